Background: an optimization exercise with open tools, aiming at small area and a short achievable clock period. Do not read the settings as production practice.
Where RTL was checked, it was by simulation tests only, not by an equivalence proof against the original.
Order is by start time. A run may have started before the one above it ended, and the first run may already hold edits.
Some runs may be left out. An edit can pass the tests and still lose a function that they never use.
Function not checked in runs 1 to 6, 19, 26, 29, 30, 32, 34, 36 and 39: the RTL went through the layout flow alone.

[flow/config.mk]
export PLATFORM = sky130hd
export DESIGN_NAME = ahb_bus_matrix
export DESIGN_NICKNAME = ahb_bus_matrix
export VERILOG_FILES = /design/flow/design.v
export SDC_FILE = /design/flow/constraint.sdc
export NUM_CORES = 4
export LEC_CHECK = 0
export CAP_MARGIN = 20
export CORE_AREA = 6 6 274 274
export DIE_AREA = 0 0 280 280
export SETUP_SLACK_MARGIN = 1.0
export SLEW_MARGIN = 20
[flow/constraint.sdc]
create_clock -name core_clock -period 4.0 [get_ports {HCLK}]
set_input_delay 0.8000 -clock core_clock [delete_from_list [all_inputs] [get_ports {HCLK}]]
set_output_delay 0.8000 -clock core_clock [all_outputs]
set_load 0.01 [all_outputs]
[flow/design.v]
module ahb_bus_matrix
(
  input HBUSREQx0,
  input HBUSREQx1,
  input HBUSREQx2,
  input HBUSREQx3,
  input HLOCKx0,
  input HLOCKx1,
  input HLOCKx2,
  input HLOCKx3,
  input [1:0] HTRANSx0,
  input [1:0] HTRANSx1,
  input [1:0] HTRANSx2,
  input [1:0] HTRANSx3,
  input [31:0] HADDRx0,
  input [31:0] HADDRx1,
  input [31:0] HADDRx2,
  input [31:0] HADDRx3,
  input HWRITEx0,
  input HWRITEx1,
  input HWRITEx2,
  input HWRITEx3,
  input [2:0] HSIZEx0,
  input [2:0] HSIZEx1,
  input [2:0] HSIZEx2,
  input [2:0] HSIZEx3,
  input [2:0] HBURSTx0,
  input [2:0] HBURSTx1,
  input [2:0] HBURSTx2,
  input [2:0] HBURSTx3,
  input [31:0] HWDATAx0,
  input [31:0] HWDATAx1,
  input [31:0] HWDATAx2,
  input [31:0] HWDATAx3,
  input HREADYx0,
  input HREADYx1,
  input HREADYx2,
  input HREADYx3,
  input HREADYx4,
  input HREADYx5,
  input HREADYx6,
  input [1:0] HRESPx0,
  input [1:0] HRESPx1,
  input [1:0] HRESPx2,
  input [1:0] HRESPx3,
  input [1:0] HRESPx4,
  input [1:0] HRESPx5,
  input [1:0] HRESPx6,
  input [31:0] HRDATAx0,
  input [31:0] HRDATAx1,
  input [31:0] HRDATAx2,
  input [31:0] HRDATAx3,
  input [31:0] HRDATAx4,
  input [31:0] HRDATAx5,
  input [31:0] HRDATAx6, 
  input [3:0] HSPLITx0,
  input [3:0] HSPLITx1,
  input [3:0] HSPLITx2,
  input [3:0] HSPLITx3,
  input [3:0] HSPLITx4,
  input [3:0] HSPLITx5,
  input [3:0] HSPLITx6,
  output HGRANTx0,
  output HGRANTx1,
  output HGRANTx2,
  output HGRANTx3,
  output HSELx0,
  output HSELx1,
  output HSELx2,
  output HSELx3,
  output HSELx4,
  output HSELx5,
  output HSELx6,
  input HRESETn,
  input HCLK,
  output [1:0] HTRANS,
  output [31:0] HADDR,
  output HWRITE,
  output [2:0] HSIZE,
  output [2:0] HBURST,
  output [31:0] HWDATA,
  output HREADY,
  output [1:0] HRESP,
  output [31:0] HRDATA,
  output [3:0] HMASTER,
  output HMASTLOCK
);
reg [1:0] grant;       
reg [1:0] hm;          
reg [1:0] hmd;         
reg       fixlen;      
reg       split_q;     
reg       retry_q;     
reg [5:0] count;       
reg [3:0] req_mask;    
reg [2:0] ss;          
wire a0 = (hm == 2'd0);
wire a1 = (hm == 2'd1);
wire a2 = (hm == 2'd2);
wire a3 = (hm == 2'd3);
assign HADDR  = ({32{a0}} & HADDRx0)  | ({32{a1}} & HADDRx1)  |
                ({32{a2}} & HADDRx2)  | ({32{a3}} & HADDRx3);
assign HWRITE = (a0 & HWRITEx0) | (a1 & HWRITEx1) |
                (a2 & HWRITEx2) | (a3 & HWRITEx3);
assign HTRANS = ({2{a0}} & HTRANSx0) | ({2{a1}} & HTRANSx1) |
                ({2{a2}} & HTRANSx2) | ({2{a3}} & HTRANSx3);
assign HSIZE  = ({3{a0}} & HSIZEx0)  | ({3{a1}} & HSIZEx1)  |
                ({3{a2}} & HSIZEx2)  | ({3{a3}} & HSIZEx3);
assign HBURST = ({3{a0}} & HBURSTx0) | ({3{a1}} & HBURSTx1) |
                ({3{a2}} & HBURSTx2) | ({3{a3}} & HBURSTx3);
wire d0 = (hmd == 2'd0);
wire d1 = (hmd == 2'd1);
wire d2 = (hmd == 2'd2);
wire d3 = (hmd == 2'd3);
assign HWDATA = ({32{d0}} & HWDATAx0) | ({32{d1}} & HWDATAx1) |
                ({32{d2}} & HWDATAx2) | ({32{d3}} & HWDATAx3);
wire [3:0] ah = HADDR[31:28];
assign HSELx1 = (ah == 4'h1);
assign HSELx2 = (ah == 4'h2);
assign HSELx3 = (ah == 4'h3);
assign HSELx4 = (ah == 4'h4);
assign HSELx5 = (ah == 4'h5);
assign HSELx6 = (ah == 4'h6);
assign HSELx0 = ah[3] | (ah[2:0] == 3'd0) | (ah[2:0] == 3'd7);
wire [2:0] ss_dec = HSELx0 ? 3'd0 : ah[2:0];
always @(posedge HCLK or negedge HRESETn) begin
  if (!HRESETn)     ss <= 3'd0;
  else if (HREADY)  ss <= ss_dec;
end
wire s0 = (ss == 3'd0);
wire s1 = (ss == 3'd1);
wire s2 = (ss == 3'd2);
wire s3 = (ss == 3'd3);
wire s4 = (ss == 3'd4);
wire s5 = (ss == 3'd5);
wire s6 = (ss == 3'd6);
assign HRDATA = ({32{s0}} & HRDATAx0) | ({32{s1}} & HRDATAx1) |
                ({32{s2}} & HRDATAx2) | ({32{s3}} & HRDATAx3) |
                ({32{s4}} & HRDATAx4) | ({32{s5}} & HRDATAx5) |
                ({32{s6}} & HRDATAx6);
assign HRESP  = ({2{s0}} & HRESPx0) | ({2{s1}} & HRESPx1) |
                ({2{s2}} & HRESPx2) | ({2{s3}} & HRESPx3) |
                ({2{s4}} & HRESPx4) | ({2{s5}} & HRESPx5) |
                ({2{s6}} & HRESPx6);
assign HREADY = (s0 & HREADYx0) | (s1 & HREADYx1) |
                (s2 & HREADYx2) | (s3 & HREADYx3) |
                (s4 & HREADYx4) | (s5 & HREADYx5) |
                (s6 & HREADYx6);
wire g0 = (grant == 2'd0);
wire g1 = (grant == 2'd1);
wire g2 = (grant == 2'd2);
wire g3 = (grant == 2'd3);
assign HGRANTx0 = g0;
assign HGRANTx1 = g1;
assign HGRANTx2 = g2;
assign HGRANTx3 = g3;
wire locked = (g0 & HLOCKx0) | (g1 & HLOCKx1) | (g2 & HLOCKx2) | (g3 & HLOCKx3);
assign HMASTLOCK = locked;
assign HMASTER   = {2'b00, hm};
wire busreq = (g0 & HBUSREQx0) | (g1 & HBUSREQx1) | (g2 & HBUSREQx2) | (g3 & HBUSREQx3);
wire t_idle   = (HTRANS == 2'b00);
wire t_busy   = (HTRANS == 2'b01);
wire t_nonseq = (HTRANS == 2'b10);
wire t_seq    = (HTRANS == 2'b11);
reg [5:0] next_count;
always @(*) begin
  case (HTRANS)
    2'b10: begin
      case (HBURST)
        3'b000: next_count = HREADY ? 6'h0 : 6'h1;
        3'b001:   next_count = 6'h20;
        3'b010,
        3'b011:  next_count = HREADY ? 6'h3 : 6'h4;
        3'b100,
        3'b101:  next_count = HREADY ? 6'h7 : 6'h8;
        default:        next_count = HREADY ? 6'hf : 6'h10;
      endcase
    end
    2'b01: next_count = count;
    2'b00: next_count = 6'h0;
    default:      next_count = (HREADY && !count[5]) ? count - 6'd1 : count;
  endcase
end
always @(posedge HCLK or negedge HRESETn) begin
  if (!HRESETn) count <= 6'h0;
  else          count <= next_count;
end
wire cnt_le1 = t_nonseq ? (HBURST == 3'b000) :
               (t_seq && HREADY && !count[5]) ? (count[5:2] == 4'd0 && count[1:0] != 2'd0 && count[1:0] != 2'd3) :
               (count[5:1] == 5'd0);
wire degrant = !busreq | t_idle | (fixlen & !locked & cnt_le1) | split_q | retry_q;
wire resp_split = (HRESP == 2'b11);
wire to_dummy = (locked & resp_split) |
                (g1 & resp_split & !HBUSREQx2 & !HBUSREQx3) |
                (req_mask == 4'b0);
wire [1:0] next_grant = (HBUSREQx3 & req_mask[3]) ? 2'd3 :
                        (HBUSREQx2 & req_mask[2]) ? 2'd2 : 2'd1;
always @(posedge HCLK or negedge HRESETn) begin
  if (!HRESETn)      grant <= 2'd1;
  else if (to_dummy) grant <= 2'd0;
  else if (degrant)  grant <= next_grant;
end
always @(posedge HCLK or negedge HRESETn) begin
  if (!HRESETn) begin
    hm  <= 2'd1;
    hmd <= 2'd0;
  end else if (HREADY) begin
    hm  <= grant;
    hmd <= hm;
  end
end
always @(posedge HCLK or negedge HRESETn) begin
  if (!HRESETn) begin
    fixlen  <= 1'b0;
    split_q <= 1'b0;
    retry_q <= 1'b0;
  end else begin
    fixlen  <= (HBURST != 3'b001);
    split_q <= resp_split;
    retry_q <= (HRESP == 2'b10);
  end
end
wire [3:0] hsplit = HSPLITx0 | HSPLITx1 | HSPLITx2 | HSPLITx3 |
                    HSPLITx4 | HSPLITx5 | HSPLITx6;
wire [3:0] hm_oh  = {a3, a2, a1, a0};
always @(posedge HCLK or negedge HRESETn) begin
  if (!HRESETn) req_mask <= 4'b1111;
  else          req_mask <= (req_mask | hsplit) & ~({4{split_q}} & hm_oh);
end
endmodule
[flow/run.sh]
#!/bin/bash
# synth_recipe.tcl (not shown) runs the flow's synth.tcl, then flattens the netlist and writes it again
# the make line also repeats each setting of config.mk as NAME=value (left out here)
make -C /OpenROAD-flow-scripts/flow DESIGN_CONFIG=/design/flow/config.mk WORK_HOME=/design/flow/orfs CLKGATE_MAP_FILE= SYNTH_SCRIPT=/design/flow/synth_recipe.tcl finish
==> results.cfg, run 1 <==
[floorplanning]
die_w_microns = 280
io_pins = 699
dieArea_sq_um = 78400
core_region_area_sq_um = 70500
fp.dieH_microns = 280
num_rows = 97
start_util_pct = 7.00

[finish]
fillers = 7648
fin_nets = 1844
syn_to_final_growth_pct = 192
final_common_cell = clkdlybuf4s50_1
drive_gt1_share_pct = 25.4
final_cell_mix = clkdlybuf4s50_1 (579), buf_4 (87), mux4_2 (86)

[clock_tree]
clk_pin_slew_worst_paths_ps = 70
cts.sinks = 22
numCtsBuffers = 3
insertion_delay_ps = 280
ctsHoldBuffers = 0
clock_path_buffers = 2
clockRootBuffer = clkbuf_16
tritoncts = done
cts_max_level = 1

[worst_setup_path]
cp-startpoint = HADDRx2[28]
cp.required_ps = 3200
cp.buffers_inverters = 3
start_kind = input port
max_stage_delay_ps = 510
endpoint_kind = output pin
worstPathCellList = dlygate4sd2_1, mux4_2, buf_6, and3_4, or3_4, buf_12
arrival_ps = 2450
crit_fanout = 3
cp_top_family = buffers and inverters
slowest_stage = mux4_2
r2r_start = hm[0]$_DFFE_PN1N_
path_class = input port to output pin

[timing]
period_share_pct = 81.1
holdWs_ps = 570
fin_crit_ps = 3250
fin_skew_ps = 13.0
setup_violations = 0
maxSlewViolCount = 0
setup-tns-final_ps = 0
hold_viol_final = 0
worst_pin_slew_ps = 844
slew_headroom_pct = 43.2
fmax_mhz = 308
rsz0062_at_grt = yes

[routing]
wl_per_cell_microns = 25.0
drcViolationCount = 0
vias_per_cell = 3.70
ant_nets = 0
vias = 8195
first_pass_iters = 4
wl_met3_microns = 4910
wirelength_met1_microns = 21100
wl_microns = 55400
drt_iter0_drc = 404
wl_met2_microns = 28300
top_layer = met5

[yosys]
synth_area_per_cell_sq_um = 9.89
synth-edff-count = 0
yosys_warnings = 1
synth_ff_type = dfrtp_1
synth.distinct_cells = 56
synth_seq_cells = 22
async_flop_share_pct = 100
syn_inst = 499
seq_area_frac_synth_pct = 11.3
syn_area_sq_um = 4930

[global_route]
track_usage_pct = 12.7
gr-total-overflow = 0
grt_pass1_wl_microns = 70800
grt_max_degree = 34
antenna_found_initial = 23
first_global_vias = 9027

[placed_design]
gp_congestion = 1.05
dp_hpwl_microns = 46900
port-buffer-count = 696

[min_path]
hold_class = flip-flop to flip-flop
min-delay-start = count[3]$_DFFE_PN0P_

[run_status]
status = finished clean

[flow_run]
cap_violations = 0
through the flow:
stage,utilization [%],setup WS [ps],std cells,area (sq um)
after detailed placement,18.7,240,2117,13200
after global placement,18.7,226,2117,13200
after CTS,19.8,704,2176,14000
final,20.4,754,2214,14400
after floorplan,-,1110,500,4940
after global routing,20.4,681,2213,14400
Yosys cell counts (all sizes together), types with 11 or more instances:
cell type	instances	area, sq um
mux4	86	1940
nor2	56	210
a21oi	38	190
mux2i	33	330
clkbuf	30	113
nand2	25	93.8
o21ai	25	125
mux2	22	251
a22oi	21	158
buf	20	110
dfrtp	16	400
a221oi	11	96.3
final cells by class:
cell class	count	area (sq um)	area share [%]
Timing Repair Buffer	812	8080	56.1
Multi-Input combinational cell	420	4420	30.6
Tap cell	940	1180	8.16
Sequential cell	22	577	4.00
Clock buffer	4	100	0.694
Inverter	8	43.8	0.304
Antenna cell	8	20.0	0.139
per-layer routing:
layer	GRT usage (%)	vias to the layer above
li1	-	3604
met1	14.6	3910
met2	23.4	604
met3	3.15	67
met4	2.99	10
met5	0	-
flip-flops by register name, summed over array words and instances, names as in the netlist:
signal / count
ss: 3
hm: 2
split_q: 1
fixlen: 1
retry_q: 1
req_mask: 4
grant: 2
count: 6
hmd: 2
path summary, 6_finish.rpt:
check                                        end  slack [ps]  depth (start not counted)
min reg2reg                 count[3]$_DFFE_PN0P_         570                          1
min in group asynchronous       fixlen$_DFF_PN0_         890                          2
max reg2reg                 grant[1]$_DFFE_PN0P_         960                          9
max in group asynchronous  req_mask[2]$_DFF_PN1_        2800                          2
min                         count[3]$_DFFE_PN0P_         570                          1
max                                       HSELx0         750                          6
timing repair:
action,4_1_cts,5_1_grt
gates resized for setup,212,94
setup endpoints to repair,106,76
pin swaps,10,9
gates cloned,4,3
buffers inserted,51,27
kinds of logic after synthesis:
logic type | share of synthesized area [%]
other | 0.0760
and+or+nand+nor | 13.0
buffers and inverters | 5.12
muxes | 51.0
AOI/OAI and AO/OA | 18.9
DFF | 11.3
adders and majority gates | 0.507
Power of run 1 is not shown: the default activity estimate is doubtful for this run.
==> run 2, diff against run 1 <==
==> flow/flow/run.sh (new file) <==
#!/bin/bash
# Standard ORFS layout, with the port buffers made from the smallest buffer cell.
set -euo pipefail
export BUFFER_PORTS_ARGS="-buffer_cell sky130_fd_sc_hd__buf_1"
bash standard.sh > flow_make.log 2>&1
==> flow/standard.sh (new file) <==
#!/bin/bash
# synth_recipe.tcl (not shown) runs the flow's synth.tcl, then flattens the netlist and writes it again
# the make line also repeats each setting of config.mk as NAME=value (left out here)
make -C /OpenROAD-flow-scripts/flow DESIGN_CONFIG=/design/flow/config.mk WORK_HOME=/design/flow/orfs CLKGATE_MAP_FILE= SYNTH_SCRIPT=/design/flow/synth_recipe.tcl "${@:-finish}"
removed: flow/run.sh
==> run 2 against run 1 <==
- still clean
- synthesized cell count unchanged
- sequential share of layout area increased by 1.8 points
- die area unchanged
- utilization down 6.2 points
- non-clock buffer count down 29
- cell count is 1.0% lower
- worst hold slack lost 62 ps
- count of clock-buffer cells in the layout decreased by 1
- clock skew decreased by 8.9 ps
- register-to-register slack improved by 60 ps
- fmax increased by 3.5%
- global-route usage is 0.49 points lower
- critical path type is now flip-flop to output pin
- critical endpoint unchanged
- highest routed layer unchanged
==> results.cfg, run 2 <==
[run_status]
status = finished clean

[yosys]
synth_area_per_cell_sq_um = 9.89
synth.area.top_cells = mux4_2 (39%), dfrtp_1 (8.1%), mux2i_1 (6.7%)
synth_commonest_cells = mux4_2 (86), nor2_1 (56), a21oi_1 (38)
async_flop_share_pct = 100
seq_area_frac_synth_pct = 11.3
yosysMostFrequentCell = mux4_2
synth_area_leader_cell = mux4_2
yosys_warnings = 1
syn_area_sq_um = 4930
synth_ff_type = dfrtp_1
synth_seq_cells = 22
post-synth-top-area-fraction_pct = 39.2
syn_inst = 499
synth-edff-count = 0
synth.distinct_cells = 56

[global_route]
grt_max_degree = 37
grt_pass1_wl_microns = 67900
track_usage_pct = 12.2
antenna_found_initial = 31
gr-total-overflow = 0
first_global_vias = 8785

[worst_setup_path]
arrival_ps = 2340
start_kind = flip-flop
endpoint_kind = output pin
path_class = flip-flop to output pin
crit_fanout = 5
reg2reg_depth = 8
cp.required_ps = 3200

[floorplanning]
fp.dieH_microns = 280
num_rows = 97
core_region_area_sq_um = 70500
dieArea_sq_um = 78400
start_util_pct = 7.00
die_w_microns = 280
io_pins = 699

[timing]
period_share_pct = 78.4
fin_skew_ps = 4.10
worst_pin_slew_ps = 789
slew_headroom_pct = 46.9
setup-tns-final_ps = 0
fmax_mhz = 319
setup_violations = 0
fin_crit_ps = 3140
rsz0062_at_grt = yes
hold_viol_final = 0
maxSlewViolCount = 0

[routing]
vias_per_cell = 3.75
drt_iter0_drc = 538
wl_microns = 53100
drcViolationCount = 0
vias = 8222
ant_nets = 0
first_pass_iters = 5
wl_per_cell_microns = 24.3

[clock_tree]
clockRootBuffer = clkbuf_16
ctsHoldBuffers = 0
cts_max_level = 1
tritoncts = done
clk_pin_slew_worst_paths_ps = 70
clock_path_buffers = 2
insertion_delay_ps = 270
numCtsBuffers = 3
cts.sinks = 22

[finish]
syn_to_final_growth_pct = 103
largestRegisters = count (6), req_mask (4), ss (3)
drive_gt1_share_pct = 24.0
regMostFlops = count
multi_input_area_sq_um = 4360
largest_reg_flops = 6
final_cell_mix = buf_1 (650), mux4_2 (86), buf_4 (62)
fin_nets = 1815
final_common_cell = buf_1
seq_area_sq_um = 577
fillers = 8108

[flow_run]
cap_violations = 0

[placed_design]
gp_congestion = 0.934
port-buffer-count = 696
dp_hpwl_microns = 45800

[min_path]
hold_class = input port to async pin
## run 2: cell types whose count changed in the layout (fill, tap and decap cells not counted), moves of 5 or more
| cell | delta |
|---|---|
| buf_1 | +650 |
| clkdlybuf4s50_1 | -579 |
| dlygate4sd2_1 | -65 |
| buf_4 | -25 |
| dlymetal6s2s_1 | -11 |
| clkbuf_2 | +8 |
| clkdlybuf4s15_1 | -6 |
| diode_2 | +6 |
| buf_2 | +5 |
| clkdlybuf4s15_2 | -5 |
## run 2: layer usage
layer  global-route usage, %  up-vias  share of wire [%]
met5                       0        -               0.20
met4                    4.50       18                4.2
met3                    3.62      118                 10
met2                    21.2      664                 48
met1                    14.1     3868                 37
li1                        -     3554                  -
## run 2: cells by family (layout without fill, tap and decap cells)
logic type / Yosys count / after routing / synth area share, %
AND/OR/NAND/NOR: 135 / 135 / 13.0
adder cells (fa/ha/maj): 2 / 2 / 0.507
multiplexers: 141 / 141 / 51.0
other: 1 / 16 / 0.0760
AO/OA/AOI/OAI: 140 / 140 / 18.9
buffers and inverters: 58 / 795 / 5.12
flip-flops: 22 / 22 / 11.3
## run 2: repair_timing
item,4_1_cts,5_1_grt
endpoints found under the setup margin,80,65
setup buffers,43,13
resized for setup,81,67
endpoints found under the hold margin,0,0
pin swaps,10,5
cloned,3,1
## run 2: critical path, cell delays in order, from the launching register on
cell     delay (ps)
dfstp_4         700
mux4_2          630
and3_4          190
or3_4           370
buf_6           150
## run 2: final cells by class
type / count / area share [%]
Inverter: 8 / 0.437
Antenna cell: 14 / 0.350
Multi-Input combinational cell: 420 / 43.6
Sequential cell: 22 / 5.76
Clock buffer: 3 / 0.750
Tap cell: 940 / 11.7
Clock inverter: 1 / 0.300
Timing Repair Buffer: 783 / 37.1
## run 2: metrics by stage
step	setup slack, ps	hold slack (ps)	util (%)	cells	cell area, sq um
floorplan	1110	481	-	500	4940
global placement	619	543	12.4	2113	8760
detailed placement	615	548	12.4	2113	8760
CTS	834	527	13.7	2163	9640
global route	799	543	14.2	2185	10000
finish	865	508	14.2	2191	10000
## run 2: final timing paths
kind	from	endpoint	slack [ps]
max	hm[0]$_DFFE_PN1N_	HSELx0	860
min	HRESETn	retry_q$_DFF_PN0_	510
max reg2reg	hm[0]$_DFFE_PN1N_	grant[1]$_DFFE_PN0P_	1020
min reg2reg	count[3]$_DFFE_PN0P_	count[3]$_DFFE_PN0P_	570
max in group asynchronous	HRESETn	hm[0]$_DFFE_PN1N_	3190
min in group core_clock	count[3]$_DFFE_PN0P_	count[3]$_DFFE_PN0P_	570
Power of run 2 is not shown: the default activity estimate is doubtful for this run.
==> run 3, diff against run 2 <==
--- a/flow/design.v
+++ b/flow/design.v
@@ -85,19 +85,22 @@
   output [3:0] HMASTER,
   output HMASTLOCK
 );
-reg [1:0] grant;       
-reg [1:0] hm;          
+reg [1:0] grant_x;     
+reg [3:0] hm_x;        
 reg [1:0] hmd;         
 reg       fixlen;      
 reg       split_q;     
 reg       retry_q;     
 reg [5:0] count;       
-reg [3:0] req_mask;    
+reg [3:0] mask_n;      
 reg [2:0] ss;          
-wire a0 = (hm == 2'd0);
-wire a1 = (hm == 2'd1);
-wire a2 = (hm == 2'd2);
-wire a3 = (hm == 2'd3);
+wire [1:0] grant    = grant_x ^ 2'b01;
+wire [3:0] hm_oh    = hm_x ^ 4'b0010;
+wire [3:0] req_mask = ~mask_n;
+wire a0 = hm_oh[0];
+wire a1 = hm_oh[1];
+wire a2 = hm_oh[2];
+wire a3 = hm_oh[3];
 assign HADDR  = ({32{a0}} & HADDRx0)  | ({32{a1}} & HADDRx1)  |
                 ({32{a2}} & HADDRx2)  | ({32{a3}} & HADDRx3);
 assign HWRITE = (a0 & HWRITEx0) | (a1 & HWRITEx1) |
@@ -108,6 +111,7 @@
                 ({3{a2}} & HSIZEx2)  | ({3{a3}} & HSIZEx3);
 assign HBURST = ({3{a0}} & HBURSTx0) | ({3{a1}} & HBURSTx1) |
                 ({3{a2}} & HBURSTx2) | ({3{a3}} & HBURSTx3);
+wire [1:0] hm = {a2 | a3, a1 | a3};
 wire d0 = (hmd == 2'd0);
 wire d1 = (hmd == 2'd1);
 wire d2 = (hmd == 2'd2);
@@ -196,17 +200,18 @@
 wire [1:0] next_grant = (HBUSREQx3 & req_mask[3]) ? 2'd3 :
                         (HBUSREQx2 & req_mask[2]) ? 2'd2 : 2'd1;
 always @(posedge HCLK or negedge HRESETn) begin
-  if (!HRESETn)      grant <= 2'd1;
-  else if (to_dummy) grant <= 2'd0;
-  else if (degrant)  grant <= next_grant;
-end
+  if (!HRESETn)      grant_x <= 2'd0;
+  else if (to_dummy) grant_x <= 2'd0 ^ 2'b01;
+  else if (degrant)  grant_x <= next_grant ^ 2'b01;
+end
+wire [3:0] grant_oh = {g3, g2, g1, g0};
 always @(posedge HCLK or negedge HRESETn) begin
   if (!HRESETn) begin
-    hm  <= 2'd1;
-    hmd <= 2'd0;
+    hm_x <= 4'd0;
+    hmd  <= 2'd0;
   end else if (HREADY) begin
-    hm  <= grant;
-    hmd <= hm;
+    hm_x <= grant_oh ^ 4'b0010;
+    hmd  <= hm;
   end
 end
 always @(posedge HCLK or negedge HRESETn) begin
@@ -222,9 +227,8 @@
 end
 wire [3:0] hsplit = HSPLITx0 | HSPLITx1 | HSPLITx2 | HSPLITx3 |
                     HSPLITx4 | HSPLITx5 | HSPLITx6;
-wire [3:0] hm_oh  = {a3, a2, a1, a0};
-always @(posedge HCLK or negedge HRESETn) begin
-  if (!HRESETn) req_mask <= 4'b1111;
-  else          req_mask <= (req_mask | hsplit) & ~({4{split_q}} & hm_oh);
+always @(posedge HCLK or negedge HRESETn) begin
+  if (!HRESETn) mask_n <= 4'b0000;
+  else          mask_n <= ~((req_mask | hsplit) & ~({4{split_q}} & hm_oh));
 end
 endmodule
--- a/flow/config.mk
+++ b/flow/config.mk
@@ -6,7 +6,7 @@
 export NUM_CORES = 4
 export LEC_CHECK = 0
 export CAP_MARGIN = 20
-export CORE_AREA = 6 6 274 274
-export DIE_AREA = 0 0 280 280
+export CORE_AREA = 6 6 194 194
+export DIE_AREA = 0 0 200 200
 export SETUP_SLACK_MARGIN = 1.0
 export SLEW_MARGIN = 20
==> run 3 against run 2 <==
- non-clock buffer count shrank 51
- sequential cell count up 2
- fmax is 5.8% higher
- largest cell class unchanged
- via count is 2.4% higher
- first-iteration DRC count grew 9.7%
- cell count decreased by 21%
- routed wire length down 21%
- clock skew shrank 0.97 ps
==> results.cfg, run 3 <==
[run_status]
status = finished clean

[yosys]
synth_area_per_cell_sq_um = 8.80
synth_seq_cells = 24
synth-edff-count = 0
synth_ff_type = dfrtp_1
synth_commonest_cells = nor2_1 (70), mux4_2 (54), a21oi_1 (41), a22o_1 (41), nand2_1 (40)
seq_area_frac_synth_pct = 11.8
yosys_warnings = 1
yosysMostFrequentCell = nor2_1
syn_area_sq_um = 5080
syn_inst = 577
synth_area_leader_cell = mux4_2
post-synth-top-area-fraction_pct = 23.9
synth.distinct_cells = 61
synth.area.top_cells = mux4_2 (24%), dfrtp_1 (12%), mux2i_1 (7.1%)
async_flop_share_pct = 100

[global_route]
grt_max_degree = 49
antenna_found_initial = 26
track_usage_pct = 18.6
grt_pass1_wl_microns = 55000
gr-total-overflow = 0
first_global_vias = 8273

[clock_tree]
insertion_delay_ps = 270
cts_max_level = 1
ctsHoldBuffers = 0
clock_path_buffers = 2
clockRootBuffer = clkbuf_16
clk_pin_slew_worst_paths_ps = 70
tritoncts = done
numCtsBuffers = 3
cts.sinks = 24

[floorplanning]
io_pins = 699
fp.dieH_microns = 200
dieArea_sq_um = 40000
num_rows = 68
core_region_area_sq_um = 34600
die_w_microns = 200
start_util_pct = 14.7

[worst_setup_path]
endpoint_kind = output pin
reg2reg_depth = 9
max_stage_delay_ps = 470
crit_fanout = 15
cp-startpoint = hm_x[2]$_DFFE_PN0N_
slowest_stage = dfrtp_2
r2r_start = hm_x[2]$_DFFE_PN0N_
arrival_ps = 2160
reg2reg_to = grant_x[1]$_DFFE_PN0P_
worstPathCellList = buf_6, a22oi_1, and3_2, inv_1, nor3_1, a211o_1, buf_1
cp.required_ps = 3200
r2r_slack_ps = 1100
critPathCapture = HSELx0
start_kind = flip-flop
path_class = flip-flop to output pin

[finish]
largest_reg_flops = 6
final_cell_mix = buf_1 (693), nor2_1 (70), mux4_2 (54)
final_cells = 1723
fin_nets = 1830
fillers = 3879
regMostFlops = count
syn_to_final_growth_pct = 68.6
final_common_cell = buf_1
drive_gt1_share_pct = 11.3
fin_area_sq_um = 8570
largestRegisters = count (6), hm_x (4), mask_n (4)

[timing]
setup_violations = 0
fin_crit_ps = 2960
slew_headroom_pct = 58.2
setup-tns-final_ps = 0
fin_ws_ps = 1040
fin_skew_ps = 3.13
worst_pin_slew_ps = 626
rsz0062_at_grt = yes
hold_viol_final = 0
fmax_mhz = 337
period_share_pct = 74.1
maxSlewViolCount = 0

[placed_design]
port-buffer-count = 696
place_ws_ps = 816
dpl.cell_count = 1688
gp_congestion = 0.942
dpl_cell_area_sq_um = 8150
dp_hpwl_microns = 36800

[routing]
drcViolationCount = 0
vias_per_cell = 4.89
first_pass_iters = 5
vias = 8417
ant_nets = 0
wl_per_cell_microns = 24.5
wl_microns = 42200
drt_iter0_drc = 590

[flow_run]
cap_violations = 0

[min_path]
hold_class = input port to async pin
-- run 3: cell count changes after synthesis, sizes merged, moves of 14 or more --
cell,delta
nor2,+14
nand2,+15
mux4,-32
a221o,+32
buf,+18
a22o,+35
-- run 3: final cells by class --
type | instances | area (sq um) | share of cell area [%]
multi-input combinational | 476 | 4180 | 48.8
timing repair buffer | 732 | 2990 | 34.9
sequential | 24 | 617 | 7.20
tap | 455 | 569 | 6.65
clock buffer | 3 | 75.1 | 0.876
inverter | 16 | 66.3 | 0.774
antenna | 16 | 40.0 | 0.467
clock inverter | 1 | 30.0 | 0.351
-- run 3: timing repair --
action,in CTS,in global routing
buffers inserted,7,6
setup endpoints to repair,42,38
endpoints found under the hold margin,0,0
resized for setup,19,17
gates cloned,1,1
pin swaps,2,2
-- run 3: worst min path at each step --
| stage | from | to | slack, ps |
|---|---|---|---|
| after floorplan | HRESETn | count[0]$_DFFE_PN0P_ | 500 |
| after global placement | count[4]$_DFFE_PN0P_ | count[4]$_DFFE_PN0P_ | 620 |
| after detailed placement | count[4]$_DFFE_PN0P_ | count[4]$_DFFE_PN0P_ | 620 |
| after CTS | HRESETn | count[0]$_DFFE_PN0P_ | 550 |
| after global routing | HRESETn | fixlen$_DFF_PN0_ | 580 |
| final | HRESETn | count[0]$_DFFE_PN0P_ | 560 |
-- run 3: logic make-up after synthesis --
family | after synthesis | synth area share [%]
simple gates | 160 | 15.0
fa+ha+maj | 2 | 0.493
other cells | 1 | 0.0738
compound gates | 202 | 30.0
buf+inv | 78 | 7.07
flops | 24 | 11.8
xor+xnor | 4 | 0.690
mux | 106 | 34.9
-- run 3: critical path: cells and delay by family (launching register included) --
family | cells | cell delay, ps
AND/OR/NAND/NOR | 2 | 560
buffers and inverters | 3 | 510
flip-flops | 1 | 470
AO/OA/AOI/OAI | 2 | 350
-- run 3: per-layer routing --
| metal | up-vias | part of all wire, % | global-route usage (%) |
|---|---|---|---|
| met4 | 22 | 2.1 | 3.41 |
| li1 | 3672 | - | - |
| met2 | 618 | 43 | 27.3 |
| met3 | 67 | 14 | 9.27 |
| met1 | 4038 | 40 | 24.6 |
| met5 | - | 0.39 | 2.35 |
-- run 3: per-stage QoR --
stage               hold slack (ps)  util [%]
floorplan                       504         -
global placement                618      23.5
detailed placement              616      23.5
CTS                             550      24.3
global route                    580      24.7
finish                          565      24.7
Power of run 3 is not shown: the default activity estimate is doubtful for this run.
==> run 4, diff against run 3 <==
--- a/flow/config.mk
+++ b/flow/config.mk
@@ -6,7 +6,7 @@
 export NUM_CORES = 4
 export LEC_CHECK = 0
 export CAP_MARGIN = 20
-export CORE_AREA = 6 6 194 194
-export DIE_AREA = 0 0 200 200
+export CORE_AREA = 6 6 274 274
+export DIE_AREA = 0 0 280 280
 export SETUP_SLACK_MARGIN = 1.0
 export SLEW_MARGIN = 20
==> run 4 against run 3 <==
- via count is 0.18% higher
- critical path depth is 1 higher
- non-clock buffer count is 29 higher
- clock skew is 1.7 ps higher
==> results.cfg, run 4 <==
[timing]
setup_violations = 0
worst_pin_slew_ps = 863
hold_viol_final = 0
slew_headroom_pct = 42.5
maxSlewViolCount = 0
period_share_pct = 74.4
fmax_mhz = 336
fin_skew_ps = 4.86
rsz0062_at_grt = yes
setup-tns-final_ps = 0
fin_crit_ps = 2980

[yosys]
synth_ff_type = dfrtp_1
yosys_warnings = 1
synth_commonest_cells = nor2_1 (70), mux4_2 (54), a21oi_1 (41), a22o_1 (41), nand2_1 (40)
synth.area.top_cells = mux4_2 (24%), dfrtp_1 (12%), mux2i_1 (7.1%)
synth_area_leader_cell = mux4_2
synth_area_per_cell_sq_um = 8.80
seq_area_frac_synth_pct = 11.8
syn_area_sq_um = 5080
synth_seq_cells = 24
async_flop_share_pct = 100
syn_inst = 577
post-synth-top-area-fraction_pct = 23.9
yosysMostFrequentCell = nor2_1
synth.distinct_cells = 61
synth-edff-count = 0

[routing]
drcViolationCount = 0
drt_iter0_drc = 605
vias_per_cell = 3.78
ant_nets = 0
vias = 8432
first_pass_iters = 5
wl_per_cell_microns = 21.6
wl_microns = 48200

[floorplanning]
dieArea_sq_um = 78400
io_pins = 699
num_rows = 97
core_region_area_sq_um = 70500
start_util_pct = 7.20
fp.dieH_microns = 280
die_w_microns = 280

[placed_design]
dp_hpwl_microns = 39900
gp_congestion = 0.996
dpl_cell_area_sq_um = 8870
port-buffer-count = 696

[finish]
final_common_cell = buf_1
syn_to_final_growth_pct = 85.8
largest_reg_flops = 6
fin_nets = 1859
fillers = 8165
postLayoutCoreUtil_pct = 13.4
drive_gt1_share_pct = 13.8
final_cell_mix = buf_1 (693), nor2_1 (68), mux4_2 (54)
largestRegisters = count (6), hm_x (4), mask_n (4)
regMostFlops = count
fin_area_sq_um = 9440

[worst_setup_path]
crit_fanout = 7
endpoint_kind = output pin
crit_top_cell = buf_4
slowest_stage = dfrtp_4
arrival_ps = 2180
worstPathCellList = buf_4, and2_1, buf_4, a21oi_1, nor2_1, a31oi_1, o21ai_0, buf_1
r2r_slack_ps = 1320
cp.required_ps = 3200
cp.buffers_inverters = 3
reg2reg_depth = 9
max_stage_delay_ps = 560
path_class = flip-flop to output pin
cp.depth = 8
start_kind = flip-flop
cp_top_family = buffers and inverters

[clock_tree]
numCtsBuffers = 3
clock_path_buffers = 2
cts.sinks = 24
clockRootBuffer = clkbuf_16
insertion_delay_ps = 280
clk_pin_slew_worst_paths_ps = 80
cts_max_level = 1
tritoncts = done

[flow_run]
cap_violations = 0

[global_route]
grt_pass1_wl_microns = 62000
track_usage_pct = 10.9
grt_max_degree = 44
antenna_found_initial = 10
first_global_vias = 8880
gr-total-overflow = 0

[min_path]
holdPathStages = 2
hold_class = flip-flop to flip-flop

[run_status]
status = finished clean
## run 4: cell count changes in the layout (fill, tap and decap cells not counted), sizes merged
cell      before  now
clkinv         0    2
inv           15   14
clkinvlp       1    0
buf          729  757
clkbuf         5    7
diode         16    7
bufinv         1    0
## run 4: logic make-up (layout without fill, tap and decap cells)
family | Yosys count | after routing | synth area share (%)
AO/OA/AOI/OAI | 202 | 202 | 30.0
XOR/XNOR | 4 | 4 | 0.690
adder cells (fa/ha/maj) | 2 | 2 | 0.493
buffers and inverters | 78 | 781 | 7.07
flip-flops | 24 | 24 | 11.8
multiplexers | 106 | 106 | 34.9
other | 1 | 9 | 0.0738
AND/OR/NAND/NOR | 160 | 160 | 15.0
## run 4: worst paths after layout
kind / start / to
min in group asynchronous: HRESETn / mask_n[0]$_DFF_PN0_
max: ss[2]$_DFFE_PN0N_ / HRDATA[12]
max reg2reg: hm_x[2]$_DFFE_PN0N_ / grant_x[0]$_DFFE_PN0P_
min: count[5]$_DFFE_PN0P_ / count[5]$_DFFE_PN0P_
max in group asynchronous: HRESETn / ss[0]$_DFFE_PN0N_
min reg2reg: count[5]$_DFFE_PN0P_ / count[5]$_DFFE_PN0P_
## run 4: area by class of cell
| class | count | area [sq um] | area share (%) |
|---|---|---|---|
| tap | 940 | 1180 | 12.5 |
| clock buffer | 4 | 88.8 | 0.941 |
| timing repair buffer | 761 | 3280 | 34.8 |
| inverter | 16 | 66.3 | 0.703 |
| sequential | 24 | 628 | 6.66 |
| antenna | 7 | 17.5 | 0.186 |
| multi-input combinational | 476 | 4180 | 44.3 |
## run 4: repair_timing
action	CTS	global route
pin swaps	0	3
endpoints found under the setup margin	53	13
cloned	1	2
gates resized for setup	26	7
hold buffers	0	0
buffers inserted	19	9
## run 4: metal layers
layer / vias up / share of wire [%] / GRT usage (%)
met5: - / 0.098 / 0
met1: 4058 / 41 / 13.6
met3: 71 / 11 / 4.07
met2: 574 / 45 / 17.4
li1: 3723 / - / -
met4: 6 / 2.7 / 3.00
## run 4: per-stage QoR
step	hold WS, ps	setup WS [ps]	instances
after floorplan	504	1210	578
after global placement	599	777	2186
after detailed placement	593	810	2186
after CTS	611	923	2210
after global routing	636	944	2223
final	614	1020	2228
## run 4: worst min-delay path, cell delays in order (launching register included)
cell,delay (ps)
dfrtp_1,390
a41oi_1,60
o22ai_1,120
Power of run 4 is not shown: the default activity estimate is doubtful for this run.
==> run 5, diff against run 4 <==
--- a/flow/config.mk
+++ b/flow/config.mk
@@ -6,7 +6,7 @@
 export NUM_CORES = 4
 export LEC_CHECK = 0
 export CAP_MARGIN = 20
-export CORE_AREA = 6 6 274 274
-export DIE_AREA = 0 0 280 280
-export SETUP_SLACK_MARGIN = 1.0
+export CORE_AREA = 6 6 194 194
+export DIE_AREA = 0 0 200 200
+export SETUP_SLACK_MARGIN = 1.5
 export SLEW_MARGIN = 20
==> run 5 against run 4 <==
- sequential share of layout area decreased by 0.60 points
- critical path type unchanged
- global-route usage up 10 points
- highest routed layer unchanged
- still clean
- register-to-register slack improved by 90 ps
- clock skew grew 2.6 ps
- sequential cell count stayed put
- worst setup slack better by 91 ps
==> results.cfg, run 5 <==
[run_status]
status = finished clean

[floorplanning]
io_pins = 699
num_rows = 68
dieArea_sq_um = 40000
fp.dieH_microns = 200
die_w_microns = 200
start_util_pct = 14.7
core_region_area_sq_um = 34600

[clock_tree]
clockRootBuffer = clkbuf_16
cts.sinks = 24
insertion_delay_ps = 270
ctsHoldBuffers = 0
cts_max_level = 1
clk_pin_slew_worst_paths_ps = 70
numCtsBuffers = 3
tritoncts = done
clock_path_buffers = 2

[finish]
drive_gt1_share_pct = 27.2
final_cell_mix = buf_1 (615), buf_4 (60), nor2_1 (59)
syn_to_final_growth_pct = 103
regMostFlops = count
largestRegisters = count (6), hm_x (4), mask_n (4)
fin_nets = 1911
final_common_cell = buf_1
fillers = 3763
largest_reg_flops = 6

[routing]
drt_iter0_drc = 743
vias_per_cell = 4.96
drcViolationCount = 0
first_pass_iters = 5
wl_per_cell_microns = 27.0
vias = 8944
ant_nets = 0
wl_microns = 48700

[timing]
fin_crit_ps = 2880
setup-tns-final_ps = 0
hold_viol_final = 0
maxSlewViolCount = 0
fmax_mhz = 347
period_share_pct = 72.1
fin_skew_ps = 7.45
setup_violations = 0
rsz0062_at_grt = yes

[yosys]
synth.area.top_cells = mux4_2 (24%), dfrtp_1 (12%), mux2i_1 (7.1%)
syn_area_sq_um = 5080
async_flop_share_pct = 100
synth_commonest_cells = nor2_1 (70), mux4_2 (54), a21oi_1 (41), a22o_1 (41), nand2_1 (40)
synth_seq_cells = 24
synth-edff-count = 0
synth_area_per_cell_sq_um = 8.80
syn_inst = 577
seq_area_frac_synth_pct = 11.8
synth.distinct_cells = 61
muxShareOfSynthArea_pct = 34.9
post-synth-top-area-fraction_pct = 23.9
synth-simple-area-share_pct = 15.0
yosysMostFrequentCell = nor2_1
synth_compound_area_share_pct = 30.0
synth_ff_type = dfrtp_1
synth_xor_area_share_pct = 0.690
synth_top_family_by_area = multiplexers
synth-adder-area-share_pct = 0.493
synth_area_leader_cell = mux4_2
yosys_warnings = 1

[global_route]
grt_max_degree = 35
gr-total-overflow = 0
antenna_found_initial = 27
track_usage_pct = 20.9
grt_pass1_wl_microns = 60800
first_global_vias = 8740

[worst_setup_path]
arrival_ps = 2080
crit_fanout = 7
path_class = flip-flop to output pin
start_kind = flip-flop
reg2reg_depth = 11
endpoint_kind = output pin
cp.required_ps = 3200

[placed_design]
port-buffer-count = 696
dp_hpwl_microns = 38500
gp_congestion = 0.986

[min_path]
hold_class = input port to async pin

[flow_run]
cap_violations = 0
## run 5: changes by cell type in the layout (fill, tap and decap cells not counted), moves of 8 or more
| cell | delta |
|---|---|
| buf_6 | +22 |
| o21ai_1 | +21 |
| buf_4 | +9 |
| buf_2 | +46 |
| nor2_1 | -9 |
| buf_1 | -78 |
| diode_2 | +9 |
| clkbuf_2 | +20 |
| nor2_2 | +8 |
| buf_16 | +9 |
| buf_12 | +11 |
| o21ai_0 | -25 |
## run 5: metrics by stage
stage	instance area, sq um	hold WS, ps	cells	util, %	setup slack (ps)
2_1_floorplan	5110	504	578	-	1420
3_3_place_gp	8140	600	1683	23.5	736
3_5_place_dp	8140	605	1683	23.5	750
4_1_cts	9370	542	1746	27.1	1140
5_1_grt	10300	568	1792	29.7	1070
6_report	10300	539	1804	29.8	1120
## run 5: metal layers
metal / wire length (microns) / GRT usage, % / part of all wire (%) / vias up
li1: - / - / - / 3861
met1: 19200 / 27.2 / 39 / 4291
met2: 20800 / 30.4 / 43 / 699
met3: 7620 / 11.6 / 16 / 71
met4: 893 / 3.87 / 1.8 / 22
met5: 128 / 1.48 / 0.26 / -
## run 5: timing repair
| action | CTS | global route |
|---|---|---|
| gates resized for setup | 152 | 155 |
| pin swaps | 22 | 33 |
| setup buffers | 50 | 34 |
| cloned | 9 | 8 |
| setup endpoints to repair | 111 | 98 |
## run 5: logic make-up (layout without fill, tap and decap cells)
logic type               after synthesis  in the layout
other                                  1             18
multiplexers                         106            106
AND/OR/NAND/NOR                      160            160
flip-flops                            24             24
XOR/XNOR                               4              4
buffers and inverters                 78            833
adder cells (fa/ha/maj)                2              2
AO/OA/AOI/OAI                        202            202
## run 5: path summary, 6_finish.rpt
check	from	to	slack (ps)
setup / recovery	ss[0]$_DFFE_PN0N_	HRDATA[27]	1120
max in group asynchronous	HRESETn	hm_x[2]$_DFFE_PN0N_	3150
hold reg to reg	count[4]$_DFFE_PN0P_	count[4]$_DFFE_PN0P_	630
hold / removal	HRESETn	fixlen$_DFF_PN0_	540
setup reg to reg	hm_x[2]$_DFFE_PN0N_	grant_x[0]$_DFFE_PN0P_	1410
min in group core_clock	count[4]$_DFFE_PN0P_	count[4]$_DFFE_PN0P_	630
## run 5: critical path: stages, from the launching register on
cell and delay [ps]:
dfrtp_4 520, buf_12 170, buf_16 150, mux2i_1 150, nor2_1 60, a21oi_1 150
nor2_1 60, a31oi_1 230, o21ai_1 150, buf_2 170
## run 5: area by class of cell
type                            instances  area, sq um  share of cell area [%]
Antenna cell                           16         40.0                   0.388
Clock buffer                            3         75.1                   0.728
Clock inverter                          1         30.0                   0.291
Inverter                               16         80.1                   0.777
Multi-Input combinational cell        476         4530                    44.0
Sequential cell                        24          624                    6.06
Tap cell                              455          569                    5.52
Timing Repair Buffer                  813         4360                    42.3
Power of run 5 is not shown: the default activity estimate is doubtful for this run.
==> run 6, diff against run 5 <==
--- a/flow/config.mk
+++ b/flow/config.mk
@@ -8,5 +8,5 @@
 export CAP_MARGIN = 20
 export CORE_AREA = 6 6 194 194
 export DIE_AREA = 0 0 200 200
-export SETUP_SLACK_MARGIN = 1.5
+export SETUP_SLACK_MARGIN = 2.0
 export SLEW_MARGIN = 20
==> run 6 against run 5 <==
- die area stayed put
- count of clock-buffer cells in the layout stayed put
- critical path type is now input port to output pin
- clock skew is 5.1 ps lower
==> results.cfg, run 6 <==
[yosys]
synth.distinct_cells = 61
syn_inst = 577
synth_area_per_cell_sq_um = 8.80
synth_compound_area_share_pct = 30.0
seq_area_frac_synth_pct = 11.8
synth_xor_area_share_pct = 0.690
synth_area_leader_cell = mux4_2
post-synth-top-area-fraction_pct = 23.9
synth_seq_cells = 24
synth-simple-area-share_pct = 15.0
synth-adder-area-share_pct = 0.493
yosysMostFrequentCell = nor2_1
synth_top_family_by_area = multiplexers
synth_commonest_cells = nor2_1 (70), mux4_2 (54), a21oi_1 (41), a22o_1 (41), nand2_1 (40)
synth_ff_type = dfrtp_1
syn_area_sq_um = 5080
muxShareOfSynthArea_pct = 34.9
async_flop_share_pct = 100
yosys_warnings = 1
synth-edff-count = 0
synth.area.top_cells = mux4_2 (24%), dfrtp_1 (12%), mux2i_1 (7.1%)

[timing]
worst_pin_slew_ps = 735
setup-tns-final_ps = 0
setup_violations = 0
maxSlewViolCount = 0
fin_skew_ps = 2.33
fin_crit_ps = 2890
fin_ws_ps = 1110
hold_viol_final = 0
period_share_pct = 72.3
rsz0062_at_grt = yes
fmax_mhz = 346
slew_headroom_pct = 51.0

[clock_tree]
insertion_delay_ps = 270
clk_pin_slew_worst_paths_ps = 70
tritoncts = done
cts_max_level = 1
clockRootBuffer = clkbuf_16
cts.sinks = 24
numCtsBuffers = 3
clock_path_buffers = 2

[finish]
postLayoutCoreUtil_pct = 32.1
regMostFlops = count
largest_reg_flops = 6
drive_gt1_share_pct = 36.0
final_cell_mix = buf_1 (573), buf_6 (65), buf_4 (55)
largestRegisters = count (6), hm_x (4), mask_n (4)
final_common_cell = buf_1
fin_nets = 1927
syn_to_final_growth_pct = 119

[global_route]
grt_max_degree = 34
antenna_found_initial = 38
gr-total-overflow = 0
first_global_vias = 9021
grt_pass1_wl_microns = 65900
track_usage_pct = 23.0

[floorplanning]
fp.dieH_microns = 200
start_util_pct = 14.7
num_rows = 68
core_region_area_sq_um = 34600
io_pins = 699
die_w_microns = 200
dieArea_sq_um = 40000

[worst_setup_path]
cp_top_family = compound AO/OA/AOI/OAI gates
crit_fanout = 3
reg2reg_depth = 12
cp.buffers_inverters = 3
start_kind = input port
r2r_slack_ps = 1470
reg2reg_to = grant_x[1]$_DFFE_PN0P_
slowest_stage = or2_4
endpoint_kind = output pin
arrival_ps = 2090
r2r_start = hm_x[2]$_DFFE_PN0N_
max_stage_delay_ps = 280
worstPathCellList = buf_1, a22o_1, a221oi_2, inv_1, or2_4, nor3_4, buf_2
cp.required_ps = 3200
path_class = input port to output pin

[run_status]
status = finished clean

[min_path]
hold_class = input port to async pin

[routing]
wl_per_cell_microns = 28.6
vias_per_cell = 5.08
vias = 9278
ant_nets = 0
drt_iter0_drc = 775
drcViolationCount = 0
wl_microns = 52300
first_pass_iters = 5

[placed_design]
gp_congestion = 0.999
port-buffer-count = 696
dp_hpwl_microns = 39100
place_ws_ps = 957

[flow_run]
cap_violations = 0
[run 6: changes by cell type in the layout (fill, tap and decap cells not counted), moves of 7 or more]
cell / previous run / this run
a21oi_1: 38 / 23
a21oi_2: 2 / 18
buf_1: 615 / 573
buf_12: 14 / 22
buf_6: 27 / 65
clkbuf_2: 21 / 40
diode_2: 16 / 23
o21ai_1: 21 / 7
o21ai_2: 4 / 21
[run 6: final cells by class]
| class | instances | area [sq um] |
|---|---|---|
| Antenna cell | 23 | 57.6 |
| Clock buffer | 3 | 75.1 |
| Clock inverter | 1 | 30.0 |
| Fill cell | 3616 | 23500 |
| Inverter | 16 | 90.1 |
| Multi-Input combinational cell | 477 | 4810 |
| Sequential cell | 24 | 632 |
| Tap cell | 455 | 569 |
| Timing Repair Buffer | 828 | 4840 |
[run 6: worst max path at each step]
stage | start | to | slack [ps] | cells after the start
floorplan | HADDRx2[30] | HSELx1 | 1420 | 4
global placement | HREADYx2 | HREADY | 1010 | 6
detailed placement | ss[2]$_DFFE_PN0N_ | HREADY | 960 | 5
CTS | ss[2]$_DFFE_PN0N_ | HREADY | 1190 | 5
global route | HADDRx2[31] | HSELx3 | 1090 | 7
finish | HADDRx2[31] | HSELx3 | 1110 | 7
[run 6: metrics by stage]
stage | hold slack, ps | std cells | area [sq um]
global route | 633 | 1817 | 11100
floorplan | 504 | 578 | 5580
CTS | 591 | 1775 | 10400
detailed placement | 608 | 1677 | 8390
global placement | 594 | 1677 | 8390
finish | 582 | 1827 | 11100
[run 6: logic make-up after synthesis]
kind of cell | Yosys count
AND/OR/NAND/NOR | 160
multiplexers | 106
AO/OA/AOI/OAI | 202
other | 1
buffers and inverters | 78
XOR/XNOR | 4
flip-flops | 24
adder cells (fa/ha/maj) | 2
[run 6: worst register-to-register path: stages (launching register included)]
cell and delay [ps]:
dfrtp_4 540, buf_12 180, buf_12 130, buf_16 140
a22oi_2 160, and3_4 260, inv_6 50, buf_6 110
buf_6 110, o21ai_2 110, a211oi_2 60, nor3_2 220
mux2_1 350
[run 6: timing repair]
item	CTS	global route
cloned	13	7
setup buffers	81	22
hold buffers	0	0
resized for setup	230	130
endpoints found under the setup margin	142	137
pin swaps	57	36
[run 6: layer usage]
metal | global-route usage [%] | up-vias | part of all wire, %
met5 | 5.31 | - | 0.55
met4 | 6.04 | 24 | 2.8
met3 | 12.0 | 116 | 15
met2 | 33.4 | 782 | 42
met1 | 29.5 | 4450 | 39
li1 | - | 3906 | -
Power of run 6 is not shown: the default activity estimate is doubtful for this run.
==> run 7, diff against run 6 <==
--- a/flow/design.v
+++ b/flow/design.v
@@ -93,7 +93,6 @@
 reg       retry_q;     
 reg [5:0] count;       
 reg [3:0] mask_n;      
-reg [2:0] ss;          
 wire [1:0] grant    = grant_x ^ 2'b01;
 wire [3:0] hm_oh    = hm_x ^ 4'b0010;
 wire [3:0] req_mask = ~mask_n;
@@ -118,26 +117,38 @@
 wire d3 = (hmd == 2'd3);
 assign HWDATA = ({32{d0}} & HWDATAx0) | ({32{d1}} & HWDATAx1) |
                 ({32{d2}} & HWDATAx2) | ({32{d3}} & HWDATAx3);
-wire [3:0] ah = HADDR[31:28];
-assign HSELx1 = (ah == 4'h1);
-assign HSELx2 = (ah == 4'h2);
-assign HSELx3 = (ah == 4'h3);
-assign HSELx4 = (ah == 4'h4);
-assign HSELx5 = (ah == 4'h5);
-assign HSELx6 = (ah == 4'h6);
-assign HSELx0 = ah[3] | (ah[2:0] == 3'd0) | (ah[2:0] == 3'd7);
-wire [2:0] ss_dec = HSELx0 ? 3'd0 : ah[2:0];
-always @(posedge HCLK or negedge HRESETn) begin
-  if (!HRESETn)     ss <= 3'd0;
-  else if (HREADY)  ss <= ss_dec;
-end
-wire s0 = (ss == 3'd0);
-wire s1 = (ss == 3'd1);
-wire s2 = (ss == 3'd2);
-wire s3 = (ss == 3'd3);
-wire s4 = (ss == 3'd4);
-wire s5 = (ss == 3'd5);
-wire s6 = (ss == 3'd6);
+function [6:0] dec;
+  input [3:0] a;
+  begin
+    dec[0] = a[3] | (a[2:0] == 3'd0) | (a[2:0] == 3'd7);
+    dec[1] = (a == 4'h1);
+    dec[2] = (a == 4'h2);
+    dec[3] = (a == 4'h3);
+    dec[4] = (a == 4'h4);
+    dec[5] = (a == 4'h5);
+    dec[6] = (a == 4'h6);
+  end
+endfunction
+wire [6:0] dm0 = dec(HADDRx0[31:28]);
+wire [6:0] dm1 = dec(HADDRx1[31:28]);
+wire [6:0] dm2 = dec(HADDRx2[31:28]);
+wire [6:0] dm3 = dec(HADDRx3[31:28]);
+wire [6:0] hsel = ({7{a0}} & dm0) | ({7{a1}} & dm1) |
+                  ({7{a2}} & dm2) | ({7{a3}} & dm3);
+assign {HSELx6, HSELx5, HSELx4, HSELx3, HSELx2, HSELx1, HSELx0} = hsel;
+reg [6:0] ss_x;
+wire [6:0] ss_oh = ss_x ^ 7'b0000001;
+always @(posedge HCLK or negedge HRESETn) begin
+  if (!HRESETn)     ss_x <= 7'd0;
+  else if (HREADY)  ss_x <= hsel ^ 7'b0000001;
+end
+wire s0 = ss_oh[0];
+wire s1 = ss_oh[1];
+wire s2 = ss_oh[2];
+wire s3 = ss_oh[3];
+wire s4 = ss_oh[4];
+wire s5 = ss_oh[5];
+wire s6 = ss_oh[6];
 assign HRDATA = ({32{s0}} & HRDATAx0) | ({32{s1}} & HRDATAx1) |
                 ({32{s2}} & HRDATAx2) | ({32{s3}} & HRDATAx3) |
                 ({32{s4}} & HRDATAx4) | ({32{s5}} & HRDATAx5) |
--- a/flow/config.mk
+++ b/flow/config.mk
@@ -8,5 +8,5 @@
 export CAP_MARGIN = 20
 export CORE_AREA = 6 6 194 194
 export DIE_AREA = 0 0 200 200
-export SETUP_SLACK_MARGIN = 2.0
+export SETUP_SLACK_MARGIN = 0.3
 export SLEW_MARGIN = 20
==> run 7 against run 6 <==
- global-route usage fell by 4.1 points
- still clean on timing, DRC and antenna
- count of clock-buffer cells in the layout is the same
- cell area fell by 28%
- critical path depth is 3 lower
- critical path type is now flip-flop to output pin
- via count is 10% lower
- first-iteration DRC count rose by 43%
- cell count down 9.8%
==> results.cfg, run 7 <==
[worst_setup_path]
cp.buffers_inverters = 2
cp_top_family = flip-flops
slowest_stage = dfrtp_1
path_class = flip-flop to output pin
cp.required_ps = 3200
max_stage_delay_ps = 680
worstPathCellList = buf_4, a222oi_1, nand3_1, buf_1
endpoint_kind = output pin
arrival_ps = 2340
crit_fanout = 15
start_kind = flip-flop

[finish]
drive_gt1_share_pct = 7.52
largest_reg_flops = 7
syn_to_final_growth_pct = 70.8
largestRegisters = ss_x (7), count (6)
fin_area_sq_um = 7950
fin_nets = 1761
final_cells = 1648
final_common_cell = buf_1
regMostFlops = ss_x
final_cell_mix = buf_1 (695), a22oi_1 (72), a22o_1 (44)

[flow_run]
cap_violations = 0

[global_route]
first_global_vias = 7978
gr-total-overflow = 0
grt_max_degree = 34
track_usage_pct = 18.9
grt_pass1_wl_microns = 55200
antenna_found_initial = 34

[timing]
hold_viol_final = 0
setup-tns-final_ps = 0
rsz0062_at_grt = no
setup_violations = 0
fmax_mhz = 319
maxSlewViolCount = 0
worst_pin_slew_ps = 973
fin_skew_ps = 10.9
slew_headroom_pct = 35.1
fin_crit_ps = 3140
period_share_pct = 78.5

[floorplanning]
core_region_area_sq_um = 34600
die_w_microns = 200
num_rows = 68
io_pins = 699
dieArea_sq_um = 40000
fp.dieH_microns = 200
start_util_pct = 13.4

[yosys]
yosys_warnings = 1
post-synth-top-area-fraction_pct = 16.0
synth_area_leader_cell = mux4_2
yosysMostFrequentCell = a22oi_1
seq_area_frac_synth_pct = 15.1
synth_seq_cells = 28
synth-edff-count = 0
synth_area_per_cell_sq_um = 9.00
synth.distinct_cells = 61
synth_commonest_cells = a22oi_1 (72), a22o_1 (44), clkbuf_1 (42)
syn_inst = 517
synth_ff_type = dfrtp_1
async_flop_share_pct = 100
synth.area.top_cells = mux4_2 (16%), dfrtp_1 (15%), a22oi_1 (12%)
syn_area_sq_um = 4650

[clock_tree]
clk_pin_slew_worst_paths_ps = 90
clockRootBuffer = clkbuf_16
cts_resized = 0
insertion_delay_ps = 280
cts.sinks = 28
cts_max_level = 1
numCtsBuffers = 3
ctsHoldBuffers = 0
postCtsSetupBuffers = 0
tritoncts = done
clock_path_buffers = 2

[placed_design]
port-buffer-count = 696
dp_hpwl_microns = 37600
dpl.cell_count = 1634
gp_congestion = 1.00
dpl_cell_area_sq_um = 7820

[routing]
wl_microns = 42600
wl_per_cell_microns = 25.9
first_pass_iters = 7
drcViolationCount = 0
vias_per_cell = 5.04
vias = 8307
drt_iter0_drc = 1106
ant_nets = 0

[run_status]
status = finished clean

[min_path]
hold_class = flip-flop to flip-flop
==> run 7: through the flow <==
stage	utilization (%)	hold WS (ps)	worst slack, ps
2_1_floorplan	-	479	1420
3_3_place_gp	22.6	492	1180
3_5_place_dp	22.6	498	1250
4_1_cts	22.9	521	926
5_1_grt	22.9	535	877
6_report	23.0	518	862
==> run 7: logic make-up (layout without fill, tap and decap cells) <==
family	after synthesis	after routing	synth area share, %
AOI/OAI and AO/OA	224	224	41.5
and+or+nand+nor	145	145	17.2
buffers and inverters	69	734	5.86
muxes	43	43	18.7
DFF	28	28	15.1
xor gates and xnor gates	5	5	0.941
adders and majority gates	2	2	0.538
other	1	12	0.0806
==> run 7: worst reg2reg max path, stage by stage, from the launching register on <==
cell	delay, ps
dfrtp_1	750
a222oi_1	540
nand4_1	350
a31oi_4	280
o2111a_1	210
o211ai_2	110
mux2_4	310
==> run 7: worst paths after layout <==
check | from | to | slack [ps] | cells past startpoint
max in group asynchronous | HRESETn | hmd[0]$_DFFE_PN0N_ | 2770 | 1
worst min register to register | hmd[1]$_DFFE_PN0N_ | hmd[1]$_DFFE_PN0N_ | 520 | 1
worst min-delay path | hmd[1]$_DFFE_PN0N_ | hmd[1]$_DFFE_PN0N_ | 520 | 1
min in group asynchronous | HRESETn | mask_n[1]$_DFF_PN0_ | 630 | 1
worst max-delay path | ss_x[2]$_DFFE_PN0N_ | HRDATA[18] | 860 | 4
worst max register to register | ss_x[3]$_DFFE_PN0N_ | grant_x[0]$_DFFE_PN0P_ | 1320 | 6
==> run 7: cell type report <==
type	instances	area (sq um)
multi-input combinational	421	3680
clock buffer	3	75.1
tap	455	569
fill	3925	26700
sequential	28	706
inverter	9	33.8
clock inverter	1	30.0
timing repair buffer	721	2830
antenna	10	25.0
==> run 7: layer usage <==
metal / vias to the layer above / track usage, % / wire, microns
met1: 3928 / 24.9 / 16800
met5: - / 0 / 225
met4: 36 / 2.43 / 704
li1: 3596 / - / -
met2: 658 / 27.2 / 17700
met3: 89 / 11.4 / 7210
Power of run 7 is not shown: the default activity estimate is doubtful for this run.
==> run 8, diff against run 7 <==
--- a/flow/config.mk
+++ b/flow/config.mk
@@ -8,5 +8,5 @@
 export CAP_MARGIN = 20
 export CORE_AREA = 6 6 194 194
 export DIE_AREA = 0 0 200 200
-export SETUP_SLACK_MARGIN = 0.3
+export SETUP_SLACK_MARGIN = 1.0
 export SLEW_MARGIN = 20
==> run 8 against run 7 <==
- worst setup slack better by 180 ps
- sequential cell count stayed put
- register-to-register slack better by 140 ps
- clock skew is 1.0 ps lower
- non-clock buffer count stayed put
- still clean on timing, DRC and antenna
- area after synthesis stayed put
==> results.cfg, run 8 <==
[worst_setup_path]
cp.required_ps = 3200
endpoint_kind = output pin
start_kind = flip-flop
arrival_ps = 2150
crit_fanout = 33
path_class = flip-flop to output pin

[yosys]
async_flop_share_pct = 100
syn_inst = 517
yosys_warnings = 1
synth_commonest_cells = a22oi_1 (72), a22o_1 (44), clkbuf_1 (42)
seq_area_frac_synth_pct = 15.1
synth-edff-count = 0
synth_area_leader_cell = mux4_2
syn_area_sq_um = 4650
synth_area_per_cell_sq_um = 9.00
yosysMostFrequentCell = a22oi_1
post-synth-top-area-fraction_pct = 16.0
synth_seq_cells = 28
synth.area.top_cells = mux4_2 (16%), dfrtp_1 (15%), a22oi_1 (12%)
synth.distinct_cells = 61
synth_ff_type = dfrtp_1

[timing]
hold_viol_final = 0
setup-tns-final_ps = 0
maxSlewViolCount = 0
fin_crit_ps = 2950
slew_headroom_pct = 39.1
fin_ws_ps = 1050
fmax_mhz = 338
worst_pin_slew_ps = 914
rsz0062_at_grt = no
setup_violations = 0
period_share_pct = 73.9
fin_skew_ps = 9.88

[floorplanning]
start_util_pct = 13.4
fp.dieH_microns = 200
core_region_area_sq_um = 34600
die_w_microns = 200
num_rows = 68
io_pins = 699
dieArea_sq_um = 40000

[clock_tree]
postCtsSetupBuffers = 0
clk_pin_slew_worst_paths_ps = 90
cts_max_level = 1
clock_path_buffers = 2
numCtsBuffers = 3
tritoncts = done
insertion_delay_ps = 280
clockRootBuffer = clkbuf_16
cts.sinks = 28

[finish]
fillers = 3925
drive_gt1_share_pct = 7.69
final_common_cell = buf_1
regMostFlops = ss_x
syn_to_final_growth_pct = 71.1
largestRegisters = ss_x (7), count (6)
final_cell_mix = buf_1 (695), a22oi_1 (72), a22o_1 (44)
largest_reg_flops = 7
fin_nets = 1761

[routing]
ant_nets = 0
wl_per_cell_microns = 25.8
drt_iter0_drc = 1092
drcViolationCount = 0
wl_microns = 42600
first_pass_iters = 7
vias = 8281
vias_per_cell = 5.02

[placed_design]
place_ws_ps = 1250
dp_hpwl_microns = 37600
gp_congestion = 1.00
port-buffer-count = 696

[global_route]
gr-total-overflow = 0
grt_max_degree = 34
grtUsageMet2_pct = 27.2
global_route.usage.met3_pct = 11.4
grt_pass1_wl_microns = 55200
antenna_found_initial = 34
first_global_vias = 7978
use_met1_pct = 24.9
busiest_layer = met2
track_usage_pct = 18.9

[min_path]
hold_class = flip-flop to flip-flop

[flow_run]
cap_violations = 0

[run_status]
status = finished clean
## run 8: cell counts after synthesis
Identical to the previous run, type by type.
## run 8: path summary, 6_finish.rpt
kind | start | to | slack [ps] | depth (start not counted)
setup / recovery | ss_x[0]$_DFFE_PN0N_ | HRDATA[18] | 1050 | 5
hold reg to reg | hmd[1]$_DFFE_PN0N_ | hmd[1]$_DFFE_PN0N_ | 520 | 1
hold / removal | hmd[1]$_DFFE_PN0N_ | hmd[1]$_DFFE_PN0N_ | 520 | 1
max in group asynchronous | HRESETn | hmd[0]$_DFFE_PN0N_ | 2730 | 1
min in group asynchronous | HRESETn | mask_n[1]$_DFF_PN0_ | 630 | 1
setup reg to reg | hm_x[3]$_DFFE_PN0N_ | grant_x[0]$_DFFE_PN0P_ | 1460 | 7
## run 8: worst max-delay path, cell delays in order (launching register included)
cell and delay [ps]:
dfrtp_1 470, inv_1 60, buf_4 240, a222oi_1 700, nand3_1 160, buf_1 220
## run 8: area by class of cell
type	count	area (sq um)	area share, %
timing repair buffer	721	2830	35.5
tap	455	569	7.15
antenna	12	30.0	0.377
clock inverter	1	30.0	0.377
multi-input combinational	421	3680	46.3
inverter	9	33.8	0.424
sequential	28	716	8.99
clock buffer	3	75.1	0.943
## run 8: layer usage
| metal | routed length (microns) | part of all wire [%] | vias to the layer above |
|---|---|---|---|
| li1 | - | - | 3598 |
| met1 | 16600 | 39 | 3906 |
| met2 | 17800 | 42 | 668 |
| met3 | 7410 | 17 | 73 |
| met4 | 602 | 1.4 | 36 |
| met5 | 224 | 0.53 | - |
## run 8: what timing repair did
item                                    4_1_cts  5_1_grt
pin swaps                                     1        0
gates resized for setup                       1        4
hold buffers                                  0        0
endpoints found under the setup margin        2       18
endpoints found under the hold margin         0        0
## run 8: kinds of logic (layout without fill, tap and decap cells)
group | after synthesis | count (layout) | share of synthesized area (%)
AND/OR/NAND/NOR | 145 | 145 | 17.2
flip-flops | 28 | 28 | 15.1
adder cells (fa/ha/maj) | 2 | 2 | 0.538
XOR/XNOR | 5 | 5 | 0.941
buffers and inverters | 69 | 734 | 5.86
multiplexers | 43 | 43 | 18.7
other | 1 | 14 | 0.0806
AO/OA/AOI/OAI | 224 | 224 | 41.5
## run 8: stage by stage
| stage | utilization [%] | instance area [sq um] | std cells | hold slack, ps |
|---|---|---|---|---|
| after floorplan | - | 4660 | 518 | 479 |
| after detailed placement | 22.6 | 7820 | 1634 | 498 |
| after CTS | 22.9 | 7930 | 1638 | 521 |
| final | 23.0 | 7960 | 1650 | 519 |
| after global placement | 22.6 | 7820 | 1634 | 492 |
| after global routing | 22.9 | 7930 | 1638 | 535 |
Power of run 8 is not shown: the default activity estimate is doubtful for this run.
==> run 9, diff against run 8 <==
==> flow/flow/run.sh (replaced) <==
#!/bin/bash
# Standard ORFS layout, with the port buffers made from the smallest buffer
# cell and I/O pins on met3 (left/right) and met2 or met4 (top/bottom).
set -euo pipefail
export BUFFER_PORTS_ARGS="-buffer_cell sky130_fd_sc_hd__buf_1"
export IO_PLACER_H="met3"
export IO_PLACER_V="met2 met4"
bash standard.sh > flow_make.log 2>&1
--- a/flow/config.mk
+++ b/flow/config.mk
@@ -6,7 +6,7 @@
 export NUM_CORES = 4
 export LEC_CHECK = 0
 export CAP_MARGIN = 20
-export CORE_AREA = 6 6 194 194
-export DIE_AREA = 0 0 200 200
+export CORE_AREA = 4 4 156 156
+export DIE_AREA = 0 0 160 160
 export SETUP_SLACK_MARGIN = 1.0
 export SLEW_MARGIN = 20
==> run 9 against run 8 <==
- still clean
- fmax rose by 0.97%
- area after synthesis did not move
- first-iteration DRC count is 15% lower
- cell count down 10%
- global-route usage grew 13 points
- sequential share of layout area up 0.32 points
==> results.cfg, run 9 <==
[routing]
drt_iter0_drc = 925
wl_microns = 43800
drcViolationCount = 0
wl_per_cell_microns = 29.5
vias = 8318
first_pass_iters = 9
ant_nets = 0
vias_per_cell = 5.61

[global_route]
first_global_vias = 8453
track_usage_pct = 31.6
antenna_found_initial = 23
grt_pass1_wl_microns = 60300
gr-total-overflow = 0
grt_max_degree = 47

[worst_setup_path]
reg2reg_depth = 6
crit_fanout = 13
max_stage_delay_ps = 770
worstPathCellList = buf_4, a222oi_1, nand3_1, buf_1
start_kind = flip-flop
cp.buffers_inverters = 2
arrival_ps = 2130
cp.required_ps = 3200
cp.depth = 4
slowest_stage = a222oi_1
cp_top_family = compound AO/OA/AOI/OAI gates
path_class = flip-flop to output pin
endpoint_kind = output pin

[floorplanning]
die_w_microns = 160
start_util_pct = 20.5
core_region_area_sq_um = 22700
io_pins = 699
num_rows = 55
fp.dieH_microns = 160
dieArea_sq_um = 25600

[finish]
fillers = 2641
final_cells = 1484
regMostFlops = ss_x
fin_nets = 1756
largest_reg_flops = 7
largestRegisters = ss_x (7), count (6)
final_cell_mix = buf_1 (695), a22oi_1 (72), a22o_1 (44)
drive_gt1_share_pct = 7.47
final_common_cell = buf_1
postLayoutCoreUtil_pct = 33.9
syn_to_final_growth_pct = 65.5

[yosys]
synth.distinct_cells = 61
muxShareOfSynthArea_pct = 18.7
synth_seq_cells = 28
synth_area_per_cell_sq_um = 9.00
synth_xor_area_share_pct = 0.941
syn_area_sq_um = 4650
post-synth-top-area-fraction_pct = 16.0
synth_ff_type = dfrtp_1
async_flop_share_pct = 100
seq_area_frac_synth_pct = 15.1
synth-simple-area-share_pct = 17.2
synth-adder-area-share_pct = 0.538
synth-edff-count = 0
synth_area_leader_cell = mux4_2
yosysMostFrequentCell = a22oi_1
synth_commonest_cells = a22oi_1 (72), a22o_1 (44), clkbuf_1 (42)
synth.area.top_cells = mux4_2 (16%), dfrtp_1 (15%), a22oi_1 (12%)
synth_compound_area_share_pct = 41.5
yosys_warnings = 1
synth_top_family_by_area = compound AO/OA/AOI/OAI gates
syn_inst = 517

[clock_tree]
insertion_delay_ps = 270
numCtsBuffers = 3
cts_max_level = 1
clock_path_buffers = 2
ctsHoldBuffers = 0
tritoncts = done
cts.sinks = 28
clockRootBuffer = clkbuf_16
clk_pin_slew_worst_paths_ps = 70

[timing]
rsz0062_at_grt = no
worst_pin_slew_ps = 855
setup-tns-final_ps = 0
period_share_pct = 73.1
hold_viol_final = 0
slew_headroom_pct = 43.0
maxSlewViolCount = 0
fin_skew_ps = 12.0
setup_violations = 0
fin_crit_ps = 2930
fmax_mhz = 342

[min_path]
hold_class = flip-flop to flip-flop
holdPathStages = 2

[placed_design]
dpl.cell_count = 1457
port-buffer-count = 696
dp_hpwl_microns = 37900
gp_congestion = 1.04

[flow_run]
cap_violations = 0

[run_status]
status = finished clean
run 9: timing repair:
action | in CTS | in global routing
cloned | 0 | 0
buffers inserted | 0 | 2
endpoints found under the setup margin | 4 | 9
gates resized for setup | 1 | 6
pin swaps | 2 | 2
run 9: kinds of logic after synthesis:
kind of cell    count (synthesis)
compound gates                224
simple gates                  145
buf+inv                        69
mux                            43
flops                          28
xor+xnor                        5
fa+ha+maj                       2
other cells                     1
run 9: final timing paths:
kind	to	from	slack (ps)
setup / recovery	HRDATA[26]	ss_x[3]$_DFFE_PN0N_	1070
hold / removal	ss_x[0]$_DFFE_PN0N_	ss_x[0]$_DFFE_PN0N_	540
setup reg to reg	grant_x[0]$_DFFE_PN0P_	ss_x[2]$_DFFE_PN0N_	1400
hold reg to reg	ss_x[0]$_DFFE_PN0N_	ss_x[0]$_DFFE_PN0N_	540
max in group asynchronous	ss_x[5]$_DFFE_PN0N_	HRESETn	2840
min in group asynchronous	grant_x[0]$_DFFE_PN0P_	HRESETn	600
run 9: layer usage:
layer / up-vias / track usage (%) / share of wire, %
li1: 3603 / - / -
met1: 3865 / 38.1 / 38
met2: 616 / 50.5 / 47
met3: 234 / 7.07 / 8.1
met4: 0 / 20.1 / 7.5
met5: - / 3.22 / 0
run 9: through the flow:
| step | worst slack, ps | hold WS (ps) | instance area (sq um) |
|---|---|---|---|
| after detailed placement | 1060 | 537 | 7540 |
| after global routing | 1040 | 606 | 7700 |
| after CTS | 947 | 552 | 7620 |
| final | 1070 | 541 | 7700 |
| after floorplan | 1420 | 479 | 4660 |
| after global placement | 1090 | 509 | 7540 |
run 9: tightest hold or removal path: cells and delay by family (launching register included):
kind,cells,cell delay (ps)
compound gates,1,80
simple gates,1,50
flops,1,370
run 9: final cells by class:
cell class | instances | area (sq um) | area share, %
Sequential cell | 28 | 717 | 9.31
Antenna cell | 21 | 52.6 | 0.682
Tap cell | 285 | 357 | 4.63
Multi-Input combinational cell | 421 | 3680 | 47.8
Clock buffer | 4 | 78.8 | 1.02
Timing Repair Buffer | 716 | 2780 | 36.1
Inverter | 9 | 33.8 | 0.439
Power of run 9 is not shown: the default activity estimate is doubtful for this run.
==> run 10, diff against run 9 <==
==> flow/flow/run.sh (replaced) <==
#!/bin/bash
# Standard ORFS layout, with:
# - the port buffers made from the smallest buffer cell,
# - I/O pins on met3 (left/right) and met2 or met4 (top/bottom),
# - the pins of each multiplexed output bit kept together.
set -euo pipefail
export BUFFER_PORTS_ARGS="-buffer_cell sky130_fd_sc_hd__buf_1"
export IO_PLACER_H="met3"
export IO_PLACER_V="met2 met4"
export PLACE_PINS_ARGS="$(cat flow/pin_groups.txt)"
bash standard.sh > flow_make.log 2>&1
==> flow/flow/pin_groups.txt (new file) <==
-group_pins {HRDATAx0[0] HRDATAx1[0] HRDATAx2[0] HRDATAx3[0] HRDATAx4[0] HRDATAx5[0] HRDATAx6[0] HRDATA[0]} -group_pins {HADDRx0[0] HADDRx1[0] HADDRx2[0] HADDRx3[0] HADDR[0]} -group_pins {HWDATAx0[0] HWDATAx1[0] HWDATAx2[0] HWDATAx3[0] HWDATA[0]} -group_pins {HRDATAx0[1] HRDATAx1[1] HRDATAx2[1] HRDATAx3[1] HRDATAx4[1] HRDATAx5[1] HRDATAx6[1] HRDATA[1]} -group_pins {HADDRx0[1] HADDRx1[1] HADDRx2[1] HADDRx3[1] HADDR[1]} -group_pins {HWDATAx0[1] HWDATAx1[1] HWDATAx2[1] HWDATAx3[1] HWDATA[1]} -group_pins {HRDATAx0[2] HRDATAx1[2] HRDATAx2[2] HRDATAx3[2] HRDATAx4[2] HRDATAx5[2] HRDATAx6[2] HRDATA[2]} -group_pins {HADDRx0[2] HADDRx1[2] HADDRx2[2] HADDRx3[2] HADDR[2]} -group_pins {HWDATAx0[2] HWDATAx1[2] HWDATAx2[2] HWDATAx3[2] HWDATA[2]} -group_pins {HRDATAx0[3] HRDATAx1[3] HRDATAx2[3] HRDATAx3[3] HRDATAx4[3] HRDATAx5[3] HRDATAx6[3] HRDATA[3]} -group_pins {HADDRx0[3] HADDRx1[3] HADDRx2[3] HADDRx3[3] HADDR[3]} -group_pins {HWDATAx0[3] HWDATAx1[3] HWDATAx2[3] HWDATAx3[3] HWDATA[3]} -group_pins {HRDATAx0[4] HRDATAx1[4] HRDATAx2[4] HRDATAx3[4] HRDATAx4[4] HRDATAx5[4] HRDATAx6[4] HRDATA[4]} -group_pins {HADDRx0[4] HADDRx1[4] HADDRx2[4] HADDRx3[4] HADDR[4]} -group_pins {HWDATAx0[4] HWDATAx1[4] HWDATAx2[4] HWDATAx3[4] HWDATA[4]} -group_pins {HRDATAx0[5] HRDATAx1[5] HRDATAx2[5] HRDATAx3[5] HRDATAx4[5] HRDATAx5[5] HRDATAx6[5] HRDATA[5]} -group_pins {HADDRx0[5] HADDRx1[5] HADDRx2[5] HADDRx3[5] HADDR[5]} -group_pins {HWDATAx0[5] HWDATAx1[5] HWDATAx2[5] HWDATAx3[5] HWDATA[5]} -group_pins {HRDATAx0[6] HRDATAx1[6] HRDATAx2[6] HRDATAx3[6] HRDATAx4[6] HRDATAx5[6] HRDATAx6[6] HRDATA[6]} -group_pins {HADDRx0[6] HADDRx1[6] HADDRx2[6] HADDRx3[6] HADDR[6]} -group_pins {HWDATAx0[6] HWDATAx1[6] HWDATAx2[6] HWDATAx3[6] HWDATA[6]} -group_pins {HRDATAx0[7] HRDATAx1[7] HRDATAx2[7] HRDATAx3[7] HRDATAx4[7] HRDATAx5[7] HRDATAx6[7] HRDATA[7]} -group_pins {HADDRx0[7] HADDRx1[7] HADDRx2[7] HADDRx3[7] HADDR[7]} -group_pins {HWDATAx0[7] HWDATAx1[7] HWDATAx2[7] HWDATAx3[7] HWDATA[7]} -group_pins {HRDATAx0[8] HRDATAx1[8] HRDATAx2[8] HRDATAx3[8] HRDATAx4[8] HRDATAx5[8] HRDATAx6[8] HRDATA[8]} -group_pins {HADDRx0[8] HADDRx1[8] HADDRx2[8] HADDRx3[8] HADDR[8]} -group_pins {HWDATAx0[8] HWDATAx1[8] HWDATAx2[8] HWDATAx3[8] HWDATA[8]} -group_pins {HRDATAx0[9] HRDATAx1[9] HRDATAx2[9] HRDATAx3[9] HRDATAx4[9] HRDATAx5[9] HRDATAx6[9] HRDATA[9]} -group_pins {HADDRx0[9] HADDRx1[9] HADDRx2[9] HADDRx3[9] HADDR[9]} -group_pins {HWDATAx0[9] HWDATAx1[9] HWDATAx2[9] HWDATAx3[9] HWDATA[9]} -group_pins {HRDATAx0[10] HRDATAx1[10] HRDATAx2[10] HRDATAx3[10] HRDATAx4[10] HRDATAx5[10] HRDATAx6[10] HRDATA[10]} -group_pins {HADDRx0[10] HADDRx1[10] HADDRx2[10] HADDRx3[10] HADDR[10]} -group_pins {HWDATAx0[10] HWDATAx1[10] HWDATAx2[10] HWDATAx3[10] HWDATA[10]} -group_pins {HRDATAx0[11] HRDATAx1[11] HRDATAx2[11] HRDATAx3[11] HRDATAx4[11] HRDATAx5[11] HRDATAx6[11] HRDATA[11]} -group_pins {HADDRx0[11] HADDRx1[11] HADDRx2[11] HADDRx3[11] HADDR[11]} -group_pins {HWDATAx0[11] HWDATAx1[11] HWDATAx2[11] HWDATAx3[11] HWDATA[11]} -group_pins {HRDATAx0[12] HRDATAx1[12] HRDATAx2[12] HRDATAx3[12] HRDATAx4[12] HRDATAx5[12] HRDATAx6[12] HRDATA[12]} -group_pins {HADDRx0[12] HADDRx1[12] HADDRx2[12] HADDRx3[12] HADDR[12]} -group_pins {HWDATAx0[12] HWDATAx1[12] HWDATAx2[12] HWDATAx3[12] HWDATA[12]} -group_pins {HRDATAx0[13] HRDATAx1[13] HRDATAx2[13] HRDATAx3[13] HRDATAx4[13] HRDATAx5[13] HRDATAx6[13] HRDATA[13]} -group_pins {HADDRx0[13] HADDRx1[13] HADDRx2[13] HADDRx3[13] HADDR[13]} -group_pins {HWDATAx0[13] HWDATAx1[13] HWDATAx2[13] HWDATAx3[13] HWDATA[13]} -group_pins {HRDATAx0[14] HRDATAx1[14] HRDATAx2[14] HRDATAx3[14] HRDATAx4[14] HRDATAx5[14] HRDATAx6[14] HRDATA[14]} -group_pins {HADDRx0[14] HADDRx1[14] HADDRx2[14] HADDRx3[14] HADDR[14]} -group_pins {HWDATAx0[14] HWDATAx1[14] HWDATAx2[14] HWDATAx3[14] HWDATA[14]} -group_pins {HRDATAx0[15] HRDATAx1[15] HRDATAx2[15] HRDATAx3[15] HRDATAx4[15] HRDATAx5[15] HRDATAx6[15] HRDATA[15]} -group_pins {HADDRx0[15] HADDRx1[15] HADDRx2[15] HADDRx3[15] HADDR[15]} -group_pins {HWDATAx0[15] HWDATAx1[15] HWDATAx2[15] HWDATAx3[15] HWDATA[15]} -group_pins {HRDATAx0[16] HRDATAx1[16] HRDATAx2[16] HRDATAx3[16] HRDATAx4[16] HRDATAx5[16] HRDATAx6[16] HRDATA[16]} -group_pins {HADDRx0[16] HADDRx1[16] HADDRx2[16] HADDRx3[16] HADDR[16]} -group_pins {HWDATAx0[16] HWDATAx1[16] HWDATAx2[16] HWDATAx3[16] HWDATA[16]} -group_pins {HRDATAx0[17] HRDATAx1[17] HRDATAx2[17] HRDATAx3[17] HRDATAx4[17] HRDATAx5[17] HRDATAx6[17] HRDATA[17]} -group_pins {HADDRx0[17] HADDRx1[17] HADDRx2[17] HADDRx3[17] HADDR[17]} -group_pins {HWDATAx0[17] HWDATAx1[17] HWDATAx2[17] HWDATAx3[17] HWDATA[17]} -group_pins {HRDATAx0[18] HRDATAx1[18] HRDATAx2[18] HRDATAx3[18] HRDATAx4[18] HRDATAx5[18] HRDATAx6[18] HRDATA[18]} -group_pins {HADDRx0[18] HADDRx1[18] HADDRx2[18] HADDRx3[18] HADDR[18]} -group_pins {HWDATAx0[18] HWDATAx1[18] HWDATAx2[18] HWDATAx3[18] HWDATA[18]} -group_pins {HRDATAx0[19] HRDATAx1[19] HRDATAx2[19] HRDATAx3[19] HRDATAx4[19] HRDATAx5[19] HRDATAx6[19] HRDATA[19]} -group_pins {HADDRx0[19] HADDRx1[19] HADDRx2[19] HADDRx3[19] HADDR[19]} -group_pins {HWDATAx0[19] HWDATAx1[19] HWDATAx2[19] HWDATAx3[19] HWDATA[19]} -group_pins {HRDATAx0[20] HRDATAx1[20] HRDATAx2[20] HRDATAx3[20] HRDATAx4[20] HRDATAx5[20] HRDATAx6[20] HRDATA[20]} -group_pins {HADDRx0[20] HADDRx1[20] HADDRx2[20] HADDRx3[20] HADDR[20]} -group_pins {HWDATAx0[20] HWDATAx1[20] HWDATAx2[20] HWDATAx3[20] HWDATA[20]} -group_pins {HRDATAx0[21] HRDATAx1[21] HRDATAx2[21] HRDATAx3[21] HRDATAx4[21] HRDATAx5[21] HRDATAx6[21] HRDATA[21]} -group_pins {HADDRx0[21] HADDRx1[21] HADDRx2[21] HADDRx3[21] HADDR[21]} -group_pins {HWDATAx0[21] HWDATAx1[21] HWDATAx2[21] HWDATAx3[21] HWDATA[21]} -group_pins {HRDATAx0[22] HRDATAx1[22] HRDATAx2[22] HRDATAx3[22] HRDATAx4[22] HRDATAx5[22] HRDATAx6[22] HRDATA[22]} -group_pins {HADDRx0[22] HADDRx1[22] HADDRx2[22] HADDRx3[22] HADDR[22]} -group_pins {HWDATAx0[22] HWDATAx1[22] HWDATAx2[22] HWDATAx3[22] HWDATA[22]} -group_pins {HRDATAx0[23] HRDATAx1[23] HRDATAx2[23] HRDATAx3[23] HRDATAx4[23] HRDATAx5[23] HRDATAx6[23] HRDATA[23]} -group_pins {HADDRx0[23] HADDRx1[23] HADDRx2[23] HADDRx3[23] HADDR[23]} -group_pins {HWDATAx0[23] HWDATAx1[23] HWDATAx2[23] HWDATAx3[23] HWDATA[23]} -group_pins {HRDATAx0[24] HRDATAx1[24] HRDATAx2[24] HRDATAx3[24] HRDATAx4[24] HRDATAx5[24] HRDATAx6[24] HRDATA[24]} -group_pins {HADDRx0[24] HADDRx1[24] HADDRx2[24] HADDRx3[24] HADDR[24]} -group_pins {HWDATAx0[24] HWDATAx1[24] HWDATAx2[24] HWDATAx3[24] HWDATA[24]} -group_pins {HRDATAx0[25] HRDATAx1[25] HRDATAx2[25] HRDATAx3[25] HRDATAx4[25] HRDATAx5[25] HRDATAx6[25] HRDATA[25]} -group_pins {HADDRx0[25] HADDRx1[25] HADDRx2[25] HADDRx3[25] HADDR[25]} -group_pins {HWDATAx0[25] HWDATAx1[25] HWDATAx2[25] HWDATAx3[25] HWDATA[25]} -group_pins {HRDATAx0[26] HRDATAx1[26] HRDATAx2[26] HRDATAx3[26] HRDATAx4[26] HRDATAx5[26] HRDATAx6[26] HRDATA[26]} -group_pins {HADDRx0[26] HADDRx1[26] HADDRx2[26] HADDRx3[26] HADDR[26]} -group_pins {HWDATAx0[26] HWDATAx1[26] HWDATAx2[26] HWDATAx3[26] HWDATA[26]} -group_pins {HRDATAx0[27] HRDATAx1[27] HRDATAx2[27] HRDATAx3[27] HRDATAx4[27] HRDATAx5[27] HRDATAx6[27] HRDATA[27]} -group_pins {HADDRx0[27] HADDRx1[27] HADDRx2[27] HADDRx3[27] HADDR[27]} -group_pins {HWDATAx0[27] HWDATAx1[27] HWDATAx2[27] HWDATAx3[27] HWDATA[27]} -group_pins {HRDATAx0[28] HRDATAx1[28] HRDATAx2[28] HRDATAx3[28] HRDATAx4[28] HRDATAx5[28] HRDATAx6[28] HRDATA[28]} -group_pins {HADDRx0[28] HADDRx1[28] HADDRx2[28] HADDRx3[28] HADDR[28]} -group_pins {HWDATAx0[28] HWDATAx1[28] HWDATAx2[28] HWDATAx3[28] HWDATA[28]} -group_pins {HRDATAx0[29] HRDATAx1[29] HRDATAx2[29] HRDATAx3[29] HRDATAx4[29] HRDATAx5[29] HRDATAx6[29] HRDATA[29]} -group_pins {HADDRx0[29] HADDRx1[29] HADDRx2[29] HADDRx3[29] HADDR[29]} -group_pins {HWDATAx0[29] HWDATAx1[29] HWDATAx2[29] HWDATAx3[29] HWDATA[29]} -group_pins {HRDATAx0[30] HRDATAx1[30] HRDATAx2[30] HRDATAx3[30] HRDATAx4[30] HRDATAx5[30] HRDATAx6[30] HRDATA[30]} -group_pins {HADDRx0[30] HADDRx1[30] HADDRx2[30] HADDRx3[30] HADDR[30]} -group_pins {HWDATAx0[30] HWDATAx1[30] HWDATAx2[30] HWDATAx3[30] HWDATA[30]} -group_pins {HRDATAx0[31] HRDATAx1[31] HRDATAx2[31] HRDATAx3[31] HRDATAx4[31] HRDATAx5[31] HRDATAx6[31] HRDATA[31]} -group_pins {HADDRx0[31] HADDRx1[31] HADDRx2[31] HADDRx3[31] HADDR[31]} -group_pins {HWDATAx0[31] HWDATAx1[31] HWDATAx2[31] HWDATAx3[31] HWDATA[31]} -group_pins {HRESPx0[0] HRESPx1[0] HRESPx2[0] HRESPx3[0] HRESPx4[0] HRESPx5[0] HRESPx6[0] HRESP[0]} -group_pins {HTRANSx0[0] HTRANSx1[0] HTRANSx2[0] HTRANSx3[0] HTRANS[0]} -group_pins {HRESPx0[1] HRESPx1[1] HRESPx2[1] HRESPx3[1] HRESPx4[1] HRESPx5[1] HRESPx6[1] HRESP[1]} -group_pins {HTRANSx0[1] HTRANSx1[1] HTRANSx2[1] HTRANSx3[1] HTRANS[1]} -group_pins {HREADYx0 HREADYx1 HREADYx2 HREADYx3 HREADYx4 HREADYx5 HREADYx6 HREADY} -group_pins {HWRITEx0 HWRITEx1 HWRITEx2 HWRITEx3 HWRITE} -group_pins {HSIZEx0[0] HSIZEx1[0] HSIZEx2[0] HSIZEx3[0] HSIZE[0]} -group_pins {HBURSTx0[0] HBURSTx1[0] HBURSTx2[0] HBURSTx3[0] HBURST[0]} -group_pins {HSIZEx0[1] HSIZEx1[1] HSIZEx2[1] HSIZEx3[1] HSIZE[1]} -group_pins {HBURSTx0[1] HBURSTx1[1] HBURSTx2[1] HBURSTx3[1] HBURST[1]} -group_pins {HSIZEx0[2] HSIZEx1[2] HSIZEx2[2] HSIZEx3[2] HSIZE[2]} -group_pins {HBURSTx0[2] HBURSTx1[2] HBURSTx2[2] HBURSTx3[2] HBURST[2]}
==> run 10 against run 9 <==
- sequential share of layout area down 0.087 points
- worst hold slack better by 76 ps
- first-iteration DRC count down 39%
- via count down 4.8%
- cell count down 1.1%
- routed wire length down 34%
- synthesized cell count unchanged
- global-route usage down 11 points
- critical path depth up 2
- count of clock-buffer cells in the layout down 1
- utilization down 0.099 points
- clock skew down 7.8 ps
- critical endpoint is now HSELx5
==> results.cfg, run 10 <==
[finish]
fillers = 2530
final_common_cell = buf_1
final_cell_mix = buf_1 (694), a22oi_1 (72), a22o_1 (44)
fin_nets = 1757
drive_gt1_share_pct = 7.55
syn_to_final_growth_pct = 65.0
multi_input_area_sq_um = 3690
largest_reg_flops = 7
regMostFlops = ss_x
seq_area_sq_um = 708
postLayoutCoreUtil_pct = 33.8
largestRegisters = ss_x (7), count (6)

[timing]
fin_skew_ps = 4.19
period_share_pct = 71.4
setup_violations = 0
fin_crit_ps = 2860
setup-tns-final_ps = 0
slew_headroom_pct = 41.7
maxSlewViolCount = 0
worst_pin_slew_ps = 875
fmax_mhz = 350
rsz0062_at_grt = no
hold_viol_final = 0

[yosys]
synth.distinct_cells = 61
post-synth-top-area-fraction_pct = 16.0
synth_area_leader_cell = mux4_2
synth_area_per_cell_sq_um = 9.00
seq_area_frac_synth_pct = 15.1
synth_seq_cells = 28
syn_inst = 517
synth_commonest_cells = a22oi_1 (72), a22o_1 (44), clkbuf_1 (42)
muxShareOfSynthArea_pct = 18.7
synth_top_family_by_area = compound AO/OA/AOI/OAI gates
synth.area.top_cells = mux4_2 (16%), dfrtp_1 (15%), a22oi_1 (12%)
async_flop_share_pct = 100
synth-adder-area-share_pct = 0.538
synth-edff-count = 0
yosys_warnings = 1
synth-simple-area-share_pct = 17.2
yosysMostFrequentCell = a22oi_1
synth_xor_area_share_pct = 0.941
synth_ff_type = dfrtp_1
syn_area_sq_um = 4650
synth_compound_area_share_pct = 41.5

[floorplanning]
io_pins = 699
core_region_area_sq_um = 22700
fp.dieH_microns = 160
start_util_pct = 20.5
die_w_microns = 160
dieArea_sq_um = 25600
num_rows = 55

[placed_design]
port-buffer-count = 696
dp_hpwl_microns = 24600
gp_congestion = 0.963

[clock_tree]
clk_pin_slew_worst_paths_ps = 80
cts_max_level = 1
ctsHoldBuffers = 0
clock_path_buffers = 2
insertion_delay_ps = 270
numCtsBuffers = 3
clockRootBuffer = clkbuf_16
tritoncts = done
cts.sinks = 28

[run_status]
status = finished clean

[routing]
vias_per_cell = 5.39
first_pass_iters = 8
wl_per_cell_microns = 19.8
ant_nets = 0
drt_iter0_drc = 563
drcViolationCount = 0
vias = 7919
wl_microns = 29100

[worst_setup_path]
endpoint_kind = output pin
r2r_start = ss_x[4]$_DFFE_PN0N_
reg2reg_depth = 7
cp-startpoint = hm_x[1]$_DFFE_PN0N_
path_class = flip-flop to output pin
arrival_ps = 2060
start_kind = flip-flop
crit_fanout = 29
cp.required_ps = 3200

[global_route]
gr-total-overflow = 0
antenna_found_initial = 4
grt_pass1_wl_microns = 42800
track_usage_pct = 20.5
first_global_vias = 8409
grt_max_degree = 36

[flow_run]
cap_violations = 0

[min_path]
hold_class = input port to async pin
## run 10: changes by cell type in the layout (fill, tap and decap cells not counted), moves of 2 or more
cell	previous run	this run
diode_2	21	4
dfrtp_1	19	24
inv_1	7	5
dfrtp_2	7	3
buf_4	18	20
clkinvlp_4	0	2
## run 10: worst paths after layout
kind                                                to  slack (ps)
worst max-delay path                            HSELx5        1140
worst min-delay path              count[2]$_DFFE_PN0P_         620
worst max register to register  grant_x[0]$_DFFE_PN0P_        1490
worst min register to register    count[4]$_DFFE_PN0P_         620
max in group asynchronous           hmd[0]$_DFFE_PN0N_        2750
min in group core_clock           count[4]$_DFFE_PN0P_         620
## run 10: cells by family after synthesis
group,Yosys count
other cells,1
simple gates,145
buf+inv,69
fa+ha+maj,2
mux,43
compound gates,224
flops,28
xor+xnor,5
## run 10: per-layer routing
layer | part of all wire [%] | up-vias | track usage [%] | wire, microns
met5 | 0.36 | - | 2.84 | 106
met1 | 35 | 3578 | 21.9 | 10300
li1 | - | 3589 | - | -
met2 | 50 | 523 | 36.7 | 14500
met4 | 6.5 | 2 | 10.2 | 1890
met3 | 7.9 | 227 | 5.70 | 2290
## run 10: metrics by stage
| step | std cells | hold slack (ps) | instance area [sq um] | worst slack, ps |
|---|---|---|---|---|
| after floorplan | 518 | 479 | 4660 | 1420 |
| after global placement | 1458 | 505 | 7540 | 1060 |
| after detailed placement | 1458 | 517 | 7540 | 1060 |
| after CTS | 1464 | 619 | 7660 | 1020 |
| after global routing | 1467 | 650 | 7680 | 1040 |
| final | 1468 | 617 | 7680 | 1140 |
## run 10: repair_timing
action	CTS	global route
buffers inserted	1	0
gates resized for setup	1	3
cloned	1	0
endpoints found under the setup margin	1	17
## run 10: layout make-up
type	count	area share (%)
repair inverters	1	0.0978
repair buffers	716	36.0
flip-flops and latches	28	9.22
well taps	285	4.64
clock inverters	1	0.391
multi-input cells	421	48.0
clock buffers	3	0.978
diodes	4	0.130
inverters	9	0.489
## run 10: worst max-delay path: stages, from the launching register on
cell and delay, ps:
dfrtp_1 390, inv_2 500, nand2_1 180, nor2_1 240, a22oi_1 150, nand2_1 110
buf_1 200
Power of run 10 is not shown: the default activity estimate is doubtful for this run.
==> run 11, diff against run 10 <==
--- a/flow/config.mk
+++ b/flow/config.mk
@@ -8,5 +8,5 @@
 export CAP_MARGIN = 20
 export CORE_AREA = 4 4 156 156
 export DIE_AREA = 0 0 160 160
-export SETUP_SLACK_MARGIN = 1.0
+export SETUP_SLACK_MARGIN = 1.6
 export SLEW_MARGIN = 20
==> run 11 against run 10 <==
- routed wire length grew 15%
- cell count grew 5.7%
- cell area increased by 23%
- count of clock-buffer cells in the layout did not move
- fmax is 13% higher
- worst hold slack worse by 82 ps
- first-iteration DRC count rose by 30%
- via count up 7.7%
- clock skew grew 2.1 ps
- critical path type is now input port to output pin
- critical endpoint is now HSELx0
==> results.cfg, run 11 <==
[timing]
hold_viol_final = 0
period_share_pct = 63.2
fin_skew_ps = 6.29
fin_crit_ps = 2530
fmax_mhz = 396
worst_pin_slew_ps = 995
slew_headroom_pct = 33.1
maxSlewViolCount = 0
setup-tns-final_ps = 0
setup_violations = 0
rsz0062_at_grt = yes

[yosys]
syn_area_sq_um = 4650
async_flop_share_pct = 100
seq_area_frac_synth_pct = 15.1
synth.distinct_cells = 61
yosysMostFrequentCell = a22oi_1
synth.area.top_cells = mux4_2 (16%), dfrtp_1 (15%), a22oi_1 (12%)
yosys_warnings = 1
synth-edff-count = 0
post-synth-top-area-fraction_pct = 16.0
synth_seq_cells = 28
syn_inst = 517
synth_area_per_cell_sq_um = 9.00
synth_ff_type = dfrtp_1
synth_commonest_cells = a22oi_1 (72), a22o_1 (44), clkbuf_1 (42)
synth_area_leader_cell = mux4_2

[routing]
wl_per_cell_microns = 21.6
drcViolationCount = 0
wl_met2_microns = 17100
drt_iter0_drc = 730
wl_microns = 33500
vias = 8525
first_pass_iters = 12
wl_met3_microns = 2390
top_layer = met5
vias_per_cell = 5.50
ant_nets = 0
wirelength_met1_microns = 11800

[finish]
fin_nets = 1844
drive_gt1_share_pct = 26.4
final_cell_mix = buf_1 (578), a22oi_1 (68), clkbuf_2 (56)
final_common_cell = buf_1
syn_to_final_growth_pct = 102
num_antenna_cells = 0
largest_reg_flops = 7
regMostFlops = ss_x
largestRegisters = ss_x (7), count (6)

[global_route]
track_usage_pct = 22.3
first_global_vias = 8506
grt_pass1_wl_microns = 45500
antenna_found_initial = 5
gr-total-overflow = 0
grt_max_degree = 37

[placed_design]
dp_hpwl_microns = 25000
port-buffer-count = 696
gp_congestion = 0.918

[worst_setup_path]
endpoint_kind = output pin
r2r_slack_ps = 1550
start_kind = input port
path_class = input port to output pin
reg2reg_to = grant_x[0]$_DFFE_PN0P_
reg2reg_depth = 9
cp.required_ps = 3200
crit_fanout = 7
arrival_ps = 1730
cp-startpoint = HADDRx1[29]
r2r_start = hm_x[2]$_DFFE_PN0N_

[floorplanning]
core_region_area_sq_um = 22700
dieArea_sq_um = 25600
num_rows = 55
die_w_microns = 160
fp.dieH_microns = 160
start_util_pct = 20.5
io_pins = 699

[clock_tree]
numCtsBuffers = 3
cts.sinks = 28
tritoncts = done
cts_max_level = 1
clk_pin_slew_worst_paths_ps = 80
clockRootBuffer = clkbuf_16
clock_path_buffers = 2
insertion_delay_ps = 280

[min_path]
hold_class = flip-flop to flip-flop
min_to = hmd[1]$_DFFE_PN0N_
holdPathStages = 1
min-delay-start = hmd[1]$_DFFE_PN0N_

[flow_run]
cap_violations = 0

[run_status]
status = finished clean
## run 11: timing repair
action                                  in CTS  in global routing
endpoints found under the setup margin     128                117
hold buffers                                 0                  0
endpoints found under the hold margin        0                  0
setup buffers                               54                 22
resized for setup                          159                144
gates cloned                                 4                  6
pin swaps                                   53                 52
## run 11: cells by family after synthesis
family                   after synthesis  synth area share, %
multiplexers                          43                 18.7
AND/OR/NAND/NOR                      145                 17.2
AO/OA/AOI/OAI                        224                 41.5
flip-flops                            28                 15.1
buffers and inverters                 69                 5.86
XOR/XNOR                               5                0.941
adder cells (fa/ha/maj)                2                0.538
other                                  1               0.0806
## run 11: area by class of cell
cell class	instances	area (sq um)
Fill cell	2325	13300
Timing Repair Buffer	804	4240
Multi-Input combinational cell	421	3950
Sequential cell	28	729
Tap cell	285	357
Clock buffer	3	75.1
Inverter	9	38.8
Clock inverter	1	30.0
## run 11: through the flow
stage | std cells | cell area [sq um] | hold slack [ps] | setup WS (ps) | util [%]
6_report | 1551 | 9420 | 535 | 1470 | 41.5
5_1_grt | 1551 | 9420 | 551 | 1420 | 41.5
4_1_cts | 1523 | 8720 | 516 | 1470 | 38.4
3_5_place_dp | 1461 | 7560 | 498 | 1190 | 33.3
3_3_place_gp | 1461 | 7560 | 495 | 1200 | 33.3
2_1_floorplan | 518 | 4670 | 479 | 1500 | -
## run 11: how the worst max path moves through the flow
stage / endpoint / slack, ps / cells past startpoint
floorplan: HREADY / 1500 / 5
global placement: grant_x[0]$_DFFE_PN0P_ / 1200 / 7
detailed placement: HSELx6 / 1190 / 5
CTS: HSELx0 / 1470 / 5
global route: HSELx6 / 1420 / 5
finish: HSELx0 / 1470 / 5
## run 11: layer usage
| layer | vias up | global-route usage (%) |
|---|---|---|
| met1 | 3932 | 24.4 |
| met5 | - | 0 |
| met4 | 4 | 11.0 |
| met2 | 589 | 40.8 |
| met3 | 245 | 4.67 |
| li1 | 3755 | - |
## run 11: critical path: stages
cell and delay [ps]:
buf_2 150, nor3_2 260, nor3_2 80, o2111ai_2 230, buf_2 200
Power of run 11 is not shown: the default activity estimate is doubtful for this run.
==> run 12, diff against run 11 <==
--- a/flow/config.mk
+++ b/flow/config.mk
@@ -8,5 +8,5 @@
 export CAP_MARGIN = 20
 export CORE_AREA = 4 4 156 156
 export DIE_AREA = 0 0 160 160
-export SETUP_SLACK_MARGIN = 1.6
+export SETUP_SLACK_MARGIN = 1.3
 export SLEW_MARGIN = 20
==> run 12 against run 11 <==
- register-to-register slack better by 100 ps
- global-route usage fell by 1.7 points
- die area unchanged
- critical path type unchanged
- highest routed layer unchanged
- synthesized cell count did not move
- cell count shrank 5.0%
- still clean on timing, DRC and antenna
==> results.cfg, run 12 <==
[run_status]
status = finished clean

[finish]
seq_area_sq_um = 718
fillers = 2511
syn_to_final_growth_pct = 68.1
fin_nets = 1763
final_cell_mix = buf_1 (685), a22oi_1 (72), a22o_1 (44)
largestRegisters = ss_x (7), count (6)
largest_reg_flops = 7
multi_input_area_sq_um = 3730
final_common_cell = buf_1
drive_gt1_share_pct = 9.62
regMostFlops = ss_x

[yosys]
synth.area.top_cells = mux4_2 (16%), dfrtp_1 (15%), a22oi_1 (12%)
synth_area_per_cell_sq_um = 9.00
synth_ff_type = dfrtp_1
synth_commonest_cells = a22oi_1 (72), a22o_1 (44), clkbuf_1 (42)
synth-edff-count = 0
syn_area_sq_um = 4650
post-synth-top-area-fraction_pct = 16.0
syn_inst = 517
seq_area_frac_synth_pct = 15.1
synth.distinct_cells = 61
async_flop_share_pct = 100
yosys_warnings = 1
yosysMostFrequentCell = a22oi_1
synth_seq_cells = 28
synth_area_leader_cell = mux4_2

[timing]
fin_crit_ps = 2660
period_share_pct = 66.4
hold_viol_final = 0
maxSlewViolCount = 0
fin_skew_ps = 4.21
worst_pin_slew_ps = 863
rsz0062_at_grt = yes
fmax_mhz = 376
slew_headroom_pct = 42.5
setup_violations = 0
fin_ws_ps = 1340
setup-tns-final_ps = 0

[floorplanning]
io_pins = 699
fp.dieH_microns = 160
dieArea_sq_um = 25600
start_util_pct = 20.5
die_w_microns = 160
num_rows = 55
core_region_area_sq_um = 22700

[clock_tree]
clock_path_buffers = 2
numCtsBuffers = 3
cts_max_level = 1
clk_pin_slew_worst_paths_ps = 80
insertion_delay_ps = 270
cts.sinks = 28
tritoncts = done
clockRootBuffer = clkbuf_16

[placed_design]
dp_hpwl_microns = 24600
gp_congestion = 0.963
port-buffer-count = 696
place_ws_ps = 1060

[min_path]
min-delay-start = count[4]$_DFFE_PN0P_
holdPathStages = 2
min_to = count[4]$_DFFE_PN0P_
hold_class = flip-flop to flip-flop

[global_route]
grt_pass1_wl_microns = 42900
first_global_vias = 8449
grt_max_degree = 36
track_usage_pct = 20.6
gr-total-overflow = 0
antenna_found_initial = 4

[worst_setup_path]
start_kind = input port
r2r_start = hm_x[0]$_DFFE_PN0N_
reg2reg_depth = 6
reg2reg_to = count[4]$_DFFE_PN0P_
path_class = input port to output pin
arrival_ps = 1860
crit_fanout = 8
endpoint_kind = output pin
cp.required_ps = 3200
r2r_slack_ps = 1650

[routing]
top_layer = met5
vias_per_cell = 5.39
wl_met3_microns = 2290
ant_nets = 0
wirelength_met1_microns = 10300
wl_met2_microns = 14600
first_pass_iters = 10
drcViolationCount = 0
drt_iter0_drc = 532
wl_per_cell_microns = 19.8
vias = 7940
wl_microns = 29200

[flow_run]
cap_violations = 0
[run 12: worst max-delay path, stage by stage]
cell and delay (ps):
buf_1 290, nor3_1 90, o31ai_1 280, o2111ai_2 180, buf_2 210
[run 12: cell families after synthesis]
logic type,share of synthesized area (%)
muxes,18.7
other,0.0806
and+or+nand+nor,17.2
DFF,15.1
AOI/OAI and AO/OA,41.5
xor gates and xnor gates,0.941
buffers and inverters,5.86
adders and majority gates,0.538
[run 12: area by class of cell]
class                      count  area share, %
sequential                    28           9.18
clock buffer                   3          0.960
tap                          285           4.56
timing repair inverter         1         0.0960
inverter                       9          0.544
antenna                        4          0.128
clock inverter                 1          0.384
timing repair buffer         722           36.5
multi-input combinational    421           47.7
[run 12: what timing repair did]
item | in CTS | in global routing
endpoints found under the setup margin | 75 | 41
hold buffers | 0 | 0
hold endpoints to repair | 0 | 0
buffers inserted | 6 | 1
pin swaps | 3 | 1
gates resized for setup | 16 | 13
gates cloned | 1 | 0
[run 12: worst max path at each step]
stage                      from     end  slack (ps)  depth (start not counted)
floorplan              HREADYx2  HREADY        1420                          5
global placement    HADDRx1[28]  HSELx0        1060                          5
detailed placement  HADDRx1[28]  HSELx0        1060                          5
CTS                    HREADYx2  HREADY        1230                          6
global route           HREADYx2  HREADY        1280                          6
finish              HADDRx3[28]  HSELx0        1340                          5
[run 12: metal layers]
| metal | vias to the layer above | GRT usage [%] |
|---|---|---|
| met2 | 528 | 37.0 |
| met3 | 225 | 5.45 |
| met5 | - | 2.84 |
| met1 | 3590 | 22.0 |
| met4 | 2 | 10.4 |
| li1 | 3595 | - |
[run 12: per-stage QoR]
step           hold WS [ps]  util, %  instance area, sq um  std cells
6_report                618     34.4                  7820       1474
5_1_grt                 647     34.4                  7820       1473
4_1_cts                 619     34.2                  7760       1469
3_5_place_dp            517     33.2                  7540       1458
3_3_place_gp            505     33.2                  7540       1458
2_1_floorplan           479        -                  4660        518
Power of run 12 is not shown: the default activity estimate is doubtful for this run.
==> run 13, diff against run 12 <==
==> flow/flow/run.sh (replaced) <==
#!/bin/bash
# Standard ORFS layout, with:
# - the port buffers made from the smallest buffer cell,
# - I/O pins on met3 (left/right) and met2 or met4 (top/bottom),
# - the pins of each multiplexed output bit kept together,
# - a fanout limit for repair_design, so high-fanout selects get buffer trees.
set -euo pipefail
export BUFFER_PORTS_ARGS="-buffer_cell sky130_fd_sc_hd__buf_1"
export IO_PLACER_H="met3"
export IO_PLACER_V="met2 met4"
export PLACE_PINS_ARGS="$(cat flow/pin_groups.txt)"
export PRE_RESIZE_TCL="$PWD/flow/pre_resize.tcl"
bash standard.sh > flow_make.log 2>&1
==> flow/flow/pre_resize.tcl (new file) <==
# Layout directive for repair_design: buffer nets with many loads (the
# multiplexer selects) into trees instead of driving them from one cell.
set_max_fanout 10 [current_design]
==> run 13 against run 12 <==
- still clean
- fmax shrank 1.1%
- utilization grew 2.5 points
- worst setup slack lost 29 ps
==> results.cfg, run 13 <==
[yosys]
post-synth-top-area-fraction_pct = 16.0
synth.area.top_cells = mux4_2 (16%), dfrtp_1 (15%), a22oi_1 (12%)
synth_commonest_cells = a22oi_1 (72), a22o_1 (44), clkbuf_1 (42)
synth_ff_type = dfrtp_1
synth_seq_cells = 28
synth_area_per_cell_sq_um = 9.00
synth-edff-count = 0
syn_inst = 517
yosys_warnings = 1
async_flop_share_pct = 100
synth_area_leader_cell = mux4_2
yosysMostFrequentCell = a22oi_1
seq_area_frac_synth_pct = 15.1
syn_area_sq_um = 4650
synth.distinct_cells = 61

[worst_setup_path]
cp.buffers_inverters = 6
arrival_ps = 1890
r2r_slack_ps = 1390
crit_top_cell = buf_8
crit_fanout = 7
worstPathCellList = buf_6, buf_8, buf_6, buf_8, buf_8, a22o_1, a221o_1, buf_2
cp_top_family = buffers and inverters
max_stage_delay_ps = 400
slowest_stage = dfrtp_2
path_class = flip-flop to output pin
endpoint_kind = output pin
cp.required_ps = 3200
start_kind = flip-flop

[finish]
final_common_cell = buf_1
largestRegisters = ss_x (7), count (6)
regMostFlops = ss_x
fillers = 2469
largest_reg_flops = 7
drive_gt1_share_pct = 15.0
fin_nets = 1831
syn_to_final_growth_pct = 80.2
final_cell_mix = buf_1 (664), a22oi_1 (72), buf_4 (47)

[clock_tree]
clk_pin_slew_worst_paths_ps = 80
numCtsBuffers = 3
cts_max_level = 1
insertion_delay_ps = 270
tritoncts = done
cts.sinks = 28
clockRootBuffer = clkbuf_16
clock_path_buffers = 2

[timing]
fmax_mhz = 372
fin_ws_ps = 1310
setup_violations = 0
maxSlewViolCount = 0
hold_viol_final = 0
worst_pin_slew_ps = 616
period_share_pct = 67.1
slew_headroom_pct = 58.9
fin_crit_ps = 2690
rsz0062_at_grt = yes
fin_skew_ps = 6.00

[routing]
vias = 8338
ant_nets = 0
vias_per_cell = 5.41
drt_iter0_drc = 708
first_pass_iters = 9
drcViolationCount = 0
wl_microns = 31400
wl_per_cell_microns = 20.3

[floorplanning]
core_region_area_sq_um = 22700
start_util_pct = 20.5
num_rows = 55
io_pins = 699
dieArea_sq_um = 25600
die_w_microns = 160
fp.dieH_microns = 160

[global_route]
antenna_found_initial = 5
gr-total-overflow = 0
track_usage_pct = 21.9
grt_max_degree = 17
first_global_vias = 8712
grt_pass1_wl_microns = 45200

[placed_design]
dp_hpwl_microns = 27200
port-buffer-count = 696
place_ws_ps = -1740
gp_congestion = 0.963

[flow_run]
cap_violations = 0

[min_path]
hold_class = flip-flop to flip-flop

[run_status]
status = finished clean
run 13: final timing paths:
check | cells after the start | endpoint | start
setup / recovery | 8 | HADDR[28] | hm_x[2]$_DFFE_PN0N_
hold / removal | 1 | hm_x[0]$_DFFE_PN0N_ | hm_x[0]$_DFFE_PN0N_
setup reg to reg | 13 | count[3]$_DFFE_PN0P_ | ss_x[0]$_DFFE_PN0N_
hold reg to reg | 1 | hm_x[0]$_DFFE_PN0N_ | hm_x[0]$_DFFE_PN0N_
max in group asynchronous | 4 | hm_x[0]$_DFFE_PN0N_ | HRESETn
min in group asynchronous | 2 | ss_x[2]$_DFFE_PN0N_ | HRESETn
run 13: worst register-to-register path, cell delays in order (launching register included):
cell and delay, ps:
dfrtp_1 370, inv_1 110, buf_4 200, buf_4 180, a221o_1 390, nor2_4 140
inv_2 40, buf_4 130, buf_4 180, buf_2 180, buf_4 190, xnor2_1 140
a31oi_1 190, a21oi_1 60
run 13: layer usage:
metal  track usage, %  vias up  wire length (microns)
li1                 -     3744                      -
met1             23.7     3770                  11000
met2             39.7      595                  15700
met3             5.45      227                   2650
met4             10.1        2                   1910
met5             3.41        -                    125
run 13: layout make-up:
cell class                      count  area, sq um  area share (%)
Multi-Input combinational cell    421         3730            44.5
Timing Repair Buffer              791         3440            41.1
Sequential cell                    28          707            8.43
Tap cell                          285          357            4.25
Clock buffer                        3         75.1           0.895
Inverter                            9         33.8           0.403
Clock inverter                      1         30.0           0.358
Antenna cell                        4         10.0           0.119
run 13: cell families (layout without fill, tap and decap cells):
family | Yosys count | count (layout) | share of synthesized area, %
flip-flops | 28 | 28 | 15.1
AO/OA/AOI/OAI | 224 | 224 | 41.5
adder cells (fa/ha/maj) | 2 | 2 | 0.538
AND/OR/NAND/NOR | 145 | 145 | 17.2
buffers and inverters | 69 | 804 | 5.86
multiplexers | 43 | 43 | 18.7
XOR/XNOR | 5 | 5 | 0.941
other | 1 | 6 | 0.0806
run 13: through the flow:
step                TNS [ps]  util, %  cell area (sq um)  instances  hold WS, ps
floorplan                  0        -               4660        518          479
global placement           0     33.2               7540       1458          505
detailed placement    -31520     35.7               8110       1515          516
CTS                        0     36.7               8330       1535          532
global route               0     36.9               8380       1542          616
finish                     0     36.9               8380       1542          588
run 13: what timing repair did:
item,in CTS,in global routing
gates resized for setup,253,65
endpoints found under the setup margin,149,91
buffers inserted,15,3
pin swaps,11,12
hold buffers,0,0
cloned,1,0
Power of run 13 is not shown: the default activity estimate is doubtful for this run.
==> run 14, diff against run 13 <==
==> flow/flow/run.sh (replaced) <==
#!/bin/bash
# Standard ORFS layout, with:
# - the port buffers made from the smallest buffer cell,
# - I/O pins on met3 (left/right) and met2 or met4 (top/bottom),
# - the pins of each multiplexed output bit kept together.
set -euo pipefail
export BUFFER_PORTS_ARGS="-buffer_cell sky130_fd_sc_hd__buf_1"
export IO_PLACER_H="met3"
export IO_PLACER_V="met2 met4"
export PLACE_PINS_ARGS="$(cat flow/pin_groups.txt)"
bash standard.sh > flow_make.log 2>&1
--- a/flow/config.mk
+++ b/flow/config.mk
@@ -8,5 +8,5 @@
 export CAP_MARGIN = 20
 export CORE_AREA = 4 4 156 156
 export DIE_AREA = 0 0 160 160
-export SETUP_SLACK_MARGIN = 1.3
+export SETUP_SLACK_MARGIN = 1.5
 export SLEW_MARGIN = 20
removed: flow/flow/pre_resize.tcl
==> run 14 against run 13 <==
- worst hold slack got worse by 74 ps
- register-to-register slack improved by 180 ps
- routed wire length rose by 3.9%
- largest cell class unchanged
- clock skew rose by 4.9 ps
- cell count fell by 0.26%
- area after synthesis did not move
- sequential share of layout area fell by 0.11 points
- sequential cell count did not move
- critical path depth fell by 2
- fmax rose by 5.0%
- still clean on timing, DRC and antenna
- highest routed layer unchanged
==> results.cfg, run 14 <==
[run_status]
status = finished clean

[placed_design]
port-buffer-count = 696
gp_congestion = 0.894
dpl.cell_count = 1455
dp_hpwl_microns = 24200

[routing]
vias_per_cell = 5.48
wl_per_cell_microns = 21.2
drt_iter0_drc = 681
top_layer = met5
first_pass_iters = 8
vias = 8434
wl_met3_microns = 2530
wl_met2_microns = 16000
drcViolationCount = 0
wirelength_met1_microns = 12000
wl_microns = 32600
ant_nets = 0

[timing]
setup_violations = 0
maxSlewViolCount = 0
slew_headroom_pct = 44.7
fin_crit_ps = 2560
period_share_pct = 63.9
setup-tns-final_ps = 0
worst_pin_slew_ps = 830
fin_skew_ps = 10.9
fmax_mhz = 391
rsz0062_at_grt = yes
hold_viol_final = 0

[worst_setup_path]
cp.required_ps = 3200
endpoint_kind = output pin
path_class = input port to output pin
start_kind = input port
crit_fanout = 4
arrival_ps = 1760

[finish]
syn_to_final_growth_pct = 89.0
fin_nets = 1828
largestRegisters = ss_x (7), count (6)
largest_reg_flops = 7
fillers = 2396
final_cells = 1538
final_common_cell = buf_1
drive_gt1_share_pct = 19.8
final_cell_mix = buf_1 (632), a22oi_1 (71), buf_4 (56)
regMostFlops = ss_x

[yosys]
async_flop_share_pct = 100
yosysMostFrequentCell = a22oi_1
syn_inst = 517
seq_area_frac_synth_pct = 15.1
synth.area.top_cells = mux4_2 (16%), dfrtp_1 (15%), a22oi_1 (12%)
post-synth-top-area-fraction_pct = 16.0
synth-edff-count = 0
synth_commonest_cells = a22oi_1 (72), a22o_1 (44), clkbuf_1 (42)
synth_ff_type = dfrtp_1
synth.distinct_cells = 61
synth_seq_cells = 28
synth_area_per_cell_sq_um = 9.00
synth_area_leader_cell = mux4_2
syn_area_sq_um = 4650
yosys_warnings = 1

[clock_tree]
numCtsBuffers = 3
insertion_delay_ps = 280
cts.sinks = 28
ctsHoldBuffers = 0
tritoncts = done
cts_max_level = 1
clk_pin_slew_worst_paths_ps = 70
clock_path_buffers = 2
clockRootBuffer = clkbuf_16

[global_route]
grt_max_degree = 34
track_usage_pct = 22.0
grt_pass1_wl_microns = 45000
first_global_vias = 8322
gr-total-overflow = 0
antenna_found_initial = 7

[flow_run]
cap_violations = 0

[floorplanning]
io_pins = 699
start_util_pct = 20.5
die_w_microns = 160
fp.dieH_microns = 160
core_region_area_sq_um = 22700
num_rows = 55
dieArea_sq_um = 25600

[min_path]
hold_class = flip-flop to flip-flop
-- run 14: changes by cell type in the layout (fill, tap and decap cells not counted), sizes merged --
cell           change
clkbuf            +13
dlygate4sd2       -10
clkdlybuf4s15      -4
buf                -3
diode              -1
inv                +1
-- run 14: cells by family after synthesis --
group / synth area share [%]
AOI/OAI and AO/OA: 41.5
buffers and inverters: 5.86
xor gates and xnor gates: 0.941
and+or+nand+nor: 17.2
adders and majority gates: 0.538
other: 0.0806
DFF: 15.1
muxes: 18.7
-- run 14: layout make-up --
cell class / instances / area [sq um] / area share (%)
clock inverters: 1 / 30.0 / 0.341
well taps: 285 / 357 / 4.05
repair buffers: 787 / 3740 / 42.5
multi-input cells: 421 / 3810 / 43.3
clock buffers: 3 / 75.1 / 0.853
flip-flops and latches: 28 / 732 / 8.32
repair inverters: 1 / 6.26 / 0.0711
inverters: 9 / 41.3 / 0.469
diodes: 3 / 7.51 / 0.0853
-- run 14: worst paths after layout --
check	slack, ps	start	depth (start not counted)	end
setup / recovery	1440	HADDRx2[31]	6	HSELx5
hold / removal	510	hmd[1]$_DFFE_PN0N_	1	hmd[1]$_DFFE_PN0N_
setup reg to reg	1570	ss_x[5]$_DFFE_PN0N_	9	grant_x[0]$_DFFE_PN0P_
hold reg to reg	510	hmd[1]$_DFFE_PN0N_	1	hmd[1]$_DFFE_PN0N_
max in group asynchronous	2780	HRESETn	1	hm_x[0]$_DFFE_PN0N_
min in group asynchronous	610	HRESETn	1	count[0]$_DFFE_PN0P_
-- run 14: per-layer routing --
metal | vias to the layer above | GRT usage (%)
li1 | 3735 | -
met1 | 3875 | 25.2
met2 | 586 | 38.4
met3 | 232 | 5.39
met4 | 6 | 10.8
met5 | - | 0
-- run 14: timing repair --
item / CTS / global route
cloned: 3 / 4
endpoints found under the setup margin: 123 / 78
setup buffers: 43 / 26
hold endpoints to repair: 0 / 0
pin swaps: 12 / 23
resized for setup: 74 / 94
-- run 14: critical path: stages --
cell	delay (ps)
buf_4	140
nand3b_1	260
nor3b_2	230
a21oi_1	80
nand2_1	80
buf_2	150
-- run 14: per-stage QoR --
stage	instance area (sq um)	worst slack [ps]	utilization (%)	hold slack [ps]
4_1_cts	8280	1400	36.4	513
6_report	8800	1440	38.7	515
2_1_floorplan	4670	1500	-	479
3_5_place_dp	7520	1160	33.1	497
5_1_grt	8800	1400	38.7	530
3_3_place_gp	7520	1140	33.1	492
Power of run 14 is not shown: the default activity estimate is doubtful for this run.
==> run 15, diff against run 14 <==
--- a/flow/config.mk
+++ b/flow/config.mk
@@ -6,7 +6,7 @@
 export NUM_CORES = 4
 export LEC_CHECK = 0
 export CAP_MARGIN = 20
-export CORE_AREA = 4 4 156 156
-export DIE_AREA = 0 0 160 160
-export SETUP_SLACK_MARGIN = 1.5
+export CORE_AREA = 4 4 146 146
+export DIE_AREA = 0 0 150 150
+export SETUP_SLACK_MARGIN = 1.4
 export SLEW_MARGIN = 20
==> run 15 against run 14 <==
- the run now fails in 3_2_place_iop
- synthesized cell count is the same
- area after synthesis stayed put
==> results.cfg, run 15 <==
[run_status]
lastStage = 3_2_place_iop
stop_error = [ERROR PPL-0024] Number of IO pins (699) exceeds maximum number of available positions (694). Increase the die perimeter from 600.00um to 1286.16um.
status = did not finish

[yosys]
syn_inst = 517
seq_area_frac_synth_pct = 15.1
synth-edff-count = 0
synth_commonest_cells = a22oi_1 (72), a22o_1 (44), clkbuf_1 (42)
yosys_warnings = 1
synth.distinct_cells = 61
async_flop_share_pct = 100
syn_area_sq_um = 4650
post-synth-top-area-fraction_pct = 16.0
synth.area.top_cells = mux4_2 (16%), dfrtp_1 (15%), a22oi_1 (12%)
synth_ff_type = dfrtp_1
yosysMostFrequentCell = a22oi_1
synth_seq_cells = 28
synth_area_per_cell_sq_um = 9.00
synth_area_leader_cell = mux4_2

[floorplanning]
num_rows = 51
die_w_microns = 150
fp.dieH_microns = 150
start_util_pct = 23.7
run 15: cell counts after synthesis:
Identical to the previous run, type by type.
run 15: logic make-up after synthesis:
kind of cell	count (synthesis)	share of synthesized area, %
and+or+nand+nor	145	17.2
other	1	0.0806
AOI/OAI and AO/OA	224	41.5
xor gates and xnor gates	5	0.941
adders and majority gates	2	0.538
muxes	43	18.7
DFF	28	15.1
buffers and inverters	69	5.86
==> run 16, diff against run 15 <==
--- a/flow/config.mk
+++ b/flow/config.mk
@@ -6,7 +6,7 @@
 export NUM_CORES = 4
 export LEC_CHECK = 0
 export CAP_MARGIN = 20
-export CORE_AREA = 4 4 146 146
-export DIE_AREA = 0 0 150 150
+export CORE_AREA = 4 4 171 171
+export DIE_AREA = 0 0 175 175
 export SETUP_SLACK_MARGIN = 1.4
 export SLEW_MARGIN = 20
==> run 16 against run 15 <==
- now clean on timing, DRC and antenna
- synthesized cell count did not move
- area after synthesis is the same
==> results.cfg, run 16 <==
[yosys]
seq_area_frac_synth_pct = 15.1
synth_area_leader_cell = mux4_2
synth.area.top_cells = mux4_2 (16%), dfrtp_1 (15%), a22oi_1 (12%)
synth_seq_cells = 28
async_flop_share_pct = 100
yosys_warnings = 1
synth_commonest_cells = a22oi_1 (72), a22o_1 (44), clkbuf_1 (42)
synth_area_per_cell_sq_um = 9.00
syn_area_sq_um = 4650
synth-edff-count = 0
syn_inst = 517
post-synth-top-area-fraction_pct = 16.0
yosysMostFrequentCell = a22oi_1
synth.distinct_cells = 61
synth_ff_type = dfrtp_1

[worst_setup_path]
cp.required_ps = 3200
arrival_ps = 1790
endpoint_kind = output pin
start_kind = input port
r2r_slack_ps = 1660
crit_fanout = 4
path_class = input port to output pin

[placed_design]
port-buffer-count = 696
dpl_cell_area_sq_um = 7650
gp_congestion = 0.828
dp_hpwl_microns = 24500

[finish]
final_common_cell = buf_1
final_cell_mix = buf_1 (677), a22oi_1 (72), a22o_1 (44)
drive_gt1_share_pct = 11.9
fin_area_sq_um = 8140
largest_reg_flops = 7
fin_nets = 1778
postLayoutCoreUtil_pct = 29.9
syn_to_final_growth_pct = 74.9
largestRegisters = ss_x (7), count (6)
regMostFlops = ss_x

[global_route]
first_global_vias = 8298
track_usage_pct = 17.3
grt_pass1_wl_microns = 42900
gr-total-overflow = 0
antenna_found_initial = 1
grt_max_degree = 36

[timing]
setup-tns-final_ps = 0
fmax_mhz = 386
fin_crit_ps = 2590
rsz0062_at_grt = yes
slew_headroom_pct = 35.9
fin_skew_ps = 11.5
worst_pin_slew_ps = 953
setup_violations = 0
holdWs_ps = 608
period_share_pct = 64.8
hold_viol_final = 0
maxSlewViolCount = 0

[routing]
drcViolationCount = 0
ant_nets = 0
first_pass_iters = 10
vias_per_cell = 5.03
drt_iter0_drc = 543
wl_per_cell_microns = 19.0
wl_microns = 29900
vias = 7915

[clock_tree]
cts_max_level = 1
clockRootBuffer = clkbuf_16
ctsHoldBuffers = 0
clk_pin_slew_worst_paths_ps = 90
numCtsBuffers = 3
cts.sinks = 28
tritoncts = done
clock_path_buffers = 2
insertion_delay_ps = 280

[floorplanning]
io_pins = 699
fp.dieH_microns = 175
die_w_microns = 175
start_util_pct = 17.1
dieArea_sq_um = 30600
num_rows = 60
core_region_area_sq_um = 27200

[flow_run]
cap_violations = 0

[min_path]
hold_class = input port to async pin

[run_status]
status = finished clean
[run 16: logic make-up (layout without fill, tap and decap cells)]
group	Yosys count	in the layout	synth area share [%]
compound gates	224	224	41.5
other cells	1	3	0.0806
flops	28	28	15.1
fa+ha+maj	2	2	0.538
buf+inv	69	751	5.86
simple gates	145	145	17.2
xor+xnor	5	5	0.941
mux	43	43	18.7
[run 16: metal layers]
layer	vias to the layer above	routed length, microns	track usage, %
li1	3625	-	-
met1	3586	10500	19.1
met2	520	15400	32.1
met3	184	2790	5.45
met4	0	1160	4.81
met5	-	0	0
[run 16: stage by stage]
step / worst slack [ps] / cells
2_1_floorplan: 1420 / 518
3_3_place_gp: 978 / 1544
3_5_place_dp: 975 / 1544
4_1_cts: 1150 / 1564
5_1_grt: 1350 / 1572
6_report: 1410 / 1573
[run 16: area by class of cell]
class,count,area [sq um]
timing repair buffer,737,3040
tap,372,465
antenna,1,2.50
clock buffer,3,75.1
timing repair inverter,1,7.51
clock inverter,1,30.0
fill,3023,19000
multi-input combinational,421,3750
inverter,9,45.0
sequential,28,728
[run 16: final timing paths]
path	from	to	cells past startpoint
worst max register to register	ss_x[2]$_DFFE_PN0N_	grant_x[0]$_DFFE_PN0P_	8
worst min-delay path	HRESETn	count[2]$_DFFE_PN0P_	1
worst max-delay path	HADDRx2[31]	HSELx3	5
worst min register to register	count[4]$_DFFE_PN0P_	count[4]$_DFFE_PN0P_	2
min in group core_clock	count[4]$_DFFE_PN0P_	count[4]$_DFFE_PN0P_	2
max in group asynchronous	HRESETn	hm_x[3]$_DFFE_PN0N_	1
[run 16: critical path, stage by stage]
cell and delay [ps]:
clkbuf_2 140, nor3b_2 290, nand3_1 110, nand4_1 220, clkbuf_2 220
[run 16: repair_timing]
item                                   4_1_cts  5_1_grt
gates resized for setup                     25       29
pin swaps                                    3        5
endpoints found under the hold margin        0        0
setup endpoints to repair                  113       42
setup buffers                               14        8
cloned                                       2        0
Power of run 16 is not shown: the default activity estimate is doubtful for this run.
==> run 17, diff against run 16 <==
--- a/flow/config.mk
+++ b/flow/config.mk
@@ -6,7 +6,8 @@
 export NUM_CORES = 4
 export LEC_CHECK = 0
 export CAP_MARGIN = 20
-export CORE_AREA = 4 4 171 171
-export DIE_AREA = 0 0 175 175
+export CORE_AREA = 4 4 156 156
+export DIE_AREA = 0 0 160 160
 export SETUP_SLACK_MARGIN = 1.4
 export SLEW_MARGIN = 20
+export TNS_END_PERCENT = 10
==> run 17 against run 16 <==
- cell area fell by 3.6%
- utilization is 4.6 points higher
- fmax decreased by 1.8%
- synthesized cell count is the same
- first-iteration DRC count is 4.4% lower
- area after synthesis did not move
- sequential cell count unchanged
- non-clock buffer count fell by 14
- global-route usage grew 3.2 points
- worst setup slack worse by 49 ps
- count of clock-buffer cells in the layout did not move
==> results.cfg, run 17 <==
[run_status]
status = finished clean

[timing]
maxSlewViolCount = 0
setup-tns-final_ps = 0
fin_crit_ps = 2640
period_share_pct = 66.0
slew_headroom_pct = 43.4
hold_viol_final = 0
fmax_mhz = 379
rsz0062_at_grt = yes
worst_pin_slew_ps = 850
fin_skew_ps = 4.54
setup_violations = 0

[routing]
ant_nets = 0
drcViolationCount = 0
vias_per_cell = 5.41
wl_per_cell_microns = 20.0
first_pass_iters = 6
drt_iter0_drc = 519
vias = 7981
wl_microns = 29400

[floorplanning]
start_util_pct = 20.5
fp.dieH_microns = 160
die_w_microns = 160
io_pins = 699
dieArea_sq_um = 25600
num_rows = 55
core_region_area_sq_um = 22700

[global_route]
grt_max_degree = 36
gr-total-overflow = 0
first_global_vias = 8429
antenna_found_initial = 4
track_usage_pct = 20.6
grt_pass1_wl_microns = 42900

[clock_tree]
clock_path_buffers = 2
clk_pin_slew_worst_paths_ps = 80
insertion_delay_ps = 270
numCtsBuffers = 3
cts.sinks = 28
clockRootBuffer = clkbuf_16
ctsHoldBuffers = 0
tritoncts = done
cts_max_level = 1

[yosys]
syn_inst = 517
synth_commonest_cells = a22oi_1 (72), a22o_1 (44), clkbuf_1 (42)
synth_area_leader_cell = mux4_2
post-synth-top-area-fraction_pct = 16.0
synth.area.top_cells = mux4_2 (16%), dfrtp_1 (15%), a22oi_1 (12%)
synth_area_per_cell_sq_um = 9.00
synth.distinct_cells = 61
synth_seq_cells = 28
syn_area_sq_um = 4650
yosysMostFrequentCell = a22oi_1
synth-edff-count = 0
yosys_warnings = 1
seq_area_frac_synth_pct = 15.1
async_flop_share_pct = 100
synth_ff_type = dfrtp_1

[placed_design]
port-buffer-count = 696
gp_congestion = 0.963
dp_hpwl_microns = 24600

[finish]
largestRegisters = ss_x (7), count (6)
fillers = 2515
seq_area_sq_um = 716
drive_gt1_share_pct = 10.2
final_common_cell = buf_1
largest_reg_flops = 7
final_cell_mix = buf_1 (679), a22oi_1 (72), a22o_1 (44)
multi_input_area_sq_um = 3740
syn_to_final_growth_pct = 68.7
fin_nets = 1764
regMostFlops = ss_x

[worst_setup_path]
start_kind = input port
reg2reg_depth = 7
reg2reg_to = count[4]$_DFFE_PN0P_
r2r_slack_ps = 1640
cp.required_ps = 3200
crit_fanout = 7
arrival_ps = 1840
path_class = input port to output pin
r2r_start = hm_x[1]$_DFFE_PN0N_
endpoint_kind = output pin

[min_path]
hold_class = input port to async pin

[flow_run]
cap_violations = 0
==> run 17: cell counts after synthesis <==
Identical to the previous run, type by type.
==> run 17: stage by stage <==
stage | area (sq um) | hold WS, ps | util (%) | std cells | worst slack [ps]
CTS | 7700 | 619 | 33.9 | 1465 | 1150
detailed placement | 7540 | 517 | 33.2 | 1458 | 1060
finish | 7850 | 616 | 34.6 | 1474 | 1360
global placement | 7540 | 505 | 33.2 | 1458 | 1060
floorplan | 4660 | 479 | - | 518 | 1420
global route | 7850 | 647 | 34.6 | 1474 | 1260
==> run 17: what timing repair did <==
item | in CTS | in global routing
buffers inserted | 2 | 6
endpoints found under the setup margin | 110 | 97
gates resized for setup | 5 | 33
pin swaps | 0 | 5
gates cloned | 1 | 0
endpoints found under the hold margin | 0 | 0
==> run 17: kinds of logic after synthesis <==
family | synth area share (%)
other cells | 0.0806
mux | 18.7
fa+ha+maj | 0.538
simple gates | 17.2
buf+inv | 5.86
compound gates | 41.5
flops | 15.1
xor+xnor | 0.941
==> run 17: metal layers <==
| layer | GRT usage (%) | vias to the layer above | share of wire (%) |
|---|---|---|---|
| met4 | 10.3 | 2 | 6.7 |
| met3 | 5.63 | 227 | 7.9 |
| met2 | 37.0 | 524 | 50 |
| met1 | 21.9 | 3630 | 35 |
| li1 | - | 3598 | - |
| met5 | 2.84 | - | 0.36 |
==> run 17: how the worst max path moves through the flow <==
stage | from | to | slack [ps] | cells after the start
after CTS | hm_x[1]$_DFFE_PN0N_ | HSELx5 | 1150 | 6
after global routing | ss_x[0]$_DFFE_PN0N_ | HRDATA[23] | 1260 | 5
after detailed placement | HADDRx1[28] | HSELx0 | 1060 | 5
after floorplan | HREADYx2 | HREADY | 1420 | 5
after global placement | HADDRx1[28] | HSELx0 | 1060 | 5
final | HADDRx0[29] | HSELx0 | 1360 | 5
==> run 17: critical path, cell delays in order <==
cell and delay [ps]:
buf_1 250, nor3_1 110, o31ai_1 290, o2111ai_2 170, clkbuf_2 210
==> run 17: area by class of cell <==
| cell class | count | share of cell area (%) |
|---|---|---|
| clock inverter | 1 | 0.383 |
| inverter | 9 | 0.542 |
| tap | 285 | 4.54 |
| timing repair buffer | 723 | 36.6 |
| antenna | 3 | 0.0956 |
| multi-input combinational | 421 | 47.7 |
| timing repair inverter | 1 | 0.0956 |
| sequential | 28 | 9.12 |
| clock buffer | 3 | 0.956 |
Power of run 17 is not shown: the default activity estimate is doubtful for this run.
==> run 18, diff against run 17 <==
--- a/flow/config.mk
+++ b/flow/config.mk
@@ -10,4 +10,3 @@
 export DIE_AREA = 0 0 160 160
 export SETUP_SLACK_MARGIN = 1.4
 export SLEW_MARGIN = 20
-export TNS_END_PERCENT = 10
==> run 18 against run 17 <==
- cell count rose by 1.0%
- via count rose by 0.35%
- utilization rose by 0.69 points
- first-iteration DRC count rose by 6.2%
- worst hold slack improved by 0.61 ps
- routed wire length rose by 0.70%
- clock skew barely moved
- die area did not move
- count of clock-buffer cells in the layout did not move
- register-to-register slack barely moved
- synthesized cell count did not move
- critical path depth did not move
- largest cell class unchanged
- highest routed layer unchanged
==> results.cfg, run 18 <==
[run_status]
status = finished clean

[yosys]
synth.distinct_cells = 61
yosys_warnings = 1
seq_area_frac_synth_pct = 15.1
synth-edff-count = 0
synth.area.top_cells = mux4_2 (16%), dfrtp_1 (15%), a22oi_1 (12%)
syn_area_sq_um = 4650
async_flop_share_pct = 100
yosysMostFrequentCell = a22oi_1
syn_inst = 517
synth_area_per_cell_sq_um = 9.00
synth_commonest_cells = a22oi_1 (72), a22o_1 (44), clkbuf_1 (42)
synth_area_leader_cell = mux4_2
synth_seq_cells = 28
synth_ff_type = dfrtp_1
post-synth-top-area-fraction_pct = 16.0

[placed_design]
place_ws_ps = 1060
gp_congestion = 0.963
dp_hpwl_microns = 24600
port-buffer-count = 696
dpl.cell_count = 1458

[clock_tree]
tritoncts = done
insertion_delay_ps = 270
numCtsBuffers = 3
clock_path_buffers = 2
clockRootBuffer = clkbuf_16
clk_pin_slew_worst_paths_ps = 80
cts.sinks = 28
cts_max_level = 1

[worst_setup_path]
arrival_ps = 1750
path_class = input port to output pin
crit_fanout = 8
cp.required_ps = 3200
endpoint_kind = output pin
start_kind = input port

[finish]
final_cell_mix = buf_1 (675), a22oi_1 (72), a22o_1 (44)
drive_gt1_share_pct = 12.0
fin_nets = 1779
final_cells = 1489
largestRegisters = ss_x (7), count (6)
regMostFlops = ss_x
final_common_cell = buf_1
largest_reg_flops = 7
syn_to_final_growth_pct = 72.1

[routing]
vias = 8009
first_pass_iters = 6
wl_per_cell_microns = 19.9
ant_nets = 0
drt_iter0_drc = 551
drcViolationCount = 0
wl_microns = 29600
vias_per_cell = 5.38

[timing]
maxSlewViolCount = 0
setup-tns-final_ps = 0
setup_violations = 0
fin_crit_ps = 2550
period_share_pct = 63.8
fin_skew_ps = 4.73
fin_ws_ps = 1450
fmax_mhz = 392
holdWs_ps = 617
worst_pin_slew_ps = 841
rsz0062_at_grt = yes
hold_viol_final = 0
slew_headroom_pct = 43.9

[global_route]
first_global_vias = 8451
track_usage_pct = 20.7
grt_pass1_wl_microns = 43100
antenna_found_initial = 3
gr-total-overflow = 0
grt_max_degree = 36

[floorplanning]
num_rows = 55
core_region_area_sq_um = 22700
start_util_pct = 20.5
die_w_microns = 160
fp.dieH_microns = 160
dieArea_sq_um = 25600
io_pins = 699

[flow_run]
cap_violations = 0

[min_path]
hold_class = input port to async pin
run 18: logic make-up (layout without fill, tap and decap cells):
kind of cell             after synthesis  count (layout)  synth area share [%]
AO/OA/AOI/OAI                        224             224                  41.5
AND/OR/NAND/NOR                      145             145                  17.2
buffers and inverters                 69             752                  5.86
multiplexers                          43              43                  18.7
flip-flops                            28              28                  15.1
XOR/XNOR                               5               5                 0.941
adder cells (fa/ha/maj)                2               2                 0.538
other                                  1               5                0.0806
run 18: area by class of cell:
type | instances | area [sq um]
fill | 2509 | 14700
sequential | 28 | 724
multi-input combinational | 421 | 3740
inverter | 9 | 42.5
tap | 285 | 357
antenna | 3 | 7.51
clock inverter | 1 | 30.0
clock buffer | 3 | 75.1
timing repair buffer | 738 | 3020
timing repair inverter | 1 | 7.51
run 18: routing by layer:
layer / up-vias / share of wire [%] / global-route usage [%]
met2: 534 / 51 / 37.5
met3: 227 / 7.7 / 5.34
met1: 3617 / 35 / 22.1
li1: 3629 / - / -
met4: 2 / 6.1 / 9.70
met5: - / 0.35 / 2.84
run 18: through the flow:
stage / cell area, sq um / utilization, %
after floorplan: 4660 / -
after global placement: 7540 / 33.2
after detailed placement: 7540 / 33.2
after CTS: 7810 / 34.4
after global routing: 8010 / 35.3
final: 8010 / 35.3
run 18: path summary, 6_finish.rpt:
| kind | startpoint | end | slack, ps | depth (start not counted) |
|---|---|---|---|---|
| min in group core_clock | count[4]$_DFFE_PN0P_ | count[4]$_DFFE_PN0P_ | 620 | 2 |
| setup reg to reg | hm_x[3]$_DFFE_PN0N_ | grant_x[0]$_DFFE_PN0P_ | 1640 | 7 |
| setup / recovery | HADDRx3[28] | HSELx0 | 1450 | 5 |
| hold / removal | HRESETn | count[2]$_DFFE_PN0P_ | 620 | 1 |
| hold reg to reg | count[4]$_DFFE_PN0P_ | count[4]$_DFFE_PN0P_ | 620 | 2 |
| max in group asynchronous | HRESETn | hm_x[0]$_DFFE_PN0N_ | 2770 | 1 |
run 18: repair_timing:
item / CTS / global route
pin swaps: 4 / 4
hold buffers: 0 / 0
gates cloned: 1 / 0
setup buffers: 8 / 15
gates resized for setup: 31 / 17
hold endpoints to repair: 0 / 0
endpoints found under the setup margin: 110 / 27
run 18: critical path, stage by stage:
cell	delay, ps
buf_2	150
and3_1	170
o31ai_1	230
o2111ai_2	180
buf_2	210
Power of run 18 is not shown: the default activity estimate is doubtful for this run.
==> run 19, diff against run 18 <==
--- a/flow/design.v
+++ b/flow/design.v
@@ -87,14 +87,14 @@
 );
 reg [1:0] grant_x;     
 reg [3:0] hm_x;        
-reg [1:0] hmd;         
+reg [3:0] hmd_oh;      
 reg       fixlen;      
 reg       split_q;     
 reg       retry_q;     
 reg [5:0] count;       
 reg [3:0] mask_n;      
 wire [1:0] grant    = grant_x ^ 2'b01;
-wire [3:0] hm_oh    = hm_x ^ 4'b0010;
+wire [3:0] hm_oh    = hm_x;
 wire [3:0] req_mask = ~mask_n;
 wire a0 = hm_oh[0];
 wire a1 = hm_oh[1];
@@ -111,10 +111,10 @@
 assign HBURST = ({3{a0}} & HBURSTx0) | ({3{a1}} & HBURSTx1) |
                 ({3{a2}} & HBURSTx2) | ({3{a3}} & HBURSTx3);
 wire [1:0] hm = {a2 | a3, a1 | a3};
-wire d0 = (hmd == 2'd0);
-wire d1 = (hmd == 2'd1);
-wire d2 = (hmd == 2'd2);
-wire d3 = (hmd == 2'd3);
+wire d0 = hmd_oh[0];
+wire d1 = hmd_oh[1];
+wire d2 = hmd_oh[2];
+wire d3 = hmd_oh[3];
 assign HWDATA = ({32{d0}} & HWDATAx0) | ({32{d1}} & HWDATAx1) |
                 ({32{d2}} & HWDATAx2) | ({32{d3}} & HWDATAx3);
 function [6:0] dec;
@@ -137,10 +137,10 @@
                   ({7{a2}} & dm2) | ({7{a3}} & dm3);
 assign {HSELx6, HSELx5, HSELx4, HSELx3, HSELx2, HSELx1, HSELx0} = hsel;
 reg [6:0] ss_x;
-wire [6:0] ss_oh = ss_x ^ 7'b0000001;
-always @(posedge HCLK or negedge HRESETn) begin
-  if (!HRESETn)     ss_x <= 7'd0;
-  else if (HREADY)  ss_x <= hsel ^ 7'b0000001;
+wire [6:0] ss_oh = ss_x;
+always @(posedge HCLK or negedge HRESETn) begin
+  if (!HRESETn)     ss_x <= 7'b0000001;
+  else if (HREADY)  ss_x <= hsel;
 end
 wire s0 = ss_oh[0];
 wire s1 = ss_oh[1];
@@ -218,11 +218,11 @@
 wire [3:0] grant_oh = {g3, g2, g1, g0};
 always @(posedge HCLK or negedge HRESETn) begin
   if (!HRESETn) begin
-    hm_x <= 4'd0;
-    hmd  <= 2'd0;
+    hm_x   <= 4'b0010;
+    hmd_oh <= 4'b0001;
   end else if (HREADY) begin
-    hm_x <= grant_oh ^ 4'b0010;
-    hmd  <= hm;
+    hm_x   <= grant_oh;
+    hmd_oh <= hm_oh;
   end
 end
 always @(posedge HCLK or negedge HRESETn) begin
==> run 19 against run 18 <==
- routed wire length fell by 2.1%
- sequential cell count grew 2
- synthesized cell count increased by 25%
- critical endpoint unchanged
==> results.cfg, run 19 <==
[yosys]
synth_ff_type = dfrtp_1
synth_seq_cells = 30
synth-edff-count = 0
synth_area_per_cell_sq_um = 7.14
synth_area_leader_cell = a22oi_1
synth.distinct_cells = 52
synth_commonest_cells = a22oi_1 (220), nand2_1 (109), clkbuf_1 (60)
yosysMostFrequentCell = a22oi_1
syn_inst = 645
yosys_warnings = 1
async_flop_share_pct = 100
synth.area.top_cells = a22oi_1 (36%), dfrtp_1 (15%), nand2_1 (8.9%)
post-synth-top-area-fraction_pct = 35.9
syn_area_sq_um = 4610
seq_area_frac_synth_pct = 16.4

[timing]
maxSlewViolCount = 0
hold_viol_final = 0
worst_pin_slew_ps = 1070
fmax_mhz = 383
rsz0062_at_grt = yes
slew_headroom_pct = 27.9
period_share_pct = 65.3
setup-tns-final_ps = 0
fin_ws_ps = 1390
setup_violations = 0
fin_skew_ps = 3.50
fin_crit_ps = 2610

[finish]
num_antenna_cells = 0
regMostFlops = ss_x
final_common_cell = buf_1
drive_gt1_share_pct = 7.04
syn_to_final_growth_pct = 70.4
fin_nets = 1883
largest_reg_flops = 7
largestRegisters = ss_x (7), count (6)
final_cell_mix = buf_1 (680), a22oi_1 (213), nand2_1 (109)
fillers = 2516

[clock_tree]
numCtsBuffers = 5
cts_max_level = 2
tritoncts = done
clock_path_buffers = 2
insertion_delay_ps = 270
clk_pin_slew_worst_paths_ps = 50
clockRootBuffer = clkbuf_16
cts.sinks = 30
ctsHoldBuffers = 0

[global_route]
grt_pass1_wl_microns = 42500
gr-total-overflow = 0
grt_max_degree = 42
track_usage_pct = 20.0
antenna_found_initial = 2
first_global_vias = 8665

[floorplanning]
core_region_area_sq_um = 22700
dieArea_sq_um = 25600
start_util_pct = 20.3
die_w_microns = 160
fp.dieH_microns = 160
io_pins = 699
num_rows = 55

[placed_design]
dp_hpwl_microns = 23000
port-buffer-count = 696
place_ws_ps = 1010
gp_congestion = 0.920

[routing]
wl_microns = 29000
first_pass_iters = 9
drcViolationCount = 0
vias = 8547
wl_per_cell_microns = 18.2
ant_nets = 0
drt_iter0_drc = 869
vias_per_cell = 5.37

[min_path]
hold_class = flip-flop to flip-flop

[worst_setup_path]
max_stage_delay_ps = 180
arrival_ps = 1810
cp.buffers_inverters = 3
cp_top_family = buffers and inverters
path_class = input port to output pin
worstPathCellList = buf_2, nor2_1, nor2_1, a21oi_1, o21ai_0, nand4_1, buf_4, buf_2
slowest_stage = nor2_1
endpoint_kind = output pin
crit_fanout = 6
start_kind = input port
cp.required_ps = 3200

[flow_run]
cap_violations = 0

[run_status]
status = finished clean
-- run 19: changes by cell type in the layout (fill, tap and decap cells not counted), moves of 7 or more --
cell / delta
mux4_2: -31
a22oi_1: +141
buf_4: -15
a21oi_1: +8
a22o_1: -39
clkbuf_2: -8
nor3_1: -10
a221o_1: -40
a22oi_2: +7
nand2_1: +94
-- run 19: timing repair --
| action | CTS | global route |
|---|---|---|
| hold endpoints to repair | 0 | 0 |
| setup buffers | 9 | 4 |
| setup endpoints to repair | 45 | 14 |
| resized for setup | 39 | 18 |
| pin swaps | 1 | 3 |
| cloned | 1 | 0 |
-- run 19: cell families after synthesis --
group / count (synthesis) / synth area share, %
AO/OA/AOI/OAI: 300 / 50.3
XOR/XNOR: 1 / 0.190
adder cells (fa/ha/maj): 2 / 0.543
buffers and inverters: 79 / 6.90
flip-flops: 30 / 16.4
multiplexers: 10 / 2.99
other: 1 / 0.0814
AND/OR/NAND/NOR: 222 / 22.6
-- run 19: per-layer routing --
metal,GRT usage (%),vias up,routed length (microns)
met3,2.84,227,2030
li1,-,3939,-
met4,11.0,0,1920
met2,36.6,594,14700
met5,0,-,0
met1,22.1,3787,10300
-- run 19: path summary, 6_finish.rpt --
kind / slack [ps] / cells after the start / end / start
setup reg to reg: 1540 / 7 / grant_x[0]$_DFFE_PN0P_ / hm_x[1]$_DFFE_PN1N_
hold reg to reg: 560 / 1 / count[4]$_DFFE_PN0P_ / count[4]$_DFFE_PN0P_
hold / removal: 560 / 1 / count[4]$_DFFE_PN0P_ / count[4]$_DFFE_PN0P_
setup / recovery: 1390 / 8 / HSELx0 / HADDRx1[29]
min in group asynchronous: 570 / 1 / fixlen$_DFF_PN0_ / HRESETn
max in group asynchronous: 2910 / 1 / hmd_oh[2]$_DFFE_PN0N_ / HRESETn
-- run 19: final cells by class --
class	count	area, sq um	area share [%]
multi-input cells	537	3620	46.2
repair buffers	723	2920	37.2
flip-flops and latches	30	769	9.80
well taps	285	357	4.54
clock buffers	7	143	1.82
inverters	9	33.8	0.430
clock inverters	1	5.00	0.0637
-- run 19: stage by stage --
stage	std cells	instance area [sq um]	hold slack [ps]	utilization [%]
final	1592	7850	561	34.6
after global routing	1592	7850	589	34.6
after CTS	1588	7750	556	34.1
after detailed placement	1570	7400	545	32.6
after global placement	1570	7400	539	32.6
after floorplan	646	4610	504	-
Power of run 19 is not shown: the default activity estimate is doubtful for this run.
==> run 20, diff against run 19 <==
--- a/flow/design.v
+++ b/flow/design.v
@@ -87,14 +87,14 @@
 );
 reg [1:0] grant_x;     
 reg [3:0] hm_x;        
-reg [3:0] hmd_oh;      
+reg [1:0] hmd;         
 reg       fixlen;      
 reg       split_q;     
 reg       retry_q;     
 reg [5:0] count;       
 reg [3:0] mask_n;      
 wire [1:0] grant    = grant_x ^ 2'b01;
-wire [3:0] hm_oh    = hm_x;
+wire [3:0] hm_oh    = hm_x ^ 4'b0010;
 wire [3:0] req_mask = ~mask_n;
 wire a0 = hm_oh[0];
 wire a1 = hm_oh[1];
@@ -111,10 +111,10 @@
 assign HBURST = ({3{a0}} & HBURSTx0) | ({3{a1}} & HBURSTx1) |
                 ({3{a2}} & HBURSTx2) | ({3{a3}} & HBURSTx3);
 wire [1:0] hm = {a2 | a3, a1 | a3};
-wire d0 = hmd_oh[0];
-wire d1 = hmd_oh[1];
-wire d2 = hmd_oh[2];
-wire d3 = hmd_oh[3];
+wire d0 = (hmd == 2'd0);
+wire d1 = (hmd == 2'd1);
+wire d2 = (hmd == 2'd2);
+wire d3 = (hmd == 2'd3);
 assign HWDATA = ({32{d0}} & HWDATAx0) | ({32{d1}} & HWDATAx1) |
                 ({32{d2}} & HWDATAx2) | ({32{d3}} & HWDATAx3);
 function [6:0] dec;
@@ -137,10 +137,10 @@
                   ({7{a2}} & dm2) | ({7{a3}} & dm3);
 assign {HSELx6, HSELx5, HSELx4, HSELx3, HSELx2, HSELx1, HSELx0} = hsel;
 reg [6:0] ss_x;
-wire [6:0] ss_oh = ss_x;
-always @(posedge HCLK or negedge HRESETn) begin
-  if (!HRESETn)     ss_x <= 7'b0000001;
-  else if (HREADY)  ss_x <= hsel;
+wire [6:0] ss_oh = ss_x ^ 7'b0000001;
+always @(posedge HCLK or negedge HRESETn) begin
+  if (!HRESETn)     ss_x <= 7'd0;
+  else if (HREADY)  ss_x <= hsel ^ 7'b0000001;
 end
 wire s0 = ss_oh[0];
 wire s1 = ss_oh[1];
@@ -218,11 +218,11 @@
 wire [3:0] grant_oh = {g3, g2, g1, g0};
 always @(posedge HCLK or negedge HRESETn) begin
   if (!HRESETn) begin
-    hm_x   <= 4'b0010;
-    hmd_oh <= 4'b0001;
+    hm_x <= 4'd0;
+    hmd  <= 2'd0;
   end else if (HREADY) begin
-    hm_x   <= grant_oh;
-    hmd_oh <= hm_oh;
+    hm_x <= grant_oh ^ 4'b0010;
+    hmd  <= hm;
   end
 end
 always @(posedge HCLK or negedge HRESETn) begin
--- a/flow/config.mk
+++ b/flow/config.mk
@@ -7,6 +7,8 @@
 export LEC_CHECK = 0
 export CAP_MARGIN = 20
 export CORE_AREA = 4 4 156 156
+export CTS_CLUSTER_DIAMETER = 150
+export CTS_CLUSTER_SIZE = 30
 export DIE_AREA = 0 0 160 160
 export SETUP_SLACK_MARGIN = 1.4
 export SLEW_MARGIN = 20
==> run 20 against run 19 <==
- die area is the same
- worst setup slack better by 62 ps
- fmax rose by 2.4%
- routed wire length rose by 2.2%
- cell area up 2.0%
- cell count decreased by 6.5%
- global-route usage increased by 0.70 points
- still clean
- sequential share of layout area shrank 0.75 points
- worst hold slack gained 55 ps
- register-to-register slack gained 100 ps
- first-iteration DRC count fell by 37%
- clock skew rose by 1.2 ps
==> results.cfg, run 20 <==
[worst_setup_path]
reg2reg_depth = 7
worstPathCellList = buf_2, and3_1, o31ai_1, o2111ai_2, buf_2
crit_fanout = 8
reg2reg_to = grant_x[0]$_DFFE_PN0P_
slowest_stage = o31ai_1
r2r_slack_ps = 1640
start_kind = input port
r2r_start = hm_x[3]$_DFFE_PN0N_
arrival_ps = 1750
cp.required_ps = 3200
path_class = input port to output pin
max_stage_delay_ps = 230
crit_top_cell = buf_2
endpoint_kind = output pin

[floorplanning]
die_w_microns = 160
dieArea_sq_um = 25600
start_util_pct = 20.5
io_pins = 699
num_rows = 55
core_region_area_sq_um = 22700
fp.dieH_microns = 160

[yosys]
synth_seq_cells = 28
synth_area_leader_cell = mux4_2
post-synth-top-area-fraction_pct = 16.0
synth.area.top_cells = mux4_2 (16%), dfrtp_1 (15%), a22oi_1 (12%)
seq_area_frac_synth_pct = 15.1
synth_commonest_cells = a22oi_1 (72), a22o_1 (44), clkbuf_1 (42)
synth_area_per_cell_sq_um = 9.00
synth.distinct_cells = 61
syn_area_sq_um = 4650
yosys_warnings = 1
async_flop_share_pct = 100
yosysMostFrequentCell = a22oi_1
synth-edff-count = 0
syn_inst = 517
synth_ff_type = dfrtp_1

[timing]
slew_headroom_pct = 43.9
setup_violations = 0
hold_viol_final = 0
maxSlewViolCount = 0
worst_pin_slew_ps = 841
setup-tns-final_ps = 0
fmax_mhz = 392
period_share_pct = 63.8
fin_crit_ps = 2550
fin_skew_ps = 4.73
rsz0062_at_grt = yes

[routing]
first_pass_iters = 6
vias_per_cell = 5.38
drt_iter0_drc = 551
wl_per_cell_microns = 19.9
wl_microns = 29600
vias = 8009
ant_nets = 0
drcViolationCount = 0

[finish]
syn_to_final_growth_pct = 72.1
fin_nets = 1779
drive_gt1_share_pct = 12.0
largest_reg_flops = 7
regMostFlops = ss_x
final_cell_mix = buf_1 (675), a22oi_1 (72), a22o_1 (44)
final_common_cell = buf_1
fillers = 2509
largestRegisters = ss_x (7), count (6)

[min_path]
hold_class = input port to async pin

[global_route]
first_global_vias = 8451
antenna_found_initial = 3
gr-total-overflow = 0
use_met1_pct = 22.1
grtUsageMet2_pct = 37.5
track_usage_pct = 20.7
grt_pass1_wl_microns = 43100
grt_max_degree = 36
busiest_layer = met2
global_route.usage.met3_pct = 5.34

[clock_tree]
clk_pin_slew_worst_paths_ps = 80
cts.sinks = 28
cts_max_level = 1
tritoncts = done
clock_path_buffers = 2
ctsHoldBuffers = 0
clockRootBuffer = clkbuf_16
insertion_delay_ps = 270
numCtsBuffers = 3

[flow_run]
cap_violations = 0

[placed_design]
port-buffer-count = 696
dp_hpwl_microns = 24600
gp_congestion = 0.963

[run_status]
status = finished clean
run 20: changes by cell type after synthesis, moves of 11 or more:
cell,before,now
a22oi_1,220,72
nand2_1,109,16
a221o_1,0,40
a22o_1,5,44
mux4_2,2,33
clkbuf_1,60,42
nor3_1,1,12
run 20: cells by family (layout without fill, tap and decap cells):
kind of cell,after synthesis,in the layout,synth area share [%]
AND/OR/NAND/NOR,145,145,17.2
XOR/XNOR,5,5,0.941
AO/OA/AOI/OAI,224,224,41.5
multiplexers,43,43,18.7
flip-flops,28,28,15.1
buffers and inverters,69,752,5.86
other,1,5,0.0806
adder cells (fa/ha/maj),2,2,0.538
run 20: worst max path at each step:
stage                startpoint  slack [ps]  cells after the start  endpoint
global placement    HADDRx1[28]        1060                      5    HSELx0
global route        HADDRx2[31]        1370                      6    HSELx5
finish              HADDRx3[28]        1450                      5    HSELx0
detailed placement  HADDRx1[28]        1060                      5    HSELx0
CTS                    HREADYx2        1230                      6    HREADY
floorplan              HREADYx2        1420                      5    HREADY
run 20: metrics by stage:
| step | setup slack [ps] | hold slack [ps] | std cells | cell area, sq um | utilization [%] |
|---|---|---|---|---|---|
| final | 1450 | 617 | 1489 | 8010 | 35.3 |
| after global routing | 1370 | 647 | 1489 | 8010 | 35.3 |
| after CTS | 1230 | 619 | 1471 | 7810 | 34.4 |
| after detailed placement | 1060 | 517 | 1458 | 7540 | 33.2 |
| after global placement | 1060 | 505 | 1458 | 7540 | 33.2 |
| after floorplan | 1420 | 479 | 518 | 4660 | - |
run 20: area by class of cell:
| type | count | area, sq um | area share (%) |
|---|---|---|---|
| antenna | 3 | 7.51 | 0.0938 |
| clock buffer | 3 | 75.1 | 0.938 |
| clock inverter | 1 | 30.0 | 0.375 |
| inverter | 9 | 42.5 | 0.531 |
| multi-input combinational | 421 | 3740 | 46.7 |
| sequential | 28 | 724 | 9.05 |
| tap | 285 | 357 | 4.45 |
| timing repair buffer | 738 | 3020 | 37.8 |
| timing repair inverter | 1 | 7.51 | 0.0938 |
run 20: per-layer routing:
layer / vias to the layer above / wire length, microns
met3: 227 / 2270
met1: 3617 / 10400
met4: 2 / 1820
met5: - / 104
met2: 534 / 15000
li1: 3629 / -
run 20: critical path, delay by kind of cell:
| kind | cells | cell delay [ps] |
|---|---|---|
| and+or+nand+nor | 1 | 170 |
| buffers and inverters | 2 | 360 |
| AOI/OAI and AO/OA | 2 | 410 |
run 20: repair_timing:
action | in CTS | in global routing
pin swaps | 4 | 4
endpoints found under the hold margin | 0 | 0
buffers inserted | 8 | 15
gates resized for setup | 31 | 17
setup endpoints to repair | 110 | 27
cloned | 1 | 0
Power of run 20 is not shown: the default activity estimate is doubtful for this run.
==> run 21, diff against run 20 <==
--- a/flow/flow/run.sh
+++ b/flow/flow/run.sh
@@ -8,4 +8,4 @@
 export IO_PLACER_H="met3"
 export IO_PLACER_V="met2 met4"
 export PLACE_PINS_ARGS="$(cat flow/pin_groups.txt)"
-bash standard.sh > flow_make.log 2>&1
+bash standard.sh SETUP_MOVE_SEQUENCE=unbuffer,swap,split,clone,buffer finish > flow_make.log 2>&1
--- a/flow/config.mk
+++ b/flow/config.mk
@@ -7,8 +7,6 @@
 export LEC_CHECK = 0
 export CAP_MARGIN = 20
 export CORE_AREA = 4 4 156 156
-export CTS_CLUSTER_DIAMETER = 150
-export CTS_CLUSTER_SIZE = 30
 export DIE_AREA = 0 0 160 160
-export SETUP_SLACK_MARGIN = 1.4
+export SETUP_SLACK_MARGIN = 1.6
 export SLEW_MARGIN = 20
==> run 21 against run 20 <==
- synthesized cell count is the same
- cell count grew 7.7%
- worst setup slack got worse by 200 ps
- area after synthesis stayed put
- cell area is 9.9% higher
- via count rose by 11%
- sequential cell count did not move
- routed wire length grew 24%
- critical path type unchanged
- first-iteration DRC count rose by 59%
- critical path depth rose by 2
- worst hold slack lost 100 ps
==> results.cfg, run 21 <==
[yosys]
yosys_warnings = 1
yosysMostFrequentCell = a22oi_1
synth_seq_cells = 28
syn_inst = 517
synth_area_leader_cell = mux4_2
synth_ff_type = dfrtp_1
synth_area_per_cell_sq_um = 9.00
async_flop_share_pct = 100
synth.area.top_cells = mux4_2 (16%), dfrtp_1 (15%), a22oi_1 (12%)
post-synth-top-area-fraction_pct = 16.0
syn_area_sq_um = 4650
synth_commonest_cells = a22oi_1 (72), a22o_1 (44), clkbuf_1 (42)
seq_area_frac_synth_pct = 15.1
synth-edff-count = 0
synth.distinct_cells = 61

[floorplanning]
start_util_pct = 20.5
num_rows = 55
dieArea_sq_um = 25600
core_region_area_sq_um = 22700
die_w_microns = 160
fp.dieH_microns = 160
io_pins = 699

[timing]
fmax_mhz = 363
fin_ws_ps = 1250
hold_viol_final = 0
period_share_pct = 68.8
setup_violations = 0
fin_skew_ps = 4.47
maxSlewViolCount = 0
setup-tns-final_ps = 0
holdWs_ps = 515
fin_crit_ps = 2750
worst_pin_slew_ps = 1220
rsz0062_at_grt = yes
slew_headroom_pct = 18.2

[global_route]
first_global_vias = 8732
track_usage_pct = 24.3
grt_pass1_wl_microns = 48300
grt_max_degree = 33
gr-total-overflow = 0
antenna_found_initial = 4

[flow_run]
cap_violations = 0

[finish]
final_common_cell = buf_1
largestRegisters = ss_x (7), count (6)
drive_gt1_share_pct = 16.8
syn_to_final_growth_pct = 89.1
num_antenna_cells = 0
regMostFlops = ss_x
largest_reg_flops = 7
final_cell_mix = buf_1 (699), buf_4 (127), a22oi_1 (72)
postLayoutCoreUtil_pct = 38.8
fin_nets = 1897

[worst_setup_path]
endpoint_kind = output pin
cp.required_ps = 3200
slowest_stage = nor3b_1
arrival_ps = 1950
worstPathCellList = buf_1, buf_4, nor3b_1, buf_4, a32oi_1, nand2_1, buf_1
max_stage_delay_ps = 260
crit_fanout = 3
start_kind = input port
cp_top_family = buffers and inverters
path_class = input port to output pin
cp.buffers_inverters = 4

[placed_design]
port-buffer-count = 696
place_ws_ps = 1190
dp_hpwl_microns = 25000
gp_congestion = 0.918

[clock_tree]
clk_pin_slew_worst_paths_ps = 80
clock_path_buffers = 2
cts_max_level = 1
numCtsBuffers = 3
insertion_delay_ps = 280
clockRootBuffer = clkbuf_16
tritoncts = done
cts.sinks = 28
cts_resized = 0

[routing]
drt_iter0_drc = 874
wl_microns = 36800
vias = 8896
first_pass_iters = 6
drcViolationCount = 0
ant_nets = 0
vias_per_cell = 5.55
wl_per_cell_microns = 23.0

[run_status]
status = finished clean

[min_path]
hold_class = flip-flop to flip-flop
## run 21: cell types whose count changed in the layout (fill, tap and decap cells not counted), moves of 3 or more
cell,change
clkbuf_4,+6
clkbuf_2,-8
diode_2,-3
buf_8,+4
buf_2,-7
nor3b_2,-4
dfrtp_4,-5
nor3b_1,+4
dfrtp_1,+5
buf_6,+4
buf_4,+94
buf_1,+24
## run 21: layer usage
metal	vias up	wire, microns	global-route usage, %
li1	3860	-	-
met1	4092	13300	27.7
met2	672	17700	42.8
met3	268	3160	5.63
met4	4	2590	11.3
met5	-	19	0
## run 21: worst reg2reg max path: stages, from the launching register on
cell      delay (ps)
dfrtp_2          460
buf_4            150
buf_4            170
a22o_1           210
a221o_1          280
buf_4            150
nor4b_2          310
nor3_1           110
o211ai_2         190
mux2_4           310
## run 21: area by class of cell
cell class | instances | area [sq um]
inverter | 9 | 33.8
sequential | 28 | 706
tap | 285 | 357
timing repair buffer | 857 | 3910
multi-input combinational | 421 | 3690
clock buffer | 3 | 75.1
clock inverter | 1 | 30.0
fill | 2414 | 13900
## run 21: per-stage QoR
step	cell area [sq um]	std cells
after floorplan	4670	518
after global placement	7560	1461
after detailed placement	7560	1461
after CTS	8400	1555
after global routing	8800	1604
final	8800	1604
## run 21: path summary, 6_finish.rpt
path | from | slack (ps) | to | depth (start not counted)
min in group asynchronous | HRESETn | 580 | count[4]$_DFFE_PN0P_ | 1
max in group asynchronous | HRESETn | 2870 | hm_x[3]$_DFFE_PN0N_ | 1
max | HADDRx2[31] | 1250 | HSELx1 | 7
min | hmd[1]$_DFFE_PN0N_ | 510 | hmd[1]$_DFFE_PN0N_ | 1
max reg2reg | hm_x[3]$_DFFE_PN0N_ | 1530 | grant_x[0]$_DFFE_PN0P_ | 9
min reg2reg | hmd[1]$_DFFE_PN0N_ | 510 | hmd[1]$_DFFE_PN0N_ | 1
## run 21: cells by family (layout without fill, tap and decap cells)
group           Yosys count  count (layout)  synth area share (%)
xor+xnor                  5               5                 0.941
flops                    28              28                  15.1
simple gates            145             145                  17.2
mux                      43              43                  18.7
other cells               1               2                0.0806
buf+inv                  69             870                  5.86
compound gates          224             224                  41.5
fa+ha+maj                 2               2                 0.538
## run 21: repair_timing
| action | 4_1_cts | 5_1_grt |
|---|---|---|
| hold buffers | 0 | 0 |
| buffers inserted | 90 | 49 |
| pin swaps | 60 | 56 |
| hold endpoints to repair | 0 | 0 |
| setup endpoints to repair | 128 | 114 |
Power of run 21 is not shown: the default activity estimate is doubtful for this run.
==> run 22, diff against run 21 <==
--- a/flow/flow/run.sh
+++ b/flow/flow/run.sh
@@ -8,4 +8,4 @@
 export IO_PLACER_H="met3"
 export IO_PLACER_V="met2 met4"
 export PLACE_PINS_ARGS="$(cat flow/pin_groups.txt)"
-bash standard.sh SETUP_MOVE_SEQUENCE=unbuffer,swap,split,clone,buffer finish > flow_make.log 2>&1
+bash standard.sh SETUP_MOVE_SEQUENCE=unbuffer,swap,split,buffer,sizeup finish > flow_make.log 2>&1
==> run 22 against run 21 <==
- count of clock-buffer cells in the layout unchanged
- register-to-register slack better by 80 ps
- worst setup slack gained 210 ps
- non-clock buffer count is 6 higher
- cell area rose by 8.7%
- global-route usage up 0.65 points
- still clean on timing, DRC and antenna
- die area unchanged
==> results.cfg, run 22 <==
[worst_setup_path]
max_stage_delay_ps = 490
r2r_start = hm_x[2]$_DFFE_PN0N_
slowest_stage = dfrtp_2
reg2reg_to = grant_x[0]$_DFFE_PN0P_
arrival_ps = 1740
crit_fanout = 6
endpoint_kind = output pin
critPathCapture = HRDATA[29]
cp-startpoint = ss_x[5]$_DFFE_PN0N_
start_kind = flip-flop
worstPathCellList = buf_4, clkbuf_2, a222oi_1, nand3_1, buf_2
reg2reg_depth = 8
cp.required_ps = 3200
path_class = flip-flop to output pin
r2r_slack_ps = 1610

[timing]
fin_crit_ps = 2540
setup_violations = 0
fin_ws_ps = 1460
fmax_mhz = 394
holdWs_ps = 523
setup-tns-final_ps = 0
fin_skew_ps = 7.56
rsz0062_at_grt = yes
hold_viol_final = 0
period_share_pct = 63.4
maxSlewViolCount = 0
worst_pin_slew_ps = 1120
slew_headroom_pct = 24.4

[finish]
largest_reg_flops = 7
final_cells = 1611
fin_nets = 1903
final_common_cell = buf_1
final_cell_mix = buf_1 (631), buf_4 (105), a22oi_1 (66)
drive_gt1_share_pct = 25.4
syn_to_final_growth_pct = 106
regMostFlops = ss_x
largestRegisters = ss_x (7), count (6)

[routing]
drcViolationCount = 0
drt_iter0_drc = 839
vias = 8920
wl_per_cell_microns = 22.9
first_pass_iters = 18
wl_microns = 36800
ant_nets = 0
vias_per_cell = 5.54

[placed_design]
place_ws_ps = 1190
dpl.cell_count = 1461
port-buffer-count = 696
gp_congestion = 0.918
dp_hpwl_microns = 25000

[yosys]
post-synth-top-area-fraction_pct = 16.0
synth_top_family_by_area = compound AO/OA/AOI/OAI gates
synth.area.top_cells = mux4_2 (16%), dfrtp_1 (15%), a22oi_1 (12%)
synth.distinct_cells = 61
async_flop_share_pct = 100
yosysMostFrequentCell = a22oi_1
synth_area_leader_cell = mux4_2
synth-adder-area-share_pct = 0.538
syn_area_sq_um = 4650
synth-edff-count = 0
synth_seq_cells = 28
synth-simple-area-share_pct = 17.2
muxShareOfSynthArea_pct = 18.7
synth_area_per_cell_sq_um = 9.00
synth_compound_area_share_pct = 41.5
synth_ff_type = dfrtp_1
synth_commonest_cells = a22oi_1 (72), a22o_1 (44), clkbuf_1 (42)
seq_area_frac_synth_pct = 15.1
synth_xor_area_share_pct = 0.941
syn_inst = 517
yosys_warnings = 1

[clock_tree]
clock_path_buffers = 2
insertion_delay_ps = 280
tritoncts = done
clk_pin_slew_worst_paths_ps = 80
cts_max_level = 1
cts.sinks = 28
numCtsBuffers = 3
clockRootBuffer = clkbuf_16
ctsHoldBuffers = 0

[flow_run]
cap_violations = 0

[global_route]
gr-total-overflow = 0
first_global_vias = 8891
grt_max_degree = 33
track_usage_pct = 24.9
grt_pass1_wl_microns = 49500
antenna_found_initial = 4

[run_status]
status = finished clean

[floorplanning]
die_w_microns = 160
fp.dieH_microns = 160
start_util_pct = 20.5
io_pins = 699
dieArea_sq_um = 25600
num_rows = 55
core_region_area_sq_um = 22700

[min_path]
hold_class = flip-flop to flip-flop
==> run 22: area by class of cell <==
| cell class | count | area, sq um |
|---|---|---|
| Clock buffer | 3 | 75.1 |
| Tap cell | 285 | 357 |
| Timing Repair Buffer | 863 | 4410 |
| Antenna cell | 1 | 2.50 |
| Sequential cell | 28 | 708 |
| Inverter | 9 | 33.8 |
| Multi-Input combinational cell | 421 | 3950 |
| Clock inverter | 1 | 30.0 |
| Fill cell | 2292 | 13100 |
==> run 22: logic make-up after synthesis <==
kind of cell / count (synthesis)
flops: 28
buf+inv: 69
compound gates: 224
fa+ha+maj: 2
xor+xnor: 5
other cells: 1
mux: 43
simple gates: 145
==> run 22: how the worst min path moves through the flow <==
stage / from / endpoint / slack, ps / depth (start not counted)
3_5_place_dp: hmd[1]$_DFFE_PN0N_ / hmd[1]$_DFFE_PN0N_ / 500 / 1
2_1_floorplan: ss_x[0]$_DFFE_PN0N_ / ss_x[0]$_DFFE_PN0N_ / 480 / 2
4_1_cts: hmd[1]$_DFFE_PN0N_ / hmd[1]$_DFFE_PN0N_ / 520 / 1
5_1_grt: hmd[1]$_DFFE_PN0N_ / hmd[1]$_DFFE_PN0N_ / 540 / 1
3_3_place_gp: hmd[1]$_DFFE_PN0N_ / hmd[1]$_DFFE_PN0N_ / 490 / 1
6_report: hmd[1]$_DFFE_PN0N_ / hmd[1]$_DFFE_PN0N_ / 520 / 1
==> run 22: routing by layer <==
| layer | global-route usage, % | wire length [microns] |
|---|---|---|
| met4 | 12.5 | 2290 |
| met5 | 0 | 19 |
| met1 | 28.5 | 13500 |
| met2 | 43.6 | 17800 |
| met3 | 5.50 | 3240 |
==> run 22: worst max-delay path, delay by kind of cell (launching register included) <==
family	cells	cell delay (ps)
AO/OA/AOI/OAI	1	330
AND/OR/NAND/NOR	1	120
flip-flops	1	490
buffers and inverters	3	510
==> run 22: timing repair <==
action                                 4_1_cts  5_1_grt
setup buffers                              105       40
endpoints found under the hold margin        0        0
setup endpoints to repair                  128      117
gates resized for setup                    102      127
pin swaps                                   36       66
==> run 22: through the flow <==
stage	util [%]	instance area, sq um
after floorplan	-	4670
after global placement	33.3	7560
after detailed placement	33.3	7560
after CTS	39.0	8850
after global routing	42.1	9560
final	42.1	9560
Power of run 22 is not shown: the default activity estimate is doubtful for this run.
==> run 23, diff against run 22 <==
--- a/flow/flow/run.sh
+++ b/flow/flow/run.sh
@@ -8,4 +8,4 @@
 export IO_PLACER_H="met3"
 export IO_PLACER_V="met2 met4"
 export PLACE_PINS_ARGS="$(cat flow/pin_groups.txt)"
-bash standard.sh SETUP_MOVE_SEQUENCE=unbuffer,swap,split,buffer,sizeup finish > flow_make.log 2>&1
+bash standard.sh > flow_make.log 2>&1
--- a/flow/config.mk
+++ b/flow/config.mk
@@ -8,5 +8,6 @@
 export CAP_MARGIN = 20
 export CORE_AREA = 4 4 156 156
 export DIE_AREA = 0 0 160 160
-export SETUP_SLACK_MARGIN = 1.6
+export PLACE_DENSITY = 0.8
+export SETUP_SLACK_MARGIN = 1.4
 export SLEW_MARGIN = 20
==> run 23 against run 22 <==
- still clean
- critical endpoint is now HREADY
- critical path depth grew 2
- fmax down 4.2%
- non-clock buffer count decreased by 135
- synthesized cell count did not move
- utilization down 7.0 points
- worst setup slack worse by 110 ps
- die area stayed put
- via count down 7.7%
- cell count down 7.9%
==> results.cfg, run 23 <==
[run_status]
status = finished clean

[finish]
largestRegisters = ss_x (7), count (6)
syn_to_final_growth_pct = 71.3
postLayoutCoreUtil_pct = 35.1
regMostFlops = ss_x
fin_nets = 1770
drive_gt1_share_pct = 11.6
largest_reg_flops = 7
final_common_cell = buf_1
final_cell_mix = buf_1 (673), a22oi_1 (72), a22o_1 (44)

[floorplanning]
num_rows = 55
io_pins = 699
dieArea_sq_um = 25600
start_util_pct = 20.5
core_region_area_sq_um = 22700
die_w_microns = 160
fp.dieH_microns = 160

[yosys]
yosys_warnings = 1
synth_compound_area_share_pct = 41.5
synth_commonest_cells = a22oi_1 (72), a22o_1 (44), clkbuf_1 (42)
synth_xor_area_share_pct = 0.941
synth.distinct_cells = 61
syn_area_sq_um = 4650
synth_top_family_by_area = compound AO/OA/AOI/OAI gates
synth-adder-area-share_pct = 0.538
synth_area_per_cell_sq_um = 9.00
synth_seq_cells = 28
synth-edff-count = 0
yosysMostFrequentCell = a22oi_1
synth_area_leader_cell = mux4_2
async_flop_share_pct = 100
synth_ff_type = dfrtp_1
post-synth-top-area-fraction_pct = 16.0
seq_area_frac_synth_pct = 15.1
synth.area.top_cells = mux4_2 (16%), dfrtp_1 (15%), a22oi_1 (12%)
synth-simple-area-share_pct = 17.2
muxShareOfSynthArea_pct = 18.7
syn_inst = 517

[placed_design]
port-buffer-count = 696
place_ws_ps = 1090
dp_hpwl_microns = 24900
gp_congestion = 0.879

[global_route]
grt_pass1_wl_microns = 43300
antenna_found_initial = 10
gr-total-overflow = 0
grt_max_degree = 37
track_usage_pct = 20.8
first_global_vias = 8530

[clock_tree]
clock_path_buffers = 2
clk_pin_slew_worst_paths_ps = 70
numCtsBuffers = 3
tritoncts = done
cts_max_level = 1
insertion_delay_ps = 270
cts.sinks = 28
clockRootBuffer = clkbuf_16
ctsHoldBuffers = 0

[worst_setup_path]
path_class = input port to output pin
cp.required_ps = 3200
endpoint_kind = output pin
start_kind = input port
crit_fanout = 5
arrival_ps = 1850

[timing]
fin_crit_ps = 2650
worst_pin_slew_ps = 1110
slew_headroom_pct = 25.0
fmax_mhz = 378
fin_skew_ps = 6.61
setup_violations = 0
setup-tns-final_ps = 0
maxSlewViolCount = 0
holdWs_ps = 595
fin_ws_ps = 1350
period_share_pct = 66.2
rsz0062_at_grt = yes
hold_viol_final = 0

[routing]
drcViolationCount = 0
drt_iter0_drc = 716
vias_per_cell = 5.55
vias = 8234
wl_microns = 30300
ant_nets = 0
first_pass_iters = 7
wl_per_cell_microns = 20.5

[min_path]
hold_class = input port to async pin

[flow_run]
cap_violations = 0
[run 23: changes by cell type in the layout (fill, tap and decap cells not counted), sizes merged]
cell	delta
diode	+5
inv	+2
clkdlybuf4s18	-1
clkbuf	-20
buf	-114
[run 23: worst paths after layout]
check | slack (ps) | endpoint | start | cells after the start
worst max-delay path | 1350 | HREADY | HREADYx2 | 7
worst min register to register | 600 | ss_x[0]$_DFFE_PN0N_ | ss_x[0]$_DFFE_PN0N_ | 2
worst max register to register | 1630 | grant_x[0]$_DFFE_PN0P_ | hm_x[3]$_DFFE_PN0N_ | 7
worst min-delay path | 600 | retry_q$_DFF_PN0_ | HRESETn | 1
min in group core_clock | 600 | ss_x[0]$_DFFE_PN0N_ | ss_x[0]$_DFFE_PN0N_ | 2
max in group asynchronous | 2840 | hm_x[2]$_DFFE_PN0N_ | HRESETn | 1
[run 23: repair_timing]
item / 4_1_cts / 5_1_grt
resized for setup: 28 / 37
pin swaps: 2 / 5
cloned: 0 / 2
buffers inserted: 9 / 9
endpoints found under the setup margin: 71 / 56
[run 23: cells by family (layout without fill, tap and decap cells)]
| kind of cell | Yosys count | count (layout) |
|---|---|---|
| AND/OR/NAND/NOR | 145 | 145 |
| XOR/XNOR | 5 | 5 |
| buffers and inverters | 69 | 743 |
| other | 1 | 8 |
| AO/OA/AOI/OAI | 224 | 224 |
| multiplexers | 43 | 43 |
| adder cells (fa/ha/maj) | 2 | 2 |
| flip-flops | 28 | 28 |
[run 23: layout make-up]
cell class / instances / area (sq um)
fillers: 2402 / 14700
multi-input cells: 421 / 3760
repair buffers: 728 / 2950
flip-flops and latches: 28 / 713
well taps: 285 / 357
clock buffers: 3 / 75.1
inverters: 9 / 48.8
clock inverters: 1 / 30.0
repair inverters: 2 / 17.5
diodes: 6 / 15.0
[run 23: critical path, stage by stage]
cell and delay [ps]:
buf_1 70, a22o_1 190, a221o_1 300, nor2_2 140, buf_6 150, clkinv_8 70, buf_6 120
[run 23: routing by layer]
metal	wire length (microns)	up-vias	track usage, %
met3	3000	232	6.19
met5	29	-	0
met1	10300	3732	21.7
met4	2140	4	11.5
li1	-	3617	-
met2	14800	649	37.2
[run 23: through the flow]
| step | cells | cell area, sq um |
|---|---|---|
| final | 1483 | 7970 |
| after detailed placement | 1453 | 7500 |
| after global routing | 1481 | 7970 |
| after global placement | 1453 | 7500 |
| after floorplan | 518 | 4660 |
| after CTS | 1466 | 7760 |
Power of run 23 is not shown: the default activity estimate is doubtful for this run.
==> run 24, diff against run 23 <==
--- a/flow/config.mk
+++ b/flow/config.mk
@@ -8,6 +8,6 @@
 export CAP_MARGIN = 20
 export CORE_AREA = 4 4 156 156
 export DIE_AREA = 0 0 160 160
-export PLACE_DENSITY = 0.8
+export PLACE_DENSITY = 0.45
 export SETUP_SLACK_MARGIN = 1.4
 export SLEW_MARGIN = 20
==> run 24 against run 23 <==
- die area stayed put
- sequential share of layout area hardly changed
- non-clock buffer count is 9 higher
- still clean on timing, DRC and antenna
==> results.cfg, run 24 <==
[clock_tree]
tritoncts = done
numCtsBuffers = 3
clock_path_buffers = 2
cts_max_level = 1
cts.sinks = 28
insertion_delay_ps = 270
clk_pin_slew_worst_paths_ps = 80
clockRootBuffer = clkbuf_16

[timing]
fmax_mhz = 380
setup-tns-final_ps = 0
fin_ws_ps = 1370
maxSlewViolCount = 0
hold_viol_final = 0
slew_headroom_pct = 47.1
period_share_pct = 65.7
rsz0062_at_grt = yes
setup_violations = 0
fin_crit_ps = 2630
worst_pin_slew_ps = 794
fin_skew_ps = 5.85

[yosys]
synth_seq_cells = 28
synth-simple-area-share_pct = 17.2
synth_area_leader_cell = mux4_2
synth_xor_area_share_pct = 0.941
seq_area_frac_synth_pct = 15.1
synth_ff_type = dfrtp_1
synth-adder-area-share_pct = 0.538
muxShareOfSynthArea_pct = 18.7
syn_inst = 517
synth-edff-count = 0
synth_area_per_cell_sq_um = 9.00
synth_top_family_by_area = compound AO/OA/AOI/OAI gates
synth.distinct_cells = 61
post-synth-top-area-fraction_pct = 16.0
yosysMostFrequentCell = a22oi_1
synth_compound_area_share_pct = 41.5
synth_commonest_cells = a22oi_1 (72), a22o_1 (44), clkbuf_1 (42)
yosys_warnings = 1
async_flop_share_pct = 100
syn_area_sq_um = 4650
synth.area.top_cells = mux4_2 (16%), dfrtp_1 (15%), a22oi_1 (12%)

[floorplanning]
dieArea_sq_um = 25600
start_util_pct = 20.5
core_region_area_sq_um = 22700
num_rows = 55
io_pins = 699
die_w_microns = 160
fp.dieH_microns = 160

[finish]
final_common_cell = buf_1
final_cell_mix = buf_1 (675), a22oi_1 (71), a22o_1 (44)
largest_reg_flops = 7
fin_area_sq_um = 8080
syn_to_final_growth_pct = 73.6
largestRegisters = ss_x (7), count (6)
drive_gt1_share_pct = 12.4
regMostFlops = ss_x
num_antenna_cells = 0
final_cells = 1484
fin_nets = 1777

[placed_design]
port-buffer-count = 696
dp_hpwl_microns = 25100
dpl.cell_count = 1457
gp_congestion = 0.951
place_ws_ps = 1190
dpl_cell_area_sq_um = 7540

[routing]
ant_nets = 0
drt_iter0_drc = 533
wl_microns = 31300
vias = 7948
first_pass_iters = 7
wl_per_cell_microns = 21.1
drcViolationCount = 0
vias_per_cell = 5.36

[global_route]
gr-total-overflow = 0
grt_pass1_wl_microns = 44400
antenna_found_initial = 2
track_usage_pct = 21.7
first_global_vias = 8200
grt_max_degree = 44

[worst_setup_path]
endpoint_kind = output pin
arrival_ps = 1830
reg2reg_to = grant_x[0]$_DFFE_PN0P_
critPathCapture = HSELx4
r2r_slack_ps = 1650
start_kind = input port
cp.required_ps = 3200
reg2reg_depth = 6
cp-startpoint = HADDRx3[31]
crit_fanout = 6
path_class = input port to output pin
r2r_start = ss_x[3]$_DFFE_PN0N_

[run_status]
status = finished clean

[flow_run]
cap_violations = 0

[min_path]
hold_class = flip-flop to flip-flop
[run 24: cell counts after synthesis]
No cell type changed its count.
[run 24: critical path, stage by stage]
cell	delay, ps
buf_1	200
nor4_1	430
a21oi_1	110
nand2_1	130
clkbuf_2	160
[run 24: final cells by class]
class	instances	area, sq um
well taps	285	357
fillers	2517	14600
multi-input cells	421	3820
clock buffers	3	75.1
repair buffers	737	3030
flip-flops and latches	28	724
inverters	9	38.8
clock inverters	1	30.0
[run 24: repair_timing]
item / 4_1_cts / 5_1_grt
pin swaps: 6 / 6
buffers inserted: 12 / 10
endpoints found under the setup margin: 104 / 30
cloned: 0 / 1
resized for setup: 47 / 22
hold buffers: 0 / 0
[run 24: stage by stage]
stage / hold slack, ps / util [%]
floorplan: 479 / -
global placement: 494 / 33.2
detailed placement: 500 / 33.2
CTS: 520 / 34.7
global route: 547 / 35.6
finish: 515 / 35.6
[run 24: kinds of logic (layout without fill, tap and decap cells)]
group / count (synthesis) / after routing
xor gates and xnor gates: 5 / 5
and+or+nand+nor: 145 / 145
adders and majority gates: 2 / 2
DFF: 28 / 28
muxes: 43 / 43
buffers and inverters: 69 / 750
other: 1 / 2
AOI/OAI and AO/OA: 224 / 224
[run 24: worst min-delay path by stage]
stage / startpoint / to / slack, ps / cells past startpoint
detailed placement: hmd[1]$_DFFE_PN0N_ / hmd[1]$_DFFE_PN0N_ / 500 / 1
finish: hmd[1]$_DFFE_PN0N_ / hmd[1]$_DFFE_PN0N_ / 520 / 1
global route: hmd[1]$_DFFE_PN0N_ / hmd[1]$_DFFE_PN0N_ / 550 / 1
global placement: hmd[1]$_DFFE_PN0N_ / hmd[1]$_DFFE_PN0N_ / 490 / 1
CTS: hmd[1]$_DFFE_PN0N_ / hmd[1]$_DFFE_PN0N_ / 520 / 1
floorplan: ss_x[0]$_DFFE_PN0N_ / ss_x[0]$_DFFE_PN0N_ / 480 / 2
[run 24: routing by layer]
metal,wire [microns],GRT usage [%],vias to the layer above,share of wire (%)
met3,2200,4.26,214,7.0
met2,16300,40.0,506,52
met5,0,0,-,0
li1,-,-,3620,-
met1,10700,23.5,3608,34
met4,2060,11.1,0,6.6
Power of run 24 is not shown: the default activity estimate is doubtful for this run.
==> run 25, diff against run 24 <==
==> flow/flow/run.sh (replaced) <==
#!/bin/bash
# Standard ORFS layout, with:
# - the combinational logic remapped for area after floorplanning,
# - the port buffers made from the smallest buffer cell,
# - I/O pins on met3 (left/right) and met2 or met4 (top/bottom),
# - the pins of each multiplexed output bit kept together.
set -euo pipefail
export BUFFER_PORTS_ARGS="-buffer_cell sky130_fd_sc_hd__buf_1"
export IO_PLACER_H="met3"
export IO_PLACER_V="met2 met4"
export PLACE_PINS_ARGS="$(cat flow/pin_groups.txt)"
export POST_FLOORPLAN_TCL="$PWD/flow/restructure.tcl"
bash standard.sh > flow_make.log 2>&1
==> flow/flow/restructure.tcl (new file) <==
# Remap the combinational logic between the registers for area with ABC
# (OpenROAD's restructure); registers and ports are left as synthesis made them.
set rmp_dir $::env(OBJECTS_DIR)/rmp
file mkdir $rmp_dir
set lib_file [lindex $::env(LIB_FILES) 0]
restructure -target area -liberty_file $lib_file \
  -tielo_port [join $::env(TIELO_CELL_AND_PORT) /] \
  -tiehi_port [join $::env(TIEHI_CELL_AND_PORT) /] \
  -work_dir $rmp_dir -abc_logfile $rmp_dir/abc.log
report_design_area
--- a/flow/config.mk
+++ b/flow/config.mk
@@ -8,6 +8,5 @@
 export CAP_MARGIN = 20
 export CORE_AREA = 4 4 156 156
 export DIE_AREA = 0 0 160 160
-export PLACE_DENSITY = 0.45
 export SETUP_SLACK_MARGIN = 1.4
 export SLEW_MARGIN = 20
==> run 25 against run 24 <==
- the flow now stops in 3_2_place_iop
- synthesized cell count is the same
- area after synthesis is the same
==> results.cfg, run 25 <==
[yosys]
synth.distinct_cells = 61
syn_area_sq_um = 4650
async_flop_share_pct = 100
synth_area_leader_cell = mux4_2
synth_area_per_cell_sq_um = 9.00
seq_area_frac_synth_pct = 15.1
yosys_warnings = 1
synth_ff_type = dfrtp_1
syn_inst = 517
post-synth-top-area-fraction_pct = 16.0
synth.area.top_cells = mux4_2 (16%), dfrtp_1 (15%), a22oi_1 (12%)
synth-edff-count = 0
synth_commonest_cells = a22oi_1 (72), a22o_1 (44), clkbuf_1 (42)
yosysMostFrequentCell = a22oi_1
synth_seq_cells = 28

[run_status]
lastStage = 3_2_place_iop
status = did not finish
stop_error = [ERROR PPL-0086] Pin group of size 8 was not assigned.

[floorplanning]
num_rows = 55
die_w_microns = 160
fp.dieH_microns = 160
start_util_pct = 20.5
==> run 25: cell counts after synthesis <==
No cell type changed its count.
==> run 25: kinds of logic after synthesis <==
group / after synthesis / share of synthesized area (%)
adders and majority gates: 2 / 0.538
DFF: 28 / 15.1
other: 1 / 0.0806
AOI/OAI and AO/OA: 224 / 41.5
muxes: 43 / 18.7
xor gates and xnor gates: 5 / 0.941
buffers and inverters: 69 / 5.86
and+or+nand+nor: 145 / 17.2
==> run 26, diff against run 25 <==
--- a/flow/design.v
+++ b/flow/design.v
@@ -87,7 +87,7 @@
 );
 reg [1:0] grant_x;     
 reg [3:0] hm_x;        
-reg [1:0] hmd;         
+reg [3:0] hmd_oh;      
 reg       fixlen;      
 reg       split_q;     
 reg       retry_q;     
@@ -111,10 +111,10 @@
 assign HBURST = ({3{a0}} & HBURSTx0) | ({3{a1}} & HBURSTx1) |
                 ({3{a2}} & HBURSTx2) | ({3{a3}} & HBURSTx3);
 wire [1:0] hm = {a2 | a3, a1 | a3};
-wire d0 = (hmd == 2'd0);
-wire d1 = (hmd == 2'd1);
-wire d2 = (hmd == 2'd2);
-wire d3 = (hmd == 2'd3);
+wire d0 = hmd_oh[0];
+wire d1 = hmd_oh[1];
+wire d2 = hmd_oh[2];
+wire d3 = hmd_oh[3];
 assign HWDATA = ({32{d0}} & HWDATAx0) | ({32{d1}} & HWDATAx1) |
                 ({32{d2}} & HWDATAx2) | ({32{d3}} & HWDATAx3);
 function [6:0] dec;
@@ -218,11 +218,11 @@
 wire [3:0] grant_oh = {g3, g2, g1, g0};
 always @(posedge HCLK or negedge HRESETn) begin
   if (!HRESETn) begin
-    hm_x <= 4'd0;
-    hmd  <= 2'd0;
+    hm_x   <= 4'd0;
+    hmd_oh <= 4'b0001;
   end else if (HREADY) begin
-    hm_x <= grant_oh ^ 4'b0010;
-    hmd  <= hm;
+    hm_x   <= grant_oh ^ 4'b0010;
+    hmd_oh <= hm_oh;
   end
 end
 always @(posedge HCLK or negedge HRESETn) begin
==> flow/flow/run.sh (replaced) <==
#!/bin/bash
# Standard ORFS layout, with:
# - the port buffers made from the smallest buffer cell,
# - I/O pins on met3 (left/right) and met2 or met4 (top/bottom),
# - the pins of each multiplexed output bit kept together.
set -euo pipefail
export BUFFER_PORTS_ARGS="-buffer_cell sky130_fd_sc_hd__buf_1"
export IO_PLACER_H="met3"
export IO_PLACER_V="met2 met4"
export PLACE_PINS_ARGS="$(cat flow/pin_groups.txt)"
bash standard.sh > flow_make.log 2>&1
removed: flow/flow/restructure.tcl
==> run 26 against run 25 <==
- the run again fails in 3_2_place_iop
- area after synthesis fell by 0.62%
- synthesized cell count rose by 15%
==> results.cfg, run 26 <==
[yosys]
seq_area_frac_synth_pct = 16.3
synth_area_per_cell_sq_um = 7.77
async_flop_share_pct = 100
synth_seq_cells = 30
syn_inst = 595
yosysMostFrequentCell = a22oi_1
syn_area_sq_um = 4620
post-synth-top-area-fraction_pct = 21.9
yosys_warnings = 1
synth.distinct_cells = 60
synth_area_leader_cell = a22oi_1
synth_ff_type = dfrtp_1
synth-edff-count = 0
synth_commonest_cells = a22oi_1 (135), nand2_1 (58), clkbuf_1 (53)
synth.area.top_cells = a22oi_1 (22%), dfrtp_1 (16%), a221o_1 (8.2%)

[floorplanning]
die_w_microns = 160
fp.dieH_microns = 160
num_rows = 55
start_util_pct = 20.4

[run_status]
status = did not finish
stop_error = [ERROR PPL-0086] Pin group of size 8 was not assigned.
lastStage = 3_2_place_iop
[run 26: cells by family after synthesis]
family	synth area share, %
other	0.0811
AO/OA/AOI/OAI	52.5
flip-flops	16.3
adder cells (fa/ha/maj)	0.541
XOR/XNOR	0.758
buffers and inverters	7.68
multiplexers	3.22
AND/OR/NAND/NOR	19.0
==> run 27, diff against run 26 <==
--- a/flow/design.v
+++ b/flow/design.v
@@ -87,7 +87,7 @@
 );
 reg [1:0] grant_x;     
 reg [3:0] hm_x;        
-reg [3:0] hmd_oh;      
+reg [1:0] hmd;         
 reg       fixlen;      
 reg       split_q;     
 reg       retry_q;     
@@ -111,10 +111,10 @@
 assign HBURST = ({3{a0}} & HBURSTx0) | ({3{a1}} & HBURSTx1) |
                 ({3{a2}} & HBURSTx2) | ({3{a3}} & HBURSTx3);
 wire [1:0] hm = {a2 | a3, a1 | a3};
-wire d0 = hmd_oh[0];
-wire d1 = hmd_oh[1];
-wire d2 = hmd_oh[2];
-wire d3 = hmd_oh[3];
+wire d0 = (hmd == 2'd0);
+wire d1 = (hmd == 2'd1);
+wire d2 = (hmd == 2'd2);
+wire d3 = (hmd == 2'd3);
 assign HWDATA = ({32{d0}} & HWDATAx0) | ({32{d1}} & HWDATAx1) |
                 ({32{d2}} & HWDATAx2) | ({32{d3}} & HWDATAx3);
 function [6:0] dec;
@@ -218,11 +218,11 @@
 wire [3:0] grant_oh = {g3, g2, g1, g0};
 always @(posedge HCLK or negedge HRESETn) begin
   if (!HRESETn) begin
-    hm_x   <= 4'd0;
-    hmd_oh <= 4'b0001;
+    hm_x <= 4'd0;
+    hmd  <= 2'd0;
   end else if (HREADY) begin
-    hm_x   <= grant_oh ^ 4'b0010;
-    hmd_oh <= hm_oh;
+    hm_x <= grant_oh ^ 4'b0010;
+    hmd  <= hm;
   end
 end
 always @(posedge HCLK or negedge HRESETn) begin
==> flow/flow/run.sh (replaced) <==
#!/bin/bash
# Standard ORFS layout, with:
# - the port buffers made from the smallest buffer cell,
# - I/O pins on met3 (left/right) and met2 or met4 (top/bottom),
# - the pins of each multiplexed output bit kept together,
# - the platform's don't-use list plus a222oi_1, a slow cell with no larger size.
set -euo pipefail
export BUFFER_PORTS_ARGS="-buffer_cell sky130_fd_sc_hd__buf_1"
export IO_PLACER_H="met3"
export IO_PLACER_V="met2 met4"
export PLACE_PINS_ARGS="$(cat flow/pin_groups.txt)"
DONT_USE="sky130_fd_sc_hd__probe_p_8 sky130_fd_sc_hd__probec_p_8 sky130_fd_sc_hd__lpflow_bleeder_1 sky130_fd_sc_hd__lpflow_clkbufkapwr_1 sky130_fd_sc_hd__lpflow_clkbufkapwr_16 sky130_fd_sc_hd__lpflow_clkbufkapwr_2 sky130_fd_sc_hd__lpflow_clkbufkapwr_4 sky130_fd_sc_hd__lpflow_clkbufkapwr_8 sky130_fd_sc_hd__lpflow_clkinvkapwr_1 sky130_fd_sc_hd__lpflow_clkinvkapwr_16 sky130_fd_sc_hd__lpflow_clkinvkapwr_2 sky130_fd_sc_hd__lpflow_clkinvkapwr_4 sky130_fd_sc_hd__lpflow_clkinvkapwr_8 sky130_fd_sc_hd__lpflow_decapkapwr_12 sky130_fd_sc_hd__lpflow_decapkapwr_3 sky130_fd_sc_hd__lpflow_decapkapwr_4 sky130_fd_sc_hd__lpflow_decapkapwr_6 sky130_fd_sc_hd__lpflow_decapkapwr_8 sky130_fd_sc_hd__lpflow_inputiso0n_1 sky130_fd_sc_hd__lpflow_inputiso0p_1 sky130_fd_sc_hd__lpflow_inputiso1n_1 sky130_fd_sc_hd__lpflow_inputiso1p_1 sky130_fd_sc_hd__lpflow_inputisolatch_1 sky130_fd_sc_hd__lpflow_isobufsrc_1 sky130_fd_sc_hd__lpflow_isobufsrc_16 sky130_fd_sc_hd__lpflow_isobufsrc_2 sky130_fd_sc_hd__lpflow_isobufsrc_4 sky130_fd_sc_hd__lpflow_isobufsrc_8 sky130_fd_sc_hd__lpflow_isobufsrckapwr_16 sky130_fd_sc_hd__lpflow_lsbuf_lh_hl_isowell_tap_1 sky130_fd_sc_hd__lpflow_lsbuf_lh_hl_isowell_tap_2 sky130_fd_sc_hd__lpflow_lsbuf_lh_hl_isowell_tap_4 sky130_fd_sc_hd__lpflow_lsbuf_lh_isowell_4 sky130_fd_sc_hd__lpflow_lsbuf_lh_isowell_tap_1 sky130_fd_sc_hd__lpflow_lsbuf_lh_isowell_tap_2 sky130_fd_sc_hd__lpflow_lsbuf_lh_isowell_tap_4 sky130_fd_sc_hd__a222oi_1"
bash standard.sh "DONT_USE_CELLS=$DONT_USE" finish > flow_make.log 2>&1
==> run 27 against run 26 <==
- now clean on timing, DRC and antenna
- area after synthesis is 4.5% higher
- synthesized cell count rose by 6.2%
==> results.cfg, run 27 <==
[run_status]
status = finished clean

[finish]
regMostFlops = ss_x
fin_nets = 1878
largest_reg_flops = 7
final_cells = 1585
final_common_cell = buf_1
num_antenna_cells = 0
drive_gt1_share_pct = 8.54
largestRegisters = ss_x (7), count (6)
final_cell_mix = buf_1 (684), a22oi_1 (106), nand2_1 (86)
syn_to_final_growth_pct = 66.4

[floorplanning]
num_rows = 55
core_region_area_sq_um = 22700
start_util_pct = 21.3
io_pins = 699
dieArea_sq_um = 25600
die_w_microns = 160
fp.dieH_microns = 160

[clock_tree]
numCtsBuffers = 3
clockRootBuffer = clkbuf_16
cts_max_level = 1
clock_path_buffers = 2
tritoncts = done
clk_pin_slew_worst_paths_ps = 80
cts.sinks = 28
insertion_delay_ps = 270

[timing]
fmax_mhz = 393
fin_skew_ps = 6.70
rsz0062_at_grt = yes
setup_violations = 0
slew_headroom_pct = 48.3
setup-tns-final_ps = 0
fin_crit_ps = 2540
hold_viol_final = 0
worst_pin_slew_ps = 776
maxSlewViolCount = 0
period_share_pct = 63.6

[global_route]
first_global_vias = 8526
antenna_found_initial = 0
grt_pass1_wl_microns = 41200
track_usage_pct = 19.2
gr-total-overflow = 0
grt_max_degree = 39

[yosys]
synth.area.top_cells = a22oi_1 (17%), mux4_2 (16%), dfrtp_1 (14%)
yosys_warnings = 1
synth_ff_type = dfrtp_1
synth_area_per_cell_sq_um = 7.65
async_flop_share_pct = 100
synth_area_leader_cell = a22oi_1
syn_inst = 632
yosysMostFrequentCell = a22oi_1
seq_area_frac_synth_pct = 14.5
syn_area_sq_um = 4830
synth.distinct_cells = 50
synth-edff-count = 0
post-synth-top-area-fraction_pct = 16.9
synth_seq_cells = 28
synth_commonest_cells = a22oi_1 (109), nand2_1 (86), inv_1 (43), o21ai_0 (43), clkbuf_1 (40)

[min_path]
hold_class = flip-flop to flip-flop
holdPathStages = 2
min_to = ss_x[0]$_DFFE_PN0N_
min-delay-start = ss_x[0]$_DFFE_PN0N_

[worst_setup_path]
r2r_start = grant_x[1]$_DFFE_PN0P_
reg2reg_depth = 6
reg2reg_to = grant_x[0]$_DFFE_PN0P_
endpoint_kind = output pin
cp.required_ps = 3200
arrival_ps = 1740
path_class = flip-flop to output pin
start_kind = flip-flop
crit_fanout = 38
r2r_slack_ps = 1650

[routing]
first_pass_iters = 5
wl_microns = 27600
vias = 8224
ant_nets = 0
drcViolationCount = 0
vias_per_cell = 5.19
wl_per_cell_microns = 17.4
drt_iter0_drc = 492

[placed_design]
gp_congestion = 0.895
dpl.cell_count = 1571
port-buffer-count = 696
dp_hpwl_microns = 22800

[flow_run]
cap_violations = 0
## run 27: cell count changes after synthesis, sizes merged, moves of 26 or more
cell / previous run / this run
a222oi: 35 / 0
o21ai: 8 / 43
a22o: 43 / 9
inv: 9 / 43
mux4: 2 / 34
nand2: 58 / 86
nand4: 2 / 30
a22oi: 135 / 109
## run 27: cells by family after synthesis
kind of cell	synth area share [%]
flops	14.5
compound gates	35.2
mux	17.8
simple gates	22.3
other cells	0.0776
fa+ha+maj	0.518
buf+inv	8.70
xor+xnor	0.906
## run 27: layout make-up
cell class / count / area (sq um)
inverters: 44 / 169
flip-flops and latches: 28 / 718
repair buffers: 724 / 2900
clock buffers: 3 / 75.1
multi-input cells: 500 / 3800
fillers: 2516 / 14700
well taps: 285 / 357
clock inverters: 1 / 30.0
## run 27: repair_timing
item,4_1_cts,5_1_grt
pin swaps,2,1
hold buffers,0,0
hold endpoints to repair,0,0
setup endpoints to repair,78,61
buffers inserted,9,1
gates resized for setup,27,18
## run 27: worst max path at each step
| stage | slack, ps | from | to |
|---|---|---|---|
| floorplan | 1470 | HREADYx2 | HREADY |
| global placement | 1120 | hm_x[0]$_DFFE_PN0N_ | HSELx2 |
| detailed placement | 1070 | hm_x[0]$_DFFE_PN0N_ | HSELx2 |
| CTS | 1400 | hm_x[2]$_DFFE_PN0N_ | HSELx2 |
| global route | 1350 | HADDRx0[28] | HSELx0 |
| finish | 1460 | hm_x[1]$_DFFE_PN0N_ | HSELx5 |
## run 27: metrics by stage
| stage | instance area [sq um] | hold slack [ps] | utilization [%] | setup slack, ps |
|---|---|---|---|---|
| after floorplan | 4840 | 458 | - | 1470 |
| after detailed placement | 7700 | 480 | 33.9 | 1070 |
| after global routing | 8040 | 591 | 35.4 | 1350 |
| after global placement | 7700 | 480 | 33.9 | 1120 |
| final | 8040 | 547 | 35.4 | 1460 |
| after CTS | 7990 | 500 | 35.2 | 1400 |
## run 27: per-layer routing
| layer | wire length (microns) | vias up | track usage (%) | share of wire [%] |
|---|---|---|---|---|
| met2 | 14800 | 523 | 37.5 | 54 |
| met3 | 1810 | 210 | 3.33 | 6.5 |
| li1 | - | 3807 | - | - |
| met1 | 9480 | 3684 | 20.0 | 34 |
| met4 | 1550 | 0 | 8.33 | 5.6 |
| met5 | 0 | - | 0 | 0 |
## run 27: worst max-delay path: stages, from the launching register on
cell and delay, ps:
dfrtp_2 420, buf_12 200, nand2b_1 170, nor2_2 70, a22oi_1 320, nand2_1 90, buf_2 160
Power of run 27 is not shown: the default activity estimate is doubtful for this run.
==> run 28, diff against run 27 <==
==> flow/flow/run.sh (replaced) <==
#!/bin/bash
# Standard ORFS layout, with:
# - the port buffers made from the smallest buffer cell,
# - I/O pins on met3 (left/right) and met2 or met4 (top/bottom),
# - the pins of each multiplexed output bit kept together.
set -euo pipefail
export BUFFER_PORTS_ARGS="-buffer_cell sky130_fd_sc_hd__buf_1"
export IO_PLACER_H="met3"
export IO_PLACER_V="met2 met4"
export PLACE_PINS_ARGS="$(cat flow/pin_groups.txt)"
bash standard.sh > flow_make.log 2>&1
--- a/flow/config.mk
+++ b/flow/config.mk
@@ -6,7 +6,7 @@
 export NUM_CORES = 4
 export LEC_CHECK = 0
 export CAP_MARGIN = 20
-export CORE_AREA = 4 4 156 156
-export DIE_AREA = 0 0 160 160
+export CORE_AREA = 4 4 161 161
+export DIE_AREA = 0 0 165 165
 export SETUP_SLACK_MARGIN = 1.4
 export SLEW_MARGIN = 20
==> run 28 against run 27 <==
- still clean on timing, DRC and antenna
- cell area is essentially flat
- critical path depth did not move
- routed wire length grew 8.7%
- highest routed layer unchanged
==> results.cfg, run 28 <==
[global_route]
track_usage_pct = 18.6
grt_pass1_wl_microns = 40100
first_global_vias = 7786
gr-total-overflow = 0
antenna_found_initial = 1
grt_max_degree = 40

[timing]
setup-tns-final_ps = 0
fmax_mhz = 388
setup_violations = 0
slew_headroom_pct = 28.5
fin_skew_ps = 5.86
fin_crit_ps = 2580
worst_pin_slew_ps = 1060
rsz0062_at_grt = yes
hold_viol_final = 0
maxSlewViolCount = 0
fin_ws_ps = 1420
period_share_pct = 64.4

[yosys]
synth_commonest_cells = a22oi_1 (72), a22o_1 (44), clkbuf_1 (42)
yosysMostFrequentCell = a22oi_1
synth_seq_cells = 28
seq_area_frac_synth_pct = 15.1
yosys_warnings = 1
synth_area_per_cell_sq_um = 9.00
synth.area.top_cells = mux4_2 (16%), dfrtp_1 (15%), a22oi_1 (12%)
synth_ff_type = dfrtp_1
syn_area_sq_um = 4650
synth-edff-count = 0
syn_inst = 517
synth.distinct_cells = 61
synth_area_leader_cell = mux4_2
post-synth-top-area-fraction_pct = 16.0
async_flop_share_pct = 100

[placed_design]
gp_congestion = 0.870
dp_hpwl_microns = 24200
place_ws_ps = 997
port-buffer-count = 696

[clock_tree]
tritoncts = done
insertion_delay_ps = 270
cts_max_level = 1
clockRootBuffer = clkbuf_16
cts.sinks = 28
ctsHoldBuffers = 0
numCtsBuffers = 3
clock_path_buffers = 2
clk_pin_slew_worst_paths_ps = 80

[routing]
drt_iter0_drc = 804
drcViolationCount = 0
vias_per_cell = 5.32
vias = 8097
ant_nets = 0
first_pass_iters = 8
wl_microns = 30000
wl_per_cell_microns = 19.7

[finish]
final_cell_mix = buf_1 (675), a22oi_1 (72), a22o_1 (44)
syn_to_final_growth_pct = 72.7
largestRegisters = ss_x (7), count (6)
drive_gt1_share_pct = 11.9
fin_nets = 1774
largest_reg_flops = 7
regMostFlops = ss_x
final_common_cell = buf_1

[worst_setup_path]
path_class = input port to output pin
slowest_stage = nand3b_1
cp-startpoint = HADDRx2[31]
cp.buffers_inverters = 2
cp.required_ps = 3200
r2r_start = hm_x[2]$_DFFE_PN0N_
worstPathCellList = clkbuf_4, nand3b_1, nor3b_2, a21oi_1, nand2_1, buf_2
crit_fanout = 4
cp_top_family = simple AND/OR/NAND/NOR gates
max_stage_delay_ps = 250
start_kind = input port
arrival_ps = 1780
endpoint_kind = output pin

[floorplanning]
dieArea_sq_um = 27200
core_region_area_sq_um = 24300
fp.dieH_microns = 165
die_w_microns = 165
io_pins = 699
num_rows = 57
start_util_pct = 19.1

[run_status]
status = finished clean

[min_path]
hold_class = input port to async pin

[flow_run]
cap_violations = 0
[run 28: cell types whose count changed after synthesis, sizes merged, moves of 25 or more]
cell,before,now
nand2,86,16
a22oi,109,72
o21ai,43,6
a22o,9,44
a222oi,0,34
inv,43,9
nand4,30,3
nand3,16,41
[run 28: worst register-to-register path: cells and delay by family (launching register included)]
family | cells | cell delay [ps]
compound gates | 3 | 810
buf+inv | 1 | 160
flops | 1 | 550
mux | 1 | 320
simple gates | 2 | 400
[run 28: stage by stage]
step	instance area [sq um]	hold WS [ps]	cells	utilization, %
3_3_place_gp	7550	545	1492	31.0
3_5_place_dp	7550	533	1492	31.0
5_1_grt	8040	624	1521	33.1
6_report	8040	599	1521	33.1
4_1_cts	7840	625	1506	32.2
2_1_floorplan	4660	479	518	-
[run 28: layout make-up]
type	instances	area, sq um
repair buffers	733	3000
multi-input cells	421	3740
diodes	1	2.50
well taps	324	405
clock inverters	1	30.0
repair inverters	1	7.51
clock buffers	3	75.1
fillers	2625	16300
inverters	9	42.5
flip-flops and latches	28	728
[run 28: final timing paths]
kind                            cells after the start  slack [ps]                endpoint
worst min register to register                      1         610     ss_x[6]$_DFFE_PN0N_
worst max-delay path                                6        1420                  HSELx5
worst max register to register                      7        1630  grant_x[0]$_DFFE_PN0P_
min in group core_clock                             1         610     ss_x[6]$_DFFE_PN0N_
max in group asynchronous                           1        2810     ss_x[6]$_DFFE_PN0N_
worst min-delay path                                1         600    count[3]$_DFFE_PN0P_
[run 28: what timing repair did]
action | CTS | global route
gates cloned | 1 | 0
endpoints found under the setup margin | 124 | 56
pin swaps | 4 | 5
gates resized for setup | 37 | 24
buffers inserted | 9 | 14
[run 28: metal layers]
layer  global-route usage [%]  vias to the layer above  share of wire [%]
li1                         -                     3615                  -
met1                     21.4                     3674                 36
met2                     33.6                      581                 51
met3                     3.54                      227                7.1
met4                     7.60                        0                5.3
met5                        0                        -                  0
[run 28: logic make-up (layout without fill, tap and decap cells)]
group | count (synthesis) | count (layout) | share of synthesized area [%]
XOR/XNOR | 5 | 5 | 0.941
multiplexers | 43 | 43 | 18.7
buffers and inverters | 69 | 747 | 5.86
AND/OR/NAND/NOR | 145 | 145 | 17.2
adder cells (fa/ha/maj) | 2 | 2 | 0.538
AO/OA/AOI/OAI | 224 | 224 | 41.5
other | 1 | 3 | 0.0806
flip-flops | 28 | 28 | 15.1
Power of run 28 is not shown: the default activity estimate is doubtful for this run.
==> run 29, diff against run 28 <==
--- a/flow/design.v
+++ b/flow/design.v
@@ -87,7 +87,7 @@
 );
 reg [1:0] grant_x;     
 reg [3:0] hm_x;        
-reg [1:0] hmd;         
+reg [3:0] hmd_oh;      
 reg       fixlen;      
 reg       split_q;     
 reg       retry_q;     
@@ -111,10 +111,10 @@
 assign HBURST = ({3{a0}} & HBURSTx0) | ({3{a1}} & HBURSTx1) |
                 ({3{a2}} & HBURSTx2) | ({3{a3}} & HBURSTx3);
 wire [1:0] hm = {a2 | a3, a1 | a3};
-wire d0 = (hmd == 2'd0);
-wire d1 = (hmd == 2'd1);
-wire d2 = (hmd == 2'd2);
-wire d3 = (hmd == 2'd3);
+wire d0 = hmd_oh[0];
+wire d1 = hmd_oh[1];
+wire d2 = hmd_oh[2];
+wire d3 = hmd_oh[3];
 assign HWDATA = ({32{d0}} & HWDATAx0) | ({32{d1}} & HWDATAx1) |
                 ({32{d2}} & HWDATAx2) | ({32{d3}} & HWDATAx3);
 function [6:0] dec;
@@ -218,11 +218,11 @@
 wire [3:0] grant_oh = {g3, g2, g1, g0};
 always @(posedge HCLK or negedge HRESETn) begin
   if (!HRESETn) begin
-    hm_x <= 4'd0;
-    hmd  <= 2'd0;
+    hm_x   <= 4'd0;
+    hmd_oh <= 4'b0001;
   end else if (HREADY) begin
-    hm_x <= grant_oh ^ 4'b0010;
-    hmd  <= hm;
+    hm_x   <= grant_oh ^ 4'b0010;
+    hmd_oh <= hm_oh;
   end
 end
 always @(posedge HCLK or negedge HRESETn) begin
==> run 29 against run 28 <==
- synthesized cell count is 15% higher
- the flow now stops in 3_2_place_iop
- area after synthesis is 0.62% lower
==> results.cfg, run 29 <==
[yosys]
synth_area_leader_cell = a22oi_1
seq_area_frac_synth_pct = 16.3
synth-edff-count = 0
async_flop_share_pct = 100
synth_seq_cells = 30
post-synth-top-area-fraction_pct = 21.9
syn_area_sq_um = 4620
synth.distinct_cells = 60
yosysMostFrequentCell = a22oi_1
syn_inst = 595
synth_commonest_cells = a22oi_1 (135), nand2_1 (58), clkbuf_1 (53)
synth.area.top_cells = a22oi_1 (22%), dfrtp_1 (16%), a221o_1 (8.2%)
synth_area_per_cell_sq_um = 7.77
synth_ff_type = dfrtp_1
yosys_warnings = 1

[floorplanning]
num_rows = 57
start_util_pct = 19.0
fp.dieH_microns = 165
die_w_microns = 165

[run_status]
status = did not finish
stop_error = [ERROR PPL-0086] Pin group of size 8 was not assigned.
lastStage = 3_2_place_iop
run 29: changes by cell type after synthesis, sizes merged, moves of 3 or more:
cell | before | now
mux4 | 34 | 2
nand3 | 41 | 34
nand2 | 16 | 58
nand2b | 7 | 11
a22oi | 72 | 135
o211ai | 1 | 4
nor3b | 5 | 2
o21a | 0 | 3
clkbuf | 42 | 53
a31oi | 5 | 2
run 29: kinds of logic after synthesis:
kind of cell               after synthesis  share of synthesized area (%)
DFF                                     30                           16.3
other                                    1                         0.0811
AOI/OAI and AO/OA                      293                           52.5
buffers and inverters                   79                           7.68
muxes                                   11                           3.22
and+or+nand+nor                        175                           19.0
xor gates and xnor gates                 4                          0.758
adders and majority gates                2                          0.541
==> run 30, diff against run 29 <==
--- a/flow/flow/run.sh
+++ b/flow/flow/run.sh
@@ -7,5 +7,5 @@
 export BUFFER_PORTS_ARGS="-buffer_cell sky130_fd_sc_hd__buf_1"
 export IO_PLACER_H="met3"
 export IO_PLACER_V="met2 met4"
-export PLACE_PINS_ARGS="$(cat flow/pin_groups.txt)"
+export PLACE_PINS_ARGS="-corner_avoidance 0 $(cat flow/pin_groups.txt)"
 bash standard.sh > flow_make.log 2>&1
--- a/flow/config.mk
+++ b/flow/config.mk
@@ -6,7 +6,7 @@
 export NUM_CORES = 4
 export LEC_CHECK = 0
 export CAP_MARGIN = 20
-export CORE_AREA = 4 4 161 161
-export DIE_AREA = 0 0 165 165
+export CORE_AREA = 4 4 156 156
+export DIE_AREA = 0 0 160 160
 export SETUP_SLACK_MARGIN = 1.4
 export SLEW_MARGIN = 20
==> run 30 against run 29 <==
- the run again fails in 3_2_place_iop
- synthesized cell count stayed put
- area after synthesis stayed put
==> results.cfg, run 30 <==
[yosys]
muxShareOfSynthArea_pct = 3.22
synth_ff_type = dfrtp_1
synth_top_family_by_area = compound AO/OA/AOI/OAI gates
synth-adder-area-share_pct = 0.541
synth.distinct_cells = 60
post-synth-top-area-fraction_pct = 21.9
async_flop_share_pct = 100
synth_compound_area_share_pct = 52.5
syn_area_sq_um = 4620
synth_seq_cells = 30
synth_area_per_cell_sq_um = 7.77
syn_inst = 595
seq_area_frac_synth_pct = 16.3
synth_area_leader_cell = a22oi_1
synth.area.top_cells = a22oi_1 (22%), dfrtp_1 (16%), a221o_1 (8.2%)
yosysMostFrequentCell = a22oi_1
synth_xor_area_share_pct = 0.758
yosys_warnings = 1
synth-edff-count = 0
synth-simple-area-share_pct = 19.0
synth_commonest_cells = a22oi_1 (135), nand2_1 (58), clkbuf_1 (53)

[run_status]
lastStage = 3_2_place_iop
status = did not finish
stop_error = [ERROR PPL-0086] Pin group of size 8 was not assigned.

[floorplanning]
die_w_microns = 160
fp.dieH_microns = 160
start_util_pct = 20.4
num_rows = 55
## run 30: cell counts after synthesis
Identical to the previous run, type by type.
## run 30: logic make-up after synthesis
logic type / after synthesis
adder cells (fa/ha/maj): 2
buffers and inverters: 79
AO/OA/AOI/OAI: 293
AND/OR/NAND/NOR: 175
other: 1
XOR/XNOR: 4
multiplexers: 11
flip-flops: 30
==> run 31, diff against run 30 <==
--- a/flow/design.v
+++ b/flow/design.v
@@ -87,7 +87,7 @@
 );
 reg [1:0] grant_x;     
 reg [3:0] hm_x;        
-reg [3:0] hmd_oh;      
+reg [1:0] hmd;         
 reg       fixlen;      
 reg       split_q;     
 reg       retry_q;     
@@ -111,10 +111,10 @@
 assign HBURST = ({3{a0}} & HBURSTx0) | ({3{a1}} & HBURSTx1) |
                 ({3{a2}} & HBURSTx2) | ({3{a3}} & HBURSTx3);
 wire [1:0] hm = {a2 | a3, a1 | a3};
-wire d0 = hmd_oh[0];
-wire d1 = hmd_oh[1];
-wire d2 = hmd_oh[2];
-wire d3 = hmd_oh[3];
+wire d0 = (hmd == 2'd0);
+wire d1 = (hmd == 2'd1);
+wire d2 = (hmd == 2'd2);
+wire d3 = (hmd == 2'd3);
 assign HWDATA = ({32{d0}} & HWDATAx0) | ({32{d1}} & HWDATAx1) |
                 ({32{d2}} & HWDATAx2) | ({32{d3}} & HWDATAx3);
 function [6:0] dec;
@@ -218,11 +218,11 @@
 wire [3:0] grant_oh = {g3, g2, g1, g0};
 always @(posedge HCLK or negedge HRESETn) begin
   if (!HRESETn) begin
-    hm_x   <= 4'd0;
-    hmd_oh <= 4'b0001;
+    hm_x <= 4'd0;
+    hmd  <= 2'd0;
   end else if (HREADY) begin
-    hm_x   <= grant_oh ^ 4'b0010;
-    hmd_oh <= hm_oh;
+    hm_x <= grant_oh ^ 4'b0010;
+    hmd  <= hm;
   end
 end
 always @(posedge HCLK or negedge HRESETn) begin
==> flow/flow/run.sh (replaced) <==
#!/bin/bash
# Standard ORFS layout, with:
# - the port buffers made from the smallest buffer cell,
# - I/O pins on met3 (left/right) and met2 or met4 (top/bottom),
# - the pins of each multiplexed output bit kept together,
# - synthesis as standard except for the ABC script (flow/synth.tcl).
set -euo pipefail
export BUFFER_PORTS_ARGS="-buffer_cell sky130_fd_sc_hd__buf_1"
export IO_PLACER_H="met3"
export IO_PLACER_V="met2 met4"
export PLACE_PINS_ARGS="$(cat flow/pin_groups.txt)"
bash standard.sh "SYNTH_SCRIPT=$PWD/flow/synth.tcl" finish > flow_make.log 2>&1
==> flow/flow/synth.tcl (new file) <==
# The standard synthesis (synth_recipe.tcl), except that ABC maps the logic with
# Yosys's own ABC script instead of ORFS's speed script. Registers are mapped
# before ABC runs, so they are the standard synthesis's.
proc synth {args} { yosys synth -nofsm -noshare {*}$args }
proc abc {args} {
  set out {}
  set skip 0
  foreach a $args {
    if {$skip} { set skip 0; continue }
    if {$a eq "-script"} { set skip 1; continue }
    lappend out $a
  }
  yosys abc {*}$out
}
source $::env(SCRIPTS_DIR)/synth.tcl
# left out here: clear keep_hierarchy, flatten, clean up, hide names made inside functions, write 1_2_yosys.v
==> run 31 against run 30 <==
- the flow again stops in 3_2_place_iop
- area after synthesis down 4.2%
- synthesized cell count rose by 8.9%
==> results.cfg, run 31 <==
[yosys]
synth_commonest_cells = nand2_1 (191), a222oi_1 (126), clkbuf_1 (51)
seq_area_frac_synth_pct = 15.8
syn_inst = 648
post-synth-top-area-fraction_pct = 28.5
yosysMostFrequentCell = nand2_1
synth_area_per_cell_sq_um = 6.84
synth_ff_type = dfrtp_1
syn_area_sq_um = 4430
synth.distinct_cells = 45
async_flop_share_pct = 100
synth-edff-count = 0
synth.area.top_cells = a222oi_1 (28%), nand2_1 (16%), dfrtp_1 (16%)
synth_area_leader_cell = a222oi_1
yosys_warnings = 1
synth_seq_cells = 28

[run_status]
status = did not finish
stop_error = [ERROR PPL-0086] Pin group of size 8 was not assigned.
lastStage = 3_2_place_iop

[floorplanning]
start_util_pct = 19.5
num_rows = 55
fp.dieH_microns = 160
die_w_microns = 160
## run 31: cell families after synthesis
| kind of cell | Yosys count | synth area share [%] |
|---|---|---|
| multiplexers | 3 | 1.02 |
| AO/OA/AOI/OAI | 208 | 42.0 |
| AND/OR/NAND/NOR | 328 | 32.9 |
| flip-flops | 28 | 15.8 |
| adder cells (fa/ha/maj) | 2 | 0.565 |
| buffers and inverters | 78 | 7.68 |
| other | 1 | 0.0846 |
==> run 32, diff against run 31 <==
--- a/flow/design.v
+++ b/flow/design.v
@@ -117,24 +117,15 @@
 wire d3 = (hmd == 2'd3);
 assign HWDATA = ({32{d0}} & HWDATAx0) | ({32{d1}} & HWDATAx1) |
                 ({32{d2}} & HWDATAx2) | ({32{d3}} & HWDATAx3);
-function [6:0] dec;
-  input [3:0] a;
-  begin
-    dec[0] = a[3] | (a[2:0] == 3'd0) | (a[2:0] == 3'd7);
-    dec[1] = (a == 4'h1);
-    dec[2] = (a == 4'h2);
-    dec[3] = (a == 4'h3);
-    dec[4] = (a == 4'h4);
-    dec[5] = (a == 4'h5);
-    dec[6] = (a == 4'h6);
-  end
-endfunction
-wire [6:0] dm0 = dec(HADDRx0[31:28]);
-wire [6:0] dm1 = dec(HADDRx1[31:28]);
-wire [6:0] dm2 = dec(HADDRx2[31:28]);
-wire [6:0] dm3 = dec(HADDRx3[31:28]);
-wire [6:0] hsel = ({7{a0}} & dm0) | ({7{a1}} & dm1) |
-                  ({7{a2}} & dm2) | ({7{a3}} & dm3);
+wire [3:0] ah = HADDR[31:28];
+wire [6:0] hsel;
+assign hsel[0] = ah[3] | (ah[2:0] == 3'd0) | (ah[2:0] == 3'd7);
+assign hsel[1] = (ah == 4'h1);
+assign hsel[2] = (ah == 4'h2);
+assign hsel[3] = (ah == 4'h3);
+assign hsel[4] = (ah == 4'h4);
+assign hsel[5] = (ah == 4'h5);
+assign hsel[6] = (ah == 4'h6);
 assign {HSELx6, HSELx5, HSELx4, HSELx3, HSELx2, HSELx1, HSELx0} = hsel;
 reg [6:0] ss_x;
 wire [6:0] ss_oh = ss_x ^ 7'b0000001;
==> run 32 against run 31 <==
- the flow again stops in 3_2_place_iop
- area after synthesis fell by 7.3%
- synthesized cell count down 8.2%
==> results.cfg, run 32 <==
[yosys]
synth-edff-count = 0
synth.area.top_cells = a222oi_1 (31%), dfrtp_1 (17%), nand2_1 (16%)
synth_ff_type = dfrtp_1
seq_area_frac_synth_pct = 17.1
synth_area_per_cell_sq_um = 6.90
synth_area_leader_cell = a222oi_1
async_flop_share_pct = 100
synth.distinct_cells = 42
syn_area_sq_um = 4110
synth_commonest_cells = nand2_1 (178), a222oi_1 (127), clkbuf_1 (52)
syn_inst = 595
post-synth-top-area-fraction_pct = 31.0
yosysMostFrequentCell = nand2_1
yosys_warnings = 1
synth_seq_cells = 28

[floorplanning]
die_w_microns = 160
num_rows = 55
start_util_pct = 18.1
fp.dieH_microns = 160

[run_status]
status = did not finish
stop_error = [ERROR PPL-0086] Pin group of size 8 was not assigned.
lastStage = 3_2_place_iop
## run 32: cell types whose count changed after synthesis, sizes merged, moves of 4 or more
cell	before	now
nand2	191	178
nand2b	11	5
a22oi	38	31
nor2	34	30
nand3	41	36
inv	10	14
nor2b	13	9
nand4	6	1
nand3b	4	0
a31oi	9	1
o311ai	4	0
buf	16	11
## run 32: logic make-up after synthesis
group | count (synthesis) | synth area share [%]
AND/OR/NAND/NOR | 282 | 29.3
AO/OA/AOI/OAI | 198 | 43.5
buffers and inverters | 78 | 7.71
flip-flops | 28 | 17.1
multiplexers | 6 | 1.71
adder cells (fa/ha/maj) | 2 | 0.609
other | 1 | 0.0913
==> run 33, diff against run 32 <==
--- a/flow/design.v
+++ b/flow/design.v
@@ -117,15 +117,24 @@
 wire d3 = (hmd == 2'd3);
 assign HWDATA = ({32{d0}} & HWDATAx0) | ({32{d1}} & HWDATAx1) |
                 ({32{d2}} & HWDATAx2) | ({32{d3}} & HWDATAx3);
-wire [3:0] ah = HADDR[31:28];
-wire [6:0] hsel;
-assign hsel[0] = ah[3] | (ah[2:0] == 3'd0) | (ah[2:0] == 3'd7);
-assign hsel[1] = (ah == 4'h1);
-assign hsel[2] = (ah == 4'h2);
-assign hsel[3] = (ah == 4'h3);
-assign hsel[4] = (ah == 4'h4);
-assign hsel[5] = (ah == 4'h5);
-assign hsel[6] = (ah == 4'h6);
+function [6:0] dec;
+  input [3:0] a;
+  begin
+    dec[0] = a[3] | (a[2:0] == 3'd0) | (a[2:0] == 3'd7);
+    dec[1] = (a == 4'h1);
+    dec[2] = (a == 4'h2);
+    dec[3] = (a == 4'h3);
+    dec[4] = (a == 4'h4);
+    dec[5] = (a == 4'h5);
+    dec[6] = (a == 4'h6);
+  end
+endfunction
+wire [6:0] dm0 = dec(HADDRx0[31:28]);
+wire [6:0] dm1 = dec(HADDRx1[31:28]);
+wire [6:0] dm2 = dec(HADDRx2[31:28]);
+wire [6:0] dm3 = dec(HADDRx3[31:28]);
+wire [6:0] hsel = ({7{a0}} & dm0) | ({7{a1}} & dm1) |
+                  ({7{a2}} & dm2) | ({7{a3}} & dm3);
 assign {HSELx6, HSELx5, HSELx4, HSELx3, HSELx2, HSELx1, HSELx0} = hsel;
 reg [6:0] ss_x;
 wire [6:0] ss_oh = ss_x ^ 7'b0000001;
--- a/flow/flow/run.sh
+++ b/flow/flow/run.sh
@@ -8,5 +8,5 @@
 export BUFFER_PORTS_ARGS="-buffer_cell sky130_fd_sc_hd__buf_1"
 export IO_PLACER_H="met3"
 export IO_PLACER_V="met2 met4"
-export PLACE_PINS_ARGS="$(cat flow/pin_groups.txt)"
+export PRE_IO_PLACEMENT_TCL="$PWD/flow/io_pins.tcl"
 bash standard.sh "SYNTH_SCRIPT=$PWD/flow/synth.tcl" finish > flow_make.log 2>&1
==> flow/flow/io_pins.tcl (new file) <==
# Pin placement before ORFS's own place_pins: keep the pins of each
# multiplexed output bit together (flow/pin_groups.txt). The grouped placement
# can fail when the groups do not fit the edge sections; then try again without
# corner avoidance, and if that fails too, ORFS's place_pins places the pins
# without groups. Pins placed here are fixed, so ORFS's call leaves them alone.
set pin_groups_file [file join [file dirname [info script]] pin_groups.txt]
set pin_groups [string trim [read [open $pin_groups_file]]]
foreach extra {{} {-corner_avoidance 0}} {
  if {![catch {place_pins -hor_layers $::env(IO_PLACER_H) -ver_layers $::env(IO_PLACER_V) \
                 {*}$extra {*}$pin_groups} err]} {
    puts "io_pins.tcl: grouped pins placed ($extra)"
    break
  }
  puts "io_pins.tcl: grouped place_pins failed ($extra): $err"
}
==> run 33 against run 32 <==
- the run again fails in 3_2_place_iop
- synthesized cell count up 8.9%
- area after synthesis rose by 7.9%
==> results.cfg, run 33 <==
[yosys]
syn_inst = 648
synth_commonest_cells = nand2_1 (191), a222oi_1 (126), clkbuf_1 (51)
synth.distinct_cells = 45
synth.area.top_cells = a222oi_1 (28%), nand2_1 (16%), dfrtp_1 (16%)
post-synth-top-area-fraction_pct = 28.5
yosys_warnings = 1
yosysMostFrequentCell = nand2_1
synth_area_per_cell_sq_um = 6.84
synth_ff_type = dfrtp_1
async_flop_share_pct = 100
seq_area_frac_synth_pct = 15.8
syn_area_sq_um = 4430
synth_seq_cells = 28
synth_area_leader_cell = a222oi_1
synth-edff-count = 0

[floorplanning]
start_util_pct = 19.5
num_rows = 55
fp.dieH_microns = 160
die_w_microns = 160

[run_status]
status = did not finish
lastStage = 3_2_place_iop
stop_error = [ERROR PPL-0104] Pins  HADDR[0] HADDR[10] HADDR[11] HADDR[12] HADDR[13] HADDR[14] HADDR[15] HADDR[16] HADDR[17] HADDR[18] HADDR[19] HADDR[1] HADDR[20] HADDR[21] HADDR[...
==> run 33: cell count changes after synthesis, moves of 5 or more <==
cell	before	now
a22oi_1	31	38
a31oi_1	1	9
inv_1	13	8
nand2_1	178	191
nand2b_1	5	11
nand3_1	36	41
nand4_1	1	6
==> run 33: cell families after synthesis <==
kind of cell	after synthesis	synth area share, %
simple gates	328	32.9
compound gates	208	42.0
buf+inv	78	7.68
flops	28	15.8
mux	3	1.02
fa+ha+maj	2	0.565
other cells	1	0.0846
==> run 34, diff against run 33 <==
--- a/flow/design.v
+++ b/flow/design.v
@@ -117,24 +117,15 @@
 wire d3 = (hmd == 2'd3);
 assign HWDATA = ({32{d0}} & HWDATAx0) | ({32{d1}} & HWDATAx1) |
                 ({32{d2}} & HWDATAx2) | ({32{d3}} & HWDATAx3);
-function [6:0] dec;
-  input [3:0] a;
-  begin
-    dec[0] = a[3] | (a[2:0] == 3'd0) | (a[2:0] == 3'd7);
-    dec[1] = (a == 4'h1);
-    dec[2] = (a == 4'h2);
-    dec[3] = (a == 4'h3);
-    dec[4] = (a == 4'h4);
-    dec[5] = (a == 4'h5);
-    dec[6] = (a == 4'h6);
-  end
-endfunction
-wire [6:0] dm0 = dec(HADDRx0[31:28]);
-wire [6:0] dm1 = dec(HADDRx1[31:28]);
-wire [6:0] dm2 = dec(HADDRx2[31:28]);
-wire [6:0] dm3 = dec(HADDRx3[31:28]);
-wire [6:0] hsel = ({7{a0}} & dm0) | ({7{a1}} & dm1) |
-                  ({7{a2}} & dm2) | ({7{a3}} & dm3);
+wire [3:0] ah = HADDR[31:28];
+wire [6:0] hsel;
+assign hsel[0] = ah[3] | (ah[2:0] == 3'd0) | (ah[2:0] == 3'd7);
+assign hsel[1] = (ah == 4'h1);
+assign hsel[2] = (ah == 4'h2);
+assign hsel[3] = (ah == 4'h3);
+assign hsel[4] = (ah == 4'h4);
+assign hsel[5] = (ah == 4'h5);
+assign hsel[6] = (ah == 4'h6);
 assign {HSELx6, HSELx5, HSELx4, HSELx3, HSELx2, HSELx1, HSELx0} = hsel;
 reg [6:0] ss_x;
 wire [6:0] ss_oh = ss_x ^ 7'b0000001;
==> run 34 against run 33 <==
- the run again fails in 3_2_place_iop
- area after synthesis decreased by 7.3%
- synthesized cell count is 8.2% lower
==> results.cfg, run 34 <==
[run_status]
status = did not finish
lastStage = 3_2_place_iop
stop_error = [ERROR PPL-0104] Pins  HADDR[0] HADDR[10] HADDR[11] HADDR[12] HADDR[13] HADDR[14] HADDR[15] HADDR[16] HADDR[17] HADDR[18] HADDR[19] HADDR[1] HADDR[20] HADDR[21] HADDR[...

[yosys]
synth-adder-area-share_pct = 0.610
synth_seq_cells = 28
synth_ff_type = dfrtp_1
syn_area_sq_um = 4110
async_flop_share_pct = 100
synth-edff-count = 0
synth_area_leader_cell = a222oi_1
syn_inst = 595
synth_top_family_by_area = compound AO/OA/AOI/OAI gates
synth_area_per_cell_sq_um = 6.90
seq_area_frac_synth_pct = 17.1
synth.distinct_cells = 42
muxShareOfSynthArea_pct = 1.71
synth_xor_area_share_pct = 0
synth_compound_area_share_pct = 43.5
post-synth-top-area-fraction_pct = 31.0
yosys_warnings = 1
synth.area.top_cells = a222oi_1 (31%), dfrtp_1 (17%), nand2_1 (16%)
yosysMostFrequentCell = nand2_1
synth-simple-area-share_pct = 29.3
synth_commonest_cells = nand2_1 (178), a222oi_1 (127), clkbuf_1 (52)

[floorplanning]
fp.dieH_microns = 160
num_rows = 55
die_w_microns = 160
start_util_pct = 18.1
[run 34: cell types whose count changed after synthesis, sizes merged, moves of 4 or more]
cell	before	now
a22oi	38	31
a31oi	9	1
buf	16	11
inv	10	14
nand2	191	178
nand2b	11	5
nand3	41	36
nand3b	4	0
nand4	6	1
nor2	34	30
nor2b	13	9
o311ai	4	0
[run 34: cells by family after synthesis]
group           count (synthesis)
mux                             6
flops                          28
simple gates                  282
other cells                     1
compound gates                198
fa+ha+maj                       2
buf+inv                        78
==> run 35, diff against run 34 <==
--- a/flow/design.v
+++ b/flow/design.v
@@ -117,15 +117,24 @@
 wire d3 = (hmd == 2'd3);
 assign HWDATA = ({32{d0}} & HWDATAx0) | ({32{d1}} & HWDATAx1) |
                 ({32{d2}} & HWDATAx2) | ({32{d3}} & HWDATAx3);
-wire [3:0] ah = HADDR[31:28];
-wire [6:0] hsel;
-assign hsel[0] = ah[3] | (ah[2:0] == 3'd0) | (ah[2:0] == 3'd7);
-assign hsel[1] = (ah == 4'h1);
-assign hsel[2] = (ah == 4'h2);
-assign hsel[3] = (ah == 4'h3);
-assign hsel[4] = (ah == 4'h4);
-assign hsel[5] = (ah == 4'h5);
-assign hsel[6] = (ah == 4'h6);
+function [6:0] dec;
+  input [3:0] a;
+  begin
+    dec[0] = a[3] | (a[2:0] == 3'd0) | (a[2:0] == 3'd7);
+    dec[1] = (a == 4'h1);
+    dec[2] = (a == 4'h2);
+    dec[3] = (a == 4'h3);
+    dec[4] = (a == 4'h4);
+    dec[5] = (a == 4'h5);
+    dec[6] = (a == 4'h6);
+  end
+endfunction
+wire [6:0] dm0 = dec(HADDRx0[31:28]);
+wire [6:0] dm1 = dec(HADDRx1[31:28]);
+wire [6:0] dm2 = dec(HADDRx2[31:28]);
+wire [6:0] dm3 = dec(HADDRx3[31:28]);
+wire [6:0] hsel = ({7{a0}} & dm0) | ({7{a1}} & dm1) |
+                  ({7{a2}} & dm2) | ({7{a3}} & dm3);
 assign {HSELx6, HSELx5, HSELx4, HSELx3, HSELx2, HSELx1, HSELx0} = hsel;
 reg [6:0] ss_x;
 wire [6:0] ss_oh = ss_x ^ 7'b0000001;
--- a/flow/flow/run.sh
+++ b/flow/flow/run.sh
@@ -8,5 +8,5 @@
 export BUFFER_PORTS_ARGS="-buffer_cell sky130_fd_sc_hd__buf_1"
 export IO_PLACER_H="met3"
 export IO_PLACER_V="met2 met4"
-export PRE_IO_PLACEMENT_TCL="$PWD/flow/io_pins.tcl"
+
 bash standard.sh "SYNTH_SCRIPT=$PWD/flow/synth.tcl" finish > flow_make.log 2>&1
removed: flow/flow/io_pins.tcl
==> run 35 against run 34 <==
- the run now finishes clean
- synthesized cell count rose by 8.9%
- area after synthesis rose by 7.9%
==> results.cfg, run 35 <==
[worst_setup_path]
cp.required_ps = 3200
path_class = input port to output pin
crit_fanout = 1
max_stage_delay_ps = 480
start_kind = input port
reg2reg_depth = 9
arrival_ps = 1850
endpoint_kind = output pin
worstPathCellList = clkbuf_2, a222oi_1, nand3_1, buf_6
slowest_stage = a222oi_1

[global_route]
busiest_layer = met2
use_met1_pct = 38.6
grt_pass1_wl_microns = 65500
grtUsageMet2_pct = 63.1
gr-total-overflow = 0
grt_max_degree = 34
antenna_found_initial = 22
track_usage_pct = 34.7
global_route.usage.met3_pct = 6.76
first_global_vias = 9189

[yosys]
yosys_warnings = 1
synth.area.top_cells = a222oi_1 (28%), nand2_1 (16%), dfrtp_1 (16%)
synth_area_per_cell_sq_um = 6.84
synth_area_leader_cell = a222oi_1
yosysMostFrequentCell = nand2_1
synth-edff-count = 0
syn_area_sq_um = 4430
async_flop_share_pct = 100
synth_commonest_cells = nand2_1 (191), a222oi_1 (126), clkbuf_1 (51)
synth.distinct_cells = 45
synth_seq_cells = 28
post-synth-top-area-fraction_pct = 28.5
seq_area_frac_synth_pct = 15.8
syn_inst = 648
synth_ff_type = dfrtp_1

[finish]
final_cells = 1657
fillers = 2621
final_common_cell = buf_1
syn_to_final_growth_pct = 85.9
fin_nets = 1934
largestRegisters = ss_x (7), count (6)
regMostFlops = ss_x
final_cell_mix = buf_1 (671), nand2_1 (191), a222oi_1 (126)
drive_gt1_share_pct = 9.88
largest_reg_flops = 7

[clock_tree]
insertion_delay_ps = 270
numCtsBuffers = 3
clock_path_buffers = 2
cts_max_level = 1
ctsHoldBuffers = 0
cts.sinks = 28
clk_pin_slew_worst_paths_ps = 80
tritoncts = done
clockRootBuffer = clkbuf_16

[routing]
drt_iter0_drc = 1520
first_pass_iters = 9
wl_per_cell_microns = 29.3
vias_per_cell = 5.72
ant_nets = 0
vias = 9482
drcViolationCount = 0
wl_microns = 48600

[floorplanning]
io_pins = 699
die_w_microns = 160
start_util_pct = 19.5
core_region_area_sq_um = 22700
fp.dieH_microns = 160
num_rows = 55
dieArea_sq_um = 25600

[timing]
fin_skew_ps = 3.23
slew_headroom_pct = 23.2
setup_violations = 0
worst_pin_slew_ps = 1140
setup-tns-final_ps = 0
hold_viol_final = 0
fmax_mhz = 377
period_share_pct = 66.2
rsz0062_at_grt = yes
maxSlewViolCount = 0
fin_crit_ps = 2650

[min_path]
hold_class = input port to async pin

[placed_design]
dpl.cell_count = 1582
gp_congestion = 1.03
dp_hpwl_microns = 40200
port-buffer-count = 696

[flow_run]
cap_violations = 0

[run_status]
status = finished clean
[run 35: cell count changes after synthesis, sizes merged, moves of 4 or more]
cell	delta
nand2	+13
a31oi	+8
a22oi	+7
nand2b	+6
buf	+5
nand3	+5
nand4	+5
inv	-4
nand3b	+4
nor2	+4
nor2b	+4
o311ai	+4
[run 35: area by class of cell]
cell class,count,area (sq um),area share [%]
tap,285,357,4.33
antenna,16,40.0,0.486
timing repair inverter,2,16.3,0.198
clock buffer,4,88.8,1.08
timing repair buffer,766,3480,42.2
multi-input combinational,545,3480,42.3
sequential,28,718,8.72
inverter,11,57.6,0.699
[run 35: logic make-up after synthesis]
| family | synth area share (%) |
|---|---|
| AOI/OAI and AO/OA | 42.0 |
| other | 0.0846 |
| adders and majority gates | 0.565 |
| DFF | 15.8 |
| buffers and inverters | 7.68 |
| muxes | 1.02 |
| and+or+nand+nor | 32.9 |
[run 35: timing repair]
action,CTS,global route
buffers inserted,30,17
resized for setup,64,47
cloned,7,1
hold endpoints to repair,0,0
pin swaps,15,25
endpoints found under the setup margin,103,60
[run 35: worst paths after layout]
path                                            from                      to  slack (ps)
max in group asynchronous                    HRESETn     hm_x[0]$_DFFE_PN0N_        3140
worst max-delay path                     HRDATAx2[2]               HRDATA[2]        1350
worst max register to register   ss_x[1]$_DFFE_PN0N_  grant_x[1]$_DFFE_PN0P_        1470
worst min register to register  count[5]$_DFFE_PN0P_    count[5]$_DFFE_PN0P_         580
min in group core_clock         count[5]$_DFFE_PN0P_    count[5]$_DFFE_PN0P_         580
worst min-delay path                         HRESETn     mask_n[3]$_DFF_PN0_         530
[run 35: stage by stage]
stage | area, sq um | hold WS (ps) | utilization [%] | worst slack, ps
floorplan | 4430 | 489 | - | 1450
global placement | 7260 | 555 | 32.0 | 1130
detailed placement | 7260 | 558 | 32.0 | 1160
CTS | 7890 | 547 | 34.7 | 1270
global route | 8230 | 565 | 36.3 | 1280
finish | 8240 | 525 | 36.3 | 1350
[run 35: routing by layer]
metal  vias to the layer above  routed length, microns
li1                       4060                       -
met1                      4359                   16700
met2                       821                   24500
met3                       238                    4440
met4                         4                    2970
met5                         -                      26
[run 35: worst max-delay path, delay by kind of cell]
| kind | cells | cell delay, ps |
|---|---|---|
| compound gates | 1 | 480 |
| buf+inv | 2 | 300 |
| simple gates | 1 | 270 |
Power of run 35 is not shown: the default activity estimate is doubtful for this run.
==> run 36, diff against run 35 <==
--- a/flow/design.v
+++ b/flow/design.v
@@ -117,24 +117,15 @@
 wire d3 = (hmd == 2'd3);
 assign HWDATA = ({32{d0}} & HWDATAx0) | ({32{d1}} & HWDATAx1) |
                 ({32{d2}} & HWDATAx2) | ({32{d3}} & HWDATAx3);
-function [6:0] dec;
-  input [3:0] a;
-  begin
-    dec[0] = a[3] | (a[2:0] == 3'd0) | (a[2:0] == 3'd7);
-    dec[1] = (a == 4'h1);
-    dec[2] = (a == 4'h2);
-    dec[3] = (a == 4'h3);
-    dec[4] = (a == 4'h4);
-    dec[5] = (a == 4'h5);
-    dec[6] = (a == 4'h6);
-  end
-endfunction
-wire [6:0] dm0 = dec(HADDRx0[31:28]);
-wire [6:0] dm1 = dec(HADDRx1[31:28]);
-wire [6:0] dm2 = dec(HADDRx2[31:28]);
-wire [6:0] dm3 = dec(HADDRx3[31:28]);
-wire [6:0] hsel = ({7{a0}} & dm0) | ({7{a1}} & dm1) |
-                  ({7{a2}} & dm2) | ({7{a3}} & dm3);
+wire [3:0] ah = HADDR[31:28];
+wire [6:0] hsel;
+assign hsel[0] = ah[3] | (ah[2:0] == 3'd0) | (ah[2:0] == 3'd7);
+assign hsel[1] = (ah == 4'h1);
+assign hsel[2] = (ah == 4'h2);
+assign hsel[3] = (ah == 4'h3);
+assign hsel[4] = (ah == 4'h4);
+assign hsel[5] = (ah == 4'h5);
+assign hsel[6] = (ah == 4'h6);
 assign {HSELx6, HSELx5, HSELx4, HSELx3, HSELx2, HSELx1, HSELx0} = hsel;
 reg [6:0] ss_x;
 wire [6:0] ss_oh = ss_x ^ 7'b0000001;
==> run 36 against run 35 <==
- still clean on timing, DRC and antenna
- via count fell by 7.7%
- sequential cell count did not move
- register-to-register slack got worse by 70 ps
- fmax fell by 18%
- die area did not move
- cell count fell by 3.6%
- area after synthesis fell by 7.3%
- largest cell class is now buffers
==> results.cfg, run 36 <==
[global_route]
track_usage_pct = 30.7
grt_max_degree = 42
grt_pass1_wl_microns = 58500
gr-total-overflow = 0
antenna_found_initial = 11
first_global_vias = 8574

[routing]
wl_microns = 43900
vias_per_cell = 5.48
drt_iter0_drc = 1402
vias = 8751
first_pass_iters = 10
wl_per_cell_microns = 27.5
drcViolationCount = 0
ant_nets = 0

[timing]
fmax_mhz = 309
rsz0062_at_grt = yes
fin_crit_ps = 3240
fin_skew_ps = 1.80
worst_pin_slew_ps = 817
setup_violations = 0
hold_viol_final = 0
slew_headroom_pct = 45.5
maxSlewViolCount = 0
period_share_pct = 81.0
setup-tns-final_ps = 0

[yosys]
synth_seq_cells = 28
syn_inst = 595
seq_area_frac_synth_pct = 17.1
async_flop_share_pct = 100
synth_area_leader_cell = a222oi_1
synth_commonest_cells = nand2_1 (178), a222oi_1 (127), clkbuf_1 (52)
syn_area_sq_um = 4110
yosysMostFrequentCell = nand2_1
post-synth-top-area-fraction_pct = 31.0
synth_area_per_cell_sq_um = 6.90
synth.area.top_cells = a222oi_1 (31%), dfrtp_1 (17%), nand2_1 (16%)
synth_ff_type = dfrtp_1
yosys_warnings = 1
synth-edff-count = 0
synth.distinct_cells = 42

[worst_setup_path]
endpoint_kind = output pin
cp.required_ps = 3200
arrival_ps = 2440
reg2reg_depth = 8
crit_fanout = 3
start_kind = input port
path_class = input port to output pin

[floorplanning]
dieArea_sq_um = 25600
start_util_pct = 18.1
core_region_area_sq_um = 22700
num_rows = 55
fp.dieH_microns = 160
io_pins = 699
die_w_microns = 160

[finish]
largestRegisters = ss_x (7), count (6)
final_cells = 1598
syn_to_final_growth_pct = 94.5
drive_gt1_share_pct = 11.3
final_common_cell = buf_1
regMostFlops = ss_x
final_cell_mix = buf_1 (669), nand2_1 (174), a222oi_1 (127)
largest_reg_flops = 7
fin_nets = 1880

[min_path]
holdPathStages = 2
hold_class = flip-flop to flip-flop

[clock_tree]
numCtsBuffers = 3
clockRootBuffer = clkbuf_16
clock_path_buffers = 2
cts.sinks = 28
tritoncts = done
clk_pin_slew_worst_paths_ps = 70
ctsHoldBuffers = 0
insertion_delay_ps = 270
cts_max_level = 1

[run_status]
status = finished clean

[placed_design]
port-buffer-count = 696
gp_congestion = 1.03
dp_hpwl_microns = 35800
dpl.cell_count = 1532

[flow_run]
cap_violations = 0
## run 36: changes by cell type in the layout (fill, tap and decap cells not counted), sizes merged, moves of 5 or more
cell / change
a22oi: -7
a31oi: -8
diode: -5
nand2: -13
nand2b: -6
nand3: -5
nand4: -5
nor2: -5
nor2b: -5
## run 36: final cells by class
class | count | area [sq um]
clock inverter | 1 | 30.0
clock buffer | 3 | 75.1
multi-input combinational | 490 | 3250
antenna | 11 | 27.5
fill | 2622 | 14700
sequential | 28 | 712
inverter | 15 | 80.1
tap | 285 | 357
timing repair inverter | 2 | 17.5
timing repair buffer | 763 | 3440
## run 36: final timing paths
path                                              from                endpoint  slack (ps)
worst max-delay path                       HADDRx2[31]                  HSELx3         760
worst min-delay path            grant_x[1]$_DFFE_PN0P_  grant_x[1]$_DFFE_PN0P_         590
worst max register to register     hm_x[2]$_DFFE_PN0N_  grant_x[0]$_DFFE_PN0P_        1400
worst min register to register  grant_x[1]$_DFFE_PN0P_  grant_x[1]$_DFFE_PN0P_         590
max in group asynchronous                      HRESETn     ss_x[1]$_DFFE_PN0N_        2810
min in group asynchronous                      HRESETn     ss_x[1]$_DFFE_PN0N_         600
## run 36: logic make-up after synthesis
family	synth area share (%)
AO/OA/AOI/OAI	43.5
adder cells (fa/ha/maj)	0.609
buffers and inverters	7.71
flip-flops	17.1
multiplexers	1.71
other	0.0913
AND/OR/NAND/NOR	29.3
## run 36: layer usage
layer  GRT usage (%)  share of wire [%]
met1            36.9                 37
met5               0              0.034
met2            50.1                 47
met3            8.18                9.8
met4            16.6                6.5
## run 36: timing repair
| action | CTS | global route |
|---|---|---|
| endpoints found under the setup margin | 86 | 57 |
| setup buffers | 29 | 18 |
| resized for setup | 84 | 51 |
| gates cloned | 1 | 3 |
| pin swaps | 23 | 31 |
| endpoints found under the hold margin | 0 | 0 |
## run 36: stage by stage
stage / hold slack (ps) / utilization (%) / cell area, sq um / setup slack, ps
global placement: 486 / 30.8 / 7000 / 621
finish: 590 / 35.2 / 7990 / 762
global route: 625 / 35.2 / 7980 / 786
detailed placement: 503 / 30.8 / 7000 / 634
CTS: 573 / 33.5 / 7620 / 799
floorplan: 470 / - / 4140 / 1380
## run 36: worst max-delay path, stage by stage
cell and delay (ps):
buf_1 70, a222oi_1 580, o21ai_1 270, or2_4 340, inv_4 70, and3_4 190, buf_6 110
Power of run 36 is not shown: the default activity estimate is doubtful for this run.
==> run 37, diff against run 36 <==
--- a/flow/design.v
+++ b/flow/design.v
@@ -117,15 +117,24 @@
 wire d3 = (hmd == 2'd3);
 assign HWDATA = ({32{d0}} & HWDATAx0) | ({32{d1}} & HWDATAx1) |
                 ({32{d2}} & HWDATAx2) | ({32{d3}} & HWDATAx3);
-wire [3:0] ah = HADDR[31:28];
-wire [6:0] hsel;
-assign hsel[0] = ah[3] | (ah[2:0] == 3'd0) | (ah[2:0] == 3'd7);
-assign hsel[1] = (ah == 4'h1);
-assign hsel[2] = (ah == 4'h2);
-assign hsel[3] = (ah == 4'h3);
-assign hsel[4] = (ah == 4'h4);
-assign hsel[5] = (ah == 4'h5);
-assign hsel[6] = (ah == 4'h6);
+function [6:0] dec;
+  input [3:0] a;
+  begin
+    dec[0] = a[3] | (a[2:0] == 3'd0) | (a[2:0] == 3'd7);
+    dec[1] = (a == 4'h1);
+    dec[2] = (a == 4'h2);
+    dec[3] = (a == 4'h3);
+    dec[4] = (a == 4'h4);
+    dec[5] = (a == 4'h5);
+    dec[6] = (a == 4'h6);
+  end
+endfunction
+wire [6:0] dm0 = dec(HADDRx0[31:28]);
+wire [6:0] dm1 = dec(HADDRx1[31:28]);
+wire [6:0] dm2 = dec(HADDRx2[31:28]);
+wire [6:0] dm3 = dec(HADDRx3[31:28]);
+wire [6:0] hsel = ({7{a0}} & dm0) | ({7{a1}} & dm1) |
+                  ({7{a2}} & dm2) | ({7{a3}} & dm3);
 assign {HSELx6, HSELx5, HSELx4, HSELx3, HSELx2, HSELx1, HSELx0} = hsel;
 reg [6:0] ss_x;
 wire [6:0] ss_oh = ss_x ^ 7'b0000001;
==> flow/flow/run.sh (replaced) <==
#!/bin/bash
# Standard ORFS layout, with:
# - the port buffers made from the smallest buffer cell,
# - I/O pins on met3 (left/right) and met2 or met4 (top/bottom), placed by
#   flow/io_pins.tcl with the pins of each multiplexed output bit together,
set -euo pipefail
export BUFFER_PORTS_ARGS="-buffer_cell sky130_fd_sc_hd__buf_1"
export IO_PLACER_H="met3"
export IO_PLACER_V="met2 met4"
export PRE_IO_PLACEMENT_TCL="$PWD/flow/io_pins.tcl"
bash standard.sh > flow_make.log 2>&1
==> flow/flow/io_pins.tcl (new file) <==
# I/O pin placement, sourced before ORFS's place_pins (PRE_IO_PLACEMENT_TCL).
# Each multiplexed output bit's pins (flow/pin_groups.txt) form a group that is
# placed on consecutive slots next to the cells it connects to; other pins are
# placed singly the same way. Slots are every other routing track: met3 on the
# left and right edges, met2 and met4 on the top and bottom edges. Pins placed
# here are fixed, so ORFS's place_pins call afterwards has nothing left to do.
set block [ord::get_db_block]
set tech [ord::get_db_tech]
set dbu [$tech getDbUnitsPerMicron]
set die [$block getDieArea]
set W [$die xMax]
set H [$die yMax]
set corner [expr {int(3.0 * $dbu)}]

proc io_tracks {block layer_name axis} {
  set layer [[ord::get_db_tech] findLayer $layer_name]
  set tg [$block findTrackGrid $layer]
  if {$axis eq "x"} { return [$tg getGridX] }
  return [$tg getGridY]
}

# Slots: {t layer x y}, t the position along the perimeter, counter-clockwise
# from the lower left corner.
set slots {}
foreach lname {met2 met4} {
  set i 0
  foreach x [io_tracks $block $lname x] {
    if {$i % 2 == 0 && $x > $corner && $x < $W - $corner} {
      lappend slots [list $x $lname $x 0]
      lappend slots [list [expr {$W + $H + ($W - $x)}] $lname $x $H]
    }
    incr i
  }
}
set i 0
foreach y [io_tracks $block met3 y] {
  if {$i % 2 == 0 && $y > $corner && $y < $H - $corner} {
    lappend slots [list [expr {$W + $y}] met3 $W $y]
    lappend slots [list [expr {2 * $W + $H + ($H - $y)}] met3 0 $y]
  }
  incr i
}
set slots [lsort -real -index 0 $slots]
set nslots [llength $slots]

# Where each pin would like to be: the mean location of the cells on its net.
proc io_target {bterm} {
  set net [$bterm getNet]
  set sx 0.0
  set sy 0.0
  set n 0
  if {$net ne "NULL"} {
    foreach it [$net getITerms] {
      set inst [$it getInst]
      set loc [$inst getLocation]
      set sx [expr {$sx + [lindex $loc 0]}]
      set sy [expr {$sy + [lindex $loc 1]}]
      incr n
    }
  }
  if {$n == 0} { return {} }
  return [list [expr {$sx / $n}] [expr {$sy / $n}]]
}

proc io_perimeter_t {x y W H} {
  set dl $x
  set dr [expr {$W - $x}]
  set db $y
  set dt [expr {$H - $y}]
  set m [tcl::mathfunc::min $dl $dr $db $dt]
  if {$m == $db} { return $x }
  if {$m == $dr} { return [expr {$W + $y}] }
  if {$m == $dt} { return [expr {$W + $H + ($W - $x)}] }
  return [expr {2 * $W + $H + ($H - $y)}]
}

# Items: lists of pin names placed together.
set grouped [dict create]
set items {}
set spec [string trim [read [open [file join [file dirname [info script]] pin_groups.txt]]]]
foreach {flag names} $spec {
  lappend items $names
  foreach n $names { dict set grouped $n 1 }
}
foreach bterm [$block getBTerms] {
  set n [$bterm getName]
  if {![dict exists $grouped $n]} { lappend items [list $n] }
}

set keyed {}
foreach item $items {
  set sx 0.0
  set sy 0.0
  set k 0
  foreach n $item {
    set tg [io_target [$block findBTerm $n]]
    if {$tg ne {}} {
      set sx [expr {$sx + [lindex $tg 0]}]
      set sy [expr {$sy + [lindex $tg 1]}]
      incr k
    }
  }
  if {$k == 0} {
    set t [expr {$W / 2.0}]
  } else {
    set t [io_perimeter_t [expr {$sx / $k}] [expr {$sy / $k}] $W $H]
  }
  lappend keyed [list $t $item]
}
set keyed [lsort -real -index 0 $keyed]

# Nearest slot index for a perimeter position.
proc io_nearest {slots t} {
  set lo 0
  set hi [expr {[llength $slots] - 1}]
  while {$lo < $hi} {
    set mid [expr {($lo + $hi) / 2}]
    if {[lindex $slots $mid 0] < $t} { set lo [expr {$mid + 1}] } else { set hi $mid }
  }
  return $lo
}

# Pack the items onto consecutive slots in perimeter order: forward, then
# backward so that nothing runs past the last slot.
set starts {}
set end 0
foreach e $keyed {
  set n [llength [lindex $e 1]]
  set s [tcl::mathfunc::max $end [expr {[io_nearest $slots [lindex $e 0]] - $n / 2}]]
  lappend starts $s
  set end [expr {$s + $n}]
}
set limit $nslots
for {set i [expr {[llength $keyed] - 1}]} {$i >= 0} {incr i -1} {
  set n [llength [lindex $keyed $i 1]]
  set s [tcl::mathfunc::min [lindex $starts $i] [expr {$limit - $n}]]
  lset starts $i $s
  set limit $s
}
if {[lindex $starts 0] < 0} { error "io_pins.tcl: not enough pin slots ($nslots)" }

set i 0
foreach e $keyed {
  set s [lindex $starts $i]
  foreach n [lindex $e 1] {
    lassign [lindex $slots $s] t lname x y
    place_pin -pin_name $n -layer $lname \
      -location [list [expr {double($x) / $dbu}] [expr {double($y) / $dbu}]] \
      -force_to_die_boundary
    incr s
  }
  incr i
}
puts "io_pins.tcl: placed [llength $keyed] pin groups and pins on $nslots slots"
removed: flow/flow/synth.tcl
==> run 37 against run 36 <==
- the flow now stops in 6_report
- global-route usage fell by 12 points
- via count fell by 8.8%
- area after synthesis rose by 13%
- synthesized cell count fell by 13%
- first-iteration DRC count fell by 56%
- routed wire length fell by 37%
==> results.cfg, run 37 <==
[global_route]
grt_pass1_wl_microns = 40800
track_usage_pct = 19.0
global_route.usage.met3_pct = 3.10
busiest_layer = met2
antenna_found_initial = 1
gr-total-overflow = 0
grt_max_degree = 40
grtUsageMet2_pct = 35.7
first_global_vias = 8326
use_met1_pct = 20.9

[yosys]
syn_inst = 517
synth_area_leader_cell = mux4_2
yosys_warnings = 1
synth_ff_type = dfrtp_1
synth-edff-count = 0
yosysMostFrequentCell = a22oi_1
syn_area_sq_um = 4650
seq_area_frac_synth_pct = 15.1
synth.distinct_cells = 61
synth_area_per_cell_sq_um = 9.00
async_flop_share_pct = 100
post-synth-top-area-fraction_pct = 16.0
synth_seq_cells = 28
synth.area.top_cells = mux4_2 (16%), dfrtp_1 (15%), a22oi_1 (12%)
synth_commonest_cells = a22oi_1 (72), a22o_1 (44), clkbuf_1 (42)

[routing]
wl_microns = 27400
drt_iter0_drc = 621
first_pass_iters = 8
ant_nets = 0
vias = 7982

[clock_tree]
cts.sinks = 28
clockRootBuffer = clkbuf_16
cts_max_level = 1
clock_path_buffers = 2
numCtsBuffers = 3

[run_status]
stop_error = [ERROR PSM-0069] Check connectivity failed on VDD.
lastStage = 6_report
status = did not finish

[floorplanning]
num_rows = 55
die_w_microns = 160
io_pins = 0
fp.dieH_microns = 160
start_util_pct = 20.5

[placed_design]
gp_congestion = 0.915
dp_hpwl_microns = 22100
dpl_cell_area_sq_um = 7530
port-buffer-count = 696

[timing]
endpoint_type = primary output
grt_worst_setup_endpoint = HADDR[12]
## run 37: worst max path at each step
stage | startpoint | end | slack (ps) | depth (start not counted)
4_1_cts | HADDRx0[29] | HSELx0 | 1360 | 5
5_1_grt | hm_x[2]$_DFFE_PN0N_ | HADDR[12] | 1350 | 5
3_5_place_dp | HADDRx1[28] | HSELx0 | 1050 | 5
3_3_place_gp | HADDRx1[29] | HSELx0 | 1050 | 5
2_1_floorplan | HREADYx2 | HREADY | 1420 | 5
## run 37: routing by layer
| metal | routed length (microns) | vias to the layer above |
|---|---|---|
| met2 | 14000 | 520 |
| met1 | 9960 | 3639 |
| met5 | 0 | - |
| met4 | 1480 | 0 |
| li1 | - | 3619 |
| met3 | 1930 | 204 |
## run 37: through the flow
| stage | instances | setup WS [ps] | hold slack, ps | util (%) |
|---|---|---|---|---|
| CTS | 1472 | 1360 | 529 | 34.5 |
| detailed placement | 1456 | 1050 | 512 | 33.2 |
| global placement | 1456 | 1050 | 499 | 33.2 |
| global route | 1481 | 1350 | 544 | 35.2 |
| floorplan | 518 | 1420 | 479 | - |
## run 37: timing repair
item	CTS	global route
pin swaps	4	3
hold endpoints to repair	0	0
resized for setup	23	24
cloned	1	0
endpoints found under the setup margin	115	36
buffers inserted	11	9
hold buffers	0	0
## run 37: cell families after synthesis
| logic type | share of synthesized area, % |
|---|---|
| AOI/OAI and AO/OA | 41.5 |
| and+or+nand+nor | 17.2 |
| buffers and inverters | 5.86 |
| muxes | 18.7 |
| DFF | 15.1 |
| xor gates and xnor gates | 0.941 |
| adders and majority gates | 0.538 |
| other | 0.0806 |
==> run 38, diff against run 37 <==
--- a/flow/flow/io_pins.tcl
+++ b/flow/flow/io_pins.tcl
@@ -84,6 +84,7 @@
 }
 foreach bterm [$block getBTerms] {
   set n [$bterm getName]
+  if {[$bterm getSigType] in {POWER GROUND}} { continue }
   if {![dict exists $grouped $n]} { lappend items [list $n] }
 }
 
==> run 38 against run 37 <==
- now clean on timing, DRC and antenna
- first-iteration DRC count fell by 12%
- global-route usage fell by 0.078 points
- area after synthesis did not move
- via count barely moved
- highest routed layer unchanged
- synthesized cell count did not move
- routed wire length fell by 0.55%
==> results.cfg, run 38 <==
[floorplanning]
io_pins = 0
core_region_area_sq_um = 22700
num_rows = 55
dieArea_sq_um = 25600
die_w_microns = 160
start_util_pct = 20.5
fp.dieH_microns = 160

[yosys]
synth_seq_cells = 28
seq_area_frac_synth_pct = 15.1
synth_ff_type = dfrtp_1
syn_area_sq_um = 4650
yosysMostFrequentCell = a22oi_1
synth_commonest_cells = a22oi_1 (72), a22o_1 (44), clkbuf_1 (42)
syn_inst = 517
yosys_warnings = 1
async_flop_share_pct = 100
synth-edff-count = 0
synth_area_per_cell_sq_um = 9.00
post-synth-top-area-fraction_pct = 16.0
synth_area_leader_cell = mux4_2
synth.distinct_cells = 61
synth.area.top_cells = mux4_2 (16%), dfrtp_1 (15%), a22oi_1 (12%)

[global_route]
track_usage_pct = 18.9
first_global_vias = 8271
grt_max_degree = 36
gr-total-overflow = 0
grt_pass1_wl_microns = 40500
antenna_found_initial = 0

[timing]
setup_violations = 0
worst_pin_slew_ps = 789
setup-tns-final_ps = 0
maxSlewViolCount = 0
fmax_mhz = 393
fin_skew_ps = 5.53
slew_headroom_pct = 47.4
rsz0062_at_grt = no
period_share_pct = 63.6
fin_crit_ps = 2550
hold_viol_final = 0

[min_path]
min_to = hmd[1]$_DFFE_PN0N_
min-delay-start = hmd[1]$_DFFE_PN0N_
holdPathStages = 1
hold_class = flip-flop to flip-flop

[worst_setup_path]
cp.buffers_inverters = 2
endpoint_kind = output pin
path_class = input port to output pin
reg2reg_to = grant_x[0]$_DFFE_PN0P_
start_kind = input port
slowest_stage = o31ai_1
max_stage_delay_ps = 260
cp.required_ps = 3200
arrival_ps = 1750
crit_fanout = 5
r2r_slack_ps = 1670
r2r_start = hm_x[2]$_DFFE_PN0N_
cp_top_family = compound AO/OA/AOI/OAI gates
reg2reg_depth = 7
worstPathCellList = buf_1, and3_1, o31ai_1, o2111ai_2, clkbuf_2

[finish]
fin_nets = 1780
syn_to_final_growth_pct = 72.6
postLayoutCoreUtil_pct = 35.4
seq_area_sq_um = 731
fin_area_sq_um = 8030
regMostFlops = ss_x
final_common_cell = buf_1
fillers = 2441
num_antenna_cells = 0
final_cell_mix = buf_1 (679), a22oi_1 (72), a22o_1 (44)
largest_reg_flops = 7
multi_input_area_sq_um = 3740
largestRegisters = ss_x (7), count (6)
drive_gt1_share_pct = 11.8

[clock_tree]
numCtsBuffers = 3
clk_pin_slew_worst_paths_ps = 80
cts.sinks = 28
tritoncts = done
insertion_delay_ps = 270
clock_path_buffers = 2
cts_max_level = 1
clockRootBuffer = clkbuf_16
ctsHoldBuffers = 0

[placed_design]
port-buffer-count = 696
dpl_cell_area_sq_um = 7500
dp_hpwl_microns = 21900
gp_congestion = 0.893

[routing]
first_pass_iters = 8
wl_microns = 27300
drt_iter0_drc = 545
ant_nets = 0
wl_per_cell_microns = 18.3
drcViolationCount = 0
vias = 7989
vias_per_cell = 5.37

[flow_run]
cap_violations = 0

[run_status]
status = finished clean
[run 38: cell counts after synthesis]
Identical to the previous run, type by type.
[run 38: metrics by stage]
step / instances / hold WS (ps) / worst slack, ps
after global routing: 1487 / 543 / 1390
after detailed placement: 1454 / 501 / 1100
final: 1487 / 515 / 1450
after global placement: 1454 / 493 / 1070
after floorplan: 518 / 479 / 1420
after CTS: 1469 / 519 / 1270
[run 38: logic make-up after synthesis]
family	count (synthesis)	synth area share [%]
AO/OA/AOI/OAI	224	41.5
XOR/XNOR	5	0.941
adder cells (fa/ha/maj)	2	0.538
buffers and inverters	69	5.86
flip-flops	28	15.1
multiplexers	43	18.7
other	1	0.0806
AND/OR/NAND/NOR	145	17.2
[run 38: final cells by class]
class / count / area share [%]
Clock inverter: 1 / 0.374
Inverter: 9 / 0.670
Tap cell: 285 / 4.44
Clock buffer: 3 / 0.935
Sequential cell: 28 / 9.10
Timing Repair inverter: 2 / 0.202
Multi-Input combinational cell: 421 / 46.5
Timing Repair Buffer: 738 / 37.8
[run 38: per-layer routing]
layer	global-route usage [%]	vias up	part of all wire (%)
met2	35.2	570	51
met5	0.189	-	0
met4	9.19	0	5.6
met3	3.74	204	7.7
met1	20.4	3590	36
li1	-	3625	-
[run 38: timing repair]
item	4_1_cts	5_1_grt
setup buffers	10	17
gates cloned	1	1
endpoints found under the setup margin	116	36
resized for setup	30	21
pin swaps	3	4
[run 38: how the worst max path moves through the flow]
stage | cells after the start | slack [ps] | from | to
CTS | 6 | 1270 | HREADYx2 | HREADY
finish | 5 | 1450 | HADDRx0[30] | HSELx0
global route | 5 | 1390 | HADDRx3[31] | HSELx3
floorplan | 5 | 1420 | HREADYx2 | HREADY
global placement | 5 | 1070 | HADDRx1[28] | HSELx0
detailed placement | 5 | 1100 | HADDRx1[29] | HSELx0
Power of run 38 is not shown: the default activity estimate is doubtful for this run.
==> run 39, diff against run 38 <==
--- a/flow/design.v
+++ b/flow/design.v
@@ -117,24 +117,15 @@
 wire d3 = (hmd == 2'd3);
 assign HWDATA = ({32{d0}} & HWDATAx0) | ({32{d1}} & HWDATAx1) |
                 ({32{d2}} & HWDATAx2) | ({32{d3}} & HWDATAx3);
-function [6:0] dec;
-  input [3:0] a;
-  begin
-    dec[0] = a[3] | (a[2:0] == 3'd0) | (a[2:0] == 3'd7);
-    dec[1] = (a == 4'h1);
-    dec[2] = (a == 4'h2);
-    dec[3] = (a == 4'h3);
-    dec[4] = (a == 4'h4);
-    dec[5] = (a == 4'h5);
-    dec[6] = (a == 4'h6);
-  end
-endfunction
-wire [6:0] dm0 = dec(HADDRx0[31:28]);
-wire [6:0] dm1 = dec(HADDRx1[31:28]);
-wire [6:0] dm2 = dec(HADDRx2[31:28]);
-wire [6:0] dm3 = dec(HADDRx3[31:28]);
-wire [6:0] hsel = ({7{a0}} & dm0) | ({7{a1}} & dm1) |
-                  ({7{a2}} & dm2) | ({7{a3}} & dm3);
+wire [3:0] ah = HADDR[31:28];
+wire [6:0] hsel;
+assign hsel[0] = ah[3] | (ah[2:0] == 3'd0) | (ah[2:0] == 3'd7);
+assign hsel[1] = (ah == 4'h1);
+assign hsel[2] = (ah == 4'h2);
+assign hsel[3] = (ah == 4'h3);
+assign hsel[4] = (ah == 4'h4);
+assign hsel[5] = (ah == 4'h5);
+assign hsel[6] = (ah == 4'h6);
 assign {HSELx6, HSELx5, HSELx4, HSELx3, HSELx2, HSELx1, HSELx0} = hsel;
 reg [6:0] ss_x;
 wire [6:0] ss_oh = ss_x ^ 7'b0000001;
==> run 39 against run 38 <==
- utilization is 0.072 points lower
- highest routed layer unchanged
- synthesized cell count is 6.0% lower
- die area stayed put
- fmax is 7.9% lower
- critical endpoint is now HSELx1
- critical path type unchanged
- non-clock buffer count is 19 higher
- critical path depth is 1 higher
- clock skew is 3.0 ps higher
==> results.cfg, run 39 <==
[timing]
slew_headroom_pct = 48.4
hold_viol_final = 0
fmax_mhz = 362
fin_crit_ps = 2760
rsz0062_at_grt = yes
fin_skew_ps = 8.51
setup_violations = 0
maxSlewViolCount = 0
setup-tns-final_ps = 0
worst_pin_slew_ps = 774
period_share_pct = 69.1

[yosys]
post-synth-top-area-fraction_pct = 17.6
yosysMostFrequentCell = a22oi_1
synth.area.top_cells = mux4_2 (18%), dfrtp_1 (16%), a22oi_1 (12%)
synth_seq_cells = 28
syn_area_sq_um = 4360
synth-edff-count = 0
synth_area_per_cell_sq_um = 8.98
async_flop_share_pct = 100
synth_commonest_cells = a22oi_1 (72), a22o_1 (42), clkbuf_1 (42)
synth.distinct_cells = 50
synth_ff_type = dfrtp_1
synth_area_leader_cell = mux4_2
seq_area_frac_synth_pct = 16.1
syn_inst = 486
yosys_warnings = 1

[routing]
drt_iter0_drc = 580
wl_microns = 27900
vias = 7769
first_pass_iters = 8
drcViolationCount = 0
wl_per_cell_microns = 18.9
vias_per_cell = 5.28
ant_nets = 0

[worst_setup_path]
cp-startpoint = HADDRx2[31]
crit_fanout = 5
start_kind = input port
endpoint_kind = output pin
worstPathCellList = buf_1, a22o_1, a221o_1, nand2b_4, nor3_4, buf_2
max_stage_delay_ps = 340
cp.required_ps = 3200
reg2reg_to = grant_x[0]$_DFFE_PN0P_
path_class = input port to output pin
r2r_start = hm_x[2]$_DFFE_PN0N_
arrival_ps = 1960
r2r_slack_ps = 1450
slowest_stage = a221o_1
reg2reg_depth = 7

[finish]
final_cell_mix = buf_1 (686), a22oi_1 (71), a22o_1 (42), buf_4 (42), a222oi_1 (35)
drive_gt1_share_pct = 12.7
largest_reg_flops = 7
final_common_cell = buf_1
fin_nets = 1765
fillers = 2404
largestRegisters = ss_x (7), count (6)
num_antenna_cells = 0
syn_to_final_growth_pct = 83.7
regMostFlops = ss_x

[clock_tree]
insertion_delay_ps = 280
cts.sinks = 28
cts_max_level = 1
tritoncts = done
clock_path_buffers = 2
numCtsBuffers = 3
clockRootBuffer = clkbuf_16
clk_pin_slew_worst_paths_ps = 80

[placed_design]
gp_congestion = 0.883
port-buffer-count = 696
dp_hpwl_microns = 21700

[floorplanning]
dieArea_sq_um = 25600
core_region_area_sq_um = 22700
die_w_microns = 160
fp.dieH_microns = 160
num_rows = 55
start_util_pct = 19.2
io_pins = 0

[min_path]
min-delay-start = hmd[1]$_DFFE_PN0N_
min_to = hmd[1]$_DFFE_PN0N_
hold_class = flip-flop to flip-flop
holdPathStages = 2

[global_route]
gr-total-overflow = 0
grt_pass1_wl_microns = 40000
grt_max_degree = 37
track_usage_pct = 19.0
antenna_found_initial = 0
first_global_vias = 8005

[flow_run]
cap_violations = 0

[run_status]
status = finished clean
## run 39: changes by cell type after synthesis, moves of 4 or more
cell and change:
nor3b_1 -4, nand3_1 -6, inv_1 +5, buf_1 -4, nor3_1 -5, nand2_1 +8
buf_2 +5
## run 39: per-stage QoR
step           cells  cell area, sq um  utilization, %  setup slack [ps]  hold slack (ps)
4_1_cts         1455              7760            34.2              1260              533
6_report        1472              8020            35.3              1240              521
2_1_floorplan    487              4370               -              1330              471
5_1_grt         1472              8020            35.3              1180              560
3_5_place_dp    1423              7220            31.8              1020              515
3_3_place_gp    1423              7220            31.8              1090              503
## run 39: cells by family after synthesis
logic type                 synth area share [%]
AOI/OAI and AO/OA                          42.4
xor gates and xnor gates                  0.402
adders and majority gates                 0.573
buffers and inverters                      7.03
DFF                                        16.1
muxes                                      19.7
other                                    0.0860
and+or+nand+nor                            13.7
## run 39: routing by layer
| metal | GRT usage [%] | part of all wire, % | vias to the layer above |
|---|---|---|---|
| met5 | 0 | 0 | - |
| met1 | 20.4 | 35 | 3504 |
| met4 | 8.92 | 5.0 | 0 |
| met2 | 36.4 | 53 | 563 |
| li1 | - | - | 3510 |
| met3 | 2.43 | 7.1 | 192 |
## run 39: layout make-up
| cell class | instances | area, sq um | area share, % |
|---|---|---|---|
| timing repair buffer | 757 | 3320 | 41.4 |
| multi-input combinational | 383 | 3440 | 42.9 |
| clock buffer | 3 | 75.1 | 0.936 |
| clock inverter | 1 | 30.0 | 0.375 |
| sequential | 28 | 723 | 9.02 |
| tap | 285 | 357 | 4.45 |
| inverter | 15 | 72.6 | 0.905 |
## run 39: what timing repair did
| item | CTS | global route |
|---|---|---|
| pin swaps | 4 | 7 |
| hold buffers | 0 | 0 |
| endpoints found under the setup margin | 92 | 45 |
| resized for setup | 51 | 23 |
| buffers inserted | 28 | 14 |
| gates cloned | 0 | 3 |
## run 39: worst max-delay path by stage
| stage | slack (ps) | endpoint |
|---|---|---|
| 2_1_floorplan | 1330 | HSELx4 |
| 3_3_place_gp | 1090 | HSELx4 |
| 3_5_place_dp | 1020 | HSELx1 |
| 4_1_cts | 1260 | HSELx0 |
| 5_1_grt | 1180 | HSELx1 |
| 6_report | 1240 | HSELx1 |
## run 39: critical path: cells and delay by family
kind,cells,cell delay [ps]
compound gates,2,550
simple gates,2,370
buf+inv,2,240
Power of run 39 is not shown: the default activity estimate is doubtful for this run.
==> run 40, diff against run 39 <==
--- a/flow/design.v
+++ b/flow/design.v
@@ -117,15 +117,24 @@
 wire d3 = (hmd == 2'd3);
 assign HWDATA = ({32{d0}} & HWDATAx0) | ({32{d1}} & HWDATAx1) |
                 ({32{d2}} & HWDATAx2) | ({32{d3}} & HWDATAx3);
-wire [3:0] ah = HADDR[31:28];
-wire [6:0] hsel;
-assign hsel[0] = ah[3] | (ah[2:0] == 3'd0) | (ah[2:0] == 3'd7);
-assign hsel[1] = (ah == 4'h1);
-assign hsel[2] = (ah == 4'h2);
-assign hsel[3] = (ah == 4'h3);
-assign hsel[4] = (ah == 4'h4);
-assign hsel[5] = (ah == 4'h5);
-assign hsel[6] = (ah == 4'h6);
+function [6:0] dec;
+  input [3:0] a;
+  begin
+    dec[0] = a[3] | (a[2:0] == 3'd0) | (a[2:0] == 3'd7);
+    dec[1] = (a == 4'h1);
+    dec[2] = (a == 4'h2);
+    dec[3] = (a == 4'h3);
+    dec[4] = (a == 4'h4);
+    dec[5] = (a == 4'h5);
+    dec[6] = (a == 4'h6);
+  end
+endfunction
+wire [6:0] dm0 = dec(HADDRx0[31:28]);
+wire [6:0] dm1 = dec(HADDRx1[31:28]);
+wire [6:0] dm2 = dec(HADDRx2[31:28]);
+wire [6:0] dm3 = dec(HADDRx3[31:28]);
+wire [6:0] hsel = ({7{a0}} & dm0) | ({7{a1}} & dm1) |
+                  ({7{a2}} & dm2) | ({7{a3}} & dm3);
 assign {HSELx6, HSELx5, HSELx4, HSELx3, HSELx2, HSELx1, HSELx0} = hsel;
 reg [6:0] ss_x;
 wire [6:0] ss_oh = ss_x ^ 7'b0000001;
--- a/flow/config.mk
+++ b/flow/config.mk
@@ -8,5 +8,5 @@
 export CAP_MARGIN = 20
 export CORE_AREA = 4 4 156 156
 export DIE_AREA = 0 0 160 160
-export SETUP_SLACK_MARGIN = 1.4
+export SETUP_SLACK_MARGIN = 1.35
 export SLEW_MARGIN = 20
==> run 40 against run 39 <==
- via count grew 1.7%
- non-clock buffer count down 34
- still clean on timing, DRC and antenna
- utilization is 0.71 points lower
- critical endpoint is now HREADY
- synthesized cell count is 6.4% higher
- sequential share of layout area grew 0.19 points
- area after synthesis increased by 6.7%
- critical path type unchanged
- worst setup slack gained 150 ps
- critical path depth did not move
- worst hold slack got worse by 0.57 ps
- die area unchanged
- first-iteration DRC count decreased by 5.7%
==> results.cfg, run 40 <==
[worst_setup_path]
path_class = input port to output pin
max_stage_delay_ps = 330
crit_fanout = 7
reg2reg_depth = 7
cp.required_ps = 3200
slowest_stage = a221o_1
worstPathCellList = buf_1, a22o_1, a221o_1, nor2_4, inv_2, buf_1
endpoint_kind = output pin
start_kind = input port
arrival_ps = 1810
crit_top_cell = buf_1

[placed_design]
dp_hpwl_microns = 21900
dpl_cell_area_sq_um = 7500
gp_congestion = 0.893
dpl.cell_count = 1454
port-buffer-count = 696

[clock_tree]
tritoncts = done
cts_max_level = 1
numCtsBuffers = 3
clock_path_buffers = 2
insertion_delay_ps = 270
clk_pin_slew_worst_paths_ps = 80
ctsHoldBuffers = 0
cts.sinks = 28
clockRootBuffer = clkbuf_16

[routing]
ant_nets = 0
drcViolationCount = 0
drt_iter0_drc = 547
vias = 7901
wl_per_cell_microns = 18.3
vias_per_cell = 5.37
first_pass_iters = 12
wl_microns = 26900

[yosys]
synth_commonest_cells = a22oi_1 (72), a22o_1 (44), clkbuf_1 (42)
async_flop_share_pct = 100
syn_inst = 517
post-synth-top-area-fraction_pct = 16.0
synth.area.top_cells = mux4_2 (16%), dfrtp_1 (15%), a22oi_1 (12%)
yosys_warnings = 1
synth.distinct_cells = 61
synth_seq_cells = 28
synth_area_per_cell_sq_um = 9.00
seq_area_frac_synth_pct = 15.1
synth_area_leader_cell = mux4_2
yosysMostFrequentCell = a22oi_1
synth_ff_type = dfrtp_1
synth-edff-count = 0
syn_area_sq_um = 4650

[finish]
drive_gt1_share_pct = 9.61
regMostFlops = ss_x
final_cells = 1471
largest_reg_flops = 7
fin_nets = 1764
fillers = 2459
final_cell_mix = buf_1 (687), a22oi_1 (72), a22o_1 (44)
largestRegisters = ss_x (7), count (6)
num_antenna_cells = 0
syn_to_final_growth_pct = 68.8
final_common_cell = buf_1
fin_area_sq_um = 7860

[global_route]
gr-total-overflow = 0
antenna_found_initial = 1
track_usage_pct = 18.7
grt_max_degree = 36
grt_pass1_wl_microns = 40200
first_global_vias = 8247

[timing]
maxSlewViolCount = 0
slew_headroom_pct = 48.2
rsz0062_at_grt = yes
setup-tns-final_ps = 0
period_share_pct = 65.3
fin_skew_ps = 8.78
setup_violations = 0
hold_viol_final = 0
worst_pin_slew_ps = 777
fmax_mhz = 383
fin_crit_ps = 2610

[floorplanning]
fp.dieH_microns = 160
dieArea_sq_um = 25600
io_pins = 0
die_w_microns = 160
start_util_pct = 20.5
core_region_area_sq_um = 22700
num_rows = 55

[min_path]
hold_class = flip-flop to flip-flop
holdPathStages = 1

[run_status]
status = finished clean

[flow_run]
cap_violations = 0
## run 40: final cells by class
type	count	area [sq um]	share of cell area [%]
clock buffer	3	75.1	0.956
clock inverter	1	30.0	0.382
inverter	9	63.8	0.812
multi-input combinational	421	3720	47.3
sequential	28	723	9.21
tap	285	357	4.54
timing repair buffer	723	2880	36.7
timing repair inverter	1	7.51	0.0956
## run 40: worst max-delay path, delay by kind of cell
family | cells | cell delay [ps]
and+or+nand+nor | 1 | 220
buffers and inverters | 3 | 270
AOI/OAI and AO/OA | 2 | 530
## run 40: per-layer routing
metal	share of wire [%]	up-vias	routed length, microns	GRT usage, %
met5	0	-	0	0.189
li1	-	3596	-	-
met4	5.4	0	1460	8.92
met2	52	543	13900	35.0
met1	36	3566	9600	20.1
met3	7.4	196	2000	3.77
## run 40: path summary, 6_finish.rpt
kind / startpoint / endpoint / slack, ps
max reg2reg: hm_x[2]$_DFFE_PN0N_ / grant_x[0]$_DFFE_PN0P_ / 1610
max: HREADYx2 / HREADY / 1390
min: hmd[1]$_DFFE_PN0N_ / hmd[1]$_DFFE_PN0N_ / 520
min reg2reg: hmd[1]$_DFFE_PN0N_ / hmd[1]$_DFFE_PN0N_ / 520
min in group asynchronous: HRESETn / mask_n[2]$_DFF_PN0_ / 590
max in group asynchronous: HRESETn / ss_x[3]$_DFFE_PN0N_ / 2830
## run 40: timing repair
item,in CTS,in global routing
cloned,1,0
pin swaps,3,0
setup endpoints to repair,105,47
resized for setup,19,14
setup buffers,10,2
endpoints found under the hold margin,0,0
## run 40: cell families (layout without fill, tap and decap cells)
kind of cell	Yosys count	in the layout	share of synthesized area, %
compound gates	224	224	41.5
xor+xnor	5	5	0.941
fa+ha+maj	2	2	0.538
buf+inv	69	737	5.86
flops	28	28	15.1
mux	43	43	18.7
other cells	1	2	0.0806
simple gates	145	145	17.2
## run 40: through the flow
stage	setup WS, ps	hold WS, ps	utilization, %
2_1_floorplan	1420	479	-
3_3_place_gp	1070	493	33.0
3_5_place_dp	1100	501	33.0
4_1_cts	1270	519	34.3
5_1_grt	1280	543	34.6
6_report	1390	520	34.6
Power of run 40 is not shown: the default activity estimate is doubtful for this run.
==> run 41, diff against run 40 <==
--- a/flow/config.mk
+++ b/flow/config.mk
@@ -8,5 +8,5 @@
 export CAP_MARGIN = 20
 export CORE_AREA = 4 4 156 156
 export DIE_AREA = 0 0 160 160
-export SETUP_SLACK_MARGIN = 1.35
+export SETUP_SLACK_MARGIN = 1.45
 export SLEW_MARGIN = 20
==> run 41 against run 40 <==
- sequential share of layout area is 0.39 points lower
- critical path depth decreased by 2
- count of clock-buffer cells in the layout unchanged
- non-clock buffer count rose by 26
- via count increased by 3.2%
- fmax grew 3.2%
- utilization increased by 1.6 points
- area after synthesis did not move
==> results.cfg, run 41 <==
[worst_setup_path]
cp.required_ps = 3200
reg2reg_to = grant_x[0]$_DFFE_PN0P_
reg2reg_depth = 9
arrival_ps = 1730
path_class = flip-flop to output pin
crit_fanout = 6
critPathCapture = HBURST[1]
r2r_slack_ps = 1540
r2r_start = ss_x[5]$_DFFE_PN0N_
start_kind = flip-flop
cp-startpoint = hm_x[2]$_DFFE_PN0N_
endpoint_kind = output pin

[clock_tree]
clockRootBuffer = clkbuf_16
insertion_delay_ps = 270
tritoncts = done
ctsHoldBuffers = 0
cts_max_level = 1
clock_path_buffers = 2
cts.sinks = 28
numCtsBuffers = 3
clk_pin_slew_worst_paths_ps = 80

[timing]
fmax_mhz = 395
setup_violations = 0
worst_pin_slew_ps = 747
fin_crit_ps = 2530
hold_viol_final = 0
period_share_pct = 63.2
maxSlewViolCount = 0
slew_headroom_pct = 50.2
fin_skew_ps = 7.72
setup-tns-final_ps = 0
fin_ws_ps = 1470
rsz0062_at_grt = yes

[yosys]
synth_area_leader_cell = mux4_2
synth.distinct_cells = 61
syn_inst = 517
yosysMostFrequentCell = a22oi_1
synth_area_per_cell_sq_um = 9.00
synth_seq_cells = 28
yosys_warnings = 1
post-synth-top-area-fraction_pct = 16.0
synth_ff_type = dfrtp_1
seq_area_frac_synth_pct = 15.1
synth.area.top_cells = mux4_2 (16%), dfrtp_1 (15%), a22oi_1 (12%)
async_flop_share_pct = 100
synth-edff-count = 0
syn_area_sq_um = 4650
synth_commonest_cells = a22oi_1 (72), a22o_1 (44), clkbuf_1 (42)

[finish]
largest_reg_flops = 7
syn_to_final_growth_pct = 76.8
largestRegisters = ss_x (7), count (6)
regMostFlops = ss_x
fin_nets = 1790
final_cell_mix = buf_1 (676), a22oi_1 (71), a22o_1 (44)
drive_gt1_share_pct = 13.4
num_antenna_cells = 0
seq_area_sq_um = 726
fillers = 2429
multi_input_area_sq_um = 3790
final_cells = 1497
final_common_cell = buf_1

[routing]
wl_microns = 28800
drcViolationCount = 0
wl_per_cell_microns = 19.2
vias = 8156
first_pass_iters = 8
drt_iter0_drc = 714
vias_per_cell = 5.45
ant_nets = 0

[global_route]
antenna_found_initial = 0
track_usage_pct = 19.1
grt_max_degree = 37
grt_pass1_wl_microns = 41100
gr-total-overflow = 0
first_global_vias = 8393

[placed_design]
gp_congestion = 0.987
dp_hpwl_microns = 22200
dpl.cell_count = 1453
place_ws_ps = 1100
port-buffer-count = 696

[floorplanning]
fp.dieH_microns = 160
die_w_microns = 160
num_rows = 55
dieArea_sq_um = 25600
start_util_pct = 20.5
io_pins = 0
core_region_area_sq_um = 22700

[flow_run]
cap_violations = 0

[run_status]
status = finished clean

[min_path]
hold_class = flip-flop to flip-flop
## run 41: cell counts after synthesis
No cell type changed its count.
## run 41: cells by family (layout without fill, tap and decap cells)
family	count (synthesis)	in the layout	synth area share [%]
buffers and inverters	69	763	5.86
other	1	2	0.0806
AOI/OAI and AO/OA	224	224	41.5
DFF	28	28	15.1
and+or+nand+nor	145	145	17.2
muxes	43	43	18.7
adders and majority gates	2	2	0.538
xor gates and xnor gates	5	5	0.941
## run 41: area by class of cell
class | instances | share of cell area, %
well taps | 285 | 4.33
multi-input cells | 421 | 46.1
clock inverters | 1 | 0.365
flip-flops and latches | 28 | 8.82
repair inverters | 1 | 0.0760
clock buffers | 3 | 0.913
inverters | 9 | 0.593
repair buffers | 749 | 38.8
## run 41: per-layer routing
| metal | routed length (microns) | GRT usage, % | vias to the layer above | part of all wire (%) |
|---|---|---|---|---|
| li1 | - | - | 3644 | - |
| met1 | 10400 | 20.7 | 3725 | 36 |
| met2 | 14600 | 36.2 | 581 | 51 |
| met3 | 2110 | 3.15 | 206 | 7.3 |
| met4 | 1670 | 8.88 | 0 | 5.8 |
| met5 | 0 | 0 | - | 0 |
## run 41: worst min-delay path by stage
stage / start / end / slack [ps] / cells after the start
floorplan: ss_x[0]$_DFFE_PN0N_ / ss_x[0]$_DFFE_PN0N_ / 480 / 2
global placement: hmd[1]$_DFFE_PN0N_ / hmd[1]$_DFFE_PN0N_ / 510 / 1
detailed placement: hmd[1]$_DFFE_PN0N_ / hmd[1]$_DFFE_PN0N_ / 500 / 1
CTS: hmd[1]$_DFFE_PN0N_ / hmd[1]$_DFFE_PN0N_ / 520 / 1
global route: hmd[1]$_DFFE_PN0N_ / hmd[1]$_DFFE_PN0N_ / 540 / 1
finish: hmd[1]$_DFFE_PN0N_ / hmd[1]$_DFFE_PN0N_ / 520 / 1
## run 41: timing repair
item	4_1_cts	5_1_grt
endpoints found under the setup margin	105	65
buffers inserted	18	19
gates resized for setup	32	40
gates cloned	1	2
pin swaps	5	8
## run 41: stage by stage
stage	hold WS (ps)	cell area [sq um]	util, %
after floorplan	479	4660	-
after global placement	509	7500	33.0
after detailed placement	502	7500	33.0
after CTS	519	7880	34.7
after global routing	541	8230	36.2
final	516	8230	36.2
## run 41: critical path, cell delays in order, from the launching register on
cell,delay (ps)
dfrtp_4,520
buf_4,200
a22o_1,210
a221o_1,360
buf_1,170
Power of run 41 is not shown: the default activity estimate is doubtful for this run.
==> run 42, diff against run 41 <==
--- a/flow/flow/io_pins.tcl
+++ b/flow/flow/io_pins.tcl
@@ -2,7 +2,8 @@
 # Each multiplexed output bit's pins (flow/pin_groups.txt) form a group that is
 # placed on consecutive slots next to the cells it connects to; other pins are
 # placed singly the same way. Slots are every other routing track: met3 on the
-# left and right edges, met2 and met4 on the top and bottom edges. Pins placed
+# left and right edges, met2 and every met4 track (as far apart as every
+# other met2 track) on the top and bottom edges. Pins placed
 # here are fixed, so ORFS's place_pins call afterwards has nothing left to do.
 set block [ord::get_db_block]
 set tech [ord::get_db_tech]
@@ -22,10 +23,10 @@
 # Slots: {t layer x y}, t the position along the perimeter, counter-clockwise
 # from the lower left corner.
 set slots {}
-foreach lname {met2 met4} {
+foreach {lname step} {met2 2 met4 1} {
   set i 0
   foreach x [io_tracks $block $lname x] {
-    if {$i % 2 == 0 && $x > $corner && $x < $W - $corner} {
+    if {$i % $step == 0 && $x > $corner && $x < $W - $corner} {
       lappend slots [list $x $lname $x 0]
       lappend slots [list [expr {$W + $H + ($W - $x)}] $lname $x $H]
     }
--- a/flow/config.mk
+++ b/flow/config.mk
@@ -6,7 +6,7 @@
 export NUM_CORES = 4
 export LEC_CHECK = 0
 export CAP_MARGIN = 20
-export CORE_AREA = 4 4 156 156
-export DIE_AREA = 0 0 160 160
-export SETUP_SLACK_MARGIN = 1.45
+export CORE_AREA = 4 4 136 136
+export DIE_AREA = 0 0 140 140
+export SETUP_SLACK_MARGIN = 1.4
 export SLEW_MARGIN = 20
==> run 42 against run 41 <==
- synthesized cell count unchanged
- first-iteration DRC count up 1.4%
- routed wire length up 4.0%
- still clean
- global-route usage up 8.1 points
- fmax down 2.9%
- critical path depth up 1
- clock skew down 3.7 ps
- cell area down 3.9%
- sequential cell count unchanged
- count of clock-buffer cells in the layout up 1
- worst setup slack worse by 76 ps
==> results.cfg, run 42 <==
[run_status]
status = finished clean

[finish]
largestRegisters = ss_x (7), count (6)
largest_reg_flops = 7
regMostFlops = ss_x
final_cells = 1417
drive_gt1_share_pct = 11.5
final_cell_mix = buf_1 (675), a22oi_1 (72), a22o_1 (44)
final_common_cell = buf_1
fin_nets = 1769
syn_to_final_growth_pct = 69.8

[timing]
holdWs_ps = 532
fmax_mhz = 384
fin_skew_ps = 4.06
hold_viol_final = 0
worst_pin_slew_ps = 709
fin_crit_ps = 2600
rsz0062_at_grt = yes
setup_violations = 0
maxSlewViolCount = 0
period_share_pct = 65.1
slew_headroom_pct = 52.7
setup-tns-final_ps = 0

[flow_run]
cap_violations = 0

[floorplanning]
io_pins = 0
die_w_microns = 140
fp.dieH_microns = 140
dieArea_sq_um = 19600
core_region_area_sq_um = 17200
start_util_pct = 27.1
num_rows = 48

[global_route]
first_global_vias = 8255
grt_pass1_wl_microns = 43500
grt_max_degree = 37
antenna_found_initial = 1
gr-total-overflow = 0
track_usage_pct = 27.2

[clock_tree]
cts_max_level = 1
cts.sinks = 28
clock_path_buffers = 2
tritoncts = done
numCtsBuffers = 3
clk_pin_slew_worst_paths_ps = 70
insertion_delay_ps = 270
clockRootBuffer = clkbuf_16

[yosys]
synth_commonest_cells = a22oi_1 (72), a22o_1 (44), clkbuf_1 (42)
yosysMostFrequentCell = a22oi_1
seq_area_frac_synth_pct = 15.1
syn_area_sq_um = 4650
synth_top_family_by_area = compound AO/OA/AOI/OAI gates
synth.distinct_cells = 61
synth_area_leader_cell = mux4_2
muxShareOfSynthArea_pct = 18.7
synth_xor_area_share_pct = 0.941
synth-adder-area-share_pct = 0.538
synth_area_per_cell_sq_um = 9.00
synth.area.top_cells = mux4_2 (16%), dfrtp_1 (15%), a22oi_1 (12%)
yosys_warnings = 1
syn_inst = 517
synth-simple-area-share_pct = 17.2
synth_compound_area_share_pct = 41.5
synth-edff-count = 0
async_flop_share_pct = 100
post-synth-top-area-fraction_pct = 16.0
synth_ff_type = dfrtp_1
synth_seq_cells = 28

[placed_design]
port-buffer-count = 696
dp_hpwl_microns = 23900
dpl.cell_count = 1392
gp_congestion = 0.975

[routing]
wl_per_cell_microns = 21.1
top_layer = met4
vias_per_cell = 5.87
wl_microns = 29900
drcViolationCount = 0
wirelength_met1_microns = 9730
first_pass_iters = 11
drt_iter0_drc = 724
vias = 8324
wl_met3_microns = 2480
wl_met2_microns = 14800
ant_nets = 0

[worst_setup_path]
start_kind = input port
endpoint_kind = output pin
arrival_ps = 1800
crit_fanout = 4
r2r_slack_ps = 1610
path_class = input port to output pin
cp.required_ps = 3200

[min_path]
hold_class = flip-flop to flip-flop
run 42: cell counts after synthesis:
Identical to the previous run, type by type.
run 42: cell type report:
class                   instances  area [sq um]
fillers                      1825          9270
multi-input cells             421          3810
repair buffers                728          2950
flip-flops and latches         28           719
well taps                     225           282
clock buffers                   4          88.8
inverters                       9          46.3
repair inverters                1          6.26
diodes                          1          2.50
run 42: repair_timing:
item                                    in CTS  in global routing
gates cloned                                 1                  0
hold buffers                                 0                  0
setup buffers                               11                  8
endpoints found under the setup margin      79                 29
resized for setup                           40                 25
hold endpoints to repair                     0                  0
pin swaps                                    6                  8
run 42: per-stage QoR:
| stage | area (sq um) | util [%] | worst slack (ps) |
|---|---|---|---|
| after floorplan | 4660 | - | 1420 |
| after global placement | 7420 | 43.2 | 986 |
| after detailed placement | 7420 | 43.2 | 985 |
| after CTS | 7720 | 45.0 | 1320 |
| after global routing | 7900 | 46.0 | 1360 |
| final | 7900 | 46.0 | 1400 |
run 42: path summary, 6_finish.rpt:
kind	to	start	cells past startpoint
min reg2reg	ss_x[0]$_DFFE_PN0N_	ss_x[0]$_DFFE_PN0N_	2
min in group asynchronous	retry_q$_DFF_PN0_	HRESETn	1
max in group asynchronous	hm_x[3]$_DFFE_PN0N_	HRESETn	1
max	HSELx6	HADDRx2[31]	5
max reg2reg	grant_x[0]$_DFFE_PN0P_	hm_x[3]$_DFFE_PN0N_	7
min	ss_x[0]$_DFFE_PN0N_	ss_x[0]$_DFFE_PN0N_	2
run 42: kinds of logic after synthesis:
kind of cell,after synthesis
compound gates,224
xor+xnor,5
fa+ha+maj,2
buf+inv,69
flops,28
mux,43
other cells,1
simple gates,145
run 42: critical path: stages:
cell and delay, ps:
clkbuf_2 190, nand3b_1 230, o32ai_2 110, a221o_1 300
buf_1 160
run 42: metal layers:
metal | vias up | track usage [%]
met4 | 0 | 19.0
met1 | 3720 | 28.3
met5 | - | 0.501
met2 | 663 | 48.4
li1 | 3603 | -
met3 | 338 | 6.08
Power of run 42 is not shown: the default activity estimate is doubtful for this run.
==> run 43, diff against run 42 <==
--- a/flow/config.mk
+++ b/flow/config.mk
@@ -6,7 +6,7 @@
 export NUM_CORES = 4
 export LEC_CHECK = 0
 export CAP_MARGIN = 20
-export CORE_AREA = 4 4 136 136
-export DIE_AREA = 0 0 140 140
+export CORE_AREA = 4 4 146 146
+export DIE_AREA = 0 0 150 150
 export SETUP_SLACK_MARGIN = 1.4
 export SLEW_MARGIN = 20
==> run 43 against run 42 <==
- still clean
- non-clock buffer count up 15
- sequential cell count unchanged
- global-route usage down 4.4 points
- first-iteration DRC count down 21%
- utilization down 4.8 points
- synthesized cell count unchanged
- via count down 0.83%
- cell area up 2.5%
- area after synthesis unchanged
- sequential share of layout area down 0.11 points
- critical path type unchanged
==> results.cfg, run 43 <==
[floorplanning]
io_pins = 0
dieArea_sq_um = 22500
fp.dieH_microns = 150
start_util_pct = 23.7
core_region_area_sq_um = 19700
die_w_microns = 150
num_rows = 51

[yosys]
async_flop_share_pct = 100
post-synth-top-area-fraction_pct = 16.0
seq_area_frac_synth_pct = 15.1
yosys_warnings = 1
synth_area_per_cell_sq_um = 9.00
synth_ff_type = dfrtp_1
synth_seq_cells = 28
synth_commonest_cells = a22oi_1 (72), a22o_1 (44), clkbuf_1 (42)
yosysMostFrequentCell = a22oi_1
syn_area_sq_um = 4650
synth.area.top_cells = mux4_2 (16%), dfrtp_1 (15%), a22oi_1 (12%)
synth.distinct_cells = 61
synth_area_leader_cell = mux4_2
synth-edff-count = 0
syn_inst = 517

[timing]
rsz0062_at_grt = yes
fmax_mhz = 387
worst_pin_slew_ps = 776
fin_crit_ps = 2580
maxSlewViolCount = 0
setup-tns-final_ps = 0
hold_viol_final = 0
slew_headroom_pct = 48.3
period_share_pct = 64.6
fin_skew_ps = 4.34
setup_violations = 0

[global_route]
grt_max_degree = 37
antenna_found_initial = 1
first_global_vias = 7899
gr-total-overflow = 0
track_usage_pct = 22.8
grt_pass1_wl_microns = 40900

[worst_setup_path]
endpoint_kind = output pin
path_class = input port to output pin
r2r_slack_ps = 1650
worstPathCellList = buf_12, and3_4, o31ai_4, o2111ai_4, buf_6
start_kind = input port
reg2reg_to = grant_x[0]$_DFFE_PN0P_
slowest_stage = o31ai_4
crit_fanout = 4
cp.required_ps = 3200
r2r_start = ss_x[2]$_DFFE_PN0N_
reg2reg_depth = 8
cp.buffers_inverters = 2
max_stage_delay_ps = 290
arrival_ps = 1780
cp_top_family = compound AO/OA/AOI/OAI gates

[finish]
final_common_cell = buf_1
postLayoutCoreUtil_pct = 41.2
fillers = 2117
drive_gt1_share_pct = 12.9
seq_area_sq_um = 728
regMostFlops = ss_x
final_cell_mix = buf_1 (675), a22oi_1 (72), a22o_1 (44), buf_4 (44)
fin_nets = 1784
syn_to_final_growth_pct = 74.0
largest_reg_flops = 7
multi_input_area_sq_um = 3810
largestRegisters = ss_x (7), count (6)

[flow_run]
cap_violations = 0

[clock_tree]
clock_path_buffers = 2
tritoncts = done
cts.sinks = 28
clockRootBuffer = clkbuf_16
numCtsBuffers = 3
cts_max_level = 1
insertion_delay_ps = 270
clk_pin_slew_worst_paths_ps = 70

[routing]
drcViolationCount = 0
vias = 8255
vias_per_cell = 5.61
wl_microns = 30000
first_pass_iters = 7
wl_per_cell_microns = 20.4
drt_iter0_drc = 572
ant_nets = 0

[placed_design]
dp_hpwl_microns = 23900
gp_congestion = 0.950
port-buffer-count = 696

[min_path]
hold_class = input port to async pin

[run_status]
status = finished clean
-- run 43: what timing repair did --
action                     CTS  global route
buffers inserted            13            15
hold endpoints to repair     0             0
setup endpoints to repair  106            49
pin swaps                    7             7
resized for setup           44            31
hold buffers                 0             0
gates cloned                 1             0
-- run 43: final cells by class --
| cell class | count | share of cell area [%] |
|---|---|---|
| inverters | 9 | 0.525 |
| repair buffers | 743 | 37.9 |
| flip-flops and latches | 28 | 8.99 |
| clock inverters | 1 | 0.371 |
| repair inverters | 1 | 0.0927 |
| well taps | 265 | 4.09 |
| clock buffers | 3 | 0.927 |
| diodes | 1 | 0.0309 |
| multi-input cells | 421 | 47.1 |
-- run 43: cells by family after synthesis --
group           count (synthesis)  synth area share, %
compound gates                224                 41.5
xor+xnor                        5                0.941
fa+ha+maj                       2                0.538
buf+inv                        69                 5.86
flops                          28                 15.1
mux                            43                 18.7
other cells                     1               0.0806
simple gates                  145                 17.2
-- run 43: stage by stage --
step / instances / setup WS, ps / hold slack (ps) / area [sq um]
6_report: 1472 / 1420 / 597 / 8100
3_5_place_dp: 1438 / 1090 / 540 / 7520
5_1_grt: 1472 / 1300 / 644 / 8100
4_1_cts: 1456 / 1220 / 618 / 7880
3_3_place_gp: 1438 / 1130 / 578 / 7520
2_1_floorplan: 518 / 1420 / 479 / 4660
-- run 43: how the worst max path moves through the flow --
stage	start	to	slack, ps	depth (start not counted)
after detailed placement	HADDRx2[29]	HSELx0	1090	5
after global routing	HADDRx2[31]	HSELx5	1300	6
final	HADDRx2[28]	HSELx0	1420	5
after CTS	ss_x[2]$_DFFE_PN0N_	HREADY	1220	5
after global placement	HADDRx3[29]	HSELx0	1130	5
after floorplan	HREADYx2	HREADY	1420	5
-- run 43: per-layer routing --
layer | part of all wire, % | GRT usage [%]
met5 | 0 | 0.909
met3 | 8.6 | 5.45
met4 | 9.0 | 14.4
met1 | 32 | 23.4
met2 | 50 | 41.3
-- run 43: worst register-to-register path, stage by stage, from the launching register on --
cell and delay [ps]:
dfrtp_4 510, buf_4 230, a222oi_1 330, nand4_1 170
buf_4 190, a31oi_4 180, o2111a_1 220, o211ai_2 120
mux2_4 310
Power of run 43 is not shown: the default activity estimate is doubtful for this run.
==> run 44, diff against run 43 <==
--- a/flow/flow/io_pins.tcl
+++ b/flow/flow/io_pins.tcl
@@ -2,8 +2,7 @@
 # Each multiplexed output bit's pins (flow/pin_groups.txt) form a group that is
 # placed on consecutive slots next to the cells it connects to; other pins are
 # placed singly the same way. Slots are every other routing track: met3 on the
-# left and right edges, met2 and every met4 track (as far apart as every
-# other met2 track) on the top and bottom edges. Pins placed
+# left and right edges, met2 and met4 on the top and bottom edges. Pins placed
 # here are fixed, so ORFS's place_pins call afterwards has nothing left to do.
 set block [ord::get_db_block]
 set tech [ord::get_db_tech]
@@ -23,10 +22,10 @@
 # Slots: {t layer x y}, t the position along the perimeter, counter-clockwise
 # from the lower left corner.
 set slots {}
-foreach {lname step} {met2 2 met4 1} {
+foreach lname {met2 met4} {
   set i 0
   foreach x [io_tracks $block $lname x] {
-    if {$i % $step == 0 && $x > $corner && $x < $W - $corner} {
+    if {$i % 2 == 0 && $x > $corner && $x < $W - $corner} {
       lappend slots [list $x $lname $x 0]
       lappend slots [list [expr {$W + $H + ($W - $x)}] $lname $x $H]
     }
--- a/flow/config.mk
+++ b/flow/config.mk
@@ -6,7 +6,8 @@
 export NUM_CORES = 4
 export LEC_CHECK = 0
 export CAP_MARGIN = 20
-export CORE_AREA = 4 4 146 146
-export DIE_AREA = 0 0 150 150
+export CORE_AREA = 4 4 156 156
+export DIE_AREA = 0 0 160 160
+export GPL_ROUTABILITY_DRIVEN = 0
 export SETUP_SLACK_MARGIN = 1.4
 export SLEW_MARGIN = 20
==> run 44 against run 43 <==
- still clean on timing, DRC and antenna
- via count down 3.2%
- first-iteration DRC count down 4.7%
- register-to-register slack better by 20 ps
- worst setup slack better by 39 ps
- global-route usage down 3.9 points
- area after synthesis unchanged
- count of clock-buffer cells in the layout unchanged
- utilization down 5.8 points
==> results.cfg, run 44 <==
[run_status]
status = finished clean

[clock_tree]
tritoncts = done
ctsHoldBuffers = 0
cts.sinks = 28
clock_path_buffers = 2
clockRootBuffer = clkbuf_16
cts_max_level = 1
numCtsBuffers = 3
insertion_delay_ps = 270
clk_pin_slew_worst_paths_ps = 80

[finish]
final_cell_mix = buf_1 (679), a22oi_1 (72), a22o_1 (44)
multi_input_area_sq_um = 3740
num_antenna_cells = 0
final_common_cell = buf_1
largestRegisters = ss_x (7), count (6)
seq_area_sq_um = 731
largest_reg_flops = 7
drive_gt1_share_pct = 11.8
syn_to_final_growth_pct = 72.6
regMostFlops = ss_x
fin_nets = 1780
fillers = 2441

[timing]
setup_violations = 0
setup-tns-final_ps = 0
fin_ws_ps = 1450
fin_skew_ps = 5.53
slew_headroom_pct = 47.4
rsz0062_at_grt = no
hold_viol_final = 0
fin_crit_ps = 2550
period_share_pct = 63.6
fmax_mhz = 393
maxSlewViolCount = 0
worst_pin_slew_ps = 789

[placed_design]
port-buffer-count = 696
dp_hpwl_microns = 21900
place_ws_ps = 1100

[routing]
vias = 7989
wl_per_cell_microns = 18.3
drt_iter0_drc = 545
drcViolationCount = 0
wl_microns = 27300
vias_per_cell = 5.37
first_pass_iters = 8
ant_nets = 0

[floorplanning]
core_region_area_sq_um = 22700
fp.dieH_microns = 160
io_pins = 0
die_w_microns = 160
dieArea_sq_um = 25600
num_rows = 55
start_util_pct = 20.5

[worst_setup_path]
endpoint_kind = output pin
start_kind = input port
worstPathCellList = buf_1, and3_1, o31ai_1, o2111ai_2, clkbuf_2
cp.required_ps = 3200
slowest_stage = o31ai_1
max_stage_delay_ps = 260
crit_fanout = 5
arrival_ps = 1750
path_class = input port to output pin

[yosys]
yosysMostFrequentCell = a22oi_1
synth_area_per_cell_sq_um = 9.00
synth_seq_cells = 28
yosys_warnings = 1
synth.distinct_cells = 61
seq_area_frac_synth_pct = 15.1
synth_commonest_cells = a22oi_1 (72), a22o_1 (44), clkbuf_1 (42)
post-synth-top-area-fraction_pct = 16.0
synth.area.top_cells = mux4_2 (16%), dfrtp_1 (15%), a22oi_1 (12%)
syn_inst = 517
synth-edff-count = 0
syn_area_sq_um = 4650
synth_area_leader_cell = mux4_2
async_flop_share_pct = 100
synth_ff_type = dfrtp_1

[global_route]
global_route.usage.met3_pct = 3.74
use_met1_pct = 20.4
track_usage_pct = 18.9
antenna_found_initial = 0
gr-total-overflow = 0
busiest_layer = met2
grt_pass1_wl_microns = 40500
first_global_vias = 8271
grt_max_degree = 36
grtUsageMet2_pct = 35.2

[flow_run]
cap_violations = 0

[min_path]
hold_class = flip-flop to flip-flop
==> run 44: cell count changes in the layout (fill, tap and decap cells not counted), sizes merged <==
cell and change:
clkinv -1, inv +2, buf -6, clkbuf +1, diode -1
==> run 44: path summary, 6_finish.rpt <==
kind / to / startpoint / cells after the start / slack [ps]
min in group asynchronous: mask_n[2]$_DFF_PN0_ / HRESETn / 1 / 600
worst max-delay path: HSELx0 / HADDRx0[30] / 5 / 1450
worst min register to register: hmd[1]$_DFFE_PN0N_ / hmd[1]$_DFFE_PN0N_ / 1 / 510
max in group asynchronous: ss_x[6]$_DFFE_PN0N_ / HRESETn / 1 / 2810
worst min-delay path: hmd[1]$_DFFE_PN0N_ / hmd[1]$_DFFE_PN0N_ / 1 / 510
worst max register to register: grant_x[0]$_DFFE_PN0P_ / hm_x[2]$_DFFE_PN0N_ / 7 / 1670
==> run 44: final cells by class <==
class	count	area share, %
tap	285	4.44
inverter	9	0.670
timing repair buffer	738	37.8
multi-input combinational	421	46.5
timing repair inverter	2	0.202
clock inverter	1	0.374
clock buffer	3	0.935
sequential	28	9.10
==> run 44: worst max-delay path: cells and delay by family <==
kind                   cells  cell delay [ps]
AO/OA/AOI/OAI              2              430
buffers and inverters      2              320
AND/OR/NAND/NOR            1              200
==> run 44: routing by layer <==
layer | part of all wire, % | up-vias | wire length (microns)
li1 | - | 3625 | -
met1 | 36 | 3590 | 9740
met2 | 51 | 570 | 13900
met3 | 7.7 | 204 | 2090
met4 | 5.6 | 0 | 1530
met5 | 0 | - | 0
==> run 44: what timing repair did <==
action,in CTS,in global routing
pin swaps,3,4
setup buffers,10,17
gates resized for setup,30,21
cloned,1,1
setup endpoints to repair,116,36
==> run 44: logic make-up after synthesis <==
group                      after synthesis  share of synthesized area [%]
and+or+nand+nor                        145                           17.2
buffers and inverters                   69                           5.86
AOI/OAI and AO/OA                      224                           41.5
other                                    1                         0.0806
xor gates and xnor gates                 5                          0.941
adders and majority gates                2                          0.538
muxes                                   43                           18.7
DFF                                     28                           15.1
==> run 44: through the flow <==
| stage | hold slack [ps] | cell area (sq um) | utilization (%) | std cells |
|---|---|---|---|---|
| after detailed placement | 501 | 7500 | 33.0 | 1454 |
| after CTS | 519 | 7820 | 34.4 | 1469 |
| after global routing | 543 | 8030 | 35.4 | 1487 |
| final | 515 | 8030 | 35.4 | 1487 |
| after floorplan | 479 | 4660 | - | 518 |
| after global placement | 493 | 7500 | 33.0 | 1454 |
Power of run 44 is not shown: the default activity estimate is doubtful for this run.
==> run 45, diff against run 44 <==
--- a/flow/flow/run.sh
+++ b/flow/flow/run.sh
@@ -8,4 +8,4 @@
 export IO_PLACER_H="met3"
 export IO_PLACER_V="met2 met4"
 export PRE_IO_PLACEMENT_TCL="$PWD/flow/io_pins.tcl"
-bash standard.sh > flow_make.log 2>&1
+bash standard.sh SETUP_MOVE_SEQUENCE=unbuffer,sizeup,swap finish > flow_make.log 2>&1
--- a/flow/config.mk
+++ b/flow/config.mk
@@ -8,6 +8,5 @@
 export CAP_MARGIN = 20
 export CORE_AREA = 4 4 156 156
 export DIE_AREA = 0 0 160 160
-export GPL_ROUTABILITY_DRIVEN = 0
-export SETUP_SLACK_MARGIN = 1.4
+export SETUP_SLACK_MARGIN = 1.5
 export SLEW_MARGIN = 20
==> run 45 against run 44 <==
- count of clock-buffer cells in the layout increased by 1
- synthesized cell count did not move
- first-iteration DRC count up 33%
- non-clock buffer count decreased by 28
- sequential share of layout area fell by 0.18 points
- cell area down 0.12%
- cell count shrank 2.0%
==> results.cfg, run 45 <==
[run_status]
status = finished clean

[worst_setup_path]
arrival_ps = 2010
reg2reg_depth = 6
r2r_start = hm_x[2]$_DFFE_PN0N_
endpoint_kind = output pin
crit_fanout = 24
path_class = input port to output pin
cp.buffers_inverters = 3
worstPathCellList = buf_1, a22o_1, a221o_1, nor2_4, inv_8, buf_6
max_stage_delay_ps = 330
reg2reg_to = grant_x[0]$_DFFE_PN0P_
cp.required_ps = 3200
r2r_slack_ps = 1630
cp_top_family = compound AO/OA/AOI/OAI gates
slowest_stage = a221o_1
start_kind = input port

[placed_design]
place_ws_ps = 1010
dpl.cell_count = 1453
dp_hpwl_microns = 22500
gp_congestion = 0.918
port-buffer-count = 696

[global_route]
grtUsageMet2_pct = 36.0
use_met1_pct = 21.6
grt_pass1_wl_microns = 41600
grt_max_degree = 38
gr-total-overflow = 0
track_usage_pct = 19.4
global_route.usage.met3_pct = 3.20
antenna_found_initial = 0
first_global_vias = 8351
busiest_layer = met2

[min_path]
min_to = hmd[1]$_DFFE_PN0N_
holdPathStages = 1
min-delay-start = hmd[1]$_DFFE_PN0N_
hold_class = flip-flop to flip-flop

[clock_tree]
clock_path_buffers = 2
cts_max_level = 1
ctsHoldBuffers = 0
clockRootBuffer = clkbuf_16
numCtsBuffers = 3
cts.sinks = 28
tritoncts = done
insertion_delay_ps = 260
postCtsSetupBuffers = 0
clk_pin_slew_worst_paths_ps = 70

[floorplanning]
io_pins = 0
dieArea_sq_um = 25600
fp.dieH_microns = 160
core_region_area_sq_um = 22700
num_rows = 55
start_util_pct = 20.5
die_w_microns = 160

[timing]
fin_crit_ps = 2810
fin_ws_ps = 1190
slew_headroom_pct = 50.4
maxSlewViolCount = 0
setup-tns-final_ps = 0
rsz0062_at_grt = yes
period_share_pct = 70.2
fmax_mhz = 356
fin_skew_ps = 1.87
worst_pin_slew_ps = 744
setup_violations = 0
hold_viol_final = 0

[yosys]
async_flop_share_pct = 100
synth_xor_area_share_pct = 0.941
yosys_warnings = 1
yosysMostFrequentCell = a22oi_1
synth_commonest_cells = a22oi_1 (72), a22o_1 (44), clkbuf_1 (42)
synth.distinct_cells = 61
synth_ff_type = dfrtp_1
synth-adder-area-share_pct = 0.538
synth_compound_area_share_pct = 41.5
seq_area_frac_synth_pct = 15.1
synth_area_leader_cell = mux4_2
synth_top_family_by_area = compound AO/OA/AOI/OAI gates
syn_area_sq_um = 4650
muxShareOfSynthArea_pct = 18.7
syn_inst = 517
synth_area_per_cell_sq_um = 9.00
synth-edff-count = 0
post-synth-top-area-fraction_pct = 16.0
synth.area.top_cells = mux4_2 (16%), dfrtp_1 (15%), a22oi_1 (12%)
synth_seq_cells = 28
synth-simple-area-share_pct = 17.2

[routing]
wl_microns = 27400
vias = 7913
ant_nets = 0
first_pass_iters = 9
drt_iter0_drc = 724
wl_per_cell_microns = 18.8
drcViolationCount = 0
vias_per_cell = 5.43

[finish]
final_cells = 1457
fillers = 2426
syn_to_final_growth_pct = 72.4
final_cell_mix = buf_1 (610), a22oi_1 (71), clkbuf_2 (53)
drive_gt1_share_pct = 16.2
num_antenna_cells = 0
postLayoutCoreUtil_pct = 35.3
fin_nets = 1750
largest_reg_flops = 7
largestRegisters = ss_x (7), count (6)
final_common_cell = buf_1
regMostFlops = ss_x

[flow_run]
cap_violations = 0
run 45: cell counts after synthesis:
Identical to the previous run, type by type.
run 45: repair_timing:
action                     CTS  global route
setup endpoints to repair   86            95
pin swaps                   14            31
gates resized for setup     86            94
run 45: worst max path at each step:
| stage | from | endpoint | cells after the start |
|---|---|---|---|
| floorplan | HREADYx2 | HREADY | 5 |
| global placement | HREADYx2 | HREADY | 6 |
| detailed placement | HREADYx2 | HREADY | 6 |
| CTS | HREADYx2 | HREADY | 6 |
| global route | HREADYx2 | HREADY | 6 |
| finish | HREADYx2 | HREADY | 6 |
run 45: logic make-up (layout without fill, tap and decap cells):
logic type | Yosys count | after routing
AOI/OAI and AO/OA | 224 | 224
and+or+nand+nor | 145 | 145
buffers and inverters | 69 | 723
muxes | 43 | 43
DFF | 28 | 28
xor gates and xnor gates | 5 | 5
adders and majority gates | 2 | 2
other | 1 | 2
run 45: area by class of cell:
type	count	area, sq um	area share (%)
clock buffer	4	88.8	1.11
inverter	9	46.3	0.577
multi-input combinational	421	3840	47.8
sequential	28	716	8.92
tap	285	357	4.44
timing repair buffer	710	2980	37.1
run 45: stage by stage:
stage	area [sq um]	hold WS, ps
3_3_place_gp	7500	495
3_5_place_dp	7500	510
2_1_floorplan	4670	479
5_1_grt	8020	546
6_report	8020	524
4_1_cts	7870	527
run 45: per-layer routing:
metal,vias up,share of wire [%]
met5,-,0
met4,0,5.7
met3,204,7.4
met2,587,51
met1,3559,36
li1,3563,-
Power of run 45 is not shown: the default activity estimate is doubtful for this run.
==> run 46, diff against run 45 <==
--- a/flow/flow/run.sh
+++ b/flow/flow/run.sh
@@ -8,4 +8,4 @@
 export IO_PLACER_H="met3"
 export IO_PLACER_V="met2 met4"
 export PRE_IO_PLACEMENT_TCL="$PWD/flow/io_pins.tcl"
-bash standard.sh SETUP_MOVE_SEQUENCE=unbuffer,sizeup,swap finish > flow_make.log 2>&1
+bash standard.sh > flow_make.log 2>&1
==> flow/config.mk (replaced) <==
export PLATFORM = sky130hd
export DESIGN_NAME = ahb_bus_matrix
export DESIGN_NICKNAME = ahb_bus_matrix
export VERILOG_FILES = /design/flow/design.v
export SDC_FILE = /design/flow/constraint.sdc
export NUM_CORES = 4
export LEC_CHECK = 0
export CAP_MARGIN = 0
export CORE_AREA = 4 4 156 156
export DIE_AREA = 0 0 160 160
export SETUP_SLACK_MARGIN = 1.4
export SLEW_MARGIN = 0
==> run 46 against run 45 <==
- sequential share of layout area up 0.18 points
- synthesized cell count unchanged
- area after synthesis stayed put
- cell count grew 2.1%
- register-to-register slack better by 40 ps
- global-route usage down 0.47 points
- clock skew increased by 3.7 ps
- worst setup slack improved by 260 ps
- critical path type unchanged
- critical endpoint is now HSELx0
- highest routed layer unchanged
==> results.cfg, run 46 <==
[global_route]
antenna_found_initial = 0
first_global_vias = 8271
track_usage_pct = 18.9
gr-total-overflow = 0
grt_pass1_wl_microns = 40500
grt_max_degree = 36

[worst_setup_path]
start_kind = input port
crit_fanout = 5
slowest_stage = o31ai_1
cp_top_family = compound AO/OA/AOI/OAI gates
arrival_ps = 1750
path_class = input port to output pin
cp.buffers_inverters = 2
endpoint_kind = output pin
worstPathCellList = buf_1, and3_1, o31ai_1, o2111ai_2, clkbuf_2
cp.required_ps = 3200
max_stage_delay_ps = 260

[routing]
drcViolationCount = 0
first_pass_iters = 8
drt_iter0_drc = 545
wl_per_cell_microns = 18.3
vias_per_cell = 5.37
wl_microns = 27300
ant_nets = 0
vias = 7989

[yosys]
seq_area_frac_synth_pct = 15.1
syn_area_sq_um = 4650
synth_area_leader_cell = mux4_2
synth_seq_cells = 28
async_flop_share_pct = 100
syn_inst = 517
synth_commonest_cells = a22oi_1 (72), a22o_1 (44), clkbuf_1 (42)
synth-edff-count = 0
synth_ff_type = dfrtp_1
synth_area_per_cell_sq_um = 9.00
post-synth-top-area-fraction_pct = 16.0
synth.distinct_cells = 61
synth.area.top_cells = mux4_2 (16%), dfrtp_1 (15%), a22oi_1 (12%)
yosys_warnings = 1
yosysMostFrequentCell = a22oi_1

[finish]
fin_nets = 1780
num_antenna_cells = 0
postLayoutCoreUtil_pct = 35.4
regMostFlops = ss_x
syn_to_final_growth_pct = 72.6
final_common_cell = buf_1
drive_gt1_share_pct = 11.8
largestRegisters = ss_x (7), count (6)
largest_reg_flops = 7
final_cell_mix = buf_1 (679), a22oi_1 (72), a22o_1 (44)

[timing]
rsz0062_at_grt = no
setup-tns-final_ps = 0
fmax_mhz = 393
holdWs_ps = 515
fin_crit_ps = 2550
fin_skew_ps = 5.53
hold_viol_final = 0
maxSlewViolCount = 0
period_share_pct = 63.6
worst_pin_slew_ps = 789
slew_headroom_pct = 47.4
setup_violations = 0

[clock_tree]
cts_max_level = 1
clk_pin_slew_worst_paths_ps = 80
clockRootBuffer = clkbuf_16
insertion_delay_ps = 270
tritoncts = done
clock_path_buffers = 2
ctsHoldBuffers = 0
cts.sinks = 28
numCtsBuffers = 3

[placed_design]
gp_congestion = 0.893
dp_hpwl_microns = 21900
port-buffer-count = 696

[min_path]
hold_class = flip-flop to flip-flop

[floorplanning]
core_region_area_sq_um = 22700
dieArea_sq_um = 25600
die_w_microns = 160
io_pins = 0
fp.dieH_microns = 160
num_rows = 55
start_util_pct = 20.5

[run_status]
status = finished clean

[flow_run]
cap_violations = 0
-- run 46: cells by family (layout without fill, tap and decap cells) --
family                   count (synthesis)  in the layout  share of synthesized area (%)
XOR/XNOR                                 5              5                          0.941
adder cells (fa/ha/maj)                  2              2                          0.538
AND/OR/NAND/NOR                        145            145                           17.2
multiplexers                            43             43                           18.7
flip-flops                              28             28                           15.1
AO/OA/AOI/OAI                          224            224                           41.5
buffers and inverters                   69            753                           5.86
other                                    1              2                         0.0806
-- run 46: final timing paths --
path	start	end	slack (ps)	cells past startpoint
max	HADDRx0[30]	HSELx0	1450	5
min	hmd[1]$_DFFE_PN0N_	hmd[1]$_DFFE_PN0N_	510	1
max reg2reg	hm_x[2]$_DFFE_PN0N_	grant_x[0]$_DFFE_PN0P_	1670	7
min reg2reg	hmd[1]$_DFFE_PN0N_	hmd[1]$_DFFE_PN0N_	510	1
max in group asynchronous	HRESETn	ss_x[6]$_DFFE_PN0N_	2810	1
min in group asynchronous	HRESETn	mask_n[2]$_DFF_PN0_	600	1
-- run 46: stage by stage --
step                      worst slack (ps)  instances  cell area, sq um
final                                 1450       1487              8030
after global routing                  1390       1487              8030
after CTS                             1270       1469              7820
after detailed placement              1100       1454              7500
after global placement                1070       1454              7500
after floorplan                       1420        518              4660
-- run 46: area by class of cell --
type	instances	area [sq um]
fill	2441	14700
multi-input combinational	421	3740
timing repair buffer	738	3030
sequential	28	731
tap	285	357
clock buffer	3	75.1
inverter	9	53.8
clock inverter	1	30.0
timing repair inverter	2	16.3
-- run 46: layer usage --
layer	vias to the layer above	global-route usage, %	share of wire (%)
met2	570	35.2	51
met1	3590	20.4	36
met5	-	0.189	0
met3	204	3.74	7.7
met4	0	9.19	5.6
li1	3625	-	-
-- run 46: what timing repair did --
item                                    4_1_cts  5_1_grt
endpoints found under the setup margin      116       36
gates cloned                                  1        1
pin swaps                                     3        4
buffers inserted                             10       17
gates resized for setup                      30       21
-- run 46: worst register-to-register path, cell delays in order, from the launching register on --
cell	delay, ps
dfrtp_4	570
buf_4	170
a22o_1	200
a221o_1	370
nor4b_2	280
nor3_1	100
o211ai_2	230
mux2_4	320
Power of run 46 is not shown: the default activity estimate is doubtful for this run.

-- separate check: timing with driven ports --
How much do the figures lean on ideal ports? The routed layouts below were timed once more, with nothing changed but the port constraints. Step 1, drivers: a clkbuf_16 drives HCLK and a buf_2 each remaining input, both assumed. Step 2 moves the port delays by t, midway between the first and last clock arrival at a register: inputs arrive t later, outputs are due t later. That takes back most of the time a late clock gives input paths. a / b / c = no drivers / after step 1 / after step 2; a / b = the first two.
| run | t (ns) | setup slack, ns | hold WS [ns] |
|---|---|---|---|
| run 1 | 0.322 | 0.754 / 0.717 / 0.663 | 0.570 / 0.570 / 0.570 |
| run 2 | 0.306 | 0.865 / 0.824 / 0.949 | 0.508 / 0.500 / 0.571 |
| run 3 | 0.312 | 1.035 / 0.988 / 1.036 | 0.565 / 0.553 / 0.632 |
| run 4 | 0.334 | 1.024 / 0.971 / 1.150 | 0.614 / 0.603 / 0.614 |
| run 5 | 0.312 | 1.115 / 1.069 / 1.109 | 0.539 / 0.530 / 0.631 |
| run 6 | 0.311 | 1.107 / 1.071 / 1.071 | 0.582 / 0.580 / 0.630 |
| run 7 | 0.320 | 0.862 / 0.820 / 1.140 | 0.518 / 0.518 / 0.518 |
| run 8 | 0.320 | 1.046 / 1.004 / 1.212 | 0.519 / 0.519 / 0.519 |
| run 9 | 0.300 | 1.074 / 1.008 / 1.008 | 0.541 / 0.541 / 0.541 |
| run 10 | 0.304 | 1.142 / 1.110 / 1.127 | 0.617 / 0.613 / 0.617 |
| run 11 | 0.322 | 1.473 / 1.423 / 1.312 | 0.535 / 0.535 / 0.535 |
| run 12 | 0.304 | 1.344 / 1.295 / 1.295 | 0.618 / 0.617 / 0.618 |
| run 13 | 0.304 | 1.315 / 1.282 / 1.222 | 0.588 / 0.588 / 0.588 |
| run 14 | 0.305 | 1.442 / 1.375 / 1.240 | 0.515 / 0.515 / 0.515 |
| run 16 | 0.307 | 1.409 / 1.347 / 1.347 | 0.608 / 0.599 / 0.622 |
| run 17 | 0.304 | 1.361 / 1.319 / 1.319 | 0.616 / 0.611 / 0.616 |
| run 18 | 0.304 | 1.449 / 1.399 / 1.399 | 0.617 / 0.608 / 0.618 |
| run 19 | 0.303 | 1.387 / 1.352 / 1.229 | 0.561 / 0.561 / 0.561 |
| run 20 | 0.304 | 1.449 / 1.399 / 1.399 | 0.617 / 0.608 / 0.618 |
| run 21 | 0.322 | 1.249 / 1.210 / 1.210 | 0.515 / 0.515 / 0.515 |
| run 22 | 0.323 | 1.464 / 1.415 / 1.201 | 0.523 / 0.523 / 0.523 |
| run 23 | 0.305 | 1.352 / 1.324 / 1.324 | 0.595 / 0.579 / 0.601 |
| run 24 | 0.298 | 1.371 / 1.335 / 1.318 | 0.515 / 0.515 / 0.515 |
| run 27 | 0.307 | 1.456 / 1.416 / 1.277 | 0.547 / 0.547 / 0.547 |
| run 28 | 0.304 | 1.424 / 1.387 / 1.387 | 0.599 / 0.587 / 0.610 |
| run 35 | 0.309 | 1.350 / 1.304 / 1.163 | 0.525 / 0.544 / 0.578 |
| run 36 | 0.319 | 0.762 / 0.716 / 0.716 | 0.590 / 0.587 / 0.590 |
| run 38 | 0.305 | 1.454 / 1.418 / 1.400 | 0.515 / 0.515 / 0.515 |
| run 39 | 0.310 | 1.236 / 1.211 / 1.211 | 0.521 / 0.521 / 0.521 |
| run 40 | 0.307 | 1.390 / 1.346 / 1.346 | 0.520 / 0.520 / 0.520 |
| run 41 | 0.295 | 1.471 / 1.437 / 1.241 | 0.516 / 0.516 / 0.516 |
| run 42 | 0.295 | 1.396 / 1.346 / 1.292 | 0.532 / 0.532 / 0.532 |
| run 43 | 0.295 | 1.415 / 1.335 / 1.335 | 0.597 / 0.596 / 0.617 |
| run 44 | 0.305 | 1.454 / 1.418 / 1.400 | 0.515 / 0.515 / 0.515 |
| run 45 | 0.298 | 1.193 / 1.170 / 1.170 | 0.524 / 0.524 / 0.524 |
| run 46 | 0.305 | 1.454 / 1.418 / 1.400 | 0.515 / 0.515 / 0.515 |
After both steps every run listed still meets setup and hold. The setup slack of run 22, which loses most, moves by -0.049 ns with the drivers and by -0.263 ns with both steps.
